Source: an optimization exercise on an open RTL-to-GDS flow (aim: small area, a short achievable clock period and few clock cycles per item). Production flows keep margins and buffers that such runs may drop. At most, simulation tests tie the RTL to the original design; equivalence was not proved. Order is by start time. A run may have started before the one above it ended, and the first run may already hold edits. Not every run is shown, and edits may drop behaviour that the tests do not exercise. Function not checked in runs 1 to 19, 21, 22, 24, 27, 36 to 39, 42 to 47, 50 to 52 and 57: the RTL went through the layout flow alone. Power and IR drop assume default switching activity.

`run.sh`:
```
#!/bin/bash
# synth_recipe.tcl (not shown) runs the flow's synth.tcl, then flattens the netlist and writes it again
# the make line also repeats each setting of config.mk as NAME=value (left out here)
make -C /OpenROAD-flow-scripts/flow DESIGN_CONFIG=/design/flow/config.mk WORK_HOME=/design/flow/orfs CLKGATE_MAP_FILE= SYNTH_SCRIPT=/design/flow/synth_recipe.tcl finish
```
`config.mk`:
```
export PLATFORM = sky130hd
export DESIGN_NAME = cordic
export DESIGN_NICKNAME = cordic
export VERILOG_FILES = /design/flow/design.v
export SDC_FILE = /design/flow/constraint.sdc
export NUM_CORES = 4
export LEC_CHECK = 0
export CAP_MARGIN = 20
export CORE_MARGIN = 2
export CORE_UTILIZATION = 40
export SLEW_MARGIN = 20
```
`constraint.sdc`:
```
create_clock -name core_clock -period 5.5 [get_ports {clk_i}]
set_input_delay 1.1000 -clock core_clock [delete_from_list [all_inputs] [get_ports {clk_i}]]
set_output_delay 1.1000 -clock core_clock [all_outputs]
set_load 0.01 [all_outputs]
```
`design.v`:
```
module adder_sel #(
    parameter int Width = 16
) (
    input  logic signed [Width-1:0] x_i,
    input  logic signed [Width-1:0] y_i,
    input  logic                    d_i,
    output logic signed [Width-1:0] xn_o
);
  assign xn_o = (d_i) ? x_i + y_i : x_i - y_i;
endmodule
module barrel_shifter #(
    parameter int Width = 16
) (
    input  logic [Width-1:0] x_i,
    input  logic [      3:0] amount_i,
    output logic [Width-1:0] y_o
);
  logic [Width-1:0] s0, s1, s2;
  logic sign;
  assign sign = x_i[Width-1];
  assign s0   = (amount_i[0]) ? {{1{sign}}, x_i[Width-1:1]} : x_i;
  assign s1   = (amount_i[1]) ? {{2{sign}}, s0[Width-1:2]} : s0;
  assign s2   = (amount_i[2]) ? {{4{sign}}, s1[Width-1:4]} : s1;
  assign y_o  = (amount_i[3]) ? {{8{sign}}, s2[Width-1:8]} : s2;
endmodule
module counter #(
    parameter int Width = 4
) (
    input  logic             clk_i,
    input  logic             rst_i,
    input  logic             ena_i,
    input  logic [Width-1:0] max_i,
    output logic [Width-1:0] cnt_o,
    output logic             tick_o
);
  logic [Width-1:0] counter_q, counter_d;
  logic counter_done;
  always_ff @(posedge clk_i, posedge rst_i) begin
    if (rst_i) begin
      counter_q <= 'd0;
    end else if (ena_i) begin
      counter_q <= counter_d;
    end
  end
  assign counter_done = (counter_q == max_i - 'd1) ? 1'b1 : 1'b0;
  assign counter_d = (counter_done) ? 'd0 : counter_q + 'd1;
  assign cnt_o = counter_q;
  assign tick_o = counter_done;
endmodule
module fsm_cordic (
    input  logic clk_i,
    input  logic rst_i,
    input  logic start_cordic_i,
    input  logic cnt_tick_i,
    output logic sel_o,
    output logic ena1_o,
    output logic ena2_o,
    output logic ena_cnt_o,
    output logic done_tick_cordic_o
);
  typedef enum {
    IDLE,
    INIT_COND1,
    INIT_COND2,
    INC_ADDR,
    ITER_STAGE1,
    ITER_STAGE2,
    XXX
  } state_type_e;
  state_type_e state_reg, state_next;
  logic done_tick_d;
  always_ff @(posedge clk_i, posedge rst_i) begin
    if (rst_i) begin
      state_reg <= IDLE;
      done_tick_cordic_o <= 1'b0;
    end else begin
      state_reg <= state_next;
      done_tick_cordic_o <= done_tick_d;
    end
  end
  always_comb begin
    state_next         = state_reg;
    done_tick_d        = 1'b0;
    sel_o              = 1'b1;
    ena1_o             = 1'b0;
    ena2_o             = 1'b0;
    ena_cnt_o          = 1'b0;
    case (state_reg)
      IDLE: begin
        sel_o = 1'b0;
        if (start_cordic_i) begin
          state_next = INIT_COND1;
        end
      end
      INIT_COND1: begin
        sel_o = 1'b0;
        ena1_o = 1'b1;
        state_next = INIT_COND2;
      end
      INIT_COND2: begin
        sel_o = 1'b0;
        ena2_o = 1'b1;
        state_next = INC_ADDR;
      end
      INC_ADDR: begin
        ena_cnt_o  = 1'b1;
        state_next = ITER_STAGE1;
      end
      ITER_STAGE1: begin
        ena1_o = 1'b1;
        state_next = ITER_STAGE2;
      end
      ITER_STAGE2: begin
        ena2_o = 1'b1;
        if (cnt_tick_i) begin
          done_tick_d = 1'b1;
          ena_cnt_o = 1'b1;
          state_next = IDLE;
        end else begin
          state_next = INC_ADDR;
        end
      end
      default: begin
        state_next = XXX;
      end
    endcase
  end
endmodule
module mux #(
    parameter int Width = 16
) (
    input  logic [Width-1:0] x1_i,
    input  logic [Width-1:0] x2_i,
    input  logic             sel_i,
    output logic [Width-1:0] xn_o
);
  assign xn_o = (sel_i) ? x2_i : x1_i;
endmodule
module reg_ena #(
    parameter int Width = 16
) (
    input  logic             clk_i,
    input  logic             rst_i,
    input  logic             ena_i,
    input  logic [Width-1:0] d_i,
    output logic [Width-1:0] q_o
);
  always_ff @(posedge clk_i, posedge rst_i) begin
    if (rst_i) begin
      q_o <= 'd0;
    end else if (ena_i) begin
      q_o <= d_i;
    end
  end
endmodule
module rom_cordic #(
    parameter int Width = 16
) (
    input  logic [      3:0] addr_i,
    output logic [Width-1:0] data_o
);
  always_comb begin
    case (addr_i)
      4'd0:    data_o = 16'b0010110100000000;   
      4'd1:    data_o = 16'b0001101010010001;   
      4'd2:    data_o = 16'b0000111000001001;   
      4'd3:    data_o = 16'b0000011100100000;   
      4'd4:    data_o = 16'b0000001110010100;   
      4'd5:    data_o = 16'b0000000111001010;   
      4'd6:    data_o = 16'b0000000011100101;   
      4'd7:    data_o = 16'b0000000001110011;   
      4'd8:    data_o = 16'b0000000000111001;   
      4'd9:    data_o = 16'b0000000000011101;   
      4'd10:   data_o = 16'b0000000000001110;   
      4'd11:   data_o = 16'b0000000000000111;   
      4'd12:   data_o = 16'b0000000000000100;   
      4'd13:   data_o = 16'b0000000000000010;   
      4'd14:   data_o = 16'b0000000000000001;   
      4'd15:   data_o = 16'b0000000000000000;   
      default: data_o = 'x;
    endcase
  end
endmodule
module cordic #(
    parameter int Width = 16
) (
    input logic clk_i,
    input logic rst_i,
    input logic start_cordic_i,
    input logic [Width-1:0] x0_i,
    input logic [Width-1:0] y0_i,
    input logic [Width-1:0] z0_i,
    output logic [Width-1:0] xn_o,
    output logic [Width-1:0] yn_o,
    output logic [Width-1:0] zn_o,
    output logic done_tick_cordic_o
);
  wire di;
  wire [Width-1:0] xn, yn, zn;
  wire [Width-1:0] xn_mux, yn_mux, zn_mux;
  wire sel;
  wire [Width-1:0] xn_aux, yn_aux, zn_aux, rom_aux;
  wire ena1;
  wire ena2;
  wire ena_cnt;
  localparam logic [3:0] MaxIter = 'd15;
  wire [3:0] addr;
  wire cnt_tick;
  wire [Width-1:0] rom_data;
  wire [Width-1:0] xn_shift, yn_shift;
  wire [Width-1:0] xn_sum, yn_sum;
  assign di = zn_aux[Width-1];
  fsm_cordic fsm_cordic_inst (
      .clk_i(clk_i),
      .rst_i(rst_i),
      .start_cordic_i(start_cordic_i),
      .cnt_tick_i(cnt_tick),
      .sel_o(sel),
      .ena1_o(ena1),
      .ena2_o(ena2),
      .ena_cnt_o(ena_cnt),
      .done_tick_cordic_o(done_tick_cordic_o)
  );
  counter #(
      .Width(4)
  ) addr_counter (
      .clk_i (clk_i),
      .rst_i (rst_i),
      .ena_i (ena_cnt),
      .max_i (MaxIter),
      .cnt_o (addr),
      .tick_o(cnt_tick)
  );
  mux #(
      .Width(Width)
  ) mux_z (
      .x1_i (z0_i),
      .x2_i (zn),
      .sel_i(sel),
      .xn_o (zn_mux)
  );
  reg_ena #(
      .Width(Width)
  ) reg_z (
      .clk_i(clk_i),
      .rst_i(rst_i),
      .ena_i(ena1),
      .d_i  (zn_mux),
      .q_o  (zn_aux)
  );
  rom_cordic #(
      .Width(Width)
  ) angle_rom (
      .addr_i(addr),
      .data_o(rom_data)
  );
  reg_ena #(
      .Width(Width)
  ) reg_rom (
      .clk_i(clk_i),
      .rst_i(rst_i),
      .ena_i(ena1),
      .d_i  (rom_data),
      .q_o  (rom_aux)
  );
  adder_sel #(
      .Width(Width)
  ) sum_z (
      .x_i (zn_aux),
      .y_i (rom_aux),
      .d_i (di),
      .xn_o(zn)
  );
  mux #(
      .Width(Width)
  ) mux_x (
      .x1_i (x0_i),
      .x2_i (xn),
      .sel_i(sel),
      .xn_o (xn_mux)
  );
  reg_ena #(
      .Width(Width)
  ) reg_x (
      .clk_i(clk_i),
      .rst_i(rst_i),
      .ena_i(ena1),
      .d_i  (xn_mux),
      .q_o  (xn_aux)
  );
  barrel_shifter #(
      .Width(Width)
  ) shifter_x (
      .x_i(xn_aux),
      .amount_i(addr),
      .y_o(xn_shift)
  );
  adder_sel #(
      .Width(Width)
  ) sum_x (
      .x_i (xn_aux),
      .y_i (yn_shift),
      .d_i (di),
      .xn_o(xn_sum)
  );
  reg_ena #(
      .Width(Width)
  ) reg_xn (
      .clk_i(clk_i),
      .rst_i(rst_i),
      .ena_i(ena2),
      .d_i  (xn_sum),
      .q_o  (xn)
  );
  mux #(
      .Width(Width)
  ) mux_y (
      .x1_i (y0_i),
      .x2_i (yn),
      .sel_i(sel),
      .xn_o (yn_mux)
  );
  reg_ena #(
      .Width(Width)
  ) reg_y (
      .clk_i(clk_i),
      .rst_i(rst_i),
      .ena_i(ena1),
      .d_i  (yn_mux),
      .q_o  (yn_aux)
  );
  barrel_shifter #(
      .Width(Width)
  ) shifter_y (
      .x_i(yn_aux),
      .amount_i(addr),
      .y_o(yn_shift)
  );
  adder_sel #(
      .Width(Width)
  ) sum_y (
      .x_i (yn_aux),
      .y_i (xn_shift),
      .d_i (~di),
      .xn_o(yn_sum)
  );
  reg_ena #(
      .Width(Width)
  ) reg_yn (
      .clk_i(clk_i),
      .rst_i(rst_i),
      .ena_i(ena2),
      .d_i  (yn_sum),
      .q_o  (yn)
  );
  assign xn_o = xn;
  assign yn_o = yn;
  assign zn_o = zn;
endmodule
```
==> results of run 1 <==
-- cell families after synthesis --
| group | after synthesis | synth area share [%] |
|---|---|---|
| AOI/OAI and AO/OA | 279 | 19.1 |
| xor gates and xnor gates | 79 | 7.60 |
| adders and majority gates | 60 | 8.49 |
| buffers and inverters | 96 | 4.66 |
| DFF | 102 | 28.0 |
| muxes | 71 | 11.4 |
| and+or+nand+nor | 424 | 20.7 |
-- metal layers --
metal	wire, microns	vias up	global-route usage (%)
met5	0	-	0
met4	455	0	6.75
met3	1380	26	3.40
met2	12100	228	36.5
met1	11600	3928	29.3
li1	-	4106	-
-- worst reg2reg max path, cell delays in order, from the launching register on --
cell and delay (ns):
dfrtp_1 0.72, buf_4 0.28, mux4_1 0.65, a221oi_2 0.31
a32oi_1 0.14, nor4_4 0.39, and3_4 0.28, nor2_1 0.06
xor2_1 0.16, ha_1 0.38, and4_1 0.22, a21oi_1 0.22
a311oi_1 0.18, a211o_1 0.31, a21o_1 0.19, a21oi_1 0.18
xnor2_1 0.13, a21oi_1 0.08
-- final cells by class --
cell class	instances	area (sq um)	area share (%)
inverter	31	119	1.11
sequential	102	2550	23.9
tap	285	357	3.33
multi-input combinational	913	6180	57.7
timing repair buffer	122	1160	10.9
clock inverter	6	92.6	0.865
clock buffer	10	239	2.23
-- worst min-delay path by stage --
stage	end	slack [ns]	cells after the start
detailed placement	reg_z.q_o[10]	0.49	2
floorplan	reg_z.q_o[10]	0.46	2
finish	reg_z.q_o[10]	0.49	2
CTS	reg_z.q_o[10]	0.51	2
global route	reg_z.q_o[10]	0.54	2
global placement	reg_z.q_o[10]	0.48	2
-- timing repair --
item	in CTS	in global routing
setup buffers	0	0
endpoints found under the hold margin	0	0
endpoints found under the setup margin	0	2
gates resized for setup	0	2
-- per-stage QoR --
step | setup slack (ns) | cell area [sq um] | instances | utilization (%) | hold slack (ns)
global route | 0.126 | 10700 | 1469 | 47.6 | 0.538
finish | 0.310 | 10700 | 1469 | 47.6 | 0.493
detailed placement | 0.449 | 10400 | 1453 | 46.0 | 0.488
global placement | 0.521 | 10400 | 1453 | 46.0 | 0.482
CTS | 0.0345 | 10700 | 1469 | 47.5 | 0.506
floorplan | 0.990 | 9100 | 1111 | - | 0.456
-- layout by cell type (no fill, tap or decap), drive strengths merged, types with 3 or more instances in the layout --
cell type,Yosys,final
nor4,3,3
buf,24,23
inv,29,31
ha,57,57
nor2b,11,11
or3,7,7
and3,9,9
o31ai,5,5
nand4,4,4
clkbuf,41,10
nand2b,14,14
a21oi,89,89
or4,3,3
or2,7,7
xnor2,32,32
mux2,27,27
nor2,145,145
nand3,26,26
a21o,12,12
o211ai,11,11
a211oi,3,3
and2,4,4
xor2,47,47
o22ai,5,5
a22oi,6,6
o311ai,3,3
o21a,6,6
nor3,18,18
mux4,22,22
o21ai,52,52
dfrtp,102,102
fa,3,3
a221oi,3,3
mux2i,22,22
o31a,3,3
a211o,3,3
a31oi,52,52
nand2,161,161
clkdlybuf4s50,0,99
==> run_results.csv, run 1 <==
group,metric,value,unit
placed_design,place_congestion,0.941,
cells_and_area,nFillCells,2216,
worst_hold_path,hold_start,"reg_z.q_o[10]",
sta,fmax,193,MHz
synth,ys.flop_type,"dfrtp_1",
setup_path,path_cells,"inv_1 -> ha_1 -> mux2_2 -> fa_1 -> a21o_1 -> a21oi_1 -> nor2b_1 -> o21a_1 -> o41ai_2 -> o21bai_1 -> a31o_2 -> xor2_1 -> clkdlybuf4s50_1",
setup_path,crit_end,"zn_o[14]",
floorplanning,fp.dieH,155,microns
detailed_routing,firstDrtPassIters,5,
setup_path,worstPathRequired,4.40,ns
cells_and_area,areaGrowthSynthToFinish,17.6,%
clocking,cts_max_level,3,
setup_path,crit_fanout,5,
synth,synth_area_per_cell,8.20,sq um
setup_path,worst_r2r_path_depth,17,
floorplanning,dieWidth,155,microns
sta,hold_viol,0,
synth,synth_area_leaders,"dfrtp_1, ha_1, nand2_1, nor2_1, a21oi_1",
setup_path,endpoint_kind,"primary output",
synth,synthTopCellsByCount,"nand2_1, nor2_1, dfrtp_1",
floorplanning,row_count,55,
placed_design,place_hpwl,18700,microns
synth,syn_nets,1222,
clocking,clkLatencyLatePin,0.37,ns
global_routing,grt_pass1_vias,8002,
synth,synth-async-reset-ratio,100,%
sta,tightest_slew,0.978,ns
setup_path,cp.depth,13,
detailed_routing,wl_per_cell,17.4,microns
synth,synthMostInstantiatedCell,"nand2_1",
floorplanning,initial_core_util,40.5,%
clocking,hold_buffers,0,
setup_path,cpMaxStageDelayCell,"clkdlybuf4s50_1",
run_status,status,"no timing/DRC/antenna violations",
synth,yosysSeqAreaShare,28.0,%
sta,fin_skew,0.00737,ns
setup_path,critical-path-top-delay-family,"compound AO/OA/AOI/OAI gates",
placed_design,port_buffers,99,
detailed_routing,ant_nets,0,
cells_and_area,drive_above_1_share,9.38,%
detailed_routing,vias,8288,
cells_and_area,nNetsFinal,1290,
clocking,cts_max_path_buffers,2,
setup_path,cpPeakStageDelay,0.55,ns
global_routing,overflow,0,
detailed_routing,drc,0,
synth,syn_area,0.00910,sq mm
detailed_routing,drt-total-wl,25500,microns
clocking,cts_made_buffers,9,
sta,finalSetupViolCount,0,
sta,min_period,5.19,ns
synth,synth_edf_count,0,
synth,synth_cells,1111,
setup_path,cp.arrival,4.09,ns
global_routing,grt_pass1_wl,41900,microns
setup_path,startpoint,"reg_rom.q_o[0]",
global_routing,antenna_found_initial,0,
synth,yosysWarningCount,4,
job,maxCapViolCount,0,
setup_path,cp_num_buf_inv,2,
sta,relSlewSlack,34.8,%
synth,yosys.area.top_type,"dfrtp_1",
floorplanning,num_io_pins,100,
sta,rsz0062_at_grt,"false",
setup_path,cp-start-kind,"register",
clocking,cts.sinks,102,
setup_path,ff2ff_setup_slack,0.50,ns
clocking,clkTransAtPathRegs,0.07,ns
setup_path,reg2reg_to,"reg_yn.q_o[15]",
setup_path,reg2reg_from,"addr_counter.counter_q[0]",
detailed_routing,viasPerCell,5.64,
sta,fin_tns_setup,0,ns
global_routing,grt_max_degree,66,
synth,synthDistinctLibCells,77,
sta,fin_crit_sh,94.4,%
clocking,cts_tree,"yes",
clocking,clk_root_buffer_cell,"clkbuf_16",
global_routing,grt_use_total,21.9,%
worst_hold_path,hold_path.class,"reg -> reg",
synth,synth_top_area_share,28.0,%
synth,ys_seq_elements,102,
floorplanning,core,0.0225,sq mm
sta,final-max-slew-violation-count,0,
detailed_routing,drtIter0Drc,663,
floorplanning,die_area,0.0240,sq mm
cells_and_area,antennaDiodeCount,0,
setup_path,path_class,"reg -> out",
Power of run 1 is not shown: default switching activity piles up to over one toggle a cycle in this logic, so the estimate is an artifact.
==> run 2: changes to the inputs <==
==> design.v (replaced) <==
module rom_cordic (
    input  logic [ 3:0] addr_i,
    output logic [15:0] data_o
);
  always_comb begin
    case (addr_i)
      4'd1:    data_o = 16'h1A91;
      4'd2:    data_o = 16'h0E09;
      4'd3:    data_o = 16'h0720;
      4'd4:    data_o = 16'h0394;
      4'd5:    data_o = 16'h01CA;
      4'd6:    data_o = 16'h00E5;
      4'd7:    data_o = 16'h0073;
      4'd8:    data_o = 16'h0039;
      4'd9:    data_o = 16'h001D;
      4'd10:   data_o = 16'h000E;
      4'd11:   data_o = 16'h0007;
      4'd12:   data_o = 16'h0004;
      4'd13:   data_o = 16'h0002;
      4'd14:   data_o = 16'h0001;
      default: data_o = 16'h0000;
    endcase
  end
endmodule
module cordic #(
    parameter int Width = 16
) (
    input  logic             clk_i,
    input  logic             rst_i,
    input  logic             start_cordic_i,
    input  logic [Width-1:0] x0_i,
    input  logic [Width-1:0] y0_i,
    input  logic [Width-1:0] z0_i,
    output logic [Width-1:0] xn_o,
    output logic [Width-1:0] yn_o,
    output logic [Width-1:0] zn_o,
    output logic             done_tick_cordic_o
);
  logic [15:0] x_q, y_q, z_q;
  logic [ 3:0] cnt_q;   
  logic        done_q;
  logic [15:0] rom_data;
  rom_cordic angle_rom (
      .addr_i(cnt_q),
      .data_o(rom_data)
  );
  logic [15:0] xa, ya, za, xs, ys, az;
  logic        neg;   
  always_comb begin
    if (start_cordic_i) begin
      xa  = x0_i;
      ya  = y0_i;
      za  = z0_i;
      xs  = x0_i;
      ys  = y0_i;
      az  = 16'h2D00;
      neg = z0_i[15];
    end else begin
      xa  = x_q;
      ya  = y_q;
      za  = z_q;
      xs  = (cnt_q == 4'd0) ? 16'd0 : 16'($signed(x_q) >>> cnt_q);
      ys  = (cnt_q == 4'd0) ? 16'd0 : 16'($signed(y_q) >>> cnt_q);
      az  = rom_data;
      neg = z_q[15];
    end
  end
  logic [16:0] x_s, y_s, z_s;
  assign x_s = {xa, 1'b1} + {ys ^ {16{~neg}}, ~neg};
  assign y_s = {ya, 1'b1} + {xs ^ {16{neg}}, neg};
  assign z_s = {za, 1'b1} + {az ^ {16{~neg}}, ~neg};
  logic [15:0] x_d, y_d, z_d;
  assign x_d = x_s[16:1];
  assign y_d = y_s[16:1];
  assign z_d = z_s[16:1];
  always_ff @(posedge clk_i) begin
    x_q <= x_d;
    y_q <= y_d;
    z_q <= z_d;
  end
  always_ff @(posedge clk_i, posedge rst_i) begin
    if (rst_i) begin
      cnt_q  <= 4'd0;
      done_q <= 1'b0;
    end else begin
      if (start_cordic_i) cnt_q <= 4'd1;
      else if (cnt_q == 4'd14) cnt_q <= 4'd0;
      else if (cnt_q != 4'd0) cnt_q <= cnt_q + 4'd1;
      done_q <= (cnt_q == 4'd14) && !start_cordic_i;
    end
  end
  assign xn_o = x_q;
  assign yn_o = y_q;
  assign zn_o = z_q;
  assign done_tick_cordic_o = done_q;
endmodule
==> run 2 against run 1 <==
Net effect: utilization rose by 1.8 points; critical path type is now reg -> reg; global-route usage rose by 1.6 points; highest routed layer unchanged; maximum frequency rose by 12%; routed wire length fell by 24%; synthesized cell count fell by 30%; non-clock buffer count fell by 8.
==> run_results.csv, run 2 <==
group,metric,value,unit
run_status,status,"no timing/DRC/antenna violations",
synth,synth_top_family_by_area,"compound AO/OA/AOI/OAI gates",
worst_hold_path,hold_start,"z_q[0]",
detailed_routing,drt-total-wl,19400,microns
global_routing,grt_use_total,23.5,%
sta,relSlewSlack,34.0,%
floorplanning,dieWidth,129,microns
setup_path,worst_r2r_path_depth,14,
detailed_routing,viasPerCell,5.82,
synth,synthMostInstantiatedCell,"nand2_1",
cells_and_area,layout_commonest_cell,"clkdlybuf4s50_1",
clocking,cts_max_level,2,
setup_path,endpoint_kind,"register",
placed_design,place_hpwl,15000,microns
clocking,cts_tree,"yes",
sta,min_period,4.62,ns
synth,yosysSeqAreaShare,17.5,%
synth,synth-async-reset-ratio,9.43,%
setup_path,reg2reg_from,"cnt_q[2]",
setup_path,cpPeakStageDelay,0.97,ns
synth,synthTopCellsByCount,"nand2_1, o21ai_0, xnor2_1",
clocking,clk_root_buffer_cell,"clkbuf_16",
synth,synth_mux_area_share,15.5,%
sta,fin_crit_sh,84.1,%
worst_hold_path,hold-path-endpoint,"z_q[1]",
setup_path,reg2reg_to,"x_q[14]",
floorplanning,core,0.0152,sq mm
clocking,post_cts_buffers,0,
global_routing,overflow,0,
cells_and_area,areaGrowthSynthToFinish,20.9,%
floorplanning,num_io_pins,100,
clocking,clkTransAtPathRegs,0.08,ns
detailed_routing,drc,0,
setup_path,cpMaxStageDelayCell,"dfrtp_1",
synth,yosysWarningCount,2,
detailed_routing,drtIter0Drc,394,
synth,synth_top_area_share,15.5,%
synth,syn_area,0.00621,sq mm
worst_hold_path,hold_depth,3,
global_routing,grt_max_degree,39,
clocking,cts_made_buffers,5,
setup_path,cp-start-kind,"register",
clocking,cts_resized,0,
synth,synthDistinctLibCells,65,
cells_and_area,reg.largest.list,"x_q: 16 flops, y_q: 16 flops, z_q: 16 flops",
sta,tightest_slew,0.964,ns
sta,timing.hold.ws,0.670,ns
clocking,cts_max_path_buffers,2,
synth,synth_edf_count,0,
placed_design,place_congestion,0.905,
detailed_routing,firstDrtPassIters,4,
job,maxCapViolCount,0,
cells_and_area,antennaDiodeCount,0,
clocking,cts.sinks,53,
sta,final-max-slew-violation-count,0,
global_routing,grt_pass1_vias,6021,
clocking,clkLatencyLatePin,0.32,ns
detailed_routing,wl_per_cell,18.6,microns
placed_design,pre_cts_slack,0.904,ns
sta,finalSetupViolCount,0,
synth,synth_area_per_cell,7.96,sq um
synth,ys.flop_type,"dfxtp_1",
synth,synth_simple_gate_area_share,13.6,%
sta,rsz0062_at_grt,"false",
cells_and_area,nNetsFinal,960,
synth,synth_cells,780,
global_routing,grt_pass1_wl,30800,microns
synth,synth-xor-area-share,11.7,%
floorplanning,die_area,0.0165,sq mm
worst_hold_path,hold_path.class,"reg -> reg",
setup_path,path_cells,"inv_2 -> a211oi_1 -> o21ai_1 -> and4_1 -> nor2_1 -> ha_1 -> a21o_1 -> a21o_1 -> a2111oi_2 -> o21bai_1 -> a41oi_1 -> o21bai_1 -> a41oi_1 -> xnor2_1",
placed_design,port_buffers,99,
sta,setup_ws,0.877,ns
synth,synthAdderAreaFrac,10.9,%
floorplanning,initial_core_util,40.8,%
synth,syn_nets,885,
setup_path,worstPathRequired,5.75,ns
sta,fin_skew,0.00953,ns
sta,fmax,216,MHz
sta,fin_tns_setup,0,ns
synth,synth_compound_area_share,25.6,%
synth,yosys.area.top_type,"dfxtp_1",
clocking,hold_buffers,0,
setup_path,ff2ff_setup_slack,0.88,ns
floorplanning,fp.dieH,129,microns
detailed_routing,ant_nets,0,
synth,ys_seq_elements,53,
cells_and_area,nFillCells,1482,
cells_and_area,fin_util,49.4,%
setup_path,crit_fanout,28,
cells_and_area,drive_above_1_share,10.2,%
synth,synth_area_leaders,"dfxtp_1, ha_1, xnor2_1, mux2_2, o21ai_0",
floorplanning,row_count,45,
detailed_routing,vias,6075,
setup_path,path_class,"reg -> reg",
sta,hold_viol,0,
global_routing,antenna_found_initial,0,
cells_and_area,layout_common_cells,"clkdlybuf4s50_1, nand2_1, o21ai_0",
setup_path,cp.arrival,4.88,ns
-- run 2: cell count changes in the layout (fill, tap and decap cells not counted), moves of 27 or more --
cell and delta:
a31oi_1 -40, nand2_1 -76, dfrtp_1 -97, a21oi_1 -44, dfxtp_1 +48, xor2_1 -33, xnor2_1 +37, nor2_1 -91
o21ai_0 +27
-- run 2: worst max path at each step --
stage	startpoint	to	slack, ns
2_1_floorplan	cnt_q[0]	x_q[14]	0.96
3_3_place_gp	start_cordic_i	y_q[15]	0.96
3_5_place_dp	z0_i[15]	x_q[14]	0.90
4_1_cts	cnt_q[2]	x_q[14]	0.93
5_1_grt	cnt_q[1]	y_q[14]	0.57
6_report	cnt_q[2]	x_q[14]	0.88
-- run 2: worst max-delay path: cells and delay by family (launching register included) --
kind                       cells  cell delay, ns
AOI/OAI and AO/OA              9            2.35
xor gates and xnor gates       1            0.14
adders and majority gates      1            0.25
buffers and inverters          1            0.47
DFF                            1            0.97
and+or+nand+nor                2            0.37
-- run 2: logic make-up (layout without fill, tap and decap cells) --
group | after synthesis | count (layout)
simple gates | 189 | 189
compound gates | 242 | 242
mux | 77 | 77
buf+inv | 82 | 158
fa+ha+maj | 54 | 54
flops | 53 | 53
xor+xnor | 83 | 83
-- run 2: per-stage QoR --
step,instance area [sq um],instances
after floorplan,6210,780
after global placement,7360,1036
after detailed placement,7360,1036
after CTS,7510,1044
after global routing,7510,1044
final,7510,1044
-- run 2: layer usage --
| metal | global-route usage [%] | routed length, microns | vias up | part of all wire [%] |
|---|---|---|---|---|
| met2 | 41.6 | 9580 | 178 | 49 |
| met1 | 30.3 | 8680 | 2912 | 45 |
| met3 | 2.41 | 799 | 22 | 4.1 |
| met4 | 6.65 | 350 | 0 | 1.8 |
| met5 | 0 | 0 | - | 0 |
| li1 | - | - | 2963 | - |
-- run 2: layout make-up --
| cell class | count | area (sq um) | area share (%) |
|---|---|---|---|
| clock inverter | 1 | 7.51 | 0.100 |
| multi-input combinational | 645 | 4800 | 63.9 |
| clock buffer | 7 | 143 | 1.90 |
| timing repair buffer | 114 | 1100 | 14.6 |
| inverter | 36 | 135 | 1.80 |
| tap | 188 | 235 | 3.13 |
| sequential | 53 | 1090 | 14.5 |
Power of run 2 is not shown: the default activity estimate is doubtful for this run.
==> run 3: changes to the inputs <==
--- a/config.mk
+++ b/config.mk
@@ -5,6 +5,7 @@
 export SDC_FILE = /design/flow/constraint.sdc
 export NUM_CORES = 4
 export LEC_CHECK = 0
+export ABC_CLOCK_PERIOD_IN_PS = 2000
 export CAP_MARGIN = 20
 export CORE_MARGIN = 2
 export CORE_UTILIZATION = 40
==> run 3 against run 2 <==
Net effect: non-clock buffer count stayed put; global-route usage stayed put; die area stayed put; maximum frequency unchanged; still clean; largest cell class unchanged; worst hold slack stayed put; highest routed layer unchanged; critical path depth did not move; cell count unchanged.
==> run_results.csv, run 3 <==
group,metric,value,unit
detailed_routing,viasPerCell,5.82,
setup_path,reg2reg_from,"cnt_q[2]",
clocking,cts_max_level,2,
clocking,cts.sinks,53,
sta,hold_viol,0,
setup_path,cpMaxStageDelayCell,"dfrtp_1",
floorplanning,die_area,0.0165,sq mm
clocking,cts_made_buffers,5,
setup_path,crit_fanout,28,
detailed_routing,vias,6075,
floorplanning,num_io_pins,100,
floorplanning,row_count,45,
cells_and_area,layout_commonest_cell,"clkdlybuf4s50_1",
global_routing,overflow,0,
setup_path,ff2ff_setup_slack,0.88,ns
detailed_routing,wl_met3,799,microns
setup_path,startpoint,"cnt_q[2]",
clocking,clkTransAtPathRegs,0.08,ns
setup_path,cp.arrival,4.88,ns
setup_path,cpPeakStageDelay,0.97,ns
synth,ys.flop_type,"dfxtp_1",
detailed_routing,wl_per_cell,18.6,microns
synth,synth_edf_count,0,
floorplanning,dieWidth,129,microns
detailed_routing,highest_layer,"met4",
detailed_routing,drtIter0Drc,394,
clocking,clkLatencyLatePin,0.32,ns
setup_path,path_cells,"inv_2 -> a211oi_1 -> o21ai_1 -> and4_1 -> nor2_1 -> ha_1 -> a21o_1 -> a21o_1 -> a2111oi_2 -> o21bai_1 -> a41oi_1 -> o21bai_1 -> a41oi_1 -> xnor2_1",
sta,finalSetupViolCount,0,
clocking,hold_buffers,0,
synth,synth_area_per_cell,7.96,sq um
cells_and_area,antennaDiodeCount,0,
global_routing,grt_max_degree,39,
setup_path,critical-path-top-delay-family,"compound AO/OA/AOI/OAI gates",
clocking,cts_tree,"yes",
global_routing,grt_pass1_vias,6021,
cells_and_area,drive_above_1_share,10.2,%
synth,synth_top_area_share,15.5,%
detailed_routing,firstDrtPassIters,4,
detailed_routing,ant_nets,0,
global_routing,grt_pass1_wl,30800,microns
setup_path,endpoint_kind,"register",
synth,synth_cells,780,
setup_path,cp_num_buf_inv,1,
synth,syn_area,0.00621,sq mm
detailed_routing,drt-total-wl,19400,microns
clocking,clk_root_buffer_cell,"clkbuf_16",
sta,relSlewSlack,34.0,%
cells_and_area,areaGrowthSynthToFinish,20.9,%
setup_path,reg2reg_to,"x_q[14]",
synth,ys_seq_elements,53,
floorplanning,core,0.0152,sq mm
sta,fin_skew,0.00953,ns
setup_path,crit_end,"x_q[14]",
cells_and_area,layout_common_cells,"clkdlybuf4s50_1, nand2_1, o21ai_0",
detailed_routing,drc,0,
job,maxCapViolCount,0,
sta,min_period,4.62,ns
detailed_routing,route.met2.wl,9580,microns
placed_design,place_hpwl,15000,microns
cells_and_area,nFillCells,1482,
clocking,cts_max_path_buffers,2,
sta,fin_tns_setup,0,ns
sta,tightest_slew,0.964,ns
clocking,cts_resized,0,
detailed_routing,wl_met1,8680,microns
placed_design,port_buffers,99,
global_routing,grt_use_total,23.5,%
cells_and_area,reg.largest.list,"x_q: 16 flops, y_q: 16 flops, z_q: 16 flops",
setup_path,cp-start-kind,"register",
synth,synth_area_leaders,"dfxtp_1, ha_1, xnor2_1, mux2_2, o21ai_0",
sta,fmax,216,MHz
setup_path,path_class,"reg -> reg",
sta,fin_crit_sh,84.1,%
cells_and_area,nNetsFinal,960,
worst_hold_path,hold_path.class,"reg -> reg",
global_routing,antenna_found_initial,0,
synth,yosys.area.top_type,"dfxtp_1",
synth,synth-async-reset-ratio,9.43,%
clocking,post_cts_buffers,0,
worst_hold_path,hold_depth,3,
run_status,status,"no timing/DRC/antenna violations",
sta,final-max-slew-violation-count,0,
sta,timing.hold.ws,0.670,ns
synth,yosysWarningCount,2,
placed_design,place_congestion,0.905,
floorplanning,initial_core_util,40.8,%
synth,synthMostInstantiatedCell,"nand2_1",
synth,syn_nets,885,
synth,yosysSeqAreaShare,17.5,%
setup_path,cp.depth,14,
floorplanning,fp.dieH,129,microns
synth,synthDistinctLibCells,65,
setup_path,worst_r2r_path_depth,14,
cells_and_area,finish.instance_area,0.00751,sq mm
setup_path,worstPathRequired,5.75,ns
synth,synthTopCellsByCount,"nand2_1, o21ai_0, xnor2_1",
placed_design,placed_cell_area,0.00736,sq mm
sta,rsz0062_at_grt,"false",
run 3: logic make-up (layout without fill, tap and decap cells):
| family | after synthesis | in the layout | synth area share (%) |
|---|---|---|---|
| AO/OA/AOI/OAI | 242 | 242 | 25.6 |
| XOR/XNOR | 83 | 83 | 11.7 |
| adder cells (fa/ha/maj) | 54 | 54 | 10.9 |
| buffers and inverters | 82 | 158 | 5.22 |
| flip-flops | 53 | 53 | 17.5 |
| multiplexers | 77 | 77 | 15.5 |
| AND/OR/NAND/NOR | 189 | 189 | 13.6 |
run 3: tightest hold or removal path: cells and delay by family, from the launching register on:
kind	cells	cell delay [ns]
xor gates and xnor gates	1	0.06
and+or+nand+nor	2	0.24
DFF	1	0.33
run 3: through the flow:
stage               utilization [%]  std cells  worst slack [ns]
floorplan                         -        780             0.961
global placement               48.4       1036             0.963
detailed placement             48.4       1036             0.904
CTS                            49.4       1044             0.934
global route                   49.4       1044             0.570
finish                         49.4       1044             0.877
run 3: worst min-delay path by stage:
stage / start / end
after floorplan: z_q[0] / z_q[1]
after global placement: z_q[0] / z_q[1]
after detailed placement: z_q[0] / z_q[1]
after CTS: z_q[0] / z_q[1]
after global routing: z_q[14] / z_q[15]
final: z_q[0] / z_q[1]
run 3: area by class of cell:
cell class	instances	area, sq um	share of cell area, %
multi-input cells	645	4800	63.9
repair buffers	114	1100	14.6
flip-flops and latches	53	1090	14.5
well taps	188	235	3.13
clock buffers	7	143	1.90
inverters	36	135	1.80
clock inverters	1	7.51	0.100
run 3: routing by layer:
layer	GRT usage, %	vias to the layer above
met4	6.65	0
met5	0	-
met1	30.3	2912
met2	41.6	178
met3	2.41	22
li1	-	2963
Power of run 3 is not shown: the default activity estimate is doubtful for this run.
==> run 4: changes to the inputs <==
--- a/config.mk
+++ b/config.mk
@@ -5,7 +5,7 @@
 export SDC_FILE = /design/flow/constraint.sdc
 export NUM_CORES = 4
 export LEC_CHECK = 0
-export ABC_CLOCK_PERIOD_IN_PS = 2000
+export ABC_CLOCK_PERIOD_IN_PS = 3000
 export CAP_MARGIN = 20
 export CORE_MARGIN = 2
 export CORE_UTILIZATION = 40
==> run 4 against run 3 <==
Net effect: global-route usage unchanged; first-iteration DRC count is the same; setup slack stayed put; clock-buffer cell count did not move; via count unchanged.
==> run_results.csv, run 4 <==
group,metric,value,unit
clocking,cts_made_buffers,5,
setup_path,critical-path-top-delay-family,"compound AO/OA/AOI/OAI gates",
synth,synth-async-reset-ratio,9.43,%
synth,synth_top_family_by_area,"compound AO/OA/AOI/OAI gates",
sta,tightest_slew,0.964,ns
clocking,cts.sinks,53,
clocking,cts_resized,0,
placed_design,place_congestion,0.905,
detailed_routing,vias,6075,
global_routing,antenna_found_initial,0,
setup_path,cpPeakStageDelay,0.97,ns
synth,synth_area_leaders,"dfxtp_1, ha_1, xnor2_1, mux2_2, o21ai_0",
setup_path,path_cells,"inv_2 -> a211oi_1 -> o21ai_1 -> and4_1 -> nor2_1 -> ha_1 -> a21o_1 -> a21o_1 -> a2111oi_2 -> o21bai_1 -> a41oi_1 -> o21bai_1 -> a41oi_1 -> xnor2_1",
job,maxCapViolCount,0,
floorplanning,initial_core_util,40.8,%
cells_and_area,reg.largest.list,"x_q: 16 flops, y_q: 16 flops, z_q: 16 flops",
clocking,clkLatencyLatePin,0.32,ns
detailed_routing,drt-total-wl,19400,microns
synth,synth_compound_area_share,25.6,%
setup_path,worstPathRequired,5.75,ns
synth,synth_area_per_cell,7.96,sq um
global_routing,grt_max_degree,39,
placed_design,place_hpwl,15000,microns
clocking,cts_max_level,2,
sta,timing.hold.ws,0.670,ns
setup_path,cp.arrival,4.88,ns
synth,ys_seq_elements,53,
setup_path,cp-start-kind,"register",
synth,synth_simple_gate_area_share,13.6,%
clocking,post_cts_buffers,0,
cells_and_area,drive_above_1_share,10.2,%
cells_and_area,nNetsFinal,960,
setup_path,cpMaxStageDelayCell,"dfrtp_1",
clocking,clk_root_buffer_cell,"clkbuf_16",
synth,synthDistinctLibCells,65,
cells_and_area,areaGrowthSynthToFinish,20.9,%
sta,fin_crit_sh,84.1,%
sta,min_period,4.62,ns
cells_and_area,fin_util,49.4,%
cells_and_area,layout_commonest_cell,"clkdlybuf4s50_1",
detailed_routing,wl_per_cell,18.6,microns
cells_and_area,antennaDiodeCount,0,
synth,yosys.area.top_type,"dfxtp_1",
floorplanning,num_io_pins,100,
detailed_routing,firstDrtPassIters,4,
synth,synthTopCellsByCount,"nand2_1, o21ai_0, xnor2_1",
placed_design,port_buffers,99,
clocking,hold_buffers,0,
synth,synth_mux_area_share,15.5,%
floorplanning,fp.dieH,129,microns
synth,synthAdderAreaFrac,10.9,%
synth,synth_edf_count,0,
global_routing,grt_pass1_wl,30800,microns
synth,synth_top_area_share,15.5,%
run_status,status,"no timing/DRC/antenna violations",
setup_path,cp_num_buf_inv,1,
synth,yosysWarningCount,2,
setup_path,path_class,"reg -> reg",
synth,synthMostInstantiatedCell,"nand2_1",
detailed_routing,ant_nets,0,
synth,syn_nets,885,
sta,final-max-slew-violation-count,0,
synth,ys.flop_type,"dfxtp_1",
floorplanning,core,0.0152,sq mm
clocking,cts_tree,"yes",
clocking,clkTransAtPathRegs,0.08,ns
setup_path,crit_fanout,28,
synth,syn_area,0.00621,sq mm
clocking,cts_max_path_buffers,2,
cells_and_area,layout_common_cells,"clkdlybuf4s50_1, nand2_1, o21ai_0",
setup_path,endpoint_kind,"register",
global_routing,overflow,0,
sta,finalSetupViolCount,0,
floorplanning,dieWidth,129,microns
detailed_routing,drc,0,
sta,rsz0062_at_grt,"false",
sta,relSlewSlack,34.0,%
floorplanning,row_count,45,
sta,hold_viol,0,
global_routing,grt_use_total,23.5,%
global_routing,grt_pass1_vias,6021,
floorplanning,die_area,0.0165,sq mm
worst_hold_path,hold_path.class,"reg -> reg",
detailed_routing,drtIter0Drc,394,
sta,fin_skew,0.00953,ns
sta,fin_tns_setup,0,ns
synth,synth_cells,780,
sta,fmax,216,MHz
detailed_routing,viasPerCell,5.82,
synth,yosysSeqAreaShare,17.5,%
synth,synth-xor-area-share,11.7,%
run 4: cell counts in the layout (fill, tap and decap cells not counted):
Identical to the previous run, type by type.
run 4: final timing paths:
path,from,end,slack (ns),cells past startpoint
min in group asynchronous,rst_i,cnt_q[2],0.99,2
worst min register to register,z_q[0],z_q[1],0.67,3
worst max register to register,cnt_q[2],x_q[14],0.88,14
max in group asynchronous,rst_i,cnt_q[0],4.30,2
worst max-delay path,cnt_q[2],x_q[14],0.88,14
worst min-delay path,z_q[0],z_q[1],0.67,3
run 4: cell type report:
type | instances | area (sq um)
inverters | 36 | 135
clock buffers | 7 | 143
repair buffers | 114 | 1100
flip-flops and latches | 53 | 1090
well taps | 188 | 235
multi-input cells | 645 | 4800
clock inverters | 1 | 7.51
fillers | 1482 | 7700
run 4: cells by family after synthesis:
logic type / Yosys count
AND/OR/NAND/NOR: 189
AO/OA/AOI/OAI: 242
flip-flops: 53
multiplexers: 77
buffers and inverters: 82
XOR/XNOR: 83
adder cells (fa/ha/maj): 54
run 4: layer usage:
metal	GRT usage, %	share of wire [%]	wire length (microns)
met1	30.3	45	8680
met2	41.6	49	9580
met3	2.41	4.1	799
met4	6.65	1.8	350
met5	0	0	0
run 4: metrics by stage:
step / area, sq um / setup WS (ns) / std cells
floorplan: 6210 / 0.961 / 780
global route: 7510 / 0.570 / 1044
detailed placement: 7360 / 0.904 / 1036
CTS: 7510 / 0.934 / 1044
finish: 7510 / 0.877 / 1044
global placement: 7360 / 0.963 / 1036
run 4: worst reg2reg max path: cells and delay by family, from the launching register on:
kind	cells	cell delay, ns
compound gates	9	2.36
flops	1	0.97
buf+inv	1	0.48
simple gates	2	0.37
fa+ha+maj	1	0.25
xor+xnor	1	0.14
Power of run 4 is not shown: the default activity estimate is doubtful for this run.
==> run 5: changes to the inputs <==
==> design.v (replaced) <==
module cordic #(
    parameter int Width = 16
) (
    input  logic             clk_i,
    input  logic             rst_i,
    input  logic             start_cordic_i,
    input  logic [Width-1:0] x0_i,
    input  logic [Width-1:0] y0_i,
    input  logic [Width-1:0] z0_i,
    output logic [Width-1:0] xn_o,
    output logic [Width-1:0] yn_o,
    output logic [Width-1:0] zn_o,
    output logic             done_tick_cordic_o
);
  localparam logic [239:0] Atan = {
      16'h0001, 16'h0002, 16'h0004, 16'h0007, 16'h000E, 16'h001D, 16'h0039, 16'h0073,
      16'h00E5, 16'h01CA, 16'h0394, 16'h0720, 16'h0E09, 16'h1A91, 16'h2D00
  };
  logic [15:0] x_q, y_q, z_q;
  logic [14:0] it_q;   
  logic        done_q;
  logic [15:0] xs, ys, az;
  always_comb begin
    xs = 16'd0;
    ys = 16'd0;
    az = 16'd0;
    for (int i = 0; i < 15; i++) begin
      xs = xs | ({16{it_q[i]}} & 16'($signed(x_q) >>> i));
      ys = ys | ({16{it_q[i]}} & 16'($signed(y_q) >>> i));
      az = az | ({16{it_q[i]}} & Atan[16*i+:16]);
    end
  end
  logic        neg;
  logic [16:0] x_s, y_s, z_s;
  assign neg = z_q[15];
  assign x_s = {x_q, 1'b1} + {ys ^ {16{~neg}}, ~neg};
  assign y_s = {y_q, 1'b1} + {xs ^ {16{neg}}, neg};
  assign z_s = {z_q, 1'b1} + {az ^ {16{~neg}}, ~neg};
  always_ff @(posedge clk_i) begin
    if (start_cordic_i) begin
      x_q <= x0_i;
      y_q <= y0_i;
      z_q <= z0_i;
    end else begin
      x_q <= x_s[16:1];
      y_q <= y_s[16:1];
      z_q <= z_s[16:1];
    end
  end
  always_ff @(posedge clk_i, posedge rst_i) begin
    if (rst_i) begin
      it_q   <= 15'd0;
      done_q <= 1'b0;
    end else begin
      it_q   <= start_cordic_i ? 15'd1 : {it_q[13:0], 1'b0};
      done_q <= it_q[14] && !start_cordic_i;
    end
  end
  assign xn_o = x_q;
  assign yn_o = y_q;
  assign zn_o = z_q;
  assign done_tick_cordic_o = done_q;
endmodule
--- a/config.mk
+++ b/config.mk
@@ -5,7 +5,7 @@
 export SDC_FILE = /design/flow/constraint.sdc
 export NUM_CORES = 4
 export LEC_CHECK = 0
-export ABC_CLOCK_PERIOD_IN_PS = 3000
+export ABC_AREA = 1
 export CAP_MARGIN = 20
 export CORE_MARGIN = 2
 export CORE_UTILIZATION = 40
==> run 5 against run 4 <==
Net effect: still clean; sequential cell count is 11 higher; clock skew is 0.0032 ns lower; setup slack better by 0.88 ns; synthesized area is 12% higher; maximum frequency is 24% higher; non-clock buffer count is 11 lower; cell count is 32% higher; worst hold slack better by 0.025 ns; global-route usage is 6.2 points higher; cell area is 9.8% higher; clock-buffer cell count is 2 higher; routed wire length is 37% higher.
==> run_results.csv, run 5 <==
group,metric,value,unit
detailed_routing,drt-total-wl,26700,microns
floorplanning,die_area,0.0184,sq mm
detailed_routing,viasPerCell,5.68,
global_routing,antenna_found_initial,0,
global_routing,overflow,0,
detailed_routing,firstDrtPassIters,16,
synth,synth-async-reset-ratio,25.0,%
clocking,hold_buffers,0,
cells_and_area,multi_input_area,0.00490,sq mm
setup_path,critical-path-top-delay-family,"flip-flops",
sta,rsz0062_at_grt,"false",
synth,synth_edf_count,0,
floorplanning,num_io_pins,100,
cells_and_area,layout_common_cells,"nand2_1, clkdlybuf4s50_1, inv_1",
run_status,status,"no timing/DRC/antenna violations",
detailed_routing,drc,0,
cells_and_area,nNetsFinal,1254,
sta,fin_tns_setup,0,ns
placed_design,place_congestion,1.02,
floorplanning,row_count,48,
detailed_routing,route.met2.wl,11500,microns
detailed_routing,wl_met3,2220,microns
cells_and_area,antennaDiodeCount,0,
cells_and_area,nFillCells,1843,
sta,fin_skew,0.00632,ns
setup_path,cpPeakStageDelay,1.05,ns
setup_path,cp.arrival,3.98,ns
clocking,cts_resized,0,
synth,ys_seq_elements,64,
synth,syn_nets,1194,
setup_path,crit_top_cell,"nand2_1",
sta,hold_viol,0,
global_routing,grt_use_total,29.7,%
setup_path,reg2reg_to,"x_q[12]",
setup_path,worst_r2r_path_depth,16,
sta,fmax,267,MHz
placed_design,port_buffers,99,
placed_design,place_hpwl,19700,microns
synth,synthMostInstantiatedCell,"nand2_1",
global_routing,grt_max_degree,40,
synth,synthDistinctLibCells,49,
floorplanning,core,0.0171,sq mm
synth,synth_area_leaders,"nand2_1, dfxtp_1, ha_1, dfrtp_1, xor2_1",
sta,fin_crit_sh,68.1,%
cells_and_area,reg.largest.list,"x_q: 16 flops, y_q: 16 flops, z_q: 16 flops",
detailed_routing,vias,7849,
job,maxCapViolCount,0,
synth,ys.flop_type,"dfxtp_1",
clocking,cts.sinks,64,
floorplanning,dieWidth,136,microns
synth,yosysSeqAreaShare,19.6,%
clocking,cts_made_buffers,9,
synth,synth_area_per_cell,6.36,sq um
synth,syn_area,0.00694,sq mm
cells_and_area,areaGrowthSynthToFinish,18.7,%
setup_path,worstPathRequired,5.74,ns
worst_hold_path,hold_start,"z_q[14]",
clocking,cts_max_level,3,
detailed_routing,highest_layer,"met4",
setup_path,cp-start-kind,"register",
global_routing,grt_pass1_vias,7466,
setup_path,path_cells,"inv_1 -> o21ai_1 -> a221oi_1 -> o2111ai_1 -> nor3_1 -> xor2_1 -> ha_1 -> nand2_1 -> nor2_1 -> nand4_1 -> nand3_1 -> nand3_1 -> nand2_1 -> a21oi_1 -> o21ai_0 -> nand2_1",
sta,tightest_slew,1.08,ns
clocking,clk_root_buffer_cell,"clkbuf_16",
setup_path,cpMaxStageDelayCell,"dfrtp_1",
sta,finalSetupViolCount,0,
synth,synthTopCellsByCount,"nand2_1, inv_1, nor2_1",
detailed_routing,wl_met1,12100,microns
setup_path,endpoint_kind,"register",
detailed_routing,wl_per_cell,19.3,microns
synth,yosysWarningCount,1,
cells_and_area,layout_commonest_cell,"nand2_1",
sta,relSlewSlack,27.9,%
floorplanning,fp.dieH,136,microns
synth,synth_top_area_share,17.3,%
worst_hold_path,hold_depth,4,
sta,min_period,3.74,ns
clocking,cts_max_path_buffers,2,
floorplanning,initial_core_util,40.6,%
worst_hold_path,hold_path.class,"reg -> reg",
clocking,post_cts_buffers,0,
global_routing,grt_pass1_wl,41800,microns
detailed_routing,ant_nets,0,
setup_path,ff2ff_setup_slack,1.76,ns
cells_and_area,seqCellArea,0.00136,sq mm
worst_hold_path,hold-path-endpoint,"z_q[15]",
detailed_routing,drtIter0Drc,619,
setup_path,reg2reg_from,"it_q[1]",
sta,timing.hold.ws,0.695,ns
setup_path,crit_fanout,26,
setup_path,cp_num_buf_inv,1,
clocking,cts_tree,"yes",
cells_and_area,drive_above_1_share,6.48,%
sta,final-max-slew-violation-count,0,
clocking,clkLatencyLatePin,0.35,ns
setup_path,path_class,"reg -> reg",
clocking,clkTransAtPathRegs,0.06,ns
synth,synth_cells,1092,
synth,yosys.area.top_type,"nand2_1",
==> run 5: layout make-up <==
class                      count  area share, %
clock buffer                   9           2.73
clock inverter                 7           1.15
inverter                      96           4.43
multi-input combinational    878           59.4
sequential                    64           16.5
tap                          225           3.42
timing repair buffer         103           12.3
==> run 5: worst register-to-register path, stage by stage, from the launching register on <==
cell and delay [ns]:
dfrtp_1 1.05, inv_1 0.43, o21ai_1 0.24, a221oi_1 0.08, o2111ai_1 0.14, nor3_1 0.08
xor2_1 0.15, ha_1 0.38, nand2_1 0.10, nor2_1 0.25, nand4_1 0.15, nand3_1 0.18
nand3_1 0.09, nand2_1 0.09, a21oi_1 0.06, o21ai_0 0.09, nand2_1 0.06
==> run 5: worst max path at each step <==
stage / startpoint / endpoint / slack (ns) / cells after the start
final: it_q[1] / x_q[12] / 1.76 / 16
after global routing: it_q[1] / x_q[12] / 1.54 / 16
after CTS: it_q[1] / x_q[12] / 1.83 / 16
after detailed placement: it_q[1] / x_q[12] / 1.88 / 16
after global placement: it_q[1] / x_q[12] / 1.87 / 16
after floorplan: it_q[0] / x_q[14] / 2.78 / 16
==> run 5: cells by family (layout without fill, tap and decap cells) <==
logic type / count (synthesis) / after routing / synth area share [%]
and+or+nand+nor: 548 / 548 / 34.3
AOI/OAI and AO/OA: 227 / 227 / 20.5
buffers and inverters: 150 / 215 / 9.86
DFF: 64 / 64 / 19.6
xor gates and xnor gates: 52 / 52 / 6.56
adders and majority gates: 51 / 51 / 9.19
==> run 5: routing by layer <==
| layer | GRT usage, % | vias up |
|---|---|---|
| met4 | 14.0 | 0 |
| met5 | 0 | - |
| met3 | 5.91 | 65 |
| met2 | 44.5 | 382 |
| li1 | - | 3826 |
| met1 | 40.7 | 3576 |
==> run 5: per-stage QoR <==
step	setup WS, ns	instances	area (sq um)	utilization [%]
after floorplan	2.78	1092	6940	-
after global placement	1.87	1366	7920	46.3
after detailed placement	1.88	1366	7920	46.3
after CTS	1.83	1382	8240	48.2
after global routing	1.54	1382	8240	48.2
final	1.76	1382	8240	48.2
Power of run 5 is not shown: the default activity estimate is doubtful for this run.
==> run 6: changes to the inputs <==
--- a/design.v
+++ b/design.v
@@ -19,22 +19,26 @@
   logic [15:0] x_q, y_q, z_q;
   logic [14:0] it_q;   
   logic        done_q;
+  logic        busy_q;   
+  logic neg;
+  assign neg = z_q[15];
+  logic [15:0] xi, yi;   
+  assign xi = x_q ^ {16{neg}};
+  assign yi = y_q ^ {16{~neg}};
   logic [15:0] xs, ys, az;
   always_comb begin
     xs = 16'd0;
     ys = 16'd0;
     az = 16'd0;
     for (int i = 0; i < 15; i++) begin
-      xs = xs | ({16{it_q[i]}} & 16'($signed(x_q) >>> i));
-      ys = ys | ({16{it_q[i]}} & 16'($signed(y_q) >>> i));
+      xs = xs | ({16{it_q[i]}} & 16'($signed(xi) >>> i));
+      ys = ys | ({16{it_q[i]}} & 16'($signed(yi) >>> i));
       az = az | ({16{it_q[i]}} & Atan[16*i+:16]);
     end
   end
-  logic        neg;
   logic [16:0] x_s, y_s, z_s;
-  assign neg = z_q[15];
-  assign x_s = {x_q, 1'b1} + {ys ^ {16{~neg}}, ~neg};
-  assign y_s = {y_q, 1'b1} + {xs ^ {16{neg}}, neg};
+  assign x_s = {x_q, 1'b1} + {ys, ~neg & busy_q};
+  assign y_s = {y_q, 1'b1} + {xs, neg & busy_q};
   assign z_s = {z_q, 1'b1} + {az ^ {16{~neg}}, ~neg};
   always_ff @(posedge clk_i) begin
     if (start_cordic_i) begin
@@ -50,9 +54,11 @@
   always_ff @(posedge clk_i, posedge rst_i) begin
     if (rst_i) begin
       it_q   <= 15'd0;
+      busy_q <= 1'b0;
       done_q <= 1'b0;
     end else begin
       it_q   <= start_cordic_i ? 15'd1 : {it_q[13:0], 1'b0};
+      busy_q <= start_cordic_i || (busy_q && !it_q[14]);
       done_q <= it_q[14] && !start_cordic_i;
     end
   end
==> run 6 against run 5 <==
Net effect: still clean on timing, DRC and antenna; clock-buffer cell count rose by 1; sequential share of layout area fell by 0.10 points; register-to-register slack lost 0.13 ns; global-route usage increased by 1.3 points; sequential cell count grew 1; via count grew 6.6%; synthesized area grew 2.3%; non-clock buffer count fell by 1; utilization is 0.55 points higher; synthesized cell count grew 3.4%; cell count increased by 3.1%.
==> run_results.csv, run 6 <==
group,metric,value,unit
setup_path,critical-path-top-delay-family,"simple AND/OR/NAND/NOR gates",
detailed_routing,wl_per_cell,20.2,microns
sta,relSlewSlack,37.2,%
setup_path,path_class,"reg -> reg",
global_routing,grt_pass1_vias,7668,
sta,fin_crit_sh,70.4,%
clocking,clkTransAtPathRegs,0.06,ns
synth,ys.flop_type,"dfxtp_1",
cells_and_area,layout_common_cells,"nand2_1, clkdlybuf4s50_1, nor2_1",
cells_and_area,nNetsFinal,1293,
cells_and_area,drive_above_1_share,6.75,%
synth,ys_seq_elements,65,
floorplanning,row_count,48,
setup_path,cpPeakStageDelay,0.56,ns
placed_design,port_buffers,99,
floorplanning,core,0.0174,sq mm
detailed_routing,drt-total-wl,28800,microns
placed_design,place_hpwl,21600,microns
synth,synth_mux_area_share,0,%
sta,finalSetupViolCount,0,
clocking,hold_buffers,0,
detailed_routing,viasPerCell,5.87,
floorplanning,initial_core_util,40.9,%
synth,synth-xor-area-share,4.95,%
global_routing,grt_use_total,30.9,%
detailed_routing,firstDrtPassIters,8,
global_routing,overflow,0,
synth,synthDistinctLibCells,59,
sta,min_period,3.87,ns
clocking,cts.sinks,65,
cells_and_area,areaGrowthSynthToFinish,19.0,%
detailed_routing,drtIter0Drc,1320,
synth,synthTopCellsByCount,"nand2_1, nor2_1, a21oi_1",
clocking,cts_max_path_buffers,2,
detailed_routing,ant_nets,0,
clocking,clkLatencyLatePin,0.36,ns
placed_design,place_congestion,0.974,
synth,synth_top_area_share,17.4,%
cells_and_area,layout_commonest_cell,"nand2_1",
worst_hold_path,hold_path.class,"reg -> reg",
sta,fin_tns_setup,0,ns
setup_path,worstPathRequired,5.76,ns
floorplanning,dieWidth,137,microns
clocking,post_cts_buffers,0,
setup_path,cp_num_buf_inv,3,
synth,synth_compound_area_share,21.6,%
synth,synth_cells,1129,
sta,hold_viol,0,
global_routing,antenna_found_initial,0,
setup_path,crit_fanout,46,
job,maxCapViolCount,0,
synth,synthMostInstantiatedCell,"nand2_1",
global_routing,grt_max_degree,54,
run_status,status,"no timing/DRC/antenna violations",
setup_path,cp-start-kind,"register",
setup_path,endpoint_kind,"register",
cells_and_area,antennaDiodeCount,0,
setup_path,path_cells,"buf_4 -> nand2_1 -> nand2_1 -> inv_1 -> a21oi_1 -> o21ai_0 -> nor3_1 -> nand3_1 -> ha_1 -> a21oi_1 -> o21ai_0 -> inv_1 -> nand3_1 -> or2_2 -> nand3_1 -> nand2_1",
clocking,clk_root_buffer_cell,"clkbuf_16",
synth,synth_top_family_by_area,"simple AND/OR/NAND/NOR gates",
clocking,cts_max_level,3,
synth,syn_area,0.00710,sq mm
sta,rsz0062_at_grt,"false",
sta,final-max-slew-violation-count,0,
detailed_routing,vias,8365,
setup_path,cp.arrival,4.13,ns
synth,syn_nets,1227,
global_routing,grt_pass1_wl,44300,microns
synth,yosys.area.top_type,"nand2_1",
sta,fmax,258,MHz
synth,synthAdderAreaFrac,8.49,%
cells_and_area,reg.largest.list,"x_q: 16 flops, y_q: 16 flops, z_q: 16 flops",
clocking,cts_resized,0,
clocking,cts_tree,"yes",
sta,fin_skew,0.00656,ns
synth,synth_area_leaders,"nand2_1, dfxtp_1, ha_1, dfrtp_1, a21oi_1",
floorplanning,die_area,0.0188,sq mm
synth,synth-async-reset-ratio,26.2,%
floorplanning,fp.dieH,137,microns
setup_path,cpMaxStageDelayCell,"buf_4",
sta,tightest_slew,0.942,ns
synth,yosysWarningCount,1,
synth,yosysSeqAreaShare,19.5,%
clocking,cts_made_buffers,9,
synth,synth_edf_count,0,
synth,synth_area_per_cell,6.29,sq um
floorplanning,num_io_pins,100,
synth,synth_simple_gate_area_share,36.8,%
detailed_routing,drc,0,
run 6: changes by cell type after synthesis, sizes merged, moves of 5 or more:
cell	change
o21ai	+10
a21oi	+10
a2111oi	-5
buf	-10
a211oi	+5
o22ai	+42
o2111ai	-13
a221oi	-7
xor2	-21
nand2	+5
nand3	+18
nand3b	+6
ha	-6
or2	+11
run 6: layer usage:
layer | GRT usage (%) | part of all wire [%] | vias to the layer above
met2 | 44.1 | 41 | 498
met3 | 6.44 | 10 | 76
met5 | 0 | 0 | -
li1 | - | - | 4007
met4 | 11.1 | 2.8 | 0
met1 | 45.6 | 46 | 3784
run 6: cell type report:
type                    count  area, sq um
flip-flops and latches     65         1390
clock inverters             6         90.1
repair buffers            102         1010
fillers                  1822         8900
inverters                  92          350
multi-input cells         925         5100
well taps                 225          282
clock buffers              10          239
run 6: metrics by stage:
stage | hold slack, ns | utilization [%] | cell area (sq um) | cells | setup slack [ns]
after floorplan | 0.464 | - | 7100 | 1129 | 2.86
after global placement | 0.494 | 46.8 | 8130 | 1409 | 1.71
after detailed placement | 0.488 | 46.8 | 8130 | 1409 | 1.70
after CTS | 0.504 | 48.7 | 8450 | 1425 | 1.68
after global routing | 0.547 | 48.7 | 8450 | 1425 | 1.21
final | 0.507 | 48.7 | 8450 | 1425 | 1.63
run 6: path summary, 6_finish.rpt:
check / start / to / slack, ns / cells after the start
max in group asynchronous: rst_i / it_q[12] / 3.72 / 2
hold / removal: busy_q / busy_q / 0.51 / 2
setup / recovery: z_q[15] / y_q[10] / 1.63 / 16
min in group asynchronous: rst_i / it_q[10] / 1.24 / 2
setup reg to reg: z_q[15] / y_q[10] / 1.63 / 16
hold reg to reg: busy_q / busy_q / 0.51 / 2
run 6: worst min-delay path, delay by kind of cell (launching register included):
| family | cells | cell delay, ns |
|---|---|---|
| DFF | 1 | 0.36 |
| and+or+nand+nor | 2 | 0.11 |
run 6: cell families (layout without fill, tap and decap cells):
logic type,count (synthesis),in the layout
AOI/OAI and AO/OA,257,257
xor gates and xnor gates,32,32
adders and majority gates,47,47
buffers and inverters,139,210
DFF,65,65
and+or+nand+nor,589,589
Power of run 6 is not shown: the default activity estimate is doubtful for this run.
==> run 7: changes to the inputs <==
==> design.v (replaced) <==
module cordic #(
    parameter int Width = 16
) (
    input  logic             clk_i,
    input  logic             rst_i,
    input  logic             start_cordic_i,
    input  logic [Width-1:0] x0_i,
    input  logic [Width-1:0] y0_i,
    input  logic [Width-1:0] z0_i,
    output logic [Width-1:0] xn_o,
    output logic [Width-1:0] yn_o,
    output logic [Width-1:0] zn_o,
    output logic             done_tick_cordic_o
);
  function automatic logic [15:0] atan(input logic [3:0] i);
    case (i)
      4'd0: atan = 16'h2D00;
      4'd1: atan = 16'h1A91;
      4'd2: atan = 16'h0E09;
      4'd3: atan = 16'h0720;
      4'd4: atan = 16'h0394;
      4'd5: atan = 16'h01CA;
      4'd6: atan = 16'h00E5;
      4'd7: atan = 16'h0073;
      4'd8: atan = 16'h0039;
      4'd9: atan = 16'h001D;
      4'd10: atan = 16'h000E;
      4'd11: atan = 16'h0007;
      4'd12: atan = 16'h0004;
      4'd13: atan = 16'h0002;
      4'd14: atan = 16'h0001;
      default: atan = 16'h0000;
    endcase
  endfunction
  logic [15:0] x_q, y_q, z_q;
  logic        busy_q;   
  logic        done_q;
  logic neg;
  assign neg = z_q[15];
  logic [15:0] xi, yi;   
  assign xi = x_q ^ {16{neg}};
  assign yi = y_q ^ {16{~neg}};
  logic [15:0] xs, ys, az;
  logic [3:0] lo_q, hi_q;
  logic       last;
  assign last = hi_q[3] & lo_q[2];
  logic [15:0] xl, yl;
  always_comb begin
    xl = 16'd0;
    yl = 16'd0;
    for (int i = 0; i < 4; i++) begin
      xl = xl | ({16{lo_q[i]}} & 16'($signed(xi) >>> i));
      yl = yl | ({16{lo_q[i]}} & 16'($signed(yi) >>> i));
    end
    xs = 16'd0;
    ys = 16'd0;
    for (int i = 0; i < 4; i++) begin
      xs = xs | ({16{hi_q[i]}} & 16'($signed(xl) >>> (4 * i)));
      ys = ys | ({16{hi_q[i]}} & 16'($signed(yl) >>> (4 * i)));
    end
    az = 16'd0;
    for (int i = 0; i < 15; i++) begin
      az = az | ({16{hi_q[i/4] & lo_q[i%4]}} & atan(i));
    end
  end
  logic [15:0] x_d, y_d, z_d, azi;
  logic        cx, cy, cz;
  assign cx  = ~neg & busy_q;
  assign cy  = neg & busy_q;
  assign cz  = ~neg & busy_q;
  assign azi = az ^ {16{~neg & busy_q}};
  logic [16:0] x_s;
  assign x_s = {x_q, 1'b1} + {ys, cx};
  assign x_d = x_s[16:1];
  logic [16:0] y_s;
  assign y_s = {y_q, 1'b1} + {xs, cy};
  assign y_d = y_s[16:1];
  logic [16:0] z_s;
  assign z_s = {z_q, 1'b1} + {azi, cz};
  assign z_d = z_s[16:1];
  always_ff @(posedge clk_i) begin
    if (start_cordic_i) begin
      x_q <= x0_i;
      y_q <= y0_i;
      z_q <= z0_i;
    end else begin
      x_q <= x_d;
      y_q <= y_d;
      z_q <= z_d;
    end
  end
  always_ff @(posedge clk_i, posedge rst_i) begin
    if (rst_i) begin
      lo_q   <= 4'd0;
      hi_q   <= 4'd0;
      busy_q <= 1'b0;
      done_q <= 1'b0;
    end else begin
      if (start_cordic_i) begin
        lo_q <= 4'd1;
        hi_q <= 4'd1;
      end else if (last) begin
        lo_q <= 4'd0;
        hi_q <= 4'd0;
      end else begin
        lo_q <= {lo_q[2:0], lo_q[3]};
        if (lo_q[3]) hi_q <= {hi_q[2:0], 1'b0};
      end
      busy_q <= start_cordic_i || (busy_q && !last);
      done_q <= busy_q && last && !start_cordic_i;
    end
  end
  assign xn_o = x_q;
  assign yn_o = y_q;
  assign zn_o = z_q;
  assign done_tick_cordic_o = done_q;
endmodule
--- a/config.mk
+++ b/config.mk
@@ -9,4 +9,5 @@
 export CAP_MARGIN = 20
 export CORE_MARGIN = 2
 export CORE_UTILIZATION = 40
+export SETUP_SLACK_MARGIN = 2.0
 export SLEW_MARGIN = 20
==> run 7 against run 6 <==
Net effect: synthesized area decreased by 13%; die area decreased by 13%; utilization increased by 1.7 points; first-iteration DRC count decreased by 56%; cell area decreased by 9.8%; clock skew decreased by 0.0029 ns; setup slack improved by 0.53 ns; synthesized cell count decreased by 14%; sequential cell count decreased by 7; global-route usage decreased by 6.2 points; critical path depth decreased by 1; still clean; non-clock buffer count increased by 12.
==> run_results.csv, run 7 <==
group,metric,value,unit
synth,synth_area_leaders,"nand2_1, dfxtp_1, ha_1, a21oi_1, nand3_1",
synth,yosysSeqAreaShare,19.6,%
clocking,cts_max_path_buffers,2,
sta,rsz0062_at_grt,"true",
clocking,clk_root_buffer_cell,"clkbuf_16",
sta,min_period,3.34,ns
synth,synth_area_per_cell,6.38,sq um
detailed_routing,drc,0,
setup_path,worst_r2r_path_depth,15,
synth,synth-async-reset-ratio,17.2,%
setup_path,reg2reg_to,"x_q[10]",
sta,tightest_slew,0.670,ns
synth,synth_edf_count,0,
sta,fin_tns_setup,0,ns
cells_and_area,layout_commonest_cell,"nand2_1",
setup_path,ff2ff_setup_slack,2.16,ns
synth,syn_nets,1067,
worst_hold_path,hold_path.class,"reg -> reg",
global_routing,grt_use_total,24.7,%
synth,yosys.area.top_type,"nand2_1",
job,maxCapViolCount,0,
floorplanning,fp.dieH,128,microns
global_routing,grt_pass1_vias,6142,
setup_path,worstPathRequired,5.79,ns
cells_and_area,drive_above_1_share,8.86,%
synth,synth_top_area_share,19.0,%
floorplanning,num_io_pins,100,
run_status,status,"no timing/DRC/antenna violations",
setup_path,cp_num_buf_inv,3,
floorplanning,initial_core_util,40.8,%
clocking,cts_tree,"yes",
cells_and_area,nFillCells,1566,
setup_path,startpoint,"lo_q[2]",
placed_design,place_hpwl,15400,microns
setup_path,endpoint_kind,"register",
sta,fmax,299,MHz
cells_and_area,nNetsFinal,1154,
worst_hold_path,hold_depth,4,
setup_path,crit_end,"x_q[10]",
sta,fin_skew,0.00367,ns
cells_and_area,layout_common_cells,"nand2_1, clkdlybuf4s50_1, inv_1",
setup_path,cp.arrival,3.63,ns
synth,yosysWarningCount,1,
setup_path,reg2reg_from,"lo_q[2]",
detailed_routing,viasPerCell,5.42,
setup_path,crit_fanout,25,
detailed_routing,ant_nets,0,
setup_path,cpPeakStageDelay,0.46,ns
clocking,clkLatencyLatePin,0.35,ns
detailed_routing,wl_per_cell,16.3,microns
detailed_routing,drt-total-wl,20400,microns
synth,synthTopCellsByCount,"nand2_1, inv_1, a21oi_1",
global_routing,grt_max_degree,38,
setup_path,cp.depth,15,
cells_and_area,areaGrowthSynthToFinish,23.5,%
placed_design,port_buffers,99,
synth,synthMostInstantiatedCell,"nand2_1",
floorplanning,row_count,45,
detailed_routing,drtIter0Drc,587,
detailed_routing,firstDrtPassIters,5,
setup_path,path_class,"reg -> reg",
sta,relSlewSlack,55.4,%
floorplanning,core,0.0151,sq mm
sta,hold_viol,0,
synth,synth_cells,969,
worst_hold_path,hold_start,"z_q[14]",
cells_and_area,antennaDiodeCount,0,
clocking,cts.sinks,58,
setup_path,critical-path-top-delay-family,"compound AO/OA/AOI/OAI gates",
global_routing,grt_pass1_wl,32000,microns
synth,synthDistinctLibCells,53,
setup_path,cpMaxStageDelayCell,"o2111ai_2",
synth,ys.flop_type,"dfxtp_1",
worst_hold_path,hold-path-endpoint,"z_q[14]",
sta,fin_crit_sh,60.8,%
floorplanning,die_area,0.0165,sq mm
setup_path,crit_top_cell,"a21oi_1",
global_routing,overflow,0,
setup_path,path_cells,"buf_4 -> clkinv_1 -> o2111ai_2 -> a21oi_1 -> o211ai_1 -> ha_1 -> a21oi_1 -> o21ai_4 -> a21oi_4 -> o21ai_4 -> a21oi_1 -> inv_1 -> nand2_1 -> nand3_1 -> nand2_1",
clocking,clkTransAtPathRegs,0.05,ns
global_routing,antenna_found_initial,0,
floorplanning,dieWidth,128,microns
placed_design,place_congestion,1.03,
clocking,cts_max_level,3,
clocking,cts_made_buffers,9,
synth,syn_area,0.00618,sq mm
synth,ys_seq_elements,58,
setup_path,cp-start-kind,"register",
sta,finalSetupViolCount,0,
cells_and_area,reg.largest.list,"x_q: 16 flops, y_q: 16 flops, z_q: 16 flops",
detailed_routing,vias,6773,
sta,final-max-slew-violation-count,0,
-- run 7: cell types whose count changed in the layout (fill, tap and decap cells not counted), moves of 10 or more --
cell     change
nand3_1     -23
xor2_1      +10
dfrtp_1     -12
a21oi_1     -12
nor2_1      -31
nand2_1     -18
o22ai_1     -42
buf_4       +11
o21ai_0     -16
-- run 7: final cells by class --
class                      count  area, sq um  area share, %
inverter                      82          319           4.18
tap                          188          235           3.08
sequential                    58         1220           16.0
multi-input combinational    791         4480           58.8
clock buffer                  13          250           3.28
timing repair buffer         114         1100           14.4
clock inverter                 3         15.0          0.197
-- run 7: routing by layer --
metal / global-route usage, % / wire (microns) / share of wire (%) / vias to the layer above
li1: - / - / - / 3414
met1: 34.2 / 9400 / 46 / 3065
met2: 38.4 / 9040 / 44 / 253
met3: 4.97 / 1390 / 6.8 / 41
met4: 8.14 / 535 / 2.6 / 0
met5: 0 / 0 / 0 / -
-- run 7: cells by family (layout without fill, tap and decap cells) --
group | Yosys count | in the layout | share of synthesized area, %
DFF | 58 | 58 | 19.6
xor gates and xnor gates | 42 | 42 | 5.95
buffers and inverters | 120 | 212 | 8.65
adders and majority gates | 47 | 47 | 9.76
and+or+nand+nor | 496 | 496 | 35.0
AOI/OAI and AO/OA | 206 | 206 | 21.0
-- run 7: timing repair --
action	CTS	global route
setup endpoints to repair	24	23
resized for setup	6	16
buffers inserted	0	11
hold buffers	0	0
endpoints found under the hold margin	0	0
pin swaps	0	4
-- run 7: metrics by stage --
stage | util (%) | instances | hold WS, ns | worst slack, ns | instance area (sq um)
floorplan | - | 969 | 0.538 | 2.81 | 6180
global placement | 47.6 | 1222 | 0.702 | 1.75 | 7210
detailed placement | 47.6 | 1222 | 0.698 | 1.66 | 7210
CTS | 49.4 | 1238 | 0.706 | 2.05 | 7480
global route | 50.4 | 1249 | 0.756 | 1.94 | 7630
finish | 50.4 | 1249 | 0.695 | 2.16 | 7630
Power of run 7 is not shown: the default activity estimate is doubtful for this run.
==> run 8: changes to the inputs <==
--- a/config.mk
+++ b/config.mk
@@ -9,5 +9,5 @@
 export CAP_MARGIN = 20
 export CORE_MARGIN = 2
 export CORE_UTILIZATION = 40
-export SETUP_SLACK_MARGIN = 2.0
+export SETUP_SLACK_MARGIN = 2.8
 export SLEW_MARGIN = 20
==> run 8 against run 7 <==
Net effect: still clean on timing, DRC and antenna; utilization up 9.5 points; global-route usage up 2.2 points; critical path depth unchanged; critical path type unchanged; largest cell class unchanged.
==> run_results.csv, run 8 <==
group,metric,value,unit
detailed_routing,viasPerCell,5.49,
sta,finalSetupViolCount,0,
worst_hold_path,hold_start,"hi_q[2]",
synth,synth_compound_area_share,21.0,%
synth,synth_cells,969,
synth,yosysWarningCount,1,
synth,synthTopCellsByCount,"nand2_1, inv_1, a21oi_1",
sta,fin_crit_sh,55.6,%
clocking,cts_tree,"yes",
setup_path,worstPathRequired,5.73,ns
cells_and_area,areaGrowthSynthToFinish,46.7,%
setup_path,cp-start-kind,"register",
cells_and_area,multi_input_area,0.00507,sq mm
detailed_routing,firstDrtPassIters,5,
setup_path,worst_r2r_path_depth,15,
floorplanning,dieWidth,128,microns
synth,synthDistinctLibCells,53,
cells_and_area,antennaDiodeCount,0,
clocking,clkLatencyLatePin,0.34,ns
worst_hold_path,hold_path.class,"reg -> reg",
sta,relSlewSlack,55.3,%
floorplanning,num_io_pins,100,
run_status,status,"no timing/DRC/antenna violations",
synth,synth_edf_count,0,
detailed_routing,drc,0,
clocking,cts_made_buffers,9,
synth,synth-async-reset-ratio,17.2,%
global_routing,antenna_found_initial,0,
floorplanning,core,0.0151,sq mm
synth,synth_mux_area_share,0,%
sta,fin_tns_setup,0,ns
global_routing,grt_pass1_vias,6716,
clocking,clk_root_buffer_cell,"clkbuf_16",
global_routing,grt_max_degree,38,
setup_path,startpoint,"z_q[15]",
synth,syn_area,0.00618,sq mm
clocking,cts.sinks,58,
synth,synth_area_leaders,"nand2_1, dfxtp_1, ha_1, a21oi_1, nand3_1",
synth,synth_area_per_cell,6.38,sq um
synth,synthAdderAreaFrac,9.76,%
synth,synth-xor-area-share,5.95,%
clocking,cts_max_level,3,
synth,ys.flop_type,"dfxtp_1",
setup_path,endpoint_kind,"register",
cells_and_area,nNetsFinal,1243,
job,maxCapViolCount,0,
floorplanning,initial_core_util,40.8,%
synth,yosys.area.top_type,"nand2_1",
sta,fmax,327,MHz
detailed_routing,drtIter0Drc,681,
sta,final-max-slew-violation-count,0,
sta,fin_skew,0.00631,ns
setup_path,cp.arrival,3.29,ns
global_routing,grt_use_total,26.9,%
synth,synthMostInstantiatedCell,"nand2_1",
synth,synth_top_area_share,19.0,%
sta,min_period,3.06,ns
placed_design,place_hpwl,15400,microns
cells_and_area,nFillCells,1413,
synth,synth_top_family_by_area,"simple AND/OR/NAND/NOR gates",
worst_hold_path,hold_depth,2,
floorplanning,fp.dieH,128,microns
setup_path,crit_fanout,7,
global_routing,grt_pass1_wl,34700,microns
cells_and_area,layout_common_cells,"nand2_1, clkdlybuf4s50_1, buf_4",
floorplanning,die_area,0.0165,sq mm
setup_path,path_class,"reg -> reg",
global_routing,overflow,0,
synth,yosysSeqAreaShare,19.6,%
sta,rsz0062_at_grt,"true",
cells_and_area,layout_commonest_cell,"nand2_1",
clocking,cts_max_path_buffers,2,
setup_path,reg2reg_from,"z_q[15]",
cells_and_area,reg.largest.list,"x_q: 16 flops, y_q: 16 flops, z_q: 16 flops",
synth,syn_nets,1067,
sta,hold_viol,0,
sta,tightest_slew,0.671,ns
synth,ys_seq_elements,58,
detailed_routing,vias,7347,
cells_and_area,drive_above_1_share,26.1,%
detailed_routing,ant_nets,0,
synth,synth_simple_gate_area_share,35.0,%
placed_design,place_congestion,1.03,
floorplanning,row_count,45,
detailed_routing,drt-total-wl,22800,microns
cells_and_area,seqCellArea,0.00124,sq mm
detailed_routing,wl_per_cell,17.1,microns
placed_design,port_buffers,99,
clocking,clkTransAtPathRegs,0.06,ns
==> run 8: cell count changes in the layout (fill, tap and decap cells not counted), sizes merged <==
cell / change
buf: +87
clkbuf: +1
clkdlybuf4s50: -1
clkinv: +1
clkinvlp: +2
dlygate4sd2: +1
inv: -2
==> run 8: area by class of cell <==
class	instances	share of cell area, %
timing repair buffer	202	20.9
multi-input combinational	791	56.0
sequential	58	13.7
inverter	82	3.88
tap	188	2.59
clock buffer	13	2.76
clock inverter	3	0.166
timing repair inverter	1	0.0966
==> run 8: worst max-delay path, cell delays in order, from the launching register on <==
cell      delay, ns
dfxtp_4        0.40
buf_12         0.15
buf_6          0.11
xor2_2         0.18
nand2_1        0.09
nand4_1        0.22
a22oi_2        0.25
o211ai_1       0.26
fa_2           0.44
nand3_2        0.09
nand3_4        0.10
a21oi_2        0.17
inv_2          0.08
or2_2          0.27
nand3_1        0.08
nand2_1        0.05
==> run 8: path summary, 6_finish.rpt <==
path	end	slack, ns
max	y_q[7]	2.44
min reg2reg	hi_q[2]	0.69
max reg2reg	y_q[7]	2.44
min in group asynchronous	busy_q	1.03
max in group asynchronous	lo_q[3]	4.17
min	hi_q[2]	0.69
==> run 8: metal layers <==
metal | wire, microns | up-vias | global-route usage, %
met4 | 708 | 0 | 9.89
met2 | 10500 | 298 | 42.6
met3 | 1530 | 56 | 5.55
met1 | 10100 | 3396 | 36.1
li1 | - | 3597 | -
met5 | 0 | - | 0
==> run 8: repair_timing <==
action	4_1_cts	5_1_grt
hold buffers	0	0
gates resized for setup	144	70
gates cloned	1	2
buffers inserted	60	37
pin swaps	43	47
setup endpoints to repair	47	39
==> run 8: stage by stage <==
| stage | util, % | instance area [sq um] | setup slack, ns | instances | hold slack, ns |
|---|---|---|---|---|---|
| after floorplan | - | 6180 | 2.81 | 969 | 0.538 |
| after global placement | 47.6 | 7210 | 1.75 | 1222 | 0.702 |
| after detailed placement | 47.6 | 7210 | 1.66 | 1222 | 0.698 |
| after CTS | 55.9 | 8470 | 2.47 | 1299 | 0.687 |
| after global routing | 59.9 | 9060 | 2.31 | 1338 | 0.729 |
| final | 59.9 | 9060 | 2.44 | 1338 | 0.687 |
Power of run 8 is not shown: the default activity estimate is doubtful for this run.
==> run 9: changes to the inputs <==
--- a/config.mk
+++ b/config.mk
@@ -9,5 +9,5 @@
 export CAP_MARGIN = 20
 export CORE_MARGIN = 2
 export CORE_UTILIZATION = 40
-export SETUP_SLACK_MARGIN = 2.8
+export SETUP_SLACK_MARGIN = 1.5
 export SLEW_MARGIN = 20
==> run 9 against run 8 <==
Net effect: largest cell class unchanged; cell count fell by 7.5%; clock skew fell by 0.0022 ns; die area did not move; utilization fell by 10 points; maximum frequency fell by 18%; non-clock buffer count fell by 99; critical endpoint is now y_q[6]; sequential share of layout area rose by 2.6 points.
==> run_results.csv, run 9 <==
group,metric,value,unit
sta,fin_crit_sh,68.1,%
floorplanning,die_area,0.0165,sq mm
floorplanning,core,0.0151,sq mm
cells_and_area,layout_common_cells,"nand2_1, clkdlybuf4s50_1, inv_1",
synth,synth_area_per_cell,6.38,sq um
global_routing,overflow,0,
floorplanning,row_count,45,
sta,fmax,267,MHz
cells_and_area,nFillCells,1579,
synth,synth_area_leaders,"nand2_1, dfxtp_1, ha_1, a21oi_1, nand3_1",
synth,synth-async-reset-ratio,17.2,%
sta,min_period,3.75,ns
detailed_routing,drt-total-wl,20200,microns
floorplanning,num_io_pins,100,
setup_path,worst_r2r_path_depth,12,
clocking,clkLatencyLatePin,0.34,ns
clocking,cts_made_buffers,9,
cells_and_area,antennaDiodeCount,0,
sta,hold_viol,0,
synth,ys_seq_elements,58,
clocking,cts_max_path_buffers,2,
cells_and_area,seqCellArea,0.00121,sq mm
synth,synthTopCellsByCount,"nand2_1, inv_1, a21oi_1",
global_routing,grt_use_total,24.7,%
detailed_routing,drtIter0Drc,584,
clocking,cts_tree,"yes",
detailed_routing,drc,0,
synth,synth_edf_count,0,
job,maxCapViolCount,0,
cells_and_area,layout_commonest_cell,"nand2_1",
detailed_routing,ant_nets,0,
placed_design,port_buffers,99,
sta,rsz0062_at_grt,"false",
sta,finalSetupViolCount,0,
placed_design,place_congestion,1.03,
run_status,status,"no timing/DRC/antenna violations",
global_routing,grt_pass1_wl,32000,microns
sta,tightest_slew,0.965,ns
floorplanning,dieWidth,128,microns
setup_path,cp.arrival,3.98,ns
clocking,clk_root_buffer_cell,"clkbuf_16",
detailed_routing,viasPerCell,5.43,
cells_and_area,areaGrowthSynthToFinish,21.0,%
sta,fin_skew,0.00407,ns
sta,relSlewSlack,35.7,%
cells_and_area,finish.instance_area,0.00748,sq mm
clocking,cts.sinks,58,
synth,synth_cells,969,
placed_design,place_hpwl,15400,microns
detailed_routing,vias,6722,
floorplanning,fp.dieH,128,microns
global_routing,antenna_found_initial,0,
sta,fin_tns_setup,0,ns
global_routing,grt_pass1_vias,6138,
clocking,cts_max_level,3,
setup_path,cp-start-kind,"register",
synth,synthDistinctLibCells,53,
setup_path,endpoint_kind,"register",
setup_path,path_class,"reg -> reg",
synth,yosysWarningCount,1,
global_routing,grt_max_degree,38,
synth,yosysSeqAreaShare,19.6,%
worst_hold_path,hold_depth,4,
cells_and_area,multi_input_area,0.00443,sq mm
detailed_routing,wl_per_cell,16.3,microns
clocking,clkTransAtPathRegs,0.05,ns
synth,synthMostInstantiatedCell,"nand2_1",
setup_path,worstPathRequired,5.73,ns
setup_path,crit_fanout,22,
synth,syn_nets,1067,
sta,final-max-slew-violation-count,0,
worst_hold_path,hold_path.class,"reg -> reg",
cells_and_area,drive_above_1_share,6.76,%
placed_design,placed_cell_area,0.00721,sq mm
synth,synth_top_area_share,19.0,%
cells_and_area,nNetsFinal,1143,
synth,yosys.area.top_type,"nand2_1",
synth,syn_area,0.00618,sq mm
detailed_routing,firstDrtPassIters,7,
floorplanning,initial_core_util,40.8,%
cells_and_area,reg.largest.list,"x_q: 16 flops, y_q: 16 flops, z_q: 16 flops",
synth,ys.flop_type,"dfxtp_1",
==> run 9: cell families after synthesis <==
group / after synthesis / synth area share [%]
AOI/OAI and AO/OA: 206 / 21.0
xor gates and xnor gates: 42 / 5.95
adders and majority gates: 47 / 9.76
buffers and inverters: 120 / 8.65
DFF: 58 / 19.6
and+or+nand+nor: 496 / 35.0
==> run 9: what timing repair did <==
item / 4_1_cts / 5_1_grt
hold buffers: 0 / 0
setup buffers: 0 / 0
endpoints found under the setup margin: 0 / 16
gates resized for setup: 0 / 3
==> run 9: area by class of cell <==
type                            count  area share (%)
Sequential cell                    58            16.2
Multi-Input combinational cell    791            59.3
Inverter                           82            4.20
Clock inverter                      3           0.201
Clock buffer                       13            3.35
Timing Repair Buffer              103            13.6
Tap cell                          188            3.15
==> run 9: metal layers <==
layer,routed length [microns],GRT usage [%],vias up,part of all wire (%)
li1,-,-,3398,-
met1,9450,34.3,3035,47
met2,8970,38.5,255,44
met3,1360,4.92,34,6.7
met4,376,7.63,0,1.9
met5,0,0,-,0
==> run 9: per-stage QoR <==
step                      setup slack (ns)  util (%)  hold WS [ns]  instances
after floorplan                       2.81         -         0.538        969
after global placement                1.75      47.6         0.702       1222
after detailed placement              1.66      47.6         0.698       1222
after CTS                             1.61      49.3         0.706       1238
after global routing                  1.57      49.4         0.756       1238
final                                 1.75      49.4         0.696       1238
==> run 9: path summary, 6_finish.rpt <==
check                      startpoint      end  slack [ns]
hold / removal                z_q[14]  z_q[14]        0.70
min in group asynchronous       rst_i   busy_q        1.03
hold reg to reg               z_q[14]  z_q[14]        0.70
setup / recovery              lo_q[1]   y_q[6]        1.75
max in group asynchronous       rst_i  lo_q[3]        4.18
setup reg to reg              lo_q[1]   y_q[6]        1.75
==> run 9: critical path: stages (launching register included) <==
cell      delay, ns
dfrtp_1        0.97
inv_1          0.45
o221ai_1       0.55
nand2_1        0.10
o211ai_1       0.18
ha_1           0.34
a21oi_1        0.17
o21ai_2        0.10
a21oi_2        0.26
o21ai_4        0.11
or2_2          0.28
nand3_1        0.08
nand2_1        0.05
Power of run 9 is not shown: the default activity estimate is doubtful for this run.
==> run 10: changes to the inputs <==
--- a/config.mk
+++ b/config.mk
@@ -8,6 +8,6 @@
 export ABC_AREA = 1
 export CAP_MARGIN = 20
 export CORE_MARGIN = 2
-export CORE_UTILIZATION = 40
-export SETUP_SLACK_MARGIN = 1.5
+export CORE_UTILIZATION = 60
+export SETUP_SLACK_MARGIN = 2.0
 export SLEW_MARGIN = 20
==> run 10 against run 9 <==
Net effect: clock skew increased by 0.0049 ns; sequential share of layout area increased by 0.32 points; via count is 0.25% higher; cell count decreased by 4.0%; global-route usage grew 8.5 points; sequential cell count is the same; first-iteration DRC count rose by 19%; register-to-register slack better by 0.43 ns; routed wire length decreased by 8.8%; critical path depth increased by 4.
==> run_results.csv, run 10 <==
group,metric,value,unit
run_status,status,"no timing/DRC/antenna violations",
synth,synth_area_leaders,"nand2_1, dfxtp_1, ha_1, a21oi_1, nand3_1",
placed_design,port_buffers,99,
worst_hold_path,hold_path.class,"reg -> reg",
cells_and_area,drive_above_1_share,7.98,%
floorplanning,die_area,0.0111,sq mm
global_routing,grt_use_total,33.2,%
floorplanning,core,0.0101,sq mm
cells_and_area,antennaDiodeCount,0,
floorplanning,row_count,37,
global_routing,grt_pass1_wl,30100,microns
cells_and_area,fin_util,72.8,%
global_routing,grt_max_degree,71,
clocking,cts_max_path_buffers,2,
sta,fin_tns_setup,0,ns
cells_and_area,seqCellArea,0.00122,sq mm
setup_path,cp-start-kind,"register",
sta,fin_skew,0.00902,ns
setup_path,path_cells,"buf_6 -> or2_2 -> nand2_1 -> inv_1 -> nand2_1 -> nand4_1 -> a22oi_1 -> o211ai_1 -> fa_2 -> nand3_1 -> nand3_1 -> a21oi_1 -> o21ai_0 -> or2_2 -> nand3_1 -> nand2_1",
detailed_routing,wl_per_cell,15.5,microns
cells_and_area,final_cells,1188,
cells_and_area,reg.largest.list,"x_q: 16 flops, y_q: 16 flops, z_q: 16 flops",
detailed_routing,drt-total-wl,18400,microns
synth,yosysSeqAreaShare,19.6,%
sta,fin_crit_sh,60.3,%
detailed_routing,viasPerCell,5.67,
job,maxCapViolCount,0,
cells_and_area,layout_commonest_cell,"nand2_1",
placed_design,place_congestion,1.02,
setup_path,reg2reg_to,"y_q[9]",
sta,fmax,302,MHz
synth,syn_area,0.00618,sq mm
sta,finalSetupViolCount,0,
setup_path,cpMaxStageDelayCell,"dfxtp_4",
synth,yosys.area.top_type,"nand2_1",
placed_design,dp.cells,1169,
detailed_routing,firstDrtPassIters,6,
synth,synth_area_per_cell,6.38,sq um
synth,synthTopCellsByCount,"nand2_1, inv_1, a21oi_1",
sta,hold_viol,0,
setup_path,cp_num_buf_inv,2,
setup_path,worst_r2r_path_depth,16,
clocking,cts.sinks,58,
synth,syn_nets,1067,
cells_and_area,nFillCells,876,
worst_hold_path,hold-path-endpoint,"z_q[14]",
worst_hold_path,hold_depth,4,
clocking,cts_tree,"yes",
clocking,cts_made_buffers,9,
setup_path,cp.arrival,3.57,ns
floorplanning,dieWidth,105,microns
floorplanning,fp.dieH,105,microns
placed_design,place_hpwl,13900,microns
cells_and_area,multi_input_area,0.00445,sq mm
synth,yosysWarningCount,1,
sta,final-max-slew-violation-count,0,
synth,synthMostInstantiatedCell,"nand2_1",
synth,synth_edf_count,0,
setup_path,startpoint,"z_q[15]",
sta,rsz0062_at_grt,"false",
setup_path,crit_fanout,27,
clocking,clkLatencyLatePin,0.36,ns
cells_and_area,layout_common_cells,"nand2_1, clkdlybuf4s50_1, a21oi_1, inv_1, nand3_1",
global_routing,grt_pass1_vias,6316,
setup_path,path_class,"reg -> reg",
setup_path,ff2ff_setup_slack,2.19,ns
synth,synth_top_area_share,19.0,%
setup_path,cpPeakStageDelay,0.41,ns
synth,ys_seq_elements,58,
cells_and_area,areaGrowthSynthToFinish,19.5,%
sta,min_period,3.31,ns
global_routing,overflow,0,
detailed_routing,ant_nets,0,
detailed_routing,drtIter0Drc,696,
detailed_routing,drc,0,
synth,synth-async-reset-ratio,17.2,%
synth,synthDistinctLibCells,53,
cells_and_area,nNetsFinal,1145,
floorplanning,initial_core_util,60.9,%
detailed_routing,vias,6739,
clocking,clkTransAtPathRegs,0.07,ns
setup_path,reg2reg_from,"z_q[15]",
setup_path,critical-path-top-delay-family,"simple AND/OR/NAND/NOR gates",
worst_hold_path,hold_start,"z_q[14]",
setup_path,endpoint_kind,"register",
sta,tightest_slew,0.725,ns
synth,ys.flop_type,"dfxtp_1",
setup_path,worstPathRequired,5.75,ns
sta,relSlewSlack,51.6,%
clocking,cts_max_level,3,
floorplanning,num_io_pins,100,
global_routing,antenna_found_initial,0,
synth,synth_cells,969,
clocking,clk_root_buffer_cell,"clkbuf_8",
run 10: how the worst max path moves through the flow:
stage          endpoint  slack (ns)  cells past startpoint
2_1_floorplan    y_q[9]        2.81                     17
3_3_place_gp     y_q[9]        1.90                     16
3_5_place_dp    z_q[10]        1.84                     13
4_1_cts          y_q[9]        2.04                     14
5_1_grt          y_q[9]        2.00                     14
6_report         y_q[9]        2.19                     16
run 10: what timing repair did:
| action | CTS | global route |
|---|---|---|
| hold buffers | 0 | 0 |
| pin swaps | 0 | 1 |
| gates resized for setup | 3 | 11 |
| setup buffers | 0 | 2 |
| setup endpoints to repair | 18 | 25 |
| gates cloned | 0 | 1 |
run 10: tightest hold or removal path, stage by stage, from the launching register on:
cell and delay [ns]:
dfxtp_1 0.35, ha_1 0.16, nand2_1 0.05, nand3_1 0.05, nand2_1 0.04
run 10: metal layers:
| layer | global-route usage (%) | up-vias | wire length (microns) |
|---|---|---|---|
| met5 | 0 | - | 0 |
| met3 | 6.12 | 67 | 1340 |
| met2 | 57.1 | 303 | 8670 |
| met1 | 41.5 | 2972 | 7720 |
| li1 | - | 3397 | - |
| met4 | 11.4 | 0 | 647 |
run 10: logic make-up after synthesis:
group           Yosys count  share of synthesized area (%)
compound gates          206                           21.0
buf+inv                 120                           8.65
flops                    58                           19.6
xor+xnor                 42                           5.95
fa+ha+maj                47                           9.76
simple gates            496                           35.0
run 10: final cells by class:
cell class                      count  share of cell area [%]
Multi-Input combinational cell    791                    60.2
Sequential cell                    58                    16.6
Timing Repair Buffer              104                    13.9
Inverter                           82                    4.30
Tap cell                          136                    2.30
Clock buffer                        9                    1.68
Clock inverter                      7                   0.932
Timing Repair inverter              1                  0.0678
run 10: metrics by stage:
step | area, sq um | setup slack, ns | hold WS [ns]
floorplan | 6180 | 2.81 | 0.538
global placement | 7130 | 1.90 | 0.679
detailed placement | 7130 | 1.84 | 0.679
CTS | 7330 | 2.04 | 0.698
global route | 7380 | 2.00 | 0.754
finish | 7380 | 2.19 | 0.687
Power of run 10 is not shown: the default activity estimate is doubtful for this run.
==> run 11: changes to the inputs <==
--- a/config.mk
+++ b/config.mk
@@ -5,9 +5,8 @@
 export SDC_FILE = /design/flow/constraint.sdc
 export NUM_CORES = 4
 export LEC_CHECK = 0
-export ABC_AREA = 1
 export CAP_MARGIN = 20
 export CORE_MARGIN = 2
-export CORE_UTILIZATION = 60
+export CORE_UTILIZATION = 40
 export SETUP_SLACK_MARGIN = 2.0
 export SLEW_MARGIN = 20
==> run 11 against run 10 <==
Net effect: die area grew 53%; cell count shrank 0.67%; setup slack worse by 0.26 ns; critical path depth is 3 lower; clock skew up 0.00076 ns; register-to-register slack got worse by 0.26 ns; via count up 13%; clock-buffer cell count increased by 4; routed wire length rose by 39%; global-route usage is 4.5 points lower; critical path type unchanged; critical endpoint is now y_q[15].
==> run_results.csv, run 11 <==
group,metric,value,unit
clocking,cts_made_buffers,9,
setup_path,crit_fanout,6,
setup_path,cp_num_buf_inv,2,
setup_path,crit_top_cell,"a21o_1",
floorplanning,fp.dieH,131,microns
synth,yosysWarningCount,1,
global_routing,antenna_found_initial,0,
setup_path,cpMaxStageDelayCell,"dfrtp_2",
sta,fin_crit_sh,65.0,%
worst_hold_path,hold_start,"hi_q[3]",
detailed_routing,ant_nets,0,
synth,synth-async-reset-ratio,17.2,%
synth,synth_edf_count,0,
synth,yosys.area.top_type,"dfxtp_1",
global_routing,grt_max_degree,60,
setup_path,reg2reg_to,"y_q[15]",
setup_path,cp-start-kind,"register",
setup_path,critical-path-top-delay-family,"compound AO/OA/AOI/OAI gates",
detailed_routing,drtIter0Drc,1062,
worst_hold_path,hold-path-endpoint,"lo_q[3]",
cells_and_area,layout_commonest_cell,"clkdlybuf4s50_1",
sta,fmax,280,MHz
global_routing,grt_use_met2,40.9,%
cells_and_area,nNetsFinal,1057,
detailed_routing,viasPerCell,6.46,
clocking,cts.sinks,58,
global_routing,grt_use_total,28.7,%
job,maxCapViolCount,0,
cells_and_area,fin_util,55.3,%
global_routing,grtUsageMet1,42.0,%
detailed_routing,firstDrtPassIters,6,
clocking,cts_resized,45,
sta,finalSetupViolCount,0,
cells_and_area,nFillCells,1504,
clocking,cts_tree,"yes",
clocking,clkTransAtPathRegs,0.05,ns
setup_path,worst_r2r_path_depth,13,
global_routing,grt_pass1_vias,6786,
cells_and_area,areaGrowthSynthToFinish,36.2,%
synth,ys.flop_type,"dfxtp_1",
floorplanning,die_area,0.0171,sq mm
setup_path,path_cells,"clkinvlp_4 -> buf_4 -> nand2_1 -> a221oi_2 -> o22ai_2 -> a221o_1 -> ha_4 -> a21o_1 -> a21o_1 -> a21o_1 -> a21o_1 -> or4_4 -> o2111a_1",
clocking,clk_root_buffer_cell,"clkbuf_16",
sta,tightest_slew,0.659,ns
detailed_routing,drt-total-wl,25600,microns
setup_path,ff2ff_setup_slack,1.92,ns
synth,synth_cells,868,
sta,fin_skew,0.00978,ns
synth,synth_area_per_cell,7.38,sq um
detailed_routing,drc,0,
synth,syn_area,0.00641,sq mm
placed_design,place_congestion,0.975,
synth,syn_nets,966,
setup_path,reg2reg_from,"lo_q[3]",
synth,yosysSeqAreaShare,18.9,%
synth,synthTopCellsByCount,"nand2_1, a22oi_1, o22ai_1",
setup_path,cp.arrival,3.80,ns
cells_and_area,reg.largest.list,"x_q: 16 flops, y_q: 16 flops, z_q: 16 flops",
cells_and_area,drive_above_1_share,18.7,%
sta,final-max-slew-violation-count,0,
sta,min_period,3.58,ns
clocking,hold_buffers,0,
clocking,post_cts_buffers,12,
detailed_routing,vias,7624,
floorplanning,dieWidth,131,microns
clocking,cts_max_path_buffers,2,
worst_hold_path,hold_path.class,"reg -> reg",
clocking,clkLatencyLatePin,0.34,ns
sta,relSlewSlack,55.8,%
cells_and_area,antennaDiodeCount,0,
setup_path,endpoint_kind,"register",
synth,synth_area_leaders,"dfxtp_1, ha_1, a22oi_1, o22ai_1, nand2_1",
floorplanning,row_count,46,
cells_and_area,layout_common_cells,"clkdlybuf4s50_1, nand2_1, a22oi_1",
synth,synth_top_area_share,15.0,%
global_routing,grt_most_used_layer,"met1",
floorplanning,initial_core_util,40.6,%
run_status,status,"no timing/DRC/antenna violations",
sta,fin_tns_setup,0,ns
setup_path,cpPeakStageDelay,0.50,ns
sta,hold_viol,0,
worst_hold_path,hold_depth,1,
placed_design,place_hpwl,16400,microns
synth,ys_seq_elements,58,
global_routing,overflow,0,
global_routing,grt_pass1_wl,37800,microns
placed_design,port_buffers,99,
floorplanning,core,0.0158,sq mm
setup_path,path_class,"reg -> reg",
global_routing,grtUsageMet3,6.43,%
sta,rsz0062_at_grt,"true",
detailed_routing,wl_per_cell,21.7,microns
clocking,cts_max_level,3,
synth,synthMostInstantiatedCell,"nand2_1",
setup_path,worstPathRequired,5.73,ns
synth,synthDistinctLibCells,68,
floorplanning,num_io_pins,100,
## run 11: cell families (layout without fill, tap and decap cells)
| kind of cell | after synthesis | in the layout | synth area share, % |
|---|---|---|---|
| buffers and inverters | 111 | 207 | 7.05 |
| muxes | 5 | 5 | 0.839 |
| DFF | 58 | 58 | 18.9 |
| AOI/OAI and AO/OA | 360 | 360 | 39.5 |
| adders and majority gates | 47 | 47 | 9.41 |
| and+or+nand+nor | 234 | 234 | 17.0 |
| xor gates and xnor gates | 53 | 53 | 7.24 |
## run 11: worst reg2reg max path: cells and delay by family, from the launching register on
kind	cells	cell delay, ns
AO/OA/AOI/OAI	8	1.76
adder cells (fa/ha/maj)	1	0.28
buffers and inverters	2	0.32
flip-flops	1	0.50
AND/OR/NAND/NOR	2	0.59
## run 11: per-stage QoR
| step | cell area, sq um | cells | hold WS, ns | setup slack [ns] |
|---|---|---|---|---|
| after floorplan | 6430 | 868 | 0.532 | 2.02 |
| after global placement | 7360 | 1101 | 0.708 | 1.47 |
| after detailed placement | 7360 | 1101 | 0.709 | 1.40 |
| after CTS | 7980 | 1135 | 0.714 | 1.91 |
| after global routing | 8730 | 1180 | 0.741 | 1.86 |
| final | 8730 | 1180 | 0.703 | 1.92 |
## run 11: worst max path at each step
stage	depth (start not counted)	from	slack [ns]	end
after floorplan	14	lo_q[0]	2.02	y_q[15]
after global placement	10	lo_q[1]	1.47	z_q[15]
after detailed placement	12	lo_q[1]	1.40	y_q[15]
after CTS	12	lo_q[2]	1.91	y_q[15]
after global routing	14	lo_q[1]	1.86	x_q[15]
final	13	lo_q[3]	1.92	y_q[15]
## run 11: layer usage
layer / up-vias / share of wire (%)
li1: 3511 / -
met1: 3529 / 44
met2: 482 / 42
met3: 102 / 10
met4: 0 / 4.1
met5: - / 0
## run 11: area by class of cell
type / count / area (sq um) / area share (%)
Clock buffer: 13 / 250 / 2.87
Clock inverter: 3 / 40.0 / 0.459
Inverter: 20 / 93.8 / 1.08
Multi-Input combinational cell: 699 / 5150 / 59.1
Sequential cell: 58 / 1230 / 14.1
Tap cell: 216 / 270 / 3.10
Timing Repair Buffer: 163 / 1630 / 18.7
Timing Repair inverter: 8 / 60.1 / 0.688
Power of run 11 is not shown: the default activity estimate is doubtful for this run.
--- run 12: outline of the changes from run 11 ---
design.v: 117 -> 444 lines; modules unchanged: 0
  cordic: edited, 117 -> 444 lines, not shown
--- a/config.mk
+++ b/config.mk
@@ -5,6 +5,7 @@
 export SDC_FILE = /design/flow/constraint.sdc
 export NUM_CORES = 4
 export LEC_CHECK = 0
+export ABC_AREA = 1
 export CAP_MARGIN = 20
 export CORE_MARGIN = 2
 export CORE_UTILIZATION = 40
==> run 12 against run 11 <==
Net effect: synthesized cell count is 3.6% lower; global-route usage is 4.9 points lower; maximum frequency is 8.0% higher; setup slack better by 0.26 ns; cell area is 18% lower; register-to-register slack better by 0.26 ns; via count is 23% lower; clock skew is 0.0067 ns lower; critical path type unchanged; critical endpoint is now x_q[8].
==> run_results.csv, run 12 <==
group,metric,value,unit
run_status,status,"no timing/DRC/antenna violations",
synth,yosysWarningCount,1,
clocking,cts_max_level,3,
sta,fin_skew,0.00311,ns
floorplanning,num_io_pins,100,
setup_path,path_cells,"clkinvlp_4 -> o21ai_0 -> a21oi_1 -> o22ai_1 -> a21oi_1 -> o211ai_1 -> fa_1 -> nand3_1 -> nand3_2 -> nand4_1 -> o211ai_1 -> inv_1 -> fa_2 -> xor2_1 -> o21ai_0",
sta,timing.hold.ws,0.535,ns
synth,synth_cells,837,
sta,rsz0062_at_grt,"false",
global_routing,grt_pass1_wl,27500,microns
synth,synthMostInstantiatedCell,"nand2_1",
global_routing,grtUsageMet1,33.5,%
placed_design,port_buffers,99,
synth,synthDistinctLibCells,48,
global_routing,grt_max_degree,45,
synth,yosys.area.top_type,"dfxtp_1",
cells_and_area,antennaDiodeCount,0,
global_routing,grt_pass1_vias,5382,
synth,syn_nets,945,
detailed_routing,wl_per_cell,15.7,microns
sta,fin_tns_setup,0,ns
job,maxCapViolCount,0,
detailed_routing,drc,0,
cells_and_area,areaGrowthSynthToFinish,27.9,%
cells_and_area,nFillCells,1451,
setup_path,critical-path-top-delay-family,"compound AO/OA/AOI/OAI gates",
detailed_routing,drtIter0Drc,329,
setup_path,cp.arrival,3.53,ns
detailed_routing,vias,5874,
floorplanning,row_count,43,
sta,hold_viol,0,
clocking,clkLatencyLatePin,0.35,ns
clocking,cts_tree,"yes",
sta,min_period,3.31,ns
floorplanning,fp.dieH,122,microns
sta,fin_crit_sh,60.2,%
setup_path,cpPeakStageDelay,0.61,ns
cells_and_area,layout_common_cells,"nand2_1, clkdlybuf4s50_1, nor2_1",
setup_path,endpoint_kind,"register",
cells_and_area,layout_commonest_cell,"nand2_1",
sta,finalSetupViolCount,0,
sta,relSlewSlack,36.5,%
clocking,clkTransAtPathRegs,0.05,ns
setup_path,crit_fanout,12,
cells_and_area,nNetsFinal,1036,
synth,synth_edf_count,0,
sta,final-max-slew-violation-count,0,
cells_and_area,finish.instance_area,0.00718,sq mm
setup_path,cp_num_buf_inv,2,
global_routing,antenna_found_initial,0,
global_routing,overflow,0,
detailed_routing,viasPerCell,5.28,
synth,synth_top_area_share,17.1,%
synth,syn_area,0.00561,sq mm
global_routing,grt_use_met2,35.2,%
synth,synth_area_per_cell,6.71,sq um
cells_and_area,reg.largest.list,"x_q: 16 flops, y_q: 16 flops, z_q: 16 flops",
setup_path,ff2ff_setup_slack,2.19,ns
floorplanning,initial_core_util,40.8,%
clocking,hold_buffers,0,
placed_design,place_hpwl,12800,microns
synth,synth_area_leaders,"dfxtp_1, nand2_1, ha_1, fa_1, inv_1",
synth,ys_seq_elements,58,
floorplanning,die_area,0.0150,sq mm
sta,fmax,302,MHz
cells_and_area,drive_above_1_share,10.9,%
global_routing,grtUsageMet3,4.79,%
synth,synthTopCellsByCount,"nand2_1, inv_1, nor2_1",
detailed_routing,drt-total-wl,17400,microns
placed_design,place_congestion,0.972,
clocking,clk_root_buffer_cell,"clkbuf_16",
floorplanning,dieWidth,122,microns
synth,ys.flop_type,"dfxtp_1",
setup_path,worstPathRequired,5.72,ns
global_routing,grt_use_total,23.8,%
detailed_routing,firstDrtPassIters,5,
clocking,cts.sinks,58,
setup_path,cp-start-kind,"register",
synth,yosysSeqAreaShare,21.6,%
sta,tightest_slew,0.946,ns
clocking,cts_made_buffers,9,
worst_hold_path,hold_path.class,"reg -> reg",
floorplanning,core,0.0138,sq mm
global_routing,grt_most_used_layer,"met2",
detailed_routing,ant_nets,0,
placed_design,placed_cell_area,0.00663,sq mm
setup_path,path_class,"reg -> reg",
setup_path,cpMaxStageDelayCell,"dfrtp_2",
clocking,cts_max_path_buffers,2,
synth,synth-async-reset-ratio,17.2,%
==> run 12: timing repair <==
item / in CTS / in global routing
gates cloned: 1 / 1
endpoints found under the hold margin: 0 / 0
resized for setup: 12 / 37
pin swaps: 1 / 9
setup buffers: 4 / 8
setup endpoints to repair: 23 / 25
==> run 12: per-layer routing <==
layer	share of wire [%]	routed length, microns
met5	0	0
met4	2.8	483
met3	6.8	1190
met2	44	7630
met1	47	8120
==> run 12: logic make-up (layout without fill, tap and decap cells) <==
group,after synthesis,after routing,share of synthesized area [%]
buf+inv,114,210,9.18
compound gates,172,172,18.3
xor+xnor,38,38,6.06
simple gates,398,398,30.1
flops,58,58,21.6
fa+ha+maj,57,57,14.7
==> run 12: per-stage QoR <==
stage | setup slack (ns) | cells | utilization (%)
2_1_floorplan | 2.54 | 837 | -
3_3_place_gp | 1.60 | 1083 | 48.1
3_5_place_dp | 1.65 | 1083 | 48.1
4_1_cts | 1.97 | 1104 | 50.8
5_1_grt | 2.00 | 1113 | 52.1
6_report | 2.19 | 1113 | 52.1
==> run 12: cell type report <==
cell class	instances	area, sq um	area share (%)
clock buffer	9	225	3.14
sequential	58	1220	17.0
inverter	77	302	4.20
clock inverter	7	60.1	0.836
multi-input combinational	665	4010	55.9
timing repair inverter	2	15.0	0.209
tap	180	225	3.14
timing repair buffer	115	1120	15.6
==> run 12: worst paths after layout <==
check | start | endpoint | depth (start not counted)
worst max register to register | lo_q[1] | x_q[8] | 15
max in group asynchronous | rst_i | hi_q[1] | 2
worst min register to register | z_q[0] | z_q[0] | 2
min in group asynchronous | rst_i | done_q | 2
worst min-delay path | z_q[0] | z_q[0] | 2
worst max-delay path | lo_q[1] | x_q[8] | 15
==> run 12: worst register-to-register path: stages (launching register included) <==
cell and delay [ns]:
dfrtp_2 0.61, clkinvlp_4 0.36, o21ai_0 0.26, a21oi_1 0.06, o22ai_1 0.22, a21oi_1 0.08
o211ai_1 0.12, fa_1 0.26, nand3_1 0.10, nand3_2 0.09, nand4_1 0.09, o211ai_1 0.19
inv_1 0.14, fa_2 0.37, xor2_1 0.15, o21ai_0 0.08
Power of run 12 is not shown: the default activity estimate is doubtful for this run.
==> run 13: changes to the inputs <==
==> design.v (replaced) <==
module cordic #(
    parameter int Width = 16
) (
    input  logic             clk_i,
    input  logic             rst_i,
    input  logic             start_cordic_i,
    input  logic [Width-1:0] x0_i,
    input  logic [Width-1:0] y0_i,
    input  logic [Width-1:0] z0_i,
    output logic [Width-1:0] xn_o,
    output logic [Width-1:0] yn_o,
    output logic [Width-1:0] zn_o,
    output logic             done_tick_cordic_o
);
  function automatic logic [15:0] atan(input logic [3:0] i);
    case (i)
      4'd0: atan = 16'h2D00;
      4'd1: atan = 16'h1A91;
      4'd2: atan = 16'h0E09;
      4'd3: atan = 16'h0720;
      4'd4: atan = 16'h0394;
      4'd5: atan = 16'h01CA;
      4'd6: atan = 16'h00E5;
      4'd7: atan = 16'h0073;
      4'd8: atan = 16'h0039;
      4'd9: atan = 16'h001D;
      4'd10: atan = 16'h000E;
      4'd11: atan = 16'h0007;
      4'd12: atan = 16'h0004;
      4'd13: atan = 16'h0002;
      4'd14: atan = 16'h0001;
      default: atan = 16'h0000;
    endcase
  endfunction
  logic [15:0] x_q, y_q, z_q;
  logic        busy_q;   
  logic        done_q;
  logic neg;
  assign neg = z_q[15];
  logic [15:0] xi, yi;   
  assign xi = x_q ^ {16{neg}};
  assign yi = y_q ^ {16{~neg}};
  logic [15:0] xs, ys, az;
  logic [14:0] it_q;   
  logic        last;
  assign last = it_q[14];
  always_comb begin
    xs = 16'd0;
    ys = 16'd0;
    az = 16'd0;
    for (int i = 0; i < 15; i++) begin
      xs = xs | ({16{it_q[i]}} & 16'($signed(xi) >>> i));
      ys = ys | ({16{it_q[i]}} & 16'($signed(yi) >>> i));
      az = az | ({16{it_q[i]}} & atan(i));
    end
  end
  logic [15:0] x_d, y_d, z_d, azi;
  logic        cx, cy, cz;
  assign cx  = ~neg & busy_q;
  assign cy  = neg & busy_q;
  assign cz  = ~neg & busy_q;
  assign azi = az ^ {16{~neg & busy_q}};
  logic [16:0] x_s;
  assign x_s = {x_q, 1'b1} + {ys, cx};
  assign x_d = x_s[16:1];
  logic [16:0] y_s;
  assign y_s = {y_q, 1'b1} + {xs, cy};
  assign y_d = y_s[16:1];
  logic [16:0] z_s;
  assign z_s = {z_q, 1'b1} + {azi, cz};
  assign z_d = z_s[16:1];
  always_ff @(posedge clk_i) begin
    if (start_cordic_i) begin
      x_q <= x0_i;
      y_q <= y0_i;
      z_q <= z0_i;
    end else begin
      x_q <= x_d;
      y_q <= y_d;
      z_q <= z_d;
    end
  end
  always_ff @(posedge clk_i, posedge rst_i) begin
    if (rst_i) begin
      it_q   <= 15'd0;
      busy_q <= 1'b0;
      done_q <= 1'b0;
    end else begin
      it_q   <= start_cordic_i ? 15'd1 : {it_q[13:0], 1'b0};
      busy_q <= start_cordic_i || (busy_q && !last);
      done_q <= busy_q && last && !start_cordic_i;
    end
  end
  assign xn_o = x_q;
  assign yn_o = y_q;
  assign zn_o = z_q;
  assign done_tick_cordic_o = done_q;
endmodule
==> run 13 against run 12 <==
Net effect: still clean; synthesized area up 22%; critical path depth decreased by 2; worst hold slack improved by 0.081 ns; cell area rose by 20%; sequential cell count up 7; synthesized cell count grew 31%; utilization decreased by 0.51 points; routed wire length grew 50%; global-route usage increased by 4.7 points; critical endpoint is now x_q[6].
==> run_results.csv, run 13 <==
group,metric,value,unit
cells_and_area,drive_above_1_share,12.2,%
placed_design,place_hpwl,19200,microns
global_routing,grt_pass1_wl,40700,microns
synth,syn_area,0.00686,sq mm
job,maxCapViolCount,0,
setup_path,reg2reg_from,"it_q[1]",
clocking,cts_tree,"yes",
setup_path,cpPeakStageDelay,0.67,ns
synth,syn_nets,1196,
clocking,cts.sinks,65,
detailed_routing,firstDrtPassIters,8,
floorplanning,num_io_pins,100,
cells_and_area,nNetsFinal,1278,
sta,fin_tns_setup,0,ns
setup_path,worstPathRequired,5.74,ns
setup_path,reg2reg_to,"x_q[6]",
detailed_routing,wl_per_cell,18.7,microns
global_routing,grt_max_degree,76,
sta,final-max-slew-violation-count,0,
cells_and_area,areaGrowthSynthToFinish,25.7,%
synth,synthTopCellsByCount,"nand2_1, inv_1, nor2_1",
clocking,clk_root_buffer_cell,"clkbuf_16",
cells_and_area,layout_common_cells,"nand2_1, clkdlybuf4s50_1, inv_1",
synth,synthDistinctLibCells,51,
detailed_routing,vias,8197,
cells_and_area,layout_commonest_cell,"nand2_1",
floorplanning,fp.dieH,135,microns
synth,yosysSeqAreaShare,20.2,%
floorplanning,core,0.0167,sq mm
setup_path,endpoint_kind,"register",
synth,ys.flop_type,"dfxtp_1",
synth,synth_area_per_cell,6.25,sq um
sta,hold_viol,0,
floorplanning,dieWidth,135,microns
floorplanning,initial_core_util,41.1,%
setup_path,cp.arrival,3.56,ns
floorplanning,die_area,0.0182,sq mm
sta,finalSetupViolCount,0,
sta,fin_skew,0.00559,ns
synth,yosysWarningCount,1,
worst_hold_path,hold_path.class,"reg -> reg",
clocking,cts_made_buffers,9,
clocking,cts_max_path_buffers,2,
placed_design,port_buffers,99,
clocking,hold_buffers,0,
setup_path,cp-start-kind,"register",
global_routing,antenna_found_initial,0,
detailed_routing,drt-total-wl,26200,microns
global_routing,grt_pass1_vias,7414,
synth,synth_area_leaders,"nand2_1, dfxtp_1, ha_1, dfrtp_1, o22ai_1",
synth,synth-async-reset-ratio,26.2,%
synth,ys_seq_elements,65,
clocking,cts_max_level,3,
setup_path,path_class,"reg -> reg",
clocking,clkTransAtPathRegs,0.06,ns
synth,synth_edf_count,0,
setup_path,cpMaxStageDelayCell,"dfrtp_2",
synth,synth_top_area_share,16.8,%
sta,fmax,301,MHz
worst_hold_path,hold_depth,2,
cells_and_area,antennaDiodeCount,0,
cells_and_area,multi_input_area,0.00505,sq mm
synth,synth_cells,1098,
setup_path,worst_r2r_path_depth,13,
cells_and_area,reg.largest.list,"x_q: 16 flops, y_q: 16 flops, z_q: 16 flops",
setup_path,ff2ff_setup_slack,2.18,ns
sta,rsz0062_at_grt,"false",
sta,relSlewSlack,49.8,%
worst_hold_path,hold-path-endpoint,"done_q",
detailed_routing,viasPerCell,5.83,
sta,min_period,3.32,ns
setup_path,crit_fanout,19,
synth,yosys.area.top_type,"nand2_1",
detailed_routing,ant_nets,0,
cells_and_area,nFillCells,1757,
sta,fin_crit_sh,60.4,%
cells_and_area,seqCellArea,0.00139,sq mm
synth,synthMostInstantiatedCell,"nand2_1",
setup_path,path_cells,"clkinvlp_4 -> o22ai_1 -> nor4_1 -> nand3_1 -> ha_1 -> a21oi_1 -> o21ai_2 -> a21oi_2 -> o21ai_2 -> buf_4 -> or2_2 -> nand3_1 -> nand2_1",
placed_design,place_congestion,1.04,
global_routing,grt_use_total,28.6,%
detailed_routing,drtIter0Drc,839,
detailed_routing,drc,0,
floorplanning,row_count,47,
sta,tightest_slew,0.752,ns
worst_hold_path,hold_start,"busy_q",
clocking,clkLatencyLatePin,0.35,ns
global_routing,overflow,0,
run_status,status,"no timing/DRC/antenna violations",
==> run 13: cell families after synthesis <==
kind of cell,after synthesis,synth area share [%]
AO/OA/AOI/OAI,256,23.2
XOR/XNOR,26,3.43
adder cells (fa/ha/maj),47,8.79
buffers and inverters,151,9.23
flip-flops,65,20.2
AND/OR/NAND/NOR,553,35.1
==> run 13: worst max-delay path: cells and delay by family, from the launching register on <==
family          cells  cell delay (ns)
buf+inv             2             0.66
compound gates      5             0.97
fa+ha+maj           1             0.30
flops               1             0.67
simple gates        5             0.60
==> run 13: layer usage <==
layer  wire length (microns)  up-vias  share of wire, %  global-route usage, %
li1                        -     3926                 -                      -
met1                   11600     3698                44                   40.7
met2                   10900      475                42                   41.5
met3                    2780       98                11                   7.24
met4                     887        0               3.4                   10.5
met5                       0        -                 0                      0
==> run 13: what timing repair did <==
action	CTS	global route
buffers inserted	1	16
pin swaps	0	8
setup endpoints to repair	20	33
resized for setup	14	52
gates cloned	0	0
==> run 13: area by class of cell <==
type,count,share of cell area (%)
timing repair buffer,120,13.6
inverter,102,4.77
clock inverter,7,1.09
sequential,65,16.2
clock buffer,9,2.61
tap,220,3.19
multi-input combinational,882,58.6
==> run 13: how the worst max path moves through the flow <==
stage	to	depth (start not counted)	start	slack [ns]
after floorplan	x_q[11]	18	z_q[15]	2.69
after CTS	x_q[11]	14	it_q[4]	2.00
after global placement	x_q[11]	17	z_q[15]	1.65
final	x_q[6]	13	it_q[1]	2.18
after global routing	y_q[8]	18	z_q[15]	1.98
after detailed placement	x_q[11]	17	z_q[15]	1.58
==> run 13: stage by stage <==
step	utilization (%)	cells	hold WS (ns)	worst slack [ns]	instance area, sq um
global placement	47.3	1372	0.588	1.65	7900
finish	51.6	1405	0.616	2.18	8620
global route	51.6	1405	0.665	1.98	8620
floorplan	-	1098	0.534	2.69	6860
detailed placement	47.3	1372	0.600	1.58	7900
CTS	49.6	1389	0.609	2.00	8280
Power of run 13 is not shown: the default activity estimate is doubtful for this run.
==> run 14: changes to the inputs <==
--- a/design.v
+++ b/design.v
@@ -41,17 +41,26 @@
   assign xi = x_q ^ {16{neg}};
   assign yi = y_q ^ {16{~neg}};
   logic [15:0] xs, ys, az;
-  logic [14:0] it_q;   
-  logic        last;
-  assign last = it_q[14];
+  logic [3:0] lo_q, hi_q;
+  logic       last;
+  assign last = hi_q[3] & lo_q[2];
+  logic [15:0] xl, yl;
   always_comb begin
+    xl = 16'd0;
+    yl = 16'd0;
+    for (int i = 0; i < 4; i++) begin
+      xl = xl | ({16{lo_q[i]}} & 16'($signed(xi) >>> i));
+      yl = yl | ({16{lo_q[i]}} & 16'($signed(yi) >>> i));
+    end
     xs = 16'd0;
     ys = 16'd0;
+    for (int i = 0; i < 4; i++) begin
+      xs = xs | ({16{hi_q[i]}} & 16'($signed(xl) >>> (4 * i)));
+      ys = ys | ({16{hi_q[i]}} & 16'($signed(yl) >>> (4 * i)));
+    end
     az = 16'd0;
     for (int i = 0; i < 15; i++) begin
-      xs = xs | ({16{it_q[i]}} & 16'($signed(xi) >>> i));
-      ys = ys | ({16{it_q[i]}} & 16'($signed(yi) >>> i));
-      az = az | ({16{it_q[i]}} & atan(i));
+      az = az | ({16{hi_q[i/4] & lo_q[i%4]}} & atan(i));
     end
   end
   logic [15:0] x_d, y_d, z_d, azi;
@@ -82,11 +91,21 @@
   end
   always_ff @(posedge clk_i, posedge rst_i) begin
     if (rst_i) begin
-      it_q   <= 15'd0;
+      lo_q   <= 4'd0;
+      hi_q   <= 4'd0;
       busy_q <= 1'b0;
       done_q <= 1'b0;
     end else begin
-      it_q   <= start_cordic_i ? 15'd1 : {it_q[13:0], 1'b0};
+      if (start_cordic_i) begin
+        lo_q <= 4'd1;
+        hi_q <= 4'd1;
+      end else if (last) begin
+        lo_q <= 4'd0;
+        hi_q <= 4'd0;
+      end else begin
+        lo_q <= {lo_q[2:0], lo_q[3]};
+        if (lo_q[3]) hi_q <= {hi_q[2:0], 1'b0};
+      end
       busy_q <= start_cordic_i || (busy_q && !last);
       done_q <= busy_q && last && !start_cordic_i;
     end
--- a/config.mk
+++ b/config.mk
@@ -9,5 +9,5 @@
 export CAP_MARGIN = 20
 export CORE_MARGIN = 2
 export CORE_UTILIZATION = 40
-export SETUP_SLACK_MARGIN = 2.0
+export SETUP_SLACK_MARGIN = 2.4
 export SLEW_MARGIN = 20
==> run 14 against run 13 <==
Net effect: still clean; maximum frequency up 7.0%; die area decreased by 9.7%; register-to-register slack better by 0.22 ns; setup slack better by 0.22 ns; utilization grew 2.6 points; synthesized area down 9.9%; critical path depth grew 5; global-route usage is 3.3 points lower; first-iteration DRC count is 25% lower; cell area down 4.8%; synthesized cell count down 12%; sequential share of layout area decreased by 1.1 points; highest routed layer unchanged.
==> run_results.csv, run 14 <==
group,metric,value,unit
detailed_routing,vias,7065,
sta,hold_viol,0,
cells_and_area,finish.instance_area,0.00821,sq mm
clocking,cts.sinks,58,
synth,yosys.area.top_type,"nand2_1",
global_routing,antenna_found_initial,0,
floorplanning,fp.dieH,128,microns
setup_path,path_class,"reg -> reg",
floorplanning,row_count,45,
job,maxCapViolCount,0,
sta,finalSetupViolCount,0,
detailed_routing,firstDrtPassIters,6,
detailed_routing,drt-total-wl,21500,microns
synth,syn_nets,1067,
cells_and_area,fin_util,54.2,%
clocking,hold_buffers,0,
sta,final-max-slew-violation-count,0,
cells_and_area,layout_commonest_cell,"nand2_1",
global_routing,grt_pass1_vias,6275,
placed_design,place_hpwl,15400,microns
synth,synthTopCellsByCount,"nand2_1, inv_1, a21oi_1",
global_routing,grt_max_degree,38,
detailed_routing,drtIter0Drc,628,
clocking,cts_max_level,3,
setup_path,cp-start-kind,"register",
setup_path,endpoint_kind,"register",
setup_path,reg2reg_to,"y_q[8]",
sta,fin_skew,0.00314,ns
synth,ys_seq_elements,58,
synth,synth-async-reset-ratio,17.2,%
detailed_routing,viasPerCell,5.52,
setup_path,critical-path-top-delay-family,"compound AO/OA/AOI/OAI gates",
synth,yosysSeqAreaShare,19.6,%
placed_design,port_buffers,99,
synth,synth_area_leaders,"nand2_1, dfxtp_1, ha_1, a21oi_1, nand3_1",
cells_and_area,antennaDiodeCount,0,
setup_path,cpPeakStageDelay,0.40,ns
global_routing,overflow,0,
cells_and_area,reg.largest.list,"x_q: 16 flops, y_q: 16 flops, z_q: 16 flops",
setup_path,cp.arrival,3.33,ns
sta,fin_tns_setup,0,ns
global_routing,grt_use_total,25.3,%
clocking,cts_max_path_buffers,2,
clocking,clk_root_buffer_cell,"clkbuf_16",
global_routing,grt_pass1_wl,32600,microns
setup_path,startpoint,"z_q[15]",
cells_and_area,layout_common_cells,"nand2_1, clkdlybuf4s50_1, inv_1",
detailed_routing,drc,0,
cells_and_area,drive_above_1_share,16.3,%
clocking,clkLatencyLatePin,0.34,ns
setup_path,cpMaxStageDelayCell,"dfxtp_4",
clocking,cts_tree,"yes",
synth,yosysWarningCount,1,
setup_path,cp.depth,18,
floorplanning,core,0.0151,sq mm
synth,synth_top_area_share,19.0,%
setup_path,worstPathRequired,5.73,ns
synth,synthMostInstantiatedCell,"nand2_1",
setup_path,crit_fanout,7,
sta,timing.hold.ws,0.696,ns
cells_and_area,nNetsFinal,1185,
setup_path,worst_r2r_path_depth,18,
floorplanning,initial_core_util,40.8,%
placed_design,placed_cell_area,0.00721,sq mm
floorplanning,dieWidth,128,microns
setup_path,cp_num_buf_inv,2,
cells_and_area,areaGrowthSynthToFinish,32.9,%
detailed_routing,wl_per_cell,16.8,microns
detailed_routing,ant_nets,0,
synth,ys.flop_type,"dfxtp_1",
setup_path,crit_top_cell,"nand2_1",
synth,synthDistinctLibCells,53,
setup_path,crit_end,"y_q[8]",
run_status,status,"no timing/DRC/antenna violations",
synth,synth_edf_count,0,
setup_path,ff2ff_setup_slack,2.40,ns
clocking,clkTransAtPathRegs,0.05,ns
sta,fmax,322,MHz
setup_path,path_cells,"clkbuf_16 -> or2_1 -> nand2_1 -> inv_1 -> nand2_1 -> nand4_1 -> a22oi_1 -> o211ai_1 -> ha_1 -> nand2_2 -> o21ai_4 -> a21oi_4 -> o21ai_4 -> nand3_2 -> nand2_1 -> nand2_1 -> nand3_2 -> nand2_1",
sta,rsz0062_at_grt,"true",
worst_hold_path,hold_path.class,"reg -> reg",
placed_design,place_congestion,1.03,
synth,synth_area_per_cell,6.38,sq um
clocking,cts_made_buffers,9,
cells_and_area,nFillCells,1519,
sta,relSlewSlack,57.2,%
floorplanning,die_area,0.0165,sq mm
setup_path,reg2reg_from,"z_q[15]",
floorplanning,num_io_pins,100,
sta,min_period,3.10,ns
synth,synth_cells,969,
sta,tightest_slew,0.642,ns
sta,fin_crit_sh,56.4,%
synth,syn_area,0.00618,sq mm
==> run 14: cell types whose count changed after synthesis, sizes merged, moves of 9 or more <==
cell and delta:
nor2 -31, a221oi -14, or2 -11, inv -18, a2111oi -9, o22ai -41
==> run 14: worst min-delay path: stages (launching register included) <==
cell and delay, ns:
dfxtp_1 0.35, ha_1 0.16, nand2_1 0.05, nand3_1 0.05, nand2_1 0.04
==> run 14: worst min path at each step <==
stage	from	end	slack (ns)	depth (start not counted)
floorplan	hi_q[3]	done_q	0.54	2
global placement	z_q[14]	z_q[14]	0.70	4
detailed placement	z_q[14]	z_q[14]	0.70	4
CTS	z_q[14]	z_q[14]	0.71	4
global route	hi_q[2]	hi_q[2]	0.74	2
finish	z_q[14]	z_q[14]	0.70	4
==> run 14: layout make-up <==
class / instances / area (sq um) / share of cell area (%)
multi-input combinational: 791 / 4750 / 57.9
inverter: 82 / 328 / 3.99
clock inverter: 3 / 15.0 / 0.183
timing repair buffer: 145 / 1400 / 17.0
clock buffer: 13 / 250 / 3.05
tap: 188 / 235 / 2.86
sequential: 58 / 1230 / 15.0
==> run 14: cell families (layout without fill, tap and decap cells) <==
kind of cell               Yosys count  count (layout)  synth area share, %
adders and majority gates           47              47                 9.76
buffers and inverters              120             243                 8.65
DFF                                 58              58                 19.6
AOI/OAI and AO/OA                  206             206                 21.0
and+or+nand+nor                    496             496                 35.0
xor gates and xnor gates            42              42                 5.95
==> run 14: stage by stage <==
stage          setup slack (ns)  instances
4_1_cts                    2.37       1253
3_3_place_gp               1.75       1222
5_1_grt                    2.24       1280
6_report                   2.40       1280
2_1_floorplan              2.81        969
3_5_place_dp               1.66       1222
==> run 14: layer usage <==
layer / vias up / track usage [%] / share of wire (%)
li1: 3483 / - / -
met1: 3213 / 34.7 / 45
met2: 314 / 39.7 / 44
met3: 55 / 5.18 / 7.8
met4: 0 / 8.14 / 3.2
met5: - / 0 / 0
==> run 14: what timing repair did <==
item,in CTS,in global routing
endpoints found under the setup margin,40,30
pin swaps,7,28
gates cloned,0,1
buffers inserted,15,26
gates resized for setup,29,73
Power of run 14 is not shown: the default activity estimate is doubtful for this run.
==> run 15: changes to the inputs <==
--- a/design.v
+++ b/design.v
@@ -38,10 +38,12 @@
   logic neg;
   assign neg = z_q[15];
   logic [15:0] xi, yi;   
-  assign xi = x_q ^ {16{neg}};
-  assign yi = y_q ^ {16{~neg}};
+  logic negx_q, posy_q;
+  assign xi = x_q ^ {16{~posy_q}};
+  assign yi = y_q ^ {16{~negx_q}};
   logic [15:0] xs, ys, az;
   logic [3:0] lo_q, hi_q;
+  logic [3:0] loy_q, hiy_q;   
   logic       last;
   assign last = hi_q[3] & lo_q[2];
   logic [15:0] xl, yl;
@@ -50,13 +52,13 @@
     yl = 16'd0;
     for (int i = 0; i < 4; i++) begin
       xl = xl | ({16{lo_q[i]}} & 16'($signed(xi) >>> i));
-      yl = yl | ({16{lo_q[i]}} & 16'($signed(yi) >>> i));
+      yl = yl | ({16{loy_q[i]}} & 16'($signed(yi) >>> i));
     end
     xs = 16'd0;
     ys = 16'd0;
     for (int i = 0; i < 4; i++) begin
       xs = xs | ({16{hi_q[i]}} & 16'($signed(xl) >>> (4 * i)));
-      ys = ys | ({16{hi_q[i]}} & 16'($signed(yl) >>> (4 * i)));
+      ys = ys | ({16{hiy_q[i]}} & 16'($signed(yl) >>> (4 * i)));
     end
     az = 16'd0;
     for (int i = 0; i < 15; i++) begin
@@ -65,8 +67,8 @@
   end
   logic [15:0] x_d, y_d, z_d, azi;
   logic        cx, cy, cz;
-  assign cx  = ~neg & busy_q;
-  assign cy  = neg & busy_q;
+  assign cx  = ~negx_q & busy_q;
+  assign cy  = ~posy_q & busy_q;
   assign cz  = ~neg & busy_q;
   assign azi = az ^ {16{~neg & busy_q}};
   logic [16:0] x_s;
@@ -83,16 +85,22 @@
       x_q <= x0_i;
       y_q <= y0_i;
       z_q <= z0_i;
+      negx_q <= z0_i[15];
+      posy_q <= ~z0_i[15];
     end else begin
       x_q <= x_d;
       y_q <= y_d;
       z_q <= z_d;
+      negx_q <= z_d[15];
+      posy_q <= ~z_d[15];
     end
   end
   always_ff @(posedge clk_i, posedge rst_i) begin
     if (rst_i) begin
       lo_q   <= 4'd0;
       hi_q   <= 4'd0;
+      loy_q  <= 4'd0;
+      hiy_q  <= 4'd0;
       busy_q <= 1'b0;
       done_q <= 1'b0;
     end else begin
@@ -106,6 +114,16 @@
         lo_q <= {lo_q[2:0], lo_q[3]};
         if (lo_q[3]) hi_q <= {hi_q[2:0], 1'b0};
       end
+      if (start_cordic_i) begin
+        loy_q <= 4'd1;
+        hiy_q <= 4'd1;
+      end else if (!busy_q || last) begin
+        loy_q <= 4'd0;
+        hiy_q <= 4'd0;
+      end else begin
+        loy_q <= {loy_q[2:0], loy_q[3]};
+        if (loy_q[3]) hiy_q <= {hiy_q[2:0], 1'b0};
+      end
       busy_q <= start_cordic_i || (busy_q && !last);
       done_q <= busy_q && last && !start_cordic_i;
     end
--- a/config.mk
+++ b/config.mk
@@ -9,5 +9,5 @@
 export CAP_MARGIN = 20
 export CORE_MARGIN = 2
 export CORE_UTILIZATION = 40
-export SETUP_SLACK_MARGIN = 2.4
+export SETUP_SLACK_MARGIN = 2.0
 export SLEW_MARGIN = 20
==> run 15 against run 14 <==
Net effect: still clean; routed wire length fell by 6.6%; non-clock buffer count down 42; utilization down 4.6 points; worst hold slack got worse by 0.12 ns; die area increased by 4.3%; cell area fell by 4.3%; setup slack worse by 0.11 ns; sequential cell count rose by 9; global-route usage is 1.1 points lower; via count is 2.6% lower.
==> run_results.csv, run 15 <==
group,metric,value,unit
placed_design,port_buffers,99,
synth,ys_seq_elements,67,
cells_and_area,antennaDiodeCount,0,
synth,syn_nets,1110,
synth,synth-async-reset-ratio,26.9,%
setup_path,worst_r2r_path_depth,16,
placed_design,place_hpwl,15700,microns
floorplanning,core,0.0158,sq mm
clocking,cts_made_buffers,9,
worst_hold_path,hold_path.class,"reg -> reg",
synth,synth_cells,1012,
synth,synthMostInstantiatedCell,"nand2_1",
synth,yosysSeqAreaShare,22.2,%
synth,synthDistinctLibCells,50,
floorplanning,dieWidth,131,microns
sta,hold_viol,0,
sta,tightest_slew,0.759,ns
detailed_routing,viasPerCell,5.24,
worst_hold_path,hold_depth,1,
cells_and_area,nNetsFinal,1191,
floorplanning,initial_core_util,40.8,%
synth,synth_area_leaders,"nand2_1, dfxtp_1, ha_1, dfrtp_1, a21oi_1",
detailed_routing,ant_nets,0,
global_routing,antenna_found_initial,0,
clocking,cts_resized,1,
synth,synthTopCellsByCount,"nand2_1, inv_1, a21oi_1",
cells_and_area,nFillCells,1663,
cells_and_area,drive_above_1_share,8.01,%
cells_and_area,layout_common_cells,"nand2_1, clkdlybuf4s50_1, inv_1",
detailed_routing,wl_per_cell,15.3,microns
setup_path,crit_fanout,15,
clocking,clkTransAtPathRegs,0.06,ns
setup_path,worstPathRequired,5.74,ns
job,maxCapViolCount,0,
global_routing,grt_pass1_wl,32400,microns
clocking,hold_buffers,0,
sta,fin_skew,0.00578,ns
synth,yosys.area.top_type,"nand2_1",
setup_path,endpoint_kind,"register",
clocking,post_cts_buffers,0,
global_routing,grt_max_degree,44,
run_status,status,"no timing/DRC/antenna violations",
global_routing,grt_pass1_vias,6356,
clocking,cts_tree,"yes",
synth,synth_area_per_cell,6.37,sq um
synth,synth_edf_count,0,
sta,rsz0062_at_grt,"false",
sta,fmax,311,MHz
setup_path,ff2ff_setup_slack,2.29,ns
sta,final-max-slew-violation-count,0,
synth,syn_area,0.00645,sq mm
detailed_routing,firstDrtPassIters,5,
global_routing,grt_use_total,24.2,%
sta,fin_crit_sh,58.4,%
setup_path,path_class,"reg -> reg",
synth,synth_top_area_share,18.2,%
detailed_routing,drc,0,
floorplanning,fp.dieH,131,microns
cells_and_area,layout_commonest_cell,"nand2_1",
cells_and_area,areaGrowthSynthToFinish,21.8,%
cells_and_area,reg.largest.list,"x_q: 16 flops, y_q: 16 flops, z_q: 16 flops",
sta,min_period,3.21,ns
sta,relSlewSlack,49.3,%
floorplanning,row_count,46,
detailed_routing,drtIter0Drc,568,
clocking,cts.sinks,67,
sta,finalSetupViolCount,0,
floorplanning,die_area,0.0172,sq mm
setup_path,cp-start-kind,"register",
synth,yosysWarningCount,1,
synth,ys.flop_type,"dfxtp_1",
clocking,cts_max_path_buffers,2,
placed_design,place_congestion,0.951,
global_routing,overflow,0,
clocking,clk_root_buffer_cell,"clkbuf_16",
sta,fin_tns_setup,0,ns
detailed_routing,vias,6879,
floorplanning,num_io_pins,100,
detailed_routing,drt-total-wl,20100,microns
clocking,clkLatencyLatePin,0.35,ns
setup_path,cp.arrival,3.46,ns
clocking,cts_max_level,3,
==> run 15: cell count changes after synthesis, sizes merged, moves of 5 or more <==
cell and change:
clkbuf -5, inv +8, o21ai +16, or2 +6, dfrtp +8, nor2 +13
==> run 15: path summary, 6_finish.rpt <==
check	endpoint	from
worst max-delay path	x_q[9]	z_q[15]
worst min-delay path	lo_q[3]	hi_q[3]
worst max register to register	x_q[9]	z_q[15]
worst min register to register	lo_q[3]	hi_q[3]
max in group asynchronous	lo_q[3]	rst_i
min in group asynchronous	done_q	rst_i
==> run 15: layout make-up <==
class	count	area, sq um	share of cell area, %
clock buffer	11	253	3.22
tap	216	270	3.44
clock inverter	5	75.1	0.955
multi-input combinational	822	4460	56.7
sequential	67	1440	18.3
timing repair buffer	103	1020	12.9
inverter	90	350	4.46
==> run 15: logic make-up (layout without fill, tap and decap cells) <==
family / count (synthesis) / after routing / share of synthesized area, %
buffers and inverters: 123 / 209 / 8.73
AOI/OAI and AO/OA: 219 / 219 / 20.2
DFF: 67 / 67 / 22.2
and+or+nand+nor: 520 / 520 / 34.7
adders and majority gates: 47 / 47 / 9.35
xor gates and xnor gates: 36 / 36 / 4.89
==> run 15: routing by layer <==
layer,wire [microns],global-route usage (%),vias up,part of all wire [%]
li1,-,-,3552,-
met1,9670,33.5,3075,48
met2,9020,39.0,220,45
met3,934,3.01,32,4.6
met4,468,8.57,0,2.3
met5,0,0,-,0
==> run 15: through the flow <==
step	cells	util [%]	hold slack, ns	setup slack [ns]	instance area, sq um
2_1_floorplan	1012	-	0.503	2.77	6450
3_3_place_gp	1296	47.4	0.546	2.04	7500
3_5_place_dp	1296	47.4	0.548	2.01	7500
4_1_cts	1312	49.5	0.557	2.19	7830
5_1_grt	1314	49.6	0.592	2.01	7860
6_report	1314	49.6	0.580	2.29	7860
==> run 15: worst max-delay path, cell delays in order (launching register included) <==
cell      delay [ns]
dfxtp_4         0.45
inv_2           0.14
or2_2           0.29
nand2_1         0.08
inv_1           0.07
nand2_1         0.05
nand4_1         0.17
a22oi_1         0.20
o211ai_1        0.15
ha_1            0.37
a21oi_1         0.22
o21ai_0         0.16
a21oi_1         0.22
o21ai_0         0.13
or2_2           0.28
nand3_1         0.07
nand2_1         0.05
Power of run 15 is not shown: the default activity estimate is doubtful for this run.
==> run 16: changes to the inputs <==
--- a/config.mk
+++ b/config.mk
@@ -9,5 +9,5 @@
 export CAP_MARGIN = 20
 export CORE_MARGIN = 2
 export CORE_UTILIZATION = 40
-export SETUP_SLACK_MARGIN = 2.0
+export SETUP_SLACK_MARGIN = 2.4
 export SLEW_MARGIN = 20
==> run 16 against run 15 <==
Net effect: still clean on timing, DRC and antenna; non-clock buffer count grew 10; setup slack improved by 0.28 ns; cell area is 4.2% higher; register-to-register slack improved by 0.28 ns; global-route usage about the same; maximum frequency grew 9.4%; worst hold slack worse by 0.017 ns; sequential share of layout area shrank 0.62 points.
==> run_results.csv, run 16 <==
group,metric,value,unit
worst_hold_path,hold_path.class,"reg -> reg",
detailed_routing,viasPerCell,5.30,
cells_and_area,nFillCells,1616,
clocking,cts_tree,"yes",
synth,synthTopCellsByCount,"nand2_1, inv_1, a21oi_1",
cells_and_area,areaGrowthSynthToFinish,26.9,%
sta,min_period,2.94,ns
worst_hold_path,hold-path-endpoint,"lo_q[3]",
setup_path,path_cells,"buf_12 -> xor2_1 -> o22ai_1 -> nor3_1 -> o221ai_1 -> ha_1 -> a21oi_1 -> o21ai_2 -> a21oi_1 -> o21ai_0 -> or2_2 -> nand3_1 -> nand2_1",
detailed_routing,wl_per_cell,15.5,microns
synth,synth_area_leaders,"nand2_1, dfxtp_1, ha_1, dfrtp_1, a21oi_1",
floorplanning,dieWidth,131,microns
synth,yosys.area.top_type,"nand2_1",
global_routing,antenna_found_initial,0,
setup_path,reg2reg_to,"y_q[9]",
setup_path,cp.arrival,3.18,ns
sta,fmax,341,MHz
sta,relSlewSlack,50.7,%
detailed_routing,vias,7011,
placed_design,pre_cts_slack,2.01,ns
synth,synthDistinctLibCells,50,
global_routing,grt_pass1_wl,32500,microns
synth,yosysSeqAreaShare,22.2,%
placed_design,place_hpwl,15700,microns
sta,setup_ws,2.56,ns
setup_path,worstPathRequired,5.74,ns
global_routing,grt_max_degree,44,
setup_path,endpoint_kind,"register",
setup_path,crit_fanout,5,
run_status,status,"no timing/DRC/antenna violations",
floorplanning,row_count,46,
floorplanning,core,0.0158,sq mm
detailed_routing,drt-total-wl,20500,microns
sta,fin_crit_sh,53.4,%
worst_hold_path,hold_depth,1,
cells_and_area,layout_common_cells,"nand2_1, clkdlybuf4s50_1, inv_1",
synth,synth_top_area_share,18.2,%
sta,finalSetupViolCount,0,
global_routing,grt_pass1_vias,6367,
synth,ys_seq_elements,67,
synth,syn_nets,1110,
setup_path,path_class,"reg -> reg",
setup_path,worst_r2r_path_depth,13,
synth,synthMostInstantiatedCell,"nand2_1",
sta,fin_tns_setup,0,ns
sta,timing.hold.ws,0.564,ns
cells_and_area,final_cells,1324,
clocking,cts_max_path_buffers,2,
setup_path,reg2reg_from,"posy_q",
floorplanning,die_area,0.0172,sq mm
synth,synth-async-reset-ratio,26.9,%
sta,final-max-slew-violation-count,0,
sta,fin_skew,0.00701,ns
synth,yosysWarningCount,1,
cells_and_area,layout_commonest_cell,"nand2_1",
placed_design,place_congestion,0.951,
clocking,cts_made_buffers,9,
clocking,hold_buffers,0,
floorplanning,fp.dieH,131,microns
detailed_routing,ant_nets,0,
detailed_routing,drtIter0Drc,515,
cells_and_area,drive_above_1_share,12.9,%
global_routing,grt_use_total,24.3,%
setup_path,crit_top_cell,"a21oi_1",
synth,syn_area,0.00645,sq mm
clocking,clkTransAtPathRegs,0.06,ns
sta,rsz0062_at_grt,"true",
floorplanning,num_io_pins,100,
clocking,cts.sinks,67,
cells_and_area,seqCellArea,0.00145,sq mm
clocking,clkLatencyLatePin,0.35,ns
detailed_routing,firstDrtPassIters,5,
setup_path,ff2ff_setup_slack,2.56,ns
synth,synth_edf_count,0,
clocking,cts_max_level,3,
floorplanning,initial_core_util,40.8,%
placed_design,dp.cells,1296,
worst_hold_path,hold_start,"hi_q[3]",
synth,synth_cells,1012,
setup_path,cp-start-kind,"register",
job,maxCapViolCount,0,
clocking,clk_root_buffer_cell,"clkbuf_16",
cells_and_area,antennaDiodeCount,0,
setup_path,cpMaxStageDelayCell,"ha_1",
sta,tightest_slew,0.739,ns
synth,ys.flop_type,"dfxtp_1",
cells_and_area,reg.largest.list,"x_q: 16 flops, y_q: 16 flops, z_q: 16 flops",
global_routing,overflow,0,
setup_path,cpPeakStageDelay,0.38,ns
detailed_routing,drc,0,
cells_and_area,multi_input_area,0.00467,sq mm
cells_and_area,nNetsFinal,1201,
synth,synth_area_per_cell,6.37,sq um
placed_design,port_buffers,99,
sta,hold_viol,0,
run 16: critical path, delay by kind of cell, from the launching register on:
| kind | cells | cell delay, ns |
|---|---|---|
| adders and majority gates | 1 | 0.38 |
| xor gates and xnor gates | 1 | 0.35 |
| DFF | 1 | 0.37 |
| AOI/OAI and AO/OA | 6 | 0.91 |
| buffers and inverters | 1 | 0.13 |
| and+or+nand+nor | 4 | 0.67 |
run 16: layer usage:
layer  wire [microns]  up-vias  share of wire [%]  GRT usage [%]
met2             9360      240                 46           39.0
met4              501        0                2.4           8.39
li1                 -     3572                  -              -
met1             9610     3164                 47           33.5
met3             1040       35                5.0           3.14
met5                0        -                  0              0
run 16: layout make-up:
class | instances | area share, %
Timing Repair Buffer | 113 | 13.5
Clock buffer | 11 | 3.09
Inverter | 90 | 4.48
Sequential cell | 67 | 17.7
Clock inverter | 5 | 0.917
Tap cell | 216 | 3.30
Multi-Input combinational cell | 822 | 57.1
run 16: worst max path at each step:
stage | slack [ns] | cells after the start | endpoint | start
after floorplan | 2.77 | 16 | y_q[6] | posy_q
after global placement | 2.04 | 16 | x_q[9] | z_q[15]
after detailed placement | 2.01 | 16 | x_q[9] | z_q[15]
after CTS | 2.39 | 14 | x_q[9] | loy_q[3]
after global routing | 2.35 | 16 | y_q[13] | lo_q[0]
final | 2.56 | 13 | y_q[9] | posy_q
run 16: repair_timing:
| item | CTS | global route |
|---|---|---|
| buffers inserted | 1 | 11 |
| setup endpoints to repair | 24 | 25 |
| gates resized for setup | 10 | 59 |
| pin swaps | 0 | 18 |
run 16: per-stage QoR:
stage | instance area, sq um | utilization [%]
2_1_floorplan | 6450 | -
3_3_place_gp | 7500 | 47.4
3_5_place_dp | 7500 | 47.4
4_1_cts | 7850 | 49.6
5_1_grt | 8180 | 51.7
6_report | 8180 | 51.7
run 16: cells by family (layout without fill, tap and decap cells):
| family | count (synthesis) | after routing | synth area share [%] |
|---|---|---|---|
| and+or+nand+nor | 520 | 520 | 34.7 |
| buffers and inverters | 123 | 219 | 8.73 |
| AOI/OAI and AO/OA | 219 | 219 | 20.2 |
| xor gates and xnor gates | 36 | 36 | 4.89 |
| DFF | 67 | 67 | 22.2 |
| adders and majority gates | 47 | 47 | 9.35 |
Power of run 16 is not shown: the default activity estimate is doubtful for this run.
==> run 17: changes to the inputs <==
--- a/design.v
+++ b/design.v
@@ -38,12 +38,10 @@
   logic neg;
   assign neg = z_q[15];
   logic [15:0] xi, yi;   
-  logic negx_q, posy_q;
-  assign xi = x_q ^ {16{~posy_q}};
-  assign yi = y_q ^ {16{~negx_q}};
+  assign xi = x_q ^ {16{neg}};
+  assign yi = y_q ^ {16{~neg}};
   logic [15:0] xs, ys, az;
   logic [3:0] lo_q, hi_q;
-  logic [3:0] loy_q, hiy_q;   
   logic       last;
   assign last = hi_q[3] & lo_q[2];
   logic [15:0] xl, yl;
@@ -52,13 +50,13 @@
     yl = 16'd0;
     for (int i = 0; i < 4; i++) begin
       xl = xl | ({16{lo_q[i]}} & 16'($signed(xi) >>> i));
-      yl = yl | ({16{loy_q[i]}} & 16'($signed(yi) >>> i));
+      yl = yl | ({16{lo_q[i]}} & 16'($signed(yi) >>> i));
     end
     xs = 16'd0;
     ys = 16'd0;
     for (int i = 0; i < 4; i++) begin
       xs = xs | ({16{hi_q[i]}} & 16'($signed(xl) >>> (4 * i)));
-      ys = ys | ({16{hiy_q[i]}} & 16'($signed(yl) >>> (4 * i)));
+      ys = ys | ({16{hi_q[i]}} & 16'($signed(yl) >>> (4 * i)));
     end
     az = 16'd0;
     for (int i = 0; i < 15; i++) begin
@@ -67,8 +65,8 @@
   end
   logic [15:0] x_d, y_d, z_d, azi;
   logic        cx, cy, cz;
-  assign cx  = ~negx_q & busy_q;
-  assign cy  = ~posy_q & busy_q;
+  assign cx  = ~neg & busy_q;
+  assign cy  = neg & busy_q;
   assign cz  = ~neg & busy_q;
   assign azi = az ^ {16{~neg & busy_q}};
   logic [16:0] x_s;
@@ -85,22 +83,16 @@
       x_q <= x0_i;
       y_q <= y0_i;
       z_q <= z0_i;
-      negx_q <= z0_i[15];
-      posy_q <= ~z0_i[15];
     end else begin
       x_q <= x_d;
       y_q <= y_d;
       z_q <= z_d;
-      negx_q <= z_d[15];
-      posy_q <= ~z_d[15];
     end
   end
   always_ff @(posedge clk_i, posedge rst_i) begin
     if (rst_i) begin
       lo_q   <= 4'd0;
       hi_q   <= 4'd0;
-      loy_q  <= 4'd0;
-      hiy_q  <= 4'd0;
       busy_q <= 1'b0;
       done_q <= 1'b0;
     end else begin
@@ -114,16 +106,6 @@
         lo_q <= {lo_q[2:0], lo_q[3]};
         if (lo_q[3]) hi_q <= {hi_q[2:0], 1'b0};
       end
-      if (start_cordic_i) begin
-        loy_q <= 4'd1;
-        hiy_q <= 4'd1;
-      end else if (!busy_q || last) begin
-        loy_q <= 4'd0;
-        hiy_q <= 4'd0;
-      end else begin
-        loy_q <= {loy_q[2:0], loy_q[3]};
-        if (loy_q[3]) hiy_q <= {hiy_q[2:0], 1'b0};
-      end
       busy_q <= start_cordic_i || (busy_q && !last);
       done_q <= busy_q && last && !start_cordic_i;
     end
==> flow/run.sh (new file) <==
#!/bin/bash
# The standard layout (standard.sh, standard synthesis included), with
# one change: the port buffers that placement inserts are the smallest buffer
# cell, sky130_fd_sc_hd__buf_1, instead of the one OpenROAD picks by default.
# Every input and output port still gets its buffer. Full output in standard.log.
set -euo pipefail
export BUFFER_PORTS_ARGS="-buffer_cell sky130_fd_sc_hd__buf_1"
bash standard.sh > standard.log 2>&1
==> standard.sh (new file) <==
#!/bin/bash
# synth_recipe.tcl (not shown) runs the flow's synth.tcl, then flattens the netlist and writes it again
# the make line also repeats each setting of config.mk as NAME=value (left out here)
make -C /OpenROAD-flow-scripts/flow DESIGN_CONFIG=/design/flow/config.mk WORK_HOME=/design/flow/orfs CLKGATE_MAP_FILE= SYNTH_SCRIPT=/design/flow/synth_recipe.tcl "${@:-finish}"
--- a/config.mk
+++ b/config.mk
@@ -9,5 +9,5 @@
 export CAP_MARGIN = 20
 export CORE_MARGIN = 2
 export CORE_UTILIZATION = 40
-export SETUP_SLACK_MARGIN = 2.4
+export SETUP_SLACK_MARGIN = 2.0
 export SLEW_MARGIN = 20
removed: run.sh
==> run 17 against run 16 <==
Net effect: still clean on timing, DRC and antenna; first-iteration DRC count up 5.2%; sequential cell count down 9; clock-buffer cell count up 5; synthesized cell count down 4.2%; maximum frequency down 10%; routed wire length down 7.0%; global-route usage down 0.63 points; utilization down 5.7 points; die area down 4.1%; clock skew down 0.00066 ns; register-to-register slack worse by 0.33 ns; critical endpoint is now x_q[7]; largest cell class unchanged.
==> run_results.csv, run 17 <==
group,metric,value,unit
sta,fin_skew,0.00635,ns
synth,ys_seq_elements,58,
setup_path,path_cells,"buf_8 -> inv_4 -> or2_2 -> nand2_1 -> o22ai_1 -> nor2_1 -> nor2_1 -> nor2_1 -> o221ai_1 -> ha_1 -> a21oi_1 -> o21ai_1 -> a21oi_1 -> inv_1 -> or2_2 -> nand3_1 -> nand2_1",
clocking,clk_root_buffer_cell,"clkbuf_16",
detailed_routing,drt-total-wl,19100,microns
floorplanning,core,0.0151,sq mm
setup_path,crit_fanout,18,
placed_design,dp.cells,1221,
setup_path,startpoint,"z_q[15]",
clocking,clkTransAtPathRegs,0.05,ns
setup_path,reg2reg_from,"z_q[15]",
synth,ys.flop_type,"dfxtp_1",
setup_path,critical-path-top-delay-family,"simple AND/OR/NAND/NOR gates",
clocking,cts_tree,"yes",
synth,synthMostInstantiatedCell,"nand2_1",
sta,finalSetupViolCount,0,
cells_and_area,drive_above_1_share,7.86,%
setup_path,cp.arrival,3.50,ns
detailed_routing,drtIter0Drc,542,
worst_hold_path,hold_path.class,"reg -> reg",
global_routing,grt_use_total,23.6,%
synth,syn_area,0.00618,sq mm
floorplanning,num_io_pins,100,
clocking,hold_buffers,0,
synth,synth_area_leaders,"nand2_1, dfxtp_1, ha_1, a21oi_1, nand3_1",
setup_path,worstPathRequired,5.73,ns
run_status,status,"no timing/DRC/antenna violations",
global_routing,overflow,0,
placed_design,port_buffers,99,
setup_path,path_class,"reg -> reg",
sta,hold_viol,0,
worst_hold_path,hold_start,"z_q[15]",
setup_path,crit_top_cell,"nor2_1",
cells_and_area,antennaDiodeCount,0,
cells_and_area,nNetsFinal,1149,
sta,fin_tns_setup,0,ns
synth,synth_edf_count,0,
global_routing,grt_max_degree,38,
detailed_routing,wl_per_cell,15.3,microns
placed_design,place_congestion,0.948,
sta,rsz0062_at_grt,"false",
global_routing,grt_pass1_wl,31100,microns
synth,synth_cells,969,
detailed_routing,viasPerCell,5.40,
clocking,clkLatencyLatePin,0.34,ns
global_routing,antenna_found_initial,0,
cells_and_area,layout_commonest_cell,"nand2_1",
placed_design,place_hpwl,14700,microns
global_routing,grt_pass1_vias,6125,
detailed_routing,firstDrtPassIters,6,
cells_and_area,reg.largest.list,"x_q: 16 flops, y_q: 16 flops, z_q: 16 flops",
sta,min_period,3.27,ns
setup_path,cpMaxStageDelayCell,"dfxtp_4",
floorplanning,dieWidth,128,microns
cells_and_area,areaGrowthSynthToFinish,12.9,%
setup_path,cpPeakStageDelay,0.40,ns
synth,synth_area_per_cell,6.38,sq um
synth,synthTopCellsByCount,"nand2_1, inv_1, a21oi_1",
cells_and_area,layout_common_cells,"nand2_1, buf_1, inv_1",
floorplanning,row_count,45,
job,maxCapViolCount,0,
cells_and_area,final_cells,1244,
synth,synth-async-reset-ratio,17.2,%
sta,fin_crit_sh,59.4,%
clocking,cts_max_level,3,
sta,final-max-slew-violation-count,0,
detailed_routing,drc,0,
synth,synthDistinctLibCells,53,
setup_path,endpoint_kind,"register",
floorplanning,initial_core_util,40.8,%
detailed_routing,ant_nets,0,
floorplanning,die_area,0.0165,sq mm
setup_path,cp_num_buf_inv,3,
clocking,cts_made_buffers,9,
synth,yosysSeqAreaShare,19.6,%
synth,yosys.area.top_type,"nand2_1",
sta,relSlewSlack,53.0,%
sta,fmax,306,MHz
synth,yosysWarningCount,1,
synth,synth_top_area_share,19.0,%
setup_path,cp-start-kind,"register",
floorplanning,fp.dieH,128,microns
detailed_routing,vias,6712,
clocking,cts.sinks,58,
clocking,cts_max_path_buffers,2,
synth,syn_nets,1067,
sta,tightest_slew,0.705,ns
## run 17: kinds of logic after synthesis
| family | synth area share [%] |
|---|---|
| buffers and inverters | 8.65 |
| AOI/OAI and AO/OA | 21.0 |
| xor gates and xnor gates | 5.95 |
| adders and majority gates | 9.76 |
| DFF | 19.6 |
| and+or+nand+nor | 35.0 |
## run 17: per-layer routing
layer	global-route usage, %	share of wire (%)	wire (microns)	vias to the layer above
met5	0	0	0	-
met4	6.14	1.9	354	0
met3	4.01	6.3	1200	26
met2	38.6	45	8650	251
met1	32.3	46	8860	3025
li1	-	-	-	3410
## run 17: repair_timing
item / 4_1_cts / 5_1_grt
setup buffers: 0 / 7
gates resized for setup: 7 / 13
endpoints found under the setup margin: 29 / 21
## run 17: worst min-delay path, stage by stage, from the launching register on
cell     delay, ns
dfxtp_4       0.40
nor2_1        0.07
inv_1         0.05
nand2_1       0.04
nand3_1       0.06
nand2_1       0.04
## run 17: path summary, 6_finish.rpt
kind	end	depth (start not counted)	slack, ns
hold reg to reg	z_q[15]	5	0.70
max in group asynchronous	lo_q[3]	2	4.48
setup reg to reg	x_q[7]	17	2.23
min in group asynchronous	busy_q	2	0.71
hold / removal	z_q[15]	5	0.70
setup / recovery	x_q[7]	17	2.23
## run 17: final cells by class
type                            instances  area, sq um
Clock buffer                           16          272
Sequential cell                        58         1230
Tap cell                              188          235
Timing Repair Buffer                  109          468
Fill cell                            1617         8170
Multi-Input combinational cell        791         4450
Inverter                               82          319
## run 17: stage by stage
step	cell area, sq um	utilization (%)	setup slack (ns)	hold slack, ns
4_1_cts	6870	45.3	2.01	0.710
3_3_place_gp	6590	43.5	1.62	0.702
5_1_grt	6980	46.1	2.01	0.746
2_1_floorplan	6180	-	2.81	0.538
3_5_place_dp	6590	43.5	1.61	0.709
6_report	6980	46.1	2.23	0.700
Power of run 17 is not shown: the default activity estimate is doubtful for this run.
==> run 18: changes to the inputs <==
==> run.sh (new file) <==
#!/bin/bash
# synth_recipe.tcl (not shown) runs the flow's synth.tcl, then flattens the netlist and writes it again
# the make line also repeats each setting of config.mk as NAME=value (left out here)
make -C /OpenROAD-flow-scripts/flow DESIGN_CONFIG=/design/flow/config.mk WORK_HOME=/design/flow/orfs CLKGATE_MAP_FILE= SYNTH_SCRIPT=/design/flow/synth_recipe.tcl finish
--- a/config.mk
+++ b/config.mk
@@ -9,5 +9,6 @@
 export CAP_MARGIN = 20
 export CORE_MARGIN = 2
 export CORE_UTILIZATION = 40
+export CTS_BUF_LIST = sky130_fd_sc_hd__clkbuf_4
 export SETUP_SLACK_MARGIN = 2.0
 export SLEW_MARGIN = 20
removed: flow/run.sh
removed: standard.sh
==> run 18 against run 17 <==
Net effect: maximum frequency decreased by 4.8%; non-clock buffer count increased by 3; global-route usage increased by 1.0 points; routed wire length is 6.4% higher; largest cell class unchanged; setup slack got worse by 0.16 ns; utilization grew 3.1 points; highest routed layer unchanged; still clean on timing, DRC and antenna.
==> run_results.csv, run 18 <==
group,metric,value,unit
run_status,status,"no timing/DRC/antenna violations",
setup_path,crit_top_cell,"o21ai_0",
setup_path,endpoint_kind,"register",
global_routing,overflow,0,
floorplanning,core,0.0151,sq mm
synth,synth_area_per_cell,6.38,sq um
setup_path,crit_fanout,12,
global_routing,grt_max_degree,38,
synth,synth_edf_count,0,
cells_and_area,nFillCells,1593,
detailed_routing,drtIter0Drc,584,
synth,synth_cells,969,
synth,syn_area,0.00618,sq mm
synth,syn_nets,1067,
synth,yosysSeqAreaShare,19.6,%
floorplanning,num_io_pins,100,
floorplanning,dieWidth,128,microns
detailed_routing,viasPerCell,5.42,
detailed_routing,wl_per_cell,16.2,microns
detailed_routing,firstDrtPassIters,7,
floorplanning,die_area,0.0165,sq mm
setup_path,cpMaxStageDelayCell,"xnor2_1",
sta,relSlewSlack,55.1,%
clocking,clkTransAtPathRegs,0.11,ns
clocking,clkLatencyLatePin,0.45,ns
synth,synth_area_leaders,"nand2_1, dfxtp_1, ha_1, a21oi_1, nand3_1",
sta,final-max-slew-violation-count,0,
global_routing,antenna_found_initial,1,
worst_hold_path,hold_path.class,"reg -> reg",
synth,ys_seq_elements,58,
placed_design,place_congestion,1.03,
global_routing,grt_pass1_wl,31900,microns
clocking,cts.sinks,58,
cells_and_area,drive_above_1_share,8.88,%
setup_path,cp-start-kind,"register",
job,maxCapViolCount,0,
cells_and_area,layout_common_cells,"nand2_1, clkdlybuf4s50_1, inv_1",
floorplanning,row_count,45,
synth,ys.flop_type,"dfxtp_1",
clocking,hold_buffers,0,
sta,fin_crit_sh,62.4,%
synth,synthMostInstantiatedCell,"nand2_1",
sta,finalSetupViolCount,0,
floorplanning,fp.dieH,128,microns
sta,fmax,291,MHz
global_routing,grt_pass1_vias,6098,
global_routing,grt_use_total,24.7,%
cells_and_area,nNetsFinal,1152,
sta,tightest_slew,0.674,ns
setup_path,worstPathRequired,5.82,ns
sta,fin_skew,0.0158,ns
cells_and_area,reg.largest.list,"x_q: 16 flops, y_q: 16 flops, z_q: 16 flops",
sta,min_period,3.43,ns
floorplanning,initial_core_util,40.8,%
clocking,cts_max_level,3,
detailed_routing,drc,0,
sta,hold_viol,0,
clocking,cts_tree,"yes",
synth,yosysWarningCount,1,
setup_path,critical-path-top-delay-family,"compound AO/OA/AOI/OAI gates",
clocking,cts_resized,6,
placed_design,place_hpwl,15400,microns
cells_and_area,layout_commonest_cell,"nand2_1",
clocking,cts_max_path_buffers,2,
synth,synthDistinctLibCells,53,
setup_path,cp.arrival,3.75,ns
synth,synthTopCellsByCount,"nand2_1, inv_1, a21oi_1",
synth,synth_top_area_share,19.0,%
setup_path,cpPeakStageDelay,0.49,ns
clocking,clk_root_buffer_cell,"clkbuf_4",
sta,rsz0062_at_grt,"false",
setup_path,path_cells,"buf_4 -> xnor2_1 -> o21ai_0 -> a221oi_1 -> o221ai_1 -> ha_1 -> a21oi_1 -> o21ai_0 -> nand2_1 -> nand3_1 -> a21o_1 -> xor2_1 -> o21ai_0",
synth,synth-async-reset-ratio,17.2,%
synth,yosys.area.top_type,"nand2_1",
detailed_routing,ant_nets,0,
detailed_routing,drt-total-wl,20300,microns
setup_path,path_class,"reg -> reg",
placed_design,port_buffers,99,
setup_path,cp_num_buf_inv,1,
clocking,cts_made_buffers,9,
clocking,post_cts_buffers,0,
cells_and_area,areaGrowthSynthToFinish,20.5,%
sta,fin_tns_setup,0,ns
detailed_routing,vias,6758,
run 18: changes by cell type in the layout (fill, tap and decap cells not counted), moves of 4 or more:
| cell | before | now |
|---|---|---|
| clkdlybuf4s50_1 | 0 | 98 |
| clkbuf_1 | 5 | 0 |
| clkbuf_4 | 0 | 12 |
| buf_4 | 8 | 12 |
| buf_1 | 98 | 0 |
| clkbuf_16 | 9 | 0 |
run 18: worst paths after layout:
check / slack, ns / start / cells past startpoint / endpoint
max in group asynchronous: 4.29 / rst_i / 2 / lo_q[3]
setup reg to reg: 2.07 / z_q[15] / 13 / y_q[13]
hold / removal: 0.70 / z_q[14] / 4 / z_q[14]
hold reg to reg: 0.70 / z_q[14] / 4 / z_q[14]
min in group asynchronous: 0.90 / rst_i / 2 / busy_q
setup / recovery: 2.07 / z_q[15] / 13 / y_q[13]
run 18: area by class of cell:
cell class	instances	area, sq um	area share [%]
tap	188	235	3.16
inverter	82	323	4.34
multi-input combinational	791	4460	59.9
clock inverter	4	18.8	0.252
clock buffer	12	90.1	1.21
sequential	58	1230	16.5
antenna	1	2.50	0.0336
timing repair buffer	112	1090	14.6
run 18: metrics by stage:
step / util, % / area [sq um] / setup WS (ns) / hold WS [ns] / cells
5_1_grt: 49.2 / 7450 / 1.99 / 0.764 / 1248
4_1_cts: 48.4 / 7320 / 2.04 / 0.713 / 1238
3_5_place_dp: 47.6 / 7210 / 1.66 / 0.698 / 1222
2_1_floorplan: - / 6180 / 2.81 / 0.538 / 969
6_report: 49.2 / 7450 / 2.07 / 0.705 / 1248
3_3_place_gp: 47.6 / 7210 / 1.75 / 0.702 / 1222
run 18: per-layer routing:
layer,vias up,wire length (microns),global-route usage [%]
met4,0,346,5.75
met2,286,9010,38.8
met3,31,1560,5.80
li1,3412,-,-
met5,-,0,0
met1,3029,9350,34.2
run 18: logic make-up (layout without fill, tap and decap cells):
family                   after synthesis  in the layout  share of synthesized area [%]
adder cells (fa/ha/maj)               47             47                           9.76
buffers and inverters                120            210                           8.65
AO/OA/AOI/OAI                        206            206                           21.0
XOR/XNOR                              42             42                           5.95
AND/OR/NAND/NOR                      496            496                           35.0
flip-flops                            58             58                           19.6
other                                  0              1                              0
Power of run 18 is not shown: the default activity estimate is doubtful for this run.
==> run 19: too many edits to list; what changed since run 18 <==
design.v: 117 -> 462 lines; modules unchanged: 0
  cordic: edited, 117 -> 462 lines, shown in part
==> module cordic, changes in run 19, first 48 of 427 lines <==
@@ -38,10 +38,12 @@
   logic neg;
   assign neg = z_q[15];
   logic [15:0] xi, yi;   
-  assign xi = x_q ^ {16{neg}};
-  assign yi = y_q ^ {16{~neg}};
+  logic negx_q, posy_q;
+  assign xi = x_q ^ {16{~posy_q}};
+  assign yi = y_q ^ {16{~negx_q}};
   logic [15:0] xs, ys, az;
   logic [3:0] lo_q, hi_q;
+  logic [3:0] loy_q, hiy_q;   
   logic       last;
   assign last = hi_q[3] & lo_q[2];
   logic [15:0] xl, yl;
@@ -50,13 +52,13 @@
     yl = 16'd0;
     for (int i = 0; i < 4; i++) begin
       xl = xl | ({16{lo_q[i]}} & 16'($signed(xi) >>> i));
-      yl = yl | ({16{lo_q[i]}} & 16'($signed(yi) >>> i));
+      yl = yl | ({16{loy_q[i]}} & 16'($signed(yi) >>> i));
     end
     xs = 16'd0;
     ys = 16'd0;
     for (int i = 0; i < 4; i++) begin
       xs = xs | ({16{hi_q[i]}} & 16'($signed(xl) >>> (4 * i)));
-      ys = ys | ({16{hi_q[i]}} & 16'($signed(yl) >>> (4 * i)));
+      ys = ys | ({16{hiy_q[i]}} & 16'($signed(yl) >>> (4 * i)));
     end
     az = 16'd0;
     for (int i = 0; i < 15; i++) begin
@@ -65,34 +67,367 @@
   end
   logic [15:0] x_d, y_d, z_d, azi;
   logic        cx, cy, cz;
-  assign cx  = ~neg & busy_q;
-  assign cy  = neg & busy_q;
+  assign cx  = ~negx_q & busy_q;
+  assign cy  = ~posy_q & busy_q;
   assign cz  = ~neg & busy_q;
   assign azi = az ^ {16{~neg & busy_q}};
-  logic [16:0] x_s;
-  assign x_s = {x_q, 1'b1} + {ys, cx};
-  assign x_d = x_s[16:1];
-  logic [16:0] y_s;
-  assign y_s = {y_q, 1'b1} + {xs, cy};
-  assign y_d = y_s[16:1];
-  logic [16:0] z_s;
--- a/config.mk
+++ b/config.mk
@@ -9,6 +9,5 @@
 export CAP_MARGIN = 20
 export CORE_MARGIN = 2
 export CORE_UTILIZATION = 40
-export CTS_BUF_LIST = sky130_fd_sc_hd__clkbuf_4
 export SETUP_SLACK_MARGIN = 2.0
 export SLEW_MARGIN = 20
==> run 19 against run 18 <==
Net effect: critical path depth unchanged; utilization up 1.5 points; largest cell class unchanged; routed wire length down 11%; still clean; critical path type unchanged; clock skew down 0.0052 ns.
==> run_results.csv, run 19 <==
group,metric,value,unit
cells_and_area,finish.instance_area,0.00743,sq mm
synth,synthMostInstantiatedCell,"nand2_1",
clocking,cts_tree,"yes",
synth,synth_mux_area_share,0,%
clocking,cts_max_path_buffers,2,
cells_and_area,areaGrowthSynthToFinish,22.5,%
clocking,cts_max_level,3,
floorplanning,initial_core_util,41.4,%
cells_and_area,nFillCells,1501,
clocking,hold_buffers,0,
synth,synth_area_per_cell,6.88,sq um
synth,syn_nets,989,
cells_and_area,antennaDiodeCount,0,
sta,rsz0062_at_grt,"true",
synth,synth_edf_count,0,
setup_path,cpPeakStageDelay,0.63,ns
floorplanning,core,0.0146,sq mm
floorplanning,row_count,44,
global_routing,grt_use_total,22.7,%
placed_design,pre_cts_slack,1.81,ns
setup_path,worstPathRequired,5.77,ns
global_routing,grtUsageMet1,32.4,%
setup_path,cp.arrival,3.52,ns
clocking,cts.sinks,67,
cells_and_area,drive_above_1_share,6.72,%
sta,fin_tns_setup,0,ns
cells_and_area,nNetsFinal,1070,
setup_path,cpMaxStageDelayCell,"dfrtp_1",
synth,synthTopCellsByCount,"nand2_1, inv_1, nor2_1",
synth,syn_area,0.00606,sq mm
sta,min_period,3.25,ns
synth,yosysWarningCount,1,
job,maxCapViolCount,0,
placed_design,placed_cell_area,0.00709,sq mm
detailed_routing,drt-total-wl,18000,microns
global_routing,grt_use_met2,34.9,%
global_routing,grt_pass1_wl,29000,microns
synth,synth_top_area_share,16.2,%
detailed_routing,wl_per_cell,15.7,microns
detailed_routing,drtIter0Drc,452,
cells_and_area,layout_common_cells,"nand2_1, clkdlybuf4s50_1, inv_1",
sta,finalSetupViolCount,0,
detailed_routing,vias,6052,
synth,synth-async-reset-ratio,26.9,%
synth,synthDistinctLibCells,49,
clocking,clkLatencyLatePin,0.35,ns
placed_design,place_congestion,0.936,
synth,synthAdderAreaFrac,13.6,%
sta,hold_viol,0,
synth,synth_simple_gate_area_share,29.6,%
synth,synth_area_leaders,"dfxtp_1, nand2_1, ha_1, dfrtp_1, inv_1",
setup_path,path_class,"reg -> reg",
sta,timing.hold.ws,0.545,ns
sta,fin_skew,0.0106,ns
synth,synth_compound_area_share,18.0,%
setup_path,endpoint_kind,"register",
sta,fin_crit_sh,59.1,%
global_routing,grt_max_degree,45,
detailed_routing,firstDrtPassIters,5,
placed_design,place_hpwl,13900,microns
clocking,cts_made_buffers,9,
clocking,clkTransAtPathRegs,0.06,ns
global_routing,antenna_found_initial,0,
global_routing,grt_pass1_vias,5599,
synth,synth_cells,881,
sta,setup_ws,2.25,ns
clocking,clk_root_buffer_cell,"clkbuf_16",
floorplanning,dieWidth,127,microns
run_status,status,"no timing/DRC/antenna violations",
global_routing,grt_most_used_layer,"met2",
floorplanning,num_io_pins,100,
sta,fmax,308,MHz
sta,tightest_slew,0.753,ns
setup_path,cp-start-kind,"register",
detailed_routing,drc,0,
synth,ys_seq_elements,67,
floorplanning,die_area,0.0161,sq mm
synth,synth_top_family_by_area,"simple AND/OR/NAND/NOR gates",
setup_path,crit_top_cell,"a21oi_1",
cells_and_area,layout_commonest_cell,"nand2_1",
cells_and_area,reg.largest.list,"x_q: 16 flops, y_q: 16 flops, z_q: 16 flops",
global_routing,grtUsageMet3,3.73,%
setup_path,crit_fanout,14,
placed_design,port_buffers,99,
synth,ys.flop_type,"dfxtp_1",
setup_path,path_cells,"nand2_1 -> nand4_1 -> a21oi_1 -> xor2_1 -> ha_1 -> a21oi_1 -> nor2_1 -> a211oi_1 -> nand2_4 -> a21oi_2 -> o21a_1 -> fa_1 -> o21ai_0",
synth,synth-xor-area-share,5.76,%
floorplanning,fp.dieH,127,microns
global_routing,overflow,0,
worst_hold_path,hold_path.class,"reg -> reg",
synth,yosysSeqAreaShare,23.6,%
detailed_routing,viasPerCell,5.26,
detailed_routing,ant_nets,0,
sta,final-max-slew-violation-count,0,
synth,yosys.area.top_type,"dfxtp_1",
sta,relSlewSlack,49.7,%
## run 19: cell count changes in the layout (fill, tap and decap cells not counted), moves of 7 or more
cell	change
nand3b_1	-7
clkbuf_4	-12
clkbuf_16	+9
nor2_1	+9
dfrtp_1	+11
a21oi_1	-20
inv_1	+20
fa_1	+14
o21ai_0	-8
buf_4	-8
nand4_1	+10
a31oi_1	+8
nand2_1	-64
nand3_1	-23
## run 19: final timing paths
path / endpoint / startpoint / slack, ns / cells after the start
max: z_q[13] / hi_q[2] / 2.25 / 13
min: z_q[0] / z_q[0] / 0.54 / 2
max reg2reg: z_q[13] / hi_q[2] / 2.25 / 13
min reg2reg: z_q[0] / z_q[0] / 0.54 / 2
max in group asynchronous: lo_q[3] / rst_i / 3.79 / 2
min in group asynchronous: loy_q[3] / rst_i / 1.19 / 2
## run 19: cells by family (layout without fill, tap and decap cells)
kind of cell    Yosys count  in the layout
fa+ha+maj                57             57
buf+inv                 132            218
flops                    67             67
xor+xnor                 39             39
simple gates            409            409
compound gates          177            177
## run 19: what timing repair did
| item | 4_1_cts | 5_1_grt |
|---|---|---|
| buffers inserted | 0 | 2 |
| endpoints found under the setup margin | 8 | 15 |
| gates resized for setup | 1 | 6 |
| hold endpoints to repair | 0 | 0 |
| pin swaps | 0 | 1 |
## run 19: final cells by class
class	instances	area (sq um)	area share, %
clock buffer	15	298	4.01
clock inverter	1	5.00	0.0674
inverter	99	375	5.05
multi-input combinational	682	4060	54.7
sequential	67	1440	19.4
tap	184	230	3.10
timing repair buffer	103	1020	13.7
## run 19: worst max-delay path, delay by kind of cell, from the launching register on
family	cells	cell delay (ns)
xor gates and xnor gates	1	0.17
adders and majority gates	2	0.76
DFF	1	0.63
AOI/OAI and AO/OA	6	1.10
and+or+nand+nor	4	0.50
## run 19: metal layers
| metal | wire [microns] | up-vias |
|---|---|---|
| met5 | 0 | - |
| met4 | 298 | 0 |
| met1 | 9100 | 2738 |
| met3 | 841 | 22 |
| li1 | - | 3095 |
| met2 | 7780 | 197 |
## run 19: metrics by stage
step	cells	utilization (%)
2_1_floorplan	881	-
3_3_place_gp	1133	48.4
3_5_place_dp	1133	48.4
4_1_cts	1149	50.5
5_1_grt	1151	50.7
6_report	1151	50.7
Power of run 19 is not shown: the default activity estimate is doubtful for this run.
==> run 20: changes to the inputs <==
--- a/design.v
+++ b/design.v
@@ -32,18 +32,19 @@
       default: atan = 16'h0000;
     endcase
   endfunction
+  function automatic logic [15:0] asr(input logic [15:0] v, input int k);
+    for (int b = 0; b < 16; b++) asr[b] = (b + k > 15) ? v[15] : v[b + k];
+  endfunction
   logic [15:0] x_q, y_q, z_q;
   logic        busy_q;   
   logic        done_q;
   logic neg;
   assign neg = z_q[15];
   logic [15:0] xi, yi;   
-  logic negx_q, posy_q;
-  assign xi = x_q ^ {16{~posy_q}};
-  assign yi = y_q ^ {16{~negx_q}};
+  assign xi = x_q ^ {16{neg}};
+  assign yi = y_q ^ {16{~neg}};
   logic [15:0] xs, ys, az;
   logic [3:0] lo_q, hi_q;
-  logic [3:0] loy_q, hiy_q;   
   logic       last;
   assign last = hi_q[3] & lo_q[2];
   logic [15:0] xl, yl;
@@ -51,14 +52,14 @@
     xl = 16'd0;
     yl = 16'd0;
     for (int i = 0; i < 4; i++) begin
-      xl = xl | ({16{lo_q[i]}} & 16'($signed(xi) >>> i));
-      yl = yl | ({16{loy_q[i]}} & 16'($signed(yi) >>> i));
+      xl = xl | ({16{lo_q[i]}} & asr(xi, i));
+      yl = yl | ({16{lo_q[i]}} & asr(yi, i));
     end
     xs = 16'd0;
     ys = 16'd0;
     for (int i = 0; i < 4; i++) begin
-      xs = xs | ({16{hi_q[i]}} & 16'($signed(xl) >>> (4 * i)));
-      ys = ys | ({16{hiy_q[i]}} & 16'($signed(yl) >>> (4 * i)));
+      xs = xs | ({16{hi_q[i]}} & asr(xl, (4 * i)));
+      ys = ys | ({16{hi_q[i]}} & asr(yl, (4 * i)));
     end
     az = 16'd0;
     for (int i = 0; i < 15; i++) begin
@@ -67,8 +68,8 @@
   end
   logic [15:0] x_d, y_d, z_d, azi;
   logic        cx, cy, cz;
-  assign cx  = ~negx_q & busy_q;
-  assign cy  = ~posy_q & busy_q;
+  assign cx  = ~neg & busy_q;
+  assign cy  = neg & busy_q;
   assign cz  = ~neg & busy_q;
   assign azi = az ^ {16{~neg & busy_q}};
   logic [16:0] x_g0, x_p0;
@@ -412,22 +413,16 @@
       x_q <= x0_i;
       y_q <= y0_i;
       z_q <= z0_i;
-      negx_q <= z0_i[15];
-      posy_q <= ~z0_i[15];
     end else begin
       x_q <= x_d;
       y_q <= y_d;
       z_q <= z_d;
-      negx_q <= z_d[15];
-      posy_q <= ~z_d[15];
     end
   end
   always_ff @(posedge clk_i, posedge rst_i) begin
     if (rst_i) begin
       lo_q   <= 4'd0;
       hi_q   <= 4'd0;
-      loy_q  <= 4'd0;
-      hiy_q  <= 4'd0;
       busy_q <= 1'b0;
       done_q <= 1'b0;
     end else begin
@@ -441,16 +436,6 @@
         lo_q <= {lo_q[2:0], lo_q[3]};
         if (lo_q[3]) hi_q <= {hi_q[2:0], 1'b0};
       end
-      if (start_cordic_i) begin
-        loy_q <= 4'd1;
-        hiy_q <= 4'd1;
-      end else if (!busy_q || last) begin
-        loy_q <= 4'd0;
-        hiy_q <= 4'd0;
-      end else begin
-        loy_q <= {loy_q[2:0], loy_q[3]};
-        if (loy_q[3]) hiy_q <= {hiy_q[2:0], 1'b0};
-      end
       busy_q <= start_cordic_i || (busy_q && !last);
       done_q <= busy_q && last && !start_cordic_i;
     end
==> run 20 against run 19 <==
Net effect: still clean; synthesized area down 6.4%; die area fell by 6.2%; cell count is 3.8% lower; synthesized cell count fell by 4.7%; maximum frequency shrank 1.4%; setup slack worse by 0.048 ns; non-clock buffer count rose by 3; clock skew shrank 0.0046 ns; critical path type unchanged; critical endpoint is now y_q[8]; highest routed layer unchanged.
==> run_results.csv, run 20 <==
group,metric,value,unit
clocking,clkLatencyLatePin,0.34,ns
global_routing,grt_pass1_vias,5089,
sta,finalSetupViolCount,0,
cells_and_area,drive_above_1_share,9.28,%
synth,synth_top_area_share,16.9,%
setup_path,cp.arrival,3.50,ns
detailed_routing,drtIter0Drc,416,
cells_and_area,reg.largest.list,"x_q: 16 flops, y_q: 16 flops, z_q: 16 flops",
clocking,cts_made_buffers,9,
setup_path,worstPathRequired,5.70,ns
setup_path,cpMaxStageDelayCell,"fa_1",
synth,synth_area_per_cell,6.75,sq um
setup_path,crit_fanout,19,
synth,synthDistinctLibCells,52,
detailed_routing,ant_nets,0,
global_routing,grt_pass1_wl,26200,microns
setup_path,cp-start-kind,"register",
job,maxCapViolCount,0,
synth,syn_nets,948,
clocking,cts_max_level,3,
synth,synth_area_leaders,"dfxtp_1, nand2_1, ha_1, fa_1, inv_1",
run_status,status,"no timing/DRC/antenna violations",
synth,synth-async-reset-ratio,17.2,%
floorplanning,fp.dieH,123,microns
synth,ys_seq_elements,58,
sta,final-max-slew-violation-count,0,
global_routing,grt_use_total,22.2,%
global_routing,grt_max_degree,77,
placed_design,port_buffers,99,
detailed_routing,drc,0,
synth,syn_area,0.00567,sq mm
floorplanning,num_io_pins,100,
cells_and_area,areaGrowthSynthToFinish,27.3,%
synth,ys.flop_type,"dfxtp_1",
clocking,cts_tree,"yes",
clocking,hold_buffers,0,
setup_path,path_cells,"clkbuf_16 -> or2_1 -> nand2_2 -> o22ai_1 -> a21oi_1 -> o21ai_1 -> a21oi_1 -> o211ai_1 -> ha_1 -> nand3_1 -> nand3_1 -> nand4_1 -> o211ai_1 -> inv_1 -> fa_1 -> xor2_1 -> o21ai_0",
detailed_routing,wl_per_cell,15.4,microns
detailed_routing,vias,5740,
sta,tightest_slew,0.944,ns
floorplanning,dieWidth,123,microns
synth,synth_cells,840,
clocking,clkTransAtPathRegs,0.06,ns
cells_and_area,layout_commonest_cell,"nand2_1",
synth,yosysSeqAreaShare,21.4,%
clocking,clk_root_buffer_cell,"clkbuf_16",
synth,yosysWarningCount,1,
setup_path,cp_num_buf_inv,2,
setup_path,endpoint_kind,"register",
clocking,cts.sinks,58,
sta,fmax,303,MHz
synth,synthTopCellsByCount,"nand2_1, inv_1, nor2_1",
sta,fin_crit_sh,60.0,%
setup_path,critical-path-top-delay-family,"compound AO/OA/AOI/OAI gates",
floorplanning,initial_core_util,40.9,%
clocking,cts_max_path_buffers,2,
sta,min_period,3.30,ns
detailed_routing,drt-total-wl,17000,microns
floorplanning,core,0.0139,sq mm
setup_path,path_class,"reg -> reg",
sta,fin_tns_setup,0,ns
detailed_routing,firstDrtPassIters,5,
sta,rsz0062_at_grt,"false",
global_routing,overflow,0,
placed_design,place_hpwl,12100,microns
setup_path,cpPeakStageDelay,0.41,ns
floorplanning,row_count,43,
cells_and_area,nNetsFinal,1030,
cells_and_area,nFillCells,1438,
cells_and_area,layout_common_cells,"nand2_1, clkdlybuf4s50_1, nor2_1",
worst_hold_path,hold_path.class,"reg -> reg",
global_routing,antenna_found_initial,0,
placed_design,place_congestion,0.921,
synth,yosys.area.top_type,"dfxtp_1",
floorplanning,die_area,0.0151,sq mm
sta,hold_viol,0,
sta,relSlewSlack,36.7,%
detailed_routing,viasPerCell,5.19,
sta,fin_skew,0.00599,ns
synth,synth_edf_count,0,
synth,synthMostInstantiatedCell,"nand2_1",
cells_and_area,antennaDiodeCount,0,
==> run 20: cell types whose count changed after synthesis, moves of 6 or more <==
| cell | delta |
|---|---|
| nand2_1 | -15 |
| o22ai_1 | +10 |
| nand4_1 | -12 |
| nor2_1 | +12 |
| nor3_1 | +6 |
| dfrtp_1 | -8 |
| or2_2 | +9 |
| buf_2 | +8 |
| inv_1 | -19 |
==> run 20: repair_timing <==
item,in CTS,in global routing
gates cloned,1,3
buffers inserted,0,3
gates resized for setup,9,21
pin swaps,0,4
setup endpoints to repair,29,25
==> run 20: kinds of logic after synthesis <==
kind of cell,after synthesis,synth area share (%)
compound gates,171,18.5
buf+inv,116,9.07
flops,58,21.4
simple gates,400,30.2
xor+xnor,38,6.27
fa+ha+maj,57,14.6
==> run 20: per-stage QoR <==
step	hold WS (ns)	worst slack, ns	utilization [%]	cells	cell area (sq um)
after CTS	0.522	2.00	51.1	1101	7090
final	0.516	2.20	52.0	1107	7220
after global routing	0.545	2.00	52.0	1107	7220
after detailed placement	0.515	1.62	48.1	1084	6680
after floorplan	0.529	2.54	-	840	5670
after global placement	0.519	1.66	48.1	1084	6680
==> run 20: path summary, 6_finish.rpt <==
path / slack (ns) / cells after the start / from / endpoint
max in group asynchronous: 4.10 / 2 / rst_i / hi_q[0]
min in group asynchronous: 1.06 / 2 / rst_i / hi_q[0]
worst max register to register: 2.20 / 17 / z_q[15] / y_q[8]
worst min register to register: 0.52 / 2 / z_q[0] / z_q[0]
worst min-delay path: 0.52 / 2 / z_q[0] / z_q[0]
worst max-delay path: 2.20 / 17 / z_q[15] / y_q[8]
==> run 20: cell type report <==
cell class / instances / area (sq um) / share of cell area [%]
timing repair inverter: 2 / 12.5 / 0.173
clock inverter: 5 / 150 / 2.08
multi-input combinational: 666 / 3980 / 55.1
inverter: 79 / 314 / 4.35
clock buffer: 11 / 233 / 3.22
sequential: 58 / 1220 / 16.9
tap: 180 / 225 / 3.12
timing repair buffer: 106 / 1090 / 15.0
==> run 20: metal layers <==
layer  GRT usage, %  share of wire (%)  up-vias
met1           33.8                 51     2549
met2           31.7                 40      212
li1               -                  -     2962
met4           6.39                1.6        0
met3           3.87                7.2       17
met5              0                  0        -
Testbench counts for the RTL of run 20, summed over its fixed seeds: cycles 8,200, items 512.
Power of run 20 is not shown: the default activity estimate is doubtful for this run.
==> run 21: changes to the inputs <==
==> design.v: back to that of run 19 <==
--- a/config.mk
+++ b/config.mk
@@ -9,5 +9,5 @@
 export CAP_MARGIN = 20
 export CORE_MARGIN = 2
 export CORE_UTILIZATION = 40
-export SETUP_SLACK_MARGIN = 2.0
+export SETUP_SLACK_MARGIN = 2.4
 export SLEW_MARGIN = 20
==> run 21 against run 20 <==
Net effect: still clean on timing, DRC and antenna; setup slack improved by 0.32 ns; routed wire length rose by 9.7%; non-clock buffer count rose by 36; largest cell class unchanged.
==> run_results.csv, run 21 <==
group,metric,value,unit
cells_and_area,layout_common_cells,"nand2_1, clkdlybuf4s50_1, inv_1",
detailed_routing,firstDrtPassIters,5,
global_routing,grt_pass1_vias,5623,
synth,synth_edf_count,0,
clocking,clkLatencyLatePin,0.35,ns
synth,synth_cells,881,
sta,fin_tns_setup,0,ns
synth,synth_area_leaders,"dfxtp_1, nand2_1, ha_1, dfrtp_1, inv_1",
synth,yosysSeqAreaShare,23.6,%
synth,syn_area,0.00606,sq mm
clocking,cts.sinks,67,
synth,yosys.area.top_type,"dfxtp_1",
placed_design,place_hpwl,13900,microns
floorplanning,fp.dieH,127,microns
global_routing,grt_max_degree,45,
setup_path,endpoint_kind,"register",
sta,relSlewSlack,50.0,%
synth,synthDistinctLibCells,49,
setup_path,cp-start-kind,"register",
cells_and_area,fin_util,54.7,%
sta,timing.hold.ws,0.558,ns
synth,synthTopCellsByCount,"nand2_1, inv_1, nor2_1",
clocking,cts_max_path_buffers,2,
detailed_routing,viasPerCell,5.31,
sta,fin_crit_sh,54.1,%
floorplanning,dieWidth,127,microns
clocking,cts_max_level,3,
run_status,status,"no timing/DRC/antenna violations",
detailed_routing,drc,0,
detailed_routing,highest_layer,"met4",
cells_and_area,reg.largest.list,"x_q: 16 flops, y_q: 16 flops, z_q: 16 flops",
floorplanning,initial_core_util,41.4,%
global_routing,antenna_found_initial,0,
detailed_routing,drtIter0Drc,506,
floorplanning,num_io_pins,100,
clocking,cts_tree,"yes",
clocking,clkTransAtPathRegs,0.06,ns
placed_design,port_buffers,99,
worst_hold_path,hold_path.class,"reg -> reg",
floorplanning,die_area,0.0161,sq mm
synth,synthMostInstantiatedCell,"nand2_1",
cells_and_area,layout_commonest_cell,"nand2_1",
floorplanning,core,0.0146,sq mm
synth,syn_nets,989,
synth,synth-async-reset-ratio,26.9,%
sta,fmax,336,MHz
floorplanning,row_count,44,
synth,synth_top_area_share,16.2,%
cells_and_area,antennaDiodeCount,0,
sta,min_period,2.98,ns
detailed_routing,wl_met1,9040,microns
sta,finalSetupViolCount,0,
detailed_routing,wl_met3,1060,microns
synth,ys.flop_type,"dfxtp_1",
setup_path,cp.arrival,3.24,ns
global_routing,overflow,0,
sta,tightest_slew,0.749,ns
synth,synth_area_per_cell,6.88,sq um
sta,rsz0062_at_grt,"true",
synth,yosysWarningCount,1,
detailed_routing,wl_per_cell,15.7,microns
cells_and_area,areaGrowthSynthToFinish,32.3,%
global_routing,grt_pass1_wl,29200,microns
detailed_routing,ant_nets,0,
clocking,cts_made_buffers,9,
worst_hold_path,hold_start,"z_q[0]",
detailed_routing,route.met2.wl,8240,microns
setup_path,path_class,"reg -> reg",
sta,fin_skew,0.0103,ns
worst_hold_path,hold_depth,2,
job,maxCapViolCount,0,
clocking,clk_root_buffer_cell,"clkbuf_16",
setup_path,reg2reg_from,"hi_q[1]",
cells_and_area,nNetsFinal,1110,
setup_path,worstPathRequired,5.76,ns
global_routing,grt_use_total,22.9,%
setup_path,reg2reg_to,"z_q[13]",
detailed_routing,vias,6322,
synth,ys_seq_elements,67,
detailed_routing,drt-total-wl,18700,microns
cells_and_area,drive_above_1_share,16.1,%
sta,final-max-slew-violation-count,0,
setup_path,crit_fanout,8,
setup_path,worst_r2r_path_depth,13,
placed_design,place_congestion,0.936,
worst_hold_path,hold-path-endpoint,"z_q[0]",
sta,hold_viol,0,
setup_path,ff2ff_setup_slack,2.52,ns
==> run 21: cell types whose count changed after synthesis, moves of 8 or more <==
cell     delta
inv_1      +19
nand2_1    +15
nand4_1    +12
nor2_1     -12
o22ai_1    -10
or2_2       -9
buf_2       -8
dfrtp_1     +8
==> run 21: worst max path at each step <==
stage	from	to
final	hi_q[1]	z_q[13]
after CTS	z_q[15]	x_q[8]
after floorplan	lo_q[1]	z_q[14]
after global routing	z_q[15]	x_q[7]
after global placement	z_q[15]	z_q[13]
after detailed placement	z_q[15]	x_q[8]
==> run 21: stage by stage <==
stage / std cells / setup slack, ns / area (sq um)
2_1_floorplan: 881 / 2.48 / 6060
3_3_place_gp: 1133 / 1.90 / 7090
3_5_place_dp: 1133 / 1.81 / 7090
4_1_cts: 1154 / 2.40 / 7500
5_1_grt: 1191 / 2.35 / 8020
6_report: 1191 / 2.52 / 8020
==> run 21: metal layers <==
metal / track usage (%) / vias up
li1: - / 3174
met1: 32.7 / 2901
met2: 35.2 / 221
met3: 3.60 / 26
met4: 7.95 / 0
met5: 0 / -
==> run 21: layout make-up <==
type                            count  area (sq um)
Multi-Input combinational cell    682          4290
Timing Repair Buffer              142          1340
Tap cell                          184           230
Fill cell                        1428          6630
Inverter                           99           403
Clock buffer                       15           298
Clock inverter                      1          5.00
Timing Repair inverter              1          7.51
Sequential cell                    67          1450
==> run 21: repair_timing <==
item	in CTS	in global routing
gates resized for setup	21	69
buffers inserted	5	36
pin swaps	0	35
setup endpoints to repair	37	23
gates cloned	0	1
hold buffers	0	0
hold endpoints to repair	0	0
==> run 21: critical path, cell delays in order (launching register included) <==
cell	delay, ns
dfrtp_2	0.50
nand2_4	0.13
nand4_1	0.13
a21oi_2	0.15
xor2_1	0.18
ha_1	0.30
a21oi_2	0.18
nor2_1	0.07
a211oi_2	0.26
nand2_4	0.10
a21oi_4	0.16
o21a_1	0.15
fa_1	0.42
o21ai_0	0.15
==> run 21: kinds of logic after synthesis <==
kind of cell	synth area share (%)
flip-flops	23.6
AO/OA/AOI/OAI	18.0
XOR/XNOR	5.76
adder cells (fa/ha/maj)	13.6
buffers and inverters	9.42
AND/OR/NAND/NOR	29.6
Power of run 21 is not shown: the default activity estimate is doubtful for this run.
==> run 22: too many edits to list; what changed since run 21 <==
design.v: 462 -> 426 lines; modules unchanged: 0
  cordic: edited, 462 -> 426 lines, not shown
--- a/config.mk
+++ b/config.mk
@@ -9,5 +9,5 @@
 export CAP_MARGIN = 20
 export CORE_MARGIN = 2
 export CORE_UTILIZATION = 40
-export SETUP_SLACK_MARGIN = 2.4
+export SETUP_SLACK_MARGIN = 2.0
 export SLEW_MARGIN = 20
==> run 22 against run 21 <==
Net effect: critical path depth increased by 5; clock-buffer cell count decreased by 1; register-to-register slack got worse by 0.40 ns; die area decreased by 1.8%; first-iteration DRC count decreased by 18%; non-clock buffer count decreased by 28; cell count decreased by 8.0%; critical path type unchanged; largest cell class unchanged.
==> run_results.csv, run 22 <==
group,metric,value,unit
run_status,status,"no timing/DRC/antenna violations",
clocking,clkLatencyLatePin,0.34,ns
clocking,cts.sinks,67,
floorplanning,dieWidth,126,microns
synth,ys_seq_elements,67,
detailed_routing,wl_per_cell,16.1,microns
clocking,hold_buffers,0,
setup_path,cp.arrival,3.58,ns
sta,fin_tns_setup,0,ns
cells_and_area,antennaDiodeCount,0,
synth,yosysWarningCount,1,
synth,synthDistinctLibCells,49,
cells_and_area,drive_above_1_share,13.3,%
detailed_routing,drtIter0Drc,415,
job,maxCapViolCount,0,
clocking,cts_tree,"yes",
global_routing,grt_pass1_vias,5519,
synth,synth_edf_count,0,
sta,setup_ws,2.12,ns
detailed_routing,firstDrtPassIters,6,
setup_path,reg2reg_from,"lo_q[2]",
sta,fin_crit_sh,61.4,%
synth,synth_cells,814,
setup_path,path_class,"reg -> reg",
cells_and_area,nNetsFinal,1023,
setup_path,cp-start-kind,"register",
detailed_routing,viasPerCell,5.35,
setup_path,crit_fanout,7,
cells_and_area,areaGrowthSynthToFinish,28.8,%
floorplanning,die_area,0.0159,sq mm
setup_path,path_cells,"inv_2 -> nand2_1 -> nor2_2 -> nand2_1 -> nand2_1 -> inv_2 -> o21ai_0 -> inv_1 -> a221o_1 -> ha_4 -> inv_1 -> o31ai_1 -> inv_1 -> nand2_1 -> a31oi_4 -> fa_1 -> xor2_1 -> o21ai_0",
clocking,cts_max_path_buffers,2,
global_routing,overflow,0,
synth,syn_nets,930,
floorplanning,row_count,44,
sta,fmax,296,MHz
sta,rsz0062_at_grt,"true",
sta,final-max-slew-violation-count,0,
placed_design,pre_cts_slack,1.48,ns
cells_and_area,reg.largest.list,"x_q: 16 flops, y_q: 16 flops, z_q: 16 flops",
sta,min_period,3.38,ns
detailed_routing,drt-total-wl,17600,microns
detailed_routing,ant_nets,0,
setup_path,cpMaxStageDelayCell,"dfrtp_4",
clocking,clkTransAtPathRegs,0.06,ns
synth,yosys.area.top_type,"dfxtp_1",
cells_and_area,layout_common_cells,"nand2_1, clkdlybuf4s50_1, inv_1",
synth,synth_top_area_share,16.5,%
sta,timing.hold.ws,0.528,ns
synth,synth-async-reset-ratio,26.9,%
floorplanning,num_io_pins,100,
sta,tightest_slew,0.748,ns
worst_hold_path,hold_start,"z_q[0]",
global_routing,antenna_found_initial,0,
synth,ys.flop_type,"dfxtp_1",
synth,synthMostInstantiatedCell,"nand2_1",
synth,yosysSeqAreaShare,24.1,%
sta,relSlewSlack,50.1,%
synth,synthTopCellsByCount,"nand2_1, inv_1, dfxtp_1",
cells_and_area,final_cells,1096,
setup_path,cpPeakStageDelay,0.53,ns
setup_path,worstPathRequired,5.71,ns
placed_design,place_hpwl,13300,microns
setup_path,startpoint,"lo_q[2]",
sta,fin_skew,0.00719,ns
worst_hold_path,hold_path.class,"reg -> reg",
placed_design,place_congestion,0.940,
synth,synth_area_leaders,"dfxtp_1, nand2_1, ha_1, fa_1, dfrtp_1",
synth,synth_area_per_cell,7.31,sq um
floorplanning,core,0.0145,sq mm
floorplanning,fp.dieH,126,microns
clocking,clk_root_buffer_cell,"clkbuf_16",
detailed_routing,vias,5859,
floorplanning,initial_core_util,40.9,%
global_routing,grt_use_total,22.1,%
setup_path,endpoint_kind,"register",
clocking,cts_made_buffers,9,
synth,syn_area,0.00595,sq mm
detailed_routing,drc,0,
global_routing,grt_max_degree,50,
placed_design,port_buffers,99,
global_routing,grt_pass1_wl,28100,microns
placed_design,dp.cells,1067,
setup_path,crit_top_cell,"nand2_1",
sta,finalSetupViolCount,0,
cells_and_area,layout_commonest_cell,"nand2_1",
sta,hold_viol,0,
clocking,cts_max_level,3,
==> run 22: per-stage QoR <==
| step | area (sq um) | util (%) |
|---|---|---|
| 2_1_floorplan | 5950 | - |
| 3_3_place_gp | 7000 | 48.2 |
| 3_5_place_dp | 7000 | 48.2 |
| 4_1_cts | 7390 | 50.9 |
| 5_1_grt | 7660 | 52.7 |
| 6_report | 7660 | 52.7 |
==> run 22: metal layers <==
metal	up-vias	global-route usage (%)	part of all wire, %
met5	-	0	0
met1	2714	30.0	45
met4	0	6.53	2.2
met2	217	36.1	47
met3	33	3.78	6.0
li1	2895	-	-
==> run 22: kinds of logic (layout without fill, tap and decap cells) <==
logic type      after synthesis  in the layout  synth area share (%)
compound gates              169            169                  17.8
xor+xnor                     61             61                  9.36
fa+ha+maj                    65             65                  16.6
buf+inv                     121            219                  8.58
flops                        67             67                  24.1
simple gates                331            331                  23.6
==> run 22: final cells by class <==
type,instances,area [sq um]
multi-input cells,626,4190
clock inverters,2,35.0
flip-flops and latches,67,1460
clock buffers,14,274
inverters,89,348
fillers,1454,6870
repair buffers,114,1130
well taps,184,230
==> run 22: worst max-delay path, delay by kind of cell, from the launching register on <==
family                     cells  cell delay, ns
buffers and inverters          5            0.43
and+or+nand+nor                5            0.54
DFF                            1            0.53
adders and majority gates      2            0.71
AOI/OAI and AO/OA              5            0.86
xor gates and xnor gates       1            0.16
==> run 22: path summary, 6_finish.rpt <==
kind	endpoint	slack [ns]	cells after the start
max	y_q[14]	2.12	18
min	z_q[0]	0.53	2
max reg2reg	y_q[14]	2.12	18
min reg2reg	z_q[0]	0.53	2
max in group asynchronous	lo_q[3]	3.76	2
min in group asynchronous	loy_q[3]	1.18	2
==> run 22: repair_timing <==
action | 4_1_cts | 5_1_grt
pin swaps | 0 | 4
resized for setup | 7 | 49
setup endpoints to repair | 26 | 17
setup buffers | 5 | 8
Power of run 22 is not shown: the default activity estimate is doubtful for this run.
==> run 23: changes to the inputs <==
==> design.v: back to that of run 20 <==
==> flow/run.sh (new file) <==
#!/bin/bash
# The standard layout (standard.sh, standard synthesis included), with
# one change: the port buffers that placement inserts are the smallest buffer
# cell, sky130_fd_sc_hd__buf_1, instead of the one OpenROAD picks by default.
# Every input and output port still gets its buffer. Full output in standard.log.
set -euo pipefail
export BUFFER_PORTS_ARGS="-buffer_cell sky130_fd_sc_hd__buf_1"
bash standard.sh > standard.log 2>&1
==> standard.sh (new file) <==
#!/bin/bash
# synth_recipe.tcl (not shown) runs the flow's synth.tcl, then flattens the netlist and writes it again
# the make line also repeats each setting of config.mk as NAME=value (left out here)
make -C /OpenROAD-flow-scripts/flow DESIGN_CONFIG=/design/flow/config.mk WORK_HOME=/design/flow/orfs CLKGATE_MAP_FILE= SYNTH_SCRIPT=/design/flow/synth_recipe.tcl "${@:-finish}"
--- a/config.mk
+++ b/config.mk
@@ -8,6 +8,6 @@
 export ABC_AREA = 1
 export CAP_MARGIN = 20
 export CORE_MARGIN = 2
-export CORE_UTILIZATION = 40
-export SETUP_SLACK_MARGIN = 2.0
+export CORE_UTILIZATION = 60
+export SETUP_SLACK_MARGIN = 2.2
 export SLEW_MARGIN = 20
removed: run.sh
==> run 23 against run 22 <==
Net effect: critical path type unchanged; first-iteration DRC count increased by 38%; utilization rose by 25 points; critical endpoint is now x_q[12]; synthesized cell count rose by 3.2%; worst hold slack improved by 0.014 ns.
==> run_results.csv, run 23 <==
group,metric,value,unit
run_status,status,"no timing/DRC/antenna violations",
cells_and_area,multi_input_area,0.00424,sq mm
sta,min_period,3.32,ns
placed_design,place_hpwl,12300,microns
setup_path,crit_top_cell,"nand2_1",
detailed_routing,ant_nets,0,
synth,syn_area,0.00567,sq mm
detailed_routing,firstDrtPassIters,5,
cells_and_area,drive_above_1_share,19.8,%
sta,fin_skew,0.00850,ns
sta,fin_tns_setup,0,ns
setup_path,path_class,"reg -> reg",
global_routing,overflow,0,
setup_path,path_cells,"buf_4 -> clkinvlp_4 -> o21ai_0 -> a21oi_1 -> o22ai_1 -> a21oi_1 -> o211ai_1 -> fa_2 -> nand3_2 -> nand3_2 -> nand4_1 -> o211ai_1 -> buf_4 -> buf_4 -> nand2_1 -> nand2_2 -> nand2_1 -> nand2_1 -> nand3_1 -> nand2_1",
clocking,clk_root_buffer_cell,"clkbuf_8",
global_routing,grt_max_degree,77,
global_routing,grt_use_total,33.4,%
setup_path,cp.arrival,3.56,ns
setup_path,cp-start-kind,"register",
floorplanning,initial_core_util,61.7,%
sta,relSlewSlack,38.6,%
synth,ys_seq_elements,58,
sta,rsz0062_at_grt,"true",
cells_and_area,layout_common_cells,"nand2_1, buf_1, nor2_1",
cells_and_area,reg.largest.list,"x_q: 16 flops, y_q: 16 flops, z_q: 16 flops",
setup_path,worstPathRequired,5.74,ns
synth,synth_cells,840,
placed_design,port_buffers,99,
clocking,cts.sinks,58,
cells_and_area,seqCellArea,0.00124,sq mm
sta,tightest_slew,0.916,ns
cells_and_area,finish.instance_area,0.00713,sq mm
sta,fmax,301,MHz
clocking,cts_max_level,3,
synth,synthTopCellsByCount,"nand2_1, inv_1, nor2_1",
global_routing,grt_pass1_vias,5594,
detailed_routing,drt-total-wl,18300,microns
clocking,cts_max_path_buffers,2,
synth,synth_top_area_share,16.9,%
detailed_routing,drtIter0Drc,572,
placed_design,place_congestion,0.917,
floorplanning,dieWidth,101,microns
detailed_routing,vias,6378,
cells_and_area,nFillCells,714,
floorplanning,die_area,0.0102,sq mm
synth,yosysSeqAreaShare,21.4,%
cells_and_area,antennaDiodeCount,0,
global_routing,antenna_found_initial,0,
cells_and_area,areaGrowthSynthToFinish,25.7,%
floorplanning,core,0.00920,sq mm
cells_and_area,nNetsFinal,1084,
synth,synth_area_leaders,"dfxtp_1, nand2_1, ha_1, fa_1, inv_1",
global_routing,grt_pass1_wl,27200,microns
synth,syn_nets,948,
worst_hold_path,hold_depth,2,
synth,synthMostInstantiatedCell,"nand2_1",
setup_path,crit_fanout,12,
synth,synth-async-reset-ratio,17.2,%
clocking,hold_buffers,0,
setup_path,cpPeakStageDelay,0.53,ns
floorplanning,row_count,35,
synth,synth_area_per_cell,6.75,sq um
worst_hold_path,hold_path.class,"reg -> reg",
synth,synthDistinctLibCells,52,
synth,synth_edf_count,0,
synth,ys.flop_type,"dfxtp_1",
sta,finalSetupViolCount,0,
cells_and_area,fin_util,77.5,%
job,maxCapViolCount,0,
cells_and_area,layout_commonest_cell,"nand2_1",
setup_path,endpoint_kind,"register",
detailed_routing,viasPerCell,5.84,
setup_path,worst_r2r_path_depth,20,
clocking,clkLatencyLatePin,0.35,ns
clocking,cts_made_buffers,9,
clocking,clkTransAtPathRegs,0.08,ns
sta,fin_crit_sh,60.3,%
clocking,cts_tree,"yes",
setup_path,cpMaxStageDelayCell,"dfrtp_4",
synth,yosysWarningCount,1,
synth,yosys.area.top_type,"dfxtp_1",
detailed_routing,wl_per_cell,16.8,microns
detailed_routing,drc,0,
floorplanning,fp.dieH,101,microns
floorplanning,num_io_pins,100,
sta,hold_viol,0,
placed_design,placed_cell_area,0.00599,sq mm
sta,final-max-slew-violation-count,0,
[run 23: cell types whose count changed after synthesis, sizes merged, moves of 8 or more]
cell   before  now
nor2       44   77
xnor2      31   13
o22ai      13   30
o21ai      58   46
or2         7   19
buf        14   25
inv        86   76
nand3      30   39
dfrtp      18   10
fa         23   15
nand2     237  245
[run 23: cell type report]
type	count	area share, %
multi-input combinational	666	59.5
sequential	58	17.3
timing repair buffer	161	13.6
inverter	79	4.51
clock buffer	11	1.98
tap	111	1.95
clock inverter	5	1.09
timing repair inverter	1	0.105
[run 23: critical path: cells and delay by family (launching register included)]
family	cells	cell delay (ns)
AND/OR/NAND/NOR	9	0.68
flip-flops	1	0.53
adder cells (fa/ha/maj)	1	0.40
AO/OA/AOI/OAI	6	0.93
buffers and inverters	4	0.67
[run 23: kinds of logic (layout without fill, tap and decap cells)]
logic type / Yosys count / in the layout / share of synthesized area (%)
and+or+nand+nor: 400 / 400 / 30.2
DFF: 58 / 58 / 21.4
xor gates and xnor gates: 38 / 38 / 6.27
buffers and inverters: 116 / 257 / 9.07
AOI/OAI and AO/OA: 171 / 171 / 18.5
adders and majority gates: 57 / 57 / 14.6
[run 23: final timing paths]
| kind | slack [ns] | startpoint | endpoint |
|---|---|---|---|
| max | 2.18 | lo_q[1] | x_q[12] |
| max in group asynchronous | 4.46 | rst_i | hi_q[2] |
| min reg2reg | 0.54 | z_q[0] | z_q[0] |
| min | 0.54 | z_q[0] | z_q[0] |
| max reg2reg | 2.18 | lo_q[1] | x_q[12] |
| min in group asynchronous | 0.70 | rst_i | lo_q[1] |
[run 23: per-layer routing]
metal	track usage, %	routed length, microns	up-vias
met5	0	0	-
met4	10.1	622	0
met3	4.42	1490	62
met2	54.0	8200	341
met1	46.4	8020	2917
li1	-	-	3058
[run 23: per-stage QoR]
stage	instances	hold slack, ns	setup WS, ns
global route	1092	0.579	2.05
floorplan	840	0.529	2.54
global placement	1016	0.514	1.74
CTS	1037	0.527	2.10
detailed placement	1016	0.516	1.61
finish	1092	0.542	2.18
[run 23: timing repair]
action	CTS	global route
endpoints found under the hold margin	0	0
cloned	2	4
gates resized for setup	26	79
pin swaps	4	38
endpoints found under the setup margin	38	29
buffers inserted	3	51
Testbench counts for the RTL of run 23, summed over its fixed seeds: cycles 8,200, items 512.
Power of run 23 is not shown: the default activity estimate is doubtful for this run.
==> run 24: changes to the inputs <==
==> design.v (replaced) <==
module cordic #(
    parameter int Width = 16
) (
    input  logic             clk_i,
    input  logic             rst_i,
    input  logic             start_cordic_i,
    input  logic [Width-1:0] x0_i,
    input  logic [Width-1:0] y0_i,
    input  logic [Width-1:0] z0_i,
    output logic [Width-1:0] xn_o,
    output logic [Width-1:0] yn_o,
    output logic [Width-1:0] zn_o,
    output logic             done_tick_cordic_o
);
  function automatic logic [15:0] atan(input logic [3:0] i);
    case (i)
      4'd0: atan = 16'h2D00;
      4'd1: atan = 16'h1A91;
      4'd2: atan = 16'h0E09;
      4'd3: atan = 16'h0720;
      4'd4: atan = 16'h0394;
      4'd5: atan = 16'h01CA;
      4'd6: atan = 16'h00E5;
      4'd7: atan = 16'h0073;
      4'd8: atan = 16'h0039;
      4'd9: atan = 16'h001D;
      4'd10: atan = 16'h000E;
      4'd11: atan = 16'h0007;
      4'd12: atan = 16'h0004;
      4'd13: atan = 16'h0002;
      4'd14: atan = 16'h0001;
      default: atan = 16'h0000;
    endcase
  endfunction
  function automatic logic [15:0] asr(input logic [15:0] v, input int k);
    for (int b = 0; b < 16; b++) asr[b] = (b + k > 15) ? v[15] : v[b + k];
  endfunction
  logic [15:0] x_q, y_q, z_q;
  logic        busy_q;   
  logic        done_q;
  logic neg;
  assign neg = z_q[15];
  logic [15:0] xi, yi;   
  assign xi = x_q;
  assign yi = y_q;
  logic [15:0] xs, ys, az;
  logic [3:0] lo_q, hi_q;
  logic       last;
  assign last = hi_q[3] & lo_q[2];
  logic [15:0] xl, yl;
  always_comb begin
    xl = 16'd0;
    yl = 16'd0;
    for (int i = 0; i < 4; i++) begin
      xl = xl | ({16{lo_q[i]}} & asr(xi, i));
      yl = yl | ({16{lo_q[i]}} & asr(yi, i));
    end
    xs = 16'd0;
    ys = 16'd0;
    for (int i = 0; i < 4; i++) begin
      xs = xs | ({16{hi_q[i]}} & asr(xl, (4 * i)));
      ys = ys | ({16{hi_q[i]}} & asr(yl, (4 * i)));
    end
    az = 16'd0;
    for (int i = 0; i < 15; i++) begin
      az = az | ({16{hi_q[i/4] & lo_q[i%4]}} & atan(i));
    end
  end
  logic [15:0] x_d, y_d, z_d, azi;
  logic        cz;
  assign cz  = ~neg & busy_q;
  assign azi = az ^ {16{~neg & busy_q}};
  logic [15:0] mx, my, xa, ya;
  assign mx = {16{~neg}};
  assign my = {16{neg}};
  assign xa = x_q ^ mx;
  assign ya = y_q ^ my;
  logic [15:0] x_s;
  assign x_s = xa + ys;
  assign x_d = x_s ^ mx;
  logic [15:0] y_s;
  assign y_s = ya + xs;
  assign y_d = y_s ^ my;
  logic [16:0] z_g0, z_p0;
  assign z_g0 = {z_q & azi, cz};
  assign z_p0 = {z_q ^ azi, 1'b0};
  logic z_g0_, z_p0_;
  assign z_g0_ = z_g0[1] | (z_p0[1] & z_g0[0]);
  assign z_p0_ = z_p0[1] & z_p0[0];
  logic z_g1_, z_p1_;
  assign z_g1_ = z_g0[3] | (z_p0[3] & z_g0[2]);
  assign z_p1_ = z_p0[3] & z_p0[2];
  logic z_g2_, z_p2_;
  assign z_g2_ = z_g0[5] | (z_p0[5] & z_g0[4]);
  assign z_p2_ = z_p0[5] & z_p0[4];
  logic z_g3_, z_p3_;
  assign z_g3_ = z_g0[7] | (z_p0[7] & z_g0[6]);
  assign z_p3_ = z_p0[7] & z_p0[6];
  logic z_g4_, z_p4_;
  assign z_g4_ = z_g0[9] | (z_p0[9] & z_g0[8]);
  assign z_p4_ = z_p0[9] & z_p0[8];
  logic z_g5_, z_p5_;
  assign z_g5_ = z_g0[11] | (z_p0[11] & z_g0[10]);
  assign z_p5_ = z_p0[11] & z_p0[10];
  logic z_g6_, z_p6_;
  assign z_g6_ = z_g0[13] | (z_p0[13] & z_g0[12]);
  assign z_p6_ = z_p0[13] & z_p0[12];
  logic z_g7_, z_p7_;
  assign z_g7_ = z_g0[15] | (z_p0[15] & z_g0[14]);
  assign z_p7_ = z_p0[15] & z_p0[14];
  logic z_g8_, z_p8_;
  assign z_g8_ = z_g1_ | (z_p1_ & z_g0_);
  assign z_p8_ = z_p1_ & z_p0_;
  logic z_g9_, z_p9_;
  assign z_g9_ = z_g3_ | (z_p3_ & z_g2_);
  assign z_p9_ = z_p3_ & z_p2_;
  logic z_g10_, z_p10_;
  assign z_g10_ = z_g5_ | (z_p5_ & z_g4_);
  assign z_p10_ = z_p5_ & z_p4_;
  logic z_g11_, z_p11_;
  assign z_g11_ = z_g7_ | (z_p7_ & z_g6_);
  assign z_p11_ = z_p7_ & z_p6_;
  logic z_g12_, z_p12_;
  assign z_g12_ = z_g9_ | (z_p9_ & z_g8_);
  assign z_p12_ = z_p9_ & z_p8_;
  logic z_g13_, z_p13_;
  assign z_g13_ = z_g11_ | (z_p11_ & z_g10_);
  assign z_p13_ = z_p11_ & z_p10_;
  logic z_g14_, z_p14_;
  assign z_g14_ = z_g13_ | (z_p13_ & z_g12_);
  assign z_p14_ = z_p13_ & z_p12_;
  logic z_g15_, z_p15_;
  assign z_g15_ = z_g10_ | (z_p10_ & z_g12_);
  assign z_p15_ = z_p10_ & z_p12_;
  logic z_g16_, z_p16_;
  assign z_g16_ = z_g2_ | (z_p2_ & z_g8_);
  assign z_p16_ = z_p2_ & z_p8_;
  logic z_g17_, z_p17_;
  assign z_g17_ = z_g4_ | (z_p4_ & z_g12_);
  assign z_p17_ = z_p4_ & z_p12_;
  logic z_g18_, z_p18_;
  assign z_g18_ = z_g6_ | (z_p6_ & z_g15_);
  assign z_p18_ = z_p6_ & z_p15_;
  logic z_g19_, z_p19_;
  assign z_g19_ = z_g0[2] | (z_p0[2] & z_g0_);
  assign z_p19_ = z_p0[2] & z_p0_;
  logic z_g20_, z_p20_;
  assign z_g20_ = z_g0[4] | (z_p0[4] & z_g8_);
  assign z_p20_ = z_p0[4] & z_p8_;
  logic z_g21_, z_p21_;
  assign z_g21_ = z_g0[6] | (z_p0[6] & z_g16_);
  assign z_p21_ = z_p0[6] & z_p16_;
  logic z_g22_, z_p22_;
  assign z_g22_ = z_g0[8] | (z_p0[8] & z_g12_);
  assign z_p22_ = z_p0[8] & z_p12_;
  logic z_g23_, z_p23_;
  assign z_g23_ = z_g0[10] | (z_p0[10] & z_g17_);
  assign z_p23_ = z_p0[10] & z_p17_;
  logic z_g24_, z_p24_;
  assign z_g24_ = z_g0[12] | (z_p0[12] & z_g15_);
  assign z_p24_ = z_p0[12] & z_p15_;
  logic z_g25_, z_p25_;
  assign z_g25_ = z_g0[14] | (z_p0[14] & z_g18_);
  assign z_p25_ = z_p0[14] & z_p18_;
  logic z_g26_, z_p26_;
  assign z_g26_ = z_g0[16] | (z_p0[16] & z_g14_);
  assign z_p26_ = z_p0[16] & z_p14_;
  assign z_d[0] = z_p0[1] ^ z_g0[0];
  assign z_d[1] = z_p0[2] ^ z_g0_;
  assign z_d[2] = z_p0[3] ^ z_g19_;
  assign z_d[3] = z_p0[4] ^ z_g8_;
  assign z_d[4] = z_p0[5] ^ z_g20_;
  assign z_d[5] = z_p0[6] ^ z_g16_;
  assign z_d[6] = z_p0[7] ^ z_g21_;
  assign z_d[7] = z_p0[8] ^ z_g12_;
  assign z_d[8] = z_p0[9] ^ z_g22_;
  assign z_d[9] = z_p0[10] ^ z_g17_;
  assign z_d[10] = z_p0[11] ^ z_g23_;
  assign z_d[11] = z_p0[12] ^ z_g15_;
  assign z_d[12] = z_p0[13] ^ z_g24_;
  assign z_d[13] = z_p0[14] ^ z_g18_;
  assign z_d[14] = z_p0[15] ^ z_g25_;
  assign z_d[15] = z_p0[16] ^ z_g14_;
  always_ff @(posedge clk_i) begin
    if (start_cordic_i) begin
      x_q <= x0_i;
      y_q <= y0_i;
      z_q <= z0_i;
    end else begin
      x_q <= x_d;
      y_q <= y_d;
      z_q <= z_d;
    end
  end
  always_ff @(posedge clk_i, posedge rst_i) begin
    if (rst_i) begin
      lo_q   <= 4'd0;
      hi_q   <= 4'd0;
      busy_q <= 1'b0;
      done_q <= 1'b0;
    end else begin
      if (start_cordic_i) begin
        lo_q <= 4'd1;
        hi_q <= 4'd1;
      end else if (last) begin
        lo_q <= 4'd0;
        hi_q <= 4'd0;
      end else begin
        lo_q <= {lo_q[2:0], lo_q[3]};
        if (lo_q[3]) hi_q <= {hi_q[2:0], 1'b0};
      end
      busy_q <= start_cordic_i || (busy_q && !last);
      done_q <= busy_q && last && !start_cordic_i;
    end
  end
  assign xn_o = x_q;
  assign yn_o = y_q;
  assign zn_o = z_q;
  assign done_tick_cordic_o = done_q;
endmodule
--- a/config.mk
+++ b/config.mk
@@ -8,6 +8,6 @@
 export ABC_AREA = 1
 export CAP_MARGIN = 20
 export CORE_MARGIN = 2
-export CORE_UTILIZATION = 60
-export SETUP_SLACK_MARGIN = 2.2
+export CORE_UTILIZATION = 40
+export SETUP_SLACK_MARGIN = 2.0
 export SLEW_MARGIN = 20
==> run 24 against run 23 <==
Net effect: utilization fell by 31 points; first-iteration DRC count fell by 28%; clock skew hardly changed; highest routed layer unchanged.
==> run_results.csv, run 24 <==
group,metric,value,unit
clocking,cts_made_buffers,9,
cells_and_area,antennaDiodeCount,0,
synth,synth_area_leaders,"dfxtp_1, nand2_1, ha_1, xor2_1, xnor2_1",
synth,synth-async-reset-ratio,17.2,%
synth,synthMostInstantiatedCell,"nand2_1",
synth,syn_area,0.00581,sq mm
cells_and_area,final_cells,1106,
clocking,clkTransAtPathRegs,0.06,ns
floorplanning,dieWidth,124,microns
sta,min_period,3.32,ns
cells_and_area,nNetsFinal,1021,
global_routing,grt_most_used_layer,"met2",
clocking,cts_max_path_buffers,2,
floorplanning,die_area,0.0155,sq mm
global_routing,grt_pass1_wl,26800,microns
cells_and_area,areaGrowthSynthToFinish,15.9,%
clocking,clk_root_buffer_cell,"clkbuf_16",
setup_path,cpMaxStageDelayCell,"dfrtp_2",
detailed_routing,firstDrtPassIters,5,
detailed_routing,vias,5884,
worst_hold_path,hold_path.class,"reg -> reg",
synth,yosysWarningCount,1,
setup_path,cp.arrival,3.60,ns
global_routing,grtUsageMet1,29.8,%
sta,relSlewSlack,55.7,%
run_status,status,"no timing/DRC/antenna violations",
sta,final-max-slew-violation-count,0,
global_routing,overflow,0,
job,maxCapViolCount,0,
floorplanning,num_io_pins,100,
setup_path,cp_num_buf_inv,2,
detailed_routing,drtIter0Drc,411,
setup_path,path_class,"reg -> reg",
placed_design,place_congestion,0.916,
synth,ys_seq_elements,58,
clocking,clkLatencyLatePin,0.35,ns
global_routing,grt_max_degree,48,
setup_path,cpPeakStageDelay,0.48,ns
synth,synth_cells,829,
sta,fin_skew,0.00832,ns
global_routing,antenna_found_initial,0,
synth,syn_nets,933,
sta,fin_tns_setup,0,ns
placed_design,port_buffers,99,
clocking,cts_max_level,3,
detailed_routing,drc,0,
synth,synthTopCellsByCount,"nand2_1, inv_1, o21ai_0",
sta,rsz0062_at_grt,"true",
synth,synthDistinctLibCells,42,
sta,setup_ws,2.18,ns
global_routing,grtUsageMet3,5.58,%
cells_and_area,seqCellArea,0.00123,sq mm
detailed_routing,wl_per_cell,15.0,microns
sta,hold_viol,0,
setup_path,crit_fanout,18,
cells_and_area,reg.largest.list,"x_q: 16 flops, y_q: 16 flops, z_q: 16 flops",
detailed_routing,ant_nets,0,
cells_and_area,layout_commonest_cell,"nand2_1",
floorplanning,initial_core_util,40.4,%
global_routing,grt_pass1_vias,5406,
setup_path,endpoint_kind,"register",
synth,yosys.area.top_type,"dfxtp_1",
setup_path,worstPathRequired,5.78,ns
setup_path,cp-start-kind,"register",
placed_design,dp.cells,1078,
floorplanning,fp.dieH,124,microns
detailed_routing,drt-total-wl,16600,microns
synth,synth_edf_count,0,
clocking,cts_tree,"yes",
sta,finalSetupViolCount,0,
synth,synth_area_per_cell,7.00,sq um
placed_design,pre_cts_slack,1.73,ns
cells_and_area,drive_above_1_share,7.48,%
sta,tightest_slew,0.661,ns
setup_path,path_cells,"clkinvlp_4 -> buf_4 -> o22ai_1 -> a221oi_2 -> nor2_1 -> nor2_1 -> o221ai_1 -> ha_1 -> fa_1 -> nand3_1 -> nand2_1 -> nand3_1 -> nand4_1 -> xnor2_1 -> or2_0 -> a21oi_1",
synth,synth_top_area_share,16.6,%
sta,fin_crit_sh,60.3,%
setup_path,critical-path-top-delay-family,"simple AND/OR/NAND/NOR gates",
cells_and_area,multi_input_area,0.00408,sq mm
global_routing,grt_use_total,21.2,%
synth,ys.flop_type,"dfxtp_1",
clocking,cts.sinks,58,
floorplanning,core,0.0144,sq mm
detailed_routing,viasPerCell,5.32,
cells_and_area,nFillCells,1537,
placed_design,place_hpwl,12400,microns
floorplanning,row_count,44,
synth,yosysSeqAreaShare,20.9,%
global_routing,grt_use_met2,32.1,%
cells_and_area,layout_common_cells,"nand2_1, buf_1, inv_1",
sta,fmax,302,MHz
run 24: changes by cell type after synthesis, sizes merged, moves of 16 or more:
cell and delta:
o21ai +25, xor2 +36, nor2 -42, inv +16, nand2 -58, xnor2 +27
run 24: worst paths after layout:
kind,slack (ns),depth (start not counted),endpoint,from
max,2.18,16,y_q[12],lo_q[0]
min,0.53,2,z_q[0],z_q[0]
max reg2reg,2.18,16,y_q[12],lo_q[0]
min reg2reg,0.53,2,z_q[0],z_q[0]
max in group asynchronous,4.49,2,hi_q[0],rst_i
min in group asynchronous,0.70,2,hi_q[0],rst_i
run 24: kinds of logic (layout without fill, tap and decap cells):
family	Yosys count	count (layout)	share of synthesized area, %
DFF	58	58	20.9
and+or+nand+nor	278	278	20.7
buffers and inverters	131	224	9.20
xor gates and xnor gates	101	101	15.2
AOI/OAI and AO/OA	208	208	21.4
adders and majority gates	53	53	12.6
run 24: layout make-up:
class / count / area share, %
clock buffers: 10 / 3.40
clock inverters: 6 / 1.23
inverters: 93 / 5.41
multi-input cells: 640 / 60.7
flip-flops and latches: 58 / 18.2
well taps: 184 / 3.42
repair buffers: 114 / 7.51
repair inverters: 1 / 0.112
run 24: what timing repair did:
action / in CTS / in global routing
gates cloned: 0 / 1
gates resized for setup: 5 / 13
pin swaps: 0 / 0
setup endpoints to repair: 11 / 23
hold buffers: 0 / 0
setup buffers: 0 / 11
run 24: through the flow:
stage | utilization [%] | hold slack (ns) | cell area (sq um)
3_5_place_dp | 43.5 | 0.529 | 6260
6_report | 46.8 | 0.531 | 6730
2_1_floorplan | - | 0.518 | 5810
3_3_place_gp | 43.5 | 0.522 | 6260
4_1_cts | 45.8 | 0.536 | 6580
5_1_grt | 46.8 | 0.547 | 6730
run 24: routing by layer:
| layer | vias to the layer above | wire length [microns] |
|---|---|---|
| li1 | 2966 | - |
| met1 | 2694 | 7950 |
| met2 | 211 | 7310 |
| met3 | 13 | 1220 |
| met4 | 0 | 155 |
| met5 | - | 0 |
Power of run 24 is not shown: the default activity estimate is doubtful for this run.
==> run 25: changes to the inputs <==
==> design.v: back to that of run 20 <==
==> run 25 against run 24 <==
Net effect: still clean on timing, DRC and antenna; via count is 2.4% lower; first-iteration DRC count shrank 12%; sequential share of layout area rose by 0.16 points; routed wire length decreased by 1.8%; clock skew increased by 0.0016 ns; largest cell class unchanged.
==> run_results.csv, run 25 <==
group,metric,value,unit
worst_hold_path,hold_path.class,"reg -> reg",
setup_path,worstPathRequired,5.70,ns
cells_and_area,layout_commonest_cell,"nand2_1",
setup_path,reg2reg_from,"z_q[15]",
setup_path,cpMaxStageDelayCell,"fa_1",
setup_path,endpoint_kind,"register",
cells_and_area,layout_common_cells,"nand2_1, buf_1, nor2_1",
detailed_routing,firstDrtPassIters,5,
floorplanning,dieWidth,123,microns
global_routing,grt_pass1_wl,26500,microns
synth,ys_seq_elements,58,
setup_path,cp_num_buf_inv,3,
detailed_routing,drc,0,
detailed_routing,drt-total-wl,16300,microns
setup_path,cpPeakStageDelay,0.41,ns
sta,fin_tns_setup,0,ns
sta,fmax,303,MHz
synth,synthTopCellsByCount,"nand2_1, inv_1, nor2_1",
synth,synthDistinctLibCells,52,
synth,ys.flop_type,"dfxtp_1",
placed_design,placed_cell_area,0.00607,sq mm
setup_path,cp-start-kind,"register",
job,maxCapViolCount,0,
sta,fin_skew,0.00996,ns
setup_path,path_cells,"bufbuf_16 -> or2_1 -> nand2_1 -> inv_1 -> a21oi_1 -> a21oi_1 -> a21oi_1 -> o211ai_1 -> ha_1 -> nand3_1 -> nand3_2 -> nand4_1 -> o211ai_1 -> inv_1 -> fa_1 -> xor2_1 -> o21ai_0",
setup_path,cp.arrival,3.50,ns
detailed_routing,wl_per_cell,14.6,microns
sta,min_period,3.30,ns
floorplanning,fp.dieH,123,microns
synth,synth_area_leaders,"dfxtp_1, nand2_1, ha_1, fa_1, inv_1",
cells_and_area,nNetsFinal,1039,
clocking,clkLatencyLatePin,0.35,ns
floorplanning,die_area,0.0151,sq mm
sta,fin_crit_sh,60.0,%
global_routing,antenna_found_initial,0,
detailed_routing,ant_nets,0,
cells_and_area,antennaDiodeCount,0,
sta,finalSetupViolCount,0,
floorplanning,core,0.0139,sq mm
synth,syn_nets,948,
setup_path,path_class,"reg -> reg",
clocking,cts_max_level,3,
synth,yosys.area.top_type,"dfxtp_1",
setup_path,crit_fanout,19,
floorplanning,num_io_pins,100,
synth,synth_top_area_share,16.9,%
global_routing,overflow,0,
cells_and_area,areaGrowthSynthToFinish,16.9,%
clocking,cts.sinks,58,
clocking,cts_tree,"yes",
clocking,cts_made_buffers,9,
floorplanning,initial_core_util,40.9,%
setup_path,crit_top_cell,"a21oi_1",
sta,final-max-slew-violation-count,0,
sta,tightest_slew,0.903,ns
global_routing,grt_use_total,22.2,%
clocking,clkTransAtPathRegs,0.06,ns
detailed_routing,vias,5741,
floorplanning,row_count,43,
setup_path,critical-path-top-delay-family,"compound AO/OA/AOI/OAI gates",
placed_design,port_buffers,99,
synth,yosysWarningCount,1,
global_routing,grt_max_degree,78,
synth,syn_area,0.00567,sq mm
synth,synth_area_per_cell,6.75,sq um
worst_hold_path,hold_start,"z_q[0]",
sta,relSlewSlack,39.4,%
setup_path,startpoint,"z_q[15]",
detailed_routing,viasPerCell,5.14,
synth,synthMostInstantiatedCell,"nand2_1",
cells_and_area,nFillCells,1498,
detailed_routing,drtIter0Drc,361,
sta,hold_viol,0,
sta,rsz0062_at_grt,"false",
synth,synth_edf_count,0,
synth,synth_cells,840,
synth,yosysSeqAreaShare,21.4,%
clocking,cts_max_path_buffers,2,
synth,synth-async-reset-ratio,17.2,%
run_status,status,"no timing/DRC/antenna violations",
cells_and_area,reg.largest.list,"x_q: 16 flops, y_q: 16 flops, z_q: 16 flops",
cells_and_area,finish.instance_area,0.00663,sq mm
global_routing,grt_pass1_vias,5221,
cells_and_area,drive_above_1_share,10.8,%
placed_design,place_congestion,0.943,
clocking,clk_root_buffer_cell,"clkbuf_16",
placed_design,place_hpwl,12000,microns
## run 25: cell types whose count changed after synthesis, moves of 15 or more
cell     before  now
nand2_1     175  233
xor2_1       61   24
o21ai_0      65   44
inv_1        88   73
xnor2_1      40   11
nor2_1       33   73
## run 25: final cells by class
type	count	area [sq um]	share of cell area [%]
well taps	180	225	3.40
clock inverters	6	82.6	1.25
repair buffers	115	543	8.19
repair inverters	2	12.5	0.189
flip-flops and latches	58	1220	18.4
multi-input cells	666	4000	60.4
inverters	79	314	4.74
clock buffers	10	229	3.45
## run 25: path summary, 6_finish.rpt
kind                            to  slack (ns)  cells past startpoint
setup / recovery            y_q[8]        2.20                     17
hold / removal              z_q[0]        0.53                      2
setup reg to reg            y_q[8]        2.20                     17
hold reg to reg             z_q[0]        0.53                      2
max in group asynchronous  hi_q[0]        4.46                      2
min in group asynchronous   done_q        0.71                      2
## run 25: what timing repair did
| action | CTS | global route |
|---|---|---|
| hold buffers | 0 | 0 |
| pin swaps | 0 | 6 |
| buffers inserted | 0 | 12 |
| hold endpoints to repair | 0 | 0 |
| cloned | 2 | 1 |
| setup endpoints to repair | 27 | 22 |
| gates resized for setup | 12 | 21 |
## run 25: stage by stage
stage	hold WS, ns	std cells	util [%]	worst slack [ns]
floorplan	0.529	840	-	2.54
global placement	0.525	1085	43.8	1.71
detailed placement	0.524	1085	43.8	1.67
CTS	0.531	1103	46.5	2.03
global route	0.558	1116	47.7	2.00
finish	0.529	1116	47.7	2.20
## run 25: kinds of logic (layout without fill, tap and decap cells)
group / count (synthesis) / in the layout / synth area share (%)
xor gates and xnor gates: 38 / 38 / 6.27
AOI/OAI and AO/OA: 171 / 171 / 18.5
adders and majority gates: 57 / 57 / 14.6
buffers and inverters: 116 / 212 / 9.07
and+or+nand+nor: 400 / 400 / 30.2
DFF: 58 / 58 / 21.4
## run 25: routing by layer
| metal | part of all wire (%) | global-route usage (%) |
|---|---|---|
| met3 | 6.7 | 3.37 |
| met4 | 1.6 | 6.89 |
| met2 | 41 | 32.1 |
| met5 | 0 | 0 |
| met1 | 51 | 33.7 |
Testbench counts for the RTL of run 25, summed over its fixed seeds: cycles 8,200, items 512.
Power of run 25 is not shown: the default activity estimate is doubtful for this run.
==> run 26: changes to the inputs <==
==> flow/run.sh (replaced) <==
#!/bin/bash
# The standard layout (standard.sh), with two changes:
#  - synthesis maps additions to ordinary logic cells (ADDER_MAP_FILE empty,
#    so Yosys does not extract full/half-adder cells); registers are unchanged;
#  - the port buffers that placement inserts are the smallest buffer cell,
#    sky130_fd_sc_hd__buf_1, instead of the one OpenROAD picks by default.
#    Every input and output port still gets its buffer.
# Full output in standard.log.
set -euo pipefail
export ADDER_MAP_FILE=
export BUFFER_PORTS_ARGS="-buffer_cell sky130_fd_sc_hd__buf_1"
bash standard.sh > standard.log 2>&1
==> run 26 against run 25 <==
Net effect: still clean; via count increased by 32%; synthesized cell count increased by 51%; register-to-register slack improved by 0.16 ns; clock skew decreased by 0.0015 ns; cell area increased by 11%; maximum frequency increased by 5.0%; first-iteration DRC count increased by 74%; synthesized area increased by 17%.
==> run_results.csv, run 26 <==
group,metric,value,unit
setup_path,cp.arrival,3.38,ns
placed_design,place_hpwl,15200,microns
cells_and_area,drive_above_1_share,7.20,%
placed_design,place_congestion,0.981,
cells_and_area,antennaDiodeCount,0,
cells_and_area,reg.largest.list,"x_q: 16 flops, y_q: 16 flops, z_q: 16 flops",
setup_path,worst_r2r_path_depth,15,
global_routing,grt_max_degree,58,
detailed_routing,drc,0,
clocking,clkTransAtPathRegs,0.06,ns
global_routing,grt_pass1_wl,33000,microns
floorplanning,row_count,47,
worst_hold_path,hold_path.class,"reg -> reg",
detailed_routing,drtIter0Drc,629,
clocking,clk_root_buffer_cell,"clkbuf_16",
clocking,cts_max_path_buffers,2,
synth,synth_area_leaders,"nand2_1, dfxtp_1, nand3_1, inv_1, nor2_1",
setup_path,crit_top_cell,"nand2_1",
sta,relSlewSlack,40.4,%
cells_and_area,areaGrowthSynthToFinish,11.1,%
synth,ys_seq_elements,58,
job,maxCapViolCount,0,
synth,yosys.area.top_type,"nand2_1",
setup_path,critical-path-top-delay-family,"simple AND/OR/NAND/NOR gates",
setup_path,path_class,"reg -> reg",
synth,synth-async-reset-ratio,17.2,%
global_routing,overflow,0,
clocking,hold_buffers,0,
floorplanning,num_io_pins,100,
clocking,cts_resized,1,
synth,synth_top_area_share,28.6,%
sta,tightest_slew,0.894,ns
clocking,cts_max_level,3,
sta,fin_crit_sh,57.2,%
worst_hold_path,hold_depth,2,
setup_path,path_cells,"inv_1 -> nor2_1 -> nor2_1 -> nand2_1 -> nor2_1 -> o21ai_1 -> nand2_1 -> nand2_2 -> nand2_2 -> nand2_4 -> nand2_1 -> nand2_1 -> nand2_1 -> nand3_1 -> nand2_1",
global_routing,grt_use_total,23.0,%
sta,fin_skew,0.00850,ns
sta,final-max-slew-violation-count,0,
synth,synthDistinctLibCells,43,
setup_path,worstPathRequired,5.74,ns
detailed_routing,vias,7592,
sta,hold_viol,0,
global_routing,grt_pass1_vias,6591,
synth,yosysSeqAreaShare,18.3,%
global_routing,antenna_found_initial,0,
synth,synth_area_per_cell,5.21,sq um
detailed_routing,viasPerCell,4.84,
setup_path,cpMaxStageDelayCell,"dfrtp_1",
synth,synth_edf_count,0,
setup_path,ff2ff_setup_slack,2.36,ns
synth,synthTopCellsByCount,"nand2_1, nand3_1, inv_1",
detailed_routing,firstDrtPassIters,7,
setup_path,startpoint,"hi_q[0]",
floorplanning,fp.dieH,133,microns
cells_and_area,nNetsFinal,1394,
sta,fmax,318,MHz
detailed_routing,wl_per_cell,12.8,microns
clocking,post_cts_buffers,0,
detailed_routing,drt-total-wl,20100,microns
setup_path,endpoint_kind,"register",
sta,min_period,3.14,ns
clocking,cts_tree,"yes",
synth,synth_cells,1270,
worst_hold_path,hold-path-endpoint,"z_q[0]",
detailed_routing,ant_nets,0,
clocking,cts_made_buffers,9,
floorplanning,die_area,0.0176,sq mm
sta,rsz0062_at_grt,"false",
synth,syn_nets,1321,
synth,synthMostInstantiatedCell,"nand2_1",
setup_path,reg2reg_from,"hi_q[0]",
run_status,status,"no timing/DRC/antenna violations",
floorplanning,core,0.0163,sq mm
setup_path,reg2reg_to,"x_q[15]",
cells_and_area,layout_common_cells,"nand2_1, nand3_1, inv_1",
placed_design,port_buffers,99,
clocking,clkLatencyLatePin,0.35,ns
setup_path,cp-start-kind,"register",
cells_and_area,layout_commonest_cell,"nand2_1",
synth,ys.flop_type,"dfxtp_1",
setup_path,crit_fanout,22,
synth,syn_area,0.00662,sq mm
setup_path,cp_num_buf_inv,1,
synth,yosysWarningCount,1,
floorplanning,initial_core_util,40.5,%
setup_path,cpPeakStageDelay,0.91,ns
sta,finalSetupViolCount,0,
sta,fin_tns_setup,0,ns
clocking,cts.sinks,58,
worst_hold_path,hold_start,"z_q[0]",
floorplanning,dieWidth,133,microns
run 26: cell types whose count changed after synthesis, sizes merged, moves of 13 or more:
| cell | delta |
|---|---|
| nand2 | +287 |
| inv | +85 |
| or2 | -13 |
| ha | -42 |
| a21oi | -21 |
| o22ai | -30 |
| nand3 | +136 |
| fa | -15 |
| nor2 | +63 |
run 26: final cells by class:
class	count	area (sq um)
clock buffer	10	239
clock inverter	6	42.5
fill	1938	9000
inverter	162	611
multi-input combinational	1009	4570
sequential	58	1220
tap	220	275
timing repair buffer	103	403
run 26: per-stage QoR:
| stage | setup slack (ns) | area (sq um) | utilization (%) | cells | hold WS [ns] |
|---|---|---|---|---|---|
| after global routing | 2.07 | 7350 | 45.0 | 1568 | 0.555 |
| after global placement | 2.04 | 7070 | 43.2 | 1552 | 0.508 |
| final | 2.36 | 7350 | 45.0 | 1568 | 0.522 |
| after floorplan | 3.36 | 6620 | - | 1270 | 0.529 |
| after detailed placement | 2.01 | 7070 | 43.2 | 1552 | 0.520 |
| after CTS | 2.25 | 7350 | 45.0 | 1568 | 0.528 |
run 26: kinds of logic after synthesis:
logic type             share of synthesized area, %
flip-flops                                     18.3
AO/OA/AOI/OAI                                  8.81
XOR/XNOR                                       3.84
AND/OR/NAND/NOR                                56.3
buffers and inverters                          12.7
run 26: routing by layer:
layer,global-route usage (%),up-vias,wire (microns)
met1,33.7,3265,10400
met2,34.5,198,8310
met4,7.11,0,337
met5,0,-,0
li1,-,4107,-
met3,3.68,22,1010
run 26: worst max-delay path by stage:
| stage | end | slack, ns | cells after the start |
|---|---|---|---|
| after floorplan | y_q[8] | 3.36 | 23 |
| after global placement | y_q[15] | 2.04 | 15 |
| after detailed placement | y_q[15] | 2.01 | 20 |
| after CTS | y_q[15] | 2.25 | 19 |
| after global routing | x_q[11] | 2.07 | 21 |
| final | x_q[15] | 2.36 | 15 |
Power of run 26 is not shown: the default activity estimate is doubtful for this run.
==> run 27: changes to the inputs <==
==> design.v: back to that of run 19 <==
--- a/config.mk
+++ b/config.mk
@@ -9,5 +9,5 @@
 export CAP_MARGIN = 20
 export CORE_MARGIN = 2
 export CORE_UTILIZATION = 40
-export SETUP_SLACK_MARGIN = 2.0
+export SETUP_SLACK_MARGIN = 2.6
 export SLEW_MARGIN = 20
==> run 27 against run 26 <==
Net effect: die area increased by 2.6%; sequential share of layout area increased by 2.3 points; worst hold slack improved by 0.0080 ns; critical path type unchanged; critical path depth increased by 5; non-clock buffer count increased by 8; synthesized area increased by 2.7%; cell count increased by 2.3%.
==> run_results.csv, run 27 <==
group,metric,value,unit
cells_and_area,layout_commonest_cell,"nand2_1",
synth,yosys.area.top_type,"nand2_1",
sta,fin_crit_sh,49.6,%
detailed_routing,vias,8178,
cells_and_area,seq_cells,67,
floorplanning,fp.dieH,134,microns
cells_and_area,antennaDiodeCount,0,
synth,ys.flop_type,"dfxtp_1",
setup_path,cp-start-kind,"register",
cells_and_area,areaGrowthSynthToFinish,13.8,%
floorplanning,die_area,0.0180,sq mm
job,maxCapViolCount,0,
cells_and_area,clk_share,4.01,%
setup_path,ff2ff_setup_slack,2.77,ns
synth,synthDistinctLibCells,34,
cells_and_area,n_clock_buffer,14,
synth,yosysWarningCount,1,
cells_and_area,multi_input_area,0.00460,sq mm
cells_and_area,multi_input_area_share,59.4,%
cells_and_area,drive_above_1_share,5.92,%
detailed_routing,wl_met1,9760,microns
setup_path,worstPathRequired,5.74,ns
global_routing,grt_use_total,24.4,%
sta,fin_skew,0.00825,ns
clocking,cts_tree,"yes",
setup_path,cp.arrival,2.97,ns
synth,synth_edf_count,0,
synth,synth_cells,1297,
sta,finalSetupViolCount,0,
cells_and_area,n_all_inverters,159,
clocking,cts_max_level,3,
global_routing,grt_pass1_vias,7447,
sta,final-max-slew-violation-count,0,
cells_and_area,sh_seq_area,18.9,%
sta,timing.hold.ws,0.530,ns
synth,synthTopCellsByCount,"nand2_1, nand3_1, inv_1",
floorplanning,taps,220,
detailed_routing,drtIter0Drc,487,
detailed_routing,highest_layer,"met4",
clocking,clkLatencyLatePin,0.35,ns
detailed_routing,route.met2.wl,10200,microns
sta,tightest_slew,0.747,ns
floorplanning,row_count,47,
cells_and_area,nFillCells,1876,
detailed_routing,wl_met3,1270,microns
detailed_routing,wl_per_cell,13.7,microns
detailed_routing,viasPerCell,5.10,
synth,synth_area_leaders,"nand2_1, dfxtp_1, nand3_1, inv_1, nor2_1",
setup_path,crit_fanout,13,
floorplanning,core,0.0166,sq mm
detailed_routing,ant_nets,0,
setup_path,path_class,"reg -> reg",
sta,rsz0062_at_grt,"true",
sta,relSlewSlack,50.2,%
synth,syn_nets,1348,
sta,min_period,2.73,ns
setup_path,endpoint_kind,"register",
cells_and_area,reg.largest.list,"x_q: 16 flops, y_q: 16 flops, z_q: 16 flops",
worst_hold_path,hold_path.class,"reg -> reg",
detailed_routing,drc,0,
synth,ys_seq_elements,67,
cells_and_area,multi_input_cells,1031,
cells_and_area,layout_common_cells,"nand2_1, nand3_1, inv_1",
clocking,clk_root_buffer_cell,"clkbuf_16",
global_routing,antenna_found_initial,0,
cells_and_area,nNetsFinal,1430,
sta,fmax,367,MHz
detailed_routing,firstDrtPassIters,5,
placed_design,port_buffers,99,
synth,synth-async-reset-ratio,26.9,%
detailed_routing,drt-total-wl,21900,microns
floorplanning,num_io_pins,100,
synth,syn_area,0.00680,sq mm
placed_design,place_hpwl,16700,microns
clocking,cts.sinks,67,
synth,yosysSeqAreaShare,21.1,%
global_routing,overflow,0,
clocking,clkTransAtPathRegs,0.06,ns
synth,synth_area_per_cell,5.24,sq um
cells_and_area,buf_share,6.20,%
cells_and_area,largest_cell_class,"multi-input combinational cells",
placed_design,place_congestion,0.955,
clocking,hold_buffers,0,
sta,fin_tns_setup,0,ns
sta,hold_viol,0,
clocking,cts_max_path_buffers,2,
synth,synth_top_area_share,27.8,%
run_status,status,"no timing/DRC/antenna violations",
floorplanning,initial_core_util,41.0,%
clocking,cts_made_buffers,9,
global_routing,grt_pass1_wl,35100,microns
floorplanning,dieWidth,134,microns
cells_and_area,seqCellArea,0.00146,sq mm
synth,synthMostInstantiatedCell,"nand2_1",
global_routing,grt_max_degree,61,
cells_and_area,n_all_buffers,111,
-- run 27: path summary, 6_finish.rpt --
path / startpoint / endpoint / cells past startpoint
min in group asynchronous: rst_i / lo_q[3] / 2
max in group asynchronous: rst_i / lo_q[2] / 2
hold / removal: z_q[0] / z_q[0] / 2
setup / recovery: z_q[15] / x_q[12] / 20
setup reg to reg: z_q[15] / x_q[12] / 20
hold reg to reg: z_q[0] / z_q[0] / 2
-- run 27: what timing repair did --
| action | CTS | global route |
|---|---|---|
| buffers inserted | 0 | 10 |
| endpoints found under the setup margin | 37 | 34 |
| gates resized for setup | 5 | 28 |
| cloned | 0 | 1 |
| pin swaps | 0 | 3 |
-- run 27: critical path, cell delays in order, from the launching register on --
cell and delay (ns):
dfxtp_4 0.48, buf_6 0.21, nand2_1 0.07, nand3_1 0.07, nand2_1 0.06, nor2_1 0.28
nor2_1 0.07, a21oi_1 0.32, nand2_1 0.09, nand2_1 0.09, nand2_1 0.07, inv_1 0.07
nand2_1 0.07, nor2_1 0.12, nand2_2 0.11, nand2_4 0.11, nand2_1 0.10, nand2_1 0.07
nand2_1 0.04, nand3_1 0.06, nand2_1 0.05
-- run 27: routing by layer --
metal / up-vias / GRT usage (%)
li1: 4248 / -
met1: 3661 / 31.2
met2: 224 / 40.2
met3: 45 / 4.42
met4: 0 / 10.6
met5: - / 0
-- run 27: per-stage QoR --
step                worst slack, ns  util, %  std cells  cell area, sq um
floorplan                      3.36        -       1297              6800
global placement               2.03     43.8       1577              7260
detailed placement             1.99     43.8       1577              7260
CTS                            2.61     45.7       1593              7580
global route                   2.59     46.6       1604              7730
finish                         2.77     46.6       1604              7730
-- run 27: cells by family after synthesis --
| family | after synthesis | synth area share [%] |
|---|---|---|
| compound gates | 123 | 9.70 |
| buf+inv | 199 | 11.7 |
| xor+xnor | 30 | 3.87 |
| flops | 67 | 21.1 |
| simple gates | 878 | 53.7 |
Power of run 27 is not shown: the default activity estimate is doubtful for this run.
==> run 28: changes to the inputs <==
==> design.v: back to that of run 20 <==
--- a/config.mk
+++ b/config.mk
@@ -9,5 +9,5 @@
 export CAP_MARGIN = 20
 export CORE_MARGIN = 2
 export CORE_UTILIZATION = 40
-export SETUP_SLACK_MARGIN = 2.6
+export SETUP_SLACK_MARGIN = 2.9
 export SLEW_MARGIN = 20
==> run 28 against run 27 <==
Net effect: clock-buffer cell count is 4 lower; worst hold slack worse by 0.0044 ns; maximum frequency is 4.6% higher; global-route usage is 0.55 points lower; cell count is 0.81% higher; synthesized area is 2.6% lower; sequential cell count is 9 lower; critical path type unchanged; highest routed layer unchanged.
==> run_results.csv, run 28 <==
group,metric,value,unit
run_status,status,"no timing/DRC/antenna violations",
sta,rsz0062_at_grt,"true",
detailed_routing,firstDrtPassIters,6,
floorplanning,die_area,0.0176,sq mm
synth,ys.flop_type,"dfxtp_1",
sta,timing.hold.ws,0.526,ns
cells_and_area,finish.instance_area,0.00839,sq mm
detailed_routing,viasPerCell,4.98,
clocking,clkTransAtPathRegs,0.06,ns
detailed_routing,drc,0,
synth,synthDistinctLibCells,43,
synth,synth_edf_count,0,
cells_and_area,nFillCells,1802,
setup_path,worst_r2r_path_depth,23,
global_routing,grt_pass1_vias,6756,
floorplanning,fp.dieH,133,microns
synth,syn_area,0.00662,sq mm
detailed_routing,ant_nets,0,
setup_path,cp-start-kind,"register",
placed_design,place_hpwl,15200,microns
synth,synth_cells,1270,
clocking,clkLatencyLatePin,0.35,ns
synth,synth_area_per_cell,5.21,sq um
synth,yosysWarningCount,1,
setup_path,crit_fanout,8,
global_routing,grt_max_degree,58,
cells_and_area,layout_commonest_cell,"nand2_1",
clocking,cts_made_buffers,9,
global_routing,overflow,0,
cells_and_area,areaGrowthSynthToFinish,26.8,%
setup_path,path_class,"reg -> reg",
placed_design,port_buffers,99,
sta,fmax,384,MHz
sta,fin_crit_sh,47.4,%
sta,tightest_slew,0.636,ns
sta,fin_tns_setup,0,ns
global_routing,antenna_found_initial,0,
global_routing,grt_use_total,23.8,%
setup_path,cp.arrival,2.85,ns
cells_and_area,fin_util,51.3,%
synth,synthMostInstantiatedCell,"nand2_1",
cells_and_area,multi_input_area,0.00503,sq mm
setup_path,worstPathRequired,5.74,ns
synth,yosysSeqAreaShare,18.3,%
placed_design,placed_cell_area,0.00707,sq mm
worst_hold_path,hold_depth,2,
sta,relSlewSlack,57.6,%
cells_and_area,seqCellArea,0.00123,sq mm
worst_hold_path,hold_path.class,"reg -> reg",
sta,min_period,2.61,ns
clocking,cts.sinks,58,
detailed_routing,drt-total-wl,22500,microns
floorplanning,core,0.0163,sq mm
floorplanning,row_count,47,
global_routing,grt_pass1_wl,34000,microns
cells_and_area,reg.largest.list,"x_q: 16 flops, y_q: 16 flops, z_q: 16 flops",
sta,final-max-slew-violation-count,0,
placed_design,place_congestion,0.981,
cells_and_area,drive_above_1_share,19.0,%
job,maxCapViolCount,0,
floorplanning,num_io_pins,100,
sta,hold_viol,0,
synth,synth_area_leaders,"nand2_1, dfxtp_1, nand3_1, inv_1, nor2_1",
synth,synth-async-reset-ratio,17.2,%
cells_and_area,layout_common_cells,"nand2_1, nand3_1, inv_1",
synth,synthTopCellsByCount,"nand2_1, nand3_1, inv_1",
clocking,cts_max_level,3,
synth,yosys.area.top_type,"nand2_1",
detailed_routing,wl_per_cell,13.9,microns
clocking,cts_max_path_buffers,2,
synth,syn_nets,1321,
floorplanning,dieWidth,133,microns
synth,synth_top_area_share,28.6,%
clocking,clk_root_buffer_cell,"clkbuf_16",
sta,finalSetupViolCount,0,
setup_path,endpoint_kind,"register",
setup_path,ff2ff_setup_slack,2.89,ns
cells_and_area,nNetsFinal,1443,
clocking,cts_tree,"yes",
detailed_routing,vias,8046,
cells_and_area,antennaDiodeCount,0,
sta,fin_skew,0.00890,ns
floorplanning,initial_core_util,40.5,%
synth,ys_seq_elements,58,
detailed_routing,drtIter0Drc,621,
run 28: cell count changes after synthesis, sizes merged, moves of 7 or more:
cell	previous run	this run
clkbuf	16	9
buf	25	32
nand2	514	532
nor2	156	140
dfrtp	18	10
o21ai	77	58
run 28: layer usage:
layer	GRT usage (%)	part of all wire (%)	up-vias
li1	-	-	4209
met1	34.2	48	3517
met2	36.5	44	299
met3	4.18	7.3	21
met4	6.99	1.3	0
met5	0	0	-
run 28: what timing repair did:
item,4_1_cts,5_1_grt
pin swaps,1,40
gates cloned,0,5
hold buffers,0,0
setup buffers,11,33
gates resized for setup,25,159
endpoints found under the setup margin,44,35
run 28: cells by family (layout without fill, tap and decap cells):
kind of cell	count (synthesis)	count (layout)	share of synthesized area, %
AO/OA/AOI/OAI	104	104	8.81
flip-flops	58	58	18.3
AND/OR/NAND/NOR	876	876	56.3
buffers and inverters	203	330	12.7
XOR/XNOR	29	29	3.84
run 28: worst max-delay path, stage by stage, from the launching register on:
cell	delay, ns
dfxtp_4	0.44
buf_6	0.12
buf_6	0.09
buf_12	0.11
nand2_2	0.06
and2_4	0.16
nand2_1	0.05
nand2_1	0.09
nor2_4	0.11
nor2_1	0.06
nor2_2	0.18
nand2_1	0.09
nand2_2	0.11
nand2_2	0.07
inv_2	0.05
nand2_1	0.07
nor2_2	0.15
nand2_4	0.08
nand2_8	0.12
nand2_2	0.07
nand2_1	0.06
nand2_1	0.05
nand3_1	0.06
nand2_1	0.05
run 28: final cells by class:
class	instances	share of cell area, %
Multi-Input combinational cell	1009	60.0
Sequential cell	58	14.7
Timing Repair Buffer	150	10.8
Inverter	162	7.67
Tap cell	220	3.28
Clock buffer	10	2.85
Clock inverter	6	0.507
Timing Repair inverter	2	0.239
run 28: worst paths after layout:
check                      startpoint  endpoint
setup / recovery              z_q[15]    y_q[9]
hold / removal                 z_q[0]    z_q[0]
setup reg to reg              z_q[15]    y_q[9]
hold reg to reg                z_q[0]    z_q[0]
max in group asynchronous       rst_i   hi_q[1]
min in group asynchronous       rst_i   lo_q[2]
run 28: metrics by stage:
step	worst slack [ns]	std cells
floorplan	3.36	1270
global placement	2.04	1552
detailed placement	2.01	1552
CTS	2.90	1579
global route	2.73	1617
finish	2.89	1617
Testbench counts for the RTL of run 28, summed over its fixed seeds: cycles 8,200, items 512.
Power of run 28 is not shown: the default activity estimate is doubtful for this run.
==> run 29: changes to the inputs <==
--- a/config.mk
+++ b/config.mk
@@ -9,5 +9,5 @@
 export CAP_MARGIN = 20
 export CORE_MARGIN = 2
 export CORE_UTILIZATION = 40
-export SETUP_SLACK_MARGIN = 2.9
+export SETUP_SLACK_MARGIN = 3.2
 export SLEW_MARGIN = 20
==> run 29 against run 28 <==
Net effect: maximum frequency up 0.36%; cell count up 1.5%; sequential cell count unchanged; global-route usage up 1.2 points; utilization up 5.0 points; die area unchanged; setup slack better by 0.0093 ns; first-iteration DRC count up 3.5%; synthesized cell count unchanged; cell area up 9.6%; sequential share of layout area down 1.3 points.
==> run_results.csv, run 29 <==
group,metric,value,unit
run_status,status,"no timing/DRC/antenna violations",
cells_and_area,reg.largest.list,"x_q: 16 flops, y_q: 16 flops, z_q: 16 flops",
clocking,hold_buffers,0,
global_routing,grt_use_total,25.0,%
sta,fin_skew,0.00989,ns
setup_path,worst_r2r_path_depth,17,
synth,synthTopCellsByCount,"nand2_1, nand3_1, inv_1",
floorplanning,num_io_pins,100,
setup_path,cp-start-kind,"register",
setup_path,cpMaxStageDelayCell,"dfxtp_4",
clocking,cts_max_path_buffers,2,
worst_hold_path,hold_start,"z_q[0]",
setup_path,cp.arrival,2.84,ns
setup_path,critical-path-top-delay-family,"simple AND/OR/NAND/NOR gates",
floorplanning,core,0.0163,sq mm
detailed_routing,firstDrtPassIters,6,
synth,synth_edf_count,0,
detailed_routing,drtIter0Drc,643,
synth,synthDistinctLibCells,43,
cells_and_area,multi_input_area,0.00555,sq mm
cells_and_area,antennaDiodeCount,0,
setup_path,endpoint_kind,"register",
sta,relSlewSlack,56.2,%
clocking,cts.sinks,58,
worst_hold_path,hold-path-endpoint,"z_q[0]",
global_routing,grt_most_used_layer,"met2",
sta,fin_tns_setup,0,ns
detailed_routing,vias,8273,
synth,synth_area_leaders,"nand2_1, dfxtp_1, nand3_1, inv_1, nor2_1",
setup_path,path_class,"reg -> reg",
cells_and_area,drive_above_1_share,28.1,%
worst_hold_path,hold_depth,2,
setup_path,path_cells,"buf_12 -> buf_12 -> nand2_1 -> nand3_1 -> o21ai_1 -> o21ai_0 -> nand2_1 -> nand2_1 -> nand2_2 -> nand2_4 -> nor2_2 -> nor2_4 -> nand2_8 -> nand2_2 -> nand3_1 -> nand3_1 -> nand2_1",
detailed_routing,viasPerCell,5.04,
global_routing,grt_max_degree,58,
global_routing,grtUsageMet1,34.9,%
clocking,cts_max_level,3,
sta,hold_viol,0,
cells_and_area,layout_common_cells,"nand2_1, nand3_1, inv_1",
floorplanning,die_area,0.0176,sq mm
setup_path,cpPeakStageDelay,0.42,ns
detailed_routing,ant_nets,0,
worst_hold_path,hold_path.class,"reg -> reg",
detailed_routing,wl_per_cell,14.5,microns
floorplanning,initial_core_util,40.5,%
global_routing,grt_pass1_wl,35500,microns
placed_design,port_buffers,99,
detailed_routing,drt-total-wl,23800,microns
synth,yosysSeqAreaShare,18.3,%
synth,synth_cells,1270,
sta,rsz0062_at_grt,"true",
setup_path,reg2reg_from,"z_q[15]",
setup_path,ff2ff_setup_slack,2.90,ns
synth,ys.flop_type,"dfxtp_1",
floorplanning,fp.dieH,133,microns
synth,synth-async-reset-ratio,17.2,%
global_routing,antenna_found_initial,0,
synth,syn_nets,1321,
setup_path,crit_fanout,8,
placed_design,place_hpwl,15200,microns
setup_path,crit_top_cell,"nand2_1",
global_routing,grt_pass1_vias,7002,
cells_and_area,areaGrowthSynthToFinish,39.0,%
setup_path,cp_num_buf_inv,2,
global_routing,grtUsageMet3,4.25,%
sta,tightest_slew,0.657,ns
global_routing,overflow,0,
clocking,cts_made_buffers,9,
cells_and_area,nFillCells,1700,
synth,synth_area_per_cell,5.21,sq um
global_routing,grt_use_met2,39.0,%
placed_design,place_congestion,0.981,
clocking,clkLatencyLatePin,0.35,ns
synth,ys_seq_elements,58,
setup_path,worstPathRequired,5.74,ns
clocking,clk_root_buffer_cell,"clkbuf_16",
clocking,clkTransAtPathRegs,0.06,ns
synth,yosysWarningCount,1,
setup_path,reg2reg_to,"y_q[14]",
synth,syn_area,0.00662,sq mm
sta,finalSetupViolCount,0,
synth,synthMostInstantiatedCell,"nand2_1",
floorplanning,row_count,47,
cells_and_area,seqCellArea,0.00123,sq mm
sta,final-max-slew-violation-count,0,
sta,fmax,385,MHz
cells_and_area,layout_commonest_cell,"nand2_1",
cells_and_area,nNetsFinal,1467,
clocking,cts_tree,"yes",
synth,yosys.area.top_type,"nand2_1",
sta,timing.hold.ws,0.529,ns
synth,synth_top_area_share,28.6,%
sta,min_period,2.60,ns
detailed_routing,drc,0,
job,maxCapViolCount,0,
floorplanning,dieWidth,133,microns
sta,fin_crit_sh,47.2,%
==> run 29: cell count changes in the layout (fill, tap and decap cells not counted), sizes merged <==
cell / before / now
inv: 159 / 158
buf: 146 / 171
==> run 29: how the worst max path moves through the flow <==
stage / from / endpoint / slack [ns] / cells past startpoint
after floorplan: z_q[15] / y_q[8] / 3.36 / 23
after global placement: z_q[15] / y_q[15] / 2.04 / 15
after detailed placement: z_q[15] / y_q[15] / 2.01 / 20
after CTS: lo_q[1] / y_q[15] / 2.98 / 16
after global routing: z_q[15] / y_q[9] / 2.81 / 20
final: z_q[15] / y_q[14] / 2.90 / 17
==> run 29: worst min-delay path: cells and delay by family, from the launching register on <==
family | cells | cell delay [ns]
and+or+nand+nor | 1 | 0.08
DFF | 1 | 0.33
AOI/OAI and AO/OA | 1 | 0.07
==> run 29: cell type report <==
cell class / instances / share of cell area [%]
clock buffer: 10 / 2.60
clock inverter: 6 / 0.462
inverter: 162 / 7.15
multi-input combinational: 1009 / 60.3
sequential: 58 / 13.4
tap: 220 / 2.99
timing repair buffer: 175 / 13.0
timing repair inverter: 1 / 0.122
==> run 29: cell families (layout without fill, tap and decap cells) <==
kind of cell    Yosys count  count (layout)  synth area share (%)
simple gates            876             876                  56.3
buf+inv                 203             354                  12.7
compound gates          104             104                  8.81
flops                    58              58                  18.3
xor+xnor                 29              29                  3.84
==> run 29: timing repair <==
action,4_1_cts,5_1_grt
resized for setup,103,238
setup endpoints to repair,51,41
cloned,3,3
pin swaps,11,105
setup buffers,31,36
==> run 29: per-stage QoR <==
step | setup slack, ns | std cells | util (%) | area (sq um)
after floorplan | 3.36 | 1270 | - | 6620
after detailed placement | 2.01 | 1552 | 43.2 | 7070
after global routing | 2.81 | 1641 | 56.3 | 9200
after global placement | 2.04 | 1552 | 43.2 | 7070
final | 2.90 | 1641 | 56.3 | 9200
after CTS | 2.98 | 1602 | 49.1 | 8030
==> run 29: per-layer routing <==
| metal | vias up | wire [microns] |
|---|---|---|
| met1 | 3661 | 10900 |
| met2 | 299 | 10500 |
| li1 | 4261 | - |
| met4 | 0 | 751 |
| met5 | - | 0 |
| met3 | 52 | 1660 |
Power of run 29 is not shown: the default activity estimate is doubtful for this run.
==> run 30: changes to the inputs <==
--- a/config.mk
+++ b/config.mk
@@ -5,9 +5,8 @@
 export SDC_FILE = /design/flow/constraint.sdc
 export NUM_CORES = 4
 export LEC_CHECK = 0
-export ABC_AREA = 1
 export CAP_MARGIN = 20
 export CORE_MARGIN = 2
 export CORE_UTILIZATION = 40
-export SETUP_SLACK_MARGIN = 3.2
+export SETUP_SLACK_MARGIN = 2.6
 export SLEW_MARGIN = 20
==> run 30 against run 29 <==
Net effect: via count decreased by 5.1%; clock-buffer cell count increased by 1; non-clock buffer count increased by 19; highest routed layer unchanged.
==> run_results.csv, run 30 <==
group,metric,value,unit
synth,synth-async-reset-ratio,17.2,%
detailed_routing,vias,7851,
detailed_routing,firstDrtPassIters,6,
global_routing,grt_max_degree,69,
synth,synth_area_per_cell,7.47,sq um
synth,synth_cells,904,
setup_path,path_cells,"buf_12 -> or3_4 -> buf_4 -> a22o_1 -> mux2_4 -> a222oi_1 -> nand2_2 -> a21o_1 -> a31oi_4 -> o31ai_4 -> maj3_2 -> maj3_2 -> xnor2_2 -> o21ai_1",
detailed_routing,drc,0,
setup_path,ff2ff_setup_slack,1.50,ns
clocking,cts.sinks,58,
floorplanning,fp.dieH,134,microns
synth,ys.flop_type,"dfxtp_1",
floorplanning,dieWidth,134,microns
worst_hold_path,hold_depth,2,
detailed_routing,ant_nets,0,
setup_path,worst_r2r_path_depth,14,
synth,yosysSeqAreaShare,17.9,%
cells_and_area,areaGrowthSynthToFinish,34.0,%
synth,syn_nets,955,
clocking,cts_max_path_buffers,2,
detailed_routing,drt-total-wl,25200,microns
clocking,clk_root_buffer_cell,"clkbuf_16",
setup_path,worstPathRequired,5.72,ns
sta,tightest_slew,0.894,ns
cells_and_area,reg.largest.list,"x_q: 16 flops, y_q: 16 flops, z_q: 16 flops",
sta,finalSetupViolCount,0,
run_status,status,"no timing/DRC/antenna violations",
synth,synth_edf_count,0,
clocking,cts_tree,"yes",
floorplanning,num_io_pins,100,
setup_path,critical-path-top-delay-family,"compound AO/OA/AOI/OAI gates",
sta,relSlewSlack,40.3,%
setup_path,cp-start-kind,"register",
setup_path,reg2reg_to,"x_q[14]",
sta,hold_viol,0,
synth,yosysWarningCount,1,
synth,ys_seq_elements,58,
global_routing,antenna_found_initial,0,
job,maxCapViolCount,0,
setup_path,cpMaxStageDelayCell,"dfrtp_4",
clocking,hold_buffers,0,
sta,fmax,250,MHz
synth,synth_area_leaders,"dfxtp_1, xnor2_1, a22oi_1, nand2_1, dfrtp_1",
setup_path,crit_fanout,7,
setup_path,cp_num_buf_inv,2,
clocking,cts_made_buffers,9,
global_routing,grt_use_total,26.4,%
clocking,clkLatencyLatePin,0.35,ns
cells_and_area,nNetsFinal,1071,
floorplanning,core,0.0165,sq mm
setup_path,crit_top_cell,"maj3_2",
detailed_routing,viasPerCell,6.31,
cells_and_area,antennaDiodeCount,0,
floorplanning,initial_core_util,40.9,%
setup_path,crit_end,"x_q[14]",
sta,fin_skew,0.00950,ns
cells_and_area,layout_commonest_cell,"buf_1",
sta,fin_tns_setup,0,ns
global_routing,grt_pass1_wl,37800,microns
detailed_routing,drtIter0Drc,903,
setup_path,startpoint,"lo_q[2]",
setup_path,path_class,"reg -> reg",
setup_path,cpPeakStageDelay,0.49,ns
worst_hold_path,hold_start,"busy_q",
sta,rsz0062_at_grt,"true",
floorplanning,row_count,47,
synth,synthTopCellsByCount,"nand2_1, xnor2_1, dfxtp_1",
global_routing,overflow,0,
synth,yosys.area.top_type,"dfxtp_1",
worst_hold_path,hold_path.class,"reg -> reg",
placed_design,place_hpwl,16100,microns
clocking,cts_max_level,3,
sta,final-max-slew-violation-count,0,
clocking,clkTransAtPathRegs,0.06,ns
sta,min_period,4.00,ns
synth,synthDistinctLibCells,87,
setup_path,reg2reg_from,"lo_q[2]",
synth,synthMostInstantiatedCell,"nand2_1",
setup_path,endpoint_kind,"register",
worst_hold_path,hold-path-endpoint,"busy_q",
global_routing,grt_pass1_vias,6992,
sta,fin_crit_sh,72.8,%
cells_and_area,drive_above_1_share,27.2,%
setup_path,cp.arrival,4.22,ns
synth,synth_top_area_share,14.2,%
synth,syn_area,0.00676,sq mm
detailed_routing,wl_per_cell,20.2,microns
setup_path,cp.depth,14,
placed_design,place_congestion,0.918,
placed_design,port_buffers,99,
floorplanning,die_area,0.0179,sq mm
cells_and_area,layout_common_cells,"buf_1, nand2_1, buf_4",
[run 30: changes by cell type in the layout (fill, tap and decap cells not counted), moves of 26 or more]
cell | previous run | this run
a22oi_1 | 0 | 41
inv_1 | 129 | 27
nand2_1 | 395 | 75
nand2_2 | 107 | 3
nand2_4 | 28 | 0
nand2b_1 | 0 | 30
nand3_1 | 153 | 28
nor2_1 | 78 | 41
nor2_2 | 38 | 2
nor2b_1 | 0 | 26
xnor2_1 | 6 | 47
[run 30: final cells by class]
type / count / area, sq um
clock buffers: 11 / 233
clock inverters: 5 / 80.1
fillers: 1534 / 7470
inverters: 32 / 138
multi-input cells: 724 / 5740
flip-flops and latches: 58 / 1230
well taps: 220 / 275
repair buffers: 194 / 1340
repair inverters: 1 / 7.51
[run 30: per-layer routing]
layer / track usage (%) / wire, microns
met2: 41.5 / 11500
met4: 12.6 / 1100
met5: 0 / 0
met3: 6.27 / 2100
met1: 34.1 / 10500
[run 30: per-stage QoR]
step           setup WS [ns]  instances  hold slack [ns]  utilization [%]  instance area, sq um
6_report                1.50       1245            0.535             54.8                  9050
3_3_place_gp            1.04       1148            0.495             43.5                  7190
3_5_place_dp            1.05       1148            0.538             43.5                  7190
5_1_grt                 1.37       1245            0.589             54.8                  9050
4_1_cts                 1.51       1208            0.551             49.4                  8160
2_1_floorplan           1.89        904            0.469                -                  6870
[run 30: what timing repair did]
| action | 4_1_cts | 5_1_grt |
|---|---|---|
| pin swaps | 37 | 53 |
| setup endpoints to repair | 42 | 40 |
| cloned | 2 | 3 |
| setup buffers | 42 | 34 |
| resized for setup | 70 | 114 |
[run 30: cell families (layout without fill, tap and decap cells)]
family | count (synthesis) | count (layout) | share of synthesized area (%)
buf+inv | 122 | 243 | 7.98
simple gates | 287 | 287 | 21.8
flops | 58 | 58 | 17.9
fa+ha+maj | 16 | 16 | 2.50
compound gates | 309 | 309 | 34.5
xor+xnor | 88 | 88 | 11.4
mux | 24 | 24 | 3.87
[run 30: worst min-delay path, stage by stage (launching register included)]
cell and delay, ns:
dfrtp_1 0.38, nand2_1 0.06, nand2_1 0.06
Power of run 30 is not shown: the default activity estimate is doubtful for this run.
==> run 31: changes to the inputs <==
--- a/flow/run.sh
+++ b/flow/run.sh
@@ -8,5 +8,6 @@
 # Full output in standard.log.
 set -euo pipefail
 export ADDER_MAP_FILE=
+export RECOVER_POWER=50
 export BUFFER_PORTS_ARGS="-buffer_cell sky130_fd_sc_hd__buf_1"
 bash standard.sh > standard.log 2>&1
--- a/config.mk
+++ b/config.mk
@@ -5,6 +5,7 @@
 export SDC_FILE = /design/flow/constraint.sdc
 export NUM_CORES = 4
 export LEC_CHECK = 0
+export ABC_AREA = 1
 export CAP_MARGIN = 20
 export CORE_MARGIN = 2
 export CORE_UTILIZATION = 40
==> run 31 against run 30 <==
Net effect: critical path type unchanged; critical path depth rose by 4; utilization shrank 8.4 points; sequential share of layout area is 2.5 points higher; maximum frequency is 51% higher; die area down 2.0%; largest cell class unchanged; cell area fell by 16%; setup slack better by 1.3 ns; still clean on timing, DRC and antenna; synthesized area shrank 2.0%; cell count is 27% higher; via count shrank 2.3%; synthesized cell count grew 40%.
==> run_results.csv, run 31 <==
group,metric,value,unit
cells_and_area,final_cells,1584,
cells_and_area,nFillCells,1921,
detailed_routing,firstDrtPassIters,5,
cells_and_area,layout_common_cells,"nand2_1, nand3_1, inv_1",
worst_hold_path,hold_depth,2,
setup_path,path_class,"reg -> reg",
clocking,cts_made_buffers,9,
worst_hold_path,hold_start,"z_q[0]",
sta,relSlewSlack,39.4,%
synth,synthAdderAreaFrac,0,%
sta,finalSetupViolCount,0,
floorplanning,num_io_pins,100,
floorplanning,initial_core_util,40.5,%
placed_design,place_congestion,0.981,
synth,synthMostInstantiatedCell,"nand2_1",
synth,yosysWarningCount,1,
floorplanning,row_count,47,
synth,synth_mux_area_share,0,%
sta,fin_crit_sh,48.2,%
global_routing,overflow,0,
synth,syn_nets,1321,
setup_path,crit_top_cell,"nand2_1",
run_status,status,"no timing/DRC/antenna violations",
synth,synthDistinctLibCells,43,
sta,min_period,2.65,ns
detailed_routing,drtIter0Drc,587,
cells_and_area,areaGrowthSynthToFinish,14.6,%
clocking,clkTransAtPathRegs,0.06,ns
sta,setup_ws,2.85,ns
synth,synth_area_leaders,"nand2_1, dfxtp_1, nand3_1, inv_1, nor2_1",
sta,fin_tns_setup,0,ns
synth,synth_compound_area_share,8.81,%
synth,ys_seq_elements,58,
setup_path,cpPeakStageDelay,0.44,ns
detailed_routing,drt-total-wl,20800,microns
setup_path,cp.arrival,2.89,ns
clocking,cts_max_path_buffers,2,
sta,fmax,377,MHz
sta,fin_skew,0.00937,ns
synth,synth-async-reset-ratio,17.2,%
setup_path,path_cells,"buf_4 -> nand2_1 -> nand3_1 -> nand2_1 -> nor2_1 -> nor2_1 -> nor2_1 -> nand2_1 -> nor2_1 -> o21ai_1 -> nand2_1 -> nand2_2 -> nand2_2 -> nand2_4 -> nand2_1 -> nand3_1 -> nand3_1 -> nand2_1",
sta,hold_viol,0,
synth,syn_area,0.00662,sq mm
cells_and_area,reg.largest.list,"x_q: 16 flops, y_q: 16 flops, z_q: 16 flops",
setup_path,reg2reg_from,"z_q[15]",
global_routing,grt_pass1_wl,33300,microns
clocking,cts_tree,"yes",
floorplanning,dieWidth,133,microns
detailed_routing,ant_nets,0,
setup_path,ff2ff_setup_slack,2.85,ns
sta,tightest_slew,0.908,ns
placed_design,place_hpwl,15200,microns
clocking,cts_max_level,3,
floorplanning,core,0.0163,sq mm
synth,synth-xor-area-share,3.84,%
detailed_routing,vias,7673,
clocking,clkLatencyLatePin,0.35,ns
clocking,cts.sinks,58,
global_routing,grt_max_degree,58,
placed_design,pre_cts_slack,2.01,ns
global_routing,grt_use_total,23.3,%
sta,final-max-slew-violation-count,0,
global_routing,grt_pass1_vias,6660,
detailed_routing,wl_per_cell,13.1,microns
synth,synth_top_area_share,28.6,%
synth,ys.flop_type,"dfxtp_1",
setup_path,reg2reg_to,"x_q[9]",
setup_path,crit_fanout,8,
synth,synth_simple_gate_area_share,56.3,%
setup_path,cp-start-kind,"register",
cells_and_area,antennaDiodeCount,0,
run 31: changes by cell type after synthesis, sizes merged, moves of 26 or more:
cell	before	now
nand2b	33	0
inv	32	161
nor2	45	140
nand2	78	532
a22oi	46	0
xnor2	61	11
clkbuf	41	9
nor2b	26	0
o22ai	29	0
nand3	30	175
run 31: cells by family after synthesis:
group | Yosys count
AND/OR/NAND/NOR | 876
buffers and inverters | 203
AO/OA/AOI/OAI | 104
flip-flops | 58
XOR/XNOR | 29
run 31: how the worst max path moves through the flow:
stage | start | to | slack, ns | cells past startpoint
3_5_place_dp | z_q[15] | y_q[15] | 2.01 | 20
5_1_grt | z_q[15] | x_q[11] | 2.56 | 23
2_1_floorplan | z_q[15] | y_q[8] | 3.36 | 23
6_report | z_q[15] | x_q[9] | 2.85 | 18
3_3_place_gp | z_q[15] | y_q[15] | 2.04 | 15
4_1_cts | z_q[15] | x_q[15] | 2.64 | 21
run 31: worst max-delay path: cells and delay by family, from the launching register on:
kind                   cells  cell delay (ns)
AND/OR/NAND/NOR           16             1.72
buffers and inverters      1             0.22
flip-flops                 1             0.44
AO/OA/AOI/OAI              1             0.16
run 31: stage by stage:
stage	instance area [sq um]	hold slack, ns	utilization [%]
after detailed placement	7070	0.520	43.2
final	7590	0.524	46.4
after global routing	7590	0.555	46.4
after CTS	7400	0.528	45.3
after global placement	7070	0.508	43.2
after floorplan	6620	0.529	-
run 31: what timing repair did:
item | CTS | global route
hold buffers | 0 | 0
pin swaps | 0 | 2
gates resized for setup | 9 | 20
setup endpoints to repair | 36 | 31
cloned | 0 | 0
buffers inserted | 2 | 14
run 31: cell type report:
type                            count  area, sq um  area share, %
Clock inverter                      6         42.5          0.561
Inverter                          162          628           8.28
Clock buffer                       10          239           3.15
Tap cell                          220          275           3.63
Multi-Input combinational cell   1009         4600           60.7
Sequential cell                    58         1230           16.2
Timing Repair Buffer              119          571           7.52
run 31: per-layer routing:
| layer | share of wire (%) | vias up | track usage (%) |
|---|---|---|---|
| met5 | 0 | - | 0 |
| met4 | 1.7 | 0 | 7.17 |
| met3 | 6.4 | 21 | 3.87 |
| met2 | 42 | 238 | 35.2 |
| met1 | 50 | 3275 | 33.9 |
| li1 | - | 4139 | - |
Power of run 31 is not shown: the default activity estimate is doubtful for this run.
==> run 32: changes to the inputs <==
--- a/flow/run.sh
+++ b/flow/run.sh
@@ -8,6 +8,5 @@
 # Full output in standard.log.
 set -euo pipefail
 export ADDER_MAP_FILE=
-export RECOVER_POWER=50
 export BUFFER_PORTS_ARGS="-buffer_cell sky130_fd_sc_hd__buf_1"
 bash standard.sh > standard.log 2>&1
==> run 32 against run 31 <==
Net effect: still clean on timing, DRC and antenna; cell count unchanged; setup slack unchanged; utilization unchanged; synthesized cell count unchanged; worst hold slack unchanged; clock-buffer cell count unchanged; critical path type unchanged.
==> run_results.csv, run 32 <==
group,metric,value,unit
cells_and_area,drive_above_1_share,9.53,%
cells_and_area,antennaDiodeCount,0,
global_routing,antenna_found_initial,0,
detailed_routing,vias,7673,
detailed_routing,wl_per_cell,13.1,microns
clocking,clk_root_buffer_cell,"clkbuf_16",
sta,min_period,2.65,ns
setup_path,endpoint_kind,"register",
sta,fmax,377,MHz
placed_design,port_buffers,99,
setup_path,worst_r2r_path_depth,18,
floorplanning,dieWidth,133,microns
sta,tightest_slew,0.908,ns
synth,ys.flop_type,"dfxtp_1",
synth,synthDistinctLibCells,43,
synth,yosysSeqAreaShare,18.3,%
global_routing,grt_max_degree,58,
synth,synthTopCellsByCount,"nand2_1, nand3_1, inv_1",
sta,fin_crit_sh,48.2,%
worst_hold_path,hold_depth,2,
synth,synth_area_leaders,"nand2_1, dfxtp_1, nand3_1, inv_1, nor2_1",
cells_and_area,layout_commonest_cell,"nand2_1",
synth,synth_top_area_share,28.6,%
cells_and_area,reg.largest.list,"x_q: 16 flops, y_q: 16 flops, z_q: 16 flops",
synth,yosys.area.top_type,"nand2_1",
setup_path,critical-path-top-delay-family,"simple AND/OR/NAND/NOR gates",
clocking,cts_max_level,3,
setup_path,cpMaxStageDelayCell,"dfxtp_4",
sta,hold_viol,0,
detailed_routing,ant_nets,0,
floorplanning,fp.dieH,133,microns
placed_design,place_congestion,0.981,
cells_and_area,multi_input_area,0.00460,sq mm
floorplanning,initial_core_util,40.5,%
clocking,cts_made_buffers,9,
setup_path,path_class,"reg -> reg",
cells_and_area,seqCellArea,0.00123,sq mm
placed_design,place_hpwl,15200,microns
detailed_routing,drtIter0Drc,587,
setup_path,cp_num_buf_inv,1,
cells_and_area,layout_common_cells,"nand2_1, nand3_1, inv_1",
sta,rsz0062_at_grt,"true",
setup_path,worstPathRequired,5.73,ns
sta,finalSetupViolCount,0,
clocking,clkLatencyLatePin,0.35,ns
setup_path,cp-start-kind,"register",
run_status,status,"no timing/DRC/antenna violations",
cells_and_area,nNetsFinal,1410,
synth,synth-async-reset-ratio,17.2,%
synth,syn_area,0.00662,sq mm
synth,yosysWarningCount,1,
global_routing,grt_pass1_vias,6660,
floorplanning,core,0.0163,sq mm
sta,final-max-slew-violation-count,0,
detailed_routing,viasPerCell,4.84,
job,maxCapViolCount,0,
setup_path,cp.arrival,2.89,ns
sta,fin_tns_setup,0,ns
cells_and_area,nFillCells,1921,
global_routing,overflow,0,
clocking,clkTransAtPathRegs,0.06,ns
setup_path,crit_top_cell,"nand2_1",
synth,synth_area_per_cell,5.21,sq um
synth,synthMostInstantiatedCell,"nand2_1",
detailed_routing,drt-total-wl,20800,microns
floorplanning,row_count,47,
clocking,cts_max_path_buffers,2,
detailed_routing,firstDrtPassIters,5,
cells_and_area,areaGrowthSynthToFinish,14.6,%
sta,relSlewSlack,39.4,%
global_routing,grt_use_total,23.3,%
sta,fin_skew,0.00937,ns
setup_path,cpPeakStageDelay,0.44,ns
synth,ys_seq_elements,58,
setup_path,ff2ff_setup_slack,2.85,ns
clocking,cts_tree,"yes",
detailed_routing,drc,0,
setup_path,crit_fanout,8,
synth,synth_cells,1270,
floorplanning,num_io_pins,100,
floorplanning,die_area,0.0176,sq mm
synth,syn_nets,1321,
synth,synth_edf_count,0,
global_routing,grt_pass1_wl,33300,microns
clocking,cts.sinks,58,
setup_path,path_cells,"buf_4 -> nand2_1 -> nand3_1 -> nand2_1 -> nor2_1 -> nor2_1 -> nor2_1 -> nand2_1 -> nor2_1 -> o21ai_1 -> nand2_1 -> nand2_2 -> nand2_2 -> nand2_4 -> nand2_1 -> nand3_1 -> nand3_1 -> nand2_1",
setup_path,cp.depth,18,
worst_hold_path,hold_path.class,"reg -> reg",
-- run 32: worst reg2reg max path: stages, from the launching register on --
cell     delay, ns
dfxtp_4       0.44
buf_4         0.22
nand2_1       0.09
nand3_1       0.07
nand2_1       0.05
nor2_1        0.34
nor2_1        0.07
nor2_1        0.14
nand2_1       0.09
nor2_1        0.13
o21ai_1       0.16
nand2_1       0.15
nand2_2       0.09
nand2_2       0.10
nand2_4       0.09
nand2_1       0.09
nand3_1       0.07
nand3_1       0.09
nand2_1       0.06
-- run 32: layout make-up --
| class | instances | share of cell area [%] |
|---|---|---|
| repair buffers | 119 | 7.52 |
| clock inverters | 6 | 0.561 |
| inverters | 162 | 8.28 |
| clock buffers | 10 | 3.15 |
| multi-input cells | 1009 | 60.7 |
| flip-flops and latches | 58 | 16.2 |
| well taps | 220 | 3.63 |
-- run 32: what timing repair did --
item                                    CTS  global route
resized for setup                         9            20
cloned                                    0             0
hold buffers                              0             0
pin swaps                                 0             2
endpoints found under the setup margin   36            31
buffers inserted                          2            14
-- run 32: cells by family after synthesis --
family	synth area share [%]
xor+xnor	3.84
simple gates	56.3
flops	18.3
buf+inv	12.7
compound gates	8.81
-- run 32: routing by layer --
metal / track usage [%] / wire length [microns] / vias up
met5: 0 / 0 / -
met4: 7.17 / 361 / 0
met3: 3.87 / 1340 / 21
met2: 35.2 / 8700 / 238
met1: 33.9 / 10400 / 3275
li1: - / - / 4139
-- run 32: per-stage QoR --
stage | cells | instance area, sq um | utilization (%) | worst slack, ns | hold slack, ns
finish | 1584 | 7590 | 46.4 | 2.85 | 0.524
CTS | 1570 | 7400 | 45.3 | 2.64 | 0.528
detailed placement | 1552 | 7070 | 43.2 | 2.01 | 0.520
global route | 1584 | 7590 | 46.4 | 2.56 | 0.555
floorplan | 1270 | 6620 | - | 3.36 | 0.529
global placement | 1552 | 7070 | 43.2 | 2.04 | 0.508
-- run 32: worst paths after layout --
path,startpoint,end
max,z_q[15],x_q[9]
min,z_q[0],z_q[0]
max reg2reg,z_q[15],x_q[9]
min reg2reg,z_q[0],z_q[0]
max in group asynchronous,rst_i,hi_q[0]
min in group asynchronous,rst_i,lo_q[0]
Power of run 32 is not shown: the default activity estimate is doubtful for this run.
==> run 33: changes to the inputs <==
--- a/config.mk
+++ b/config.mk
@@ -9,5 +9,6 @@
 export CAP_MARGIN = 20
 export CORE_MARGIN = 2
 export CORE_UTILIZATION = 40
+export CTS_BUF_LIST = sky130_fd_sc_hd__clkbuf_8
 export SETUP_SLACK_MARGIN = 2.6
 export SLEW_MARGIN = 20
==> run 33 against run 32 <==
Net effect: synthesized area is the same; critical path depth up 2; utilization down 0.35 points; cell area is 0.76% lower; critical path type unchanged.
==> run_results.csv, run 33 <==
group,metric,value,unit
floorplanning,num_io_pins,100,
sta,fin_skew,0.0101,ns
setup_path,crit_top_cell,"nand2_1",
job,maxCapViolCount,0,
setup_path,cp-start-kind,"register",
setup_path,path_class,"reg -> reg",
global_routing,overflow,0,
cells_and_area,antennaDiodeCount,0,
synth,synthDistinctLibCells,43,
placed_design,place_hpwl,15200,microns
setup_path,worst_r2r_path_depth,20,
placed_design,port_buffers,99,
setup_path,crit_end,"y_q[15]",
detailed_routing,drtIter0Drc,576,
synth,synthMostInstantiatedCell,"nand2_1",
cells_and_area,nFillCells,1925,
floorplanning,dieWidth,133,microns
worst_hold_path,hold_path.class,"reg -> reg",
setup_path,path_cells,"buf_6 -> inv_1 -> nand3_1 -> nand2_1 -> nor2_1 -> inv_1 -> nand2_1 -> a21oi_2 -> nand2_1 -> nand2_1 -> nand2_1 -> nand2_2 -> nor2_1 -> nor2_4 -> nand2_8 -> nand2_2 -> nand2_1 -> nand2_1 -> nand3_1 -> nand2_1",
setup_path,cp.arrival,2.94,ns
synth,ys.flop_type,"dfxtp_1",
floorplanning,fp.dieH,133,microns
sta,fin_tns_setup,0,ns
clocking,cts_max_path_buffers,2,
global_routing,grt_pass1_wl,33200,microns
clocking,hold_buffers,0,
run_status,status,"no timing/DRC/antenna violations",
sta,fin_crit_sh,48.6,%
detailed_routing,drc,0,
setup_path,reg2reg_to,"y_q[15]",
cells_and_area,nNetsFinal,1412,
setup_path,reg2reg_from,"lo_q[1]",
setup_path,cpPeakStageDelay,0.43,ns
clocking,cts_made_buffers,9,
sta,hold_viol,0,
synth,syn_nets,1321,
setup_path,cp.depth,20,
sta,finalSetupViolCount,0,
clocking,cts.sinks,58,
cells_and_area,layout_commonest_cell,"nand2_1",
clocking,clkTransAtPathRegs,0.08,ns
setup_path,endpoint_kind,"register",
setup_path,cp_num_buf_inv,3,
sta,fmax,374,MHz
setup_path,critical-path-top-delay-family,"simple AND/OR/NAND/NOR gates",
synth,yosysWarningCount,1,
synth,ys_seq_elements,58,
cells_and_area,layout_common_cells,"nand2_1, nand3_1, inv_1",
synth,synth_cells,1270,
floorplanning,die_area,0.0176,sq mm
floorplanning,core,0.0163,sq mm
cells_and_area,reg.largest.list,"x_q: 16 flops, y_q: 16 flops, z_q: 16 flops",
sta,relSlewSlack,38.8,%
detailed_routing,drt-total-wl,21000,microns
detailed_routing,ant_nets,0,
setup_path,crit_fanout,28,
clocking,cts_tree,"yes",
detailed_routing,vias,7721,
synth,syn_area,0.00662,sq mm
global_routing,grt_use_total,23.2,%
setup_path,cpMaxStageDelayCell,"dfrtp_1",
floorplanning,initial_core_util,40.5,%
worst_hold_path,hold_start,"z_q[0]",
sta,rsz0062_at_grt,"false",
placed_design,place_congestion,0.981,
worst_hold_path,hold-path-endpoint,"z_q[0]",
setup_path,ff2ff_setup_slack,2.83,ns
synth,synth_edf_count,0,
clocking,clkLatencyLatePin,0.37,ns
clocking,cts_max_level,3,
detailed_routing,wl_per_cell,13.3,microns
worst_hold_path,hold_depth,2,
sta,min_period,2.67,ns
cells_and_area,areaGrowthSynthToFinish,13.8,%
global_routing,grt_max_degree,58,
setup_path,startpoint,"lo_q[1]",
setup_path,worstPathRequired,5.77,ns
synth,yosys.area.top_type,"nand2_1",
detailed_routing,firstDrtPassIters,5,
synth,yosysSeqAreaShare,18.3,%
synth,synth_area_per_cell,5.21,sq um
clocking,clk_root_buffer_cell,"clkbuf_8",
global_routing,antenna_found_initial,0,
synth,synth-async-reset-ratio,17.2,%
floorplanning,row_count,47,
synth,synthTopCellsByCount,"nand2_1, nand3_1, inv_1",
cells_and_area,drive_above_1_share,10.0,%
synth,synth_top_area_share,28.6,%
detailed_routing,viasPerCell,4.87,
sta,final-max-slew-violation-count,0,
global_routing,grt_pass1_vias,6674,
synth,synth_area_leaders,"nand2_1, dfxtp_1, nand3_1, inv_1, nor2_1",
sta,tightest_slew,0.917,ns
## run 33: routing by layer
layer	routed length [microns]	GRT usage [%]	part of all wire, %
met5	0	0	0
met4	412	7.83	2.0
met3	1280	3.91	6.1
met2	8720	34.9	41
met1	10600	33.6	51
## run 33: worst reg2reg max path: cells and delay by family, from the launching register on
kind,cells,cell delay [ns]
flops,1,0.43
compound gates,1,0.04
simple gates,16,1.57
buf+inv,3,0.52
## run 33: stage by stage
| step | util [%] | std cells | setup WS [ns] | area (sq um) | hold slack, ns |
|---|---|---|---|---|---|
| final | 46.1 | 1586 | 2.83 | 7530 | 0.530 |
| after global routing | 46.1 | 1586 | 2.60 | 7530 | 0.559 |
| after CTS | 44.7 | 1571 | 2.64 | 7310 | 0.531 |
| after detailed placement | 43.2 | 1552 | 2.01 | 7070 | 0.520 |
| after global placement | 43.2 | 1552 | 2.04 | 7070 | 0.508 |
| after floorplan | - | 1270 | 3.36 | 6620 | 0.529 |
## run 33: timing repair
action                     CTS  global route
pin swaps                    0             3
setup endpoints to repair   36            28
hold endpoints to repair     0             0
gates resized for setup      8            25
buffers inserted             3            14
gates cloned                 0             1
## run 33: cell families (layout without fill, tap and decap cells)
logic type | count (synthesis) | count (layout) | share of synthesized area, %
DFF | 58 | 58 | 18.3
buffers and inverters | 203 | 299 | 12.7
xor gates and xnor gates | 29 | 29 | 3.84
AOI/OAI and AO/OA | 104 | 104 | 8.81
and+or+nand+nor | 876 | 876 | 56.3
## run 33: layout make-up
| class | count | area, sq um | share of cell area (%) |
|---|---|---|---|
| flip-flops and latches | 58 | 1230 | 16.3 |
| clock inverters | 6 | 42.5 | 0.565 |
| multi-input cells | 1009 | 4620 | 61.4 |
| repair buffers | 121 | 597 | 7.93 |
| inverters | 162 | 628 | 8.34 |
| well taps | 220 | 275 | 3.66 |
| clock buffers | 10 | 138 | 1.83 |
Power of run 33 is not shown: the default activity estimate is doubtful for this run.
==> run 34: changes to the inputs <==
--- a/config.mk
+++ b/config.mk
@@ -8,7 +8,6 @@
 export ABC_AREA = 1
 export CAP_MARGIN = 20
 export CORE_MARGIN = 2
-export CORE_UTILIZATION = 40
-export CTS_BUF_LIST = sky130_fd_sc_hd__clkbuf_8
+export CORE_UTILIZATION = 60
 export SETUP_SLACK_MARGIN = 2.6
 export SLEW_MARGIN = 20
==> run 34 against run 33 <==
Net effect: critical path depth up 1; clock-buffer cell count up 1; maximum frequency down 1.7%; routed wire length down 6.3%; die area down 32%; clock skew about the same; cell count down 5.5%; global-route usage up 10 points; utilization up 22 points; register-to-register slack worse by 0.05 ns; critical path type unchanged; critical endpoint is now y_q[8]; largest cell class unchanged.
==> run_results.csv, run 34 <==
group,metric,value,unit
placed_design,port_buffers,99,
detailed_routing,viasPerCell,5.27,
setup_path,critical-path-top-delay-family,"simple AND/OR/NAND/NOR gates",
setup_path,reg2reg_to,"y_q[8]",
floorplanning,die_area,0.0119,sq mm
setup_path,cpPeakStageDelay,0.49,ns
sta,fin_tns_setup,0,ns
detailed_routing,ant_nets,0,
setup_path,path_cells,"buf_6 -> nand2_1 -> and2_4 -> nand2_1 -> nand2_1 -> nor2_2 -> nor2_1 -> nor2_2 -> nand2_1 -> nand2_2 -> nand2_1 -> inv_2 -> nand2_1 -> nor2_2 -> nand2_4 -> nand2_8 -> nand2_2 -> nand2_1 -> nand2_1 -> nand3_1 -> nand2_1",
cells_and_area,reg.largest.list,"x_q: 16 flops, y_q: 16 flops, z_q: 16 flops",
cells_and_area,antennaDiodeCount,0,
placed_design,place_congestion,0.974,
sta,min_period,2.72,ns
setup_path,reg2reg_from,"z_q[15]",
worst_hold_path,hold_start,"z_q[0]",
sta,rsz0062_at_grt,"false",
global_routing,grt_max_degree,58,
setup_path,cp_num_buf_inv,2,
global_routing,overflow,0,
placed_design,place_hpwl,14100,microns
cells_and_area,layout_commonest_cell,"nand2_1",
run_status,status,"no timing/DRC/antenna violations",
synth,synth_edf_count,0,
synth,ys_seq_elements,58,
clocking,clk_root_buffer_cell,"clkbuf_8",
detailed_routing,drt-total-wl,19700,microns
setup_path,worstPathRequired,5.77,ns
clocking,clkLatencyLatePin,0.38,ns
cells_and_area,layout_common_cells,"nand2_1, nand3_1, inv_1",
sta,fmax,368,MHz
placed_design,pre_cts_slack,2.08,ns
global_routing,antenna_found_initial,0,
synth,synth-async-reset-ratio,17.2,%
clocking,clkTransAtPathRegs,0.08,ns
synth,ys.flop_type,"dfxtp_1",
clocking,cts.sinks,58,
cells_and_area,areaGrowthSynthToFinish,11.3,%
synth,synthDistinctLibCells,43,
global_routing,grt_use_total,33.7,%
sta,final-max-slew-violation-count,0,
cells_and_area,nFillCells,1093,
clocking,cts_max_level,3,
synth,yosysSeqAreaShare,18.3,%
setup_path,worst_r2r_path_depth,21,
detailed_routing,wl_per_cell,13.2,microns
floorplanning,row_count,38,
setup_path,ff2ff_setup_slack,2.78,ns
synth,syn_nets,1321,
sta,relSlewSlack,43.6,%
worst_hold_path,hold_depth,2,
setup_path,cpMaxStageDelayCell,"dfxtp_4",
synth,syn_area,0.00662,sq mm
floorplanning,num_io_pins,100,
floorplanning,fp.dieH,109,microns
detailed_routing,vias,7897,
setup_path,path_class,"reg -> reg",
sta,setup_ws,2.78,ns
sta,fin_crit_sh,49.4,%
floorplanning,core,0.0108,sq mm
synth,yosys.area.top_type,"nand2_1",
synth,synthMostInstantiatedCell,"nand2_1",
sta,tightest_slew,0.845,ns
synth,yosysWarningCount,1,
synth,synthTopCellsByCount,"nand2_1, nand3_1, inv_1",
synth,synth_cells,1270,
setup_path,endpoint_kind,"register",
sta,fin_skew,0.0102,ns
synth,synth_top_area_share,28.6,%
detailed_routing,drc,0,
detailed_routing,firstDrtPassIters,5,
setup_path,crit_fanout,12,
sta,finalSetupViolCount,0,
synth,synth_area_leaders,"nand2_1, dfxtp_1, nand3_1, inv_1, nor2_1",
global_routing,grt_pass1_vias,7061,
setup_path,crit_top_cell,"nand2_1",
job,maxCapViolCount,0,
worst_hold_path,hold_path.class,"reg -> reg",
sta,hold_viol,0,
clocking,cts_tree,"yes",
synth,synth_area_per_cell,5.21,sq um
cells_and_area,drive_above_1_share,9.28,%
clocking,cts_made_buffers,9,
setup_path,cp.arrival,2.99,ns
worst_hold_path,hold-path-endpoint,"z_q[0]",
cells_and_area,nNetsFinal,1404,
floorplanning,initial_core_util,61.3,%
setup_path,cp-start-kind,"register",
floorplanning,dieWidth,109,microns
detailed_routing,drtIter0Drc,604,
global_routing,grt_pass1_wl,31900,microns
clocking,cts_max_path_buffers,2,
==> run 34: worst max-delay path by stage <==
stage | start | to | slack [ns] | cells past startpoint
3_5_place_dp | z_q[15] | y_q[8] | 2.08 | 20
3_3_place_gp | z_q[15] | y_q[8] | 2.17 | 20
4_1_cts | lo_q[3] | x_q[15] | 2.64 | 21
6_report | z_q[15] | y_q[8] | 2.78 | 21
5_1_grt | z_q[15] | x_q[14] | 2.60 | 20
2_1_floorplan | z_q[15] | y_q[8] | 3.36 | 23
==> run 34: layout make-up <==
cell class                 instances  area [sq um]  share of cell area (%)
tap                              140           175                    2.38
clock buffer                      11           151                    2.06
timing repair buffer             113           509                    6.92
clock inverter                     5          61.3                   0.833
multi-input combinational       1009          4620                    62.7
inverter                         162           621                    8.43
sequential                        58          1230                    16.7
==> run 34: repair_timing <==
action	in CTS	in global routing
setup buffers	1	9
gates resized for setup	4	26
endpoints found under the setup margin	35	32
hold buffers	0	0
pin swaps	0	1
==> run 34: stage by stage <==
stage               std cells  cell area, sq um  util (%)  hold WS, ns
floorplan                1270              6620         -        0.529
finish                   1498              7360      68.2        0.530
global placement         1472              6970      64.5        0.511
global route             1498              7360      68.2        0.554
detailed placement       1472              6970      64.5        0.514
CTS                      1489              7210      66.8        0.526
==> run 34: kinds of logic (layout without fill, tap and decap cells) <==
logic type	after synthesis	after routing	synth area share, %
flip-flops	58	58	18.3
buffers and inverters	203	291	12.7
AO/OA/AOI/OAI	104	104	8.81
AND/OR/NAND/NOR	876	876	56.3
XOR/XNOR	29	29	3.84
==> run 34: layer usage <==
metal	global-route usage, %	up-vias	wire (microns)
met5	0	-	0
met3	5.08	56	1440
li1	-	4138	-
met2	55.9	334	8950
met4	18.1	0	636
met1	42.0	3369	8690
==> run 34: tightest hold or removal path, cell delays in order, from the launching register on <==
cell,delay (ns)
dfxtp_1,0.34
nand3_1,0.08
a31oi_1,0.07
Power of run 34 is not shown: the default activity estimate is doubtful for this run.
==> run 35: changes to the inputs <==
--- a/config.mk
+++ b/config.mk
@@ -8,6 +8,6 @@
 export ABC_AREA = 1
 export CAP_MARGIN = 20
 export CORE_MARGIN = 2
-export CORE_UTILIZATION = 60
-export SETUP_SLACK_MARGIN = 2.6
+export CORE_UTILIZATION = 40
+export SETUP_SLACK_MARGIN = 2.4
 export SLEW_MARGIN = 20
==> run 35 against run 34 <==
Net effect: register-to-register slack got worse by 0.10 ns; worst hold slack got worse by 0.0065 ns; first-iteration DRC count fell by 9.9%; global-route usage decreased by 10 points; die area grew 48%; critical endpoint is now x_q[15]; synthesized cell count did not move; clock skew shrank 0.0015 ns; via count shrank 3.8%.
==> run_results.csv, run 35 <==
group,metric,value,unit
run_status,status,"no timing/DRC/antenna violations",
clocking,cts_tree,"yes",
floorplanning,core,0.0163,sq mm
placed_design,place_congestion,0.981,
detailed_routing,firstDrtPassIters,6,
synth,synth_top_area_share,28.6,%
sta,rsz0062_at_grt,"false",
detailed_routing,ant_nets,0,
synth,yosysWarningCount,1,
global_routing,grt_pass1_vias,6620,
floorplanning,num_io_pins,100,
synth,ys_seq_elements,58,
clocking,clk_root_buffer_cell,"clkbuf_16",
clocking,clkLatencyLatePin,0.35,ns
global_routing,grt_pass1_wl,33200,microns
floorplanning,die_area,0.0176,sq mm
setup_path,path_cells,"clkinv_1 -> nor2_1 -> nor2_1 -> nand2_1 -> nor2_1 -> o21ai_1 -> nand2_1 -> nand2_2 -> nand2_2 -> nand2_4 -> nand2_1 -> nand2_1 -> nand2_1 -> nand3_1 -> nand2_1",
clocking,clkTransAtPathRegs,0.06,ns
setup_path,crit_top_cell,"nand2_1",
cells_and_area,seqCellArea,0.00122,sq mm
cells_and_area,layout_common_cells,"nand2_1, nand3_1, inv_1",
setup_path,cp.arrival,3.06,ns
clocking,cts_made_buffers,9,
cells_and_area,areaGrowthSynthToFinish,12.4,%
sta,tightest_slew,0.904,ns
synth,synth_area_per_cell,5.21,sq um
floorplanning,dieWidth,133,microns
setup_path,cpMaxStageDelayCell,"dfrtp_1",
sta,fin_skew,0.00872,ns
setup_path,ff2ff_setup_slack,2.68,ns
clocking,cts.sinks,58,
detailed_routing,drc,0,
synth,yosysSeqAreaShare,18.3,%
global_routing,grt_max_degree,58,
clocking,cts_max_level,3,
floorplanning,row_count,47,
setup_path,crit_fanout,16,
sta,finalSetupViolCount,0,
cells_and_area,multi_input_area,0.00457,sq mm
placed_design,port_buffers,99,
sta,fin_crit_sh,51.3,%
detailed_routing,drtIter0Drc,544,
cells_and_area,antennaDiodeCount,0,
setup_path,path_class,"reg -> reg",
worst_hold_path,hold_path.class,"reg -> reg",
clocking,cts_max_path_buffers,2,
job,maxCapViolCount,0,
setup_path,endpoint_kind,"register",
placed_design,place_hpwl,15200,microns
sta,relSlewSlack,39.7,%
sta,fmax,355,MHz
synth,synth_edf_count,0,
synth,synth-async-reset-ratio,17.2,%
cells_and_area,nNetsFinal,1400,
global_routing,grt_use_total,23.3,%
synth,syn_nets,1321,
setup_path,cp-start-kind,"register",
sta,fin_tns_setup,0,ns
sta,final-max-slew-violation-count,0,
sta,setup_ws,2.68,ns
synth,yosys.area.top_type,"nand2_1",
clocking,hold_buffers,0,
detailed_routing,vias,7593,
setup_path,worstPathRequired,5.74,ns
detailed_routing,wl_per_cell,13.0,microns
sta,hold_viol,0,
cells_and_area,layout_commonest_cell,"nand2_1",
synth,synthDistinctLibCells,43,
synth,synthMostInstantiatedCell,"nand2_1",
cells_and_area,reg.largest.list,"x_q: 16 flops, y_q: 16 flops, z_q: 16 flops",
floorplanning,initial_core_util,40.5,%
placed_design,pre_cts_slack,2.01,ns
synth,synth_cells,1270,
synth,synth_area_leaders,"nand2_1, dfxtp_1, nand3_1, inv_1, nor2_1",
cells_and_area,nFillCells,1928,
global_routing,overflow,0,
sta,min_period,2.82,ns
synth,synthTopCellsByCount,"nand2_1, nand3_1, inv_1",
global_routing,antenna_found_initial,0,
detailed_routing,drt-total-wl,20500,microns
floorplanning,fp.dieH,133,microns
synth,syn_area,0.00662,sq mm
detailed_routing,viasPerCell,4.82,
setup_path,cpPeakStageDelay,0.77,ns
cells_and_area,drive_above_1_share,7.98,%
synth,ys.flop_type,"dfxtp_1",
==> run 35: cell counts after synthesis <==
No cell type changed its count.
==> run 35: area by class of cell <==
cell class              count  area share [%]
well taps                 220            3.70
multi-input cells        1009            61.4
inverters                 162            8.34
clock buffers              10            3.21
repair buffers            109            6.34
clock inverters             6           0.572
flip-flops and latches     58            16.4
==> run 35: logic make-up after synthesis <==
logic type                count (synthesis)  share of synthesized area, %
AOI/OAI and AO/OA                       104                          8.81
and+or+nand+nor                         876                          56.3
buffers and inverters                   203                          12.7
xor gates and xnor gates                 29                          3.84
DFF                                      58                          18.3
==> run 35: final timing paths <==
path	endpoint	startpoint	depth (start not counted)
min	z_q[0]	z_q[0]	2
max in group asynchronous	lo_q[0]	rst_i	2
max reg2reg	x_q[15]	hi_q[2]	15
min reg2reg	z_q[0]	z_q[0]	2
min in group asynchronous	hi_q[3]	rst_i	2
max	x_q[15]	hi_q[2]	15
==> run 35: routing by layer <==
metal	up-vias	GRT usage, %	wire [microns]
li1	4116	-	-
met1	3243	33.9	10400
met2	211	34.9	8510
met3	23	3.91	1180
met4	0	7.17	364
met5	-	0	0
==> run 35: metrics by stage <==
stage / cells / instance area [sq um] / util, % / hold WS (ns)
after floorplan: 1270 / 6620 / - / 0.529
after global placement: 1552 / 7070 / 43.2 / 0.508
after detailed placement: 1552 / 7070 / 43.2 / 0.520
after CTS: 1569 / 7380 / 45.1 / 0.528
after global routing: 1574 / 7440 / 45.5 / 0.555
final: 1574 / 7440 / 45.5 / 0.523
==> run 35: timing repair <==
action / 4_1_cts / 5_1_grt
buffers inserted: 1 / 5
pin swaps: 0 / 0
endpoints found under the setup margin: 26 / 33
hold endpoints to repair: 0 / 0
resized for setup: 2 / 9
==> run 35: worst max-delay path: cells and delay by family (launching register included) <==
family	cells	cell delay [ns]
AND/OR/NAND/NOR	13	1.17
buffers and inverters	1	0.44
AO/OA/AOI/OAI	1	0.33
flip-flops	1	0.77
Power of run 35 is not shown: the default activity estimate is doubtful for this run.
==> run 36: changes to the inputs <==
--- a/design.v
+++ b/design.v
@@ -41,10 +41,12 @@
   logic neg;
   assign neg = z_q[15];
   logic [15:0] xi, yi;   
-  assign xi = x_q ^ {16{neg}};
-  assign yi = y_q ^ {16{~neg}};
+  logic negx_q, posy_q;
+  assign xi = x_q ^ {16{~posy_q}};
+  assign yi = y_q ^ {16{~negx_q}};
   logic [15:0] xs, ys, az;
   logic [3:0] lo_q, hi_q;
+  logic [3:0] loy_q, hiy_q;   
   logic       last;
   assign last = hi_q[3] & lo_q[2];
   logic [15:0] xl, yl;
@@ -53,13 +55,13 @@
     yl = 16'd0;
     for (int i = 0; i < 4; i++) begin
       xl = xl | ({16{lo_q[i]}} & asr(xi, i));
-      yl = yl | ({16{lo_q[i]}} & asr(yi, i));
+      yl = yl | ({16{loy_q[i]}} & asr(yi, i));
     end
     xs = 16'd0;
     ys = 16'd0;
     for (int i = 0; i < 4; i++) begin
       xs = xs | ({16{hi_q[i]}} & asr(xl, (4 * i)));
-      ys = ys | ({16{hi_q[i]}} & asr(yl, (4 * i)));
+      ys = ys | ({16{hiy_q[i]}} & asr(yl, (4 * i)));
     end
     az = 16'd0;
     for (int i = 0; i < 15; i++) begin
@@ -68,8 +70,8 @@
   end
   logic [15:0] x_d, y_d, z_d, azi;
   logic        cx, cy, cz;
-  assign cx  = ~neg & busy_q;
-  assign cy  = neg & busy_q;
+  assign cx  = ~negx_q & busy_q;
+  assign cy  = ~posy_q & busy_q;
   assign cz  = ~neg & busy_q;
   assign azi = az ^ {16{~neg & busy_q}};
   logic [16:0] x_g0, x_p0;
@@ -413,16 +415,22 @@
       x_q <= x0_i;
       y_q <= y0_i;
       z_q <= z0_i;
+      negx_q <= z0_i[15];
+      posy_q <= ~z0_i[15];
     end else begin
       x_q <= x_d;
       y_q <= y_d;
       z_q <= z_d;
+      negx_q <= z_d[15] & busy_q;   
+      posy_q <= ~z_d[15];
     end
   end
   always_ff @(posedge clk_i, posedge rst_i) begin
     if (rst_i) begin
       lo_q   <= 4'd0;
       hi_q   <= 4'd0;
+      loy_q  <= 4'd0;
+      hiy_q  <= 4'd0;
       busy_q <= 1'b0;
       done_q <= 1'b0;
     end else begin
@@ -436,6 +444,16 @@
         lo_q <= {lo_q[2:0], lo_q[3]};
         if (lo_q[3]) hi_q <= {hi_q[2:0], 1'b0};
       end
+      if (start_cordic_i) begin
+        loy_q <= 4'd1;
+        hiy_q <= 4'd1;
+      end else if (!busy_q || last) begin
+        loy_q <= 4'd0;
+        hiy_q <= 4'd0;
+      end else begin
+        loy_q <= {loy_q[2:0], loy_q[3]};
+        if (loy_q[3]) hiy_q <= {hiy_q[2:0], 1'b0};
+      end
       busy_q <= start_cordic_i || (busy_q && !last);
       done_q <= busy_q && last && !start_cordic_i;
     end
--- a/config.mk
+++ b/config.mk
@@ -9,5 +9,5 @@
 export CAP_MARGIN = 20
 export CORE_MARGIN = 2
 export CORE_UTILIZATION = 40
-export SETUP_SLACK_MARGIN = 2.4
+export SETUP_SLACK_MARGIN = 2.6
 export SLEW_MARGIN = 20
==> run 36 against run 35 <==
Net effect: synthesized cell count rose by 3.6%; still clean; critical path depth rose by 1; cell count rose by 3.7%; synthesized area rose by 4.4%.
==> run_results.csv, run 36 <==
group,metric,value,unit
sta,timing.hold.ws,0.491,ns
setup_path,crit_top_cell,"nand2_1",
setup_path,endpoint_kind,"register",
cells_and_area,layout_common_cells,"nand2_1, nand3_1, inv_1",
clocking,cts.sinks,68,
clocking,clkTransAtPathRegs,0.06,ns
detailed_routing,firstDrtPassIters,5,
pwr,p_leak,4.41,nW
setup_path,cp_num_buf_inv,2,
pwr,vdd_drop_max,0.000267,V
synth,synth_top_family_by_area,"simple AND/OR/NAND/NOR gates",
cells_and_area,final_cells,1633,
synth,synthTopCellsByCount,"nand2_1, nand3_1, inv_1",
setup_path,crit_fanout,15,
pwr,fin_total_pwr,5.23,mW
pwr,power_frac_seq,18.9,%
synth,synth-xor-area-share,3.42,%
clocking,cts_max_level,3,
cells_and_area,reg.largest.list,"x_q: 16 flops, y_q: 16 flops, z_q: 16 flops",
clocking,cts_tree,"yes",
synth,ys_seq_elements,68,
sta,finalSetupViolCount,0,
clocking,hold_buffers,0,
sta,relSlewSlack,50.1,%
pwr,switching_share,56.1,%
floorplanning,dieWidth,135,microns
sta,fin_tns_setup,0,ns
sta,fmax,380,MHz
floorplanning,row_count,48,
placed_design,place_congestion,0.930,
cells_and_area,layout_commonest_cell,"nand2_1",
clocking,clk_root_buffer_cell,"clkbuf_16",
synth,synth_area_per_cell,5.25,sq um
placed_design,port_buffers,99,
sta,fin_crit_sh,47.9,%
global_routing,grt_max_degree,61,
placed_design,dp.cells,1606,
job,maxCapViolCount,0,
detailed_routing,vias,8232,
floorplanning,initial_core_util,40.4,%
setup_path,cp-start-kind,"register",
sta,min_period,2.63,ns
global_routing,overflow,0,
synth,synth_compound_area_share,9.07,%
global_routing,grt_pass1_vias,7253,
detailed_routing,drtIter0Drc,666,
floorplanning,core,0.0171,sq mm
synth,synth_top_area_share,28.3,%
synth,synthMostInstantiatedCell,"nand2_1",
setup_path,cp.arrival,2.89,ns
clocking,cts_made_buffers,9,
detailed_routing,drc,0,
setup_path,critical-path-top-delay-family,"simple AND/OR/NAND/NOR gates",
sta,hold_viol,0,
floorplanning,fp.dieH,135,microns
setup_path,worstPathRequired,5.75,ns
detailed_routing,drt-total-wl,22500,microns
setup_path,cpMaxStageDelayCell,"dfrtp_1",
pwr,p_int,2.29,mW
synth,synth_edf_count,0,
global_routing,antenna_found_initial,0,
synth,yosys.area.top_type,"nand2_1",
run_status,status,"no timing/DRC/antenna violations",
synth,syn_area,0.00691,sq mm
synth,synth_cells,1316,
sta,final-max-slew-violation-count,0,
clocking,cts_max_path_buffers,2,
detailed_routing,viasPerCell,5.04,
detailed_routing,ant_nets,0,
synth,synthDistinctLibCells,39,
cells_and_area,nNetsFinal,1454,
sta,rsz0062_at_grt,"true",
setup_path,cpPeakStageDelay,0.57,ns
cells_and_area,antennaDiodeCount,0,
clocking,clkLatencyLatePin,0.36,ns
setup_path,path_cells,"inv_1 -> nand4_1 -> nand2_1 -> inv_1 -> o21ai_2 -> nand2_1 -> o21ai_1 -> nand2_1 -> nor2_1 -> nand3_1 -> nand2_1 -> a21boi_0 -> nand2_1 -> nand2_1 -> nand3_1 -> nand2_1",
setup_path,path_class,"reg -> reg",
synth,yosysSeqAreaShare,21.0,%
floorplanning,die_area,0.0183,sq mm
synth,synthAdderAreaFrac,0,%
pwr,power_frac_clock,11.4,%
synth,synth_area_leaders,"nand2_1, dfxtp_1, nand3_1, inv_1, nor2_1",
synth,syn_nets,1367,
synth,synth-async-reset-ratio,26.5,%
cells_and_area,drive_above_1_share,5.47,%
worst_hold_path,hold_path.class,"reg -> reg",
cells_and_area,fin_util,45.8,%
pwr,p_per_area,667,mW/mm^2
synth,synth_mux_area_share,0,%
synth,ys.flop_type,"dfxtp_1",
pwr,power_frac_comb,69.7,%
placed_design,place_hpwl,17500,microns
floorplanning,num_io_pins,100,
pwr,p_switching,2.93,mW
global_routing,grt_pass1_wl,36000,microns
detailed_routing,wl_per_cell,13.8,microns
cells_and_area,areaGrowthSynthToFinish,13.4,%
global_routing,grt_use_total,24.7,%
synth,yosysWarningCount,1,
synth,synth_simple_gate_area_share,54.0,%
sta,fin_skew,0.00956,ns
sta,tightest_slew,0.748,ns
-- run 36: changes by cell type in the layout (fill, tap and decap cells not counted), moves of 6 or more --
cell / previous run / this run
inv_2: 19 / 3
nor2_1: 126 / 142
inv_1: 141 / 167
nand3_1: 174 / 181
nand2_2: 23 / 12
nand2_1: 505 / 518
o21ai_0: 37 / 44
nand4_1: 13 / 19
-- run 36: routing by layer --
layer	global-route usage, %	part of all wire [%]
met5	0	0
met4	7.52	1.9
met3	3.70	5.8
met2	37.5	42
met1	36.1	50
-- run 36: power groups by stage --
stage	logic, mW	registers [mW]	clock network (mW)
finish	3.64	0.986	0.598
global placement	3.44	0.997	0
global route	4.20	1.01	0.627
CTS	3.50	0.989	0.610
floorplan	2.70	0.955	0
detailed placement	3.47	0.997	0
-- run 36: logic make-up after synthesis --
group	Yosys count
simple gates	899
buf+inv	211
compound gates	111
flops	68
xor+xnor	27
-- run 36: area by class of cell --
cell class	count	area [sq um]
clock buffers	12	236
clock inverters	4	51.3
fillers	1983	9280
inverters	174	669
multi-input cells	1037	4640
flip-flops and latches	68	1470
well taps	225	282
repair buffers	113	494
-- run 36: per-stage QoR --
step                setup WS [ns]  instance area [sq um]
floorplan                    3.39                   6910
global placement             2.55                   7380
detailed placement           2.52                   7380
CTS                          2.63                   7670
global route                 2.57                   7840
finish                       2.87                   7840
-- run 36: path summary, 6_finish.rpt --
path,endpoint,from,cells past startpoint,slack [ns]
max,x_q[13],loy_q[1],16,2.87
max in group asynchronous,lo_q[0],rst_i,2,4.11
min reg2reg,z_q[0],z_q[0],2,0.49
min in group asynchronous,lo_q[3],rst_i,2,0.84
min,z_q[0],z_q[0],2,0.49
max reg2reg,x_q[13],loy_q[1],16,2.87
-- run 36: worst reg2reg max path, delay by kind of cell (launching register included) --
| kind | cells | cell delay (ns) |
|---|---|---|
| AO/OA/AOI/OAI | 3 | 0.48 |
| AND/OR/NAND/NOR | 11 | 1.20 |
| flip-flops | 1 | 0.57 |
| buffers and inverters | 2 | 0.29 |
-- run 36: repair_timing --
action                                  4_1_cts  5_1_grt
resized for setup                             1       37
gates cloned                                  0        0
setup buffers                                 0       11
endpoints found under the setup margin        9       29
pin swaps                                     0        1
endpoints found under the hold margin         0        0
==> run 37: changes to the inputs <==
--- a/config.mk
+++ b/config.mk
@@ -9,5 +9,5 @@
 export CAP_MARGIN = 20
 export CORE_MARGIN = 2
 export CORE_UTILIZATION = 40
-export SETUP_SLACK_MARGIN = 2.6
+export SETUP_SLACK_MARGIN = 2.9
 export SLEW_MARGIN = 20
==> run 37 against run 36 <==
Net effect: still clean on timing, DRC and antenna; utilization is 6.7 points higher; sequential share of layout area is 2.2 points lower; register-to-register slack better by 0.13 ns; clock skew is 0.0033 ns higher; setup slack better by 0.13 ns; non-clock buffer count is 43 higher; critical path depth is 3 higher; maximum frequency is 5.2% higher; largest cell class unchanged.
==> run_results.csv, run 37 <==
group,metric,value,unit
detailed_routing,drtIter0Drc,681,
synth,synthDistinctLibCells,39,
global_routing,grt_pass1_vias,7296,
floorplanning,initial_core_util,40.4,%
sta,fin_skew,0.0128,ns
detailed_routing,drc,0,
clocking,cts_max_level,3,
floorplanning,fp.dieH,135,microns
synth,yosysSeqAreaShare,21.0,%
global_routing,grt_use_total,24.8,%
global_routing,antenna_found_initial,0,
cells_and_area,seqCellArea,0.00148,sq mm
clocking,cts_tree,"yes",
clocking,cts_made_buffers,9,
synth,synth_top_area_share,28.3,%
worst_hold_path,hold_path.class,"reg -> reg",
floorplanning,dieWidth,135,microns
sta,min_period,2.50,ns
clocking,clk_root_buffer_cell,"clkbuf_16",
placed_design,place_hpwl,17500,microns
floorplanning,num_io_pins,100,
setup_path,cp_num_buf_inv,3,
synth,synthTopCellsByCount,"nand2_1, nand3_1, inv_1",
setup_path,cpMaxStageDelayCell,"dfrtp_4",
cells_and_area,reg.largest.list,"x_q: 16 flops, y_q: 16 flops, z_q: 16 flops",
setup_path,worst_r2r_path_depth,19,
worst_hold_path,hold-path-endpoint,"z_q[0]",
detailed_routing,firstDrtPassIters,5,
setup_path,ff2ff_setup_slack,3.00,ns
sta,fin_crit_sh,45.5,%
cells_and_area,nNetsFinal,1497,
cells_and_area,fin_util,52.5,%
global_routing,grt_max_degree,61,
setup_path,path_cells,"buf_6 -> buf_6 -> nand3_1 -> nand2_2 -> nor2_4 -> nor2_1 -> nor2_1 -> nand2_1 -> nand2_2 -> nand2_2 -> nor2_2 -> nand2_1 -> nand2_2 -> nand2_4 -> nand2_8 -> nand2_4 -> buf_4 -> nand3_1 -> nand2_1",
setup_path,path_class,"reg -> reg",
synth,synthMostInstantiatedCell,"nand2_1",
clocking,clkLatencyLatePin,0.36,ns
floorplanning,die_area,0.0183,sq mm
cells_and_area,drive_above_1_share,21.7,%
setup_path,critical-path-top-delay-family,"simple AND/OR/NAND/NOR gates",
cells_and_area,multi_input_area,0.00534,sq mm
setup_path,reg2reg_to,"y_q[7]",
synth,syn_nets,1367,
synth,ys_seq_elements,68,
setup_path,crit_fanout,8,
sta,rsz0062_at_grt,"true",
setup_path,crit_top_cell,"nand2_2",
setup_path,worstPathRequired,5.75,ns
global_routing,overflow,0,
cells_and_area,antennaDiodeCount,0,
floorplanning,row_count,48,
setup_path,cp.arrival,2.75,ns
synth,synth_area_per_cell,5.25,sq um
detailed_routing,ant_nets,0,
clocking,clkTransAtPathRegs,0.06,ns
synth,synth_area_leaders,"nand2_1, dfxtp_1, nand3_1, inv_1, nor2_1",
global_routing,grt_pass1_wl,36100,microns
cells_and_area,layout_common_cells,"nand2_1, nand3_1, inv_1",
sta,final-max-slew-violation-count,0,
setup_path,cpPeakStageDelay,0.54,ns
synth,ys.flop_type,"dfxtp_1",
sta,finalSetupViolCount,0,
detailed_routing,drt-total-wl,23800,microns
placed_design,place_congestion,0.930,
synth,synth_edf_count,0,
sta,setup_ws,3.00,ns
job,maxCapViolCount,0,
sta,fin_tns_setup,0,ns
synth,syn_area,0.00691,sq mm
synth,yosys.area.top_type,"nand2_1",
floorplanning,core,0.0171,sq mm
detailed_routing,wl_per_cell,14.2,microns
sta,fmax,399,MHz
setup_path,endpoint_kind,"register",
synth,synth_cells,1316,
worst_hold_path,hold_depth,2,
run_status,status,"no timing/DRC/antenna violations",
detailed_routing,vias,8607,
synth,yosysWarningCount,1,
worst_hold_path,hold_start,"z_q[0]",
cells_and_area,areaGrowthSynthToFinish,30.0,%
synth,synth-async-reset-ratio,26.5,%
placed_design,pre_cts_slack,2.52,ns
sta,hold_viol,0,
sta,tightest_slew,0.760,ns
clocking,cts_max_path_buffers,2,
sta,relSlewSlack,49.3,%
setup_path,cp-start-kind,"register",
cells_and_area,layout_commonest_cell,"nand2_1",
detailed_routing,viasPerCell,5.14,
clocking,cts.sinks,68,
setup_path,reg2reg_from,"lo_q[0]",
placed_design,port_buffers,99,
cells_and_area,nFillCells,1896,
run 37: cell counts after synthesis:
Identical to the previous run, type by type.
run 37: layout make-up:
type / count / area share, %
multi-input combinational: 1037 / 59.5
sequential: 68 / 16.5
timing repair buffer: 156 / 9.97
inverter: 174 / 7.71
tap: 225 / 3.13
clock buffer: 12 / 2.63
clock inverter: 4 / 0.571
run 37: worst min-delay path: stages (launching register included):
cell and delay (ns):
dfxtp_1 0.32, nand2_1 0.06, a31oi_1 0.06
run 37: cell families after synthesis:
| kind of cell | count (synthesis) | synth area share (%) |
|---|---|---|
| AOI/OAI and AO/OA | 111 | 9.07 |
| buffers and inverters | 211 | 12.5 |
| xor gates and xnor gates | 27 | 3.42 |
| and+or+nand+nor | 899 | 54.0 |
| DFF | 68 | 21.0 |
run 37: metal layers:
layer | wire length (microns) | GRT usage, % | vias up
li1 | - | - | 4391
met3 | 1680 | 3.70 | 27
met5 | 0 | 0 | -
met4 | 398 | 7.47 | 0
met1 | 11200 | 36.1 | 3873
met2 | 10600 | 37.8 | 316
run 37: timing repair:
item,CTS,global route
buffers inserted,0,52
endpoints found under the setup margin,31,33
pin swaps,0,79
hold buffers,0,0
gates resized for setup,22,271
hold endpoints to repair,0,0
cloned,0,2
run 37: worst max-delay path by stage:
stage             start      end  cells after the start
6_report        lo_q[0]   y_q[7]                     19
5_1_grt         hi_q[0]   posy_q                     20
4_1_cts         lo_q[0]   posy_q                     20
3_5_place_dp     posy_q  y_q[14]                     19
3_3_place_gp     posy_q  y_q[12]                     17
2_1_floorplan  loy_q[0]  x_q[12]                     17
run 37: through the flow:
step / hold WS [ns] / area [sq um] / instances
after floorplan: 0.502 / 6910 / 1316
after global placement: 0.482 / 7380 / 1606
after detailed placement: 0.482 / 7380 / 1606
after CTS: 0.490 / 7710 / 1622
after global routing: 0.525 / 8980 / 1676
final: 0.490 / 8980 / 1676
Power of run 37 is not shown: the default activity estimate is doubtful for this run.
==> run 38: changes to the inputs <==
--- a/design.v
+++ b/design.v
@@ -41,12 +41,10 @@
   logic neg;
   assign neg = z_q[15];
   logic [15:0] xi, yi;   
-  logic negx_q, posy_q;
-  assign xi = x_q ^ {16{~posy_q}};
-  assign yi = y_q ^ {16{~negx_q}};
+  assign xi = x_q;
+  assign yi = y_q;
   logic [15:0] xs, ys, az;
   logic [3:0] lo_q, hi_q;
-  logic [3:0] loy_q, hiy_q;   
   logic       last;
   assign last = hi_q[3] & lo_q[2];
   logic [15:0] xl, yl;
@@ -55,13 +53,13 @@
     yl = 16'd0;
     for (int i = 0; i < 4; i++) begin
       xl = xl | ({16{lo_q[i]}} & asr(xi, i));
-      yl = yl | ({16{loy_q[i]}} & asr(yi, i));
+      yl = yl | ({16{lo_q[i]}} & asr(yi, i));
     end
     xs = 16'd0;
     ys = 16'd0;
     for (int i = 0; i < 4; i++) begin
       xs = xs | ({16{hi_q[i]}} & asr(xl, (4 * i)));
-      ys = ys | ({16{hiy_q[i]}} & asr(yl, (4 * i)));
+      ys = ys | ({16{hi_q[i]}} & asr(yl, (4 * i)));
     end
     az = 16'd0;
     for (int i = 0; i < 15; i++) begin
@@ -70,13 +68,18 @@
   end
   logic [15:0] x_d, y_d, z_d, azi;
   logic        cx, cy, cz;
-  assign cx  = ~negx_q & busy_q;
-  assign cy  = ~posy_q & busy_q;
+  assign cx  = ~neg & busy_q;
+  assign cy  = neg & busy_q;
   assign cz  = ~neg & busy_q;
   assign azi = az ^ {16{~neg & busy_q}};
+  logic [15:0] mxs, mys, xsi, ysi;
+  assign mys = {16{cx}};
+  assign mxs = {16{cy}};
+  assign ysi = ys ^ mys;
+  assign xsi = xs ^ mxs;
   logic [16:0] x_g0, x_p0;
-  assign x_g0 = {x_q & ys, cx};
-  assign x_p0 = {x_q ^ ys, 1'b0};
+  assign x_g0 = {x_q & ysi, cx};
+  assign x_p0 = {x_q ^ ysi, 1'b0};
   logic x_g0_, x_p0_;
   assign x_g0_ = x_g0[1] | (x_p0[1] & x_g0[0]);
   assign x_p0_ = x_p0[1] & x_p0[0];
@@ -193,8 +196,8 @@
   assign x_d[14] = x_p0[15] ^ x_g30_;
   assign x_d[15] = x_p0[16] ^ x_g31_;
   logic [16:0] y_g0, y_p0;
-  assign y_g0 = {y_q & xs, cy};
-  assign y_p0 = {y_q ^ xs, 1'b0};
+  assign y_g0 = {y_q & xsi, cy};
+  assign y_p0 = {y_q ^ xsi, 1'b0};
   logic y_g0_, y_p0_;
   assign y_g0_ = y_g0[1] | (y_p0[1] & y_g0[0]);
   assign y_p0_ = y_p0[1] & y_p0[0];
@@ -415,22 +418,16 @@
       x_q <= x0_i;
       y_q <= y0_i;
       z_q <= z0_i;
-      negx_q <= z0_i[15];
-      posy_q <= ~z0_i[15];
     end else begin
       x_q <= x_d;
       y_q <= y_d;
       z_q <= z_d;
-      negx_q <= z_d[15] & busy_q;   
-      posy_q <= ~z_d[15];
     end
   end
   always_ff @(posedge clk_i, posedge rst_i) begin
     if (rst_i) begin
       lo_q   <= 4'd0;
       hi_q   <= 4'd0;
-      loy_q  <= 4'd0;
-      hiy_q  <= 4'd0;
       busy_q <= 1'b0;
       done_q <= 1'b0;
     end else begin
@@ -444,16 +441,6 @@
         lo_q <= {lo_q[2:0], lo_q[3]};
         if (lo_q[3]) hi_q <= {hi_q[2:0], 1'b0};
       end
-      if (start_cordic_i) begin
-        loy_q <= 4'd1;
-        hiy_q <= 4'd1;
-      end else if (!busy_q || last) begin
-        loy_q <= 4'd0;
-        hiy_q <= 4'd0;
-      end else begin
-        loy_q <= {loy_q[2:0], loy_q[3]};
-        if (loy_q[3]) hiy_q <= {hiy_q[2:0], 1'b0};
-      end
       busy_q <= start_cordic_i || (busy_q && !last);
       done_q <= busy_q && last && !start_cordic_i;
     end
--- a/config.mk
+++ b/config.mk
@@ -8,6 +8,6 @@
 export ABC_AREA = 1
 export CAP_MARGIN = 20
 export CORE_MARGIN = 2
-export CORE_UTILIZATION = 40
-export SETUP_SLACK_MARGIN = 2.9
+export CORE_UTILIZATION = 60
+export SETUP_SLACK_MARGIN = 2.6
 export SLEW_MARGIN = 20
==> run 38 against run 37 <==
Net effect: die area is 36% lower; clock-buffer cell count is 2 lower; highest routed layer unchanged; largest cell class unchanged; clock skew fell by 0.00061 ns; utilization grew 15 points; non-clock buffer count fell by 41; maximum frequency decreased by 6.5%; sequential cell count down 10; still clean on timing, DRC and antenna; synthesized cell count fell by 4.6%; via count down 7.9%.
==> run_results.csv, run 38 <==
group,metric,value,unit
global_routing,grt_pass1_wl,30700,microns
floorplanning,die_area,0.0117,sq mm
sta,tightest_slew,0.840,ns
sta,timing.hold.ws,0.528,ns
detailed_routing,drt-total-wl,19200,microns
sta,fin_skew,0.0122,ns
worst_hold_path,hold_depth,2,
detailed_routing,firstDrtPassIters,5,
synth,ys.flop_type,"dfxtp_1",
synth,yosysSeqAreaShare,18.6,%
placed_design,port_buffers,99,
sta,min_period,2.68,ns
cells_and_area,finish.instance_area,0.00724,sq mm
floorplanning,core,0.0107,sq mm
global_routing,grt_max_degree,57,
detailed_routing,vias,7923,
worst_hold_path,hold_start,"z_q[0]",
setup_path,cpPeakStageDelay,0.58,ns
sta,fin_tns_setup,0,ns
clocking,clk_root_buffer_cell,"clkbuf_8",
run_status,status,"no timing/DRC/antenna violations",
setup_path,path_class,"reg -> reg",
synth,synth_top_area_share,28.4,%
clocking,hold_buffers,0,
sta,finalSetupViolCount,0,
cells_and_area,layout_commonest_cell,"nand2_1",
setup_path,path_cells,"buf_4 -> nand2_1 -> o21ai_1 -> nor2_2 -> nor2_1 -> nor2_1 -> nand2_1 -> nand2_1 -> nand3_1 -> nand2_1 -> nand2_1 -> a21oi_2 -> nand2_2 -> nand2_1 -> nand3_1 -> nand3_1 -> nand2_1",
synth,synthDistinctLibCells,37,
sta,hold_viol,0,
cells_and_area,antennaDiodeCount,0,
floorplanning,fp.dieH,108,microns
detailed_routing,wl_per_cell,12.9,microns
sta,fin_crit_sh,48.7,%
synth,synthMostInstantiatedCell,"nand2_1",
cells_and_area,drive_above_1_share,6.98,%
sta,rsz0062_at_grt,"true",
floorplanning,dieWidth,108,microns
synth,synth_cells,1256,
sta,fmax,373,MHz
worst_hold_path,hold_path.class,"reg -> reg",
setup_path,worstPathRequired,5.76,ns
detailed_routing,ant_nets,0,
clocking,cts_made_buffers,9,
sta,final-max-slew-violation-count,0,
setup_path,worst_r2r_path_depth,17,
setup_path,crit_top_cell,"nand2_1",
setup_path,reg2reg_from,"lo_q[1]",
detailed_routing,viasPerCell,5.33,
clocking,clkLatencyLatePin,0.38,ns
synth,ys_seq_elements,58,
synth,yosysWarningCount,1,
setup_path,critical-path-top-delay-family,"simple AND/OR/NAND/NOR gates",
floorplanning,row_count,38,
clocking,cts.sinks,58,
clocking,cts_tree,"yes",
cells_and_area,reg.largest.list,"x_q: 16 flops, y_q: 16 flops, z_q: 16 flops",
clocking,clkTransAtPathRegs,0.08,ns
setup_path,reg2reg_to,"x_q[8]",
setup_path,endpoint_kind,"register",
clocking,cts_max_path_buffers,2,
synth,synthTopCellsByCount,"nand2_1, nor2_1, nand3_1",
floorplanning,initial_core_util,60.9,%
job,maxCapViolCount,0,
global_routing,grt_pass1_vias,6797,
detailed_routing,drc,0,
clocking,cts_max_level,3,
cells_and_area,nNetsFinal,1393,
cells_and_area,nFillCells,1093,
setup_path,cp.arrival,2.94,ns
setup_path,cp-start-kind,"register",
synth,synth_area_leaders,"nand2_1, dfxtp_1, nand3_1, nor2_1, inv_1",
cells_and_area,layout_common_cells,"nand2_1, nor2_1, nand3_1",
synth,synth_area_per_cell,5.19,sq um
setup_path,cp_num_buf_inv,1,
worst_hold_path,hold-path-endpoint,"z_q[0]",
synth,synth-async-reset-ratio,17.2,%
synth,yosys.area.top_type,"nand2_1",
sta,relSlewSlack,43.9,%
placed_design,placed_cell_area,0.00685,sq mm
synth,synth_edf_count,0,
global_routing,grt_use_total,32.8,%
setup_path,ff2ff_setup_slack,2.82,ns
synth,syn_area,0.00652,sq mm
global_routing,antenna_found_initial,0,
floorplanning,num_io_pins,100,
synth,syn_nets,1307,
setup_path,cpMaxStageDelayCell,"dfrtp_4",
global_routing,overflow,0,
cells_and_area,areaGrowthSynthToFinish,11.1,%
placed_design,place_hpwl,13900,microns
placed_design,place_congestion,0.962,
detailed_routing,drtIter0Drc,711,
setup_path,crit_fanout,13,
run 38: per-layer routing:
layer	global-route usage [%]	wire length, microns
met4	16.6	632
met3	3.68	1300
met2	55.8	8930
met1	41.1	8380
met5	0	0
run 38: layout make-up:
type                    instances  area (sq um)  area share (%)
inverters                     149           591            8.16
well taps                     140           175            2.42
flip-flops and latches         58          1220            16.9
clock buffers                  10           138            1.90
multi-input cells            1009          4530            62.6
repair buffers                115           539            7.45
clock inverters                 6          42.5           0.588
run 38: repair_timing:
item,CTS,global route
setup endpoints to repair,23,30
pin swaps,0,2
gates cloned,0,1
buffers inserted,0,9
gates resized for setup,5,39
run 38: cells by family after synthesis:
logic type             after synthesis  share of synthesized area (%)
AO/OA/AOI/OAI                      130                           10.9
XOR/XNOR                            34                           4.57
buffers and inverters              189                           12.5
flip-flops                          58                           18.6
AND/OR/NAND/NOR                    845                           53.4
run 38: worst max path at each step:
stage / depth (start not counted) / from / endpoint / slack, ns
global placement: 7 / start_cordic_i / z_q[4] / 2.40
detailed placement: 7 / start_cordic_i / z_q[4] / 2.41
floorplan: 20 / lo_q[3] / y_q[14] / 3.38
global route: 19 / lo_q[1] / x_q[8] / 2.58
CTS: 15 / hi_q[0] / z_q[15] / 2.64
finish: 17 / lo_q[1] / x_q[8] / 2.82
run 38: metrics by stage:
| step | worst slack (ns) | utilization [%] | instances |
|---|---|---|---|
| finish | 2.82 | 67.7 | 1487 |
| global route | 2.58 | 67.7 | 1487 |
| CTS | 2.64 | 65.8 | 1477 |
| detailed placement | 2.41 | 64.1 | 1461 |
| global placement | 2.40 | 64.1 | 1461 |
| floorplan | 3.38 | - | 1256 |
run 38: tightest hold or removal path, cell delays in order (launching register included):
cell and delay, ns:
dfxtp_1 0.33, nand3_1 0.09, a31oi_1 0.07
Power of run 38 is not shown: the default activity estimate is doubtful for this run.
==> run 39: changes to the inputs <==
--- a/design.v
+++ b/design.v
@@ -43,8 +43,10 @@
   logic [15:0] xi, yi;   
   assign xi = x_q;
   assign yi = y_q;
+  logic negx_q, posy_q;
   logic [15:0] xs, ys, az;
   logic [3:0] lo_q, hi_q;
+  logic [3:0] loy_q, hiy_q;   
   logic       last;
   assign last = hi_q[3] & lo_q[2];
   logic [15:0] xl, yl;
@@ -53,13 +55,13 @@
     yl = 16'd0;
     for (int i = 0; i < 4; i++) begin
       xl = xl | ({16{lo_q[i]}} & asr(xi, i));
-      yl = yl | ({16{lo_q[i]}} & asr(yi, i));
+      yl = yl | ({16{loy_q[i]}} & asr(yi, i));
     end
     xs = 16'd0;
     ys = 16'd0;
     for (int i = 0; i < 4; i++) begin
       xs = xs | ({16{hi_q[i]}} & asr(xl, (4 * i)));
-      ys = ys | ({16{hi_q[i]}} & asr(yl, (4 * i)));
+      ys = ys | ({16{hiy_q[i]}} & asr(yl, (4 * i)));
     end
     az = 16'd0;
     for (int i = 0; i < 15; i++) begin
@@ -68,8 +70,8 @@
   end
   logic [15:0] x_d, y_d, z_d, azi;
   logic        cx, cy, cz;
-  assign cx  = ~neg & busy_q;
-  assign cy  = neg & busy_q;
+  assign cx  = ~negx_q & busy_q;
+  assign cy  = ~posy_q & busy_q;
   assign cz  = ~neg & busy_q;
   assign azi = az ^ {16{~neg & busy_q}};
   logic [15:0] mxs, mys, xsi, ysi;
@@ -418,16 +420,22 @@
       x_q <= x0_i;
       y_q <= y0_i;
       z_q <= z0_i;
+      negx_q <= z0_i[15];
+      posy_q <= ~z0_i[15];
     end else begin
       x_q <= x_d;
       y_q <= y_d;
       z_q <= z_d;
+      negx_q <= z_d[15] & busy_q;   
+      posy_q <= ~z_d[15];
     end
   end
   always_ff @(posedge clk_i, posedge rst_i) begin
     if (rst_i) begin
       lo_q   <= 4'd0;
       hi_q   <= 4'd0;
+      loy_q  <= 4'd0;
+      hiy_q  <= 4'd0;
       busy_q <= 1'b0;
       done_q <= 1'b0;
     end else begin
@@ -441,6 +449,16 @@
         lo_q <= {lo_q[2:0], lo_q[3]};
         if (lo_q[3]) hi_q <= {hi_q[2:0], 1'b0};
       end
+      if (start_cordic_i) begin
+        loy_q <= 4'd1;
+        hiy_q <= 4'd1;
+      end else if (!busy_q || last) begin
+        loy_q <= 4'd0;
+        hiy_q <= 4'd0;
+      end else begin
+        loy_q <= {loy_q[2:0], loy_q[3]};
+        if (loy_q[3]) hiy_q <= {hiy_q[2:0], 1'b0};
+      end
       busy_q <= start_cordic_i || (busy_q && !last);
       done_q <= busy_q && last && !start_cordic_i;
     end
==> run 39 against run 38 <==
Net effect: synthesized cell count grew 3.7%; maximum frequency grew 0.85%; critical path depth increased by 2; critical path type unchanged; critical endpoint is now z_q[10]; largest cell class unchanged.
==> run_results.csv, run 39 <==
group,metric,value,unit
pwr,fin_total_pwr,5.17,mW
clocking,cts_tree,"yes",
floorplanning,fp.dieH,112,microns
cells_and_area,reg.largest.list,"x_q: 16 flops, y_q: 16 flops, z_q: 16 flops",
cells_and_area,multi_input_area,0.00475,sq mm
floorplanning,initial_core_util,61.7,%
floorplanning,num_io_pins,100,
synth,yosysSeqAreaShare,20.6,%
sta,fmax,377,MHz
worst_hold_path,hold_path.class,"reg -> reg",
cells_and_area,areaGrowthSynthToFinish,9.41,%
setup_path,worst_r2r_path_depth,19,
global_routing,grt_pass1_vias,6860,
clocking,cts_max_path_buffers,2,
worst_hold_path,hold_depth,2,
worst_hold_path,hold_start,"x_q[0]",
placed_design,place_congestion,0.945,
floorplanning,core,0.0114,sq mm
job,maxCapViolCount,0,
sta,fin_skew,0.00624,ns
cells_and_area,antennaDiodeCount,0,
setup_path,startpoint,"hi_q[1]",
detailed_routing,drc,0,
synth,synth-async-reset-ratio,26.5,%
clocking,cts_made_buffers,9,
synth,synth_top_area_share,26.4,%
detailed_routing,drt-total-wl,19600,microns
synth,syn_nets,1354,
setup_path,cp-start-kind,"register",
sta,relSlewSlack,31.7,%
synth,syn_area,0.00704,sq mm
setup_path,crit_fanout,11,
synth,synthMostInstantiatedCell,"nand2_1",
cells_and_area,layout_commonest_cell,"nand2_1",
cells_and_area,seq_cells,68,
detailed_routing,drtIter0Drc,735,
sta,hold_viol,0,
synth,synth_cells,1303,
cells_and_area,n_all_buffers,101,
placed_design,place_hpwl,14900,microns
synth,synth_area_per_cell,5.41,sq um
synth,synthDistinctLibCells,45,
synth,yosysWarningCount,1,
pwr,vdd_drop_max,0.000434,V
cells_and_area,layout_common_cells,"nand2_1, nand3_1, nor2_1",
cells_and_area,sh_seq_area,19.0,%
cells_and_area,finish.instance_area,0.00771,sq mm
cells_and_area,nFillCells,1180,
cells_and_area,n_clock_buffer,12,
clocking,clkTransAtPathRegs,0.06,ns
cells_and_area,seqCellArea,0.00146,sq mm
sta,fin_crit_sh,48.3,%
global_routing,grt_max_degree,59,
detailed_routing,ant_nets,0,
clocking,clk_root_buffer_cell,"clkbuf_16",
detailed_routing,viasPerCell,5.27,
global_routing,grt_pass1_wl,32500,microns
global_routing,grt_use_total,31.0,%
clocking,cts_max_level,3,
setup_path,reg2reg_from,"hi_q[1]",
detailed_routing,vias,8046,
setup_path,crit_end,"z_q[10]",
clocking,clkLatencyLatePin,0.35,ns
sta,fin_tns_setup,0,ns
placed_design,placed_cell_area,0.00737,sq mm
pwr,p_per_area,671,mW/mm^2
run_status,status,"no timing/DRC/antenna violations",
setup_path,cpMaxStageDelayCell,"dfrtp_1",
sta,min_period,2.66,ns
setup_path,endpoint_kind,"register",
synth,ys.flop_type,"dfxtp_1",
pwr,p_leak,4.27,nW
placed_design,port_buffers,99,
cells_and_area,n_all_inverters,160,
cells_and_area,nNetsFinal,1431,
cells_and_area,multi_input_cells,1040,
synth,synth_edf_count,0,
cells_and_area,largest_cell_class,"multi-input combinational cells",
synth,synthTopCellsByCount,"nand2_1, nand3_1, nor2_1",
setup_path,ff2ff_setup_slack,2.84,ns
synth,yosys.area.top_type,"nand2_1",
setup_path,reg2reg_to,"z_q[10]",
synth,ys_seq_elements,68,
sta,tightest_slew,1.02,ns
floorplanning,row_count,39,
global_routing,antenna_found_initial,0,
setup_path,cpPeakStageDelay,0.63,ns
detailed_routing,firstDrtPassIters,6,
synth,synth_area_leaders,"nand2_1, dfxtp_1, nand3_1, nor2_1, inv_1",
cells_and_area,fin_util,67.5,%
setup_path,worstPathRequired,5.74,ns
cells_and_area,multi_input_area_share,61.6,%
cells_and_area,clk_share,4.14,%
setup_path,path_class,"reg -> reg",
floorplanning,die_area,0.0126,sq mm
clocking,hold_buffers,0,
global_routing,overflow,0,
floorplanning,dieWidth,112,microns
cells_and_area,buf_share,5.03,%
detailed_routing,wl_per_cell,12.8,microns
setup_path,path_cells,"nand2_1 -> nand2_1 -> nor2_1 -> nand2_1 -> nand2_1 -> nand2_1 -> nand2_1 -> nand2_1 -> nand2_1 -> nor2_1 -> nand2_1 -> nand2_1 -> nand2_1 -> o21bai_2 -> nand2_1 -> nand2_1 -> nand2_1 -> nand3_1 -> nand2_1",
sta,finalSetupViolCount,0,
-- run 39: cell types whose count changed in the layout (fill, tap and decap cells not counted), moves of 8 or more --
cell,delta
xor2_1,-19
inv_2,+13
nand2_2,+12
buf_4,-10
clkbuf_8,-9
nand3_1,+9
o21ai_0,-9
clkbuf_16,+8
-- run 39: kinds of logic after synthesis --
group,synth area share [%]
AOI/OAI and AO/OA,11.4
buffers and inverters,12.1
and+or+nand+nor,54.1
xor gates and xnor gates,1.87
DFF,20.6
-- run 39: per-layer routing --
| metal | up-vias | part of all wire, % | wire length, microns | global-route usage (%) |
|---|---|---|---|---|
| met1 | 3461 | 51 | 10000 | 47.5 |
| met3 | 26 | 6.1 | 1200 | 4.10 |
| met2 | 284 | 41 | 7930 | 44.7 |
| li1 | 4275 | - | - | - |
| met4 | 0 | 2.0 | 393 | 10.3 |
| met5 | - | 0 | 0 | 0 |
-- run 39: timing repair --
action | 4_1_cts | 5_1_grt
resized for setup | 0 | 9
setup buffers | 0 | 0
setup endpoints to repair | 0 | 22
-- run 39: metrics by stage --
| stage | hold slack [ns] | worst slack [ns] | std cells |
|---|---|---|---|
| after floorplan | 0.513 | 3.44 | 1303 |
| after global placement | 0.513 | 2.63 | 1512 |
| after detailed placement | 0.511 | 2.61 | 1512 |
| after CTS | 0.519 | 2.80 | 1528 |
| after global routing | 0.556 | 2.62 | 1528 |
| final | 0.515 | 2.84 | 1528 |
-- run 39: how the worst min path moves through the flow --
stage,to,slack (ns)
floorplan,lo_q[3],0.51
global placement,x_q[0],0.51
detailed placement,x_q[0],0.51
CTS,x_q[0],0.52
global route,x_q[0],0.56
finish,x_q[0],0.52
-- run 39: worst max-delay path: cells and delay by family (launching register included) --
| family | cells | cell delay (ns) |
|---|---|---|
| simple gates | 18 | 1.73 |
| flops | 1 | 0.63 |
| compound gates | 1 | 0.17 |
-- run 39: report_power, final --
part	internal (mW)	switching, mW
registers	0.694	0.282
logic	1.20	2.34
clock network	0.409	0.244
total	2.30	2.87
==> run 40: changes to the inputs <==
==> design.v: back to that of run 20 <==
--- a/config.mk
+++ b/config.mk
@@ -9,5 +9,7 @@
 export CAP_MARGIN = 20
 export CORE_MARGIN = 2
 export CORE_UTILIZATION = 60
+export CTS_CLUSTER_DIAMETER = 200
+export CTS_CLUSTER_SIZE = 60
 export SETUP_SLACK_MARGIN = 2.6
 export SLEW_MARGIN = 20
==> run 40 against run 39 <==
Net effect: worst hold slack improved by 0.015 ns; cell area fell by 4.5%; via count fell by 1.9%; setup slack got worse by 0.064 ns; sequential share of layout area fell by 2.3 points; critical endpoint is now y_q[8]; register-to-register slack got worse by 0.06 ns; still clean on timing, DRC and antenna; clock-buffer cell count fell by 1; highest routed layer unchanged; sequential cell count fell by 10; global-route usage rose by 2.7 points.
==> run_results.csv, run 40 <==
group,metric,value,unit
run_status,status,"no timing/DRC/antenna violations",
setup_path,crit_fanout,12,
floorplanning,dieWidth,109,microns
synth,yosysSeqAreaShare,18.3,%
synth,yosysWarningCount,1,
synth,synth_top_family_by_area,"simple AND/OR/NAND/NOR gates",
setup_path,cpPeakStageDelay,0.49,ns
synth,synthTopCellsByCount,"nand2_1, nand3_1, inv_1",
global_routing,antenna_found_initial,0,
global_routing,grt_use_total,33.7,%
synth,synth_mux_area_share,0,%
placed_design,place_congestion,0.974,
sta,tightest_slew,0.845,ns
cells_and_area,reg.largest.list,"x_q: 16 flops, y_q: 16 flops, z_q: 16 flops",
job,maxCapViolCount,0,
clocking,clkLatencyLatePin,0.38,ns
sta,fin_crit_sh,49.4,%
synth,synth-async-reset-ratio,17.2,%
sta,finalSetupViolCount,0,
floorplanning,initial_core_util,61.3,%
floorplanning,num_io_pins,100,
detailed_routing,wl_per_cell,13.2,microns
floorplanning,fp.dieH,109,microns
sta,fin_skew,0.0102,ns
cells_and_area,areaGrowthSynthToFinish,11.3,%
synth,ys.flop_type,"dfxtp_1",
setup_path,endpoint_kind,"register",
synth,synthDistinctLibCells,43,
sta,final-max-slew-violation-count,0,
setup_path,critical-path-top-delay-family,"simple AND/OR/NAND/NOR gates",
setup_path,cpMaxStageDelayCell,"dfxtp_4",
synth,synth_area_per_cell,5.21,sq um
floorplanning,row_count,38,
setup_path,crit_top_cell,"nand2_1",
detailed_routing,firstDrtPassIters,5,
cells_and_area,antennaDiodeCount,0,
placed_design,port_buffers,99,
cells_and_area,fin_util,68.2,%
synth,synthMostInstantiatedCell,"nand2_1",
synth,synth_area_leaders,"nand2_1, dfxtp_1, nand3_1, inv_1, nor2_1",
sta,fin_tns_setup,0,ns
floorplanning,core,0.0108,sq mm
setup_path,path_cells,"buf_6 -> nand2_1 -> and2_4 -> nand2_1 -> nand2_1 -> nor2_2 -> nor2_1 -> nor2_2 -> nand2_1 -> nand2_2 -> nand2_1 -> inv_2 -> nand2_1 -> nor2_2 -> nand2_4 -> nand2_8 -> nand2_2 -> nand2_1 -> nand2_1 -> nand3_1 -> nand2_1",
setup_path,cp.depth,21,
floorplanning,die_area,0.0119,sq mm
synth,synth-xor-area-share,3.84,%
placed_design,place_hpwl,14100,microns
clocking,hold_buffers,0,
cells_and_area,drive_above_1_share,9.28,%
synth,syn_area,0.00662,sq mm
synth,syn_nets,1321,
setup_path,cp_num_buf_inv,2,
setup_path,worstPathRequired,5.77,ns
clocking,clk_root_buffer_cell,"clkbuf_8",
setup_path,worst_r2r_path_depth,21,
sta,min_period,2.72,ns
detailed_routing,drtIter0Drc,604,
clocking,cts.sinks,58,
synth,ys_seq_elements,58,
detailed_routing,viasPerCell,5.27,
synth,synth_cells,1270,
setup_path,cp.arrival,2.99,ns
detailed_routing,ant_nets,0,
detailed_routing,drt-total-wl,19700,microns
setup_path,cp-start-kind,"register",
cells_and_area,layout_commonest_cell,"nand2_1",
worst_hold_path,hold_depth,2,
detailed_routing,drc,0,
synth,yosys.area.top_type,"nand2_1",
cells_and_area,multi_input_area,0.00462,sq mm
global_routing,grt_pass1_vias,7061,
synth,synth_compound_area_share,8.81,%
sta,relSlewSlack,43.6,%
global_routing,grt_pass1_wl,31900,microns
sta,rsz0062_at_grt,"false",
detailed_routing,vias,7897,
clocking,cts_made_buffers,9,
clocking,clkTransAtPathRegs,0.08,ns
cells_and_area,nNetsFinal,1404,
clocking,cts_max_level,3,
clocking,cts_max_path_buffers,2,
cells_and_area,nFillCells,1093,
sta,hold_viol,0,
global_routing,overflow,0,
synth,synth_edf_count,0,
synth,synthAdderAreaFrac,0,%
global_routing,grt_max_degree,58,
synth,synth_top_area_share,28.6,%
cells_and_area,seqCellArea,0.00123,sq mm
synth,synth_simple_gate_area_share,56.3,%
cells_and_area,layout_common_cells,"nand2_1, nand3_1, inv_1",
setup_path,path_class,"reg -> reg",
clocking,cts_tree,"yes",
worst_hold_path,hold_path.class,"reg -> reg",
sta,fmax,368,MHz
-- run 40: timing repair --
action	in CTS	in global routing
endpoints found under the setup margin	35	32
buffers inserted	1	9
pin swaps	0	1
resized for setup	4	26
-- run 40: final timing paths --
check,startpoint,endpoint,slack [ns]
max in group asynchronous,rst_i,lo_q[2],4.50
max reg2reg,z_q[15],y_q[8],2.78
max,z_q[15],y_q[8],2.78
min reg2reg,z_q[0],z_q[0],0.53
min in group asynchronous,rst_i,lo_q[3],0.68
min,z_q[0],z_q[0],0.53
-- run 40: final cells by class --
class | count | share of cell area [%]
clock buffers | 11 | 2.06
clock inverters | 5 | 0.833
inverters | 162 | 8.43
multi-input cells | 1009 | 62.7
flip-flops and latches | 58 | 16.7
well taps | 140 | 2.38
repair buffers | 113 | 6.92
-- run 40: cells by family after synthesis --
family	count (synthesis)
and+or+nand+nor	876
DFF	58
buffers and inverters	203
xor gates and xnor gates	29
AOI/OAI and AO/OA	104
-- run 40: metal layers --
layer  GRT usage (%)  vias to the layer above  share of wire, %
met5               0                        -                 0
met4            18.1                        0               3.2
met3            5.08                       56               7.3
met2            55.9                      334                45
met1            42.0                     3369                44
li1                -                     4138                 -
-- run 40: metrics by stage --
step / cell area (sq um) / hold slack, ns / setup WS [ns] / std cells
global placement: 6970 / 0.511 / 2.17 / 1472
global route: 7360 / 0.554 / 2.60 / 1498
finish: 7360 / 0.530 / 2.78 / 1498
detailed placement: 6970 / 0.514 / 2.08 / 1472
CTS: 7210 / 0.526 / 2.64 / 1489
floorplan: 6620 / 0.529 / 3.36 / 1270
-- run 40: worst reg2reg max path: stages (launching register included) --
cell,delay (ns)
dfxtp_4,0.49
buf_6,0.23
nand2_1,0.12
and2_4,0.18
nand2_1,0.05
nand2_1,0.06
nor2_2,0.16
nor2_1,0.07
nor2_2,0.17
nand2_1,0.09
nand2_2,0.10
nand2_1,0.09
inv_2,0.06
nand2_1,0.10
nor2_2,0.15
nand2_4,0.09
nand2_8,0.11
nand2_2,0.07
nand2_1,0.06
nand2_1,0.05
nand3_1,0.06
nand2_1,0.06
Testbench counts for the RTL of run 40, summed over its fixed seeds: cycles 8,200, items 512.
Power of run 40 is not shown: the default activity estimate is doubtful for this run.
==> run 41: changes to the inputs <==
--- a/config.mk
+++ b/config.mk
@@ -9,7 +9,6 @@
 export CAP_MARGIN = 20
 export CORE_MARGIN = 2
 export CORE_UTILIZATION = 60
-export CTS_CLUSTER_DIAMETER = 200
-export CTS_CLUSTER_SIZE = 60
+export PLACE_DENSITY = 0.8
 export SETUP_SLACK_MARGIN = 2.6
 export SLEW_MARGIN = 20
==> run 41 against run 40 <==
Net effect: sequential share of layout area decreased by 0.057 points; clock skew about the same; cell count increased by 0.20%; still clean; non-clock buffer count increased by 3; global-route usage decreased by 0.99 points; maximum frequency increased by 2.0%; setup slack improved by 0.052 ns; synthesized cell count unchanged; largest cell class unchanged; routed wire length decreased by 3.1%; synthesized area unchanged; critical endpoint unchanged.
==> run_results.csv, run 41 <==
group,metric,value,unit
run_status,status,"no timing/DRC/antenna violations",
detailed_routing,wl_met1,8590,microns
cells_and_area,antennaDiodeCount,0,
worst_hold_path,hold_path.class,"reg -> reg",
detailed_routing,ant_nets,0,
cells_and_area,layout_common_cells,"nand2_1, nand3_1, inv_1",
synth,syn_area,0.00662,sq mm
global_routing,grtUsageMet1,43.2,%
synth,synth_edf_count,0,
clocking,cts_max_level,3,
sta,final-max-slew-violation-count,0,
detailed_routing,vias,7966,
detailed_routing,firstDrtPassIters,6,
setup_path,path_class,"reg -> reg",
setup_path,startpoint,"lo_q[1]",
detailed_routing,wl_per_cell,12.7,microns
setup_path,ff2ff_setup_slack,2.83,ns
global_routing,grtUsageMet3,5.44,%
detailed_routing,drc,0,
sta,fmax,375,MHz
synth,synthDistinctLibCells,43,
cells_and_area,reg.largest.list,"x_q: 16 flops, y_q: 16 flops, z_q: 16 flops",
clocking,cts_max_path_buffers,2,
sta,fin_skew,0.0103,ns
synth,ys_seq_elements,58,
detailed_routing,viasPerCell,5.31,
detailed_routing,route.met2.wl,8480,microns
detailed_routing,drtIter0Drc,590,
synth,synth_area_per_cell,5.21,sq um
synth,yosysWarningCount,1,
floorplanning,dieWidth,109,microns
placed_design,port_buffers,99,
detailed_routing,highest_layer,"met4",
synth,synthTopCellsByCount,"nand2_1, nand3_1, inv_1",
clocking,clkLatencyLatePin,0.38,ns
synth,synth_top_area_share,28.6,%
setup_path,reg2reg_to,"y_q[8]",
floorplanning,num_io_pins,100,
detailed_routing,wl_met3,1380,microns
global_routing,overflow,0,
global_routing,grt_use_total,32.8,%
sta,rsz0062_at_grt,"true",
clocking,clkTransAtPathRegs,0.08,ns
global_routing,grt_use_met2,51.7,%
synth,ys.flop_type,"dfxtp_1",
synth,synthMostInstantiatedCell,"nand2_1",
sta,min_period,2.67,ns
cells_and_area,areaGrowthSynthToFinish,11.3,%
global_routing,grt_max_degree,58,
worst_hold_path,hold-path-endpoint,"z_q[0]",
synth,syn_nets,1321,
clocking,cts_made_buffers,9,
sta,relSlewSlack,45.0,%
global_routing,grt_pass1_vias,6772,
setup_path,cp-start-kind,"register",
synth,yosysSeqAreaShare,18.3,%
worst_hold_path,hold_start,"z_q[0]",
placed_design,place_hpwl,13800,microns
floorplanning,fp.dieH,109,microns
floorplanning,row_count,38,
sta,tightest_slew,0.824,ns
setup_path,endpoint_kind,"register",
sta,hold_viol,0,
setup_path,worstPathRequired,5.77,ns
sta,fin_crit_sh,48.5,%
cells_and_area,drive_above_1_share,9.18,%
synth,synth_cells,1270,
setup_path,crit_end,"y_q[8]",
placed_design,place_congestion,1.02,
floorplanning,core,0.0108,sq mm
global_routing,grt_most_used_layer,"met2",
clocking,cts_tree,"yes",
setup_path,worst_r2r_path_depth,20,
worst_hold_path,hold_depth,2,
setup_path,reg2reg_from,"lo_q[1]",
floorplanning,initial_core_util,61.3,%
cells_and_area,layout_commonest_cell,"nand2_1",
synth,yosys.area.top_type,"nand2_1",
clocking,cts.sinks,58,
job,maxCapViolCount,0,
sta,fin_tns_setup,0,ns
synth,synth_area_leaders,"nand2_1, dfxtp_1, nand3_1, inv_1, nor2_1",
synth,synth-async-reset-ratio,17.2,%
setup_path,cp.arrival,2.94,ns
cells_and_area,nFillCells,1080,
global_routing,antenna_found_initial,0,
cells_and_area,nNetsFinal,1407,
sta,finalSetupViolCount,0,
detailed_routing,drt-total-wl,19100,microns
setup_path,crit_fanout,32,
floorplanning,die_area,0.0119,sq mm
global_routing,grt_pass1_wl,31000,microns
clocking,clk_root_buffer_cell,"clkbuf_8",
==> run 41: changes by cell type in the layout (fill, tap and decap cells not counted), sizes merged <==
cell	delta
bufinv	+1
inv	-1
clkinv	+2
clkbuf	-2
buf	+3
==> run 41: stage by stage <==
| stage | worst slack (ns) | instance area [sq um] | util [%] | hold WS (ns) | std cells |
|---|---|---|---|---|---|
| global route | 2.56 | 7370 | 68.2 | 0.580 | 1501 |
| global placement | 2.10 | 6970 | 64.5 | 0.519 | 1472 |
| floorplan | 3.36 | 6620 | - | 0.529 | 1270 |
| finish | 2.83 | 7370 | 68.2 | 0.549 | 1501 |
| detailed placement | 2.02 | 6970 | 64.5 | 0.522 | 1472 |
| CTS | 2.60 | 7210 | 66.8 | 0.531 | 1489 |
==> run 41: repair_timing <==
| item | in CTS | in global routing |
|---|---|---|
| endpoints found under the setup margin | 34 | 33 |
| hold buffers | 0 | 0 |
| gates resized for setup | 3 | 22 |
| pin swaps | 0 | 1 |
| setup buffers | 1 | 12 |
==> run 41: logic make-up (layout without fill, tap and decap cells) <==
| group | count (synthesis) | after routing | synth area share (%) |
|---|---|---|---|
| flops | 58 | 58 | 18.3 |
| buf+inv | 203 | 294 | 12.7 |
| simple gates | 876 | 876 | 56.3 |
| compound gates | 104 | 104 | 8.81 |
| xor+xnor | 29 | 29 | 3.84 |
==> run 41: layout make-up <==
type / count / area, sq um / share of cell area, %
clock buffers: 9 / 124 / 1.68
clock inverters: 7 / 101 / 1.38
inverters: 162 / 624 / 8.48
multi-input cells: 1009 / 4590 / 62.4
flip-flops and latches: 58 / 1220 / 16.6
well taps: 140 / 175 / 2.38
repair buffers: 116 / 523 / 7.10
==> run 41: critical path, stage by stage, from the launching register on <==
cell and delay [ns]:
dfrtp_1 0.34, buf_6 0.27, inv_1 0.19, nand3_1 0.16, nand2_1 0.14, nor2_2 0.19
inv_1 0.08, nand2_1 0.08, a21oi_2 0.04, nand2_1 0.12, nand2_1 0.06, nand2_1 0.13
nand2_2 0.09, nor2_2 0.16, nand2_4 0.10, nand2_8 0.11, nand2_2 0.08, nand2_1 0.06
nand2_1 0.04, nand3_1 0.05, nand2_1 0.06
Power of run 41 is not shown: the default activity estimate is doubtful for this run.
==> run 42: changes to the inputs <==
--- a/design.v
+++ b/design.v
@@ -41,8 +41,8 @@
   logic neg;
   assign neg = z_q[15];
   logic [15:0] xi, yi;   
-  assign xi = x_q ^ {16{neg}};
-  assign yi = y_q ^ {16{~neg}};
+  assign xi = x_q;
+  assign yi = y_q;
   logic [15:0] xs, ys, az;
   logic [3:0] lo_q, hi_q;
   logic       last;
@@ -72,9 +72,14 @@
   assign cy  = neg & busy_q;
   assign cz  = ~neg & busy_q;
   assign azi = az ^ {16{~neg & busy_q}};
+  logic [15:0] mxs, mys, xsi, ysi;
+  assign mys = {16{cx}};
+  assign mxs = {16{cy}};
+  assign ysi = ys ^ mys;
+  assign xsi = xs ^ mxs;
   logic [16:0] x_g0, x_p0;
-  assign x_g0 = {x_q & ys, cx};
-  assign x_p0 = {x_q ^ ys, 1'b0};
+  assign x_g0 = {x_q & ysi, cx};
+  assign x_p0 = {x_q ^ ysi, 1'b0};
   logic x_g0_, x_p0_;
   assign x_g0_ = x_g0[1] | (x_p0[1] & x_g0[0]);
   assign x_p0_ = x_p0[1] & x_p0[0];
@@ -191,8 +196,8 @@
   assign x_d[14] = x_p0[15] ^ x_g30_;
   assign x_d[15] = x_p0[16] ^ x_g31_;
   logic [16:0] y_g0, y_p0;
-  assign y_g0 = {y_q & xs, cy};
-  assign y_p0 = {y_q ^ xs, 1'b0};
+  assign y_g0 = {y_q & xsi, cy};
+  assign y_p0 = {y_q ^ xsi, 1'b0};
   logic y_g0_, y_p0_;
   assign y_g0_ = y_g0[1] | (y_p0[1] & y_g0[0]);
   assign y_p0_ = y_p0[1] & y_p0[0];
--- a/config.mk
+++ b/config.mk
@@ -9,6 +9,5 @@
 export CAP_MARGIN = 20
 export CORE_MARGIN = 2
 export CORE_UTILIZATION = 60
-export PLACE_DENSITY = 0.8
-export SETUP_SLACK_MARGIN = 2.6
+export SETUP_SLACK_MARGIN = 2.5
 export SLEW_MARGIN = 20
==> run 42 against run 41 <==
Net effect: still clean; cell count decreased by 1.4%; non-clock buffer count decreased by 8; sequential share of layout area increased by 0.51 points; synthesized area decreased by 1.5%; sequential cell count unchanged; routed wire length decreased by 1.4%; setup slack got worse by 0.071 ns; clock-buffer cell count increased by 1; critical path depth decreased by 4; via count decreased by 2.2%; first-iteration DRC count increased by 4.6%; maximum frequency decreased by 2.6%; critical path type unchanged.
==> run_results.csv, run 42 <==
group,metric,value,unit
detailed_routing,firstDrtPassIters,5,
sta,finalSetupViolCount,0,
global_routing,grt_pass1_vias,6797,
setup_path,ff2ff_setup_slack,2.76,ns
cells_and_area,reg.largest.list,"x_q: 16 flops, y_q: 16 flops, z_q: 16 flops",
synth,synthDistinctLibCells,37,
floorplanning,dieWidth,108,microns
synth,ys.flop_type,"dfxtp_1",
setup_path,cp-start-kind,"register",
detailed_routing,drt-total-wl,18800,microns
synth,synth_edf_count,0,
detailed_routing,ant_nets,0,
setup_path,path_class,"reg -> reg",
setup_path,cpMaxStageDelayCell,"dfrtp_1",
sta,fmax,365,MHz
detailed_routing,wl_per_cell,12.7,microns
cells_and_area,antennaDiodeCount,0,
setup_path,crit_top_cell,"nand2_1",
synth,syn_area,0.00652,sq mm
sta,fin_crit_sh,49.8,%
run_status,status,"no timing/DRC/antenna violations",
clocking,cts_max_path_buffers,2,
synth,yosysWarningCount,1,
cells_and_area,nNetsFinal,1386,
detailed_routing,wl_met1,8210,microns
sta,fin_skew,0.0134,ns
sta,min_period,2.74,ns
sta,final-max-slew-violation-count,0,
floorplanning,fp.dieH,108,microns
setup_path,cp.arrival,3.01,ns
floorplanning,die_area,0.0117,sq mm
synth,synthMostInstantiatedCell,"nand2_1",
clocking,cts_max_level,3,
clocking,clk_root_buffer_cell,"clkbuf_8",
clocking,hold_buffers,0,
sta,relSlewSlack,43.9,%
synth,synth_top_area_share,28.4,%
detailed_routing,highest_layer,"met4",
clocking,clkTransAtPathRegs,0.08,ns
setup_path,path_cells,"inv_1 -> nor2_4 -> buf_6 -> inv_6 -> xor2_1 -> or2_2 -> nand2_1 -> nor2_1 -> a21oi_1 -> nand2_1 -> nand2_1 -> nand2_2 -> nand2_1 -> nand3_1 -> nand3_1 -> nand2_1",
detailed_routing,wl_met3,1250,microns
clocking,cts_made_buffers,9,
clocking,cts.sinks,58,
cells_and_area,layout_common_cells,"nand2_1, nor2_1, nand3_1",
placed_design,port_buffers,99,
setup_path,cpPeakStageDelay,0.38,ns
detailed_routing,drc,0,
global_routing,grt_use_total,32.8,%
placed_design,place_hpwl,13900,microns
detailed_routing,route.met2.wl,8820,microns
cells_and_area,drive_above_1_share,5.90,%
detailed_routing,viasPerCell,5.26,
global_routing,grt_max_degree,57,
synth,ys_seq_elements,58,
cells_and_area,areaGrowthSynthToFinish,9.27,%
cells_and_area,layout_commonest_cell,"nand2_1",
synth,synth-async-reset-ratio,17.2,%
synth,syn_nets,1307,
floorplanning,row_count,38,
synth,yosysSeqAreaShare,18.6,%
detailed_routing,vias,7787,
sta,tightest_slew,0.841,ns
floorplanning,initial_core_util,60.9,%
setup_path,crit_fanout,37,
synth,synth_area_leaders,"nand2_1, dfxtp_1, nand3_1, nor2_1, inv_1",
floorplanning,num_io_pins,100,
synth,yosys.area.top_type,"nand2_1",
cells_and_area,nFillCells,1116,
sta,fin_tns_setup,0,ns
sta,setup_ws,2.76,ns
global_routing,grt_pass1_wl,30700,microns
clocking,clkLatencyLatePin,0.38,ns
synth,synthTopCellsByCount,"nand2_1, nor2_1, nand3_1",
setup_path,worstPathRequired,5.77,ns
synth,synth_cells,1256,
sta,hold_viol,0,
placed_design,pre_cts_slack,2.41,ns
global_routing,antenna_found_initial,0,
clocking,cts_tree,"yes",
global_routing,overflow,0,
sta,rsz0062_at_grt,"false",
worst_hold_path,hold_path.class,"reg -> reg",
synth,synth_area_per_cell,5.19,sq um
job,maxCapViolCount,0,
setup_path,endpoint_kind,"register",
placed_design,place_congestion,0.962,
floorplanning,core,0.0107,sq mm
detailed_routing,drtIter0Drc,617,
-- run 42: layout make-up --
cell class	instances	area, sq um	area share (%)
tap	140	175	2.46
clock inverter	6	42.5	0.597
clock buffer	10	138	1.93
multi-input combinational	1009	4510	63.3
sequential	58	1220	17.1
inverter	149	581	8.15
timing repair buffer	108	455	6.39
-- run 42: kinds of logic after synthesis --
kind of cell	synth area share [%]
simple gates	53.4
buf+inv	12.5
compound gates	10.9
flops	18.6
xor+xnor	4.57
-- run 42: path summary, 6_finish.rpt --
| kind | endpoint | cells after the start | start |
|---|---|---|---|
| max reg2reg | z_q[15] | 16 | busy_q |
| min reg2reg | z_q[0] | 2 | z_q[0] |
| min | z_q[0] | 2 | z_q[0] |
| max | z_q[15] | 16 | busy_q |
| min in group asynchronous | busy_q | 2 | rst_i |
| max in group asynchronous | lo_q[1] | 2 | rst_i |
-- run 42: stage by stage --
step	utilization (%)	hold slack, ns	instances	instance area [sq um]
after floorplan	-	0.514	1256	6520
after global placement	64.1	0.511	1461	6850
after detailed placement	64.1	0.517	1461	6850
after CTS	65.8	0.528	1477	7040
after global routing	66.6	0.570	1480	7120
final	66.6	0.526	1480	7120
-- run 42: metal layers --
layer  global-route usage [%]  vias up
met2                     55.8      289
li1                         -     4090
met3                     3.68       43
met5                        0        -
met1                     41.1     3365
met4                     16.6        0
-- run 42: worst max-delay path: cells and delay by family, from the launching register on --
kind | cells | cell delay, ns
xor gates and xnor gates | 1 | 0.21
AOI/OAI and AO/OA | 1 | 0.31
buffers and inverters | 3 | 0.59
DFF | 1 | 0.38
and+or+nand+nor | 11 | 1.11
-- run 42: what timing repair did --
item,CTS,global route
gates resized for setup,3,24
setup endpoints to repair,16,26
hold endpoints to repair,0,0
setup buffers,0,3
Power of run 42 is not shown: the default activity estimate is doubtful for this run.
==> run 43: changes to the inputs <==
--- a/config.mk
+++ b/config.mk
@@ -9,5 +9,5 @@
 export CAP_MARGIN = 20
 export CORE_MARGIN = 2
 export CORE_UTILIZATION = 60
-export SETUP_SLACK_MARGIN = 2.5
+export SETUP_SLACK_MARGIN = 2.7
 export SLEW_MARGIN = 20
==> run 43 against run 42 <==
Net effect: still clean on timing, DRC and antenna; first-iteration DRC count is 48% higher; highest routed layer unchanged; cell area increased by 4.9%; maximum frequency grew 2.4%; clock-buffer cell count unchanged; routed wire length is 6.9% higher; synthesized cell count is the same.
==> run_results.csv, run 43 <==
group,metric,value,unit
run_status,status,"no timing/DRC/antenna violations",
cells_and_area,final_cells,1500,
setup_path,cp-start-kind,"register",
synth,synth-async-reset-ratio,17.2,%
cells_and_area,antennaDiodeCount,0,
synth,syn_area,0.00652,sq mm
sta,fmax,374,MHz
detailed_routing,ant_nets,0,
sta,hold_viol,0,
floorplanning,initial_core_util,60.9,%
setup_path,cp.arrival,2.95,ns
placed_design,dp.cells,1461,
synth,synthTopCellsByCount,"nand2_1, nor2_1, nand3_1",
detailed_routing,wl_per_cell,13.4,microns
synth,synth_top_area_share,28.4,%
global_routing,grt_max_degree,57,
synth,synth_area_leaders,"nand2_1, dfxtp_1, nand3_1, nor2_1, inv_1",
clocking,clkLatencyLatePin,0.38,ns
worst_hold_path,hold_depth,2,
sta,fin_crit_sh,48.6,%
detailed_routing,firstDrtPassIters,6,
setup_path,cpMaxStageDelayCell,"dfrtp_4",
synth,yosys.area.top_type,"nand2_1",
setup_path,cpPeakStageDelay,0.57,ns
setup_path,reg2reg_to,"z_q[15]",
setup_path,crit_fanout,8,
placed_design,place_hpwl,13900,microns
sta,finalSetupViolCount,0,
cells_and_area,drive_above_1_share,10.1,%
synth,synth_area_per_cell,5.19,sq um
clocking,cts.sinks,58,
sta,tightest_slew,0.619,ns
setup_path,path_class,"reg -> reg",
setup_path,endpoint_kind,"register",
floorplanning,num_io_pins,100,
placed_design,port_buffers,99,
setup_path,crit_top_cell,"nand2_1",
cells_and_area,nFillCells,1056,
floorplanning,dieWidth,108,microns
setup_path,ff2ff_setup_slack,2.83,ns
synth,yosysSeqAreaShare,18.6,%
synth,ys_seq_elements,58,
clocking,cts_tree,"yes",
sta,final-max-slew-violation-count,0,
detailed_routing,viasPerCell,5.36,
synth,synthMostInstantiatedCell,"nand2_1",
setup_path,critical-path-top-delay-family,"simple AND/OR/NAND/NOR gates",
clocking,cts_max_path_buffers,2,
clocking,cts_max_level,3,
cells_and_area,areaGrowthSynthToFinish,14.6,%
cells_and_area,reg.largest.list,"x_q: 16 flops, y_q: 16 flops, z_q: 16 flops",
cells_and_area,multi_input_area,0.00465,sq mm
clocking,clkTransAtPathRegs,0.08,ns
setup_path,cp_num_buf_inv,1,
worst_hold_path,hold-path-endpoint,"z_q[0]",
cells_and_area,layout_commonest_cell,"nand2_1",
clocking,clk_root_buffer_cell,"clkbuf_8",
job,maxCapViolCount,0,
placed_design,placed_cell_area,0.00685,sq mm
clocking,hold_buffers,0,
detailed_routing,drtIter0Drc,914,
cells_and_area,finish.instance_area,0.00747,sq mm
synth,synthDistinctLibCells,37,
detailed_routing,drt-total-wl,20100,microns
global_routing,antenna_found_initial,0,
sta,timing.hold.ws,0.526,ns
global_routing,grt_use_total,32.8,%
detailed_routing,drc,0,
floorplanning,core,0.0107,sq mm
sta,rsz0062_at_grt,"true",
floorplanning,fp.dieH,108,microns
synth,syn_nets,1307,
sta,fin_skew,0.0119,ns
cells_and_area,layout_common_cells,"nand2_1, nand3_1, nor2_1",
setup_path,path_cells,"nand2_1 -> inv_1 -> nor3b_2 -> xor2_1 -> nor2_1 -> nor2_1 -> nand2_1 -> nor2_1 -> nand2_1 -> nand2_1 -> nand2_1 -> nand2_2 -> nand2_1 -> nand2_1 -> nand2_1 -> nand3_1 -> nand2_1",
synth,synth_edf_count,0,
cells_and_area,seqCellArea,0.00123,sq mm
sta,relSlewSlack,58.8,%
setup_path,reg2reg_from,"lo_q[1]",
detailed_routing,vias,8045,
global_routing,overflow,0,
setup_path,worst_r2r_path_depth,17,
setup_path,worstPathRequired,5.77,ns
synth,ys.flop_type,"dfxtp_1",
floorplanning,die_area,0.0117,sq mm
sta,min_period,2.67,ns
floorplanning,row_count,38,
global_routing,grt_pass1_vias,6798,
global_routing,grt_pass1_wl,30600,microns
synth,yosysWarningCount,1,
worst_hold_path,hold_path.class,"reg -> reg",
clocking,cts_made_buffers,9,
cells_and_area,nNetsFinal,1406,
placed_design,place_congestion,0.962,
synth,synth_cells,1256,
sta,fin_tns_setup,0,ns
worst_hold_path,hold_start,"z_q[0]",
[run 43: cell counts after synthesis]
Identical to the previous run, type by type.
[run 43: kinds of logic after synthesis]
logic type	share of synthesized area (%)
flops	18.6
xor+xnor	4.57
buf+inv	12.5
simple gates	53.4
compound gates	10.9
[run 43: worst max path at each step]
stage / end / slack (ns) / cells after the start / from
final: z_q[15] / 2.83 / 17 / lo_q[1]
after floorplan: y_q[14] / 3.38 / 20 / lo_q[3]
after global placement: z_q[4] / 2.40 / 7 / start_cordic_i
after global routing: z_q[15] / 2.64 / 19 / lo_q[1]
after CTS: z_q[15] / 2.70 / 16 / busy_q
after detailed placement: z_q[4] / 2.41 / 7 / start_cordic_i
[run 43: repair_timing]
item	in CTS	in global routing
gates resized for setup	11	75
setup endpoints to repair	29	34
cloned	0	2
pin swaps	0	8
buffers inserted	0	21
[run 43: cell type report]
| type | instances | area share [%] |
|---|---|---|
| Clock inverter | 6 | 0.569 |
| Sequential cell | 58 | 16.4 |
| Clock buffer | 10 | 1.84 |
| Tap cell | 140 | 2.34 |
| Multi-Input combinational cell | 1009 | 62.2 |
| Inverter | 149 | 8.01 |
| Timing Repair inverter | 1 | 0.0670 |
| Timing Repair Buffer | 127 | 8.56 |
[run 43: metal layers]
metal  up-vias  wire length [microns]  share of wire [%]  GRT usage, %
met5         -                      0                  0             0
met4         0                    745                3.7          16.5
met3        73                   1520                7.5          3.56
met2       374                   9380                 47          55.6
met1      3470                   8490                 42          41.2
li1       4128                      -                  -             -
[run 43: per-stage QoR]
stage          utilization, %  setup slack, ns
6_report                 69.8             2.83
5_1_grt                  69.8             2.64
4_1_cts                  66.0             2.70
3_5_place_dp             64.1             2.41
3_3_place_gp             64.1             2.40
2_1_floorplan               -             3.38
[run 43: worst min-delay path: stages (launching register included)]
cell and delay (ns):
dfxtp_1 0.33, nand3_1 0.09, a31oi_1 0.07
Power of run 43 is not shown: the default activity estimate is doubtful for this run.
==> run 44: changes to the inputs <==
==> design.v (replaced) <==
module cordic #(
    parameter int Width = 16
) (
    input  logic             clk_i,
    input  logic             rst_i,
    input  logic             start_cordic_i,
    input  logic [Width-1:0] x0_i,
    input  logic [Width-1:0] y0_i,
    input  logic [Width-1:0] z0_i,
    output logic [Width-1:0] xn_o,
    output logic [Width-1:0] yn_o,
    output logic [Width-1:0] zn_o,
    output logic             done_tick_cordic_o
);
  function automatic logic [15:0] atan(input logic [3:0] i);
    case (i)
      4'd0: atan = 16'h2D00;
      4'd1: atan = 16'h1A91;
      4'd2: atan = 16'h0E09;
      4'd3: atan = 16'h0720;
      4'd4: atan = 16'h0394;
      4'd5: atan = 16'h01CA;
      4'd6: atan = 16'h00E5;
      4'd7: atan = 16'h0073;
      4'd8: atan = 16'h0039;
      4'd9: atan = 16'h001D;
      4'd10: atan = 16'h000E;
      4'd11: atan = 16'h0007;
      4'd12: atan = 16'h0004;
      4'd13: atan = 16'h0002;
      4'd14: atan = 16'h0001;
      default: atan = 16'h0000;
    endcase
  endfunction
  function automatic logic [15:0] asr(input logic [15:0] v, input int k);
    for (int b = 0; b < 16; b++) asr[b] = (b + k > 15) ? v[15] : v[b + k];
  endfunction
  logic [15:0] x_q, y_q, z_q;
  logic        busy_q;   
  logic        done_q;
  logic neg;
  assign neg = z_q[15];
  logic [15:0] xi, yi;   
  assign xi = x_q;
  assign yi = y_q;
  logic [15:0] xs, ys, az;
  logic [3:0] lo_q, hi_q;
  logic       last;
  assign last = hi_q[3] & lo_q[2];
  logic [15:0] xl, yl;
  always_comb begin
    xl = 16'd0;
    yl = 16'd0;
    for (int i = 0; i < 4; i++) begin
      xl = xl | ({16{lo_q[i]}} & asr(xi, i));
      yl = yl | ({16{lo_q[i]}} & asr(yi, i));
    end
    xs = 16'd0;
    ys = 16'd0;
    for (int i = 0; i < 4; i++) begin
      xs = xs | ({16{hi_q[i]}} & asr(xl, (4 * i)));
      ys = ys | ({16{hi_q[i]}} & asr(yl, (4 * i)));
    end
    az = 16'd0;
    for (int i = 0; i < 15; i++) begin
      az = az | ({16{hi_q[i/4] & lo_q[i%4]}} & atan(i));
    end
  end
  logic [15:0] x_d, y_d, z_d, azi;
  logic        cx, cy, cz;
  assign cx  = ~neg & busy_q;
  assign cy  = neg & busy_q;
  assign cz  = ~neg & busy_q;
  assign azi = az ^ {16{~neg & busy_q}};
  logic [15:0] mxs, mys, xsi, ysi;
  assign mys = {16{cx}};
  assign mxs = {16{cy}};
  assign ysi = ys ^ mys;
  assign xsi = xs ^ mxs;
  logic [16:0] x_s;
  assign x_s = {x_q, 1'b1} + {ysi, cx};
  assign x_d = x_s[16:1];
  logic [16:0] y_s;
  assign y_s = {y_q, 1'b1} + {xsi, cy};
  assign y_d = y_s[16:1];
  logic [16:0] z_g0, z_p0;
  assign z_g0 = {z_q & azi, cz};
  assign z_p0 = {z_q ^ azi, 1'b0};
  logic z_g0_, z_p0_;
  assign z_g0_ = z_g0[1] | (z_p0[1] & z_g0[0]);
  assign z_p0_ = z_p0[1] & z_p0[0];
  logic z_g1_, z_p1_;
  assign z_g1_ = z_g0[3] | (z_p0[3] & z_g0[2]);
  assign z_p1_ = z_p0[3] & z_p0[2];
  logic z_g2_, z_p2_;
  assign z_g2_ = z_g0[5] | (z_p0[5] & z_g0[4]);
  assign z_p2_ = z_p0[5] & z_p0[4];
  logic z_g3_, z_p3_;
  assign z_g3_ = z_g0[7] | (z_p0[7] & z_g0[6]);
  assign z_p3_ = z_p0[7] & z_p0[6];
  logic z_g4_, z_p4_;
  assign z_g4_ = z_g0[9] | (z_p0[9] & z_g0[8]);
  assign z_p4_ = z_p0[9] & z_p0[8];
  logic z_g5_, z_p5_;
  assign z_g5_ = z_g0[11] | (z_p0[11] & z_g0[10]);
  assign z_p5_ = z_p0[11] & z_p0[10];
  logic z_g6_, z_p6_;
  assign z_g6_ = z_g0[13] | (z_p0[13] & z_g0[12]);
  assign z_p6_ = z_p0[13] & z_p0[12];
  logic z_g7_, z_p7_;
  assign z_g7_ = z_g0[15] | (z_p0[15] & z_g0[14]);
  assign z_p7_ = z_p0[15] & z_p0[14];
  logic z_g8_, z_p8_;
  assign z_g8_ = z_g1_ | (z_p1_ & z_g0_);
  assign z_p8_ = z_p1_ & z_p0_;
  logic z_g9_, z_p9_;
  assign z_g9_ = z_g3_ | (z_p3_ & z_g2_);
  assign z_p9_ = z_p3_ & z_p2_;
  logic z_g10_, z_p10_;
  assign z_g10_ = z_g5_ | (z_p5_ & z_g4_);
  assign z_p10_ = z_p5_ & z_p4_;
  logic z_g11_, z_p11_;
  assign z_g11_ = z_g7_ | (z_p7_ & z_g6_);
  assign z_p11_ = z_p7_ & z_p6_;
  logic z_g12_, z_p12_;
  assign z_g12_ = z_g9_ | (z_p9_ & z_g8_);
  assign z_p12_ = z_p9_ & z_p8_;
  logic z_g13_, z_p13_;
  assign z_g13_ = z_g11_ | (z_p11_ & z_g10_);
  assign z_p13_ = z_p11_ & z_p10_;
  logic z_g14_, z_p14_;
  assign z_g14_ = z_g13_ | (z_p13_ & z_g12_);
  assign z_p14_ = z_p13_ & z_p12_;
  logic z_g15_, z_p15_;
  assign z_g15_ = z_g10_ | (z_p10_ & z_g12_);
  assign z_p15_ = z_p10_ & z_p12_;
  logic z_g16_, z_p16_;
  assign z_g16_ = z_g2_ | (z_p2_ & z_g8_);
  assign z_p16_ = z_p2_ & z_p8_;
  logic z_g17_, z_p17_;
  assign z_g17_ = z_g4_ | (z_p4_ & z_g12_);
  assign z_p17_ = z_p4_ & z_p12_;
  logic z_g18_, z_p18_;
  assign z_g18_ = z_g6_ | (z_p6_ & z_g15_);
  assign z_p18_ = z_p6_ & z_p15_;
  logic z_g19_, z_p19_;
  assign z_g19_ = z_g0[2] | (z_p0[2] & z_g0_);
  assign z_p19_ = z_p0[2] & z_p0_;
  logic z_g20_, z_p20_;
  assign z_g20_ = z_g0[4] | (z_p0[4] & z_g8_);
  assign z_p20_ = z_p0[4] & z_p8_;
  logic z_g21_, z_p21_;
  assign z_g21_ = z_g0[6] | (z_p0[6] & z_g16_);
  assign z_p21_ = z_p0[6] & z_p16_;
  logic z_g22_, z_p22_;
  assign z_g22_ = z_g0[8] | (z_p0[8] & z_g12_);
  assign z_p22_ = z_p0[8] & z_p12_;
  logic z_g23_, z_p23_;
  assign z_g23_ = z_g0[10] | (z_p0[10] & z_g17_);
  assign z_p23_ = z_p0[10] & z_p17_;
  logic z_g24_, z_p24_;
  assign z_g24_ = z_g0[12] | (z_p0[12] & z_g15_);
  assign z_p24_ = z_p0[12] & z_p15_;
  logic z_g25_, z_p25_;
  assign z_g25_ = z_g0[14] | (z_p0[14] & z_g18_);
  assign z_p25_ = z_p0[14] & z_p18_;
  logic z_g26_, z_p26_;
  assign z_g26_ = z_g0[16] | (z_p0[16] & z_g14_);
  assign z_p26_ = z_p0[16] & z_p14_;
  assign z_d[0] = z_p0[1] ^ z_g0[0];
  assign z_d[1] = z_p0[2] ^ z_g0_;
  assign z_d[2] = z_p0[3] ^ z_g19_;
  assign z_d[3] = z_p0[4] ^ z_g8_;
  assign z_d[4] = z_p0[5] ^ z_g20_;
  assign z_d[5] = z_p0[6] ^ z_g16_;
  assign z_d[6] = z_p0[7] ^ z_g21_;
  assign z_d[7] = z_p0[8] ^ z_g12_;
  assign z_d[8] = z_p0[9] ^ z_g22_;
  assign z_d[9] = z_p0[10] ^ z_g17_;
  assign z_d[10] = z_p0[11] ^ z_g23_;
  assign z_d[11] = z_p0[12] ^ z_g15_;
  assign z_d[12] = z_p0[13] ^ z_g24_;
  assign z_d[13] = z_p0[14] ^ z_g18_;
  assign z_d[14] = z_p0[15] ^ z_g25_;
  assign z_d[15] = z_p0[16] ^ z_g14_;
  always_ff @(posedge clk_i) begin
    if (start_cordic_i) begin
      x_q <= x0_i;
      y_q <= y0_i;
      z_q <= z0_i;
    end else begin
      x_q <= x_d;
      y_q <= y_d;
      z_q <= z_d;
    end
  end
  always_ff @(posedge clk_i, posedge rst_i) begin
    if (rst_i) begin
      lo_q   <= 4'd0;
      hi_q   <= 4'd0;
      busy_q <= 1'b0;
      done_q <= 1'b0;
    end else begin
      if (start_cordic_i) begin
        lo_q <= 4'd1;
        hi_q <= 4'd1;
      end else if (last) begin
        lo_q <= 4'd0;
        hi_q <= 4'd0;
      end else begin
        lo_q <= {lo_q[2:0], lo_q[3]};
        if (lo_q[3]) hi_q <= {hi_q[2:0], 1'b0};
      end
      busy_q <= start_cordic_i || (busy_q && !last);
      done_q <= busy_q && last && !start_cordic_i;
    end
  end
  assign xn_o = x_q;
  assign yn_o = y_q;
  assign zn_o = z_q;
  assign done_tick_cordic_o = done_q;
endmodule
--- a/config.mk
+++ b/config.mk
@@ -9,5 +9,5 @@
 export CAP_MARGIN = 20
 export CORE_MARGIN = 2
 export CORE_UTILIZATION = 60
-export SETUP_SLACK_MARGIN = 2.7
+export SETUP_SLACK_MARGIN = 2.6
 export SLEW_MARGIN = 20
==> run 44 against run 43 <==
Net effect: still clean; synthesized cell count is 7.2% higher; utilization decreased by 1.8 points; die area grew 8.8%; synthesized area is 9.1% higher; sequential cell count unchanged; non-clock buffer count decreased by 14.
==> run_results.csv, run 44 <==
group,metric,value,unit
run_status,status,"no timing/DRC/antenna violations",
floorplanning,initial_core_util,61.8,%
clocking,cts.sinks,58,
placed_design,port_buffers,99,
detailed_routing,drc,0,
worst_hold_path,hold-path-endpoint,"z_q[0]",
global_routing,grt_pass1_wl,33500,microns
placed_design,placed_cell_area,0.00738,sq mm
setup_path,worstPathRequired,5.74,ns
synth,synthDistinctLibCells,40,
synth,ys_seq_elements,58,
global_routing,grt_max_degree,59,
setup_path,cpPeakStageDelay,0.55,ns
cells_and_area,finish.instance_area,0.00784,sq mm
synth,synth_area_per_cell,5.28,sq um
setup_path,path_class,"reg -> reg",
detailed_routing,wl_per_cell,13.1,microns
setup_path,worst_r2r_path_depth,19,
global_routing,grt_use_total,31.9,%
synth,synthAdderAreaFrac,0,%
floorplanning,fp.dieH,113,microns
detailed_routing,drt-total-wl,20700,microns
sta,fmax,376,MHz
synth,yosysSeqAreaShare,17.0,%
sta,relSlewSlack,40.8,%
sta,fin_tns_setup,0,ns
synth,synth-xor-area-share,4.19,%
clocking,cts_max_path_buffers,2,
synth,synth_edf_count,0,
setup_path,reg2reg_from,"lo_q[1]",
placed_design,place_hpwl,15400,microns
sta,min_period,2.66,ns
synth,synth_top_area_share,29.1,%
setup_path,critical-path-top-delay-family,"simple AND/OR/NAND/NOR gates",
clocking,clk_root_buffer_cell,"clkbuf_16",
job,maxCapViolCount,0,
worst_hold_path,hold_path.class,"reg -> reg",
cells_and_area,antennaDiodeCount,0,
synth,synth_mux_area_share,0,%
floorplanning,core,0.0115,sq mm
setup_path,cpMaxStageDelayCell,"dfrtp_4",
clocking,cts_made_buffers,9,
synth,syn_nets,1397,
detailed_routing,viasPerCell,5.40,
synth,synth_area_leaders,"nand2_1, dfxtp_1, nand3_1, inv_1, nor2_1",
detailed_routing,firstDrtPassIters,25,
setup_path,cp.arrival,2.90,ns
setup_path,cp-start-kind,"register",
placed_design,place_congestion,0.941,
clocking,clkTransAtPathRegs,0.05,ns
setup_path,path_cells,"buf_6 -> nand2_1 -> nand2_1 -> nor2_4 -> nor2_1 -> nor2_2 -> nand2_1 -> nand2_2 -> nand2_1 -> inv_1 -> nand3_2 -> a21oi_2 -> nand2_1 -> nand2_2 -> nand2_1 -> nand2_1 -> nand2_1 -> nand3_1 -> nand2_1",
synth,synth_top_family_by_area,"simple AND/OR/NAND/NOR gates",
synth,synth_cells,1346,
synth,syn_area,0.00711,sq mm
clocking,cts_max_level,3,
cells_and_area,layout_commonest_cell,"nand2_1",
synth,synthMostInstantiatedCell,"nand2_1",
sta,setup_ws,2.84,ns
setup_path,ff2ff_setup_slack,2.84,ns
setup_path,cp_num_buf_inv,2,
setup_path,crit_fanout,15,
floorplanning,die_area,0.0127,sq mm
global_routing,overflow,0,
cells_and_area,layout_common_cells,"nand2_1, nand3_1, inv_1",
cells_and_area,nNetsFinal,1479,
sta,fin_crit_sh,48.4,%
sta,finalSetupViolCount,0,
clocking,hold_buffers,0,
clocking,cts_tree,"yes",
sta,hold_viol,0,
worst_hold_path,hold_start,"z_q[0]",
floorplanning,num_io_pins,100,
cells_and_area,areaGrowthSynthToFinish,10.2,%
placed_design,dp.cells,1547,
sta,rsz0062_at_grt,"false",
global_routing,antenna_found_initial,0,
synth,synthTopCellsByCount,"nand2_1, inv_1, nand3_1",
clocking,clkLatencyLatePin,0.35,ns
placed_design,pre_cts_slack,2.40,ns
detailed_routing,drtIter0Drc,712,
detailed_routing,ant_nets,0,
sta,final-max-slew-violation-count,0,
cells_and_area,final_cells,1576,
synth,ys.flop_type,"dfxtp_1",
worst_hold_path,hold_depth,2,
detailed_routing,vias,8513,
synth,yosys.area.top_type,"nand2_1",
setup_path,crit_top_cell,"nand2_1",
cells_and_area,drive_above_1_share,9.00,%
cells_and_area,reg.largest.list,"x_q: 16 flops, y_q: 16 flops, z_q: 16 flops",
synth,synth_simple_gate_area_share,57.2,%
synth,yosysWarningCount,1,
sta,fin_skew,0.00808,ns
floorplanning,row_count,39,
floorplanning,dieWidth,113,microns
synth,synth-async-reset-ratio,17.2,%
synth,synth_compound_area_share,8.92,%
setup_path,reg2reg_to,"x_q[11]",
setup_path,endpoint_kind,"register",
global_routing,grt_pass1_vias,7252,
sta,tightest_slew,0.886,ns
## run 44: metrics by stage
| stage | utilization (%) | hold slack (ns) |
|---|---|---|
| floorplan | - | 0.529 |
| global placement | 64.1 | 0.506 |
| detailed placement | 64.1 | 0.512 |
| CTS | 66.4 | 0.519 |
| global route | 68.1 | 0.561 |
| finish | 68.1 | 0.511 |
## run 44: cell type report
| class | instances | area [sq um] |
|---|---|---|
| Fill cell | 1216 | 3680 |
| Clock inverter | 3 | 17.5 |
| Tap cell | 143 | 179 |
| Clock buffer | 13 | 240 |
| Multi-Input combinational cell | 1087 | 5030 |
| Sequential cell | 58 | 1230 |
| Timing Repair inverter | 1 | 7.51 |
| Timing Repair Buffer | 113 | 514 |
| Inverter | 158 | 621 |
## run 44: worst max path at each step
stage / startpoint / to / slack, ns / cells after the start
floorplan: lo_q[0] / x_q[15] / 3.43 / 20
global placement: lo_q[1] / y_q[15] / 2.39 / 17
detailed placement: lo_q[1] / y_q[15] / 2.40 / 17
CTS: lo_q[2] / y_q[14] / 2.61 / 17
global route: lo_q[1] / x_q[14] / 2.60 / 19
finish: lo_q[1] / x_q[11] / 2.84 / 19
## run 44: per-layer routing
layer	vias up	part of all wire, %	track usage, %
li1	4377	-	-
met1	3773	43	41.6
met2	335	48	55.0
met3	28	7.8	5.62
met4	0	1.1	7.80
met5	-	0	0
## run 44: cell families after synthesis
logic type | count (synthesis)
simple gates | 939
buf+inv | 201
compound gates | 114
flops | 58
xor+xnor | 34
## run 44: timing repair
item / 4_1_cts / 5_1_grt
resized for setup: 5 / 23
setup endpoints to repair: 31 / 34
cloned: 1 / 0
buffers inserted: 0 / 12
## run 44: tightest hold or removal path: cells and delay by family, from the launching register on
kind | cells | cell delay, ns
AND/OR/NAND/NOR | 1 | 0.08
flip-flops | 1 | 0.32
AO/OA/AOI/OAI | 1 | 0.07
Power of run 44 is not shown: the default activity estimate is doubtful for this run.
## Run 45: large edit since run 44, in outline
design.v: 222 -> 578 lines; modules unchanged: 0
  cordic: edited, 222 -> 578 lines, not shown
==> run 45 against run 44 <==
Net effect: still clean on timing, DRC and antenna; register-to-register slack gained 0.04 ns; routed wire length grew 0.76%; global-route usage increased by 0.86 points; clock skew increased by 0.0048 ns; cell count up 0.25%; via count up 0.18%; critical path depth decreased by 3; utilization down 1.7 points; clock-buffer cell count decreased by 1; setup slack better by 0.045 ns; synthesized area is 1.5% higher; critical endpoint is now y_q[13]; highest routed layer unchanged.
==> run_results.csv, run 45 <==
group,metric,value,unit
run_status,status,"no timing/DRC/antenna violations",
cells_and_area,reg.largest.list,"x_q: 16 flops, y_q: 16 flops, z_q: 16 flops",
synth,yosysWarningCount,1,
sta,tightest_slew,0.583,ns
cells_and_area,layout_common_cells,"nand2_1, nand3_1, nor2_1",
synth,syn_area,0.00722,sq mm
floorplanning,core,0.0119,sq mm
synth,synth_cells,1354,
detailed_routing,drtIter0Drc,626,
synth,syn_nets,1405,
job,maxCapViolCount,0,
floorplanning,row_count,40,
setup_path,cpMaxStageDelayCell,"dfrtp_1",
cells_and_area,nNetsFinal,1479,
sta,hold_viol,0,
setup_path,endpoint_kind,"register",
global_routing,antenna_found_initial,0,
cells_and_area,layout_commonest_cell,"nand2_1",
global_routing,overflow,0,
synth,synth-async-reset-ratio,17.2,%
sta,min_period,2.62,ns
sta,finalSetupViolCount,0,
worst_hold_path,hold-path-endpoint,"z_q[0]",
detailed_routing,vias,8528,
clocking,cts_max_path_buffers,2,
cells_and_area,seqCellArea,0.00122,sq mm
setup_path,worstPathRequired,5.74,ns
clocking,clkTransAtPathRegs,0.06,ns
sta,relSlewSlack,61.1,%
clocking,clkLatencyLatePin,0.35,ns
setup_path,reg2reg_from,"hi_q[2]",
detailed_routing,drc,0,
synth,synth_edf_count,0,
detailed_routing,drt-total-wl,20900,microns
floorplanning,fp.dieH,114,microns
placed_design,place_hpwl,15800,microns
clocking,cts_made_buffers,9,
synth,synthMostInstantiatedCell,"nand2_1",
placed_design,place_congestion,0.914,
clocking,cts_tree,"yes",
setup_path,worst_r2r_path_depth,16,
clocking,cts.sinks,58,
setup_path,crit_top_cell,"nand2_1",
synth,synth_area_per_cell,5.33,sq um
synth,synthDistinctLibCells,38,
cells_and_area,multi_input_area,0.00514,sq mm
global_routing,grt_use_total,32.8,%
setup_path,cp-start-kind,"register",
cells_and_area,drive_above_1_share,11.8,%
synth,synth_area_leaders,"nand2_1, dfxtp_1, nand3_1, nor2_1, inv_1",
setup_path,reg2reg_to,"y_q[13]",
floorplanning,die_area,0.0129,sq mm
setup_path,cp.arrival,2.86,ns
detailed_routing,wl_per_cell,13.2,microns
setup_path,critical-path-top-delay-family,"simple AND/OR/NAND/NOR gates",
detailed_routing,viasPerCell,5.40,
synth,ys_seq_elements,58,
floorplanning,num_io_pins,100,
sta,fin_crit_sh,47.6,%
clocking,clk_root_buffer_cell,"clkbuf_16",
synth,yosysSeqAreaShare,16.8,%
cells_and_area,areaGrowthSynthToFinish,9.06,%
worst_hold_path,hold_depth,2,
clocking,hold_buffers,0,
sta,fin_skew,0.0129,ns
worst_hold_path,hold_start,"z_q[0]",
placed_design,port_buffers,99,
setup_path,cpPeakStageDelay,0.52,ns
worst_hold_path,hold_path.class,"reg -> reg",
setup_path,crit_fanout,14,
sta,final-max-slew-violation-count,0,
global_routing,grt_pass1_vias,7535,
cells_and_area,antennaDiodeCount,0,
detailed_routing,firstDrtPassIters,5,
sta,rsz0062_at_grt,"false",
global_routing,grt_max_degree,55,
sta,fmax,382,MHz
detailed_routing,ant_nets,0,
cells_and_area,nFillCells,1234,
clocking,cts_max_level,3,
synth,synth_top_area_share,27.3,%
floorplanning,dieWidth,114,microns
synth,ys.flop_type,"dfxtp_1",
synth,synthTopCellsByCount,"nand2_1, nand3_1, nor2_1",
sta,fin_tns_setup,0,ns
setup_path,path_class,"reg -> reg",
synth,yosys.area.top_type,"nand2_1",
global_routing,grt_pass1_wl,34500,microns
floorplanning,initial_core_util,60.9,%
setup_path,cp_num_buf_inv,2,
setup_path,ff2ff_setup_slack,2.88,ns
setup_path,path_cells,"inv_2 -> nand2_2 -> nor2_2 -> inv_2 -> nand2_2 -> nand3_1 -> nand3_1 -> nand2_1 -> nor2_2 -> nand2_1 -> nor3_2 -> nand2_1 -> nand2_1 -> nand2_1 -> nand3_1 -> nand2_1",
## run 45: cell count changes after synthesis, moves of 9 or more
| cell | before | now |
|---|---|---|
| a21oi_1 | 25 | 16 |
| inv_1 | 149 | 136 |
| inv_2 | 5 | 16 |
| nand2_1 | 552 | 526 |
| nand2_2 | 27 | 49 |
| nand3_1 | 146 | 161 |
| nor2_2 | 21 | 30 |
| xor2_1 | 30 | 17 |
## run 45: what timing repair did
item	in CTS	in global routing
gates resized for setup	4	17
pin swaps	0	2
setup endpoints to repair	25	32
hold endpoints to repair	0	0
setup buffers	0	3
## run 45: layout make-up
type	count	share of cell area, %
Multi-Input combinational cell	1099	65.3
Inverter	154	7.48
Tap cell	147	2.34
Clock buffer	12	3.26
Sequential cell	58	15.5
Timing Repair Buffer	106	5.50
Clock inverter	4	0.651
## run 45: kinds of logic (layout without fill, tap and decap cells)
| group | count (synthesis) | in the layout | share of synthesized area (%) |
|---|---|---|---|
| AO/OA/AOI/OAI | 120 | 120 | 9.53 |
| XOR/XNOR | 20 | 20 | 2.43 |
| buffers and inverters | 197 | 276 | 12.4 |
| flip-flops | 58 | 58 | 16.8 |
| AND/OR/NAND/NOR | 959 | 959 | 58.9 |
## run 45: metrics by stage
step	cell area (sq um)	std cells	hold WS (ns)	utilization [%]	setup WS, ns
global route	7880	1580	0.578	66.4	2.60
global placement	7490	1561	0.513	63.2	2.51
floorplan	7220	1354	0.524	-	3.44
finish	7880	1580	0.522	66.4	2.88
CTS	7810	1577	0.525	65.8	2.65
detailed placement	7490	1561	0.516	63.2	2.44
## run 45: worst max-delay path by stage
stage,start,to,cells after the start
2_1_floorplan,lo_q[2],x_q[14],20
3_3_place_gp,z_q[15],z_q[15],21
3_5_place_dp,z_q[15],z_q[15],21
4_1_cts,lo_q[0],y_q[13],18
5_1_grt,lo_q[0],y_q[13],17
6_report,hi_q[2],y_q[13],16
## run 45: per-layer routing
layer,track usage [%],up-vias,share of wire [%]
li1,-,4390,-
met1,41.7,3791,43
met2,57.2,305,48
met3,5.15,42,7.2
met4,9.76,0,2.1
met5,0,-,0
Power of run 45 is not shown: the default activity estimate is doubtful for this run.
==> run 46: too many edits to list; what changed since run 45 <==
design.v: 578 -> 465 lines; modules unchanged: 0
  cordic: edited, 578 -> 465 lines, not shown
==> run 46 against run 45 <==
Net effect: die area down 3.5%; non-clock buffer count down 5; synthesized area down 3.6%; critical path depth up 1; highest routed layer unchanged; worst hold slack worse by 0.0077 ns; first-iteration DRC count up 17%; still clean; register-to-register slack about the same; largest cell class unchanged; clock-buffer cell count down 1.
==> run_results.csv, run 46 <==
group,metric,value,unit
run_status,status,"no timing/DRC/antenna violations",
synth,yosysSeqAreaShare,19.1,%
detailed_routing,firstDrtPassIters,6,
setup_path,ff2ff_setup_slack,2.89,ns
floorplanning,num_io_pins,100,
pwr,vdd_drop_max,0.000406,V
sta,fmax,383,MHz
clocking,post_cts_buffers,0,
clocking,clk_root_buffer_cell,"clkbuf_16",
setup_path,endpoint_kind,"register",
synth,ys.flop_type,"dfxtp_1",
global_routing,overflow,0,
synth,synth_edf_count,0,
placed_design,port_buffers,99,
clocking,cts.sinks,66,
clocking,cts_max_level,3,
detailed_routing,ant_nets,0,
synth,synth_top_area_share,24.4,%
sta,relSlewSlack,49.9,%
cells_and_area,nNetsFinal,1411,
synth,synthDistinctLibCells,43,
setup_path,cp-start-kind,"register",
cells_and_area,drive_above_1_share,9.83,%
detailed_routing,drt-total-wl,19200,microns
worst_hold_path,hold_path.class,"reg -> reg",
sta,rsz0062_at_grt,"false",
setup_path,cp.depth,17,
global_routing,grt_max_degree,48,
clocking,cts_made_buffers,9,
placed_design,pre_cts_slack,2.39,ns
sta,fin_crit_sh,47.4,%
clocking,hold_buffers,0,
setup_path,path_cells,"inv_1 -> nand2_4 -> inv_8 -> o21ai_1 -> nand3_1 -> nand3_1 -> nor2_1 -> nor2_1 -> nand2_1 -> nand2_1 -> nand2_1 -> nand2_2 -> nand2_2 -> nand2_1 -> nand3_1 -> nand3_1 -> nand2_1",
clocking,cts_resized,1,
setup_path,cpPeakStageDelay,0.42,ns
floorplanning,die_area,0.0125,sq mm
cells_and_area,areaGrowthSynthToFinish,9.15,%
cells_and_area,antennaDiodeCount,0,
sta,hold_viol,0,
clocking,clkLatencyLatePin,0.35,ns
cells_and_area,layout_commonest_cell,"nand2_1",
sta,timing.hold.ws,0.515,ns
detailed_routing,vias,7895,
pwr,p_per_area,675,mW/mm^2
synth,ys_seq_elements,66,
placed_design,place_congestion,0.974,
floorplanning,dieWidth,112,microns
detailed_routing,viasPerCell,5.24,
setup_path,cp.arrival,2.85,ns
global_routing,grt_pass1_vias,6843,
setup_path,cpMaxStageDelayCell,"dfxtp_1",
setup_path,worstPathRequired,5.74,ns
synth,synth_area_leaders,"nand2_1, dfxtp_1, nand3_1, nor2_1, inv_1",
synth,synth_cells,1286,
sta,fin_skew,0.00700,ns
cells_and_area,layout_common_cells,"nand2_1, nor2_1, nand3_1",
clocking,clkTransAtPathRegs,0.06,ns
setup_path,cp_num_buf_inv,2,
synth,synth-async-reset-ratio,3.03,%
setup_path,critical-path-top-delay-family,"simple AND/OR/NAND/NOR gates",
floorplanning,row_count,39,
synth,syn_area,0.00696,sq mm
worst_hold_path,hold_start,"z_q[0]",
job,maxCapViolCount,0,
sta,setup_ws,2.89,ns
worst_hold_path,hold-path-endpoint,"z_q[0]",
synth,yosysWarningCount,1,
cells_and_area,finish.instance_area,0.00760,sq mm
cells_and_area,nFillCells,1186,
synth,synthMostInstantiatedCell,"nand2_1",
global_routing,grt_use_total,31.0,%
detailed_routing,wl_per_cell,12.7,microns
placed_design,place_hpwl,14700,microns
sta,finalSetupViolCount,0,
setup_path,path_class,"reg -> reg",
cells_and_area,reg.largest.list,"x_q: 16 flops, y_q: 16 flops, z_q: 16 flops",
setup_path,reg2reg_to,"z_q[15]",
placed_design,placed_cell_area,0.00727,sq mm
sta,fin_tns_setup,0,ns
synth,yosys.area.top_type,"nand2_1",
synth,synth_area_per_cell,5.41,sq um
clocking,cts_tree,"yes",
global_routing,grt_pass1_wl,32100,microns
detailed_routing,drtIter0Drc,733,
sta,tightest_slew,0.748,ns
synth,syn_nets,1337,
floorplanning,fp.dieH,112,microns
synth,synthTopCellsByCount,"nand2_1, nor2_1, nand3_1",
worst_hold_path,hold_depth,2,
floorplanning,core,0.0114,sq mm
detailed_routing,drc,0,
sta,final-max-slew-violation-count,0,
global_routing,antenna_found_initial,0,
floorplanning,initial_core_util,61.2,%
clocking,cts_max_path_buffers,2,
setup_path,worst_r2r_path_depth,17,
setup_path,crit_top_cell,"nand2_1",
setup_path,crit_fanout,36,
setup_path,reg2reg_from,"z_q[15]",
pwr,p_leak,4.12,nW
sta,min_period,2.61,ns
-- run 46: cell count changes after synthesis, sizes merged, moves of 3 or more --
cell | before | now
a21boi | 0 | 3
a21o | 5 | 2
a21oi | 24 | 29
buf | 34 | 28
dfrtp | 10 | 2
dfxtp | 48 | 64
nand2 | 578 | 499
nand3 | 173 | 156
nand4 | 17 | 11
nor2 | 178 | 184
nor3 | 7 | 11
o211ai | 0 | 3
o21ai | 76 | 91
-- run 46: worst max path at each step --
stage | to | startpoint
global placement | y_q[14] | busy_q
floorplan | z_q[15] | busy_q
detailed placement | y_q[14] | busy_q
CTS | y_q[14] | busy_q
global route | z_q[10] | busy_q
finish | z_q[15] | z_q[15]
-- run 46: power by group --
group / switching [mW] / internal [mW] / total, mW
Combinational: 2.35 / 1.20 / 3.55
Sequential: 0.286 / 0.670 / 0.956
Clock: 0.217 / 0.403 / 0.620
Total: 2.85 / 2.28 / 5.12
-- run 46: area by class of cell --
type	count	area [sq um]	area share (%)
flip-flops and latches	66	1340	17.6
clock inverters	3	65.1	0.857
multi-input cells	1030	4800	63.1
clock buffers	11	243	3.20
well taps	143	179	2.36
inverters	152	587	7.73
repair buffers	101	388	5.11
-- run 46: cells by family after synthesis --
| kind of cell | Yosys count | synth area share (%) |
|---|---|---|
| buf+inv | 190 | 12.0 |
| simple gates | 865 | 54.3 |
| xor+xnor | 21 | 2.64 |
| compound gates | 144 | 11.9 |
| flops | 66 | 19.1 |
-- run 46: metal layers --
metal	global-route usage (%)	part of all wire, %	vias to the layer above
met1	44.2	49	3336
li1	-	-	4198
met4	13.5	3.1	0
met3	4.30	7.0	40
met5	0	0	-
met2	46.7	41	321
-- run 46: worst min-delay path, cell delays in order (launching register included) --
cell	delay [ns]
dfxtp_1	0.32
nand3_1	0.08
a31oi_1	0.07
-- run 46: stage by stage --
step	util, %	std cells	power (mW)
floorplan	-	1286	3.75
global placement	63.9	1492	4.40
detailed placement	63.9	1492	4.45
CTS	66.7	1506	5.09
global route	66.8	1506	5.71
finish	66.8	1506	5.12
## Run 47: large edit since run 46, in outline
design.v: 465 -> 416 lines; modules unchanged: 0
  cordic: edited, 465 -> 416 lines, not shown
==> run 47 against run 46 <==
Net effect: clock-buffer cell count is 1 lower; worst hold slack got worse by 0.021 ns; cell area fell by 6.3%.
==> run_results.csv, run 47 <==
group,metric,value,unit
placed_design,port_buffers,99,
sta,finalSetupViolCount,0,
synth,yosysSeqAreaShare,18.6,%
floorplanning,core,0.0107,sq mm
synth,synth_top_area_share,24.9,%
placed_design,place_hpwl,12100,microns
worst_hold_path,hold_path.class,"reg -> reg",
setup_path,crit_end,"x_q[15]",
setup_path,ff2ff_setup_slack,2.86,ns
synth,syn_area,0.00653,sq mm
setup_path,critical-path-top-delay-family,"simple AND/OR/NAND/NOR gates",
synth,synthMostInstantiatedCell,"nand2_1",
setup_path,reg2reg_from,"lo_q[3]",
sta,final-max-slew-violation-count,0,
clocking,cts_resized,2,
clocking,cts_max_level,3,
sta,fin_crit_sh,48.1,%
setup_path,path_class,"reg -> reg",
synth,synth_simple_gate_area_share,52.5,%
cells_and_area,areaGrowthSynthToFinish,9.11,%
global_routing,antenna_found_initial,0,
clocking,cts_tree,"yes",
synth,ys.flop_type,"dfxtp_1",
setup_path,cpMaxStageDelayCell,"dfrtp_4",
sta,rsz0062_at_grt,"true",
synth,synthTopCellsByCount,"nand2_1, nor2_1, inv_1",
clocking,cts.sinks,58,
floorplanning,die_area,0.0117,sq mm
synth,syn_nets,1202,
synth,synth_mux_area_share,0,%
job,maxCapViolCount,0,
cells_and_area,layout_commonest_cell,"nand2_1",
global_routing,grt_use_total,28.7,%
clocking,clkLatencyLatePin,0.38,ns
sta,tightest_slew,0.631,ns
sta,min_period,2.64,ns
setup_path,cp-start-kind,"register",
setup_path,cpPeakStageDelay,0.59,ns
setup_path,endpoint_kind,"register",
detailed_routing,ant_nets,0,
detailed_routing,firstDrtPassIters,6,
setup_path,crit_fanout,18,
setup_path,worst_r2r_path_depth,23,
synth,synthDistinctLibCells,45,
setup_path,cp.depth,23,
detailed_routing,viasPerCell,5.05,
synth,synth_area_leaders,"nand2_1, dfxtp_1, nor2_1, nand3_1, inv_1",
sta,fin_tns_setup,0,ns
setup_path,worstPathRequired,5.76,ns
floorplanning,dieWidth,108,microns
synth,yosys.area.top_type,"nand2_1",
synth,synthAdderAreaFrac,0,%
setup_path,path_cells,"buf_6 -> nand2_1 -> nand2_1 -> nor2_1 -> nor2_1 -> nor2_4 -> nand3_2 -> nand2_2 -> nand2_2 -> nand2_2 -> nand3_2 -> nand2_2 -> nand2_1 -> nand2_2 -> nand2_2 -> nand2_2 -> nand2_2 -> nand2_4 -> nand2_2 -> nand2_1 -> nand2_1 -> nand3_1 -> nand2_1",
clocking,cts_made_buffers,9,
synth,synth_cells,1151,
synth,synth_edf_count,0,
sta,fin_skew,0.0153,ns
clocking,hold_buffers,0,
cells_and_area,nNetsFinal,1286,
floorplanning,initial_core_util,60.7,%
cells_and_area,reg.largest.list,"x_q: 16 flops, y_q: 16 flops, z_q: 16 flops",
synth,synth-xor-area-share,7.23,%
global_routing,grt_max_degree,62,
synth,synth_top_family_by_area,"simple AND/OR/NAND/NOR gates",
setup_path,startpoint,"lo_q[3]",
clocking,clk_root_buffer_cell,"clkbuf_8",
sta,hold_viol,0,
floorplanning,row_count,38,
clocking,clkTransAtPathRegs,0.07,ns
cells_and_area,antennaDiodeCount,0,
synth,synth_compound_area_share,9.30,%
detailed_routing,drt-total-wl,16800,microns
sta,relSlewSlack,58.0,%
cells_and_area,drive_above_1_share,15.3,%
detailed_routing,wl_per_cell,12.1,microns
setup_path,crit_top_cell,"nand2_2",
cells_and_area,fin_util,66.3,%
floorplanning,fp.dieH,108,microns
run_status,status,"no timing/DRC/antenna violations",
floorplanning,num_io_pins,100,
global_routing,overflow,0,
setup_path,reg2reg_to,"x_q[15]",
synth,synth_area_per_cell,5.67,sq um
placed_design,place_congestion,0.886,
setup_path,cp.arrival,2.91,ns
cells_and_area,nFillCells,1105,
detailed_routing,vias,6969,
detailed_routing,drc,0,
clocking,cts_max_path_buffers,2,
global_routing,grt_pass1_wl,26900,microns
synth,synth-async-reset-ratio,17.2,%
sta,fmax,378,MHz
clocking,post_cts_buffers,0,
synth,yosysWarningCount,1,
cells_and_area,layout_common_cells,"nand2_1, nor2_1, inv_1",
synth,ys_seq_elements,58,
global_routing,grt_pass1_vias,5800,
setup_path,cp_num_buf_inv,1,
detailed_routing,drtIter0Drc,687,
[run 47: cell types whose count changed in the layout (fill, tap and decap cells not counted), moves of 17 or more]
cell,previous run,this run
inv_1,135,99
nand2_1,452,430
nand2_2,42,59
nand3_1,147,74
nor2_1,160,135
nor2_2,19,36
o21ai_0,63,43
xor2_1,17,35
[run 47: final cells by class]
type	instances	area (sq um)	share of cell area (%)
clock buffer	10	128	1.79
timing repair buffer	116	520	7.31
tap	140	175	2.46
multi-input combinational	934	4570	64.1
sequential	58	1220	17.2
inverter	115	442	6.20
clock inverter	6	58.8	0.826
timing repair inverter	1	7.51	0.105
[run 47: kinds of logic (layout without fill, tap and decap cells)]
family | count (synthesis) | after routing
compound gates | 103 | 103
xor+xnor | 49 | 49
buf+inv | 159 | 248
flops | 58 | 58
simple gates | 782 | 782
[run 47: worst register-to-register path: cells and delay by family (launching register included)]
family | cells | cell delay [ns]
flops | 1 | 0.59
simple gates | 22 | 1.77
buf+inv | 1 | 0.20
[run 47: metrics by stage]
| stage | hold WS, ns | setup WS [ns] | std cells | area, sq um |
|---|---|---|---|---|
| 2_1_floorplan | 0.509 | 3.27 | 1151 | 6530 |
| 3_3_place_gp | 0.480 | 2.42 | 1352 | 6740 |
| 3_5_place_dp | 0.488 | 2.38 | 1352 | 6740 |
| 4_1_cts | 0.498 | 2.61 | 1368 | 6930 |
| 5_1_grt | 0.546 | 2.58 | 1380 | 7120 |
| 6_report | 0.493 | 2.86 | 1380 | 7120 |
[run 47: metal layers]
layer	up-vias	GRT usage, %	part of all wire [%]
met2	224	41.8	41
met5	-	0	0
met1	2995	42.4	51
li1	3727	-	-
met3	23	4.04	6.4
met4	0	11.0	1.8
[run 47: worst min-delay path by stage]
stage | start | to | slack (ns) | cells after the start
6_report | z_q[0] | z_q[0] | 0.49 | 2
5_1_grt | z_q[0] | z_q[0] | 0.55 | 2
4_1_cts | z_q[0] | z_q[0] | 0.50 | 2
3_5_place_dp | z_q[0] | z_q[0] | 0.49 | 2
3_3_place_gp | z_q[0] | z_q[0] | 0.48 | 2
2_1_floorplan | z_q[0] | z_q[0] | 0.51 | 2
Power of run 47 is not shown: the default activity estimate is doubtful for this run.
==> run 48: too many edits to list; what changed since run 47 <==
design.v: 416 -> 452 lines; modules unchanged: 0
  cordic: edited, 416 -> 452 lines, not shown
==> run 48 against run 47 <==
Net effect: setup slack gained 0.025 ns; still clean on timing, DRC and antenna; first-iteration DRC count grew 25%; maximum frequency grew 0.94%; clock skew shrank 0.0088 ns; critical path depth shrank 5; highest routed layer unchanged; register-to-register slack gained 0.02 ns.
==> run_results.csv, run 48 <==
group,metric,value,unit
run_status,status,"no timing/DRC/antenna violations",
sta,timing.hold.ws,0.531,ns
setup_path,cpMaxStageDelayCell,"dfxtp_2",
clocking,cts.sinks,58,
clocking,clk_root_buffer_cell,"clkbuf_8",
global_routing,antenna_found_initial,0,
floorplanning,die_area,0.0120,sq mm
synth,synth_edf_count,0,
cells_and_area,nFillCells,1150,
cells_and_area,layout_commonest_cell,"nand2_1",
setup_path,ff2ff_setup_slack,2.88,ns
synth,synth-async-reset-ratio,3.45,%
cells_and_area,drive_above_1_share,9.77,%
placed_design,port_buffers,99,
floorplanning,core,0.0108,sq mm
clocking,cts_made_buffers,9,
setup_path,reg2reg_to,"z_q[15]",
setup_path,crit_fanout,22,
detailed_routing,ant_nets,0,
job,maxCapViolCount,0,
floorplanning,row_count,38,
floorplanning,initial_core_util,61.4,%
detailed_routing,viasPerCell,5.16,
synth,yosysSeqAreaShare,17.6,%
sta,setup_ws,2.88,ns
synth,synth_top_area_share,30.2,%
synth,ys.flop_type,"dfxtp_1",
detailed_routing,vias,7742,
placed_design,place_hpwl,13700,microns
sta,fin_skew,0.00650,ns
setup_path,path_class,"reg -> reg",
synth,synth_area_leaders,"nand2_1, dfxtp_1, nand3_1, nor2_1, inv_1",
sta,finalSetupViolCount,0,
worst_hold_path,hold_path.class,"reg -> reg",
floorplanning,dieWidth,109,microns
sta,final-max-slew-violation-count,0,
synth,synth_area_per_cell,5.21,sq um
worst_hold_path,hold-path-endpoint,"z_q[0]",
synth,syn_nets,1329,
synth,synth_cells,1278,
setup_path,reg2reg_from,"hi_q[0]",
synth,synthTopCellsByCount,"nand2_1, nand3_1, nor2_1",
detailed_routing,firstDrtPassIters,8,
setup_path,worst_r2r_path_depth,18,
detailed_routing,wl_per_cell,12.3,microns
global_routing,grt_pass1_wl,30300,microns
sta,rsz0062_at_grt,"true",
clocking,cts_max_level,3,
setup_path,path_cells,"nand2_1 -> nand2_1 -> nor2_1 -> xor2_1 -> or2_1 -> nand2_1 -> nor2_1 -> inv_1 -> nor2_1 -> nand2_1 -> nand2_1 -> nand2_1 -> nand2_2 -> nand2_1 -> nand2_1 -> nand2_1 -> nand3_1 -> nand2_1",
sta,tightest_slew,0.962,ns
detailed_routing,drt-total-wl,18400,microns
setup_path,crit_top_cell,"nand2_1",
cells_and_area,finish.instance_area,0.00729,sq mm
synth,syn_area,0.00666,sq mm
synth,synthMostInstantiatedCell,"nand2_1",
sta,fin_tns_setup,0,ns
worst_hold_path,hold_start,"z_q[0]",
sta,relSlewSlack,35.9,%
sta,hold_viol,0,
global_routing,grt_use_total,31.6,%
sta,min_period,2.62,ns
global_routing,grt_max_degree,47,
setup_path,cp.arrival,2.88,ns
global_routing,overflow,0,
worst_hold_path,hold_depth,2,
clocking,cts_max_path_buffers,2,
cells_and_area,areaGrowthSynthToFinish,9.53,%
clocking,clkTransAtPathRegs,0.07,ns
setup_path,endpoint_kind,"register",
sta,fin_crit_sh,47.6,%
cells_and_area,antennaDiodeCount,0,
clocking,cts_tree,"yes",
detailed_routing,drtIter0Drc,861,
floorplanning,fp.dieH,109,microns
setup_path,worstPathRequired,5.76,ns
setup_path,cpPeakStageDelay,0.66,ns
floorplanning,num_io_pins,100,
setup_path,cp-start-kind,"register",
cells_and_area,seqCellArea,0.00119,sq mm
synth,yosysWarningCount,1,
placed_design,pre_cts_slack,2.31,ns
setup_path,cp_num_buf_inv,1,
placed_design,place_congestion,0.948,
cells_and_area,reg.largest.list,"x_q: 16 flops, y_q: 16 flops, z_q: 16 flops",
setup_path,critical-path-top-delay-family,"simple AND/OR/NAND/NOR gates",
global_routing,grt_pass1_vias,6538,
clocking,clkLatencyLatePin,0.36,ns
cells_and_area,multi_input_area,0.00467,sq mm
synth,ys_seq_elements,58,
placed_design,placed_cell_area,0.00694,sq mm
sta,fmax,382,MHz
detailed_routing,drc,0,
synth,synthDistinctLibCells,43,
synth,yosys.area.top_type,"nand2_1",
cells_and_area,nNetsFinal,1407,
cells_and_area,layout_common_cells,"nand2_1, nand3_1, nor2_1",
## run 48: cell count changes in the layout (fill, tap and decap cells not counted), moves of 5 or more
cell     previous run  this run
o21ai_0            43        26
nand3_1            74       138
dfrtp_2             5         0
o21ai_1            11        26
nand2_2            59        29
inv_1              99       118
nand2_1           430       536
a21oi_1            18        30
xor2_1             35        15
inv_2              11        21
dfxtp_4             0         5
nor2_2             36        16
## run 48: through the flow
step / util (%) / std cells
finish: 67.3 / 1501
detailed placement: 64.0 / 1475
global route: 67.3 / 1501
CTS: 66.2 / 1492
floorplan: - / 1278
global placement: 64.0 / 1475
## run 48: worst register-to-register path: cells and delay by family (launching register included)
family / cells / cell delay (ns)
XOR/XNOR: 1 / 0.19
AND/OR/NAND/NOR: 16 / 1.60
flip-flops: 1 / 0.66
buffers and inverters: 1 / 0.05
## run 48: worst max-delay path by stage
stage | start | endpoint | slack [ns] | cells after the start
global placement | start_cordic_i | z_q[8] | 2.34 | 6
finish | hi_q[0] | z_q[15] | 2.88 | 18
floorplan | start_cordic_i | x_q[0] | 3.39 | 6
detailed placement | start_cordic_i | z_q[8] | 2.31 | 6
CTS | busy_q | z_q[14] | 2.61 | 15
global route | hi_q[0] | z_q[15] | 2.59 | 19
## run 48: cell type report
type	instances	area share, %
multi-input combinational	1032	64.0
clock inverter	5	1.06
inverter	144	7.62
clock buffer	11	1.94
sequential	58	16.4
tap	140	2.40
timing repair buffer	111	6.62
## run 48: per-layer routing
layer  global-route usage [%]  up-vias  part of all wire [%]
met1                     46.9     3270                    51
met4                     8.95        0                   2.0
met3                     3.50       30                   7.6
met2                     48.0      291                    40
met5                        0        -                     0
li1                         -     4151                     -
## run 48: kinds of logic after synthesis
group	share of synthesized area, %
buffers and inverters	12.5
xor gates and xnor gates	2.50
AOI/OAI and AO/OA	9.71
DFF	17.6
and+or+nand+nor	57.7
## run 48: timing repair
item                                    4_1_cts  5_1_grt
endpoints found under the setup margin       29       33
pin swaps                                     1        1
resized for setup                             5       18
hold buffers                                  0        0
buffers inserted                              0        9
gates cloned                                  1        0
Testbench counts for the RTL of run 48, summed over its fixed seeds: cycles 8,200, items 512.
Power of run 48 is not shown: the default activity estimate is doubtful for this run.
==> run 49: too many edits to list; what changed since run 48 <==
design.v: 452 -> 416 lines; modules unchanged: 0
  cordic: edited, 452 -> 416 lines, not shown
--- a/config.mk
+++ b/config.mk
@@ -9,5 +9,5 @@
 export CAP_MARGIN = 20
 export CORE_MARGIN = 2
 export CORE_UTILIZATION = 60
-export SETUP_SLACK_MARGIN = 2.6
+export SETUP_SLACK_MARGIN = 2.4
 export SLEW_MARGIN = 20
==> run 49 against run 48 <==
Net effect: still clean on timing, DRC and antenna; cell area decreased by 4.4%; routed wire length fell by 11%; sequential cell count unchanged; clock skew is 0.0012 ns higher; via count down 10%; utilization is essentially flat; die area fell by 3.2%; critical path depth up 2.
==> run_results.csv, run 49 <==
group,metric,value,unit
global_routing,grt_pass1_vias,5939,
synth,synth_area_leaders,"nand2_1, dfxtp_1, nor2_1, nand3_1, inv_1",
synth,syn_nets,1223,
synth,synthDistinctLibCells,42,
synth,ys_seq_elements,58,
cells_and_area,reg.largest.list,"x_q: 16 flops, y_q: 16 flops, z_q: 16 flops",
sta,hold_viol,0,
sta,rsz0062_at_grt,"true",
clocking,cts_max_path_buffers,2,
setup_path,path_cells,"inv_1 -> nor2_2 -> buf_4 -> inv_4 -> xor2_1 -> nor2_2 -> inv_2 -> nand2_1 -> inv_2 -> nand3b_1 -> nand2_2 -> nand2_2 -> nand2_2 -> nand2_1 -> o21ai_2 -> nand2_1 -> nand2_1 -> nand3_1 -> nand3_1 -> nand2_1",
cells_and_area,areaGrowthSynthToFinish,8.30,%
cells_and_area,drive_above_1_share,13.3,%
setup_path,cpPeakStageDelay,0.41,ns
global_routing,grt_use_total,29.4,%
detailed_routing,ant_nets,0,
clocking,cts.sinks,58,
clocking,clkLatencyLatePin,0.36,ns
sta,min_period,2.78,ns
global_routing,antenna_found_initial,0,
synth,synth_area_per_cell,5.49,sq um
cells_and_area,layout_commonest_cell,"nand2_1",
detailed_routing,drtIter0Drc,438,
detailed_routing,vias,6949,
floorplanning,fp.dieH,108,microns
floorplanning,num_io_pins,100,
floorplanning,row_count,37,
clocking,cts_made_buffers,9,
sta,fin_skew,0.00775,ns
clocking,cts_resized,0,
sta,relSlewSlack,41.7,%
worst_hold_path,hold_path.class,"reg -> reg",
synth,ys.flop_type,"dfxtp_1",
detailed_routing,wl_per_cell,11.8,microns
global_routing,overflow,0,
sta,final-max-slew-violation-count,0,
clocking,cts_tree,"yes",
floorplanning,dieWidth,108,microns
clocking,clkTransAtPathRegs,0.08,ns
synth,synthMostInstantiatedCell,"nand2_1",
synth,syn_area,0.00644,sq mm
sta,fmax,360,MHz
synth,synth_top_area_share,26.5,%
placed_design,placed_cell_area,0.00673,sq mm
synth,yosysSeqAreaShare,18.2,%
cells_and_area,finish.instance_area,0.00697,sq mm
job,maxCapViolCount,0,
setup_path,crit_fanout,27,
setup_path,cpMaxStageDelayCell,"dfrtp_1",
floorplanning,core,0.0104,sq mm
setup_path,cp-start-kind,"register",
detailed_routing,viasPerCell,5.01,
clocking,hold_buffers,0,
detailed_routing,drt-total-wl,16300,microns
sta,fin_tns_setup,0,ns
detailed_routing,drc,0,
detailed_routing,firstDrtPassIters,5,
setup_path,crit_top_cell,"nand2_1",
setup_path,cp.arrival,3.04,ns
clocking,cts_max_level,3,
placed_design,place_hpwl,12200,microns
clocking,post_cts_buffers,0,
clocking,clk_root_buffer_cell,"clkbuf_8",
setup_path,path_class,"reg -> reg",
synth,synth_edf_count,0,
cells_and_area,antennaDiodeCount,0,
global_routing,grt_max_degree,53,
synth,yosysWarningCount,1,
placed_design,port_buffers,99,
setup_path,worstPathRequired,5.76,ns
sta,tightest_slew,0.873,ns
cells_and_area,nNetsFinal,1297,
setup_path,endpoint_kind,"register",
synth,yosys.area.top_type,"nand2_1",
synth,synth-async-reset-ratio,3.45,%
floorplanning,initial_core_util,62.1,%
run_status,status,"no timing/DRC/antenna violations",
global_routing,grt_pass1_wl,27500,microns
synth,synthTopCellsByCount,"nand2_1, nor2_1, inv_1",
floorplanning,die_area,0.0116,sq mm
sta,finalSetupViolCount,0,
placed_design,place_congestion,0.891,
sta,fin_crit_sh,50.5,%
cells_and_area,layout_common_cells,"nand2_1, nor2_1, buf_1",
synth,synth_cells,1172,
==> run 49: cell types whose count changed after synthesis, moves of 9 or more <==
cell / change
nand3_1: -57
o21ai_1: -11
nor2_1: +18
nand2_2: +16
a21oi_1: -10
nand2_1: -81
inv_1: -28
xor2_1: +16
nor2_2: +17
buf_2: -9
o21ai_0: +15
==> run 49: cell type report <==
class / count / area, sq um
multi-input combinational: 953 / 4530
fill: 1059 / 3400
sequential: 58 / 1180
inverter: 119 / 449
timing repair buffer: 105 / 422
tap: 136 / 170
clock buffer: 9 / 124
clock inverter: 7 / 101
==> run 49: worst paths after layout <==
path / startpoint / to / slack [ns] / depth (start not counted)
setup / recovery: busy_q / z_q[10] / 2.72 / 20
hold / removal: x_q[0] / x_q[0] / 0.50 / 2
hold reg to reg: x_q[0] / x_q[0] / 0.50 / 2
setup reg to reg: busy_q / z_q[10] / 2.72 / 20
min in group asynchronous: rst_i / busy_q / 0.54 / 2
max in group asynchronous: rst_i / done_q / 4.85 / 2
==> run 49: per-layer routing <==
metal	part of all wire [%]	GRT usage, %	vias up
li1	-	-	3761
met1	51	43.7	2950
met2	41	42.9	215
met3	6.2	4.30	23
met4	1.9	10.3	0
met5	0	0	-
==> run 49: critical path, delay by kind of cell, from the launching register on <==
kind                      cells  cell delay (ns)
buffers and inverters         5             0.76
AOI/OAI and AO/OA             1             0.14
DFF                           1             0.41
xor gates and xnor gates      1             0.30
and+or+nand+nor              13             1.01
==> run 49: cells by family after synthesis <==
family                 share of synthesized area (%)
buffers and inverters                           11.6
flip-flops                                      18.2
AO/OA/AOI/OAI                                   8.98
XOR/XNOR                                        6.74
AND/OR/NAND/NOR                                 54.5
==> run 49: per-stage QoR <==
step	setup WS [ns]	util, %	hold WS (ns)	cells
floorplan	3.28	-	0.502	1172
CTS	2.40	67.0	0.498	1387
global placement	2.47	64.9	0.487	1371
detailed placement	2.40	64.9	0.485	1371
global route	2.39	67.2	0.527	1387
finish	2.72	67.2	0.497	1387
Testbench counts for the RTL of run 49, summed over its fixed seeds: cycles 8,200, items 512.
Power of run 49 is not shown: the default activity estimate is doubtful for this run.
==> run 50: changes to the inputs <==
--- a/design.v
+++ b/design.v
@@ -305,78 +305,96 @@
   assign z_g7_ = z_g0[15] | (z_p0[15] & z_g0[14]);
   assign z_p7_ = z_p0[15] & z_p0[14];
   logic z_g8_, z_p8_;
-  assign z_g8_ = z_g1_ | (z_p1_ & z_g0_);
-  assign z_p8_ = z_p1_ & z_p0_;
+  assign z_g8_ = z_g0[2] | (z_p0[2] & z_g0_);
+  assign z_p8_ = z_p0[2] & z_p0_;
   logic z_g9_, z_p9_;
-  assign z_g9_ = z_g3_ | (z_p3_ & z_g2_);
-  assign z_p9_ = z_p3_ & z_p2_;
+  assign z_g9_ = z_g1_ | (z_p1_ & z_g0_);
+  assign z_p9_ = z_p1_ & z_p0_;
   logic z_g10_, z_p10_;
-  assign z_g10_ = z_g5_ | (z_p5_ & z_g4_);
-  assign z_p10_ = z_p5_ & z_p4_;
+  assign z_g10_ = z_g0[6] | (z_p0[6] & z_g2_);
+  assign z_p10_ = z_p0[6] & z_p2_;
   logic z_g11_, z_p11_;
-  assign z_g11_ = z_g7_ | (z_p7_ & z_g6_);
-  assign z_p11_ = z_p7_ & z_p6_;
+  assign z_g11_ = z_g3_ | (z_p3_ & z_g2_);
+  assign z_p11_ = z_p3_ & z_p2_;
   logic z_g12_, z_p12_;
-  assign z_g12_ = z_g9_ | (z_p9_ & z_g8_);
-  assign z_p12_ = z_p9_ & z_p8_;
+  assign z_g12_ = z_g0[10] | (z_p0[10] & z_g4_);
+  assign z_p12_ = z_p0[10] & z_p4_;
   logic z_g13_, z_p13_;
-  assign z_g13_ = z_g11_ | (z_p11_ & z_g10_);
-  assign z_p13_ = z_p11_ & z_p10_;
+  assign z_g13_ = z_g5_ | (z_p5_ & z_g4_);
+  assign z_p13_ = z_p5_ & z_p4_;
   logic z_g14_, z_p14_;
-  assign z_g14_ = z_g13_ | (z_p13_ & z_g12_);
-  assign z_p14_ = z_p13_ & z_p12_;
+  assign z_g14_ = z_g0[14] | (z_p0[14] & z_g6_);
+  assign z_p14_ = z_p0[14] & z_p6_;
   logic z_g15_, z_p15_;
-  assign z_g15_ = z_g10_ | (z_p10_ & z_g12_);
-  assign z_p15_ = z_p10_ & z_p12_;
+  assign z_g15_ = z_g7_ | (z_p7_ & z_g6_);
+  assign z_p15_ = z_p7_ & z_p6_;
   logic z_g16_, z_p16_;
-  assign z_g16_ = z_g2_ | (z_p2_ & z_g8_);
-  assign z_p16_ = z_p2_ & z_p8_;
+  assign z_g16_ = z_g0[4] | (z_p0[4] & z_g9_);
+  assign z_p16_ = z_p0[4] & z_p9_;
   logic z_g17_, z_p17_;
-  assign z_g17_ = z_g4_ | (z_p4_ & z_g12_);
-  assign z_p17_ = z_p4_ & z_p12_;
+  assign z_g17_ = z_g2_ | (z_p2_ & z_g9_);
+  assign z_p17_ = z_p2_ & z_p9_;
   logic z_g18_, z_p18_;
-  assign z_g18_ = z_g6_ | (z_p6_ & z_g15_);
-  assign z_p18_ = z_p6_ & z_p15_;
+  assign z_g18_ = z_g10_ | (z_p10_ & z_g9_);
+  assign z_p18_ = z_p10_ & z_p9_;
   logic z_g19_, z_p19_;
-  assign z_g19_ = z_g0[2] | (z_p0[2] & z_g0_);
-  assign z_p19_ = z_p0[2] & z_p0_;
+  assign z_g19_ = z_g11_ | (z_p11_ & z_g9_);
+  assign z_p19_ = z_p11_ & z_p9_;
   logic z_g20_, z_p20_;
-  assign z_g20_ = z_g0[4] | (z_p0[4] & z_g8_);
-  assign z_p20_ = z_p0[4] & z_p8_;
+  assign z_g20_ = z_g0[12] | (z_p0[12] & z_g13_);
+  assign z_p20_ = z_p0[12] & z_p13_;
   logic z_g21_, z_p21_;
-  assign z_g21_ = z_g0[6] | (z_p0[6] & z_g16_);
-  assign z_p21_ = z_p0[6] & z_p16_;
+  assign z_g21_ = z_g6_ | (z_p6_ & z_g13_);
+  assign z_p21_ = z_p6_ & z_p13_;
   logic z_g22_, z_p22_;
-  assign z_g22_ = z_g0[8] | (z_p0[8] & z_g12_);
-  assign z_p22_ = z_p0[8] & z_p12_;
+  assign z_g22_ = z_g14_ | (z_p14_ & z_g13_);
+  assign z_p22_ = z_p14_ & z_p13_;
   logic z_g23_, z_p23_;
-  assign z_g23_ = z_g0[10] | (z_p0[10] & z_g17_);
-  assign z_p23_ = z_p0[10] & z_p17_;
+  assign z_g23_ = z_g15_ | (z_p15_ & z_g13_);
+  assign z_p23_ = z_p15_ & z_p13_;
   logic z_g24_, z_p24_;
-  assign z_g24_ = z_g0[12] | (z_p0[12] & z_g15_);
-  assign z_p24_ = z_p0[12] & z_p15_;
+  assign z_g24_ = z_g0[8] | (z_p0[8] & z_g19_);
+  assign z_p24_ = z_p0[8] & z_p19_;
   logic z_g25_, z_p25_;
-  assign z_g25_ = z_g0[14] | (z_p0[14] & z_g18_);
-  assign z_p25_ = z_p0[14] & z_p18_;
+  assign z_g25_ = z_g4_ | (z_p4_ & z_g19_);
+  assign z_p25_ = z_p4_ & z_p19_;
   logic z_g26_, z_p26_;
-  assign z_g26_ = z_g0[16] | (z_p0[16] & z_g14_);
-  assign z_p26_ = z_p0[16] & z_p14_;
+  assign z_g26_ = z_g12_ | (z_p12_ & z_g19_);
+  assign z_p26_ = z_p12_ & z_p19_;
+  logic z_g27_, z_p27_;
+  assign z_g27_ = z_g13_ | (z_p13_ & z_g19_);
+  assign z_p27_ = z_p13_ & z_p19_;
+  logic z_g28_, z_p28_;
+  assign z_g28_ = z_g20_ | (z_p20_ & z_g19_);
+  assign z_p28_ = z_p20_ & z_p19_;
+  logic z_g29_, z_p29_;
+  assign z_g29_ = z_g21_ | (z_p21_ & z_g19_);
+  assign z_p29_ = z_p21_ & z_p19_;
+  logic z_g30_, z_p30_;
+  assign z_g30_ = z_g22_ | (z_p22_ & z_g19_);
+  assign z_p30_ = z_p22_ & z_p19_;
+  logic z_g31_, z_p31_;
+  assign z_g31_ = z_g23_ | (z_p23_ & z_g19_);
+  assign z_p31_ = z_p23_ & z_p19_;
+  logic z_g32_, z_p32_;
+  assign z_g32_ = z_g0[16] | (z_p0[16] & z_g31_);
+  assign z_p32_ = z_p0[16] & z_p31_;
   assign z_d[0] = z_p0[1] ^ z_g0[0];
   assign z_d[1] = z_p0[2] ^ z_g0_;
-  assign z_d[2] = z_p0[3] ^ z_g19_;
-  assign z_d[3] = z_p0[4] ^ z_g8_;
-  assign z_d[4] = z_p0[5] ^ z_g20_;
-  assign z_d[5] = z_p0[6] ^ z_g16_;
-  assign z_d[6] = z_p0[7] ^ z_g21_;
-  assign z_d[7] = z_p0[8] ^ z_g12_;
-  assign z_d[8] = z_p0[9] ^ z_g22_;
-  assign z_d[9] = z_p0[10] ^ z_g17_;
-  assign z_d[10] = z_p0[11] ^ z_g23_;
-  assign z_d[11] = z_p0[12] ^ z_g15_;
-  assign z_d[12] = z_p0[13] ^ z_g24_;
-  assign z_d[13] = z_p0[14] ^ z_g18_;
-  assign z_d[14] = z_p0[15] ^ z_g25_;
-  assign z_d[15] = z_p0[16] ^ z_g14_;
+  assign z_d[2] = z_p0[3] ^ z_g8_;
+  assign z_d[3] = z_p0[4] ^ z_g9_;
+  assign z_d[4] = z_p0[5] ^ z_g16_;
+  assign z_d[5] = z_p0[6] ^ z_g17_;
+  assign z_d[6] = z_p0[7] ^ z_g18_;
+  assign z_d[7] = z_p0[8] ^ z_g19_;
+  assign z_d[8] = z_p0[9] ^ z_g24_;
+  assign z_d[9] = z_p0[10] ^ z_g25_;
+  assign z_d[10] = z_p0[11] ^ z_g26_;
+  assign z_d[11] = z_p0[12] ^ z_g27_;
+  assign z_d[12] = z_p0[13] ^ z_g28_;
+  assign z_d[13] = z_p0[14] ^ z_g29_;
+  assign z_d[14] = z_p0[15] ^ z_g30_;
+  assign z_d[15] = z_p0[16] ^ z_g31_;
   always_ff @(posedge clk_i) begin
     if (start_cordic_i) begin
       x_q <= x0_i;
--- a/config.mk
+++ b/config.mk
@@ -9,5 +9,5 @@
 export CAP_MARGIN = 20
 export CORE_MARGIN = 2
 export CORE_UTILIZATION = 60
-export SETUP_SLACK_MARGIN = 2.4
+export SETUP_SLACK_MARGIN = 2.6
 export SLEW_MARGIN = 20
==> run 50 against run 49 <==
Net effect: routed wire length is 2.0% higher; first-iteration DRC count rose by 12%; non-clock buffer count rose by 1; synthesized cell count is the same; via count is 1.3% higher; clock-buffer cell count up 3; register-to-register slack better by 0.11 ns; critical endpoint is now x_q[15]; largest cell class unchanged; highest routed layer unchanged.
==> run_results.csv, run 50 <==
group,metric,value,unit
run_status,status,"no timing/DRC/antenna violations",
job,maxCapViolCount,0,
cells_and_area,nFillCells,1046,
detailed_routing,drtIter0Drc,492,
cells_and_area,sh_seq_area,16.9,%
sta,fmax,374,MHz
floorplanning,dieWidth,107,microns
placed_design,place_congestion,0.927,
setup_path,crit_top_cell,"nand2_1",
synth,syn_area,0.00642,sq mm
floorplanning,initial_core_util,61.9,%
global_routing,grt_max_degree,56,
cells_and_area,drive_above_1_share,12.5,%
cells_and_area,multi_input_area_share,64.9,%
floorplanning,row_count,37,
synth,synth_mux_area_share,0,%
cells_and_area,areaGrowthSynthToFinish,9.12,%
detailed_routing,wl_per_cell,12.0,microns
detailed_routing,drc,0,
synth,synth_cells,1172,
clocking,cts_made_buffers,9,
cells_and_area,multi_input_area,0.00454,sq mm
clocking,cts_max_path_buffers,2,
synth,synth-async-reset-ratio,3.45,%
setup_path,cp.arrival,2.94,ns
setup_path,cpPeakStageDelay,0.45,ns
floorplanning,core,0.0104,sq mm
cells_and_area,reg.largest.list,"x_q: 16 flops, y_q: 16 flops, z_q: 16 flops",
cells_and_area,seqCellArea,0.00118,sq mm
sta,fin_tns_setup,0,ns
clocking,cts_tree,"yes",
detailed_routing,vias,7037,
synth,synthAdderAreaFrac,0,%
floorplanning,taps,136,
global_routing,grt_most_used_layer,"met2",
global_routing,grt_pass1_vias,5990,
cells_and_area,nNetsFinal,1299,
global_routing,grtUsageMet1,41.5,%
sta,min_period,2.67,ns
cells_and_area,layout_common_cells,"nand2_1, nor2_1, buf_1",
sta,tightest_slew,0.607,ns
cells_and_area,n_all_inverters,122,
synth,synth_area_per_cell,5.48,sq um
setup_path,endpoint_kind,"register",
synth,synthTopCellsByCount,"nand2_1, nor2_1, inv_1",
cells_and_area,n_all_buffers,106,
sta,relSlewSlack,59.5,%
detailed_routing,ant_nets,0,
synth,synth_edf_count,0,
synth,synthDistinctLibCells,45,
synth,syn_nets,1223,
setup_path,critical-path-top-delay-family,"simple AND/OR/NAND/NOR gates",
cells_and_area,largest_cell_class,"multi-input combinational cells",
synth,ys.flop_type,"dfxtp_1",
cells_and_area,antennaDiodeCount,0,
setup_path,path_class,"reg -> reg",
synth,synth_area_leaders,"nand2_1, dfxtp_1, nor2_1, nand3_1, inv_1",
sta,final-max-slew-violation-count,0,
setup_path,worstPathRequired,5.76,ns
floorplanning,fp.dieH,107,microns
clocking,clk_root_buffer_cell,"clkbuf_8",
synth,synth_top_area_share,26.9,%
sta,fin_skew,0.0194,ns
setup_path,crit_fanout,23,
global_routing,antenna_found_initial,0,
sta,hold_viol,0,
worst_hold_path,hold_path.class,"reg -> reg",
sta,fin_crit_sh,48.6,%
synth,synth_compound_area_share,8.73,%
floorplanning,num_io_pins,100,
placed_design,port_buffers,99,
==> run 50: changes by cell type after synthesis, moves of 4 or more <==
cell and change:
nor2_1 +7, nand2_1 +5, inv_2 -4, nand2_2 -9, inv_1 +5, o21ai_2 -4
nor2_2 -9
==> run 50: path summary, 6_finish.rpt <==
path / start / to / slack (ns) / depth (start not counted)
max reg2reg: lo_q[0] / x_q[15] / 2.83 / 20
min in group asynchronous: rst_i / busy_q / 0.54 / 2
max in group asynchronous: rst_i / done_q / 4.83 / 2
min: x_q[0] / x_q[0] / 0.53 / 2
max: lo_q[0] / x_q[15] / 2.83 / 20
min reg2reg: x_q[0] / x_q[0] / 0.53 / 2
==> run 50: worst reg2reg max path, stage by stage, from the launching register on <==
cell,delay (ns)
dfxtp_4,0.45
buf_6,0.24
nand2_1,0.08
nand2_1,0.12
nor2_4,0.06
nor2_2,0.13
inv_2,0.06
nand3_1,0.11
xor2_1,0.25
xor2_1,0.27
nand2_1,0.11
nor2_1,0.12
nand2_2,0.08
nand2_2,0.07
nand2_2,0.05
nand2_2,0.08
nand2_1,0.08
nand2_1,0.06
nand2_1,0.04
nand3_1,0.06
nand2_1,0.05
==> run 50: through the flow <==
step                      setup WS, ns  std cells  cell area, sq um  util, %  hold WS (ns)
after floorplan                   3.30       1172              6420        -         0.502
after global placement            2.18       1370              6700     64.6         0.491
final                             2.83       1388              7010     67.6         0.526
after CTS                         2.69       1386              6900     66.6         0.528
after detailed placement          2.14       1370              6700     64.6         0.518
after global routing              2.55       1388              7010     67.6         0.543
==> run 50: logic make-up (layout without fill, tap and decap cells) <==
| group | Yosys count | in the layout |
|---|---|---|
| XOR/XNOR | 48 | 48 |
| AND/OR/NAND/NOR | 804 | 805 |
| buffers and inverters | 164 | 243 |
| flip-flops | 58 | 58 |
| AO/OA/AOI/OAI | 98 | 98 |
==> run 50: repair_timing <==
action / CTS / global route
buffers inserted: 0 / 2
endpoints found under the setup margin: 38 / 24
resized for setup: 7 / 28
pin swaps: 1 / 1
cloned: 1 / 0
==> run 50: routing by layer <==
metal  vias to the layer above  share of wire [%]
met5                         -                  0
li1                       3761                  -
met2                       235                 42
met3                        25                6.7
met4                         0                1.7
met1                      3016                 50
Power of run 50 is not shown: the default activity estimate is doubtful for this run.
--- run 51: outline of the changes from run 50 ---
design.v: 434 -> 452 lines; modules unchanged: 0
  cordic: edited, 434 -> 452 lines, not shown
==> run 51 against run 50 <==
Net effect: largest cell class unchanged; via count is 8.2% higher; critical path depth fell by 5; critical endpoint unchanged; global-route usage rose by 1.9 points; worst hold slack worse by 0.0054 ns; still clean on timing, DRC and antenna; synthesized area is 2.0% higher; non-clock buffer count shrank 2; register-to-register slack better by 0.08 ns; maximum frequency rose by 3.0%.
==> run_results.csv, run 51 <==
group,metric,value,unit
setup_path,cp-start-kind,"register",
synth,ys.flop_type,"dfxtp_1",
global_routing,grt_pass1_vias,6547,
setup_path,cp.arrival,2.86,ns
sta,fmax,385,MHz
floorplanning,dieWidth,108,microns
sta,relSlewSlack,33.2,%
synth,synthDistinctLibCells,41,
setup_path,worstPathRequired,5.77,ns
detailed_routing,drtIter0Drc,647,
placed_design,dp.cells,1447,
clocking,cts_max_level,3,
placed_design,port_buffers,99,
global_routing,grt_use_total,31.3,%
setup_path,endpoint_kind,"register",
synth,synth_cells,1247,
clocking,clk_root_buffer_cell,"clkbuf_8",
detailed_routing,drt-total-wl,17800,microns
global_routing,antenna_found_initial,0,
detailed_routing,vias,7617,
synth,yosys.area.top_type,"nand2_1",
synth,synth_area_leaders,"nand2_1, dfxtp_1, nor2_1, nand3_1, inv_1",
sta,fin_skew,0.0126,ns
sta,tightest_slew,1.00,ns
setup_path,crit_top_cell,"nand2_1",
placed_design,place_congestion,0.906,
cells_and_area,layout_commonest_cell,"nand2_1",
clocking,cts_made_buffers,9,
synth,synth_area_per_cell,5.25,sq um
detailed_routing,drc,0,
synth,syn_area,0.00655,sq mm
global_routing,overflow,0,
synth,synth-async-reset-ratio,3.45,%
setup_path,path_cells,"inv_1 -> nand3_2 -> nand3_2 -> o21ai_1 -> xor2_1 -> or2_1 -> nand2_1 -> inv_2 -> nand2_1 -> nor2_1 -> a21oi_1 -> nand2_1 -> nand2_1 -> nand3_1 -> nand2_1",
clocking,clkLatencyLatePin,0.37,ns
sta,fin_tns_setup,0,ns
detailed_routing,ant_nets,0,
floorplanning,row_count,38,
sta,finalSetupViolCount,0,
synth,yosysSeqAreaShare,17.9,%
synth,synthMostInstantiatedCell,"nand2_1",
synth,synthTopCellsByCount,"nand2_1, nor2_1, inv_1",
cells_and_area,nNetsFinal,1372,
floorplanning,die_area,0.0118,sq mm
setup_path,critical-path-top-delay-family,"simple AND/OR/NAND/NOR gates",
sta,final-max-slew-violation-count,0,
floorplanning,initial_core_util,60.9,%
clocking,cts_tree,"yes",
synth,synth_edf_count,0,
setup_path,cpMaxStageDelayCell,"dfxtp_2",
detailed_routing,viasPerCell,5.20,
run_status,status,"no timing/DRC/antenna violations",
sta,fin_crit_sh,47.2,%
sta,timing.hold.ws,0.520,ns
cells_and_area,final_cells,1465,
setup_path,crit_fanout,16,
synth,syn_nets,1298,
synth,ys_seq_elements,58,
floorplanning,core,0.0107,sq mm
detailed_routing,wl_per_cell,12.2,microns
cells_and_area,drive_above_1_share,8.91,%
sta,min_period,2.60,ns
cells_and_area,antennaDiodeCount,0,
cells_and_area,layout_common_cells,"nand2_1, nor2_1, inv_1",
sta,rsz0062_at_grt,"false",
cells_and_area,areaGrowthSynthToFinish,8.06,%
setup_path,cpPeakStageDelay,0.52,ns
global_routing,grt_max_degree,55,
synth,synth_top_area_share,31.9,%
synth,yosysWarningCount,1,
setup_path,cp_num_buf_inv,2,
worst_hold_path,hold_path.class,"reg -> reg",
sta,hold_viol,0,
job,maxCapViolCount,0,
placed_design,place_hpwl,13200,microns
cells_and_area,reg.largest.list,"x_q: 16 flops, y_q: 16 flops, z_q: 16 flops",
setup_path,path_class,"reg -> reg",
clocking,cts_max_path_buffers,2,
clocking,cts.sinks,58,
clocking,clkTransAtPathRegs,0.07,ns
detailed_routing,firstDrtPassIters,6,
floorplanning,fp.dieH,108,microns
floorplanning,num_io_pins,100,
global_routing,grt_pass1_wl,29400,microns
[run 51: changes by cell type after synthesis, moves of 11 or more]
cell,change
nor2_1,-19
nand3_1,+25
nand4_1,+11
o21ai_0,-20
xor2_1,-17
inv_1,+20
nand2_2,-11
nand2_1,+96
[run 51: routing by layer]
layer | up-vias | global-route usage [%] | part of all wire [%]
met3 | 41 | 5.49 | 6.3
li1 | 4012 | - | -
met1 | 3306 | 39.3 | 45
met2 | 258 | 51.7 | 46
met5 | - | 0 | 0
met4 | 0 | 15.0 | 3.1
[run 51: layout make-up]
class | instances | area, sq um
Clock buffer | 13 | 169
Clock inverter | 2 | 12.5
Fill cell | 1157 | 3670
Inverter | 129 | 493
Multi-Input combinational cell | 1019 | 4620
Sequential cell | 58 | 1180
Tap cell | 140 | 175
Timing Repair Buffer | 104 | 433
[run 51: final timing paths]
path                       startpoint      end  slack, ns  depth (start not counted)
setup / recovery              hi_q[1]  x_q[15]       2.90                         15
hold / removal                 z_q[0]   z_q[0]       0.52                          2
setup reg to reg              hi_q[1]  x_q[15]       2.90                         15
hold reg to reg                z_q[0]   z_q[0]       0.52                          2
max in group asynchronous       rst_i   done_q       4.83                          2
min in group asynchronous       rst_i   busy_q       0.56                          2
[run 51: kinds of logic (layout without fill, tap and decap cells)]
kind of cell	after synthesis	after routing	share of synthesized area (%)
simple gates	916	917	60.4
buf+inv	171	248	11.9
flops	58	58	17.9
xor+xnor	19	19	2.54
compound gates	83	83	7.24
[run 51: through the flow]
step / setup WS [ns] / util, % / instance area [sq um]
2_1_floorplan: 3.44 / - / 6550
4_1_cts: 2.62 / 65.3 / 7010
6_report: 2.90 / 65.9 / 7080
5_1_grt: 2.61 / 65.9 / 7080
3_5_place_dp: 2.20 / 63.5 / 6820
3_3_place_gp: 2.28 / 63.5 / 6820
[run 51: tightest hold or removal path, delay by kind of cell (launching register included)]
kind,cells,cell delay (ns)
and+or+nand+nor,1,0.08
AOI/OAI and AO/OA,1,0.07
DFF,1,0.32
[run 51: what timing repair did]
action,4_1_cts,5_1_grt
endpoints found under the setup margin,30,28
cloned,1,0
pin swaps,1,1
gates resized for setup,2,16
hold endpoints to repair,0,0
hold buffers,0,0
buffers inserted,0,2
Power of run 51 is not shown: the default activity estimate is doubtful for this run.
## Run 52: large edit since run 51, in outline
design.v: 452 -> 404 lines; modules unchanged: 0
  cordic: edited, 452 -> 404 lines, not shown
==> run 52 against run 51 <==
Net effect: sequential share of layout area rose by 0.22 points; first-iteration DRC count down 29%; setup slack got worse by 0.073 ns; sequential cell count is the same; critical path depth rose by 1; maximum frequency decreased by 2.7%; synthesized area shrank 1.0%; worst hold slack worse by 0.0016 ns; routed wire length decreased by 3.5%; utilization rose by 1.7 points; critical endpoint is now x_q[12]; largest cell class unchanged.
==> run_results.csv, run 52 <==
group,metric,value,unit
synth,synthDistinctLibCells,49,
sta,fin_crit_sh,48.5,%
cells_and_area,antennaDiodeCount,0,
setup_path,worstPathRequired,5.76,ns
sta,min_period,2.67,ns
clocking,clkLatencyLatePin,0.37,ns
setup_path,cp_num_buf_inv,2,
worst_hold_path,hold_path.class,"reg -> reg",
synth,ys_seq_elements,58,
setup_path,cp.arrival,2.92,ns
sta,setup_ws,2.83,ns
clocking,cts_max_path_buffers,2,
detailed_routing,drt-total-wl,17200,microns
sta,final-max-slew-violation-count,0,
setup_path,cp-start-kind,"register",
detailed_routing,ant_nets,0,
synth,synthTopCellsByCount,"nand2_1, nor2_1, inv_1",
detailed_routing,firstDrtPassIters,5,
sta,fin_skew,0.0116,ns
floorplanning,core,0.0104,sq mm
synth,yosysSeqAreaShare,18.1,%
detailed_routing,drc,0,
detailed_routing,wl_per_cell,12.6,microns
synth,syn_nets,1195,
setup_path,cpMaxStageDelayCell,"o21ai_0",
synth,yosysWarningCount,1,
sta,hold_viol,0,
run_status,status,"no timing/DRC/antenna violations",
global_routing,grt_pass1_wl,28700,microns
synth,synth_cells,1144,
detailed_routing,viasPerCell,5.17,
placed_design,pre_cts_slack,2.50,ns
clocking,cts.sinks,58,
floorplanning,die_area,0.0117,sq mm
global_routing,grt_max_degree,52,
clocking,cts_tree,"yes",
floorplanning,fp.dieH,108,microns
detailed_routing,vias,7044,
setup_path,critical-path-top-delay-family,"simple AND/OR/NAND/NOR gates",
global_routing,overflow,0,
clocking,clk_root_buffer_cell,"clkbuf_8",
setup_path,cpPeakStageDelay,0.43,ns
cells_and_area,finish.instance_area,0.00704,sq mm
setup_path,crit_top_cell,"nand2_1",
cells_and_area,drive_above_1_share,13.3,%
global_routing,grt_pass1_vias,6234,
placed_design,port_buffers,99,
floorplanning,num_io_pins,100,
cells_and_area,reg.largest.list,"x_q: 16 flops, y_q: 16 flops, z_q: 16 flops",
cells_and_area,nFillCells,1043,
synth,syn_area,0.00648,sq mm
synth,ys.flop_type,"dfxtp_1",
setup_path,path_cells,"inv_1 -> o21ai_0 -> nor2_1 -> buf_4 -> o211ai_1 -> xor2_1 -> or2_1 -> nand2_1 -> nor2_4 -> nand2_4 -> nand2_4 -> nand2_2 -> nand2_1 -> nand2_1 -> nand3_1 -> nand2_1",
setup_path,endpoint_kind,"register",
floorplanning,row_count,37,
synth,synth_top_area_share,26.4,%
cells_and_area,nNetsFinal,1273,
setup_path,crit_fanout,6,
synth,synth_edf_count,0,
synth,synthMostInstantiatedCell,"nand2_1",
setup_path,path_class,"reg -> reg",
cells_and_area,layout_commonest_cell,"nand2_1",
placed_design,place_congestion,1.02,
synth,synth_area_leaders,"nand2_1, dfxtp_1, nor2_1, nand3_1, inv_1",
placed_design,placed_cell_area,0.00677,sq mm
clocking,cts_max_level,3,
cells_and_area,layout_common_cells,"nand2_1, nor2_1, inv_1",
floorplanning,initial_core_util,62.2,%
sta,finalSetupViolCount,0,
synth,synth-async-reset-ratio,3.45,%
sta,tightest_slew,0.566,ns
sta,rsz0062_at_grt,"false",
sta,fin_tns_setup,0,ns
clocking,cts_made_buffers,9,
global_routing,antenna_found_initial,0,
synth,synth_area_per_cell,5.67,sq um
sta,fmax,375,MHz
cells_and_area,areaGrowthSynthToFinish,8.53,%
global_routing,grt_use_total,30.8,%
sta,relSlewSlack,62.3,%
floorplanning,dieWidth,108,microns
detailed_routing,drtIter0Drc,460,
clocking,clkTransAtPathRegs,0.08,ns
job,maxCapViolCount,0,
synth,yosys.area.top_type,"nand2_1",
placed_design,place_hpwl,12800,microns
run 52: final cells by class:
class	instances	area [sq um]	area share, %
inverter	116	440	6.26
timing repair buffer	109	463	6.58
clock inverter	4	50.0	0.711
clock buffer	12	155	2.21
tap	136	170	2.42
sequential	58	1190	16.9
multi-input combinational	928	4570	64.9
run 52: cells by family after synthesis:
logic type | synth area share [%]
AND/OR/NAND/NOR | 54.7
flip-flops | 18.1
buffers and inverters | 11.5
AO/OA/AOI/OAI | 9.09
XOR/XNOR | 6.64
run 52: final timing paths:
check                             start  endpoint  slack (ns)  cells after the start
worst max register to register  lo_q[2]   x_q[12]        2.83                     16
worst max-delay path            lo_q[2]   x_q[12]        2.83                     16
worst min-delay path            lo_q[3]   hi_q[0]        0.52                      1
max in group asynchronous         rst_i    done_q        4.84                      2
min in group asynchronous         rst_i    busy_q        0.54                      2
worst min register to register  lo_q[3]   hi_q[0]        0.52                      1
run 52: worst reg2reg max path, stage by stage, from the launching register on:
cell and delay (ns):
dfxtp_1 0.36, inv_1 0.16, o21ai_0 0.43, nor2_1 0.14
buf_4 0.17, o211ai_1 0.19, xor2_1 0.24, or2_1 0.18
nand2_1 0.12, nor2_4 0.15, nand2_4 0.06, nand2_4 0.09
nand2_2 0.07, nand2_1 0.06, nand2_1 0.04, nand3_1 0.06
nand2_1 0.05
run 52: what timing repair did:
action / 4_1_cts / 5_1_grt
setup buffers: 0 / 3
setup endpoints to repair: 19 / 29
resized for setup: 3 / 16
pin swaps: 0 / 1
hold buffers: 0 / 0
run 52: routing by layer:
layer / track usage, % / wire length, microns / share of wire [%]
met5: 0 / 0 / 0
met4: 9.62 / 405 / 2.4
met3: 6.33 / 1130 / 6.5
met2: 49.1 / 7660 / 44
met1: 41.9 / 8040 / 47
run 52: stage by stage:
stage / cells / hold WS, ns / util (%)
global placement: 1344 / 0.522 / 65.0
floorplan: 1144 / 0.533 / -
detailed placement: 1344 / 0.533 / 65.0
finish: 1363 / 0.519 / 67.5
CTS: 1360 / 0.529 / 67.0
global route: 1363 / 0.521 / 67.5
Power of run 52 is not shown: the default activity estimate is doubtful for this run.
==> run 53: changes to the inputs <==
==> design.v: back to that of run 49 <==
--- a/config.mk
+++ b/config.mk
@@ -9,5 +9,5 @@
 export CAP_MARGIN = 20
 export CORE_MARGIN = 2
 export CORE_UTILIZATION = 60
-export SETUP_SLACK_MARGIN = 2.6
+export SETUP_SLACK_MARGIN = 2.7
 export SLEW_MARGIN = 20
==> run 53 against run 52 <==
Net effect: setup slack better by 0.11 ns; critical path type unchanged; sequential cell count unchanged; largest cell class unchanged; critical endpoint is now y_q[14]; still clean; clock skew hardly changed; cell count increased by 2.5%.
==> run_results.csv, run 53 <==
group,metric,value,unit
run_status,status,"no timing/DRC/antenna violations",
synth,syn_area,0.00644,sq mm
sta,hold_viol,0,
detailed_routing,drt-total-wl,16800,microns
synth,synth_simple_gate_area_share,54.5,%
global_routing,grt_pass1_wl,27600,microns
sta,finalSetupViolCount,0,
synth,yosysWarningCount,1,
cells_and_area,areaGrowthSynthToFinish,12.0,%
setup_path,cp_num_buf_inv,2,
detailed_routing,viasPerCell,5.04,
setup_path,path_cells,"clkbuf_8 -> nand2_1 -> nand2_1 -> nor2_2 -> nor2_1 -> nor2_2 -> nand2_1 -> nand2_1 -> nand3_2 -> nand2_1 -> inv_2 -> nand3_1 -> nand2_1 -> nand2_1 -> nand2_2 -> nand2_2 -> nand2_2 -> nand2_2 -> nand2_4 -> nand2_2 -> nand3_1 -> nand3_1 -> nand2_1",
setup_path,critical-path-top-delay-family,"simple AND/OR/NAND/NOR gates",
placed_design,pre_cts_slack,2.40,ns
cells_and_area,drive_above_1_share,16.1,%
detailed_routing,drtIter0Drc,519,
setup_path,cpPeakStageDelay,0.41,ns
floorplanning,num_io_pins,100,
sta,fin_skew,0.0116,ns
detailed_routing,vias,7042,
setup_path,worst_r2r_path_depth,23,
global_routing,overflow,0,
synth,synth_compound_area_share,8.98,%
cells_and_area,nNetsFinal,1307,
worst_hold_path,hold_depth,2,
placed_design,placed_cell_area,0.00673,sq mm
worst_hold_path,hold_start,"x_q[0]",
synth,synth-xor-area-share,6.74,%
synth,syn_nets,1223,
detailed_routing,drc,0,
clocking,clkLatencyLatePin,0.37,ns
setup_path,crit_fanout,15,
setup_path,crit_top_cell,"nand2_1",
floorplanning,dieWidth,108,microns
synth,synth_mux_area_share,0,%
sta,rsz0062_at_grt,"true",
synth,synthMostInstantiatedCell,"nand2_1",
sta,tightest_slew,0.869,ns
synth,synth_area_per_cell,5.49,sq um
global_routing,grtUsageMet1,43.7,%
cells_and_area,seqCellArea,0.00119,sq mm
cells_and_area,layout_commonest_cell,"nand2_1",
synth,ys_seq_elements,58,
clocking,cts_made_buffers,9,
synth,synth_area_leaders,"nand2_1, dfxtp_1, nor2_1, nand3_1, inv_1",
synth,synth_top_area_share,26.5,%
cells_and_area,multi_input_area,0.00463,sq mm
synth,synth_edf_count,0,
sta,final-max-slew-violation-count,0,
floorplanning,core,0.0104,sq mm
clocking,clkTransAtPathRegs,0.07,ns
synth,synthDistinctLibCells,42,
clocking,cts.sinks,58,
global_routing,grt_use_total,29.4,%
sta,min_period,2.56,ns
setup_path,reg2reg_from,"lo_q[1]",
detailed_routing,firstDrtPassIters,5,
global_routing,grt_most_used_layer,"met1",
placed_design,place_hpwl,12200,microns
clocking,cts_tree,"yes",
clocking,cts_max_path_buffers,2,
placed_design,place_congestion,0.891,
global_routing,grtUsageMet3,4.30,%
placed_design,dp.cells,1371,
sta,fin_tns_setup,0,ns
synth,synth-async-reset-ratio,3.45,%
synth,yosysSeqAreaShare,18.2,%
job,maxCapViolCount,0,
cells_and_area,antennaDiodeCount,0,
synth,ys.flop_type,"dfxtp_1",
cells_and_area,fin_util,69.5,%
==> run 53: cell types whose count changed after synthesis, sizes merged, moves of 3 or more <==
cell and change:
o211ai -4, inv +3, a21oi +9, or2 -8, nand4 -3, nor2 +37
==> run 53: kinds of logic (layout without fill, tap and decap cells) <==
group | Yosys count | in the layout
AO/OA/AOI/OAI | 102 | 102
AND/OR/NAND/NOR | 807 | 807
buffers and inverters | 161 | 250
XOR/XNOR | 44 | 44
flip-flops | 58 | 58
==> run 53: layout make-up <==
type	count	area share (%)
Sequential cell	58	16.5
Multi-Input combinational cell	953	64.3
Tap cell	136	2.36
Timing Repair Buffer	115	7.43
Inverter	119	6.30
Clock inverter	7	1.41
Clock buffer	9	1.72
==> run 53: how the worst max path moves through the flow <==
stage / start / to / slack, ns / depth (start not counted)
floorplan: lo_q[0] / z_q[10] / 3.28 / 17
global placement: lo_q[1] / z_q[10] / 2.47 / 19
detailed placement: lo_q[1] / z_q[10] / 2.40 / 19
CTS: lo_q[1] / z_q[10] / 2.73 / 19
global route: lo_q[3] / x_q[15] / 2.67 / 20
finish: lo_q[1] / y_q[14] / 2.94 / 23
==> run 53: worst reg2reg max path, cell delays in order (launching register included) <==
cell and delay [ns]:
dfxtp_4 0.41, clkbuf_8 0.20, nand2_1 0.07, nand2_1 0.06, nor2_2 0.19, nor2_1 0.08
nor2_2 0.16, nand2_1 0.10, nand2_1 0.08, nand3_2 0.09, nand2_1 0.11, inv_2 0.04
nand3_1 0.06, nand2_1 0.09, nand2_1 0.08, nand2_2 0.09, nand2_2 0.09, nand2_2 0.06
nand2_2 0.07, nand2_4 0.06, nand2_2 0.08, nand3_1 0.07, nand3_1 0.08, nand2_1 0.06
==> run 53: layer usage <==
layer	wire [microns]	vias up
li1	-	3777
met1	8480	3011
met2	6910	228
met3	1040	26
met4	328	0
met5	0	-
==> run 53: repair_timing <==
action / CTS / global route
pin swaps: 0 / 3
hold buffers: 0 / 0
setup endpoints to repair: 28 / 32
buffers inserted: 0 / 10
gates resized for setup: 6 / 50
Testbench counts for the RTL of run 53, summed over its fixed seeds: cycles 8,200, items 512.
Power of run 53 is not shown: the default activity estimate is doubtful for this run.
==> run 54: changes to the inputs <==
--- a/config.mk
+++ b/config.mk
@@ -9,5 +9,5 @@
 export CAP_MARGIN = 20
 export CORE_MARGIN = 2
 export CORE_UTILIZATION = 60
-export SETUP_SLACK_MARGIN = 2.7
+export SETUP_SLACK_MARGIN = 2.6
 export SLEW_MARGIN = 20
==> run 54 against run 53 <==
Net effect: critical path depth unchanged; setup slack got worse by 0.047 ns; first-iteration DRC count is 4.8% higher; still clean on timing, DRC and antenna; maximum frequency shrank 1.8%; routed wire length decreased by 0.82%; largest cell class unchanged; via count fell by 0.40%; sequential share of layout area increased by 0.25 points; critical endpoint unchanged.
==> run_results.csv, run 54 <==
group,metric,value,unit
synth,synth-async-reset-ratio,3.45,%
cells_and_area,layout_common_cells,"nand2_1, nor2_1, buf_1",
sta,timing.hold.ws,0.497,ns
synth,synth-xor-area-share,6.74,%
synth,yosysSeqAreaShare,18.2,%
clocking,cts_max_path_buffers,2,
sta,fin_skew,0.00851,ns
detailed_routing,drc,0,
detailed_routing,viasPerCell,5.04,
sta,fin_crit_sh,47.5,%
synth,syn_area,0.00644,sq mm
detailed_routing,firstDrtPassIters,6,
synth,ys.flop_type,"dfxtp_1",
sta,fin_tns_setup,0,ns
detailed_routing,drtIter0Drc,544,
synth,synth_area_leaders,"nand2_1, dfxtp_1, nor2_1, nand3_1, inv_1",
sta,tightest_slew,0.864,ns
placed_design,port_buffers,99,
setup_path,path_class,"reg -> reg",
synth,synthDistinctLibCells,42,
floorplanning,die_area,0.0116,sq mm
cells_and_area,layout_commonest_cell,"nand2_1",
floorplanning,row_count,37,
global_routing,grt_pass1_vias,5939,
clocking,hold_buffers,0,
synth,ys_seq_elements,58,
floorplanning,dieWidth,108,microns
detailed_routing,vias,7014,
setup_path,cp.arrival,2.87,ns
sta,final-max-slew-violation-count,0,
sta,relSlewSlack,42.3,%
detailed_routing,wl_met1,8470,microns
floorplanning,num_io_pins,100,
synth,synth_cells,1172,
floorplanning,core,0.0104,sq mm
detailed_routing,ant_nets,0,
global_routing,antenna_found_initial,0,
synth,synth_simple_gate_area_share,54.5,%
sta,finalSetupViolCount,0,
synth,synthTopCellsByCount,"nand2_1, nor2_1, inv_1",
sta,min_period,2.61,ns
cells_and_area,antennaDiodeCount,0,
synth,synth_mux_area_share,0,%
worst_hold_path,hold-path-endpoint,"x_q[0]",
clocking,cts_max_level,3,
floorplanning,fp.dieH,108,microns
setup_path,worstPathRequired,5.76,ns
synth,yosys.area.top_type,"nand2_1",
global_routing,grt_most_used_layer,"met1",
cells_and_area,nNetsFinal,1303,
setup_path,cp-start-kind,"register",
worst_hold_path,hold_depth,2,
global_routing,grt_use_met2,42.9,%
cells_and_area,multi_input_area,0.00457,sq mm
cells_and_area,drive_above_1_share,14.7,%
synth,syn_nets,1223,
setup_path,reg2reg_from,"lo_q[2]",
synth,synth_edf_count,0,
detailed_routing,highest_layer,"met4",
sta,hold_viol,0,
placed_design,pre_cts_slack,2.40,ns
setup_path,reg2reg_to,"y_q[14]",
sta,fmax,383,MHz
worst_hold_path,hold_path.class,"reg -> reg",
setup_path,worst_r2r_path_depth,23,
worst_hold_path,hold_start,"x_q[0]",
synth,yosysWarningCount,1,
cells_and_area,seqCellArea,0.00119,sq mm
placed_design,place_hpwl,12200,microns
setup_path,crit_fanout,23,
synth,synthMostInstantiatedCell,"nand2_1",
synth,synth_top_family_by_area,"simple AND/OR/NAND/NOR gates",
cells_and_area,nFillCells,1042,
placed_design,place_congestion,0.891,
floorplanning,initial_core_util,62.1,%
synth,synth_top_area_share,26.5,%
global_routing,grtUsageMet3,4.30,%
global_routing,overflow,0,
clocking,cts.sinks,58,
clocking,clkLatencyLatePin,0.36,ns
synth,synth_area_per_cell,5.49,sq um
global_routing,grt_pass1_wl,27500,microns
detailed_routing,drt-total-wl,16600,microns
clocking,clkTransAtPathRegs,0.07,ns
synth,synthAdderAreaFrac,0,%
global_routing,grt_max_degree,53,
global_routing,grtUsageMet1,43.7,%
job,maxCapViolCount,0,
sta,setup_ws,2.89,ns
clocking,cts_tree,"yes",
cells_and_area,areaGrowthSynthToFinish,10.2,%
setup_path,ff2ff_setup_slack,2.89,ns
global_routing,grt_use_total,29.4,%
run_status,status,"no timing/DRC/antenna violations",
cells_and_area,reg.largest.list,"x_q: 16 flops, y_q: 16 flops, z_q: 16 flops",
detailed_routing,wl_per_cell,11.9,microns
sta,rsz0062_at_grt,"false",
setup_path,endpoint_kind,"register",
clocking,clk_root_buffer_cell,"clkbuf_8",
detailed_routing,wl_met3,1030,microns
clocking,cts_made_buffers,9,
detailed_routing,route.met2.wl,6820,microns
synth,synth_compound_area_share,8.98,%
## run 54: cell counts after synthesis
No cell type changed its count.
## run 54: cell families after synthesis
family | Yosys count
flops | 58
xor+xnor | 44
simple gates | 807
buf+inv | 161
compound gates | 102
## run 54: stage by stage
step | utilization, % | std cells | instance area (sq um)
5_1_grt | 68.4 | 1393 | 7090
4_1_cts | 67.1 | 1387 | 6960
3_3_place_gp | 64.9 | 1371 | 6730
3_5_place_dp | 64.9 | 1371 | 6730
2_1_floorplan | - | 1172 | 6440
6_report | 68.4 | 1393 | 7090
## run 54: worst max-delay path by stage
stage / from / endpoint / slack (ns) / cells past startpoint
5_1_grt: lo_q[3] / x_q[15] / 2.59 / 25
6_report: lo_q[2] / y_q[14] / 2.89 / 23
4_1_cts: lo_q[2] / x_q[15] / 2.61 / 22
3_3_place_gp: lo_q[1] / z_q[10] / 2.47 / 19
3_5_place_dp: lo_q[1] / z_q[10] / 2.40 / 19
2_1_floorplan: lo_q[0] / z_q[10] / 3.28 / 17
## run 54: final cells by class
| type | instances | share of cell area [%] |
|---|---|---|
| clock inverters | 7 | 1.43 |
| clock buffers | 9 | 1.75 |
| flip-flops and latches | 58 | 16.8 |
| multi-input cells | 953 | 64.4 |
| repair buffers | 111 | 6.88 |
| inverters | 119 | 6.40 |
| well taps | 136 | 2.40 |
## run 54: worst max-delay path: stages (launching register included)
cell and delay, ns:
dfxtp_4 0.41, buf_8 0.18, nand2_2 0.08, nand2_2 0.09, nor2_2 0.19, nor2_1 0.08, nor2_2 0.19, nand2_1 0.10
nand2_1 0.08, nand3_2 0.09, nand2_1 0.11, inv_2 0.04, nand3_1 0.06, nand2_1 0.09, nand2_1 0.08, nand2_2 0.09
nand2_2 0.08, nand2_2 0.06, nand2_2 0.07, nand2_4 0.06, nand2_2 0.07, nand3_1 0.07, nand3_1 0.08, nand2_1 0.06
## run 54: repair_timing
action / in CTS / in global routing
gates resized for setup: 4 / 31
endpoints found under the hold margin: 0 / 0
endpoints found under the setup margin: 19 / 31
gates cloned: 0 / 0
setup buffers: 0 / 6
pin swaps: 0 / 2
Power of run 54 is not shown: the default activity estimate is doubtful for this run.
==> run 55: changes to the inputs <==
--- a/config.mk
+++ b/config.mk
@@ -9,5 +9,5 @@
 export CAP_MARGIN = 20
 export CORE_MARGIN = 2
 export CORE_UTILIZATION = 60
-export SETUP_SLACK_MARGIN = 2.6
+export SETUP_SLACK_MARGIN = 2.5
 export SLEW_MARGIN = 20
==> run 55 against run 54 <==
Net effect: synthesized cell count unchanged; sequential share of layout area rose by 0.15 points; clock skew about the same; non-clock buffer count shrank 6; synthesized area stayed put; die area stayed put; setup slack got worse by 0.10 ns; cell area down 1.6%; routed wire length decreased by 1.6%; worst hold slack about the same; register-to-register slack got worse by 0.10 ns.
==> run_results.csv, run 55 <==
group,metric,value,unit
setup_path,path_class,"reg -> reg",
placed_design,dp.cells,1371,
placed_design,place_hpwl,12200,microns
synth,synth_area_leaders,"nand2_1, dfxtp_1, nor2_1, nand3_1, inv_1",
clocking,clkTransAtPathRegs,0.08,ns
clocking,cts.sinks,58,
synth,yosysWarningCount,1,
worst_hold_path,hold_depth,2,
global_routing,grt_max_degree,53,
clocking,cts_max_level,3,
cells_and_area,layout_common_cells,"nand2_1, nor2_1, buf_1",
floorplanning,initial_core_util,62.1,%
global_routing,overflow,0,
synth,yosys.area.top_type,"nand2_1",
floorplanning,core,0.0104,sq mm
sta,fin_skew,0.00874,ns
cells_and_area,antennaDiodeCount,0,
sta,tightest_slew,0.876,ns
worst_hold_path,hold_start,"x_q[0]",
global_routing,antenna_found_initial,0,
detailed_routing,drtIter0Drc,486,
cells_and_area,finish.instance_area,0.00698,sq mm
floorplanning,fp.dieH,108,microns
setup_path,worst_r2r_path_depth,20,
clocking,clkLatencyLatePin,0.36,ns
placed_design,placed_cell_area,0.00673,sq mm
synth,synthDistinctLibCells,42,
clocking,cts_max_path_buffers,2,
sta,relSlewSlack,41.5,%
cells_and_area,areaGrowthSynthToFinish,8.43,%
clocking,cts_tree,"yes",
detailed_routing,drc,0,
clocking,post_cts_buffers,0,
synth,synth_cells,1172,
global_routing,grt_use_total,29.4,%
setup_path,ff2ff_setup_slack,2.79,ns
setup_path,endpoint_kind,"register",
synth,synth_area_per_cell,5.49,sq um
clocking,hold_buffers,0,
placed_design,port_buffers,99,
synth,synthMostInstantiatedCell,"nand2_1",
setup_path,cpMaxStageDelayCell,"dfrtp_1",
setup_path,critical-path-top-delay-family,"simple AND/OR/NAND/NOR gates",
sta,fin_crit_sh,49.3,%
setup_path,crit_fanout,27,
detailed_routing,drt-total-wl,16400,microns
detailed_routing,wl_per_cell,11.8,microns
setup_path,cp_num_buf_inv,5,
cells_and_area,seqCellArea,0.00118,sq mm
floorplanning,dieWidth,108,microns
floorplanning,num_io_pins,100,
floorplanning,die_area,0.0116,sq mm
worst_hold_path,hold-path-endpoint,"x_q[0]",
setup_path,path_cells,"inv_1 -> nor2_2 -> buf_4 -> inv_6 -> xor2_1 -> nor2_2 -> inv_2 -> nand2_1 -> inv_2 -> nand3b_1 -> nand2_2 -> nand2_2 -> nand2_2 -> nand2_1 -> o21ai_2 -> nand2_1 -> nand2_1 -> nand3_1 -> nand3_1 -> nand2_1",
cells_and_area,drive_above_1_share,13.4,%
floorplanning,row_count,37,
synth,ys_seq_elements,58,
sta,final-max-slew-violation-count,0,
setup_path,worstPathRequired,5.76,ns
cells_and_area,layout_commonest_cell,"nand2_1",
detailed_routing,viasPerCell,5.01,
detailed_routing,ant_nets,0,
cells_and_area,reg.largest.list,"x_q: 16 flops, y_q: 16 flops, z_q: 16 flops",
synth,synthTopCellsByCount,"nand2_1, nor2_1, inv_1",
synth,synth_top_area_share,26.5,%
synth,syn_nets,1223,
run_status,status,"no timing/DRC/antenna violations",
global_routing,grt_pass1_vias,5939,
synth,synth_edf_count,0,
sta,rsz0062_at_grt,"true",
sta,finalSetupViolCount,0,
setup_path,cpPeakStageDelay,0.41,ns
clocking,cts_resized,2,
setup_path,cp.arrival,2.97,ns
cells_and_area,nNetsFinal,1297,
synth,synth-async-reset-ratio,3.45,%
sta,fin_tns_setup,0,ns
setup_path,reg2reg_from,"busy_q",
sta,hold_viol,0,
placed_design,place_congestion,0.891,
sta,fmax,369,MHz
global_routing,grt_pass1_wl,27500,microns
synth,yosysSeqAreaShare,18.2,%
cells_and_area,final_cells,1387,
clocking,cts_made_buffers,9,
synth,syn_area,0.00644,sq mm
detailed_routing,firstDrtPassIters,5,
setup_path,reg2reg_to,"z_q[10]",
detailed_routing,vias,6949,
clocking,clk_root_buffer_cell,"clkbuf_8",
synth,ys.flop_type,"dfxtp_1",
cells_and_area,multi_input_area,0.00453,sq mm
cells_and_area,nFillCells,1060,
sta,min_period,2.71,ns
job,maxCapViolCount,0,
setup_path,cp-start-kind,"register",
worst_hold_path,hold_path.class,"reg -> reg",
setup_path,crit_top_cell,"nand2_1",
-- run 55: cell counts after synthesis --
No cell type changed its count.
-- run 55: stage by stage --
step           hold WS, ns  util (%)  setup slack, ns
5_1_grt              0.527      67.3             2.46
6_report             0.497      67.3             2.79
3_3_place_gp         0.487      64.9             2.47
2_1_floorplan        0.502         -             3.28
4_1_cts              0.498      67.1             2.54
3_5_place_dp         0.485      64.9             2.40
-- run 55: cell families after synthesis --
logic type                after synthesis  share of synthesized area [%]
AOI/OAI and AO/OA                     102                           8.98
xor gates and xnor gates               44                           6.74
buffers and inverters                 161                           11.6
DFF                                    58                           18.2
and+or+nand+nor                       807                           54.5
-- run 55: final cells by class --
| type | count | area share (%) |
|---|---|---|
| clock buffer | 9 | 1.77 |
| timing repair buffer | 105 | 6.09 |
| clock inverter | 7 | 1.45 |
| sequential | 58 | 16.9 |
| inverter | 119 | 6.47 |
| tap | 136 | 2.44 |
| multi-input combinational | 953 | 64.9 |
-- run 55: routing by layer --
metal | wire [microns] | track usage, % | vias up | share of wire [%]
met3 | 944 | 4.30 | 18 | 5.8
met1 | 8490 | 43.7 | 2958 | 52
met4 | 262 | 10.3 | 0 | 1.6
met2 | 6670 | 42.9 | 209 | 41
met5 | 0 | 0 | - | 0
li1 | - | - | 3764 | -
-- run 55: how the worst max path moves through the flow --
| stage | startpoint | end | slack (ns) | cells after the start |
|---|---|---|---|---|
| 2_1_floorplan | lo_q[0] | z_q[10] | 3.28 | 17 |
| 3_3_place_gp | lo_q[1] | z_q[10] | 2.47 | 19 |
| 3_5_place_dp | lo_q[1] | z_q[10] | 2.40 | 19 |
| 4_1_cts | busy_q | y_q[14] | 2.54 | 18 |
| 5_1_grt | hi_q[1] | x_q[15] | 2.46 | 21 |
| 6_report | busy_q | z_q[10] | 2.79 | 20 |
-- run 55: worst min-delay path: cells and delay by family, from the launching register on --
| family | cells | cell delay [ns] |
|---|---|---|
| simple gates | 1 | 0.07 |
| flops | 1 | 0.33 |
| compound gates | 1 | 0.06 |
Power of run 55 is not shown: the default activity estimate is doubtful for this run.
==> run 56: changes to the inputs <==
--- a/config.mk
+++ b/config.mk
@@ -8,6 +8,6 @@
 export ABC_AREA = 1
 export CAP_MARGIN = 20
 export CORE_MARGIN = 2
-export CORE_UTILIZATION = 60
-export SETUP_SLACK_MARGIN = 2.5
+export CORE_UTILIZATION = 70
+export SETUP_SLACK_MARGIN = 2.6
 export SLEW_MARGIN = 20
==> run 56 against run 55 <==
Net effect: still clean on timing, DRC and antenna; clock skew is 0.0022 ns higher; via count is 5.0% higher; routed wire length is 4.2% higher; clock-buffer cell count is 1 higher; worst hold slack better by 0.0019 ns; synthesized area stayed put.
==> run_results.csv, run 56 <==
group,metric,value,unit
run_status,status,"no timing/DRC/antenna violations",
sta,setup_ws,2.83,ns
synth,ys.flop_type,"dfxtp_1",
clocking,clkTransAtPathRegs,0.08,ns
setup_path,cpPeakStageDelay,0.40,ns
detailed_routing,drtIter0Drc,627,
clocking,cts_max_path_buffers,2,
synth,yosysWarningCount,1,
cells_and_area,nNetsFinal,1308,
setup_path,worst_r2r_path_depth,21,
floorplanning,initial_core_util,73.1,%
detailed_routing,drt-total-wl,17100,microns
synth,synthMostInstantiatedCell,"nand2_1",
detailed_routing,wl_per_cell,12.4,microns
sta,fin_crit_sh,48.6,%
job,maxCapViolCount,0,
cells_and_area,antennaDiodeCount,0,
detailed_routing,firstDrtPassIters,5,
sta,fmax,374,MHz
synth,synth_top_area_share,26.5,%
synth,synth_cells,1172,
global_routing,grt_pass1_wl,27500,microns
cells_and_area,reg.largest.list,"x_q: 16 flops, y_q: 16 flops, z_q: 16 flops",
setup_path,worstPathRequired,5.75,ns
setup_path,crit_fanout,25,
floorplanning,die_area,0.00998,sq mm
worst_hold_path,hold_depth,2,
cells_and_area,final_cells,1370,
synth,ys_seq_elements,58,
detailed_routing,ant_nets,0,
clocking,cts_max_level,3,
detailed_routing,viasPerCell,5.32,
synth,yosysSeqAreaShare,18.2,%
synth,syn_area,0.00644,sq mm
floorplanning,fp.dieH,99.9,microns
synth,synth_edf_count,0,
clocking,cts_tree,"yes",
placed_design,port_buffers,99,
placed_design,place_hpwl,12000,microns
global_routing,grt_pass1_vias,6102,
setup_path,endpoint_kind,"register",
placed_design,dp.cells,1342,
clocking,clk_root_buffer_cell,"clkbuf_8",
cells_and_area,layout_common_cells,"nand2_1, nor2_1, buf_1",
cells_and_area,drive_above_1_share,14.8,%
clocking,clkLatencyLatePin,0.36,ns
clocking,hold_buffers,0,
global_routing,antenna_found_initial,0,
floorplanning,dieWidth,99.9,microns
setup_path,cp.arrival,2.92,ns
sta,hold_viol,0,
detailed_routing,drc,0,
synth,yosys.area.top_type,"nand2_1",
sta,rsz0062_at_grt,"true",
synth,syn_nets,1223,
synth,synth_area_leaders,"nand2_1, dfxtp_1, nor2_1, nand3_1, inv_1",
synth,synthDistinctLibCells,42,
worst_hold_path,hold_path.class,"reg -> reg",
floorplanning,core,0.00881,sq mm
clocking,cts.sinks,58,
detailed_routing,vias,7293,
sta,relSlewSlack,40.4,%
sta,fin_tns_setup,0,ns
cells_and_area,layout_commonest_cell,"nand2_1",
synth,synth_area_per_cell,5.49,sq um
synth,synthTopCellsByCount,"nand2_1, nor2_1, inv_1",
cells_and_area,nFillCells,709,
global_routing,grt_use_total,33.4,%
clocking,cts_made_buffers,9,
setup_path,path_cells,"buf_8 -> nand2_2 -> nand2_1 -> nor2_2 -> inv_2 -> o21ai_2 -> nand3_1 -> xor2_1 -> nor2_1 -> and2b_1 -> nand2_1 -> nor2_1 -> nand2_2 -> nand2_2 -> nand2_1 -> nand2_2 -> nand2_1 -> nand2_1 -> nand2_1 -> nand3_1 -> nand2_1",
sta,tightest_slew,0.893,ns
global_routing,grt_max_degree,53,
sta,finalSetupViolCount,0,
setup_path,cpMaxStageDelayCell,"dfxtp_4",
synth,synth-async-reset-ratio,3.45,%
floorplanning,row_count,34,
placed_design,place_congestion,0.959,
placed_design,pre_cts_slack,2.04,ns
setup_path,crit_top_cell,"nand2_1",
global_routing,overflow,0,
setup_path,cp-start-kind,"register",
setup_path,path_class,"reg -> reg",
cells_and_area,areaGrowthSynthToFinish,10.5,%
sta,final-max-slew-violation-count,0,
sta,fin_skew,0.0109,ns
floorplanning,num_io_pins,100,
sta,min_period,2.67,ns
run 56: cell types whose count changed in the layout (fill, tap and decap cells not counted), sizes merged:
cell	before	now
clkinvlp	2	1
buf	104	114
clkbuf	10	11
bufinv	2	3
nor2	191	192
inv	119	118
run 56: metrics by stage:
step                      hold slack (ns)  utilization (%)  cell area (sq um)
after global placement              0.482             75.9               6680
after floorplan                     0.502                -               6440
after global routing                0.512             80.8               7120
after CTS                           0.498             78.9               6950
final                               0.499             80.8               7120
after detailed placement            0.485             75.9               6680
run 56: logic make-up after synthesis:
group | after synthesis | synth area share, %
compound gates | 102 | 8.98
xor+xnor | 44 | 6.74
buf+inv | 161 | 11.6
flops | 58 | 18.2
simple gates | 807 | 54.5
run 56: final timing paths:
path	to	slack, ns	startpoint
worst max-delay path	x_q[15]	2.83	lo_q[2]
worst min-delay path	z_q[0]	0.50	z_q[0]
worst max register to register	x_q[15]	2.83	lo_q[2]
worst min register to register	z_q[0]	0.50	z_q[0]
max in group asynchronous	done_q	4.82	rst_i
min in group asynchronous	busy_q	0.57	rst_i
run 56: layer usage:
metal	track usage [%]	wire length (microns)	vias up
li1	-	-	3784
met1	48.0	7730	3116
met4	8.54	268	0
met3	4.60	1630	31
met5	0	0	-
met2	52.8	7420	362
run 56: final cells by class:
cell class	count	area [sq um]	share of cell area, %
tap	108	135	1.90
timing repair buffer	115	520	7.31
clock buffer	10	128	1.79
inverter	119	454	6.38
multi-input combinational	954	4570	64.3
clock inverter	6	115	1.62
sequential	58	1190	16.7
run 56: timing repair:
action                     4_1_cts  5_1_grt
setup endpoints to repair       34       24
buffers inserted                 0       11
cloned                           1        0
gates resized for setup          8       25
pin swaps                        1        2
run 56: critical path, delay by kind of cell (launching register included):
kind | cells | cell delay [ns]
simple gates | 17 | 1.63
flops | 1 | 0.40
xor+xnor | 1 | 0.20
compound gates | 1 | 0.09
buf+inv | 2 | 0.25
Power of run 56 is not shown: the default activity estimate is doubtful for this run.
==> run 57: changes to the inputs <==
--- a/design.v
+++ b/design.v
@@ -68,8 +68,9 @@
   end
   logic [15:0] x_d, y_d, z_d, azi;
   logic        cx, cy, cz;
-  assign cx  = ~neg & busy_q;
-  assign cy  = neg & busy_q;
+  logic        cx_q, cy_q;
+  assign cx  = cx_q;
+  assign cy  = cy_q;
   assign cz  = ~neg & busy_q;
   assign azi = az ^ {16{~neg & busy_q}};
   logic [15:0] mxs, mys, xsi, ysi;
@@ -409,6 +410,18 @@
       if (lo_q[3]) hi_q <= {hi_q[2:0], 1'b0};
     end
   end
+  always_ff @(posedge clk_i) begin
+    if (start_cordic_i) begin
+      cx_q <= ~z0_i[15];
+      cy_q <= z0_i[15];
+    end else if (!busy_q || last) begin
+      cx_q <= 1'b0;
+      cy_q <= 1'b0;
+    end else begin
+      cx_q <= ~z_d[15];
+      cy_q <= z_d[15];
+    end
+  end
   assign xn_o = x_q;
   assign yn_o = y_q;
   assign zn_o = z_q;
--- a/config.mk
+++ b/config.mk
@@ -8,6 +8,6 @@
 export ABC_AREA = 1
 export CAP_MARGIN = 20
 export CORE_MARGIN = 2
-export CORE_UTILIZATION = 70
+export CORE_UTILIZATION = 60
 export SETUP_SLACK_MARGIN = 2.6
 export SLEW_MARGIN = 20
==> run 57 against run 56 <==
Net effect: sequential cell count is 2 higher; setup slack better by 0.058 ns; cell area is 1.0% higher; clock skew is 0.0042 ns higher; critical path depth is 2 higher; worst hold slack hardly changed; synthesized cell count is 0.77% higher; clock-buffer cell count is 3 higher; sequential share of layout area is 0.42 points higher; via count is 3.5% lower; maximum frequency is 2.2% higher; critical path type unchanged.
==> run_results.csv, run 57 <==
group,metric,value,unit
cells_and_area,drive_above_1_share,12.9,%
placed_design,port_buffers,99,
global_routing,overflow,0,
worst_hold_path,hold_depth,2,
placed_design,dp.cells,1382,
clocking,cts.sinks,60,
cells_and_area,layout_common_cells,"nand2_1, inv_1, nor2_1",
sta,final-max-slew-violation-count,0,
sta,min_period,2.62,ns
cells_and_area,layout_commonest_cell,"nand2_1",
synth,synthDistinctLibCells,47,
setup_path,cp.arrival,2.88,ns
synth,syn_area,0.00665,sq mm
synth,synth-async-reset-ratio,3.33,%
floorplanning,die_area,0.0119,sq mm
setup_path,startpoint,"lo_q[3]",
setup_path,reg2reg_to,"y_q[15]",
synth,synth_top_area_share,27.3,%
floorplanning,initial_core_util,61.3,%
cells_and_area,seqCellArea,0.00123,sq mm
sta,fin_skew,0.0151,ns
detailed_routing,drt-total-wl,16700,microns
synth,synth_cells,1181,
worst_hold_path,hold_path.class,"reg -> reg",
global_routing,antenna_found_initial,0,
clocking,hold_buffers,0,
floorplanning,row_count,38,
placed_design,place_hpwl,12500,microns
sta,fmax,382,MHz
sta,fin_crit_sh,47.6,%
cells_and_area,multi_input_area,0.00461,sq mm
cells_and_area,nNetsFinal,1309,
setup_path,crit_fanout,28,
worst_hold_path,hold-path-endpoint,"z_q[0]",
clocking,cts_made_buffers,9,
synth,yosys.area.top_type,"nand2_1",
synth,synthTopCellsByCount,"nand2_1, inv_1, nor2_1",
worst_hold_path,hold_start,"z_q[0]",
detailed_routing,drc,0,
floorplanning,core,0.0108,sq mm
clocking,clkTransAtPathRegs,0.07,ns
placed_design,place_congestion,0.876,
setup_path,worstPathRequired,5.77,ns
run_status,status,"no timing/DRC/antenna violations",
setup_path,ff2ff_setup_slack,2.88,ns
sta,timing.hold.ws,0.499,ns
sta,fin_tns_setup,0,ns
detailed_routing,wl_per_cell,11.9,microns
global_routing,grt_max_degree,52,
clocking,clkLatencyLatePin,0.37,ns
global_routing,grt_pass1_vias,6289,
sta,relSlewSlack,58.9,%
floorplanning,dieWidth,109,microns
synth,synth_area_leaders,"nand2_1, dfxtp_1, nand3_1, inv_1, nor2_1",
setup_path,endpoint_kind,"register",
clocking,cts_tree,"yes",
floorplanning,num_io_pins,100,
synth,synth_edf_count,0,
detailed_routing,firstDrtPassIters,5,
setup_path,reg2reg_from,"lo_q[3]",
detailed_routing,viasPerCell,5.02,
cells_and_area,areaGrowthSynthToFinish,8.15,%
clocking,cts_max_level,3,
synth,ys_seq_elements,60,
sta,finalSetupViolCount,0,
sta,tightest_slew,0.616,ns
synth,ys.flop_type,"dfxtp_1",
global_routing,grt_pass1_wl,28200,microns
synth,syn_nets,1232,
cells_and_area,reg.largest.list,"x_q: 16 flops, y_q: 16 flops, z_q: 16 flops",
detailed_routing,vias,7038,
synth,yosysSeqAreaShare,18.2,%
sta,hold_viol,0,
detailed_routing,drtIter0Drc,447,
synth,synth_area_per_cell,5.63,sq um
cells_and_area,final_cells,1402,
global_routing,grt_use_total,29.6,%
clocking,cts_max_path_buffers,2,
cells_and_area,antennaDiodeCount,0,
setup_path,path_class,"reg -> reg",
setup_path,crit_end,"y_q[15]",
detailed_routing,ant_nets,0,
job,maxCapViolCount,0,
sta,rsz0062_at_grt,"false",
setup_path,cp-start-kind,"register",
synth,yosysWarningCount,1,
synth,synthMostInstantiatedCell,"nand2_1",
floorplanning,fp.dieH,109,microns
clocking,clk_root_buffer_cell,"clkbuf_8",
cells_and_area,nFillCells,1142,
setup_path,worst_r2r_path_depth,23,
==> run 57: changes by cell type in the layout (fill, tap and decap cells not counted), sizes merged, moves of 4 or more <==
cell	before	now
nor2	192	134
or2	10	16
o21ai	61	68
buf	114	109
inv	118	130
xnor2	8	4
xor2	36	42
nand2	502	525
==> run 57: worst max-delay path: stages (launching register included) <==
cell and delay (ns):
dfxtp_2 0.37, buf_6 0.20, nand2_2 0.10, nand2_1 0.08, nor2_2 0.20, nor2_1 0.07
nor2_1 0.20, nand3_1 0.15, nand2_2 0.14, nand2_2 0.06, nand2_2 0.06, nand3_1 0.07
nand2_1 0.12, nand2_2 0.09, nand2_4 0.09, nand2_4 0.06, nand2_4 0.06, nand2_2 0.05
nand2_4 0.07, nand2_2 0.06, nand2_1 0.06, nand2_1 0.05, nand3_1 0.05, nand2_1 0.05
==> run 57: final cells by class <==
type	count	area share [%]
Inverter	134	7.12
Tap cell	140	2.44
Clock inverter	2	0.487
Sequential cell	60	17.1
Multi-Input combinational cell	943	64.1
Clock buffer	13	2.21
Timing Repair Buffer	110	6.49
==> run 57: what timing repair did <==
item                       in CTS  in global routing
hold endpoints to repair        0                  0
setup buffers                   0                  5
resized for setup               6                 13
pin swaps                       0                  0
setup endpoints to repair      21                 34
==> run 57: logic make-up after synthesis <==
group / count (synthesis) / share of synthesized area (%)
flip-flops: 60 / 18.2
AND/OR/NAND/NOR: 785 / 51.6
AO/OA/AOI/OAI: 108 / 9.90
adder cells (fa/ha/maj): 1 / 0.169
buffers and inverters: 178 / 12.4
XOR/XNOR: 49 / 7.68
==> run 57: stage by stage <==
stage,setup WS [ns],area (sq um),util [%]
after floorplan,3.31,6650,-
after global placement,2.36,6920,63.8
after detailed placement,2.28,6920,63.8
after CTS,2.66,7120,65.7
after global routing,2.61,7190,66.3
final,2.88,7190,66.3
==> run 57: per-layer routing <==
metal / up-vias / share of wire [%] / global-route usage (%)
met4: 0 / 2.1 / 8.77
li1: 3794 / - / -
met1: 3050 / 45 / 36.6
met3: 30 / 4.1 / 4.42
met2: 164 / 49 / 52.9
met5: - / 0 / 0
Power of run 57 is not shown: the default activity estimate is doubtful for this run.

-- re-timing with driven ports --
In the flow no input, the clock included, has a driving cell. The finished layouts below were timed again as built, in two steps.
Step 1: set_driving_cell puts a clkbuf_16 on clk_i and a buf_2 on each other input, an assumption about the parent block.
Step 2 moves the port delays by t, midway between the first and last clock arrival at a register: inputs arrive t later, outputs are due t later. That takes back most of the time a late clock gives input paths.
Slacks: no drivers / after step 1 / after step 2; pairs: no drivers / after step 1.
run | shift t [ns] | slack for setup (ns) | hold slack, ns | clock arrival spread, ns
run 1 | 0.413 | 0.310 / 0.260 / 0.496 | 0.493 / 0.493 / 0.493 | 0.007 / 0.007
run 2 | 0.354 | 0.877 / 0.877 / 0.838 | 0.670 / 0.670 / 0.670 | 0.010 / 0.010
run 3 | 0.354 | 0.877 / 0.877 / 0.838 | 0.670 / 0.670 / 0.670 | 0.010 / 0.010
run 4 | 0.354 | 0.877 / 0.877 / 0.838 | 0.670 / 0.670 / 0.670 | 0.010 / 0.010
run 5 | 0.396 | 1.757 / 1.757 / 1.757 | 0.695 / 0.695 / 0.695 | 0.007 / 0.006
run 6 | 0.397 | 1.627 / 1.627 / 1.627 | 0.507 / 0.507 / 0.507 | 0.007 / 0.006
run 7 | 0.386 | 2.158 / 2.158 / 2.158 | 0.695 / 0.695 / 0.695 | 0.004 / 0.004
run 8 | 0.384 | 2.441 / 2.441 / 2.441 | 0.687 / 0.687 / 0.687 | 0.006 / 0.007
run 9 | 0.380 | 1.752 / 1.752 / 1.752 | 0.696 / 0.696 / 0.696 | 0.004 / 0.004
run 10 | 0.388 | 2.186 / 2.186 / 2.186 | 0.687 / 0.687 / 0.687 | 0.009 / 0.009
run 11 | 0.381 | 1.923 / 1.923 / 1.923 | 0.703 / 0.703 / 0.703 | 0.010 / 0.010
run 12 | 0.389 | 2.187 / 2.187 / 2.187 | 0.535 / 0.535 / 0.535 | 0.004 / 0.004
run 13 | 0.388 | 2.180 / 2.180 / 2.180 | 0.616 / 0.616 / 0.616 | 0.006 / 0.006
run 14 | 0.383 | 2.399 / 2.399 / 2.399 | 0.696 / 0.696 / 0.696 | 0.004 / 0.004
run 15 | 0.387 | 2.286 / 2.286 / 2.286 | 0.580 / 0.580 / 0.580 | 0.006 / 0.006
run 16 | 0.387 | 2.564 / 2.564 / 2.564 | 0.564 / 0.564 / 0.564 | 0.007 / 0.007
run 17 | 0.378 | 2.233 / 2.233 / 2.233 | 0.700 / 0.686 / 0.700 | 0.006 / 0.007
run 18 | 0.481 | 2.068 / 2.068 / 2.068 | 0.705 / 0.705 / 0.705 | 0.016 / 0.016
run 19 | 0.390 | 2.249 / 2.249 / 2.249 | 0.545 / 0.545 / 0.545 | 0.011 / 0.011
run 20 | 0.377 | 2.201 / 2.201 / 2.201 | 0.516 / 0.516 / 0.516 | 0.006 / 0.006
run 21 | 0.387 | 2.525 / 2.525 / 2.525 | 0.558 / 0.558 / 0.558 | 0.010 / 0.010
run 22 | 0.383 | 2.124 / 2.124 / 2.124 | 0.528 / 0.528 / 0.528 | 0.007 / 0.007
run 23 | 0.383 | 2.181 / 2.181 / 2.181 | 0.542 / 0.542 / 0.542 | 0.009 / 0.010
run 24 | 0.387 | 2.185 / 2.185 / 2.185 | 0.531 / 0.531 / 0.531 | 0.009 / 0.008
run 25 | 0.378 | 2.198 / 2.198 / 2.169 | 0.529 / 0.529 / 0.529 | 0.010 / 0.010
run 26 | 0.388 | 2.355 / 2.355 / 2.355 | 0.522 / 0.522 / 0.522 | 0.008 / 0.009
run 27 | 0.395 | 2.772 / 2.772 / 2.578 | 0.530 / 0.530 / 0.530 | 0.009 / 0.009
run 28 | 0.389 | 2.893 / 2.893 / 2.893 | 0.526 / 0.526 / 0.526 | 0.008 / 0.008
run 29 | 0.395 | 2.902 / 2.902 / 2.902 | 0.529 / 0.529 / 0.529 | 0.010 / 0.010
run 30 | 0.397 | 1.498 / 1.498 / 1.498 | 0.535 / 0.535 / 0.535 | 0.010 / 0.010
run 31 | 0.390 | 2.846 / 2.846 / 2.685 | 0.524 / 0.524 / 0.524 | 0.009 / 0.010
run 32 | 0.390 | 2.846 / 2.846 / 2.685 | 0.524 / 0.524 / 0.524 | 0.009 / 0.010
run 33 | 0.411 | 2.827 / 2.827 / 2.677 | 0.530 / 0.530 / 0.530 | 0.010 / 0.010
run 34 | 0.413 | 2.781 / 2.781 / 2.750 | 0.530 / 0.530 / 0.530 | 0.010 / 0.010
run 35 | 0.388 | 2.680 / 2.680 / 2.680 | 0.523 / 0.523 / 0.523 | 0.009 / 0.009
run 36 | 0.399 | 2.865 / 2.865 / 2.865 | 0.491 / 0.491 / 0.491 | 0.010 / 0.010
run 37 | 0.400 | 2.995 / 2.995 / 2.953 | 0.490 / 0.490 / 0.490 | 0.013 / 0.013
run 38 | 0.408 | 2.822 / 2.822 / 2.447 | 0.528 / 0.528 / 0.528 | 0.013 / 0.012
run 39 | 0.390 | 2.844 / 2.844 / 2.610 | 0.515 / 0.515 / 0.515 | 0.006 / 0.007
run 40 | 0.413 | 2.781 / 2.781 / 2.750 | 0.530 / 0.530 / 0.530 | 0.010 / 0.010
run 41 | 0.408 | 2.833 / 2.833 / 2.749 | 0.549 / 0.549 / 0.549 | 0.011 / 0.011
run 42 | 0.407 | 2.762 / 2.762 / 2.454 | 0.526 / 0.526 / 0.526 | 0.014 / 0.013
run 43 | 0.409 | 2.825 / 2.825 / 2.574 | 0.526 / 0.526 / 0.526 | 0.012 / 0.012
run 44 | 0.384 | 2.837 / 2.837 / 2.771 | 0.511 / 0.511 / 0.511 | 0.008 / 0.008
run 45 | 0.384 | 2.882 / 2.882 / 2.882 | 0.522 / 0.522 / 0.522 | 0.013 / 0.013
run 46 | 0.382 | 2.890 / 2.890 / 2.634 | 0.515 / 0.515 / 0.515 | 0.007 / 0.007
run 47 | 0.405 | 2.856 / 2.856 / 2.856 | 0.493 / 0.493 / 0.493 | 0.015 / 0.015
run 48 | 0.393 | 2.881 / 2.881 / 2.539 | 0.531 / 0.531 / 0.531 | 0.006 / 0.006
run 49 | 0.399 | 2.722 / 2.722 / 2.668 | 0.497 / 0.497 / 0.497 | 0.008 / 0.008
run 50 | 0.398 | 2.828 / 2.828 / 2.523 | 0.526 / 0.526 / 0.526 | 0.019 / 0.019
run 51 | 0.403 | 2.905 / 2.905 / 2.530 | 0.520 / 0.520 / 0.520 | 0.012 / 0.012
run 52 | 0.397 | 2.832 / 2.832 / 2.832 | 0.519 / 0.519 / 0.519 | 0.012 / 0.012
run 53 | 0.400 | 2.937 / 2.937 / 2.650 | 0.498 / 0.498 / 0.498 | 0.012 / 0.012
run 54 | 0.399 | 2.890 / 2.890 / 2.663 | 0.497 / 0.497 / 0.497 | 0.008 / 0.009
run 55 | 0.400 | 2.790 / 2.790 / 2.668 | 0.497 / 0.497 / 0.497 | 0.009 / 0.009
run 56 | 0.385 | 2.827 / 2.827 / 2.592 | 0.499 / 0.499 / 0.499 | 0.011 / 0.011
run 57 | 0.395 | 2.884 / 2.884 / 2.531 | 0.499 / 0.499 / 0.499 | 0.015 / 0.015
After both steps setup and hold are still met in every run listed.
